What follows belongs to an exercise in optimizing a design on an open flow for small area, a short achievable clock period and few clock cycles per item; a production flow would make more cautious choices. Where RTL was checked, it was by simulation tests only, not by an equivalence proof against the original. The runs stand in the order in which they began. Some may have run side by side, so a run need not build on the results above it, and the first need not be the original design. Not every run is shown, and edits may drop behaviour that the tests do not exercise. For runs 2 to 9, 12 to 15, 21 to 24, 30, 31 and 36, only the layout was checked, not whether the RTL still works.

File: constraint.sdc
create_clock -name core_clock -period 6.0 [get_ports {clk}]
set_input_delay 1.2000 -clock core_clock [delete_from_list [all_inputs] [get_ports {clk}]]
set_output_delay 1.2000 -clock core_clock [all_outputs]
set_load 0.01 [all_outputs]
File: config.mk
export PLATFORM = sky130hd
export DESIGN_NAME = FP16_MAC_pipeline
export DESIGN_NICKNAME = FP16_MAC_pipeline
export VERILOG_FILES = /design/flow/design.v
export SDC_FILE = /design/flow/constraint.sdc
export NUM_CORES = 4
export LEC_CHECK = 0
export CAP_MARGIN = 20
export CORE_MARGIN = 2
export CORE_UTILIZATION = 40
export SLEW_MARGIN = 20
File: design.v
`timescale 1ns / 1ps
module FP16_MAC_pipeline(
    input [15:0]data_k,
    input [15:0]data_x,
    input [15:0]data_b,
    input rst,
    input input_valid,
    input clk,
    input [1:0]opcode,
    output reg [15:0]data_o,
    output reg output_up,
    output reg [1:0]opcode_o
    );
    reg [1:0]opcode1;
    reg input_check_over;
    reg sign_k;
    reg sign_x;
    reg sign_b;
    reg signed[6:0]exp_k;
    reg signed[6:0]exp_x;
    reg signed[6:0]exp_b;
    reg [10:0]rm_k;
    reg [10:0]rm_x;
    reg [10:0]rm_b;
    always@(posedge clk)    begin
        if(rst) begin                            
            opcode1 <= 2'd0;
            input_check_over <= 1'b0;
            sign_k <= 1'b0;
            sign_x <= 1'b0;
            sign_b <= 1'b0;
            exp_k <= 7'd0;
            exp_x <= 7'd0;
            exp_b <= 7'd0;
            rm_k <= 11'd0;
            rm_x <= 11'd0;
            rm_b <= 11'd0;    
        end
        else if(input_valid)    begin            
            input_check_over <= 1'b1;
            opcode1 <= opcode;
            sign_k <= data_k[15];
            sign_x <= data_x[15];
            sign_b <= data_b[15];
            rm_k[9:0] <= data_k[9:0];
            rm_x[9:0] <= data_x[9:0];
            rm_b[9:0] <= data_b[9:0];
            if(data_k[14:10] == 5'b00000)   begin
                rm_k[10] <= 1'b0;
                if(data_k[9:0] == 10'd0)         
                    exp_k <= 7'd0;
                else                             
                    exp_k <= 7'd1;
            end
            else    begin                        
                rm_k[10] <= 1'b1;
                exp_k <= data_k[14:10];
            end
            if(data_x[14:10] == 5'b00000)   begin
                rm_x[10] <= 1'b0;
                if(data_x[9:0] == 10'd0)         
                    exp_x <= 7'd0;
                else                             
                    exp_x <= 7'd1;
            end
            else    begin                        
                rm_x[10] <= 1'b1;
                exp_x <= data_x[14:10];
            end
            if(data_b[14:10] == 5'b00000)   begin
                rm_b[10] <= 1'b0;
                if(data_b[9:0] == 10'd0)         
                    exp_b <= 7'd0;
                else                             
                    exp_b <= 7'd1;
            end
            else    begin                        
                rm_b[10] <= 1'b1;
                exp_b <= data_b[14:10];
            end
        end
        else    begin                            
            input_check_over <= 1'b0;
            opcode1 <= opcode1;
            sign_k <= sign_k;
            sign_x <= sign_x;
            sign_b <= sign_b;
            exp_k <= exp_k;
            exp_x <= exp_x;
            exp_b <= exp_b;
            rm_k <= rm_k;
            rm_x <= rm_x;
            rm_b <= rm_b;
        end
    end
    reg mcl_over;
    reg [1:0]opcode2;
    reg sign_mcl;
    reg signed[6:0]exp_mcl;
    reg [21:0]rm_mcl;
    reg sign_b2;
    reg signed[6:0]exp_b2;
    reg [10:0]rm_b2;
    always@(posedge clk)    begin
        if(rst) begin                            
            mcl_over <= 1'b0;
            opcode2 <= 2'b0;
            sign_mcl <= 1'b0;
            exp_mcl <= 7'd0;
            rm_mcl <= 22'd0;
            sign_b2 <= 1'b0;
            exp_b2 <= 7'd0;
            rm_b2 <= 11'd0;
        end
        else if(input_check_over)   begin        
            mcl_over <= 1'b1;
            opcode2 <= opcode1;
            sign_mcl <= sign_k ^ sign_x;
            exp_mcl <= exp_k + exp_x - 7'd15;
            rm_mcl <= rm_k * rm_x;
            sign_b2 <= sign_b;
            exp_b2 <= exp_b;
            rm_b2 <= rm_b;
        end
        else    begin                            
            mcl_over <= 1'b0;
            opcode2 <= opcode2;
            sign_mcl <= sign_mcl;
            exp_mcl <= exp_mcl;
            rm_mcl <= rm_mcl;
            sign_b2 <= sign_b2;
            exp_b2 <= exp_b2;
            rm_b2 <= rm_b2;
        end
    end
    reg carry1_over;
    reg [1:0]opcode3;
    reg sign_mcl2;
    reg signed[6:0]exp_mcl2;
    reg [21:0]rm_mcl2;
    reg sign_b3;
    reg signed[6:0]exp_b3;
    reg [10:0]rm_b3;
    always@(posedge clk)    begin
        if(rst) begin                            
            carry1_over <= 1'b0;
            opcode3 <= 2'b0;
            sign_mcl2 <= 1'b0;
            exp_mcl2 <= 7'd0;
            rm_mcl2 <= 22'd0;
            sign_b3 <= 1'b0;
            exp_b3 <= 7'd0;
            rm_b3 <= 11'd0;
        end
        else if(mcl_over)   begin                    
            carry1_over <= 1'b1;
            opcode3 <= opcode2;
            rm_b3 <= rm_b2;
            exp_b3 <= exp_b2;
            sign_mcl2 <= sign_mcl;
            sign_b3 <= sign_b2;
            if(rm_mcl[21])  begin
                rm_mcl2 <= rm_mcl >> 1;
                exp_mcl2 <= exp_mcl + 7'd1;
            end
            else    begin
                rm_mcl2 <= rm_mcl;
                exp_mcl2 <= exp_mcl;
            end
        end
        else    begin                                
            carry1_over <= 1'b0;
            opcode3 <= opcode3;
            sign_mcl2 <= sign_mcl2;
            exp_mcl2 <= exp_mcl2;
            rm_mcl2 <= rm_mcl2;
            sign_b3 <= sign_b3;
            exp_b3 <= exp_b3;
            rm_b3 <= rm_b3;
        end
    end
    reg compare_over;
    reg [1:0]opcode4;
    reg sign_h;
    reg signed[6:0]exp_h;
    reg [32:0]rm_h;
    reg [32:0]rm_l;
    reg addorsub;
    reg [6:0]shift_bits;
    always @(posedge clk)   begin
        if(rst) begin
            compare_over <= 1'b0;
            opcode4 <= 2'b0;
            sign_h <= 1'b0;
            exp_h <= 7'd0;
            rm_h <= 33'd0;
            rm_l <= 33'd0;
            addorsub <= 1'b0;
            shift_bits <= 7'd0;
        end
        else if(carry1_over)    begin
            compare_over <= 1'b1;
            opcode4 <= opcode3;
            addorsub <= sign_mcl2 ^ sign_b3;     
            if((exp_b3 == 7'd0) || (exp_mcl2 > exp_b3)) begin
                sign_h <= sign_mcl2;
                exp_h <= exp_mcl2;
                shift_bits <= exp_mcl2 - exp_b3;
                rm_h <= {1'b0,rm_mcl2[20:0],11'd0};
                rm_l <= {1'b0,rm_b3,21'd0};
            end
            else    begin
                sign_h <= sign_b3;
                exp_h <= exp_b3;
                shift_bits <= exp_b3 - exp_mcl2;
                rm_h <= {1'b0,rm_b3,21'd0};
                rm_l <= {1'b0,rm_mcl2[20:0],11'd0};
            end
        end
        else    begin
            compare_over <= 1'b0;
            opcode4 <= opcode4;
            sign_h <= sign_h;
            exp_h <= exp_h;
            rm_h <= rm_h;
            rm_l <= rm_l;
            addorsub <= addorsub;
            shift_bits <= shift_bits;
        end
    end
    reg shift_over;
    reg [1:0]opcode5;
    reg sign_h2;
    reg signed[6:0]exp_h2;
    reg [32:0]rm_h2;
    reg [32:0]rm_l2;
    reg addorsub2;
    always@(posedge clk)    begin
        if(rst) begin                            
            shift_over <= 1'b0;
            opcode5 <= 2'b0;
            sign_h2 <= 1'b0;
            exp_h2 <= 7'd0;
            rm_h2 <= 33'd0;
            rm_l2 <= 33'd0;
            addorsub2 <= 1'b0;
        end
        else    if(compare_over)    begin        
            shift_over <= 1'b1;
            opcode5 <= opcode4;
            sign_h2 <= sign_h;
            exp_h2 <= exp_h;
            rm_h2 <= rm_h;
            addorsub2 <= addorsub;
            case(shift_bits)
                7'd0 : rm_l2 <= rm_l;
                7'd1 : rm_l2 <= rm_l >> 1;
                7'd2 : rm_l2 <= rm_l >> 2;
                7'd3 : rm_l2 <= rm_l >> 3;
                7'd4 : rm_l2 <= rm_l >> 4;
                7'd5 : rm_l2 <= rm_l >> 5;
                7'd6 : rm_l2 <= rm_l >> 6;
                7'd7 : rm_l2 <= rm_l >> 7;
                7'd8 : rm_l2 <= rm_l >> 8;
                7'd9 : rm_l2 <= rm_l >> 9;
                7'd10 : rm_l2 <= rm_l >> 10;
                7'd11 : rm_l2 <= rm_l >> 11;
                7'd12 : rm_l2 <= rm_l >> 12;
                7'd13 : rm_l2 <= rm_l >> 13;
                7'd14 : rm_l2 <= rm_l >> 14;
                7'd15 : rm_l2 <= rm_l >> 15;
                7'd16 : rm_l2 <= rm_l >> 16;
                7'd17 : rm_l2 <= rm_l >> 17;
                7'd18 : rm_l2 <= rm_l >> 18;
                7'd19 : rm_l2 <= rm_l >> 19;
                7'd20 : rm_l2 <= rm_l >> 20;
                7'd21 : rm_l2 <= rm_l >> 21;
                default : rm_l2 <= 33'd0;
            endcase
        end
        else    begin
            shift_over <= 1'b0;
            opcode5 <= opcode5;
            sign_h2 <= sign_h2;
            exp_h2 <= exp_h2;
            rm_h2 <= rm_h2;
            rm_l2 <= rm_l2;
            addorsub2 <= addorsub2;
        end
    end
    reg add_over;
    reg [1:0]opcode6;
    reg sign_add;
    reg signed[6:0]exp_add;
    reg [33:0]rm_add;                                
    always@(posedge clk)    begin
        if(rst) begin                                
            add_over <= 1'd0;
            opcode6 <= 2'b0;
            sign_add <= 1'b0;
            exp_add <= 7'd0;
            rm_add <= 33'd0;
        end
        else    if(shift_over)  begin                
            add_over <= 1'b1;
            opcode6 <= opcode5;
            sign_add <= sign_h2;
            exp_add <= exp_h2;
            if(addorsub2)
                rm_add <= rm_h2 - rm_l2;
            else
                rm_add <= rm_h2 + rm_l2;
        end
        else    begin
            add_over <= 1'b0;
            opcode6 <= opcode6;
            sign_add <= sign_add;
            exp_add <= exp_add;
            rm_add <= rm_add;
        end
    end
    reg [32:0] rm_add2;
    reg [6:0] exp_add2;
    reg sign_add2;
    reg abs_over;
    reg [1:0]opcode7;
    always @(posedge clk)   begin
        if(rst) begin
            abs_over <= 1'b0;
            opcode7 <= 2'd0;
            exp_add2 <= 0;
            rm_add2 <= 33'd0;
            sign_add2 <= 1'b0;
        end
        else if(add_over)   begin
            abs_over <= 1'b1;
            opcode7 <= opcode6;
            exp_add2 <= exp_add;
            if(rm_add[33])  begin 
                rm_add2 <= 1 + (~rm_add);
                sign_add2 <= ~sign_add;
            end
            else    begin
                rm_add2 <= rm_add;
                sign_add2 <= sign_add;
            end
        end
        else    begin
            abs_over <= 1'b0;
            opcode7 <= opcode7;
            exp_add2 <= exp_add2;
            rm_add2 <= rm_add2;
            sign_add2 <= sign_add2;
        end
    end
    reg nor_pre_over;
    reg [1:0]opcode8;
    reg sign_new;
    reg signed[6:0]exp_new;
    reg [11:0]rm_new;
    reg round_flag;
    always @(posedge clk)   begin
        if(rst) begin                            
            nor_pre_over <= 1'b0;
            opcode8 <= 2'b0;
            sign_new <= 1'b0;
            exp_new <= 7'd0;
            rm_new <= 12'd0;
            round_flag <= 1'b0;
        end
        else if(abs_over)   begin                    
            nor_pre_over <= 1'b1;
            opcode8 <= opcode7;
            sign_new <= sign_add2;
            casex(rm_add2)
                33'b1_xxxx_xxxx_xxxx_xxxx_xxxx_xxxx_xxxx_xxxx : begin
                    exp_new <= exp_add2 + 7'd1;
                    rm_new <= rm_add2[32:22];
                    round_flag <= rm_add2[21];
                end
                33'b0_1xxx_xxxx_xxxx_xxxx_xxxx_xxxx_xxxx_xxxx : begin
                    exp_new <= exp_add2;
                    rm_new <= rm_add2[31:21];
                    round_flag <= rm_add2[20];
                end
                33'b0_01xx_xxxx_xxxx_xxxx_xxxx_xxxx_xxxx_xxxx : begin
                    exp_new <= exp_add2 - 7'd1;
                    rm_new <= rm_add2[30:20];
                    round_flag <= rm_add2[19];
                end
                33'b0_001x_xxxx_xxxx_xxxx_xxxx_xxxx_xxxx_xxxx : begin
                    exp_new <= exp_add2 - 7'd2;
                    rm_new <= rm_add2[29:19];
                    round_flag <= rm_add2[18];
                end
                33'b0_0001_xxxx_xxxx_xxxx_xxxx_xxxx_xxxx_xxxx : begin
                    exp_new <= exp_add2 - 7'd3;
                    rm_new <= rm_add2[28:18];
                    round_flag <= rm_add2[17];
                end
                33'b0_0000_1xxx_xxxx_xxxx_xxxx_xxxx_xxxx_xxxx : begin
                    exp_new <= exp_add2 - 7'd4;
                    rm_new <= rm_add2[27:17];
                    round_flag <= rm_add2[16];
                end
                33'b0_0000_01xx_xxxx_xxxx_xxxx_xxxx_xxxx_xxxx : begin
                    exp_new <= exp_add2 - 7'd5;
                    rm_new <= rm_add2[26:16];
                    round_flag <= rm_add2[15];
                end
                33'b0_0000_001x_xxxx_xxxx_xxxx_xxxx_xxxx_xxxx : begin
                    exp_new <= exp_add2 - 7'd6;
                    rm_new <= rm_add2[25:15];
                    round_flag <= rm_add2[14];
                end
                33'b0_0000_0001_xxxx_xxxx_xxxx_xxxx_xxxx_xxxx : begin
                    exp_new <= exp_add2 - 7'd7;
                    rm_new <= rm_add2[24:14];
                    round_flag <= rm_add2[13];
                end
                33'b0_0000_0000_1xxx_xxxx_xxxx_xxxx_xxxx_xxxx : begin
                    exp_new <= exp_add2 - 7'd8;
                    rm_new <= rm_add2[23:13];
                    round_flag <= rm_add2[12];
                end
                33'b0_0000_0000_01xx_xxxx_xxxx_xxxx_xxxx_xxxx : begin
                    exp_new <= exp_add2 - 7'd9;
                    rm_new <= rm_add2[22:12];
                    round_flag <= rm_add2[11];
                end
                33'b0_0000_0000_001x_xxxx_xxxx_xxxx_xxxx_xxxx : begin
                    exp_new <= exp_add2 - 7'd10;
                    rm_new <= rm_add2[21:11];
                    round_flag <= rm_add2[10];
                end
                33'b0_0000_0000_0001_xxxx_xxxx_xxxx_xxxx_xxxx : begin
                    exp_new <= exp_add2 - 7'd11;
                    rm_new <= rm_add2[20:10];
                    round_flag <= rm_add2[9];
                end
                33'b0_0000_0000_0000_1xxx_xxxx_xxxx_xxxx_xxxx : begin
                    exp_new <= exp_add2 - 7'd12;
                    rm_new <= rm_add2[19:9];
                    round_flag <= rm_add2[8];
                end
                33'b0_0000_0000_0000_01xx_xxxx_xxxx_xxxx_xxxx : begin
                    exp_new <= exp_add2 - 7'd13;
                    rm_new <= rm_add2[18:8];
                    round_flag <= rm_add2[7];
                end
                33'b0_0000_0000_0000_001x_xxxx_xxxx_xxxx_xxxx : begin
                    exp_new <= exp_add2 - 7'd14;
                    rm_new <= rm_add2[17:7];
                    round_flag <= rm_add2[6];
                end
                33'b0_0000_0000_0000_0001_xxxx_xxxx_xxxx_xxxx : begin
                    exp_new <= exp_add2 - 7'd15;
                    rm_new <= rm_add2[16:6];
                    round_flag <= rm_add2[5];
                end
                33'b0_0000_0000_0000_0000_1xxx_xxxx_xxxx_xxxx : begin
                    exp_new <= exp_add2 - 7'd16;
                    rm_new <= rm_add2[15:5];
                    round_flag <= rm_add2[4];
                end
                33'b0_0000_0000_0000_0000_01xx_xxxx_xxxx_xxxx : begin
                    exp_new <= exp_add2 - 7'd17;
                    rm_new <= rm_add2[14:4];
                    round_flag <= rm_add2[3];
                end
                33'b0_0000_0000_0000_0000_001x_xxxx_xxxx_xxxx : begin
                    exp_new <= exp_add2 - 7'd18;
                    rm_new <= rm_add2[13:3];
                    round_flag <= rm_add2[2];
                end
                33'b0_0000_0000_0000_0000_0001_xxxx_xxxx_xxxx : begin
                    exp_new <= exp_add2 - 7'd19;
                    rm_new <= rm_add2[12:2];
                    round_flag <= rm_add2[1];
                end
                33'b0_0000_0000_0000_0000_0000_1xxx_xxxx_xxxx : begin
                    exp_new <= exp_add2 - 7'd20;
                    rm_new <= rm_add2[11:1];
                    round_flag <= rm_add2[0];
                end
                33'b0_0000_0000_0000_0000_0000_01xx_xxxx_xxxx : begin
                    exp_new <= exp_add2 - 7'd21;
                    rm_new <= rm_add2[10:0];
                    round_flag <= 1'b0;
                end
                33'b0_0000_0000_0000_0000_0000_001x_xxxx_xxxx : begin
                    exp_new <= exp_add2 - 7'd22;
                    rm_new <= rm_add2[9:0] << 1;
                    round_flag <= 1'b0;
                end
                33'b0_0000_0000_0000_0000_0000_0001_xxxx_xxxx : begin
                    exp_new <= exp_add2 - 7'd23;
                    rm_new <= rm_add2[9:0] << 2;
                    round_flag <= 1'b0;
                end
                33'b0_0000_0000_0000_0000_0000_0000_1xxx_xxxx : begin
                    exp_new <= exp_add2 - 7'd24;
                    rm_new <= rm_add2[9:0] << 3;
                    round_flag <= 1'b0;
                end
                default : begin
                    exp_new <= 12'd0;
                    rm_new <= 7'd0;
                    round_flag <= 1'b0;
                end
            endcase
        end
        else    begin                            
            nor_pre_over <= 1'b0;
            opcode8 <= opcode8;
            sign_new <= sign_new;
            exp_new <= exp_new;
            rm_new <= rm_new;
            round_flag <= round_flag;
        end
    end
    reg carry2_over;
    reg [1:0]opcode9;
    reg sign_new2;
    reg signed [6:0]exp_new2;
    reg [11:0]rm_new2;
    reg [11:0]rm_new2_cache;
    reg round_cache;
    always@(posedge clk)    begin
        if(rst) begin                        
            carry2_over <= 1'b0;
            opcode9 <= 2'd0;
            sign_new2 <= 1'b0;
            exp_new2 <= 7'd0;
            rm_new2 <= 12'd0;
        end
        else if(nor_pre_over)   begin            
            carry2_over <= 1'b1;
            sign_new2 <= sign_new;
            opcode9 <= opcode8;
            if((exp_new < 1) ) begin                
                case(exp_new)
                    0 : begin
                        round_cache = rm_new[0];
                        rm_new2_cache = rm_new >> 1;
                    end
                    -1 : begin
                        round_cache = rm_new[1];
                        rm_new2_cache = rm_new >> 2;
                    end
                    -2 : begin
                        round_cache = rm_new[2];
                        rm_new2_cache = rm_new >> 3;
                    end
                    -3 : begin
                        round_cache = rm_new[3];
                        rm_new2_cache = rm_new >> 4;
                    end
                    -4 : begin
                        round_cache = rm_new[4];
                        rm_new2_cache = rm_new >> 5;
                    end
                    -5 : begin
                        round_cache = rm_new[5];
                        rm_new2_cache = rm_new >> 6;
                    end
                    -6 : begin
                        round_cache = rm_new[6];
                        rm_new2_cache = rm_new >> 7;
                    end
                    -7 : begin
                        round_cache = rm_new[7];
                        rm_new2_cache = rm_new >> 8;
                    end
                    -8 : begin
                        round_cache = rm_new[8];
                        rm_new2_cache = rm_new >> 9;
                    end
                    -9 : begin
                        round_cache = rm_new[9];
                        rm_new2_cache = rm_new >> 10;
                    end
                    -10 : begin
                        round_cache = rm_new[10];
                        rm_new2_cache = rm_new >> 11;
                    end
                    default : begin
                        round_cache = 1'b0;
                        rm_new2_cache = 12'd0;
                    end
                endcase
                rm_new2 <= round_cache ? rm_new2_cache + 1 : rm_new2_cache;
                if((rm_new2_cache == 12'b001111111111) && round_cache)   
                    exp_new2 <= 7'd1;
                else
                    exp_new2 <= 7'd0;
            end   
            else                      begin               
                rm_new2_cache = round_flag ? rm_new + 1 : rm_new;
                if(rm_new2_cache[11])   begin
                    rm_new2 <= rm_new2_cache >> 1;
                    exp_new2 <= exp_new + 7'd1;
                end
                else    begin
                    rm_new2 <= rm_new2_cache;
                    exp_new2 <= exp_new;
                end
            end
        end 
        else    begin
            carry2_over <= 1'b0;
            opcode9 <= opcode9;
            sign_new2 <= sign_new2;
            exp_new2 <= exp_new2;
            rm_new2 <= rm_new2;
        end
    end
    always@(posedge clk)    begin
        if(rst) begin                        
            data_o <= 16'd0;
            output_up <= 1'b0;
            opcode_o <= 1'b0;
        end
        else if(carry2_over)    begin            
            output_up <= 1'b1;
            opcode_o <= opcode9;
            if(exp_new2 > 30)                 
                data_o <= {sign_new2,15'h7bff};
            else if(rm_new2 == 12'd0)            
                data_o <= 16'h0000;
            else
                data_o <= {sign_new2,exp_new2[4:0],rm_new2[9:0]};
        end
        else    begin                    
            data_o <= data_o;
            output_up <= 1'b0;
            opcode_o <= opcode_o;
        end
    end
endmodule
File: run.sh
#!/bin/bash
# synth_recipe.tcl (not shown) runs the flow's synth.tcl, then flattens the netlist and writes it again
# the make line also repeats each setting of config.mk as NAME=value (left out here)
make -C /OpenROAD-flow-scripts/flow DESIGN_CONFIG=/design/flow/config.mk WORK_HOME=/design/flow/orfs CLKGATE_MAP_FILE= SYNTH_SCRIPT=/design/flow/synth_recipe.tcl finish
==> results of run 1 <==
## state kept, by name (all words and copies together) (netlist names), 16 cells and up
| register | cells |
|---|---|
| rm_mcl2 | 21 |
| rm_l2 | 32 |
| rm_add | 34 |
| data_o | 16 |
| rm_add2 | 33 |
| rm_h | 21 |
| rm_h2 | 21 |
| rm_l | 21 |
| rm_mcl | 22 |
## through the flow
step	util (%)	cell area (µm²)	hold slack, ps	setup WS, ps
floorplan	-	29800	440	915
global placement	41.9	31000	456	477
detailed placement	41.9	31000	461	429
CTS	44.3	32800	469	418
global route	44.4	32900	489	147
finish	44.4	32900	467	555
## critical path, cell delays in order (launching register included)
cell     delay [ps]
dfxtp_1         600
nand2_1         140
fa_1            580
fa_1            440
fa_1            490
inv_1            50
fa_1            520
inv_1            50
fa_1            520
inv_1            40
ha_1            340
nand2_1          70
o21ai_0         400
a21oi_1         190
a21oi_1         260
a31oi_1         150
and4_1          220
a311o_1         260
## worst max path at each step
stage | endpoint | from | slack, ps | depth (start not counted)
global route | rm_mcl[21] | rm_x[3] | 150 | 22
CTS | rm_mcl[21] | rm_x[4] | 420 | 18
detailed placement | rm_mcl[21] | rm_x[4] | 430 | 18
global placement | rm_mcl[21] | rm_k[4] | 480 | 18
finish | rm_mcl[20] | rm_k[5] | 560 | 17
floorplan | rm_mcl[21] | rm_x[4] | 910 | 19
## metal layers
metal  GRT usage (%)  wire [µm]  vias up
met3            2.44       4270      148
met4            7.79       2770        0
met5               0          0        -
met1            29.0      38000    12700
li1                -          -    13000
met2            34.5      38200      805
## synthesized netlist by cell type (19+ instances only)
cell type and count:
inv_1 190, buf_1 31, xnor2_1 74, ha_1 121
xor2_1 61, nor2b_1 31, nor2_1 475, fa_1 87
nand3_1 90, a211oi_1 93, a31oi_1 31, mux2i_1 217
a222oi_1 41, and2_1 82, nand2_1 295, o21ai_0 107
a22oi_1 125, nor3_1 56, a22o_1 39, a311oi_1 32
a221o_1 19, nand4_1 40, nand2b_1 32, and3_1 38
a21oi_1 214, nor4_1 39, dfxtp_1 434, a21o_1 43
clkbuf_1 287, a221oi_1 57
## cell type report
| class | instances | area, µm² |
|---|---|---|
| Clock buffer | 64 | 1430 |
| Timing Repair Buffer | 140 | 1250 |
| Fill cell | 7438 | 41200 |
| Inverter | 192 | 721 |
| Sequential cell | 434 | 8700 |
| Tap cell | 969 | 1210 |
| Clock inverter | 29 | 377 |
| Multi-Input combinational cell | 2754 | 19200 |
## cells in the final DEF, fill, tap and decap left out, drive strengths merged, types with 38 or more instances in the layout
cell,n
a211oi,93
a21o,43
a21oi,216
a221oi,57
a222oi,41
a22o,39
a22oi,125
and2,83
and3,38
buf,71
clkbuf,64
clkdlybuf4s50,69
dfxtp,434
fa,87
ha,121
inv,193
mux2i,217
nand2,295
nand3,90
nand4,40
nor2,475
nor3,58
nor4,39
o21ai,112
xnor2,74
xor2,61
## cell families (layout without fill, tap and decap cells)
group,after synthesis,in the layout
AOI/OAI and AO/OA,938,938
DFF,434,434
muxes,221,221
xor gates and xnor gates,135,135
adders and majority gates,208,208
and+or+nand+nor,1252,1252
buffers and inverters,520,425
## what timing repair did
item                       CTS  global route
hold buffers                 0             0
gates resized for setup      0             1
setup endpoints to repair    0             1
==> results.txt, run 1 <==
Die Y=277 µm; final period utilization=90.7%; Yosys Warn Count=1; multiplexer area fraction after synthesis=7.44%; layout cells sized above 1=6.14%; Routed WL per cell=18.2 µm; Max Clk Rate=184 MHz; routability cong.=0.931; Worst-Skew Late Latency=610 ps; EDFF count, synth=0; Post-Place Cells=4488; Starting Density=40.3%; CTS clk-pin slew, worst paths=60 ps; Reg-to-Reg Start=rm_k[5]; Final Hold Fails=0; post-route ant nets=0; Num CTS Buffers=50; Post-DP HPWL=57.9 mm; Unique masters post-synth=89; vias post-DR=26700; IO buf count=71; R2R depth=17; H-tree levels=2; floorplan row count=100; Yosys top cell by area=dfxtp_1; post-synth top area share=29.1%; Vias/cell=5.82; nets@finish=3833; status=complete, no violations; first-pass GRT wire length=137 mm; Worst Hold Class=reg -> reg; xor/xnor share of the synthesized area=3.97%; sequential share of the synthesized area=29.1%; Antenna Cells=0; syn_area_per_cell=8.04 µm²; Post-Syn Instances=3708; #FFs+latches synth=434; Area Overhead vs Synth=10.2%; largest net degree at the start of global routing=159; asr flop ratio synth=0%; postcts setup bufs=0; Final Setup Violations=0; clk root buf=clkbuf_16; Die W=277 µm; CP startpoint kind=register; Hold Path Cell Cnt=2; Compound-Gate Fraction of Synth Area=22.3%; Max Clock Skew=30.5 ps; fin crit period=5440 ps; total negative slack=0 ps; Synth Cell Area=29800 µm²; Final Instance Count excl. Fillers=4582; synth top area cells=dfxtp_1, mux2i_1, nor2_1; Post-Syn Nets=3969; ys flop type=dfxtp_1; vias in the first global route=24900; Total GRT Usage=21.2%; reg2reg setup slack=560 ps; Final Max Tran Viols=0; CTS Sinks=434; RR Endpoint=rm_mcl[20]; CP Data Required Time=6490 ps; critical path arrival=5940 ps; WHS Endpoint=rm_mcl[0]; Rel. slew slack=22.3%; CTS tree=done; Core Region=74100 µm²; Detailed Route WL=83.3 mm; largest family of logic cells by synthesized area=compound AO/OA/AOI/OAI gates; adder-cell area share of the yosys netlist=10.9%; max cap viols=0; CTS max path bufs=3; antenna violations before repair=1; 1st-iter DRT viols=2570; Max FO, Critical Path=12; Die ar.=76700 µm²; drt drc=0; Crit Path Class=reg -> reg; crit path capture type=register; RSZ-0062 raised after global routing=no; final global-route overflow total=0; num ports=72; min-delay src=rm_mcl[0]; Worst Tran Pin Value=1160 ps; TritonRoute pass-1 iters=7; Simple-Gate Fraction of Synth Area=19.6%
Testbench counts, summed over its fixed seeds: cycles 2,128, items 2,048.
Power of run 1 is not shown: the default activity estimate is doubtful for this run.
==> run 2: changes to the inputs <==
==> design.v (replaced) <==
module FP16_MAC_pipeline(
    input [15:0]data_k,
    input [15:0]data_x,
    input [15:0]data_b,
    input rst,
    input input_valid,
    input clk,
    input [1:0]opcode,
    output reg [15:0]data_o,
    output reg output_up,
    output reg [1:0]opcode_o
    );
    wire [15:0] k_0;
    wire [15:0] x_0;
    wire [15:0] b_0;
    wire [1:0] op_0;
    wire v_0;
    assign k_0 = data_k;
    assign x_0 = data_x;
    assign b_0 = data_b;
    assign op_0 = opcode;
    assign v_0 = input_valid;
    reg [15:0] b_r1;
    reg [15:0] k_r1;
    reg [1:0] op_r1;
    reg v_r1;
    reg [15:0] x_r1;
    always @(posedge clk) begin
        b_r1 <= b_0;
        k_r1 <= k_0;
        op_r1 <= op_0;
        v_r1 <= v_0 & ~rst;
        x_r1 <= x_0;
    end
    wire [10:0] mk_1;
    wire [10:0] mx_1;
    wire [4:0] eb_1;
    wire [10:0] mb_1;
    wire [6:0] e0_1;
    wire sub_1;
    wire sp_1;
    wire sb_1;
    wire nzk_dec1 = |k_r1[14:10];
    wire nzx_dec1 = |x_r1[14:10];
    wire nzb_dec1 = |b_r1[14:10];
    assign mk_1 = {nzk_dec1, k_r1[9:0]};
    assign mx_1 = {nzx_dec1, x_r1[9:0]};
    assign mb_1 = {nzb_dec1, b_r1[9:0]};
    wire [4:0] ek_dec1 = nzk_dec1 ? k_r1[14:10] : {4'd0, |k_r1[9:0]};
    wire [4:0] ex_dec1 = nzx_dec1 ? x_r1[14:10] : {4'd0, |x_r1[9:0]};
    assign eb_1 = nzb_dec1 ? b_r1[14:10] : {4'd0, |b_r1[9:0]};
    assign e0_1 = {2'b00, ek_dec1} + {2'b00, ex_dec1} - 7'd15;
    assign sp_1 = k_r1[15] ^ x_r1[15];
    assign sb_1 = b_r1[15];
    assign sub_1 = k_r1[15] ^ x_r1[15] ^ b_r1[15];
    wire pp0_0_1;
    wire nbn0_1;
    wire pp0_1_1;
    wire pp0_2_1;
    wire pp1_0_1;
    wire nbn1_1;
    wire pp0_3_1;
    wire pp1_1_1;
    wire pp0_4_1;
    wire pp1_2_1;
    wire pp2_0_1;
    wire nbn2_1;
    wire pp0_5_1;
    wire pp1_3_1;
    wire pp2_1_1;
    wire pp0_6_1;
    wire pp1_4_1;
    wire pp2_2_1;
    wire pp3_0_1;
    wire nbn3_1;
    wire pp0_7_1;
    wire pp1_5_1;
    wire pp2_3_1;
    wire pp3_1_1;
    wire pp0_8_1;
    wire pp1_6_1;
    wire pp2_4_1;
    wire pp3_2_1;
    wire pp4_0_1;
    wire nbn4_1;
    wire pp0_9_1;
    wire pp1_7_1;
    wire pp2_5_1;
    wire pp3_3_1;
    wire pp4_1_1;
    wire pp0_10_1;
    wire pp1_8_1;
    wire pp2_6_1;
    wire pp3_4_1;
    wire pp4_2_1;
    wire pp5_0_1;
    wire pp0_11_1;
    wire pp1_9_1;
    wire pp2_7_1;
    wire pp3_5_1;
    wire pp4_3_1;
    wire pp5_1_1;
    wire ps0_1;
    wire pp1_10_1;
    wire pp2_8_1;
    wire pp3_6_1;
    wire pp4_4_1;
    wire pp5_2_1;
    wire pp1_11_1;
    wire pp2_9_1;
    wire pp3_7_1;
    wire pp4_5_1;
    wire pp5_3_1;
    wire ps1_1;
    wire pp2_10_1;
    wire pp3_8_1;
    wire pp4_6_1;
    wire pp5_4_1;
    wire pp2_11_1;
    wire pp3_9_1;
    wire pp4_7_1;
    wire pp5_5_1;
    wire ps2_1;
    wire pp3_10_1;
    wire pp4_8_1;
    wire pp5_6_1;
    wire pp3_11_1;
    wire pp4_9_1;
    wire pp5_7_1;
    wire ps3_1;
    wire pp4_10_1;
    wire pp5_8_1;
    wire pp4_11_1;
    wire pp5_9_1;
    wire ps4_1;
    wire pp5_10_1;
    wire pp5_11_1;
    wire bo0_ppg1 = mx_1[0] ^ 1'b0;
    wire bt0_ppg1 = (mx_1[1] & ~mx_1[0] & ~1'b0) | (~mx_1[1] & mx_1[0] & 1'b0);
    wire bn0_ppg1 = mx_1[1];
    assign pp0_0_1 = ((bo0_ppg1 & mk_1[0]) | (bt0_ppg1 & 1'b0)) ^ bn0_ppg1;
    assign pp0_1_1 = ((bo0_ppg1 & mk_1[1]) | (bt0_ppg1 & mk_1[0])) ^ bn0_ppg1;
    assign pp0_2_1 = ((bo0_ppg1 & mk_1[2]) | (bt0_ppg1 & mk_1[1])) ^ bn0_ppg1;
    assign pp0_3_1 = ((bo0_ppg1 & mk_1[3]) | (bt0_ppg1 & mk_1[2])) ^ bn0_ppg1;
    assign pp0_4_1 = ((bo0_ppg1 & mk_1[4]) | (bt0_ppg1 & mk_1[3])) ^ bn0_ppg1;
    assign pp0_5_1 = ((bo0_ppg1 & mk_1[5]) | (bt0_ppg1 & mk_1[4])) ^ bn0_ppg1;
    assign pp0_6_1 = ((bo0_ppg1 & mk_1[6]) | (bt0_ppg1 & mk_1[5])) ^ bn0_ppg1;
    assign pp0_7_1 = ((bo0_ppg1 & mk_1[7]) | (bt0_ppg1 & mk_1[6])) ^ bn0_ppg1;
    assign pp0_8_1 = ((bo0_ppg1 & mk_1[8]) | (bt0_ppg1 & mk_1[7])) ^ bn0_ppg1;
    assign pp0_9_1 = ((bo0_ppg1 & mk_1[9]) | (bt0_ppg1 & mk_1[8])) ^ bn0_ppg1;
    assign pp0_10_1 = ((bo0_ppg1 & mk_1[10]) | (bt0_ppg1 & mk_1[9])) ^ bn0_ppg1;
    assign pp0_11_1 = ((bo0_ppg1 & 1'b0) | (bt0_ppg1 & mk_1[10])) ^ bn0_ppg1;
    assign ps0_1 = ~bn0_ppg1;
    wire bo1_ppg1 = mx_1[2] ^ mx_1[1];
    wire bt1_ppg1 = (mx_1[3] & ~mx_1[2] & ~mx_1[1]) | (~mx_1[3] & mx_1[2] & mx_1[1]);
    wire bn1_ppg1 = mx_1[3];
    assign pp1_0_1 = ((bo1_ppg1 & mk_1[0]) | (bt1_ppg1 & 1'b0)) ^ bn1_ppg1;
    assign pp1_1_1 = ((bo1_ppg1 & mk_1[1]) | (bt1_ppg1 & mk_1[0])) ^ bn1_ppg1;
    assign pp1_2_1 = ((bo1_ppg1 & mk_1[2]) | (bt1_ppg1 & mk_1[1])) ^ bn1_ppg1;
    assign pp1_3_1 = ((bo1_ppg1 & mk_1[3]) | (bt1_ppg1 & mk_1[2])) ^ bn1_ppg1;
    assign pp1_4_1 = ((bo1_ppg1 & mk_1[4]) | (bt1_ppg1 & mk_1[3])) ^ bn1_ppg1;
    assign pp1_5_1 = ((bo1_ppg1 & mk_1[5]) | (bt1_ppg1 & mk_1[4])) ^ bn1_ppg1;
    assign pp1_6_1 = ((bo1_ppg1 & mk_1[6]) | (bt1_ppg1 & mk_1[5])) ^ bn1_ppg1;
    assign pp1_7_1 = ((bo1_ppg1 & mk_1[7]) | (bt1_ppg1 & mk_1[6])) ^ bn1_ppg1;
    assign pp1_8_1 = ((bo1_ppg1 & mk_1[8]) | (bt1_ppg1 & mk_1[7])) ^ bn1_ppg1;
    assign pp1_9_1 = ((bo1_ppg1 & mk_1[9]) | (bt1_ppg1 & mk_1[8])) ^ bn1_ppg1;
    assign pp1_10_1 = ((bo1_ppg1 & mk_1[10]) | (bt1_ppg1 & mk_1[9])) ^ bn1_ppg1;
    assign pp1_11_1 = ((bo1_ppg1 & 1'b0) | (bt1_ppg1 & mk_1[10])) ^ bn1_ppg1;
    assign ps1_1 = ~bn1_ppg1;
    wire bo2_ppg1 = mx_1[4] ^ mx_1[3];
    wire bt2_ppg1 = (mx_1[5] & ~mx_1[4] & ~mx_1[3]) | (~mx_1[5] & mx_1[4] & mx_1[3]);
    wire bn2_ppg1 = mx_1[5];
    assign pp2_0_1 = ((bo2_ppg1 & mk_1[0]) | (bt2_ppg1 & 1'b0)) ^ bn2_ppg1;
    assign pp2_1_1 = ((bo2_ppg1 & mk_1[1]) | (bt2_ppg1 & mk_1[0])) ^ bn2_ppg1;
    assign pp2_2_1 = ((bo2_ppg1 & mk_1[2]) | (bt2_ppg1 & mk_1[1])) ^ bn2_ppg1;
    assign pp2_3_1 = ((bo2_ppg1 & mk_1[3]) | (bt2_ppg1 & mk_1[2])) ^ bn2_ppg1;
    assign pp2_4_1 = ((bo2_ppg1 & mk_1[4]) | (bt2_ppg1 & mk_1[3])) ^ bn2_ppg1;
    assign pp2_5_1 = ((bo2_ppg1 & mk_1[5]) | (bt2_ppg1 & mk_1[4])) ^ bn2_ppg1;
    assign pp2_6_1 = ((bo2_ppg1 & mk_1[6]) | (bt2_ppg1 & mk_1[5])) ^ bn2_ppg1;
    assign pp2_7_1 = ((bo2_ppg1 & mk_1[7]) | (bt2_ppg1 & mk_1[6])) ^ bn2_ppg1;
    assign pp2_8_1 = ((bo2_ppg1 & mk_1[8]) | (bt2_ppg1 & mk_1[7])) ^ bn2_ppg1;
    assign pp2_9_1 = ((bo2_ppg1 & mk_1[9]) | (bt2_ppg1 & mk_1[8])) ^ bn2_ppg1;
    assign pp2_10_1 = ((bo2_ppg1 & mk_1[10]) | (bt2_ppg1 & mk_1[9])) ^ bn2_ppg1;
    assign pp2_11_1 = ((bo2_ppg1 & 1'b0) | (bt2_ppg1 & mk_1[10])) ^ bn2_ppg1;
    assign ps2_1 = ~bn2_ppg1;
    wire bo3_ppg1 = mx_1[6] ^ mx_1[5];
    wire bt3_ppg1 = (mx_1[7] & ~mx_1[6] & ~mx_1[5]) | (~mx_1[7] & mx_1[6] & mx_1[5]);
    wire bn3_ppg1 = mx_1[7];
    assign pp3_0_1 = ((bo3_ppg1 & mk_1[0]) | (bt3_ppg1 & 1'b0)) ^ bn3_ppg1;
    assign pp3_1_1 = ((bo3_ppg1 & mk_1[1]) | (bt3_ppg1 & mk_1[0])) ^ bn3_ppg1;
    assign pp3_2_1 = ((bo3_ppg1 & mk_1[2]) | (bt3_ppg1 & mk_1[1])) ^ bn3_ppg1;
    assign pp3_3_1 = ((bo3_ppg1 & mk_1[3]) | (bt3_ppg1 & mk_1[2])) ^ bn3_ppg1;
    assign pp3_4_1 = ((bo3_ppg1 & mk_1[4]) | (bt3_ppg1 & mk_1[3])) ^ bn3_ppg1;
    assign pp3_5_1 = ((bo3_ppg1 & mk_1[5]) | (bt3_ppg1 & mk_1[4])) ^ bn3_ppg1;
    assign pp3_6_1 = ((bo3_ppg1 & mk_1[6]) | (bt3_ppg1 & mk_1[5])) ^ bn3_ppg1;
    assign pp3_7_1 = ((bo3_ppg1 & mk_1[7]) | (bt3_ppg1 & mk_1[6])) ^ bn3_ppg1;
    assign pp3_8_1 = ((bo3_ppg1 & mk_1[8]) | (bt3_ppg1 & mk_1[7])) ^ bn3_ppg1;
    assign pp3_9_1 = ((bo3_ppg1 & mk_1[9]) | (bt3_ppg1 & mk_1[8])) ^ bn3_ppg1;
    assign pp3_10_1 = ((bo3_ppg1 & mk_1[10]) | (bt3_ppg1 & mk_1[9])) ^ bn3_ppg1;
    assign pp3_11_1 = ((bo3_ppg1 & 1'b0) | (bt3_ppg1 & mk_1[10])) ^ bn3_ppg1;
    assign ps3_1 = ~bn3_ppg1;
    wire bo4_ppg1 = mx_1[8] ^ mx_1[7];
    wire bt4_ppg1 = (mx_1[9] & ~mx_1[8] & ~mx_1[7]) | (~mx_1[9] & mx_1[8] & mx_1[7]);
    wire bn4_ppg1 = mx_1[9];
    assign pp4_0_1 = ((bo4_ppg1 & mk_1[0]) | (bt4_ppg1 & 1'b0)) ^ bn4_ppg1;
    assign pp4_1_1 = ((bo4_ppg1 & mk_1[1]) | (bt4_ppg1 & mk_1[0])) ^ bn4_ppg1;
    assign pp4_2_1 = ((bo4_ppg1 & mk_1[2]) | (bt4_ppg1 & mk_1[1])) ^ bn4_ppg1;
    assign pp4_3_1 = ((bo4_ppg1 & mk_1[3]) | (bt4_ppg1 & mk_1[2])) ^ bn4_ppg1;
    assign pp4_4_1 = ((bo4_ppg1 & mk_1[4]) | (bt4_ppg1 & mk_1[3])) ^ bn4_ppg1;
    assign pp4_5_1 = ((bo4_ppg1 & mk_1[5]) | (bt4_ppg1 & mk_1[4])) ^ bn4_ppg1;
    assign pp4_6_1 = ((bo4_ppg1 & mk_1[6]) | (bt4_ppg1 & mk_1[5])) ^ bn4_ppg1;
    assign pp4_7_1 = ((bo4_ppg1 & mk_1[7]) | (bt4_ppg1 & mk_1[6])) ^ bn4_ppg1;
    assign pp4_8_1 = ((bo4_ppg1 & mk_1[8]) | (bt4_ppg1 & mk_1[7])) ^ bn4_ppg1;
    assign pp4_9_1 = ((bo4_ppg1 & mk_1[9]) | (bt4_ppg1 & mk_1[8])) ^ bn4_ppg1;
    assign pp4_10_1 = ((bo4_ppg1 & mk_1[10]) | (bt4_ppg1 & mk_1[9])) ^ bn4_ppg1;
    assign pp4_11_1 = ((bo4_ppg1 & 1'b0) | (bt4_ppg1 & mk_1[10])) ^ bn4_ppg1;
    assign ps4_1 = ~bn4_ppg1;
    wire bo5_ppg1 = mx_1[10] ^ mx_1[9];
    wire bt5_ppg1 = (1'b0 & ~mx_1[10] & ~mx_1[9]) | (~1'b0 & mx_1[10] & mx_1[9]);
    wire bn5_ppg1 = 1'b0;
    assign pp5_0_1 = ((bo5_ppg1 & mk_1[0]) | (bt5_ppg1 & 1'b0)) ^ bn5_ppg1;
    assign pp5_1_1 = ((bo5_ppg1 & mk_1[1]) | (bt5_ppg1 & mk_1[0])) ^ bn5_ppg1;
    assign pp5_2_1 = ((bo5_ppg1 & mk_1[2]) | (bt5_ppg1 & mk_1[1])) ^ bn5_ppg1;
    assign pp5_3_1 = ((bo5_ppg1 & mk_1[3]) | (bt5_ppg1 & mk_1[2])) ^ bn5_ppg1;
    assign pp5_4_1 = ((bo5_ppg1 & mk_1[4]) | (bt5_ppg1 & mk_1[3])) ^ bn5_ppg1;
    assign pp5_5_1 = ((bo5_ppg1 & mk_1[5]) | (bt5_ppg1 & mk_1[4])) ^ bn5_ppg1;
    assign pp5_6_1 = ((bo5_ppg1 & mk_1[6]) | (bt5_ppg1 & mk_1[5])) ^ bn5_ppg1;
    assign pp5_7_1 = ((bo5_ppg1 & mk_1[7]) | (bt5_ppg1 & mk_1[6])) ^ bn5_ppg1;
    assign pp5_8_1 = ((bo5_ppg1 & mk_1[8]) | (bt5_ppg1 & mk_1[7])) ^ bn5_ppg1;
    assign pp5_9_1 = ((bo5_ppg1 & mk_1[9]) | (bt5_ppg1 & mk_1[8])) ^ bn5_ppg1;
    assign pp5_10_1 = ((bo5_ppg1 & mk_1[10]) | (bt5_ppg1 & mk_1[9])) ^ bn5_ppg1;
    assign pp5_11_1 = ((bo5_ppg1 & 1'b0) | (bt5_ppg1 & mk_1[10])) ^ bn5_ppg1;
    assign nbn0_1 = bn0_ppg1;
    assign nbn1_1 = bn1_ppg1;
    assign nbn2_1 = bn2_ppg1;
    assign nbn3_1 = bn3_ppg1;
    assign nbn4_1 = bn4_ppg1;
    wire hs1_1;
    wire hc2_1;
    wire hs3_1;
    wire hc4_1;
    assign hs1_1 = ps0_1 ^ pp1_10_1;
    assign hc2_1 = ps0_1 & pp1_10_1;
    assign hs3_1 = pp1_11_1 ^ pp2_9_1;
    assign hc4_1 = pp1_11_1 & pp2_9_1;
    wire hs5_1;
    wire hc6_1;
    wire hs7_1;
    wire hc8_1;
    wire fs9_1;
    wire fc10_1;
    wire hs11_1;
    wire hc12_1;
    wire fs13_1;
    wire fc14_1;
    wire hs15_1;
    wire hc16_1;
    wire fs17_1;
    wire fc18_1;
    wire fs19_1;
    wire fc20_1;
    wire fs21_1;
    wire fc22_1;
    wire fs23_1;
    wire fc24_1;
    wire fs25_1;
    wire fc26_1;
    wire fs27_1;
    wire fc28_1;
    wire fs29_1;
    wire fc30_1;
    wire fs31_1;
    wire fc32_1;
    wire fs33_1;
    wire fc34_1;
    wire fs35_1;
    wire fc36_1;
    wire fs37_1;
    wire fc38_1;
    wire hs39_1;
    wire hc40_1;
    wire fs41_1;
    wire fc42_1;
    wire hs43_1;
    wire hc44_1;
    assign hs5_1 = pp0_6_1 ^ pp1_4_1;
    assign hc6_1 = pp0_6_1 & pp1_4_1;
    assign hs7_1 = pp0_7_1 ^ pp1_5_1;
    assign hc8_1 = pp0_7_1 & pp1_5_1;
    assign fs9_1 = pp0_8_1 ^ pp1_6_1 ^ pp2_4_1;
    assign fc10_1 = (pp0_8_1 & pp1_6_1) | (pp0_8_1 & pp2_4_1) | (pp1_6_1 & pp2_4_1);
    assign hs11_1 = pp3_2_1 ^ pp4_0_1;
    assign hc12_1 = pp3_2_1 & pp4_0_1;
    assign fs13_1 = pp0_9_1 ^ pp1_7_1 ^ pp2_5_1;
    assign fc14_1 = (pp0_9_1 & pp1_7_1) | (pp0_9_1 & pp2_5_1) | (pp1_7_1 & pp2_5_1);
    assign hs15_1 = pp3_3_1 ^ pp4_1_1;
    assign hc16_1 = pp3_3_1 & pp4_1_1;
    assign fs17_1 = pp0_10_1 ^ pp1_8_1 ^ pp2_6_1;
    assign fc18_1 = (pp0_10_1 & pp1_8_1) | (pp0_10_1 & pp2_6_1) | (pp1_8_1 & pp2_6_1);
    assign fs19_1 = pp3_4_1 ^ pp4_2_1 ^ pp5_0_1;
    assign fc20_1 = (pp3_4_1 & pp4_2_1) | (pp3_4_1 & pp5_0_1) | (pp4_2_1 & pp5_0_1);
    assign fs21_1 = pp0_11_1 ^ pp1_9_1 ^ pp2_7_1;
    assign fc22_1 = (pp0_11_1 & pp1_9_1) | (pp0_11_1 & pp2_7_1) | (pp1_9_1 & pp2_7_1);
    assign fs23_1 = pp3_5_1 ^ pp4_3_1 ^ pp5_1_1;
    assign fc24_1 = (pp3_5_1 & pp4_3_1) | (pp3_5_1 & pp5_1_1) | (pp4_3_1 & pp5_1_1);
    assign fs25_1 = pp2_8_1 ^ pp3_6_1 ^ pp4_4_1;
    assign fc26_1 = (pp2_8_1 & pp3_6_1) | (pp2_8_1 & pp4_4_1) | (pp3_6_1 & pp4_4_1);
    assign fs27_1 = pp5_2_1 ^ 1'b1 ^ hs1_1;
    assign fc28_1 = (pp5_2_1 & 1'b1) | (pp5_2_1 & hs1_1) | (1'b1 & hs1_1);
    assign fs29_1 = pp3_7_1 ^ pp4_5_1 ^ pp5_3_1;
    assign fc30_1 = (pp3_7_1 & pp4_5_1) | (pp3_7_1 & pp5_3_1) | (pp4_5_1 & pp5_3_1);
    assign fs31_1 = 1'b1 ^ hs3_1 ^ hc2_1;
    assign fc32_1 = (1'b1 & hs3_1) | (1'b1 & hc2_1) | (hs3_1 & hc2_1);
    assign fs33_1 = ps1_1 ^ pp2_10_1 ^ pp3_8_1;
    assign fc34_1 = (ps1_1 & pp2_10_1) | (ps1_1 & pp3_8_1) | (pp2_10_1 & pp3_8_1);
    assign fs35_1 = pp4_6_1 ^ pp5_4_1 ^ hc4_1;
    assign fc36_1 = (pp4_6_1 & pp5_4_1) | (pp4_6_1 & hc4_1) | (pp5_4_1 & hc4_1);
    assign fs37_1 = pp2_11_1 ^ pp3_9_1 ^ pp4_7_1;
    assign fc38_1 = (pp2_11_1 & pp3_9_1) | (pp2_11_1 & pp4_7_1) | (pp3_9_1 & pp4_7_1);
    assign hs39_1 = pp5_5_1 ^ 1'b1;
    assign hc40_1 = pp5_5_1 & 1'b1;
    assign fs41_1 = ps2_1 ^ pp3_10_1 ^ pp4_8_1;
    assign fc42_1 = (ps2_1 & pp3_10_1) | (ps2_1 & pp4_8_1) | (pp3_10_1 & pp4_8_1);
    assign hs43_1 = pp3_11_1 ^ pp4_9_1;
    assign hc44_1 = pp3_11_1 & pp4_9_1;
    reg [6:0] e0_r2;
    reg [4:0] eb_r2;
    reg fc10_r2;
    reg fc14_r2;
    reg fc18_r2;
    reg fc20_r2;
    reg fc22_r2;
    reg fc24_r2;
    reg fc26_r2;
    reg fc28_r2;
    reg fc30_r2;
    reg fc32_r2;
    reg fc34_r2;
    reg fc36_r2;
    reg fc38_r2;
    reg fc42_r2;
    reg fs13_r2;
    reg fs17_r2;
    reg fs19_r2;
    reg fs21_r2;
    reg fs23_r2;
    reg fs25_r2;
    reg fs27_r2;
    reg fs29_r2;
    reg fs31_r2;
    reg fs33_r2;
    reg fs35_r2;
    reg fs37_r2;
    reg fs41_r2;
    reg fs9_r2;
    reg hc12_r2;
    reg hc16_r2;
    reg hc40_r2;
    reg hc44_r2;
    reg hc6_r2;
    reg hc8_r2;
    reg hs11_r2;
    reg hs15_r2;
    reg hs39_r2;
    reg hs43_r2;
    reg hs5_r2;
    reg hs7_r2;
    reg [10:0] mb_r2;
    reg nbn0_r2;
    reg nbn1_r2;
    reg nbn2_r2;
    reg nbn3_r2;
    reg nbn4_r2;
    reg [1:0] op_r2;
    reg pp0_0_r2;
    reg pp0_1_r2;
    reg pp0_2_r2;
    reg pp0_3_r2;
    reg pp0_4_r2;
    reg pp0_5_r2;
    reg pp1_0_r2;
    reg pp1_1_r2;
    reg pp1_2_r2;
    reg pp1_3_r2;
    reg pp2_0_r2;
    reg pp2_1_r2;
    reg pp2_2_r2;
    reg pp2_3_r2;
    reg pp3_0_r2;
    reg pp3_1_r2;
    reg pp4_10_r2;
    reg pp4_11_r2;
    reg pp5_10_r2;
    reg pp5_11_r2;
    reg pp5_6_r2;
    reg pp5_7_r2;
    reg pp5_8_r2;
    reg pp5_9_r2;
    reg ps3_r2;
    reg ps4_r2;
    reg sb_r2;
    reg sp_r2;
    reg sub_r2;
    reg v_r2;
    always @(posedge clk) begin
        e0_r2 <= e0_1;
        eb_r2 <= eb_1;
        fc10_r2 <= fc10_1;
        fc14_r2 <= fc14_1;
        fc18_r2 <= fc18_1;
        fc20_r2 <= fc20_1;
        fc22_r2 <= fc22_1;
        fc24_r2 <= fc24_1;
        fc26_r2 <= fc26_1;
        fc28_r2 <= fc28_1;
        fc30_r2 <= fc30_1;
        fc32_r2 <= fc32_1;
        fc34_r2 <= fc34_1;
        fc36_r2 <= fc36_1;
        fc38_r2 <= fc38_1;
        fc42_r2 <= fc42_1;
        fs13_r2 <= fs13_1;
        fs17_r2 <= fs17_1;
        fs19_r2 <= fs19_1;
        fs21_r2 <= fs21_1;
        fs23_r2 <= fs23_1;
        fs25_r2 <= fs25_1;
        fs27_r2 <= fs27_1;
        fs29_r2 <= fs29_1;
        fs31_r2 <= fs31_1;
        fs33_r2 <= fs33_1;
        fs35_r2 <= fs35_1;
        fs37_r2 <= fs37_1;
        fs41_r2 <= fs41_1;
        fs9_r2 <= fs9_1;
        hc12_r2 <= hc12_1;
        hc16_r2 <= hc16_1;
        hc40_r2 <= hc40_1;
        hc44_r2 <= hc44_1;
        hc6_r2 <= hc6_1;
        hc8_r2 <= hc8_1;
        hs11_r2 <= hs11_1;
        hs15_r2 <= hs15_1;
        hs39_r2 <= hs39_1;
        hs43_r2 <= hs43_1;
        hs5_r2 <= hs5_1;
        hs7_r2 <= hs7_1;
        mb_r2 <= mb_1;
        nbn0_r2 <= nbn0_1;
        nbn1_r2 <= nbn1_1;
        nbn2_r2 <= nbn2_1;
        nbn3_r2 <= nbn3_1;
        nbn4_r2 <= nbn4_1;
        op_r2 <= op_r1;
        pp0_0_r2 <= pp0_0_1;
        pp0_1_r2 <= pp0_1_1;
        pp0_2_r2 <= pp0_2_1;
        pp0_3_r2 <= pp0_3_1;
        pp0_4_r2 <= pp0_4_1;
        pp0_5_r2 <= pp0_5_1;
        pp1_0_r2 <= pp1_0_1;
        pp1_1_r2 <= pp1_1_1;
        pp1_2_r2 <= pp1_2_1;
        pp1_3_r2 <= pp1_3_1;
        pp2_0_r2 <= pp2_0_1;
        pp2_1_r2 <= pp2_1_1;
        pp2_2_r2 <= pp2_2_1;
        pp2_3_r2 <= pp2_3_1;
        pp3_0_r2 <= pp3_0_1;
        pp3_1_r2 <= pp3_1_1;
        pp4_10_r2 <= pp4_10_1;
        pp4_11_r2 <= pp4_11_1;
        pp5_10_r2 <= pp5_10_1;
        pp5_11_r2 <= pp5_11_1;
        pp5_6_r2 <= pp5_6_1;
        pp5_7_r2 <= pp5_7_1;
        pp5_8_r2 <= pp5_8_1;
        pp5_9_r2 <= pp5_9_1;
        ps3_r2 <= ps3_1;
        ps4_r2 <= ps4_1;
        sb_r2 <= sb_1;
        sp_r2 <= sp_1;
        sub_r2 <= sub_1;
        v_r2 <= v_r1 & ~rst;
    end
    wire hs45_2;
    wire hc46_2;
    wire hs47_2;
    wire hc48_2;
    wire fs49_2;
    wire fc50_2;
    wire fs51_2;
    wire fc52_2;
    wire fs53_2;
    wire fc54_2;
    wire fs55_2;
    wire fc56_2;
    wire fs57_2;
    wire fc58_2;
    wire fs59_2;
    wire fc60_2;
    wire fs61_2;
    wire fc62_2;
    wire fs63_2;
    wire fc64_2;
    wire fs65_2;
    wire fc66_2;
    wire fs67_2;
    wire fc68_2;
    wire fs69_2;
    wire fc70_2;
    wire fs71_2;
    wire fc72_2;
    wire fs73_2;
    wire fc74_2;
    wire hs75_2;
    wire hc76_2;
    assign hs45_2 = pp0_4_r2 ^ pp1_2_r2;
    assign hc46_2 = pp0_4_r2 & pp1_2_r2;
    assign hs47_2 = pp0_5_r2 ^ pp1_3_r2;
    assign hc48_2 = pp0_5_r2 & pp1_3_r2;
    assign fs49_2 = pp2_2_r2 ^ pp3_0_r2 ^ nbn3_r2;
    assign fc50_2 = (pp2_2_r2 & pp3_0_r2) | (pp2_2_r2 & nbn3_r2) | (pp3_0_r2 & nbn3_r2);
    assign fs51_2 = pp2_3_r2 ^ pp3_1_r2 ^ hs7_r2;
    assign fc52_2 = (pp2_3_r2 & pp3_1_r2) | (pp2_3_r2 & hs7_r2) | (pp3_1_r2 & hs7_r2);
    assign fs53_2 = nbn4_r2 ^ fs9_r2 ^ hs11_r2;
    assign fc54_2 = (nbn4_r2 & fs9_r2) | (nbn4_r2 & hs11_r2) | (fs9_r2 & hs11_r2);
    assign fs55_2 = fs13_r2 ^ hs15_r2 ^ fc10_r2;
    assign fc56_2 = (fs13_r2 & hs15_r2) | (fs13_r2 & fc10_r2) | (hs15_r2 & fc10_r2);
    assign fs57_2 = fs17_r2 ^ fs19_r2 ^ fc14_r2;
    assign fc58_2 = (fs17_r2 & fs19_r2) | (fs17_r2 & fc14_r2) | (fs19_r2 & fc14_r2);
    assign fs59_2 = fs21_r2 ^ fs23_r2 ^ fc18_r2;
    assign fc60_2 = (fs21_r2 & fs23_r2) | (fs21_r2 & fc18_r2) | (fs23_r2 & fc18_r2);
    assign fs61_2 = fs25_r2 ^ fs27_r2 ^ fc22_r2;
    assign fc62_2 = (fs25_r2 & fs27_r2) | (fs25_r2 & fc22_r2) | (fs27_r2 & fc22_r2);
    assign fs63_2 = fs29_r2 ^ fs31_r2 ^ fc26_r2;
    assign fc64_2 = (fs29_r2 & fs31_r2) | (fs29_r2 & fc26_r2) | (fs31_r2 & fc26_r2);
    assign fs65_2 = fs33_r2 ^ fs35_r2 ^ fc30_r2;
    assign fc66_2 = (fs33_r2 & fs35_r2) | (fs33_r2 & fc30_r2) | (fs35_r2 & fc30_r2);
    assign fs67_2 = fs37_r2 ^ hs39_r2 ^ fc34_r2;
    assign fc68_2 = (fs37_r2 & hs39_r2) | (fs37_r2 & fc34_r2) | (hs39_r2 & fc34_r2);
    assign fs69_2 = pp5_6_r2 ^ fs41_r2 ^ fc38_r2;
    assign fc70_2 = (pp5_6_r2 & fs41_r2) | (pp5_6_r2 & fc38_r2) | (fs41_r2 & fc38_r2);
    assign fs71_2 = pp5_7_r2 ^ 1'b1 ^ hs43_r2;
    assign fc72_2 = (pp5_7_r2 & 1'b1) | (pp5_7_r2 & hs43_r2) | (1'b1 & hs43_r2);
    assign fs73_2 = ps3_r2 ^ pp4_10_r2 ^ pp5_8_r2;
    assign fc74_2 = (ps3_r2 & pp4_10_r2) | (ps3_r2 & pp5_8_r2) | (pp4_10_r2 & pp5_8_r2);
    assign hs75_2 = pp4_11_r2 ^ pp5_9_r2;
    assign hc76_2 = pp4_11_r2 & pp5_9_r2;
    wire hs77_2;
    wire hc78_2;
    wire hs79_2;
    wire hc80_2;
    wire fs81_2;
    wire fc82_2;
    wire fs83_2;
    wire fc84_2;
    wire fs85_2;
    wire fc86_2;
    wire fs87_2;
    wire fc88_2;
    wire fs89_2;
    wire fc90_2;
    wire fs91_2;
    wire fc92_2;
    wire fs93_2;
    wire fc94_2;
    wire fs95_2;
    wire fc96_2;
    wire fs97_2;
    wire fc98_2;
    wire fs99_2;
    wire fc100_2;
    wire fs101_2;
    wire fc102_2;
    wire fs103_2;
    wire fc104_2;
    wire fs105_2;
    wire fc106_2;
    wire fs107_2;
    wire fc108_2;
    wire fs109_2;
    wire fc110_2;
    wire fs111_2;
    wire fc112_2;
    wire fs113_2;
    wire fc114_2;
    wire hs115_2;
    wire hc116_2;
    assign hs77_2 = pp0_2_r2 ^ pp1_0_r2;
    assign hc78_2 = pp0_2_r2 & pp1_0_r2;
    assign hs79_2 = pp0_3_r2 ^ pp1_1_r2;
    assign hc80_2 = pp0_3_r2 & pp1_1_r2;
    assign fs81_2 = pp2_0_r2 ^ nbn2_r2 ^ hs45_2;
    assign fc82_2 = (pp2_0_r2 & nbn2_r2) | (pp2_0_r2 & hs45_2) | (nbn2_r2 & hs45_2);
    assign fs83_2 = pp2_1_r2 ^ hs47_2 ^ hc46_2;
    assign fc84_2 = (pp2_1_r2 & hs47_2) | (pp2_1_r2 & hc46_2) | (hs47_2 & hc46_2);
    assign fs85_2 = hs5_r2 ^ fs49_2 ^ hc48_2;
    assign fc86_2 = (hs5_r2 & fs49_2) | (hs5_r2 & hc48_2) | (fs49_2 & hc48_2);
    assign fs87_2 = hc6_r2 ^ fs51_2 ^ fc50_2;
    assign fc88_2 = (hc6_r2 & fs51_2) | (hc6_r2 & fc50_2) | (fs51_2 & fc50_2);
    assign fs89_2 = hc8_r2 ^ fs53_2 ^ fc52_2;
    assign fc90_2 = (hc8_r2 & fs53_2) | (hc8_r2 & fc52_2) | (fs53_2 & fc52_2);
    assign fs91_2 = hc12_r2 ^ fs55_2 ^ fc54_2;
    assign fc92_2 = (hc12_r2 & fs55_2) | (hc12_r2 & fc54_2) | (fs55_2 & fc54_2);
    assign fs93_2 = hc16_r2 ^ fs57_2 ^ fc56_2;
    assign fc94_2 = (hc16_r2 & fs57_2) | (hc16_r2 & fc56_2) | (fs57_2 & fc56_2);
    assign fs95_2 = fc20_r2 ^ fs59_2 ^ fc58_2;
    assign fc96_2 = (fc20_r2 & fs59_2) | (fc20_r2 & fc58_2) | (fs59_2 & fc58_2);
    assign fs97_2 = fc24_r2 ^ fs61_2 ^ fc60_2;
    assign fc98_2 = (fc24_r2 & fs61_2) | (fc24_r2 & fc60_2) | (fs61_2 & fc60_2);
    assign fs99_2 = fc28_r2 ^ fs63_2 ^ fc62_2;
    assign fc100_2 = (fc28_r2 & fs63_2) | (fc28_r2 & fc62_2) | (fs63_2 & fc62_2);
    assign fs101_2 = fc32_r2 ^ fs65_2 ^ fc64_2;
    assign fc102_2 = (fc32_r2 & fs65_2) | (fc32_r2 & fc64_2) | (fs65_2 & fc64_2);
    assign fs103_2 = fc36_r2 ^ fs67_2 ^ fc66_2;
    assign fc104_2 = (fc36_r2 & fs67_2) | (fc36_r2 & fc66_2) | (fs67_2 & fc66_2);
    assign fs105_2 = hc40_r2 ^ fs69_2 ^ fc68_2;
    assign fc106_2 = (hc40_r2 & fs69_2) | (hc40_r2 & fc68_2) | (fs69_2 & fc68_2);
    assign fs107_2 = fc42_r2 ^ fs71_2 ^ fc70_2;
    assign fc108_2 = (fc42_r2 & fs71_2) | (fc42_r2 & fc70_2) | (fs71_2 & fc70_2);
    assign fs109_2 = hc44_r2 ^ fs73_2 ^ fc72_2;
    assign fc110_2 = (hc44_r2 & fs73_2) | (hc44_r2 & fc72_2) | (fs73_2 & fc72_2);
    assign fs111_2 = 1'b1 ^ hs75_2 ^ fc74_2;
    assign fc112_2 = (1'b1 & hs75_2) | (1'b1 & fc74_2) | (hs75_2 & fc74_2);
    assign fs113_2 = ps4_r2 ^ pp5_10_r2 ^ hc76_2;
    assign fc114_2 = (ps4_r2 & pp5_10_r2) | (ps4_r2 & hc76_2) | (pp5_10_r2 & hc76_2);
    assign hs115_2 = pp5_11_r2 ^ 1'b1;
    assign hc116_2 = pp5_11_r2 & 1'b1;
    wire [21:0] p_2;
    assign p_2 = {hs115_2, fs113_2, fs111_2, fs109_2, fs107_2, fs105_2, fs103_2, fs101_2, fs99_2, fs97_2, fs95_2, fs93_2, fs91_2, fs89_2, fs87_2, fs85_2, fs83_2, fs81_2, hs79_2, nbn1_r2, pp0_1_r2, pp0_0_r2} + {fc114_2, fc112_2, fc110_2, fc108_2, fc106_2, fc104_2, fc102_2, fc100_2, fc98_2, fc96_2, fc94_2, fc92_2, fc90_2, fc88_2, fc86_2, fc84_2, fc82_2, hc80_2, hc78_2, hs77_2, 1'b0, nbn0_r2};
    reg [6:0] e0_r3;
    reg [4:0] eb_r3;
    reg [10:0] mb_r3;
    reg [1:0] op_r3;
    reg [21:0] p_r3;
    reg sb_r3;
    reg sp_r3;
    reg sub_r3;
    reg v_r3;
    always @(posedge clk) begin
        e0_r3 <= e0_r2;
        eb_r3 <= eb_r2;
        mb_r3 <= mb_r2;
        op_r3 <= op_r2;
        p_r3 <= p_2;
        sb_r3 <= sb_r2;
        sp_r3 <= sp_r2;
        sub_r3 <= sub_r2;
        v_r3 <= v_r2 & ~rst;
    end
    wire [20:0] pn_3;
    wire ph_3;
    wire [4:0] d_3;
    wire big_3;
    wire [6:0] eh_3;
    wire sh_3;
    wire p21_norm3 = p_r3[21];
    assign pn_3 = p21_norm3 ? p_r3[21:1] : p_r3[20:0];
    wire signed [6:0] ep_norm3 = e0_r3 + {6'd0, p21_norm3};
    assign ph_3 = ep_norm3 > $signed({2'b00, eb_r3});
    wire [6:0] dd_norm3 = ph_3 ? ep_norm3 - {2'b00, eb_r3} : {2'b00, eb_r3} - ep_norm3;
    assign d_3 = dd_norm3[4:0];
    assign big_3 = dd_norm3 > 7'd21;
    assign eh_3 = ph_3 ? ep_norm3 : {2'b00, eb_r3};
    assign sh_3 = ph_3 ? sp_r3 : sb_r3;
    reg big_r4;
    reg [4:0] d_r4;
    reg [6:0] eh_r4;
    reg [10:0] mb_r4;
    reg [1:0] op_r4;
    reg ph_r4;
    reg [20:0] pn_r4;
    reg sh_r4;
    reg sub_r4;
    reg v_r4;
    always @(posedge clk) begin
        big_r4 <= big_3;
        d_r4 <= d_3;
        eh_r4 <= eh_3;
        mb_r4 <= mb_r3;
        op_r4 <= op_r3;
        ph_r4 <= ph_3;
        pn_r4 <= pn_3;
        sh_r4 <= sh_3;
        sub_r4 <= sub_r3;
        v_r4 <= v_r3 & ~rst;
    end
    wire [20:0] hi_4;
    wire [31:0] lo_4;
    wire [25:0] msk_4;
    assign hi_4 = ph_r4 ? pn_r4 : {mb_r4, 10'd0};
    wire [31:0] lo0_align4 = ph_r4 ? {mb_r4, 21'd0} : {pn_r4, 11'd0};
    assign lo_4 = big_r4 ? 32'd0 : lo0_align4 >> d_r4;
    wire [32:0] mk33_align4 = 33'h100000000 >> eh_r4[5:0];
    assign msk_4 = (eh_r4 <= 7'd25) ? mk33_align4[32:7] : 26'd0;
    reg [6:0] eh_r5;
    reg [20:0] hi_r5;
    reg [31:0] lo_r5;
    reg [25:0] msk_r5;
    reg [1:0] op_r5;
    reg sh_r5;
    reg sub_r5;
    reg v_r5;
    always @(posedge clk) begin
        eh_r5 <= eh_r4;
        hi_r5 <= hi_4;
        lo_r5 <= lo_4;
        msk_r5 <= msk_4;
        op_r5 <= op_r4;
        sh_r5 <= sh_r4;
        sub_r5 <= sub_r4;
        v_r5 <= v_r4 & ~rst;
    end
    wire [32:0] a_5;
    wire sgn_5;
    wire [32:0] hh_addsub5 = {1'b0, hi_r5, 11'd0};
    wire [32:0] r_addsub5 = sub_r5 ? hh_addsub5 - {1'b0, lo_r5} : hh_addsub5 + {1'b0, lo_r5};
    wire neg_addsub5 = sub_r5 & r_addsub5[32];
    assign a_5 = neg_addsub5 ? -r_addsub5 : r_addsub5;
    assign sgn_5 = sh_r5 ^ neg_addsub5;
    reg [32:0] a_r6;
    reg [6:0] eh_r6;
    reg [25:0] msk_r6;
    reg [1:0] op_r6;
    reg sgn_r6;
    reg v_r6;
    always @(posedge clk) begin
        a_r6 <= a_5;
        eh_r6 <= eh_r5;
        msk_r6 <= msk_r5;
        op_r6 <= op_r5;
        sgn_r6 <= sgn_5;
        v_r6 <= v_r5 & ~rst;
    end
    wire [4:0] s_6;
    wire zero_6;
    wire [25:0] q_lzc6 = a_r6[32:7] | msk_r6;
    reg [4:0] lz_lzc6;
    integer i_lzc6;
    always @(*) begin
        lz_lzc6 = 5'd25;
        for (i_lzc6 = 0; i_lzc6 <= 25; i_lzc6 = i_lzc6 + 1)
            if (q_lzc6[i_lzc6]) lz_lzc6 = 25 - i_lzc6;
    end
    assign s_6 = lz_lzc6;
    assign zero_6 = ~|a_r6[32:7];
    reg [32:0] a_r7;
    reg [6:0] eh_r7;
    reg [1:0] op_r7;
    reg [4:0] s_r7;
    reg sgn_r7;
    reg v_r7;
    reg zero_r7;
    always @(posedge clk) begin
        a_r7 <= a_r6;
        eh_r7 <= eh_r6;
        op_r7 <= op_r6;
        s_r7 <= s_6;
        sgn_r7 <= sgn_r6;
        v_r7 <= v_r6 & ~rst;
        zero_r7 <= zero_6;
    end
    wire [10:0] man_7;
    wire rnd_7;
    wire [6:0] ef_7;
    wire [35:0] z_shift7 = {a_r7, 3'b000} << s_r7;
    assign man_7 = z_shift7[35:25];
    assign rnd_7 = z_shift7[24];
    assign ef_7 = eh_r7 - {2'b00, s_r7};
    reg [6:0] ef_r8;
    reg [10:0] man_r8;
    reg [1:0] op_r8;
    reg rnd_r8;
    reg sgn_r8;
    reg v_r8;
    reg zero_r8;
    always @(posedge clk) begin
        ef_r8 <= ef_7;
        man_r8 <= man_7;
        op_r8 <= op_r7;
        rnd_r8 <= rnd_7;
        sgn_r8 <= sgn_r7;
        v_r8 <= v_r7 & ~rst;
        zero_r8 <= zero_r7;
    end
    wire [15:0] res_8;
    wire [16:0] t_round8 = {ef_r8, 10'd0} + {6'd0, man_r8} + {16'd0, rnd_r8};
    assign res_8 = zero_r8 ? 16'd0 :
                   (t_round8[16:10] > 7'd30) ? {sgn_r8, 15'h7bff} :
                   (t_round8 == 17'd0) ? 16'd0 : {sgn_r8, t_round8[14:0]};
always @(posedge clk) begin
    output_up <= v_r8 & ~rst;
    opcode_o  <= op_r8;
    data_o    <= res_8;
end
endmodule
==> run 2 against run 1 <==
Largest cell class unchanged. Worst setup slack better by 1100 ps. Synthesized cell count down 36%. Sequential cell count up 71. Via count down 37%. Critical path depth down 4. First-iteration DRC count down 55%. Global-route usage down 3.6 points. Still clean. Routed wire length down 36%. Fmax up 24%. Cell area down 21%.
==> results.txt, run 2 <==
max cap viols=0 (unchanged); final setup margin=1620 ps (+1060 ps); Post-Syn Nets=2586 (-35%); CTS-repair resized insts=0 (unchanged); Area Overhead vs Synth=12.6%; Final Setup Violations=0 (unchanged); first-pass GRT wire length=86.2 mm (-37%); Die W=244 µm (-12%); antenna violations before repair=1 (unchanged); Yosys Warn Count=1 (unchanged); most common cell after layout, fill and taps aside=dfxtp_1; syn_area_per_cell=9.71 µm² (+21%); min-delay src=a_r6[0]; DR top layer=met4; Crit Path Class=reg -> reg; synth top area cells=dfxtp_1, ha_1, nor2_1; top post-synthesis cells by count=dfxtp_1, nor2_1, a21oi_1; drt drc=0 (unchanged); CTS clk-pin slew, worst paths=60 ps (about the same); Rel. slew slack=34.9% (+13 points); Synth Cell Area=23100 µm² (-23%); num ports=72 (unchanged); Starting Density=40.2% (about the same); 1st-iter DRT viols=1158 (-55%); reg2reg setup slack=1620 ps (+1060 ps); status=complete, no violations; Worst Hold Class=reg -> reg; Reg-to-Reg Start=nbn3_r2; EDFF count, synth=0 (unchanged); post-layout util=45.3% (+0.95 points); ys flop type=dfxtp_1; IO buf count=71 (unchanged); CP Data Required Time=6500 ps (about the same); Post-Syn Instances=2377 (-36%); floorplan row count=88 (-12%); Post-DP HPWL=39.8 mm (-31%); sequential share of the synthesized area=43.8% (+15 points); count leader, synth=dfxtp_1; RSZ-0062 raised after global routing=no; critical path arrival=4880 ps (-1060 ps); met3 WL=2.22 mm (-48%); DRT met1 WL=23.9 mm (-37%); R2R depth=13 (-4); routability cong.=0.877 (-5.8%); post-synth top area share=43.8% (+15 points); Vias/cell=5.25 (-9.8%); metal2 WL=25.6 mm (-33%); leading cell types in the layout, fill and taps excluded=dfxtp_1, nor2_1, a21oi_1; vias in the first global route=16300 (-34%); H-tree levels=2 (unchanged); CP startpoint kind=register; CTS max path bufs=3 (unchanged); worst slack at placement=1600 ps (+1170 ps); Die ar.=59600 µm² (-22%); Unique masters post-synth=98 (+10%); clk root buf=clkbuf_16; #FFs+latches synth=505 (+16%); hold buffer count at CTS=0 (unchanged); Core Region=57400 µm² (-23%); Worst-Skew Late Latency=620 ps (about the same); Largest regs=a_r6: 33 flops, a_r7: 33 flops, lo_r5: 32 flops; Num CTS Buffers=53 (+6.0%); Max Clk Rate=228 MHz (+24%); total negative slack=0 ps (unchanged); fin crit period=4380 ps (-1060 ps); Detailed Route WL=53.0 mm (-36%); final period utilization=73.0% (-18 points); largest net degree at the start of global routing=52 (-67%); vias post-DR=16700 (-37%); Total GRT Usage=17.7% (-3.6 points); layout cells sized above 1=9.52% (+3.4 points); asr flop ratio synth=0% (unchanged); Max FO, Critical Path=6 (-6); WHS Endpoint=a_r7[0]; Worst Tran Pin Value=976 ps (-185 ps); final global-route overflow total=0 (unchanged); Antenna Cells=0 (unchanged); postcts setup bufs=0 (unchanged); Final Max Tran Viols=0 (unchanged); TritonRoute pass-1 iters=5 (-2); post-route ant nets=0 (unchanged); Yosys top cell by area=dfxtp_1; RR Endpoint=p_r3[21]; Routed WL per cell=16.7 µm (-8.4%); Max Clock Skew=34.4 ps (+3.91 ps); crit path capture type=register; CTS tree=done; Hold Path Cell Cnt=0 (-2); nets@finish=2586 (-33%); Die Y=244 µm (-12%); CTS Sinks=505 (+16%); Final Hold Fails=0 (unchanged)
[run 2: metal layers]
| layer | up-vias | GRT usage, % |
|---|---|---|
| met3 | 80 | 2.66 |
| met4 | 0 | 4.88 |
| met2 | 370 | 30.7 |
| li1 | 8348 | - |
| met5 | - | 0 |
| met1 | 7887 | 22.8 |
[run 2: cell type report]
cell class / instances / area (µm²)
multi-input combinational: 1598 / 11900
clock buffer: 78 / 1540
tap: 765 / 957
sequential: 505 / 10100
clock inverter: 15 / 200
inverter: 130 / 488
fill: 5410 / 31400
timing repair buffer: 89 / 846
[run 2: kinds of logic after synthesis]
kind of cell / share of synthesized area, %
and+or+nand+nor: 13.6
AOI/OAI and AO/OA: 15.5
DFF: 43.8
buffers and inverters: 4.88
adders and majority gates: 9.92
muxes: 7.68
xor gates and xnor gates: 4.59
other: 0.0162
[run 2: worst max path at each step]
| stage | slack, ps | from | endpoint |
|---|---|---|---|
| 2_1_floorplan | 2020 | nbn3_r2 | p_r3[21] |
| 3_3_place_gp | 1700 | nbn3_r2 | p_r3[21] |
| 3_5_place_dp | 1600 | nbn3_r2 | p_r3[21] |
| 4_1_cts | 1590 | nbn3_r2 | p_r3[21] |
| 5_1_grt | 1410 | nbn3_r2 | p_r3[21] |
| 6_report | 1620 | nbn3_r2 | p_r3[21] |
[run 2: critical path, cell delays in order, from the launching register on]
cell and delay, ps:
dfxtp_1 310, fa_1 520, inv_1 50, fa_1 490
inv_1 40, ha_1 350, a2111o_1 390, a31o_2 240
a32o_1 260, o41ai_1 570, o21ai_0 310, or4_1 450
a31oi_1 210, xnor2_1 90
[run 2: through the flow]
| stage | hold WS, ps | instances | area, µm² |
|---|---|---|---|
| finish | 298 | 3180 | 26000 |
| global route | 301 | 3180 | 26000 |
| CTS | 306 | 3180 | 26000 |
| detailed placement | 312 | 3087 | 24300 |
| global placement | 310 | 3087 | 24300 |
| floorplan | 310 | 2377 | 23100 |
Power of run 2 is not shown: the default activity estimate is doubtful for this run.
==> run 3: too many edits to list; what changed since run 2 <==
design.v: 797 -> 1050 lines; modules unchanged: 0
  FP16_MAC_pipeline: edited, 797 -> 1050 lines, shown in part
==> module FP16_MAC_pipeline, changes in run 3, first 67 of 810 lines <==
@@ -20,39 +20,53 @@
     assign b_0 = data_b;
     assign op_0 = opcode;
     assign v_0 = input_valid;
-    reg [15:0] b_r1;
-    reg [15:0] k_r1;
+    wire [10:0] mk_0;
+    wire [10:0] mx_0;
+    wire [10:0] mb_0;
+    wire [4:0] ek_0;
+    wire [4:0] ex_0;
+    wire [4:0] eb_0;
+    wire sub_0;
+    wire sp_0;
+    wire sb_0;
+    wire nzk_dec0 = |k_0[14:10];
+    wire nzx_dec0 = |x_0[14:10];
+    wire nzb_dec0 = |b_0[14:10];
+    assign mk_0 = {nzk_dec0, k_0[9:0]};
+    assign mx_0 = {nzx_dec0, x_0[9:0]};
+    assign mb_0 = {nzb_dec0, b_0[9:0]};
+    assign ek_0 = nzk_dec0 ? k_0[14:10] : {4'd0, |k_0[9:0]};
+    assign ex_0 = nzx_dec0 ? x_0[14:10] : {4'd0, |x_0[9:0]};
+    assign eb_0 = nzb_dec0 ? b_0[14:10] : {4'd0, |b_0[9:0]};
+    assign sp_0 = k_0[15] ^ x_0[15];
+    assign sb_0 = b_0[15];
+    assign sub_0 = k_0[15] ^ x_0[15] ^ b_0[15];
+    reg [4:0] eb_r1;
+    reg [4:0] ek_r1;
+    reg [4:0] ex_r1;
+    reg [10:0] mb_r1;
+    reg [10:0] mk_r1;
+    reg [10:0] mx_r1;
     reg [1:0] op_r1;
+    reg sb_r1;
+    reg sp_r1;
+    reg sub_r1;
     reg v_r1;
-    reg [15:0] x_r1;
     always @(posedge clk) begin
-        b_r1 <= b_0;
-        k_r1 <= k_0;
+        eb_r1 <= eb_0;
+        ek_r1 <= ek_0;
+        ex_r1 <= ex_0;
+        mb_r1 <= mb_0;
+        mk_r1 <= mk_0;
+        mx_r1 <= mx_0;
         op_r1 <= op_0;
+        sb_r1 <= sb_0;
+        sp_r1 <= sp_0;
+        sub_r1 <= sub_0;
         v_r1 <= v_0 & ~rst;
-        x_r1 <= x_0;
     end
-    wire [10:0] mk_1;
-    wire [10:0] mx_1;
-    wire [4:0] eb_1;
-    wire [10:0] mb_1;
     wire [6:0] e0_1;
-    wire sub_1;
-    wire sp_1;
-    wire sb_1;
-    wire nzk_dec1 = |k_r1[14:10];
-    wire nzx_dec1 = |x_r1[14:10];
-    wire nzb_dec1 = |b_r1[14:10];
-    assign mk_1 = {nzk_dec1, k_r1[9:0]};
--- a/config.mk
+++ b/config.mk
@@ -7,5 +7,6 @@
 export LEC_CHECK = 0
 export CAP_MARGIN = 20
 export CORE_MARGIN = 2
-export CORE_UTILIZATION = 40
+export CORE_UTILIZATION = 60
+export SETUP_SLACK_MARGIN = 3.0
 export SLEW_MARGIN = 20
==> run 3 against run 2 <==
Still clean. Sequential cell count fell by 82. Clock-buffer cell count down 15. Clock skew is 16 ps lower. Utilization increased by 25 points. Global-route usage is 9.4 points higher. Cell area fell by 8.7%. Critical path type unchanged. Highest routed layer unchanged.
==> results.txt, run 3 <==
status=complete, no violations; fill cell count=2626 (-51%); CTS max path bufs=3 (unchanged); Crit Path Class=reg -> reg; count leader, synth=dfxtp_1; Area Overhead vs Synth=14.9%; largest family of logic cells by synthesized area=compound AO/OA/AOI/OAI gates; xor/xnor share of the synthesized area=5.38% (+0.79 points); Yosys top cell by area=dfxtp_1; Starting Density=61.3% (+21 points); Core Region=33700 µm² (-41%); first-pass GRT wire length=78.1 mm (-9.4%); Routed WL per cell=17.8 µm (+6.7%); TritonRoute pass-1 iters=6 (+1); Final Max Tran Viols=0 (unchanged); CP Data Required Time=6440 ps (-60 ps); Die ar.=35900 µm² (-40%); Synth Cell Area=20700 µm² (-10%); final period utilization=53.9% (-19 points); Max Clk Rate=309 MHz (+35%); post-route ant nets=0 (unchanged); fin crit period=3240 ps (-1140 ps); Antenna Cells=0 (unchanged); adder-cell area share of the yosys netlist=11.9% (+2.0 points); post-layout util=70.5% (+25 points); leading cell types in the layout, fill and taps excluded=dfxtp_1, nand2_1, a21oi_1; routability cong.=0.923 (+5.3%); Post-Syn Instances=2250 (-5.3%); CTS Sinks=423 (-16%); CTS clk-pin slew, worst paths=60 ps (about the same); antenna violations before repair=0 (-1); syn_area_per_cell=9.18 µm² (-5.4%); Total GRT Usage=27.1% (+9.4 points); Worst Tran Pin Value=1050 ps (+69.4 ps); Die Y=190 µm (-22%); final global-route overflow total=0 (unchanged); floorplan row count=67 (-24%); ys flop type=dfxtp_1; post-synth top area share=41.0% (-2.8 points); CP top delay family=adder cells; Yosys Warn Count=1 (unchanged); Largest regs=a_r5: 34 flops, a_r6: 34 flops, lo_r4: 32 flops; total negative slack=0 ps (unchanged); WHS Endpoint=sp_r3; hold_ws=320 ps (+21.3 ps); Reg-to-Reg Start=nbn3_r2; Max stage delay on crit path=540 ps (-30 ps); Vias/cell=5.76 (+9.7%); reg2reg setup slack=2760 ps (+1140 ps); #FFs+latches synth=423 (-16%); critical path arrival=3680 ps (-1200 ps); Die W=190 µm (-22%); Post-Syn Nets=2447 (-5.4%); WP depth=14 (+1); Slowest-stage cell, CP=fa_1; drt drc=0 (unchanged); Final Hold Fails=0 (unchanged); synth top area cells=dfxtp_1, ha_1, mux2i_1; hold buffer count at CTS=0 (unchanged); H-tree levels=2 (unchanged); Sequential cell area=8490 µm² (-16%); Unique masters post-synth=82 (-16%); Max Clock Skew=18.0 ps (-16.4 ps); multiplexer area fraction after synthesis=7.42% (-0.26 points); max cap viols=0 (unchanged); clk root buf=clkbuf_16; sequential share of the synthesized area=41.0% (-2.8 points); Hold Path Cell Cnt=0 (unchanged); EDFF count, synth=0 (unchanged); Max FO, Critical Path=3 (-3); crit path capture type=register; Detailed Route WL=48.7 mm (-8.1%); Simple-Gate Fraction of Synth Area=14.1% (+0.55 points); Worst Hold Class=reg -> reg; Bufs and invs on worst path=2 (unchanged); largest net degree at the start of global routing=67 (+29%); RR Endpoint=p_r3[21]; CTS tree=done; Final Setup Violations=0 (unchanged); vias in the first global route=15300 (-6.3%); RSZ-0062 raised after global routing=yes; vias post-DR=15800 (-5.5%); num ports=72 (unchanged); 1st-iter DRT viols=928 (-20%); asr flop ratio synth=0% (unchanged); layout cells sized above 1=9.65% (+0.13 points); min-delay src=sp_r2; CP startpoint kind=register; most common cell after layout, fill and taps aside=dfxtp_1; R2R depth=14 (+1); multi-input combinational cell area=11600 µm² (-2.2%); nets@finish=2456 (-5.0%); Rel. slew slack=30.3% (-4.5 points); Crit path top cell by count=fa_1; IO buf count=71 (unchanged); Post-DP HPWL=35.2 mm (-12%); Worst-Skew Late Latency=560 ps (-60 ps); Num CTS Buffers=44 (-17%); top post-synthesis cells by count=dfxtp_1, nand2_1, a21oi_1; Compound-Gate Fraction of Synth Area=15.3% (-0.22 points); cells along the critical path=fa_1 > inv_1 > fa_1 > inv_2 > ha_4 > nand3_2 > a21o_1 > a221oi_4 > a31oi_4 > o21ai_4 > nand4_1 > nand4b_1 > a21oi_1 > xnor2_1
==> run 3: changes by cell type in the layout (fill, tap and decap cells not counted), moves of 15 or more <==
| cell | before | now |
|---|---|---|
| nand2_1 | 121 | 257 |
| ha_1 | 111 | 83 |
| a221oi_1 | 38 | 11 |
| mux2i_1 | 50 | 103 |
| mux2_2 | 49 | 11 |
| dfxtp_1 | 503 | 412 |
| nor2_1 | 248 | 125 |
| inv_1 | 124 | 109 |
| maj3_1 | 0 | 30 |
| mux4_2 | 32 | 8 |
| nand2b_1 | 30 | 11 |
==> run 3: worst max-delay path by stage <==
stage | from | end | slack [ps]
3_3_place_gp | nbn3_r2 | p_r3[21] | 2610
5_1_grt | fc30_r2 | p_r3[21] | 2620
6_report | nbn3_r2 | p_r3[21] | 2760
4_1_cts | nbn3_r2 | p_r3[21] | 2740
2_1_floorplan | nbn3_r2 | p_r3[21] | 2930
3_5_place_dp | nbn3_r2 | p_r3[21] | 2560
==> run 3: metal layers <==
metal / GRT usage (%) / vias up / wire [µm]
li1: - / 7791 / -
met1: 31.3 / 7379 / 19500
met2: 49.5 / 458 / 24900
met3: 3.71 / 132 / 2210
met4: 12.6 / 0 / 2060
met5: 0 / - / 0
==> run 3: final cells by class <==
type,instances,area share [%]
tap,448,2.36
clock inverter,14,0.896
multi-input combinational,1564,48.8
timing repair buffer,115,4.91
sequential,423,35.7
clock buffer,63,5.53
inverter,111,1.75
==> run 3: what timing repair did <==
item                                    CTS  global route
gates cloned                              2             2
endpoints found under the hold margin     0             0
endpoints found under the setup margin   65            85
pin swaps                                18            29
resized for setup                        30            57
setup buffers                             8            12
==> run 3: cells by family after synthesis <==
logic type / after synthesis
flops: 423
compound gates: 502
mux: 133
simple gates: 628
fa+ha+maj: 174
buf+inv: 263
xor+xnor: 127
==> run 3: per-stage QoR <==
stage	cell area (µm²)	worst slack [ps]	std cells
after detailed placement	21600	2560	2637
after floorplan	20700	2930	2250
after global placement	21600	2610	2637
final	23700	2760	2738
after CTS	23300	2740	2724
after global routing	23700	2620	2738
==> run 3: worst register-to-register path, stage by stage, from the launching register on <==
cell      delay (ps)
dfxtp_2          320
fa_1             540
inv_1             50
fa_1             490
inv_2             50
ha_4             280
nand3_2           60
a21o_1           210
a221oi_4         360
a31oi_4          160
o21ai_4          190
nand4_1          110
nand4b_1         100
a21oi_1           90
xnor2_1          130
Power of run 3 is not shown: the default activity estimate is doubtful for this run.
==> run 4: changes to the inputs <==
--- a/config.mk
+++ b/config.mk
@@ -7,6 +7,5 @@
 export LEC_CHECK = 0
 export CAP_MARGIN = 20
 export CORE_MARGIN = 2
-export CORE_UTILIZATION = 60
-export SETUP_SLACK_MARGIN = 3.0
+export CORE_UTILIZATION = 40
 export SLEW_MARGIN = 20
==> run 4 against run 3 <==
Still clean on timing, DRC and antenna. Utilization fell by 25 points. Clock skew up 6.0 ps. Global-route usage decreased by 8.5 points. Sequential share of layout area up 0.49 points. Worst setup slack worse by 540 ps. First-iteration DRC count is 3.6% higher. Worst hold slack improved by 2.4 ps. Routed wire length increased by 2.2%. Via count shrank 1.4%. Synthesized cell count is the same. Critical endpoint is now p_r3[19].
==> results.txt, run 4 <==
leading cell types in the layout, fill and taps excluded=dfxtp_1, nand2_1, a21oi_1; crit path capture type=register; Slowest-stage cell, CP=fa_1; status=complete, no violations; syn_area_per_cell=9.18 µm² (unchanged); drt drc=0 (unchanged); synth top area cells=dfxtp_1, ha_1, mux2i_1; Synth Cell Area=20700 µm² (unchanged); Core Region=51200 µm² (+52%); Final Instance Count excl. Fillers=2954 (+7.9%); Yosys top cell by area=dfxtp_1; antenna violations before repair=0 (unchanged); Final Instance Area=23400 µm² (-1.5%); Vias/cell=5.26 (-8.6%); Crit Path Class=reg -> reg; asr flop ratio synth=0% (unchanged); final period utilization=62.9% (+8.9 points); Post-Place Cells=2870 (+8.8%); Post-DP HPWL=37.4 mm (+6.2%); Num CTS Buffers=47 (+6.8%); floorplan row count=83 (+24%); Max Clk Rate=265 MHz (-14%); CTS clk-pin slew, worst paths=60 ps (about the same); Final Max Tran Viols=0 (unchanged); reg2reg setup slack=2230 ps (-540 ps); CTS max path bufs=3 (unchanged); Detailed Route WL=49.7 mm (+2.2%); post-synth top area share=41.0% (unchanged); Worst-Skew Late Latency=580 ps (+20 ps); sequential share of the synthesized area=41.0% (unchanged); Worst Tran Pin Value=1050 ps (+8.37 ps); Sequential cell area=8470 µm² (-0.16%); Compound-Gate Fraction of Synth Area=15.3% (unchanged); critical path arrival=4280 ps (+600 ps); routability cong.=0.888 (-3.8%); Routed WL per cell=16.8 µm (-5.3%); ys flop type=dfxtp_1; adder-cell area share of the yosys netlist=11.9% (unchanged); Max stage delay on crit path=530 ps (about the same); CP Data Required Time=6510 ps (+70 ps); RSZ-0062 raised after global routing=no; Post-Syn Nets=2447 (unchanged); multiplexer area fraction after synthesis=7.42% (unchanged); post-layout util=45.7% (-25 points); H-tree levels=2 (unchanged); CTS tree=done; count leader, synth=dfxtp_1; R2R depth=12 (-2); Total GRT Usage=18.5% (-8.5 points); multi-input combinational cell area=11200 µm² (-3.4%); TritonRoute pass-1 iters=5 (-1); Post-Syn Instances=2250 (unchanged); #FFs+latches synth=423 (unchanged); CTS Sinks=423 (unchanged); clk root buf=clkbuf_16; largest family of logic cells by synthesized area=compound AO/OA/AOI/OAI gates; Max Clock Skew=24.0 ps (+5.99 ps); vias post-DR=15500 (-1.4%); Worst Hold Class=reg -> reg; vias in the first global route=14900 (-2.7%); Largest regs=a_r5: 34 flops, a_r6: 34 flops, lo_r4: 32 flops; max cap viols=0 (unchanged); largest net degree at the start of global routing=67 (unchanged); first-pass GRT wire length=79.8 mm (+2.3%); final global-route overflow total=0 (unchanged); most common cell after layout, fill and taps aside=dfxtp_1; Die ar.=53500 µm² (+49%); EDFF count, synth=0 (unchanged); Final Setup Violations=0 (unchanged); Die W=231 µm (+22%); critical path endpoint=p_r3[19]; layout cells sized above 1=6.68% (-3.0 points); postcts setup bufs=0 (-8); cells along the critical path=fa_1 > inv_1 > fa_1 > inv_1 > ha_1 > a2111oi_0 > a221oi_1 > a31oi_1 > o21ai_0 > a21o_1 > a21oi_1 > xnor2_1; Yosys Warn Count=1 (unchanged); IO buf count=71 (unchanged); post-route ant nets=0 (unchanged); hold buffer count at CTS=0 (unchanged); num ports=72 (unchanged); total negative slack=0 ps (unchanged); Hold Path Cell Cnt=0 (unchanged); fin crit period=3770 ps (+536 ps); top post-synthesis cells by count=dfxtp_1, nand2_1, a21oi_1; CTS-repair resized insts=0 (-100%); Antenna Cells=0 (unchanged); RR Endpoint=p_r3[19]; Reg-to-Reg Start=nbn3_r2; Simple-Gate Fraction of Synth Area=14.1% (unchanged); xor/xnor share of the synthesized area=5.38% (unchanged); Die Y=231 µm (+22%); Starting Density=40.4% (-21 points); Setup crit start=nbn3_r2; Unique masters post-synth=82 (unchanged); CP startpoint kind=register; nets@finish=2436 (-0.81%); Final Hold Fails=0 (unchanged); fill cell count=4843 (+84%); Max FO, Critical Path=5 (+2); Area Overhead vs Synth=13.2%; 1st-iter DRT viols=961 (+3.6%); Rel. slew slack=29.8% (-0.56 points); Post-DP Area=21800 µm² (+1.1%)
==> run 4: worst min path at each step <==
stage / start / endpoint / slack (ps)
final: mb_r2[2] / mb_r3[2] / 320
after global routing: sub_r1 / sub_r2 / 320
after CTS: sub_r1 / sub_r2 / 320
after detailed placement: mb_r1[4] / mb_r2[4] / 310
after global placement: mb_r1[8] / mb_r2[8] / 310
after floorplan: a_r5[0] / a_r6[0] / 310
==> run 4: worst max-delay path: cells and delay by family (launching register included) <==
kind | cells | cell delay [ps]
AO/OA/AOI/OAI | 6 | 1820
XOR/XNOR | 1 | 140
adder cells (fa/ha/maj) | 3 | 1350
buffers and inverters | 2 | 90
flip-flops | 1 | 310
==> run 4: final cells by class <==
type                    count  share of cell area (%)
clock buffers              64                    5.82
inverters                 111                    1.78
multi-input cells        1564                    47.8
repair buffers             92                    3.71
well taps                 680                    3.64
flip-flops and latches    423                    36.2
clock inverters            20                   0.974
==> run 4: kinds of logic after synthesis <==
logic type	Yosys count
AND/OR/NAND/NOR	628
AO/OA/AOI/OAI	502
flip-flops	423
buffers and inverters	263
adder cells (fa/ha/maj)	174
multiplexers	133
XOR/XNOR	127
==> run 4: per-layer routing <==
layer | vias up | share of wire, % | global-route usage (%) | wire (µm)
met2 | 333 | 49 | 32.3 | 24400
met5 | - | 0 | 0 | 0
met1 | 7351 | 44 | 23.2 | 21700
met4 | 0 | 2.9 | 6.33 | 1430
met3 | 86 | 4.3 | 3.04 | 2160
li1 | 7771 | - | - | -
==> run 4: metrics by stage <==
step | hold slack (ps) | worst slack, ps
after detailed placement | 312 | 2240
after floorplan | 310 | 2640
final | 322 | 2230
after CTS | 321 | 2220
after global routing | 321 | 1940
after global placement | 310 | 2220
Power of run 4 is not shown: the default activity estimate is doubtful for this run.
--- run 5: outline of the changes from run 4 ---
design.v: 1050 -> 1036 lines; modules unchanged: 0
  FP16_MAC_pipeline: edited, 1050 -> 1036 lines, shown in part
==> module FP16_MAC_pipeline, changes in run 5, first 64 of 859 lines <==
@@ -41,44 +41,109 @@
     assign sp_0 = k_0[15] ^ x_0[15];
     assign sb_0 = b_0[15];
     assign sub_0 = k_0[15] ^ x_0[15] ^ b_0[15];
+    wire bo0_0;
+    wire bt0_0;
+    wire bn0_0;
+    wire bo1_0;
+    wire bt1_0;
+    wire bn1_0;
+    wire bo2_0;
+    wire bt2_0;
+    wire bn2_0;
+    wire bo3_0;
+    wire bt3_0;
+    wire bn3_0;
+    wire bo4_0;
+    wire bt4_0;
+    wire bn4_0;
+    wire bo5_0;
+    wire bt5_0;
+    wire bn5_0;
+    assign bo0_0 = mx_0[0] ^ 1'b0;
+    assign bt0_0 = (mx_0[1] & ~mx_0[0] & ~1'b0) | (~mx_0[1] & mx_0[0] & 1'b0);
+    assign bn0_0 = mx_0[1];
+    assign bo1_0 = mx_0[2] ^ mx_0[1];
+    assign bt1_0 = (mx_0[3] & ~mx_0[2] & ~mx_0[1]) | (~mx_0[3] & mx_0[2] & mx_0[1]);
+    assign bn1_0 = mx_0[3];
+    assign bo2_0 = mx_0[4] ^ mx_0[3];
+    assign bt2_0 = (mx_0[5] & ~mx_0[4] & ~mx_0[3]) | (~mx_0[5] & mx_0[4] & mx_0[3]);
+    assign bn2_0 = mx_0[5];
+    assign bo3_0 = mx_0[6] ^ mx_0[5];
+    assign bt3_0 = (mx_0[7] & ~mx_0[6] & ~mx_0[5]) | (~mx_0[7] & mx_0[6] & mx_0[5]);
+    assign bn3_0 = mx_0[7];
+    assign bo4_0 = mx_0[8] ^ mx_0[7];
+    assign bt4_0 = (mx_0[9] & ~mx_0[8] & ~mx_0[7]) | (~mx_0[9] & mx_0[8] & mx_0[7]);
+    assign bn4_0 = mx_0[9];
+    assign bo5_0 = mx_0[10] ^ mx_0[9];
+    assign bt5_0 = (1'b0 & ~mx_0[10] & ~mx_0[9]) | (~1'b0 & mx_0[10] & mx_0[9]);
+    assign bn5_0 = 1'b0;
+    reg bn0_r1;
+    reg bn1_r1;
+    reg bn2_r1;
+    reg bn3_r1;
+    reg bn4_r1;
+    reg bn5_r1;
+    reg bo0_r1;
+    reg bo1_r1;
+    reg bo2_r1;
+    reg bo3_r1;
+    reg bo4_r1;
+    reg bo5_r1;
+    reg bt0_r1;
+    reg bt1_r1;
+    reg bt2_r1;
+    reg bt3_r1;
+    reg bt4_r1;
+    reg bt5_r1;
     reg [4:0] eb_r1;
     reg [4:0] ek_r1;
     reg [4:0] ex_r1;
     reg [10:0] mb_r1;
     reg [10:0] mk_r1;
-    reg [10:0] mx_r1;
--- a/config.mk
+++ b/config.mk
@@ -7,5 +7,6 @@
 export LEC_CHECK = 0
 export CAP_MARGIN = 20
 export CORE_MARGIN = 2
-export CORE_UTILIZATION = 40
+export CORE_UTILIZATION = 65
+export SETUP_SLACK_MARGIN = 4.0
 export SLEW_MARGIN = 20
==> run 5 against run 4 <==
Cell area rose by 11%. Die area shrank 42%. Synthesized area shrank 6.0%. Critical path type unchanged. First-iteration DRC count rose by 110%. Worst setup slack better by 870 ps. Register-to-register slack better by 870 ps. Cell count down 11%.
==> results.txt, run 5 <==
status=complete, no violations; top post-synthesis cells by count=dfxtp_1, nand2_1, nor2_1; cells along the critical path=ha_4 > a21oi_2 > o21bai_4 > a221oi_4 > o211ai_4 > buf_6 > a211oi_4 > buf_6 > buf_6 > o21ai_4 > o211ai_1 > xnor2_1; Setup crit start=hi_r4[10]; post-route ant nets=0 (unchanged); TritonRoute pass-1 iters=8 (+3); num ports=72 (unchanged); met3 Use GR=4.68% (+1.6 points); reg2reg setup slack=3100 ps (+870 ps); Die ar.=31300 µm² (-42%); asr flop ratio synth=0% (unchanged); vias in the first global route=16400 (+9.7%); Routed WL per cell=25.9 µm (+54%); EDFF count, synth=0 (unchanged); H-tree levels=2 (unchanged); Starting Density=65.7% (+25 points); 1st-iter DRT viols=2019 (+110%); CTS clk-pin slew, worst paths=70 ps (about the same); Post-Syn Nets=2197 (-10%); vias post-DR=17700 (+14%); CP startpoint kind=register; Detailed Route WL=68.3 mm (+37%); CTS tree=done; Max stage delay on crit path=380 ps (-150 ps); max cap viols=0 (unchanged); Max Clock Skew=13.7 ps (-10.3 ps); GRT busiest layer=met2; Reg-to-Reg Start=hi_r4[10]; floorplan row count=63 (-24%); fin crit period=2900 ps (-874 ps); count leader, synth=dfxtp_1; final period utilization=48.3% (-15 points); Worst Tran Pin Value=1100 ps (+49.7 ps); crit path capture type=register; RR Endpoint=a_r5[29]; Crit Path Class=reg -> reg; Worst-Skew Late Latency=540 ps (-40 ps); Crit path top cell by count=buf_6; total negative slack=0 ps (unchanged); IO buf count=71 (unchanged); syn_area_per_cell=9.70 µm² (+5.6%); Unique masters post-synth=82 (unchanged); R2R depth=12 (unchanged); Slowest-stage cell, CP=dfxtp_1; nets@finish=2409 (-1.1%); Max Clk Rate=345 MHz (+30%); leading cell types in the layout, fill and taps excluded=dfxtp_1, nand2_1, buf_4; CTS Sinks=401 (-5.2%); antenna violations before repair=1 (+1); Rel. slew slack=25.8% (-4.0 points); Post-Syn Instances=2002 (-11%); post-synth top area share=41.4% (+0.36 points); first-pass GRT wire length=86.1 mm (+7.9%); Total GRT Usage=34.8% (+16 points); routability cong.=0.971 (+9.4%); most common cell after layout, fill and taps aside=dfxtp_1; Area Overhead vs Synth=34.2%; CTS max path bufs=3 (unchanged); Largest regs=a_r5: 34 flops, a_r6: 34 flops, lo_r4: 32 flops; Yosys Warn Count=1 (unchanged); Yosys top cell by area=dfxtp_1; Final Max Tran Viols=0 (unchanged); Final Hold Fails=0 (unchanged); Post-DP HPWL=34.3 mm (-8.2%); Num CTS Buffers=40 (-15%); GR Util met2=64.5% (+32 points); CP Data Required Time=6430 ps (-80 ps); met1 Track Usage GR=38.9% (+16 points); Worst Hold Class=reg -> reg; sequential share of the synthesized area=41.4% (+0.36 points); hold_ws=326 ps (+3.85 ps); Synth Cell Area=19400 µm² (-6.0%); #FFs+latches synth=401 (-5.2%); drt drc=0 (unchanged); Die Y=177 µm (-24%); final global-route overflow total=0 (unchanged); ys flop type=dfxtp_1; critical path arrival=3330 ps (-950 ps); clk root buf=clkbuf_16; critical path endpoint=a_r5[29]; Vias/cell=6.70 (+27%); synth top area cells=dfxtp_1, ha_1, xnor2_1; Final Setup Violations=0 (unchanged); RSZ-0062 raised after global routing=yes; Core Region=29600 µm² (-42%); layout cells sized above 1=34.8% (+28 points); Max FO, Critical Path=6 (+1); Die W=177 µm (-24%); largest net degree at the start of global routing=45 (-33%)
-- run 5: changes by cell type after synthesis, moves of 13 or more --
cell,before,now
xnor2_1,77,108
a21oi_1,170,93
mux2i_1,107,84
clkbuf_1,122,89
nand2_1,260,172
o21ai_0,107,70
a22oi_1,3,60
o22ai_1,46,5
xor2_1,50,70
nor2b_1,48,30
mux4_2,8,21
maj3_1,30,0
dfxtp_1,423,401
-- run 5: worst max-delay path: cells and delay by family (launching register included) --
family / cells / cell delay [ps]
compound gates: 7 / 1500
xor+xnor: 1 / 200
fa+ha+maj: 1 / 250
buf+inv: 3 / 440
flops: 1 / 380
-- run 5: per-stage QoR --
stage	instances	area, µm²	setup WS (ps)	utilization [%]
after detailed placement	2356	20700	2490	69.9
after global placement	2356	20700	2580	69.9
final	2636	26100	3100	88.2
after CTS	2564	24400	3170	82.6
after global routing	2634	26100	3050	88.1
after floorplan	2002	20200	3180	-
-- run 5: area by class of cell --
type,count,area (µm²)
multi-input combinational,1390,12900
sequential,401,8210
fill,1238,3500
timing repair buffer,272,2540
clock buffer,56,1190
tap,390,488
inverter,107,445
clock inverter,16,236
timing repair inverter,2,15.0
antenna,2,5.00
-- run 5: metal layers --
layer  up-vias  part of all wire [%]  wire length (µm)
li1       7443                     -                 -
met1      8438                    34             23100
met2      1239                    49             33300
met3       542                   7.8              5320
met4         0                   9.6              6530
met5         -                     0                 0
-- run 5: how the worst min path moves through the flow --
stage,depth (start not counted),to,start
after floorplan,0,eb_r2[0],eb_r1[0]
after global placement,0,zs_r5,zs_r4
after detailed placement,0,mb_r2[1],mb_r1[1]
after CTS,0,a_r6[6],a_r5[6]
after global routing,0,eh_r5[3],eh_r4[3]
final,0,a_r6[5],a_r5[5]
-- run 5: timing repair --
action,in CTS,in global routing
pin swaps,124,138
setup buffers,127,68
hold buffers,0,0
setup endpoints to repair,171,164
gates cloned,9,2
resized for setup,439,237
-- run 5: kinds of logic (layout without fill, tap and decap cells) --
group / Yosys count / count (layout) / synth area share, %
simple gates: 528 / 530 / 13.1
compound gates: 416 / 421 / 14.6
flops: 401 / 401 / 41.4
buf+inv: 218 / 453 / 4.41
xor+xnor: 178 / 178 / 8.03
fa+ha+maj: 142 / 142 / 10.9
mux: 119 / 119 / 7.58
other cells: 0 / 2 / 0
Power of run 5 is not shown: the default activity estimate is doubtful for this run.
==> run 6: changes to the inputs <==
--- a/config.mk
+++ b/config.mk
@@ -7,6 +7,6 @@
 export LEC_CHECK = 0
 export CAP_MARGIN = 20
 export CORE_MARGIN = 2
-export CORE_UTILIZATION = 65
-export SETUP_SLACK_MARGIN = 4.0
+export CORE_UTILIZATION = 60
+export SETUP_SLACK_MARGIN = 3.5
 export SLEW_MARGIN = 20
==> run 6 against run 5 <==
Still clean. Via count is 13% lower. Sequential cell count stayed put. Cell count is 2.7% lower. Critical endpoint is now a_r5[32]. Worst setup slack better by 130 ps. Worst hold slack worse by 15 ps. Clock skew is 7.1 ps higher. Clock-buffer cell count is 3 lower. Sequential share of layout area is 2.4 points higher. Routed wire length is 24% lower. Synthesized area stayed put.
==> results.txt, run 6 <==
H-tree levels=2 (unchanged); 1st-iter DRT viols=1204 (-40%); CTS tree=done; CTS max path bufs=3 (unchanged); Largest regs=a_r5: 34 flops, a_r6: 34 flops, lo_r4: 32 flops; antenna violations before repair=0 (-1); fin crit period=2770 ps (-131 ps); cells along the critical path=ha_4 > a21o_1 > o21bai_4 > a221oi_4 > o211ai_4 > buf_6 > buf_6 > o41a_4 > xor2_1 > a21oi_1 > mux2_2; ys flop type=dfxtp_1; Final Instance Count excl. Fillers=2565 (-2.7%); Unique masters post-synth=82 (unchanged); post-synth top area share=41.4% (unchanged); hold buffer count at CTS=0 (unchanged); post-route ant nets=0 (unchanged); Final Hold Fails=0 (unchanged); Bufs and invs on worst path=2 (-1); critical path arrival=3180 ps (-150 ps); syn_area_per_cell=9.70 µm² (unchanged); drt drc=0 (unchanged); Vias/cell=6.00 (-10%); Slowest-stage cell, CP=o41a_4; vias post-DR=15400 (-13%); count leader, synth=dfxtp_1; routability cong.=0.899 (-7.5%); vias in the first global route=15200 (-7.2%); post-layout util=76.1% (-12 points); Synth Cell Area=19400 µm² (unchanged); Rel. slew slack=36.2% (+10 points); CTS Sinks=401 (unchanged); Detailed Route WL=51.8 mm (-24%); asr flop ratio synth=0% (unchanged); Max Clock Skew=20.9 ps (+7.13 ps); Post-Place Cells=2371 (+0.64%); IO buf count=71 (unchanged); top post-synthesis cells by count=dfxtp_1, nand2_1, nor2_1; Final Setup Violations=0 (unchanged); Post-DP HPWL=34.6 mm (+0.79%); leading cell types in the layout, fill and taps excluded=dfxtp_1, nand2_1, nor2_1; CP Data Required Time=6410 ps (-20 ps); sequential share of the synthesized area=41.4% (unchanged); max cap viols=0 (unchanged); Die Y=184 µm (+4.0%); Final Instance Area=24100 µm² (-7.4%); CTS clk-pin slew, worst paths=60 ps (about the same); first-pass GRT wire length=80.3 mm (-6.7%); #FFs+latches synth=401 (unchanged); Total GRT Usage=29.8% (-5.0 points); RSZ-0062 raised after global routing=yes; largest net degree at the start of global routing=45 (unchanged); final period utilization=46.1% (-2.2 points); Num CTS Buffers=40 (unchanged); Post-Syn Nets=2197 (unchanged); clk root buf=clkbuf_16; Worst Hold Class=reg -> reg; synth top area cells=dfxtp_1, ha_1, xnor2_1; Antenna Cells=0 (-2); Worst Tran Pin Value=956 ps (-147 ps); crit path capture type=register; Crit Path Class=reg -> reg; Post-DP Area=20300 µm² (-1.8%); Max Clk Rate=361 MHz (+4.7%); EDFF count, synth=0 (unchanged); nets@finish=2327 (-3.4%); Yosys top cell by area=dfxtp_1; layout cells sized above 1=22.8% (-12 points); final global-route overflow total=0 (unchanged); TritonRoute pass-1 iters=5 (-3); Worst-Skew Late Latency=540 ps (about the same); Starting Density=61.2% (-4.5 points); CP startpoint kind=register; Max FO, Critical Path=5 (-1); Post-Syn Instances=2002 (unchanged); Area Overhead vs Synth=24.3%; Routed WL per cell=20.2 µm (-22%); Core Region=31700 µm² (+7.3%); Die ar.=33800 µm² (+8.1%); most common cell after layout, fill and taps aside=dfxtp_1; CP top delay family=compound AO/OA/AOI/OAI gates; Die W=184 µm (+4.0%); Yosys Warn Count=1 (unchanged); status=complete, no violations; Final Max Tran Viols=0 (unchanged); Max stage delay on crit path=390 ps (about the same); num ports=72 (unchanged); Crit path top cell by count=buf_6; total negative slack=0 ps (unchanged); floorplan row count=65 (+3.2%)
## run 6: path summary, 6_finish.rpt
| kind | slack, ps | cells past startpoint | startpoint | end |
|---|---|---|---|---|
| min | 310 | 0 | a_r5[6] | a_r6[6] |
| max | 3230 | 11 | lo_r4[23] | a_r5[32] |
| min reg2reg | 310 | 0 | a_r5[6] | a_r6[6] |
| max reg2reg | 3230 | 11 | lo_r4[23] | a_r5[32] |
## run 6: kinds of logic (layout without fill, tap and decap cells)
kind of cell / after synthesis / after routing / share of synthesized area [%]
AO/OA/AOI/OAI: 416 / 421 / 14.6
XOR/XNOR: 178 / 178 / 8.03
adder cells (fa/ha/maj): 142 / 142 / 10.9
buffers and inverters: 218 / 374 / 4.41
flip-flops: 401 / 401 / 41.4
multiplexers: 119 / 119 / 7.58
AND/OR/NAND/NOR: 528 / 528 / 13.1
## run 6: repair_timing
| item | 4_1_cts | 5_1_grt |
|---|---|---|
| resized for setup | 209 | 134 |
| buffers inserted | 58 | 57 |
| pin swaps | 62 | 66 |
| gates cloned | 5 | 1 |
| setup endpoints to repair | 127 | 102 |
## run 6: stage by stage
stage / hold slack, ps / worst slack, ps
detailed placement: 312 / 2540
finish: 311 / 3230
global route: 308 / 3140
global placement: 310 / 2590
floorplan: 310 / 3180
CTS: 303 / 3190
## run 6: final cells by class
class	count	area [µm²]
Timing Repair Buffer	193	1710
Inverter	107	427
Multi-Input combinational cell	1388	11700
Clock inverter	20	404
Timing Repair inverter	1	5.00
Fill cell	2112	7600
Sequential cell	401	8180
Tap cell	402	503
Clock buffer	53	1150
## run 6: per-layer routing
layer	global-route usage, %	up-vias	share of wire [%]
li1	-	7270	-
met1	35.1	7413	39
met2	55.3	554	52
met3	3.66	151	5.2
met4	10.7	0	3.8
met5	0	-	0
## run 6: worst reg2reg max path, stage by stage, from the launching register on
cell and delay, ps:
dfxtp_2 330, ha_4 240, a21o_1 170, o21bai_4 180, a221oi_4 350, o211ai_4 160, buf_6 160, buf_6 100
o41a_4 390, xor2_1 180, a21oi_1 90, mux2_2 290
Power of run 6 is not shown: the default activity estimate is doubtful for this run.
==> run 7: changes to the inputs <==
--- a/design.v
+++ b/design.v
@@ -1003,9 +1003,34 @@
     wire [10:0] man_6;
     wire rnd_6;
     wire [6:0] ef_6;
-    wire [36:0] z_shift6 = {a_r6, 3'b000} << s_r6;
-    assign man_6 = z_shift6[36:26];
-    assign rnd_6 = z_shift6[25];
+    wire [36:0] z0_shift6 = {a_r6, 3'b000};
+    wire [36:10] z16_shift6;
+    genvar g16_shift6;
+    generate for (g16_shift6 = 10; g16_shift6 <= 36; g16_shift6 = g16_shift6 + 1) begin : l16_shift6
+        assign z16_shift6[g16_shift6] = s_r6[4] ? ((g16_shift6 >= 16) ? z0_shift6[g16_shift6 - 16] : 1'b0) : z0_shift6[g16_shift6];
+    end endgenerate
+    wire [36:18] z8_shift6;
+    genvar g8_shift6;
+    generate for (g8_shift6 = 18; g8_shift6 <= 36; g8_shift6 = g8_shift6 + 1) begin : l8_shift6
+        assign z8_shift6[g8_shift6] = s_r6[3] ? ((g8_shift6 >= 8) ? z16_shift6[g8_shift6 - 8] : 1'b0) : z16_shift6[g8_shift6];
+    end endgenerate
+    wire [36:22] z4_shift6;
+    genvar g4_shift6;
+    generate for (g4_shift6 = 22; g4_shift6 <= 36; g4_shift6 = g4_shift6 + 1) begin : l4_shift6
+        assign z4_shift6[g4_shift6] = s_r6[2] ? ((g4_shift6 >= 4) ? z8_shift6[g4_shift6 - 4] : 1'b0) : z8_shift6[g4_shift6];
+    end endgenerate
+    wire [36:24] z2_shift6;
+    genvar g2_shift6;
+    generate for (g2_shift6 = 24; g2_shift6 <= 36; g2_shift6 = g2_shift6 + 1) begin : l2_shift6
+        assign z2_shift6[g2_shift6] = s_r6[1] ? ((g2_shift6 >= 2) ? z4_shift6[g2_shift6 - 2] : 1'b0) : z4_shift6[g2_shift6];
+    end endgenerate
+    wire [36:25] z1_shift6;
+    genvar g1_shift6;
+    generate for (g1_shift6 = 25; g1_shift6 <= 36; g1_shift6 = g1_shift6 + 1) begin : l1_shift6
+        assign z1_shift6[g1_shift6] = s_r6[0] ? ((g1_shift6 >= 1) ? z2_shift6[g1_shift6 - 1] : 1'b0) : z2_shift6[g1_shift6];
+    end endgenerate
+    assign man_6 = z1_shift6[36:26];
+    assign rnd_6 = z1_shift6[25];
     assign ef_6 = eh_r6 + 7'd1 - {2'b00, s_r6};
     reg [6:0] ef_r7;
     reg [10:0] man_r7;
==> run 7 against run 6 <==
Synthesized area down 4.3%. Worst setup slack worse by 110 ps. Non-clock buffer count down 40. Clock skew down 1.4 ps. Die area down 4.2%. Routed wire length down 13%. Cell area down 6.0%. Fmax down 3.8%. Critical path depth up 2. First-iteration DRC count down 24%. Critical endpoint is now a_r5[22].
==> results.txt, run 7 <==
RSZ-0062 raised after global routing=yes; post-route ant nets=0 (unchanged); critical path arrival=3310 ps (+130 ps); Slowest-stage cell, CP=a31oi_4; Max Clock Skew=19.4 ps (-1.43 ps); antenna violations before repair=0 (unchanged); post-synth top area share=43.2% (+1.8 points); TritonRoute pass-1 iters=5 (unchanged); Num CTS Buffers=42 (+5.0%); Compound-Gate Fraction of Synth Area=13.8% (-0.76 points); clk root buf=clkbuf_16; Final Hold Fails=0 (unchanged); Yosys Warn Count=1 (unchanged); layout cells sized above 1=19.6% (-3.2 points); count leader, synth=dfxtp_1; CTS max path bufs=3 (unchanged); Max stage delay on crit path=370 ps (-20 ps); Final Instance Area=22700 µm² (-6.0%); ys flop type=dfxtp_1; Post-DP Area=19600 µm² (-3.4%); adder-cell area share of the yosys netlist=11.4% (+0.48 points); Total GRT Usage=25.9% (-3.8 points); Detailed Route WL=44.9 mm (-13%); Bufs and invs on worst path=3 (+1); Simple-Gate Fraction of Synth Area=11.6% (-1.6 points); Post-Syn Nets=2074 (-5.6%); worst slack at placement=3060 ps (+521 ps); Die ar.=32400 µm² (-4.2%); Post-DP HPWL=30.8 mm (-11%); #FFs+latches synth=401 (unchanged); Crit path top cell by count=buf_12; Post-Syn Instances=1879 (-6.1%); Core Region=30500 µm² (-3.8%); status=complete, no violations; Die W=180 µm (-2.1%); first-pass GRT wire length=69.0 mm (-14%); final period utilization=48.0% (+1.8 points); xor/xnor share of the synthesized area=8.67% (+0.64 points); CP startpoint kind=register; multiplexer area fraction after synthesis=6.96% (-0.62 points); CTS Sinks=401 (unchanged); Max FO, Critical Path=7 (+2); synth top area cells=dfxtp_1, ha_1, mux2i_1; Max Clk Rate=347 MHz (-3.8%); Routed WL per cell=18.7 µm (-7.6%); Yosys top cell by area=dfxtp_1; max cap viols=0 (unchanged); largest family of logic cells by synthesized area=compound AO/OA/AOI/OAI gates; Area Overhead vs Synth=22.0%; Final Max Tran Viols=0 (unchanged); Antenna Cells=0 (unchanged); drt drc=0 (unchanged); Largest regs=a_r5: 34 flops, a_r6: 34 flops, lo_r4: 32 flops; Crit Path Class=reg -> reg; nets@finish=2176 (-6.5%); total negative slack=0 ps (unchanged); Worst-Skew Late Latency=530 ps (about the same); fin crit period=2880 ps (+110 ps); Vias/cell=5.74 (-4.3%); vias in the first global route=13700 (-9.9%); Starting Density=60.9% (-0.29 points); final global-route overflow total=0 (unchanged); asr flop ratio synth=0% (unchanged); Unique masters post-synth=83 (+1.2%); H-tree levels=2 (unchanged); CP top delay family=compound AO/OA/AOI/OAI gates; 1st-iter DRT viols=910 (-24%); cells along the critical path=ha_4 > a211o_1 > a21oi_4 > nand3_2 > a21oi_4 > buf_12 > o31ai_4 > buf_12 > a31oi_4 > buf_12 > nor2_4 > a21oi_2 > xor2_1; EDFF count, synth=0 (unchanged); vias post-DR=13800 (-10%); num ports=72 (unchanged); leading cell types in the layout, fill and taps excluded=dfxtp_1, nand2_1, inv_1; IO buf count=71 (unchanged); CTS tree=done; largest net degree at the start of global routing=34 (-24%); Synth Cell Area=18600 µm² (-4.3%); Die Y=180 µm (-2.1%); CP Data Required Time=6440 ps (+30 ps); floorplan row count=64 (-1.5%); Worst Hold Class=reg -> reg; CTS clk-pin slew, worst paths=60 ps (about the same); most common cell after layout, fill and taps aside=dfxtp_1; fill cell count=2093 (-0.90%); routability cong.=0.953 (+6.1%); sequential share of the synthesized area=43.2% (+1.8 points); top post-synthesis cells by count=dfxtp_1, nand2_1, xnor2_1; syn_area_per_cell=9.89 µm² (+2.0%); crit path capture type=register; post-layout util=74.3% (-1.7 points); Worst Tran Pin Value=915 ps (-41.6 ps); final setup margin=3120 ps (-110 ps); Rel. slew slack=39.0% (+2.8 points); Final Setup Violations=0 (unchanged)
-- run 7: changes by cell type after synthesis, moves of 6 or more --
cell,before,now
a211oi_1,29,22
a21oi_2,0,6
a31oi_1,19,12
and2_1,25,17
clkbuf_1,89,82
mux2i_1,84,100
mux4_2,21,8
nand2_1,172,165
nand4_1,17,7
nor2_1,122,80
nor3_1,39,23
o22ai_1,5,11
o31ai_1,9,3
-- run 7: cell families (layout without fill, tap and decap cells) --
logic type | Yosys count | count (layout)
AND/OR/NAND/NOR | 439 | 439
flip-flops | 401 | 401
AO/OA/AOI/OAI | 385 | 387
buffers and inverters | 210 | 337
XOR/XNOR | 184 | 184
adder cells (fa/ha/maj) | 142 | 142
multiplexers | 118 | 118
-- run 7: area by class of cell --
class / count / area [µm²] / share of cell area (%)
Timing Repair inverter: 1 / 5.00 / 0.0221
Timing Repair Buffer: 153 / 1560 / 6.86
Clock inverter: 17 / 184 / 0.811
Inverter: 112 / 432 / 1.90
Sequential cell: 401 / 8150 / 36.0
Tap cell: 396 / 495 / 2.19
Multi-Input combinational cell: 1270 / 10700 / 47.0
Clock buffer: 54 / 1200 / 5.28
-- run 7: per-stage QoR --
stage / hold slack [ps] / std cells
global placement: 309 / 2256
finish: 319 / 2404
detailed placement: 312 / 2256
CTS: 321 / 2366
floorplan: 310 / 1879
global route: 327 / 2404
-- run 7: layer usage --
layer  track usage (%)  vias to the layer above  wire, µm
met4              10.7                        0      2080
met1              30.5                     6517     17700
li1                  -                     6684         -
met2              47.8                      450     23100
met5                 0                        -         0
met3              2.98                      150      1960
-- run 7: final timing paths --
kind                  start  endpoint  slack, ps  depth (start not counted)
setup / recovery  lo_r4[17]  a_r5[22]       3120                         13
hold / removal     op_r1[0]  op_r2[0]        320                          0
setup reg to reg  lo_r4[17]  a_r5[22]       3120                         13
hold reg to reg    op_r1[0]  op_r2[0]        320                          0
-- run 7: repair_timing --
action / 4_1_cts / 5_1_grt
endpoints found under the setup margin: 129 / 98
buffers inserted: 35 / 35
pin swaps: 54 / 73
cloned: 4 / 3
gates resized for setup: 161 / 117
hold buffers: 0 / 0
-- run 7: worst register-to-register path, cell delays in order (launching register included) --
cell	delay (ps)
dfxtp_2	330
ha_4	250
a211o_1	290
a21oi_4	230
nand3_2	140
a21oi_4	270
buf_12	140
o31ai_4	60
buf_12	150
a31oi_4	370
buf_12	210
nor2_4	40
a21oi_2	130
xor2_1	190
Power of run 7 is not shown: the default activity estimate is doubtful for this run.
==> run 8: changes to the inputs <==
--- a/design.v
+++ b/design.v
@@ -680,8 +680,8 @@
         sub_r3 <= sub_r2;
         v_r3 <= v_r2 & ~rst;
     end
-    wire [21:0] hi_3;
-    wire [31:0] lo_3;
+    wire [32:0] pv_3;
+    wire [21:0] gv_3;
     wire [6:0] eh_3;
     wire zs_3;
     wire sh_3;
@@ -689,26 +689,29 @@
     wire ph_align3 = dpos_r3 | (dz_r3 & p21_align3);
     wire [21:0] pp_align3 = {p_r3[21:1], p_r3[0] & ~p21_align3};
     wire big_align3 = ph_align3 ? (bA_r3 | (eA_r3 & p21_align3)) : (bB_r3 | (eB_r3 & ~p21_align3));
-    assign hi_3 = ph_align3 ? pp_align3 : {1'b0, mb_r3, 10'd0};
+    wire [21:0] hi_align3 = ph_align3 ? pp_align3 : {1'b0, mb_r3, 10'd0};
     wire [32:0] lo0_align3 = ph_align3 ? {1'b0, mb_r3, 21'd0} : {pp_align3, 11'd0};
     wire [32:0] lo1_align3 = lo0_align3 >> ad_r3;
     assign zs_3 = ph_align3 & p21_align3;
-    assign lo_3 = (big_align3 ? 32'd0 : {lo1_align3[31:1], lo1_align3[0] & ~zs_3}) ^ {32{sub_r3}};
+    wire [32:0] lx_align3 = {1'b0, (big_align3 ? 32'd0 : {lo1_align3[31:1], lo1_align3[0] & ~zs_3})} ^ {33{sub_r3}};
+    wire [32:0] hx_align3 = {hi_align3, 11'd0};
+    assign pv_3 = hx_align3 ^ lx_align3;
+    assign gv_3 = hi_align3 & lx_align3[32:11];
     assign eh_3 = ph_align3 ? e0_r3 : {2'b00, eb_r3};
     assign sh_3 = ph_align3 ? sp_r3 : sb_r3;
     reg [6:0] eh_r4;
-    reg [21:0] hi_r4;
-    reg [31:0] lo_r4;
+    reg [21:0] gv_r4;
     reg [1:0] op_r4;
+    reg [32:0] pv_r4;
     reg sh_r4;
     reg sub_r4;
     reg v_r4;
     reg zs_r4;
     always @(posedge clk) begin
         eh_r4 <= eh_3;
-        hi_r4 <= hi_3;
-        lo_r4 <= lo_3;
+        gv_r4 <= gv_3;
         op_r4 <= op_r3;
+        pv_r4 <= pv_3;
         sh_r4 <= sh_3;
         sub_r4 <= sub_r3;
         v_r4 <= v_r3 & ~rst;
@@ -716,76 +719,76 @@
     end
     wire [33:0] a_4;
     wire sgn_4;
-    wire [33:0] hh_addsub4 = {1'b0, hi_r4, 11'd0};
-    wire [33:0] bb_addsub4 = {sub_r4, sub_r4, lo_r4};
-    wire xaddsub4_p0 = hh_addsub4[0] ^ bb_addsub4[0];
-    wire xaddsub4_g0 = hh_addsub4[0] & bb_addsub4[0];
-    wire xaddsub4_p1 = hh_addsub4[1] ^ bb_addsub4[1];
-    wire xaddsub4_g1 = hh_addsub4[1] & bb_addsub4[1];
-    wire xaddsub4_p2 = hh_addsub4[2] ^ bb_addsub4[2];
-    wire xaddsub4_g2 = hh_addsub4[2] & bb_addsub4[2];
-    wire xaddsub4_p3 = hh_addsub4[3] ^ bb_addsub4[3];
-    wire xaddsub4_g3 = hh_addsub4[3] & bb_addsub4[3];
-    wire xaddsub4_p4 = hh_addsub4[4] ^ bb_addsub4[4];
-    wire xaddsub4_g4 = hh_addsub4[4] & bb_addsub4[4];
-    wire xaddsub4_p5 = hh_addsub4[5] ^ bb_addsub4[5];
-    wire xaddsub4_g5 = hh_addsub4[5] & bb_addsub4[5];
-    wire xaddsub4_p6 = hh_addsub4[6] ^ bb_addsub4[6];
-    wire xaddsub4_g6 = hh_addsub4[6] & bb_addsub4[6];
-    wire xaddsub4_p7 = hh_addsub4[7] ^ bb_addsub4[7];
-    wire xaddsub4_g7 = hh_addsub4[7] & bb_addsub4[7];
-    wire xaddsub4_p8 = hh_addsub4[8] ^ bb_addsub4[8];
-    wire xaddsub4_g8 = hh_addsub4[8] & bb_addsub4[8];
-    wire xaddsub4_p9 = hh_addsub4[9] ^ bb_addsub4[9];
-    wire xaddsub4_g9 = hh_addsub4[9] & bb_addsub4[9];
-    wire xaddsub4_p10 = hh_addsub4[10] ^ bb_addsub4[10];
-    wire xaddsub4_g10 = hh_addsub4[10] & bb_addsub4[10];
-    wire xaddsub4_p11 = hh_addsub4[11] ^ bb_addsub4[11];
-    wire xaddsub4_g11 = hh_addsub4[11] & bb_addsub4[11];
-    wire xaddsub4_p12 = hh_addsub4[12] ^ bb_addsub4[12];
-    wire xaddsub4_g12 = hh_addsub4[12] & bb_addsub4[12];
-    wire xaddsub4_p13 = hh_addsub4[13] ^ bb_addsub4[13];
-    wire xaddsub4_g13 = hh_addsub4[13] & bb_addsub4[13];
-    wire xaddsub4_p14 = hh_addsub4[14] ^ bb_addsub4[14];
-    wire xaddsub4_g14 = hh_addsub4[14] & bb_addsub4[14];
-    wire xaddsub4_p15 = hh_addsub4[15] ^ bb_addsub4[15];
-    wire xaddsub4_g15 = hh_addsub4[15] & bb_addsub4[15];
-    wire xaddsub4_p16 = hh_addsub4[16] ^ bb_addsub4[16];
-    wire xaddsub4_g16 = hh_addsub4[16] & bb_addsub4[16];
-    wire xaddsub4_p17 = hh_addsub4[17] ^ bb_addsub4[17];
-    wire xaddsub4_g17 = hh_addsub4[17] & bb_addsub4[17];
-    wire xaddsub4_p18 = hh_addsub4[18] ^ bb_addsub4[18];
-    wire xaddsub4_g18 = hh_addsub4[18] & bb_addsub4[18];
-    wire xaddsub4_p19 = hh_addsub4[19] ^ bb_addsub4[19];
-    wire xaddsub4_g19 = hh_addsub4[19] & bb_addsub4[19];
-    wire xaddsub4_p20 = hh_addsub4[20] ^ bb_addsub4[20];
-    wire xaddsub4_g20 = hh_addsub4[20] & bb_addsub4[20];
-    wire xaddsub4_p21 = hh_addsub4[21] ^ bb_addsub4[21];
-    wire xaddsub4_g21 = hh_addsub4[21] & bb_addsub4[21];
-    wire xaddsub4_p22 = hh_addsub4[22] ^ bb_addsub4[22];
-    wire xaddsub4_g22 = hh_addsub4[22] & bb_addsub4[22];
-    wire xaddsub4_p23 = hh_addsub4[23] ^ bb_addsub4[23];
-    wire xaddsub4_g23 = hh_addsub4[23] & bb_addsub4[23];
-    wire xaddsub4_p24 = hh_addsub4[24] ^ bb_addsub4[24];
-    wire xaddsub4_g24 = hh_addsub4[24] & bb_addsub4[24];
-    wire xaddsub4_p25 = hh_addsub4[25] ^ bb_addsub4[25];
-    wire xaddsub4_g25 = hh_addsub4[25] & bb_addsub4[25];
-    wire xaddsub4_p26 = hh_addsub4[26] ^ bb_addsub4[26];
-    wire xaddsub4_g26 = hh_addsub4[26] & bb_addsub4[26];
-    wire xaddsub4_p27 = hh_addsub4[27] ^ bb_addsub4[27];
-    wire xaddsub4_g27 = hh_addsub4[27] & bb_addsub4[27];
-    wire xaddsub4_p28 = hh_addsub4[28] ^ bb_addsub4[28];
-    wire xaddsub4_g28 = hh_addsub4[28] & bb_addsub4[28];
-    wire xaddsub4_p29 = hh_addsub4[29] ^ bb_addsub4[29];
-    wire xaddsub4_g29 = hh_addsub4[29] & bb_addsub4[29];
-    wire xaddsub4_p30 = hh_addsub4[30] ^ bb_addsub4[30];
-    wire xaddsub4_g30 = hh_addsub4[30] & bb_addsub4[30];
-    wire xaddsub4_p31 = hh_addsub4[31] ^ bb_addsub4[31];
-    wire xaddsub4_g31 = hh_addsub4[31] & bb_addsub4[31];
-    wire xaddsub4_p32 = hh_addsub4[32] ^ bb_addsub4[32];
-    wire xaddsub4_g32 = hh_addsub4[32] & bb_addsub4[32];
-    wire xaddsub4_p33 = hh_addsub4[33] ^ bb_addsub4[33];
-    wire xaddsub4_g33 = hh_addsub4[33] & bb_addsub4[33];
+    wire [33:0] pp34_addsub4 = {sub_r4, pv_r4};
+    wire [33:0] gg34_addsub4 = {1'b0, gv_r4, 11'd0};
+    wire xaddsub4_p0 = pp34_addsub4[0];
+    wire xaddsub4_g0 = gg34_addsub4[0];
+    wire xaddsub4_p1 = pp34_addsub4[1];
+    wire xaddsub4_g1 = gg34_addsub4[1];
+    wire xaddsub4_p2 = pp34_addsub4[2];
+    wire xaddsub4_g2 = gg34_addsub4[2];
+    wire xaddsub4_p3 = pp34_addsub4[3];
+    wire xaddsub4_g3 = gg34_addsub4[3];
+    wire xaddsub4_p4 = pp34_addsub4[4];
+    wire xaddsub4_g4 = gg34_addsub4[4];
+    wire xaddsub4_p5 = pp34_addsub4[5];
+    wire xaddsub4_g5 = gg34_addsub4[5];
+    wire xaddsub4_p6 = pp34_addsub4[6];
+    wire xaddsub4_g6 = gg34_addsub4[6];
+    wire xaddsub4_p7 = pp34_addsub4[7];
+    wire xaddsub4_g7 = gg34_addsub4[7];
+    wire xaddsub4_p8 = pp34_addsub4[8];
+    wire xaddsub4_g8 = gg34_addsub4[8];
+    wire xaddsub4_p9 = pp34_addsub4[9];
+    wire xaddsub4_g9 = gg34_addsub4[9];
+    wire xaddsub4_p10 = pp34_addsub4[10];
+    wire xaddsub4_g10 = gg34_addsub4[10];
+    wire xaddsub4_p11 = pp34_addsub4[11];
+    wire xaddsub4_g11 = gg34_addsub4[11];
+    wire xaddsub4_p12 = pp34_addsub4[12];
+    wire xaddsub4_g12 = gg34_addsub4[12];
+    wire xaddsub4_p13 = pp34_addsub4[13];
+    wire xaddsub4_g13 = gg34_addsub4[13];
+    wire xaddsub4_p14 = pp34_addsub4[14];
+    wire xaddsub4_g14 = gg34_addsub4[14];
+    wire xaddsub4_p15 = pp34_addsub4[15];
+    wire xaddsub4_g15 = gg34_addsub4[15];
+    wire xaddsub4_p16 = pp34_addsub4[16];
+    wire xaddsub4_g16 = gg34_addsub4[16];
+    wire xaddsub4_p17 = pp34_addsub4[17];
+    wire xaddsub4_g17 = gg34_addsub4[17];
+    wire xaddsub4_p18 = pp34_addsub4[18];
+    wire xaddsub4_g18 = gg34_addsub4[18];
+    wire xaddsub4_p19 = pp34_addsub4[19];
+    wire xaddsub4_g19 = gg34_addsub4[19];
+    wire xaddsub4_p20 = pp34_addsub4[20];
+    wire xaddsub4_g20 = gg34_addsub4[20];
+    wire xaddsub4_p21 = pp34_addsub4[21];
+    wire xaddsub4_g21 = gg34_addsub4[21];
+    wire xaddsub4_p22 = pp34_addsub4[22];
+    wire xaddsub4_g22 = gg34_addsub4[22];
+    wire xaddsub4_p23 = pp34_addsub4[23];
+    wire xaddsub4_g23 = gg34_addsub4[23];
+    wire xaddsub4_p24 = pp34_addsub4[24];
+    wire xaddsub4_g24 = gg34_addsub4[24];
+    wire xaddsub4_p25 = pp34_addsub4[25];
+    wire xaddsub4_g25 = gg34_addsub4[25];
+    wire xaddsub4_p26 = pp34_addsub4[26];
+    wire xaddsub4_g26 = gg34_addsub4[26];
+    wire xaddsub4_p27 = pp34_addsub4[27];
+    wire xaddsub4_g27 = gg34_addsub4[27];
+    wire xaddsub4_p28 = pp34_addsub4[28];
+    wire xaddsub4_g28 = gg34_addsub4[28];
+    wire xaddsub4_p29 = pp34_addsub4[29];
+    wire xaddsub4_g29 = gg34_addsub4[29];
+    wire xaddsub4_p30 = pp34_addsub4[30];
+    wire xaddsub4_g30 = gg34_addsub4[30];
+    wire xaddsub4_p31 = pp34_addsub4[31];
+    wire xaddsub4_g31 = gg34_addsub4[31];
+    wire xaddsub4_p32 = pp34_addsub4[32];
+    wire xaddsub4_g32 = gg34_addsub4[32];
+    wire xaddsub4_p33 = pp34_addsub4[33];
+    wire xaddsub4_g33 = gg34_addsub4[33];
     wire xaddsub4_g1_0 = xaddsub4_g1 | (xaddsub4_p1 & xaddsub4_g0);
     wire xaddsub4_q1_0 = xaddsub4_p1 & xaddsub4_p0;
     wire xaddsub4_g3_0 = xaddsub4_g3 | (xaddsub4_p3 & xaddsub4_g2);
==> run 8 against run 7 <==
Cell area is 5.3% higher. First-iteration DRC count is 21% higher. Synthesized area is 3.1% higher. Fmax is 2.8% higher. Worst hold slack better by 2.9 ps. Sequential share of layout area is 1.5 points lower.
==> results.txt, run 8 <==
crit path capture type=register; Final Instance Area=23900 µm² (+5.3%); TritonRoute pass-1 iters=5 (unchanged); Max FO, Critical Path=6 (-1); IO buf count=71 (unchanged); Yosys Warn Count=1 (unchanged); top post-synthesis cells by count=dfxtp_1, nand2_1, xnor2_1; 1st-iter DRT viols=1102 (+21%); CTS Sinks=402 (+0.25%); Post-DP Area=19900 µm² (+1.7%); largest net degree at the start of global routing=42 (+24%); Routed WL per cell=19.6 µm (+5.1%); CTS clk-pin slew, worst paths=60 ps (about the same); Detailed Route WL=49.5 mm (+10%); Worst Tran Pin Value=996 ps (+81.3 ps); syn_area_per_cell=9.85 µm² (-0.47%); cells along the critical path=buf_4 > a21oi_1 > o21ai_1 > a221oi_4 > a31o_4 > a21o_4 > buf_12 > nand2_4 > buf_4 > a2111oi_1; antenna violations before repair=0 (unchanged); leading cell types in the layout, fill and taps excluded=dfxtp_1, nand2_1, xnor2_1; Largest regs=a_r5: 34 flops, a_r6: 34 flops, pv_r4: 33 flops; RR Endpoint=a_r5[27]; Post-Syn Nets=2140 (+3.2%); final global-route overflow total=0 (unchanged); routability cong.=0.930 (-2.4%); WHS Endpoint=sub_r3; critical path arrival=3190 ps (-120 ps); RSZ-0062 raised after global routing=yes; Antenna Cells=0 (unchanged); vias post-DR=15000 (+8.4%); Crit path top cell by count=buf_4; R2R depth=10 (-3); fill cell count=2071 (-1.1%); Die ar.=33400 µm² (+3.0%); Total GRT Usage=28.0% (+2.1 points); drt drc=0 (unchanged); EDFF count, synth=0 (unchanged); first-pass GRT wire length=74.7 mm (+8.1%); Area Overhead vs Synth=24.6%; ys flop type=dfxtp_1; Post-DP HPWL=33.3 mm (+8.0%); CTS tree=done; Yosys top cell by area=dfxtp_1; num ports=72 (unchanged); total negative slack=0 ps (unchanged); Final Setup Violations=0 (unchanged); Starting Density=60.9% (about the same); Crit Path Class=reg -> reg; sequential share of the synthesized area=42.0% (-1.2 points); Post-Place Cells=2309 (+2.3%); synth top area cells=dfxtp_1, ha_1, xnor2_1; min-delay src=sub_r2; vias in the first global route=14400 (+5.2%); Core Region=31500 µm² (+3.2%); Hold Path Cell Cnt=0 (unchanged); Final Max Tran Viols=0 (unchanged); asr flop ratio synth=0% (unchanged); CP Data Required Time=6390 ps (-50 ps); Die Y=183 µm (+1.5%); hold_ws=321 ps (+2.85 ps); status=complete, no violations; Synth Cell Area=19200 µm² (+3.1%); Num CTS Buffers=42 (unchanged); Final Instance Count excl. Fillers=2520 (+4.8%); most common cell after layout, fill and taps aside=dfxtp_1; Max Clock Skew=18.3 ps (-1.13 ps); Final Hold Fails=0 (unchanged); Reg-to-Reg Start=pv_r4[22]; max cap viols=0 (unchanged); Vias/cell=5.94 (+3.4%); Unique masters post-synth=94 (+13%); Rel. slew slack=33.5% (-5.5 points); Worst Hold Class=reg -> reg; #FFs+latches synth=402 (+0.25%); fin crit period=2800 ps (-79.1 ps); Die W=183 µm (+1.5%); CP startpoint kind=register; nets@finish=2280 (+4.8%); Slowest-stage cell, CP=a2111oi_1; Max Clk Rate=357 MHz (+2.8%); final period utilization=46.6% (-1.3 points); Max stage delay on crit path=580 ps (+210 ps); Post-Syn Instances=1946 (+3.6%); count leader, synth=dfxtp_1; reg2reg setup slack=3200 ps (+80 ps); H-tree levels=2 (unchanged); layout cells sized above 1=24.8% (+5.2 points); post-route ant nets=0 (unchanged); floorplan row count=65 (+1.6%); Worst-Skew Late Latency=560 ps (+30 ps); post-synth top area share=42.0% (-1.2 points); clk root buf=clkbuf_16; CTS max path bufs=3 (unchanged)
-- run 8: cell count changes after synthesis, moves of 7 or more --
cell / before / now
nor3_1: 23 / 40
and3_1: 21 / 11
o21ai_2: 9 / 1
mux4_2: 8 / 18
o21a_1: 2 / 12
nor2_1: 80 / 105
o211ai_1: 6 / 13
nand2_1: 165 / 148
buf_2: 5 / 15
mux2i_1: 100 / 66
a21oi_1: 98 / 108
o21ai_0: 69 / 62
-- run 8: how the worst max path moves through the flow --
stage | from | to | slack (ps) | cells past startpoint
after floorplan | pv_r4[19] | a_r5[32] | 3440 | 11
after global placement | ad_r3[0] | pv_r4[16] | 2550 | 8
after detailed placement | ad_r3[0] | pv_r4[16] | 2470 | 8
after CTS | p_r3[21] | pv_r4[16] | 3370 | 9
after global routing | pv_r4[22] | a_r5[27] | 3130 | 10
final | pv_r4[22] | a_r5[27] | 3200 | 10
-- run 8: what timing repair did --
action                                 4_1_cts  5_1_grt
pin swaps                                   68      100
endpoints found under the hold margin        0        0
hold buffers                                 0        0
gates resized for setup                    213      175
setup buffers                               69       59
setup endpoints to repair                  152      128
cloned                                       7        0
-- run 8: stage by stage --
step | worst slack, ps | utilization [%]
after floorplan | 3440 | -
after global placement | 2550 | 63.3
after detailed placement | 2470 | 63.3
after CTS | 3370 | 72.3
after global routing | 3130 | 75.9
final | 3200 | 75.9
-- run 8: cell type report --
cell class	instances	area [µm²]	share of cell area, %
Multi-Input combinational cell	1314	11300	47.2
Inverter	117	462	1.93
Timing Repair Buffer	208	1960	8.20
Sequential cell	402	8220	34.4
Clock inverter	24	320	1.34
Timing Repair inverter	1	5.00	0.0210
Tap cell	402	503	2.11
Clock buffer	52	1150	4.81
-- run 8: per-layer routing --
metal,share of wire (%),up-vias,wire [µm],track usage (%)
met5,0,-,0,0
met4,5.4,0,2690,13.4
met3,4.8,158,2370,3.81
met2,50,579,24600,50.1
met1,40,7137,19800,33.2
li1,-,7091,-,-
-- run 8: critical path, delay by kind of cell, from the launching register on --
kind	cells	cell delay (ps)
AOI/OAI and AO/OA	6	1750
buffers and inverters	3	430
and+or+nand+nor	1	80
DFF	1	350
-- run 8: logic make-up (layout without fill, tap and decap cells) --
| family | after synthesis | in the layout | synth area share (%) |
|---|---|---|---|
| adder cells (fa/ha/maj) | 141 | 141 | 10.9 |
| flip-flops | 402 | 402 | 42.0 |
| buffers and inverters | 234 | 402 | 5.12 |
| multiplexers | 99 | 99 | 6.52 |
| AND/OR/NAND/NOR | 469 | 470 | 12.3 |
| XOR/XNOR | 183 | 183 | 8.37 |
| AO/OA/AOI/OAI | 418 | 421 | 14.8 |
Power of run 8 is not shown: the default activity estimate is doubtful for this run.
==> run 9: changes to the inputs <==
--- a/design.v
+++ b/design.v
@@ -177,7 +177,6 @@
     wire pp3_5_1;
     wire pp4_3_1;
     wire pp5_1_1;
-    wire ps0_1;
     wire pp1_10_1;
     wire pp2_8_1;
     wire pp3_6_1;
@@ -193,6 +192,7 @@
     wire pp3_8_1;
     wire pp4_6_1;
     wire pp5_4_1;
+    wire ps0_1;
     wire pp2_11_1;
     wire pp3_9_1;
     wire pp4_7_1;
@@ -295,12 +295,8 @@
     wire hc2_1;
     wire hs3_1;
     wire hc4_1;
-    assign hs1_1 = ps0_1 ^ pp1_10_1;
-    assign hc2_1 = ps0_1 & pp1_10_1;
-    assign hs3_1 = pp1_11_1 ^ pp2_9_1;
-    assign hc4_1 = pp1_11_1 & pp2_9_1;
-    wire hs5_1;
-    wire hc6_1;
+    wire fs5_1;
+    wire fc6_1;
     wire hs7_1;
     wire hc8_1;
     wire fs9_1;
@@ -309,8 +305,8 @@
     wire hc12_1;
     wire fs13_1;
     wire fc14_1;
-    wire hs15_1;
-    wire hc16_1;
+    wire fs15_1;
+    wire fc16_1;
     wire fs17_1;
     wire fc18_1;
     wire fs19_1;
@@ -329,60 +325,60 @@
     wire fc32_1;
     wire fs33_1;
     wire fc34_1;
-    wire fs35_1;
-    wire fc36_1;
+    wire hs35_1;
+    wire hc36_1;
     wire fs37_1;
     wire fc38_1;
     wire hs39_1;
     wire hc40_1;
-    wire fs41_1;
-    wire fc42_1;
+    assign hs1_1 = pp0_6_1 ^ pp1_4_1;
+    assign hc2_1 = pp0_6_1 & pp1_4_1;
+    assign hs3_1 = pp0_7_1 ^ pp1_5_1;
+    assign hc4_1 = pp0_7_1 & pp1_5_1;
+    assign fs5_1 = pp0_8_1 ^ pp1_6_1 ^ pp2_4_1;
+    assign fc6_1 = (pp0_8_1 & pp1_6_1) | (pp0_8_1 & pp2_4_1) | (pp1_6_1 & pp2_4_1);
+    assign hs7_1 = pp3_2_1 ^ pp4_0_1;
+    assign hc8_1 = pp3_2_1 & pp4_0_1;
+    assign fs9_1 = pp0_9_1 ^ pp1_7_1 ^ pp2_5_1;
+    assign fc10_1 = (pp0_9_1 & pp1_7_1) | (pp0_9_1 & pp2_5_1) | (pp1_7_1 & pp2_5_1);
+    assign hs11_1 = pp3_3_1 ^ pp4_1_1;
+    assign hc12_1 = pp3_3_1 & pp4_1_1;
+    assign fs13_1 = pp0_10_1 ^ pp1_8_1 ^ pp2_6_1;
+    assign fc14_1 = (pp0_10_1 & pp1_8_1) | (pp0_10_1 & pp2_6_1) | (pp1_8_1 & pp2_6_1);
+    assign fs15_1 = pp3_4_1 ^ pp4_2_1 ^ pp5_0_1;
+    assign fc16_1 = (pp3_4_1 & pp4_2_1) | (pp3_4_1 & pp5_0_1) | (pp4_2_1 & pp5_0_1);
+    assign fs17_1 = pp0_11_1 ^ pp1_9_1 ^ pp2_7_1;
+    assign fc18_1 = (pp0_11_1 & pp1_9_1) | (pp0_11_1 & pp2_7_1) | (pp1_9_1 & pp2_7_1);
+    assign fs19_1 = pp3_5_1 ^ pp4_3_1 ^ pp5_1_1;
+    assign fc20_1 = (pp3_5_1 & pp4_3_1) | (pp3_5_1 & pp5_1_1) | (pp4_3_1 & pp5_1_1);
+    assign fs21_1 = pp1_10_1 ^ pp2_8_1 ^ pp3_6_1;
+    assign fc22_1 = (pp1_10_1 & pp2_8_1) | (pp1_10_1 & pp3_6_1) | (pp2_8_1 & pp3_6_1);
+    assign fs23_1 = pp4_4_1 ^ pp5_2_1 ^ bn0_r1;
+    assign fc24_1 = (pp4_4_1 & pp5_2_1) | (pp4_4_1 & bn0_r1) | (pp5_2_1 & bn0_r1);
+    assign fs25_1 = pp1_11_1 ^ pp2_9_1 ^ pp3_7_1;
+    assign fc26_1 = (pp1_11_1 & pp2_9_1) | (pp1_11_1 & pp3_7_1) | (pp2_9_1 & pp3_7_1);
+    assign fs27_1 = pp4_5_1 ^ pp5_3_1 ^ bn0_r1;
+    assign fc28_1 = (pp4_5_1 & pp5_3_1) | (pp4_5_1 & bn0_r1) | (pp5_3_1 & bn0_r1);
+    assign fs29_1 = ps1_1 ^ pp2_10_1 ^ pp3_8_1;
+    assign fc30_1 = (ps1_1 & pp2_10_1) | (ps1_1 & pp3_8_1) | (pp2_10_1 & pp3_8_1);
+    assign fs31_1 = pp4_6_1 ^ pp5_4_1 ^ ps0_1;
+    assign fc32_1 = (pp4_6_1 & pp5_4_1) | (pp4_6_1 & ps0_1) | (pp5_4_1 & ps0_1);
+    assign fs33_1 = pp2_11_1 ^ pp3_9_1 ^ pp4_7_1;
+    assign fc34_1 = (pp2_11_1 & pp3_9_1) | (pp2_11_1 & pp4_7_1) | (pp3_9_1 & pp4_7_1);
+    assign hs35_1 = pp5_5_1 ^ 1'b1;
+    assign hc36_1 = pp5_5_1 & 1'b1;
+    assign fs37_1 = ps2_1 ^ pp3_10_1 ^ pp4_8_1;
+    assign fc38_1 = (ps2_1 & pp3_10_1) | (ps2_1 & pp4_8_1) | (pp3_10_1 & pp4_8_1);
+    assign hs39_1 = pp3_11_1 ^ pp4_9_1;
+    assign hc40_1 = pp3_11_1 & pp4_9_1;
+    wire hs41_1;
+    wire hc42_1;
     wire hs43_1;
     wire hc44_1;
-    assign hs5_1 = pp0_6_1 ^ pp1_4_1;
-    assign hc6_1 = pp0_6_1 & pp1_4_1;
-    assign hs7_1 = pp0_7_1 ^ pp1_5_1;
-    assign hc8_1 = pp0_7_1 & pp1_5_1;
-    assign fs9_1 = pp0_8_1 ^ pp1_6_1 ^ pp2_4_1;
-    assign fc10_1 = (pp0_8_1 & pp1_6_1) | (pp0_8_1 & pp2_4_1) | (pp1_6_1 & pp2_4_1);
-    assign hs11_1 = pp3_2_1 ^ pp4_0_1;
-    assign hc12_1 = pp3_2_1 & pp4_0_1;
-    assign fs13_1 = pp0_9_1 ^ pp1_7_1 ^ pp2_5_1;
-    assign fc14_1 = (pp0_9_1 & pp1_7_1) | (pp0_9_1 & pp2_5_1) | (pp1_7_1 & pp2_5_1);
-    assign hs15_1 = pp3_3_1 ^ pp4_1_1;
-    assign hc16_1 = pp3_3_1 & pp4_1_1;
-    assign fs17_1 = pp0_10_1 ^ pp1_8_1 ^ pp2_6_1;
-    assign fc18_1 = (pp0_10_1 & pp1_8_1) | (pp0_10_1 & pp2_6_1) | (pp1_8_1 & pp2_6_1);
-    assign fs19_1 = pp3_4_1 ^ pp4_2_1 ^ pp5_0_1;
-    assign fc20_1 = (pp3_4_1 & pp4_2_1) | (pp3_4_1 & pp5_0_1) | (pp4_2_1 & pp5_0_1);
-    assign fs21_1 = pp0_11_1 ^ pp1_9_1 ^ pp2_7_1;
-    assign fc22_1 = (pp0_11_1 & pp1_9_1) | (pp0_11_1 & pp2_7_1) | (pp1_9_1 & pp2_7_1);
-    assign fs23_1 = pp3_5_1 ^ pp4_3_1 ^ pp5_1_1;
-    assign fc24_1 = (pp3_5_1 & pp4_3_1) | (pp3_5_1 & pp5_1_1) | (pp4_3_1 & pp5_1_1);
-    assign fs25_1 = pp2_8_1 ^ pp3_6_1 ^ pp4_4_1;
-    assign fc26_1 = (pp2_8_1 & pp3_6_1) | (pp2_8_1 & pp4_4_1) | (pp3_6_1 & pp4_4_1);
-    assign fs27_1 = pp5_2_1 ^ 1'b1 ^ hs1_1;
-    assign fc28_1 = (pp5_2_1 & 1'b1) | (pp5_2_1 & hs1_1) | (1'b1 & hs1_1);
-    assign fs29_1 = pp3_7_1 ^ pp4_5_1 ^ pp5_3_1;
-    assign fc30_1 = (pp3_7_1 & pp4_5_1) | (pp3_7_1 & pp5_3_1) | (pp4_5_1 & pp5_3_1);
-    assign fs31_1 = 1'b1 ^ hs3_1 ^ hc2_1;
-    assign fc32_1 = (1'b1 & hs3_1) | (1'b1 & hc2_1) | (hs3_1 & hc2_1);
-    assign fs33_1 = ps1_1 ^ pp2_10_1 ^ pp3_8_1;
-    assign fc34_1 = (ps1_1 & pp2_10_1) | (ps1_1 & pp3_8_1) | (pp2_10_1 & pp3_8_1);
-    assign fs35_1 = pp4_6_1 ^ pp5_4_1 ^ hc4_1;
-    assign fc36_1 = (pp4_6_1 & pp5_4_1) | (pp4_6_1 & hc4_1) | (pp5_4_1 & hc4_1);
-    assign fs37_1 = pp2_11_1 ^ pp3_9_1 ^ pp4_7_1;
-    assign fc38_1 = (pp2_11_1 & pp3_9_1) | (pp2_11_1 & pp4_7_1) | (pp3_9_1 & pp4_7_1);
-    assign hs39_1 = pp5_5_1 ^ 1'b1;
-    assign hc40_1 = pp5_5_1 & 1'b1;
-    assign fs41_1 = ps2_1 ^ pp3_10_1 ^ pp4_8_1;
-    assign fc42_1 = (ps2_1 & pp3_10_1) | (ps2_1 & pp4_8_1) | (pp3_10_1 & pp4_8_1);
-    assign hs43_1 = pp3_11_1 ^ pp4_9_1;
-    assign hc44_1 = pp3_11_1 & pp4_9_1;
-    wire hs45_1;
-    wire hc46_1;
-    wire hs47_1;
-    wire hc48_1;
+    wire fs45_1;
+    wire fc46_1;
+    wire fs47_1;
+    wire fc48_1;
     wire fs49_1;
     wire fc50_1;
     wire fs51_1;
@@ -405,48 +401,48 @@
     wire fc68_1;
     wire fs69_1;
     wire fc70_1;
-    wire fs71_1;
-    wire fc72_1;
-    wire fs73_1;
-    wire fc74_1;
+    wire hs71_1;
+    wire hc72_1;
+    assign hs41_1 = pp0_4_1 ^ pp1_2_1;
+    assign hc42_1 = pp0_4_1 & pp1_2_1;
+    assign hs43_1 = pp0_5_1 ^ pp1_3_1;
+    assign hc44_1 = pp0_5_1 & pp1_3_1;
+    assign fs45_1 = pp2_2_1 ^ pp3_0_1 ^ bn3_r1;
+    assign fc46_1 = (pp2_2_1 & pp3_0_1) | (pp2_2_1 & bn3_r1) | (pp3_0_1 & bn3_r1);
+    assign fs47_1 = pp2_3_1 ^ pp3_1_1 ^ hs3_1;
+    assign fc48_1 = (pp2_3_1 & pp3_1_1) | (pp2_3_1 & hs3_1) | (pp3_1_1 & hs3_1);
+    assign fs49_1 = bn4_r1 ^ fs5_1 ^ hs7_1;
+    assign fc50_1 = (bn4_r1 & fs5_1) | (bn4_r1 & hs7_1) | (fs5_1 & hs7_1);
+    assign fs51_1 = fs9_1 ^ hs11_1 ^ fc6_1;
+    assign fc52_1 = (fs9_1 & hs11_1) | (fs9_1 & fc6_1) | (hs11_1 & fc6_1);
+    assign fs53_1 = fs13_1 ^ fs15_1 ^ fc10_1;
+    assign fc54_1 = (fs13_1 & fs15_1) | (fs13_1 & fc10_1) | (fs15_1 & fc10_1);
+    assign fs55_1 = fs17_1 ^ fs19_1 ^ fc14_1;
+    assign fc56_1 = (fs17_1 & fs19_1) | (fs17_1 & fc14_1) | (fs19_1 & fc14_1);
+    assign fs57_1 = fs21_1 ^ fs23_1 ^ fc18_1;
+    assign fc58_1 = (fs21_1 & fs23_1) | (fs21_1 & fc18_1) | (fs23_1 & fc18_1);
+    assign fs59_1 = fs25_1 ^ fs27_1 ^ fc22_1;
+    assign fc60_1 = (fs25_1 & fs27_1) | (fs25_1 & fc22_1) | (fs27_1 & fc22_1);
+    assign fs61_1 = fs29_1 ^ fs31_1 ^ fc26_1;
+    assign fc62_1 = (fs29_1 & fs31_1) | (fs29_1 & fc26_1) | (fs31_1 & fc26_1);
+    assign fs63_1 = fs33_1 ^ hs35_1 ^ fc30_1;
+    assign fc64_1 = (fs33_1 & hs35_1) | (fs33_1 & fc30_1) | (hs35_1 & fc30_1);
+    assign fs65_1 = pp5_6_1 ^ fs37_1 ^ fc34_1;
+    assign fc66_1 = (pp5_6_1 & fs37_1) | (pp5_6_1 & fc34_1) | (fs37_1 & fc34_1);
+    assign fs67_1 = pp5_7_1 ^ 1'b1 ^ hs39_1;
+    assign fc68_1 = (pp5_7_1 & 1'b1) | (pp5_7_1 & hs39_1) | (1'b1 & hs39_1);
+    assign fs69_1 = ps3_1 ^ pp4_10_1 ^ pp5_8_1;
+    assign fc70_1 = (ps3_1 & pp4_10_1) | (ps3_1 & pp5_8_1) | (pp4_10_1 & pp5_8_1);
+    assign hs71_1 = pp4_11_1 ^ pp5_9_1;
+    assign hc72_1 = pp4_11_1 & pp5_9_1;
+    wire hs73_1;
+    wire hc74_1;
     wire hs75_1;
     wire hc76_1;
-    assign hs45_1 = pp0_4_1 ^ pp1_2_1;
-    assign hc46_1 = pp0_4_1 & pp1_2_1;
-    assign hs47_1 = pp0_5_1 ^ pp1_3_1;
-    assign hc48_1 = pp0_5_1 & pp1_3_1;
-    assign fs49_1 = pp2_2_1 ^ pp3_0_1 ^ bn3_r1;
-    assign fc50_1 = (pp2_2_1 & pp3_0_1) | (pp2_2_1 & bn3_r1) | (pp3_0_1 & bn3_r1);
-    assign fs51_1 = pp2_3_1 ^ pp3_1_1 ^ hs7_1;
-    assign fc52_1 = (pp2_3_1 & pp3_1_1) | (pp2_3_1 & hs7_1) | (pp3_1_1 & hs7_1);
-    assign fs53_1 = bn4_r1 ^ fs9_1 ^ hs11_1;
-    assign fc54_1 = (bn4_r1 & fs9_1) | (bn4_r1 & hs11_1) | (fs9_1 & hs11_1);
-    assign fs55_1 = fs13_1 ^ hs15_1 ^ fc10_1;
-    assign fc56_1 = (fs13_1 & hs15_1) | (fs13_1 & fc10_1) | (hs15_1 & fc10_1);
-    assign fs57_1 = fs17_1 ^ fs19_1 ^ fc14_1;
-    assign fc58_1 = (fs17_1 & fs19_1) | (fs17_1 & fc14_1) | (fs19_1 & fc14_1);
-    assign fs59_1 = fs21_1 ^ fs23_1 ^ fc18_1;
-    assign fc60_1 = (fs21_1 & fs23_1) | (fs21_1 & fc18_1) | (fs23_1 & fc18_1);
-    assign fs61_1 = fs25_1 ^ fs27_1 ^ fc22_1;
-    assign fc62_1 = (fs25_1 & fs27_1) | (fs25_1 & fc22_1) | (fs27_1 & fc22_1);
-    assign fs63_1 = fs29_1 ^ fs31_1 ^ fc26_1;
-    assign fc64_1 = (fs29_1 & fs31_1) | (fs29_1 & fc26_1) | (fs31_1 & fc26_1);
-    assign fs65_1 = fs33_1 ^ fs35_1 ^ fc30_1;
-    assign fc66_1 = (fs33_1 & fs35_1) | (fs33_1 & fc30_1) | (fs35_1 & fc30_1);
-    assign fs67_1 = fs37_1 ^ hs39_1 ^ fc34_1;
-    assign fc68_1 = (fs37_1 & hs39_1) | (fs37_1 & fc34_1) | (hs39_1 & fc34_1);
-    assign fs69_1 = pp5_6_1 ^ fs41_1 ^ fc38_1;
-    assign fc70_1 = (pp5_6_1 & fs41_1) | (pp5_6_1 & fc38_1) | (fs41_1 & fc38_1);
-    assign fs71_1 = pp5_7_1 ^ 1'b1 ^ hs43_1;
-    assign fc72_1 = (pp5_7_1 & 1'b1) | (pp5_7_1 & hs43_1) | (1'b1 & hs43_1);
-    assign fs73_1 = ps3_1 ^ pp4_10_1 ^ pp5_8_1;
-    assign fc74_1 = (ps3_1 & pp4_10_1) | (ps3_1 & pp5_8_1) | (pp4_10_1 & pp5_8_1);
-    assign hs75_1 = pp4_11_1 ^ pp5_9_1;
-    assign hc76_1 = pp4_11_1 & pp5_9_1;
-    wire hs77_1;
-    wire hc78_1;
-    wire hs79_1;
-    wire hc80_1;
+    wire fs77_1;
+    wire fc78_1;
+    wire fs79_1;
+    wire fc80_1;
     wire fs81_1;
     wire fc82_1;
     wire fs83_1;
@@ -477,52 +473,48 @@
     wire fc108_1;
     wire fs109_1;
     wire fc110_1;
-    wire fs111_1;
-    wire fc112_1;
-    wire fs113_1;
-    wire fc114_1;
-    wire hs115_1;
-    wire hc116_1;
-    assign hs77_1 = pp0_2_1 ^ pp1_0_1;
-    assign hc78_1 = pp0_2_1 & pp1_0_1;
-    assign hs79_1 = pp0_3_1 ^ pp1_1_1;
-    assign hc80_1 = pp0_3_1 & pp1_1_1;
-    assign fs81_1 = pp2_0_1 ^ bn2_r1 ^ hs45_1;
-    assign fc82_1 = (pp2_0_1 & bn2_r1) | (pp2_0_1 & hs45_1) | (bn2_r1 & hs45_1);
-    assign fs83_1 = pp2_1_1 ^ hs47_1 ^ hc46_1;
-    assign fc84_1 = (pp2_1_1 & hs47_1) | (pp2_1_1 & hc46_1) | (hs47_1 & hc46_1);
-    assign fs85_1 = hs5_1 ^ fs49_1 ^ hc48_1;
-    assign fc86_1 = (hs5_1 & fs49_1) | (hs5_1 & hc48_1) | (fs49_1 & hc48_1);
-    assign fs87_1 = hc6_1 ^ fs51_1 ^ fc50_1;
-    assign fc88_1 = (hc6_1 & fs51_1) | (hc6_1 & fc50_1) | (fs51_1 & fc50_1);
-    assign fs89_1 = hc8_1 ^ fs53_1 ^ fc52_1;
-    assign fc90_1 = (hc8_1 & fs53_1) | (hc8_1 & fc52_1) | (fs53_1 & fc52_1);
-    assign fs91_1 = hc12_1 ^ fs55_1 ^ fc54_1;
-    assign fc92_1 = (hc12_1 & fs55_1) | (hc12_1 & fc54_1) | (fs55_1 & fc54_1);
-    assign fs93_1 = hc16_1 ^ fs57_1 ^ fc56_1;
-    assign fc94_1 = (hc16_1 & fs57_1) | (hc16_1 & fc56_1) | (fs57_1 & fc56_1);
-    assign fs95_1 = fc20_1 ^ fs59_1 ^ fc58_1;
-    assign fc96_1 = (fc20_1 & fs59_1) | (fc20_1 & fc58_1) | (fs59_1 & fc58_1);
-    assign fs97_1 = fc24_1 ^ fs61_1 ^ fc60_1;
-    assign fc98_1 = (fc24_1 & fs61_1) | (fc24_1 & fc60_1) | (fs61_1 & fc60_1);
-    assign fs99_1 = fc28_1 ^ fs63_1 ^ fc62_1;
-    assign fc100_1 = (fc28_1 & fs63_1) | (fc28_1 & fc62_1) | (fs63_1 & fc62_1);
-    assign fs101_1 = fc32_1 ^ fs65_1 ^ fc64_1;
-    assign fc102_1 = (fc32_1 & fs65_1) | (fc32_1 & fc64_1) | (fs65_1 & fc64_1);
-    assign fs103_1 = fc36_1 ^ fs67_1 ^ fc66_1;
-    assign fc104_1 = (fc36_1 & fs67_1) | (fc36_1 & fc66_1) | (fs67_1 & fc66_1);
+    wire hs111_1;
+    wire hc112_1;
+    assign hs73_1 = pp0_2_1 ^ pp1_0_1;
+    assign hc74_1 = pp0_2_1 & pp1_0_1;
+    assign hs75_1 = pp0_3_1 ^ pp1_1_1;
+    assign hc76_1 = pp0_3_1 & pp1_1_1;
+    assign fs77_1 = pp2_0_1 ^ bn2_r1 ^ hs41_1;
+    assign fc78_1 = (pp2_0_1 & bn2_r1) | (pp2_0_1 & hs41_1) | (bn2_r1 & hs41_1);
+    assign fs79_1 = pp2_1_1 ^ hs43_1 ^ hc42_1;
+    assign fc80_1 = (pp2_1_1 & hs43_1) | (pp2_1_1 & hc42_1) | (hs43_1 & hc42_1);
+    assign fs81_1 = hs1_1 ^ fs45_1 ^ hc44_1;
+    assign fc82_1 = (hs1_1 & fs45_1) | (hs1_1 & hc44_1) | (fs45_1 & hc44_1);
+    assign fs83_1 = hc2_1 ^ fs47_1 ^ fc46_1;
+    assign fc84_1 = (hc2_1 & fs47_1) | (hc2_1 & fc46_1) | (fs47_1 & fc46_1);
+    assign fs85_1 = hc4_1 ^ fs49_1 ^ fc48_1;
+    assign fc86_1 = (hc4_1 & fs49_1) | (hc4_1 & fc48_1) | (fs49_1 & fc48_1);
+    assign fs87_1 = hc8_1 ^ fs51_1 ^ fc50_1;
+    assign fc88_1 = (hc8_1 & fs51_1) | (hc8_1 & fc50_1) | (fs51_1 & fc50_1);
+    assign fs89_1 = hc12_1 ^ fs53_1 ^ fc52_1;
+    assign fc90_1 = (hc12_1 & fs53_1) | (hc12_1 & fc52_1) | (fs53_1 & fc52_1);
+    assign fs91_1 = fc16_1 ^ fs55_1 ^ fc54_1;
+    assign fc92_1 = (fc16_1 & fs55_1) | (fc16_1 & fc54_1) | (fs55_1 & fc54_1);
+    assign fs93_1 = fc20_1 ^ fs57_1 ^ fc56_1;
+    assign fc94_1 = (fc20_1 & fs57_1) | (fc20_1 & fc56_1) | (fs57_1 & fc56_1);
+    assign fs95_1 = fc24_1 ^ fs59_1 ^ fc58_1;
+    assign fc96_1 = (fc24_1 & fs59_1) | (fc24_1 & fc58_1) | (fs59_1 & fc58_1);
+    assign fs97_1 = fc28_1 ^ fs61_1 ^ fc60_1;
+    assign fc98_1 = (fc28_1 & fs61_1) | (fc28_1 & fc60_1) | (fs61_1 & fc60_1);
+    assign fs99_1 = fc32_1 ^ fs63_1 ^ fc62_1;
+    assign fc100_1 = (fc32_1 & fs63_1) | (fc32_1 & fc62_1) | (fs63_1 & fc62_1);
+    assign fs101_1 = hc36_1 ^ fs65_1 ^ fc64_1;
+    assign fc102_1 = (hc36_1 & fs65_1) | (hc36_1 & fc64_1) | (fs65_1 & fc64_1);
+    assign fs103_1 = fc38_1 ^ fs67_1 ^ fc66_1;
+    assign fc104_1 = (fc38_1 & fs67_1) | (fc38_1 & fc66_1) | (fs67_1 & fc66_1);
     assign fs105_1 = hc40_1 ^ fs69_1 ^ fc68_1;
     assign fc106_1 = (hc40_1 & fs69_1) | (hc40_1 & fc68_1) | (fs69_1 & fc68_1);
-    assign fs107_1 = fc42_1 ^ fs71_1 ^ fc70_1;
-    assign fc108_1 = (fc42_1 & fs71_1) | (fc42_1 & fc70_1) | (fs71_1 & fc70_1);
-    assign fs109_1 = hc44_1 ^ fs73_1 ^ fc72_1;
-    assign fc110_1 = (hc44_1 & fs73_1) | (hc44_1 & fc72_1) | (fs73_1 & fc72_1);
-    assign fs111_1 = 1'b1 ^ hs75_1 ^ fc74_1;
-    assign fc112_1 = (1'b1 & hs75_1) | (1'b1 & fc74_1) | (hs75_1 & fc74_1);
-    assign fs113_1 = ps4_1 ^ pp5_10_1 ^ hc76_1;
-    assign fc114_1 = (ps4_1 & pp5_10_1) | (ps4_1 & hc76_1) | (pp5_10_1 & hc76_1);
-    assign hs115_1 = pp5_11_1 ^ 1'b1;
-    assign hc116_1 = pp5_11_1 & 1'b1;
+    assign fs107_1 = 1'b1 ^ hs71_1 ^ fc70_1;
+    assign fc108_1 = (1'b1 & hs71_1) | (1'b1 & fc70_1) | (hs71_1 & fc70_1);
+    assign fs109_1 = ps4_1 ^ pp5_10_1 ^ hc72_1;
+    assign fc110_1 = (ps4_1 & pp5_10_1) | (ps4_1 & hc72_1) | (pp5_10_1 & hc72_1);
+    assign hs111_1 = pp5_11_1 ^ 1'b1;
+    assign hc112_1 = pp5_11_1 & 1'b1;
     reg bn0_r2;
     reg bn1_r2;
     reg [6:0] e0_r2;
@@ -533,8 +525,8 @@
     reg fc106_r2;
     reg fc108_r2;
     reg fc110_r2;
-    reg fc112_r2;
-    reg fc114_r2;
+    reg fc78_r2;
+    reg fc80_r2;
     reg fc82_r2;
     reg fc84_r2;
     reg fc86_r2;
@@ -549,8 +541,8 @@
     reg fs105_r2;
     reg fs107_r2;
     reg fs109_r2;
-    reg fs111_r2;
-    reg fs113_r2;
+    reg fs77_r2;
+    reg fs79_r2;
     reg fs81_r2;
     reg fs83_r2;
     reg fs85_r2;
@@ -561,11 +553,11 @@
     reg fs95_r2;
     reg fs97_r2;
     reg fs99_r2;
-    reg hc78_r2;
-    reg hc80_r2;
-    reg hs115_r2;
-    reg hs77_r2;
-    reg hs79_r2;
+    reg hc74_r2;
+    reg hc76_r2;
+    reg hs111_r2;
+    reg hs73_r2;
+    reg hs75_r2;
     reg [10:0] mb_r2;
     reg [1:0] op_r2;
     reg pp0_0_r2;
@@ -585,8 +577,8 @@
         fc106_r2 <= fc106_1;
         fc108_r2 <= fc108_1;
         fc110_r2 <= fc110_1;
-        fc112_r2 <= fc112_1;
-        fc114_r2 <= fc114_1;
+        fc78_r2 <= fc78_1;
+        fc80_r2 <= fc80_1;
         fc82_r2 <= fc82_1;
         fc84_r2 <= fc84_1;
         fc86_r2 <= fc86_1;
@@ -601,8 +593,8 @@
         fs105_r2 <= fs105_1;
         fs107_r2 <= fs107_1;
         fs109_r2 <= fs109_1;
-        fs111_r2 <= fs111_1;
-        fs113_r2 <= fs113_1;
+        fs77_r2 <= fs77_1;
+        fs79_r2 <= fs79_1;
         fs81_r2 <= fs81_1;
         fs83_r2 <= fs83_1;
         fs85_r2 <= fs85_1;
@@ -613,11 +605,11 @@
         fs95_r2 <= fs95_1;
         fs97_r2 <= fs97_1;
         fs99_r2 <= fs99_1;
-        hc78_r2 <= hc78_1;
-        hc80_r2 <= hc80_1;
-        hs115_r2 <= hs115_1;
-        hs77_r2 <= hs77_1;
-        hs79_r2 <= hs79_1;
+        hc74_r2 <= hc74_1;
+        hc76_r2 <= hc76_1;
+        hs111_r2 <= hs111_1;
+        hs73_r2 <= hs73_1;
+        hs75_r2 <= hs75_1;
         mb_r2 <= mb_r1;
         op_r2 <= op_r1;
         pp0_0_r2 <= pp0_0_1;
@@ -628,7 +620,7 @@
         v_r2 <= v_r1 & ~rst;
     end
     wire [21:0] p_2;
-    assign p_2 = {hs115_r2, fs113_r2, fs111_r2, fs109_r2, fs107_r2, fs105_r2, fs103_r2, fs101_r2, fs99_r2, fs97_r2, fs95_r2, fs93_r2, fs91_r2, fs89_r2, fs87_r2, fs85_r2, fs83_r2, fs81_r2, hs79_r2, bn1_r2, pp0_1_r2, pp0_0_r2} + {fc114_r2, fc112_r2, fc110_r2, fc108_r2, fc106_r2, fc104_r2, fc102_r2, fc100_r2, fc98_r2, fc96_r2, fc94_r2, fc92_r2, fc90_r2, fc88_r2, fc86_r2, fc84_r2, fc82_r2, hc80_r2, hc78_r2, hs77_r2, 1'b0, bn0_r2};
+    assign p_2 = {hs111_r2, fs109_r2, fs107_r2, fs105_r2, fs103_r2, fs101_r2, fs99_r2, fs97_r2, fs95_r2, fs93_r2, fs91_r2, fs89_r2, fs87_r2, fs85_r2, fs83_r2, fs81_r2, fs79_r2, fs77_r2, hs75_r2, bn1_r2, pp0_1_r2, pp0_0_r2} + {fc110_r2, fc108_r2, fc106_r2, fc104_r2, fc102_r2, fc100_r2, fc98_r2, fc96_r2, fc94_r2, fc92_r2, fc90_r2, fc88_r2, fc86_r2, fc84_r2, fc82_r2, fc80_r2, fc78_r2, hc76_r2, hc74_r2, hs73_r2, 1'b0, bn0_r2};
     wire [6:0] dd_2;
     wire [4:0] ad_2;
     wire dpos_2;
==> run 9 against run 8 <==
Cell area down 3.7%. Worst hold slack improved by 1.5 ps. Cell count is 2.5% lower. Die area down 1.1%. Global-route usage up 0.18 points. Via count fell by 2.5%. Synthesized cell count shrank 1.4%.
==> results.txt, run 9 <==
Yosys Warn Count=1 (unchanged); leading cell types in the layout, fill and taps excluded=dfxtp_1, nand2_1, xnor2_1; final global-route overflow total=0 (unchanged); CTS Sinks=402 (unchanged); Rel. slew slack=37.6% (+4.1 points); layout cells sized above 1=20.0% (-4.8 points); drt drc=0 (unchanged); largest net degree at the start of global routing=36 (-14%); ys flop type=dfxtp_1; Max Clock Skew=18.8 ps (+0.508 ps); most common cell after layout, fill and taps aside=dfxtp_1; count leader, synth=dfxtp_1; CTS max path bufs=3 (unchanged); CTS clk-pin slew, worst paths=60 ps (about the same); total negative slack=0 ps (unchanged); asr flop ratio synth=0% (unchanged); post-route ant nets=0 (unchanged); Worst Hold Class=reg -> reg; Yosys top cell by area=dfxtp_1; CP Data Required Time=6480 ps (+90 ps); Max Clk Rate=390 MHz (+9.0%); syn_area_per_cell=9.88 µm² (+0.35%); Num CTS Buffers=41 (-2.4%); Die Y=182 µm (-0.54%); WHS Endpoint=a_r6[4]; critical path arrival=3050 ps (-140 ps); num ports=72 (unchanged); sequential share of the synthesized area=42.5% (+0.47 points); R2R depth=7 (-3); Hold Path Cell Cnt=0 (unchanged); status=complete, no violations; H-tree levels=2 (unchanged); Routed WL per cell=19.5 µm (-0.46%); RSZ-0062 raised after global routing=yes; Synth Cell Area=18900 µm² (-1.1%); antenna violations before repair=0 (unchanged); floorplan row count=65 (unchanged); Total GRT Usage=28.2% (+0.18 points); synth top area cells=dfxtp_1, ha_1, xnor2_1; nets@finish=2215 (-2.9%); #FFs+latches synth=402 (unchanged); hold buffer count at CTS=0 (unchanged); Worst Tran Pin Value=935 ps (-60.7 ps); Final Setup Violations=0 (unchanged); IO buf count=71 (unchanged); Largest regs=a_r5: 34 flops, a_r6: 34 flops, pv_r4: 33 flops; Reg-to-Reg Start=mk_r1[5]; fin crit period=2570 ps (-231 ps); CP startpoint kind=register; min-delay src=a_r5[4]; crit path capture type=register; vias in the first global route=14400 (-0.028%); first-pass GRT wire length=74.6 mm (-0.12%); Post-Syn Instances=1918 (-1.4%); Worst-Skew Late Latency=540 ps (-20 ps); Core Region=31300 µm² (-0.52%); 1st-iter DRT viols=981 (-11%); Post-DP Area=19800 µm² (-0.51%); Unique masters post-synth=87 (-7.4%); Final Instance Area=23000 µm² (-3.7%); Area Overhead vs Synth=21.4%; routability cong.=0.905 (-2.8%); Post-Syn Nets=2110 (-1.4%); TritonRoute pass-1 iters=5 (unchanged); Die W=182 µm (-0.54%); Max FO, Critical Path=7 (+1); Detailed Route WL=48.0 mm (-2.9%); CTS tree=done; Final Hold Fails=0 (unchanged); EDFF count, synth=0 (unchanged); Post-DP HPWL=33.9 mm (+1.8%); Vias/cell=5.94 (about the same); vias post-DR=14600 (-2.5%); final period utilization=42.8% (-3.9 points); Crit Path Class=reg -> reg; post-synth top area share=42.5% (+0.47 points); top post-synthesis cells by count=dfxtp_1, nand2_1, a21oi_1; Final Max Tran Viols=0 (unchanged); reg2reg setup slack=3430 ps (+230 ps); RR Endpoint=fs87_r2; Antenna Cells=0 (unchanged); Starting Density=60.5% (-0.36 points); Die ar.=33000 µm² (-1.1%); clk root buf=clkbuf_16; max cap viols=0 (unchanged)
-- run 9: cell types whose count changed in the layout (fill, tap and decap cells not counted), moves of 10 or more --
cell	before	now
nor2_2	12	1
buf_4	101	69
nand3_1	28	38
and3_1	8	22
-- run 9: cell families after synthesis --
group	share of synthesized area [%]
AOI/OAI and AO/OA	15.1
and+or+nand+nor	12.5
buffers and inverters	4.44
muxes	6.49
adders and majority gates	10.9
xor gates and xnor gates	8.14
DFF	42.5
-- run 9: per-stage QoR --
| step | utilization (%) | setup WS (ps) | hold slack, ps | cells |
|---|---|---|---|---|
| 6_report | 73.4 | 3430 | 323 | 2457 |
| 5_1_grt | 73.4 | 3330 | 330 | 2457 |
| 4_1_cts | 70.8 | 3430 | 324 | 2412 |
| 3_5_place_dp | 63.3 | 2760 | 312 | 2290 |
| 3_3_place_gp | 63.3 | 2780 | 310 | 2290 |
| 2_1_floorplan | - | 3500 | 310 | 1918 |
-- run 9: critical path, stage by stage, from the launching register on --
cell	delay (ps)
dfxtp_4	430
buf_2	220
a22oi_1	100
xnor2_1	180
fa_1	480
fa_2	550
inv_1	50
fa_2	510
-- run 9: worst max path at each step --
stage / startpoint / depth (start not counted) / slack, ps / end
2_1_floorplan: bn1_r1 / 6 / 3500 / fs87_r2
3_3_place_gp: p_r3[21] / 9 / 2780 / pv_r4[11]
3_5_place_dp: ad_r3[1] / 8 / 2760 / pv_r4[17]
4_1_cts: dz_r3 / 10 / 3430 / pv_r4[17]
5_1_grt: dz_r3 / 9 / 3330 / pv_r4[12]
6_report: mk_r1[5] / 7 / 3430 / fs87_r2
-- run 9: per-layer routing --
| layer | vias up | track usage (%) | routed length (µm) |
|---|---|---|---|
| met3 | 167 | 3.45 | 2380 |
| met5 | - | 0 | 0 |
| met4 | 0 | 11.3 | 2170 |
| li1 | 6957 | - | - |
| met2 | 524 | 53.4 | 25000 |
| met1 | 6941 | 32.1 | 18400 |
-- run 9: layout make-up --
type / count / area [µm²]
multi-input combinational: 1307 / 10900
fill: 2214 / 8320
sequential: 402 / 8200
timing repair buffer: 163 / 1520
clock buffer: 58 / 1190
tap: 402 / 503
inverter: 108 / 423
clock inverter: 17 / 230
-- run 9: repair_timing --
item	CTS	global route
gates cloned	5	2
setup buffers	42	43
pin swaps	48	65
resized for setup	176	123
setup endpoints to repair	153	104
Power of run 9 is not shown: the default activity estimate is doubtful for this run.
==> run 10: changes to the inputs <==
--- a/design.v
+++ b/design.v
@@ -621,7 +621,6 @@
     end
     wire [21:0] p_2;
     assign p_2 = {hs111_r2, fs109_r2, fs107_r2, fs105_r2, fs103_r2, fs101_r2, fs99_r2, fs97_r2, fs95_r2, fs93_r2, fs91_r2, fs89_r2, fs87_r2, fs85_r2, fs83_r2, fs81_r2, fs79_r2, fs77_r2, hs75_r2, bn1_r2, pp0_1_r2, pp0_0_r2} + {fc110_r2, fc108_r2, fc106_r2, fc104_r2, fc102_r2, fc100_r2, fc98_r2, fc96_r2, fc94_r2, fc92_r2, fc90_r2, fc88_r2, fc86_r2, fc84_r2, fc82_r2, fc80_r2, fc78_r2, hc76_r2, hc74_r2, hs73_r2, 1'b0, bn0_r2};
-    wire [6:0] dd_2;
     wire [4:0] ad_2;
     wire dpos_2;
     wire dz_2;
@@ -629,15 +628,15 @@
     wire eA_2;
     wire bB_2;
     wire eB_2;
-    assign dd_2 = e0_r2 - {2'b00, eb_r2};
-    wire [6:0] nd_ctl2 = {2'b00, eb_r2} - e0_r2;
-    assign dpos_2 = ~dd_2[6] & |dd_2[5:0];
-    assign dz_2 = ~|dd_2;
-    assign ad_2 = dd_2[6] ? nd_ctl2[4:0] : dd_2[4:0];
-    assign bA_2 = ~dd_2[6] & (dd_2[5:0] >= 6'd22);
-    assign eA_2 = dd_2 == 7'd21;
-    assign bB_2 = ~nd_ctl2[6] & (nd_ctl2[5:0] >= 6'd23);
-    assign eB_2 = nd_ctl2 == 7'd22;
+    wire signed [6:0] dd_ctl2 = e0_r2 - {2'b00, eb_r2};
+    wire [6:0] nd_ctl2 = -dd_ctl2;
+    assign dpos_2 = dd_ctl2 > 7'sd0;
+    assign dz_2 = dd_ctl2 == 7'sd0;
+    assign ad_2 = dd_ctl2[6] ? nd_ctl2[4:0] : dd_ctl2[4:0];
+    assign bA_2 = dd_ctl2 >= 7'sd22;
+    assign eA_2 = dd_ctl2 == 7'sd21;
+    assign bB_2 = dd_ctl2 <= -7'sd23;
+    assign eB_2 = dd_ctl2 == -7'sd22;
     reg [4:0] ad_r3;
     reg bA_r3;
     reg bB_r3;
==> run 10 against run 9 <==
Die area shrank 1.3%. Fmax shrank 9.5%. Sequential share of layout area shrank 0.34 points. Non-clock buffer count grew 22. Global-route usage grew 0.060 points. Cell area grew 0.64%. Utilization grew 2.0 points.
==> results.txt, run 10 <==
hold buffer count at CTS=0 (unchanged); max cap viols=0 (unchanged); Slowest-stage cell, CP=mux4_2; 1st-iter DRT viols=883 (-10%); Largest regs=a_r5: 34 flops, a_r6: 34 flops, pv_r4: 33 flops; H-tree levels=2 (unchanged); vias in the first global route=14500 (+0.92%); total negative slack=0 ps (unchanged); CTS Sinks=402 (unchanged); synth top area cells=dfxtp_1, ha_1, xnor2_1; critical path arrival=3270 ps (+220 ps); Final Instance Count excl. Fillers=2452 (-0.20%); #FFs+latches synth=402 (unchanged); Post-Syn Nets=2091 (-0.90%); Worst-Skew Late Latency=540 ps (about the same); Reg-to-Reg Start=dz_r3; layout cells sized above 1=22.4% (+2.4 points); Yosys Warn Count=1 (unchanged); post-synth top area share=43.0% (+0.55 points); count leader, synth=dfxtp_1; Crit Path Class=reg -> reg; Worst Tran Pin Value=973 ps (+37.6 ps); Vias/cell=5.90 (-0.68%); vias post-DR=14500 (-0.88%); Rel. slew slack=35.1% (-2.5 points); reg2reg setup slack=3160 ps (-270 ps); Final Setup Violations=0 (unchanged); Final Hold Fails=0 (unchanged); num ports=72 (unchanged); Max FO, Critical Path=3 (-4); top post-synthesis cells by count=dfxtp_1, nand2_1, nor2_1; Post-Syn Instances=1902 (-0.83%); Hold Path Cell Cnt=0 (unchanged); cells along the critical path=a21oi_4 > buf_12 > mux4_2 > and3_4 > a311o_1 > mux2i_1 > nor2_1 > a41oi_2 > nor2_2 > xor2_1 > ha_2; Unique masters post-synth=90 (+3.4%); CP Data Required Time=6430 ps (-50 ps); final period utilization=47.3% (+4.5 points); Post-DP Area=19600 µm² (-1.4%); Max Clock Skew=16.2 ps (-2.60 ps); Num CTS Buffers=42 (+2.4%); status=complete, no violations; Bufs and invs on worst path=1 (-1); multi-input combinational cell area=10900 µm² (-0.48%); Final Instance Area=23100 µm² (+0.64%); post-route ant nets=0 (unchanged); Post-Place Cells=2273 (-0.74%); first-pass GRT wire length=74.8 mm (+0.29%); Max stage delay on crit path=510 ps (-40 ps); largest net degree at the start of global routing=35 (-2.8%); floorplan row count=64 (-1.5%); Starting Density=61.0% (+0.48 points); Post-DP HPWL=32.9 mm (-3.0%); Sequential cell area=8180 µm² (-0.32%); clk root buf=clkbuf_16; Total GRT Usage=28.3% (+0.060 points); most common cell after layout, fill and taps aside=dfxtp_1; Area Overhead vs Synth=23.7%; Detailed Route WL=47.7 mm (-0.61%); final global-route overflow total=0 (unchanged); Antenna Cells=0 (unchanged); EDFF count, synth=0 (unchanged); CTS tree=done; TritonRoute pass-1 iters=5 (unchanged); nets@finish=2216 (+0.045%); R2R depth=11 (+4); RR Endpoint=pv_r4[16]; drt drc=0 (unchanged); Die Y=181 µm (-0.63%); Final Max Tran Viols=0 (unchanged); Yosys top cell by area=dfxtp_1; WHS Endpoint=mb_r3[8]; syn_area_per_cell=9.83 µm² (-0.45%); Die ar.=32600 µm² (-1.3%); fill cell count=2052 (-7.3%); antenna violations before repair=0 (unchanged); CP startpoint kind=register; Synth Cell Area=18700 µm² (-1.3%); Max Clk Rate=352 MHz (-9.5%); fin crit period=2840 ps (+270 ps); leading cell types in the layout, fill and taps excluded=dfxtp_1, nand2_1, nor2_1; asr flop ratio synth=0% (unchanged); crit path capture type=register; Core Region=30700 µm² (-2.1%); Worst Hold Class=reg -> reg; ys flop type=dfxtp_1; routability cong.=0.985 (+8.9%); CP top delay family=compound AO/OA/AOI/OAI gates; RSZ-0062 raised after global routing=yes; sequential share of the synthesized area=43.0% (+0.55 points); Routed WL per cell=19.5 µm (-0.41%); CTS clk-pin slew, worst paths=70 ps (about the same); CTS max path bufs=3 (unchanged); Die W=181 µm (-0.63%); min-delay src=mb_r2[8]; IO buf count=71 (unchanged)
==> run 10: cell count changes in the layout (fill, tap and decap cells not counted), sizes merged, moves of 7 or more <==
| cell | before | now |
|---|---|---|
| mux4 | 24 | 17 |
| nor3 | 32 | 48 |
| xor2 | 68 | 76 |
| and3 | 27 | 14 |
| nor2 | 86 | 116 |
| inv | 109 | 96 |
| buf | 90 | 111 |
| clkbuf | 60 | 51 |
| nand3 | 39 | 28 |
==> run 10: layout make-up <==
cell class              instances  area share (%)
clock buffers                  50            4.98
clock inverters                23            1.24
inverters                      95            1.60
multi-input cells            1301            47.0
flip-flops and latches        402            35.3
well taps                     396            2.14
repair buffers                185            7.71
==> run 10: layer usage <==
metal  track usage (%)  share of wire (%)  up-vias
met1              31.1                 38     6850
met2              52.8                 51      526
met5                 0                  0        -
li1                  -                  -     6891
met3              3.66                4.5      194
met4              14.8                6.4        0
==> run 10: worst max path at each step <==
stage | startpoint | endpoint | slack (ps) | cells past startpoint
after floorplan | p_r3[21] | pv_r4[16] | 3330 | 12
after global placement | p_r3[21] | pv_r4[16] | 2560 | 11
after detailed placement | p_r3[21] | pv_r4[16] | 2520 | 11
after CTS | p_r3[21] | pv_r4[16] | 3210 | 11
after global routing | dz_r3 | pv_r4[16] | 3120 | 11
final | dz_r3 | pv_r4[16] | 3160 | 11
==> run 10: worst register-to-register path, stage by stage, from the launching register on <==
cell,delay (ps)
dfxtp_2,340
a21oi_4,230
buf_12,150
mux4_2,510
and3_4,200
a311o_1,300
mux2i_1,200
nor2_1,80
a41oi_2,190
nor2_2,60
xor2_1,170
ha_2,300
==> run 10: stage by stage <==
stage / util (%) / hold WS [ps] / worst slack, ps
after floorplan: - / 310 / 3330
after global placement: 63.8 / 310 / 2560
after detailed placement: 63.8 / 312 / 2520
after CTS: 72.6 / 321 / 3210
after global routing: 75.5 / 329 / 3120
final: 75.5 / 318 / 3160
==> run 10: cells by family (layout without fill, tap and decap cells) <==
group | Yosys count | after routing | synth area share [%]
XOR/XNOR | 179 | 179 | 8.38
multiplexers | 91 | 91 | 6.14
AND/OR/NAND/NOR | 486 | 486 | 12.4
adder cells (fa/ha/maj) | 136 | 136 | 10.8
flip-flops | 402 | 402 | 43.0
buffers and inverters | 201 | 353 | 4.35
AO/OA/AOI/OAI | 407 | 409 | 14.8
==> run 10: repair_timing <==
item / CTS / global route
buffers inserted: 61 / 39
pin swaps: 44 / 66
endpoints found under the setup margin: 144 / 117
cloned: 6 / 0
gates resized for setup: 207 / 140
Testbench counts for the RTL of run 10, summed over its fixed seeds: cycles 2,112, items 2,048.
Power of run 10 is not shown: the default activity estimate is doubtful for this run.
==> run 11: changes to the inputs <==
--- a/config.mk
+++ b/config.mk
@@ -5,6 +5,7 @@
 export SDC_FILE = /design/flow/constraint.sdc
 export NUM_CORES = 4
 export LEC_CHECK = 0
+export ABC_AREA = 1
 export CAP_MARGIN = 20
 export CORE_MARGIN = 2
 export CORE_UTILIZATION = 60
==> run 11 against run 10 <==
Cell area rose by 3.6%. Utilization rose by 3.6 points. Synthesized area is 1.8% lower. Highest routed layer is now met5. Clock-buffer cell count rose by 2.
==> results.txt, run 11 <==
Core Region=30300 µm² (-1.0%); final period utilization=47.5% (+0.17 points); xor/xnor share of the synthesized area=8.39% (about the same); syn_area_per_cell=8.41 µm² (-14%); ys flop type=dfxtp_1; CP startpoint kind=register; CP Data Required Time=6420 ps (about the same); vias in the first global route=15200 (+4.5%); synth top area cells=dfxtp_1, nand2_1, xor2_1; Yosys Warn Count=1 (unchanged); Post-DP HPWL=33.5 mm (+1.9%); 1st-iter DRT viols=1415 (+60%); Num CTS Buffers=42 (unchanged); CTS tree=done; count leader, synth=dfxtp_1; #FFs+latches synth=402 (unchanged); asr flop ratio synth=0% (unchanged); leading cell types in the layout, fill and taps excluded=nand2_1, dfxtp_1, inv_1; floorplan row count=64 (unchanged); total negative slack=0 ps (unchanged); Reg-to-Reg Start=pv_r4[8]; largest net degree at the start of global routing=29 (-17%); post-synth top area share=43.8% (+0.77 points); Total GRT Usage=30.8% (+2.6 points); fin crit period=2850 ps (+10.5 ps); H-tree levels=2 (unchanged); Yosys top cell by area=dfxtp_1; Detailed Route WL=54.8 mm (+15%); RSZ-0062 raised after global routing=yes; drt drc=0 (unchanged); Setup crit start=pv_r4[8]; Max Clk Rate=351 MHz (-0.37%); vias post-DR=15900 (+10%); CTS clk-pin slew, worst paths=60 ps (about the same); crit path capture type=register; Hold Path Cell Cnt=0 (unchanged); Largest regs=a_r5: 34 flops, a_r6: 34 flops, pv_r4: 33 flops; Rel. slew slack=27.4% (-7.8 points); num ports=72 (unchanged); min-delay src=eb_r1[0]; adder-cell area share of the yosys netlist=11.0% (+0.19 points); Vias/cell=5.64 (-4.5%); IO buf count=71 (unchanged); Area Overhead vs Synth=30.5%; nets@finish=2584 (+17%); Max FO, Critical Path=5 (+2); CTS Sinks=402 (unchanged); Die W=179 µm (-0.86%); TritonRoute pass-1 iters=7 (+2); hold buffer count at CTS=0 (unchanged); post-route ant nets=0 (unchanged); Post-DP Area=19300 µm² (-1.2%); worst slack at placement=2600 ps (+75.9 ps); final global-route overflow total=0 (unchanged); R2R depth=13 (+2); top post-synthesis cells by count=dfxtp_1, nand2_1, inv_1; Die ar.=32000 µm² (-1.7%); Routed WL per cell=19.4 µm (-0.28%); Post-Syn Instances=2185 (+15%); Post-Syn Nets=2374 (+14%); largest family of logic cells by synthesized area=simple AND/OR/NAND/NOR gates; Simple-Gate Fraction of Synth Area=15.6% (+3.2 points); most common cell after layout, fill and taps aside=nand2_1; sequential share of the synthesized area=43.8% (+0.77 points); Worst Tran Pin Value=1090 ps (+115 ps); Final Setup Violations=0 (unchanged); Final Instance Area=24000 µm² (+3.6%); CTS max path bufs=3 (unchanged); Worst Hold Class=reg -> reg; max cap viols=0 (unchanged); Compound-Gate Fraction of Synth Area=12.6% (-2.3 points); status=complete, no violations; first-pass GRT wire length=76.8 mm (+2.7%); clk root buf=clkbuf_16; Final Hold Fails=0 (unchanged); Unique masters post-synth=57 (-37%); post-layout util=79.0% (+3.6 points); Starting Density=60.5% (-0.44 points); Final Max Tran Viols=0 (unchanged); layout cells sized above 1=24.5% (+2.1 points); antenna violations before repair=2 (+2); critical path arrival=3270 ps (about the same); Max Clock Skew=20.7 ps (+4.47 ps); EDFF count, synth=0 (unchanged); routability cong.=0.903 (-8.4%); final setup margin=3150 ps (-10.5 ps); Synth Cell Area=18400 µm² (-1.8%); multiplexer area fraction after synthesis=0.987% (-5.2 points); Die Y=179 µm (-0.86%); Worst-Skew Late Latency=560 ps (+20 ps); Crit Path Class=reg -> reg
## run 11: cell count changes after synthesis, sizes merged, moves of 33 or more
cell    previous run  this run
xor2              76       159
o22ai             11        62
a211oi            36         3
inv               93       269
mux2i             64        17
xnor2            103        17
nand3             28        75
a22oi             64         2
o21ai             65       188
nand2            160       406
## run 11: final timing paths
check        slack (ps)       end
max reg2reg        3150  a_r5[21]
max                3150  a_r5[21]
min                 320  eb_r2[0]
min reg2reg         320  eb_r2[0]
## run 11: kinds of logic (layout without fill, tap and decap cells)
group	Yosys count	count (layout)
xor+xnor	176	176
flops	402	402
mux	18	18
buf+inv	367	601
fa+ha+maj	136	136
simple gates	682	690
compound gates	404	404
other cells	0	2
## run 11: metrics by stage
stage          std cells  hold WS (ps)
2_1_floorplan       2185           310
3_3_place_gp        2578           310
3_5_place_dp        2578           312
4_1_cts             2760           322
5_1_grt             2823           319
6_report            2825           319
## run 11: metal layers
metal	wire length (µm)	track usage (%)
met5	15	0
met4	2950	14.4
met3	3390	5.11
met2	27500	55.5
met1	21000	35.6
## run 11: timing repair
item / in CTS / in global routing
setup buffers: 99 / 58
pin swaps: 118 / 93
gates cloned: 7 / 5
endpoints found under the hold margin: 0 / 0
resized for setup: 249 / 277
endpoints found under the setup margin: 173 / 126
## run 11: critical path, stage by stage, from the launching register on
cell      delay, ps
dfxtp_1         470
nand2_1          90
inv_1           130
nand3_1         260
nor4_4          300
nand2_1         200
o21ai_2         210
nand2_1         130
nand2_1         110
nand2_2          80
nand2_2         100
a21oi_2          70
xor2_1          420
o21bai_4        130
## run 11: layout make-up
cell class	count	area, µm²
repair buffers	235	2180
repair inverters	2	15.0
multi-input cells	1424	10500
flip-flops and latches	402	8140
fillers	1858	6360
inverters	288	1230
clock buffers	52	1130
well taps	396	495
clock inverters	24	297
diodes	2	5.00
Power of run 11 is not shown: the default activity estimate is doubtful for this run.
==> run 12: changes to the inputs <==
--- a/design.v
+++ b/design.v
@@ -622,16 +622,14 @@
     wire [21:0] p_2;
     assign p_2 = {hs111_r2, fs109_r2, fs107_r2, fs105_r2, fs103_r2, fs101_r2, fs99_r2, fs97_r2, fs95_r2, fs93_r2, fs91_r2, fs89_r2, fs87_r2, fs85_r2, fs83_r2, fs81_r2, fs79_r2, fs77_r2, hs75_r2, bn1_r2, pp0_1_r2, pp0_0_r2} + {fc110_r2, fc108_r2, fc106_r2, fc104_r2, fc102_r2, fc100_r2, fc98_r2, fc96_r2, fc94_r2, fc92_r2, fc90_r2, fc88_r2, fc86_r2, fc84_r2, fc82_r2, fc80_r2, fc78_r2, hc76_r2, hc74_r2, hs73_r2, 1'b0, bn0_r2};
     wire [4:0] ad_2;
-    wire dpos_2;
-    wire dz_2;
+    wire ph_2;
     wire bA_2;
     wire eA_2;
     wire bB_2;
     wire eB_2;
     wire signed [6:0] dd_ctl2 = e0_r2 - {2'b00, eb_r2};
     wire [6:0] nd_ctl2 = -dd_ctl2;
-    assign dpos_2 = dd_ctl2 > 7'sd0;
-    assign dz_2 = dd_ctl2 == 7'sd0;
+    assign ph_2 = ~dd_ctl2[6];
     assign ad_2 = dd_ctl2[6] ? nd_ctl2[4:0] : dd_ctl2[4:0];
     assign bA_2 = dd_ctl2 >= 7'sd22;
     assign eA_2 = dd_ctl2 == 7'sd21;
@@ -640,8 +638,6 @@
     reg [4:0] ad_r3;
     reg bA_r3;
     reg bB_r3;
-    reg dpos_r3;
-    reg dz_r3;
     reg [6:0] e0_r3;
     reg eA_r3;
     reg eB_r3;
@@ -649,6 +645,7 @@
     reg [10:0] mb_r3;
     reg [1:0] op_r3;
     reg [21:0] p_r3;
+    reg ph_r3;
     reg sb_r3;
     reg sp_r3;
     reg sub_r3;
@@ -657,8 +654,6 @@
         ad_r3 <= ad_2;
         bA_r3 <= bA_2;
         bB_r3 <= bB_2;
-        dpos_r3 <= dpos_2;
-        dz_r3 <= dz_2;
         e0_r3 <= e0_r2;
         eA_r3 <= eA_2;
         eB_r3 <= eB_2;
@@ -666,6 +661,7 @@
         mb_r3 <= mb_r2;
         op_r3 <= op_r2;
         p_r3 <= p_2;
+        ph_r3 <= ph_2;
         sb_r3 <= sb_r2;
         sp_r3 <= sp_r2;
         sub_r3 <= sub_r2;
@@ -677,7 +673,7 @@
     wire zs_3;
     wire sh_3;
     wire p21_align3 = p_r3[21];
-    wire ph_align3 = dpos_r3 | (dz_r3 & p21_align3);
+    wire ph_align3 = ph_r3;
     wire [21:0] pp_align3 = {p_r3[21:1], p_r3[0] & ~p21_align3};
     wire big_align3 = ph_align3 ? (bA_r3 | (eA_r3 & p21_align3)) : (bB_r3 | (eB_r3 & ~p21_align3));
     wire [21:0] hi_align3 = ph_align3 ? pp_align3 : {1'b0, mb_r3, 10'd0};
--- a/config.mk
+++ b/config.mk
@@ -5,7 +5,6 @@
 export SDC_FILE = /design/flow/constraint.sdc
 export NUM_CORES = 4
 export LEC_CHECK = 0
-export ABC_AREA = 1
 export CAP_MARGIN = 20
 export CORE_MARGIN = 2
 export CORE_UTILIZATION = 60
==> run 12 against run 11 <==
Sequential cell count fell by 1. Critical path depth decreased by 2. Critical endpoint is now a_r5[24]. Fmax up 6.9%. Non-clock buffer count shrank 55. Clock skew fell by 6.6 ps. Still clean on timing, DRC and antenna. Worst setup slack improved by 180 ps. Utilization fell by 4.0 points. Register-to-register slack better by 180 ps. Cell count down 15%. Synthesized area increased by 0.87%.
==> results.txt, run 12 <==
fill cell count=2103 (+13%); Crit Path Class=reg -> reg; Yosys top cell by area=dfxtp_1; asr flop ratio synth=0% (unchanged); sequential share of the synthesized area=43.3% (-0.49 points); hold buffer count at CTS=0 (unchanged); Hold Path Cell Cnt=0 (unchanged); Final Instance Area=22900 µm² (-4.5%); RSZ-0062 raised after global routing=yes; drt drc=0 (unchanged); final global-route overflow total=0 (unchanged); Num CTS Buffers=41 (-2.4%); Unique masters post-synth=89 (+56%); num ports=72 (unchanged); Post-Syn Instances=1863 (-15%); Routed WL per cell=19.7 µm (+1.3%); DR top layer=met4; final period utilization=44.4% (-3.1 points); clk root buf=clkbuf_16; routability cong.=0.898 (-0.58%); syn_area_per_cell=9.95 µm² (+18%); CTS max path bufs=3 (unchanged); critical path arrival=3080 ps (-190 ps); Worst Hold Class=reg -> reg; Max Clk Rate=375 MHz (+6.9%); Max FO, Critical Path=10 (+5); DRT met1 WL=19.2 mm (-8.8%); metal2 WL=23.8 mm (-13%); top post-synthesis cells by count=dfxtp_1, nand2_1, xnor2_1; Die Y=180 µm (+0.42%); floorplan row count=64 (unchanged); CTS Sinks=401 (-0.25%); IO buf count=71 (unchanged); CP startpoint kind=register; post-layout util=75.0% (-4.0 points); R2R depth=11 (-2); leading cell types in the layout, fill and taps excluded=dfxtp_1, nand2_1, xnor2_1; EDFF count, synth=0 (unchanged); Detailed Route WL=47.4 mm (-13%); Largest regs=a_r5: 34 flops, a_r6: 34 flops, pv_r4: 33 flops; post-synth top area share=43.3% (-0.49 points); Die W=180 µm (+0.42%); count leader, synth=dfxtp_1; Post-DP HPWL=31.9 mm (-4.7%); met3 WL=2.27 mm (-33%); Yosys Warn Count=1 (unchanged); Starting Density=60.8% (+0.21 points); Final Hold Fails=0 (unchanged); total negative slack=0 ps (unchanged); most common cell after layout, fill and taps aside=dfxtp_1; post-route ant nets=0 (unchanged); Post-Syn Nets=2052 (-14%); CTS clk-pin slew, worst paths=60 ps (about the same); max cap viols=0 (unchanged); Synth Cell Area=18500 µm² (+0.87%); fin crit period=2660 ps (-184 ps); CP Data Required Time=6420 ps (about the same); TritonRoute pass-1 iters=7 (unchanged); largest net degree at the start of global routing=43 (+48%); synth top area cells=dfxtp_1, ha_1, xnor2_1; Total GRT Usage=27.6% (-3.3 points); nets@finish=2174 (-16%); Core Region=30500 µm² (+0.53%); antenna violations before repair=0 (-2); #FFs+latches synth=401 (-0.25%); crit path capture type=register; layout cells sized above 1=23.7% (-0.81 points); Final Max Tran Viols=0 (unchanged); Vias/cell=5.91 (+4.8%); first-pass GRT wire length=72.4 mm (-5.7%); Final Setup Violations=0 (unchanged); H-tree levels=2 (unchanged); Rel. slew slack=38.4% (+11 points); vias post-DR=14200 (-11%); Worst-Skew Late Latency=530 ps (-30 ps); Die ar.=32300 µm² (+0.85%); ys flop type=dfxtp_1; status=complete, no violations; CTS tree=done; Area Overhead vs Synth=23.5%; Worst Tran Pin Value=924 ps (-164 ps); vias in the first global route=13900 (-8.2%); Antenna Cells=0 (-2); 1st-iter DRT viols=846 (-40%); Post-DP Area=19400 µm² (+0.47%); Max Clock Skew=14.1 ps (-6.62 ps)
[run 12: metal layers]
layer  track usage [%]  vias up
li1                  -     6780
met1              34.0     6863
met2              48.7      464
met3              3.26      139
met4              11.9        0
met5                 0        -
[run 12: logic make-up (layout without fill, tap and decap cells)]
group / count (synthesis) / count (layout) / synth area share, %
simple gates: 432 / 432 / 11.4
compound gates: 416 / 419 / 15.0
flops: 401 / 401 / 43.3
buf+inv: 202 / 352 / 4.36
xor+xnor: 177 / 177 / 8.36
fa+ha+maj: 136 / 136 / 10.9
mux: 99 / 99 / 6.68
[run 12: metrics by stage]
stage,setup WS (ps),instances,hold WS [ps]
after global routing,3200,2412,328
after detailed placement,2280,2231,312
after floorplan,3500,1863,310
after global placement,2340,2231,311
after CTS,3310,2352,316
final,3340,2412,319
[run 12: worst paths after layout]
path	from	endpoint	slack [ps]
setup reg to reg	pv_r4[22]	a_r5[24]	3340
setup / recovery	pv_r4[22]	a_r5[24]	3340
hold / removal	eh_r4[2]	eh_r5[2]	320
hold reg to reg	eh_r4[2]	eh_r5[2]	320
[run 12: what timing repair did]
action,in CTS,in global routing
setup buffers,42,59
pin swaps,53,96
resized for setup,171,189
endpoints found under the setup margin,148,102
gates cloned,5,1
[run 12: worst max-delay path, stage by stage (launching register included)]
cell and delay, ps:
dfxtp_4 350, a21oi_2 110, o21bai_1 70, a221o_2 400, o31ai_4 360, a2111oi_4 110, buf_4 170, o31ai_4 220
buf_6 170, nand2_8 100, a221o_1 370, xnor2_1 130
[run 12: area by class of cell]
cell class	count	area (µm²)	share of cell area (%)
clock inverters	22	231	1.01
inverters	97	383	1.67
repair buffers	180	1680	7.35
clock buffers	52	1190	5.20
repair inverters	1	7.51	0.0328
well taps	396	495	2.16
multi-input cells	1263	10700	46.9
flip-flops and latches	401	8170	35.7
Power of run 12 is not shown: the default activity estimate is doubtful for this run.
==> run 13: changes to the inputs <==
--- a/config.mk
+++ b/config.mk
@@ -8,5 +8,7 @@
 export CAP_MARGIN = 20
 export CORE_MARGIN = 2
 export CORE_UTILIZATION = 60
+export CTS_CLUSTER_DIAMETER = 80
+export CTS_CLUSTER_SIZE = 30
 export SETUP_SLACK_MARGIN = 3.5
 export SLEW_MARGIN = 20
==> run 13 against run 12 <==
Die area unchanged. Sequential share of layout area increased by 0.99 points. Worst hold slack got worse by 12 ps. Still clean on timing, DRC and antenna. Largest cell class unchanged. Highest routed layer unchanged.
==> results.txt, run 13 <==
Routed WL per cell=19.5 µm (-0.77%); Vias/cell=5.92 (+0.29%); Unique masters post-synth=89 (unchanged); antenna violations before repair=0 (unchanged); CTS max path bufs=3 (unchanged); Post-DP HPWL=31.9 mm (unchanged); Synth Cell Area=18500 µm² (unchanged); Final Max Tran Viols=0 (unchanged); routability cong.=0.898 (unchanged); Max FO, Critical Path=5 (-5); largest net degree at the start of global routing=43 (unchanged); ys flop type=dfxtp_1; Post-Syn Nets=2052 (unchanged); reg2reg setup slack=3230 ps (-100 ps); Num CTS Buffers=20 (-51%); CTS tree=done; Max stage delay on crit path=370 ps (-30 ps); crit path capture type=register; total negative slack=0 ps (unchanged); asr flop ratio synth=0% (unchanged); top post-synthesis cells by count=dfxtp_1, nand2_1, xnor2_1; Yosys Warn Count=1 (unchanged); Yosys top cell by area=dfxtp_1; clk root buf=clkbuf_16; Setup crit start=pv_r4[12]; critical path endpoint=a_r5[20]; Slowest-stage cell, CP=dfxtp_4; Rel. slew slack=28.9% (-9.5 points); drt drc=0 (unchanged); final setup margin=3230 ps (-103 ps); final period utilization=46.1% (+1.7 points); Core Region=30500 µm² (unchanged); sequential share of the synthesized area=43.3% (unchanged); leading cell types in the layout, fill and taps excluded=dfxtp_1, nand2_1, xnor2_1; Worst-Skew Late Latency=550 ps (+20 ps); cells along the critical path=a211oi_4 > o21bai_2 > and3_4 > o31ai_4 > a2111oi_4 > buf_4 > o31ai_4 > buf_6 > buf_12 > buf_12 > nand2_8 > a311o_1 > nor2_1; Starting Density=60.8% (unchanged); CTS Sinks=401 (unchanged); floorplan row count=64 (unchanged); Detailed Route WL=46.2 mm (-2.6%); status=complete, no violations; Final Setup Violations=0 (unchanged); CP Data Required Time=6490 ps (+70 ps); CTS clk-pin slew, worst paths=110 ps (+50 ps); Reg-to-Reg Start=pv_r4[12]; fin crit period=2770 ps (+103 ps); most common cell after layout, fill and taps aside=dfxtp_1; R2R depth=13 (+2); vias in the first global route=13600 (-2.2%); TritonRoute pass-1 iters=5 (-2); Worst Hold Class=reg -> reg; num ports=72 (unchanged); RSZ-0062 raised after global routing=yes; first-pass GRT wire length=71.8 mm (-0.88%); vias post-DR=14000 (-1.5%); CP startpoint kind=register; Die Y=180 µm (unchanged); post-route ant nets=0 (unchanged); syn_area_per_cell=9.95 µm² (unchanged); Worst Tran Pin Value=1060 ps (+139 ps); Post-Syn Instances=1863 (unchanged); RR Endpoint=a_r5[20]; #FFs+latches synth=401 (unchanged); H-tree levels=1 (-1); critical path arrival=3260 ps (+180 ps); EDFF count, synth=0 (unchanged); 1st-iter DRT viols=887 (+4.8%); Area Overhead vs Synth=20.6%; final global-route overflow total=0 (unchanged); Largest regs=a_r5: 34 flops, a_r6: 34 flops, pv_r4: 33 flops; Antenna Cells=0 (unchanged); nets@finish=2152 (-1.0%); worst slack at placement=2280 ps (unchanged); Final Hold Fails=0 (unchanged); count leader, synth=dfxtp_1; IO buf count=71 (unchanged); Die W=180 µm (unchanged); Die ar.=32300 µm² (unchanged); post-synth top area share=43.3% (unchanged); Crit Path Class=reg -> reg; max cap viols=0 (unchanged); Max Clk Rate=361 MHz (-3.7%); Total GRT Usage=27.2% (-0.38 points); layout cells sized above 1=23.4% (-0.28 points); Max Clock Skew=27.1 ps (+13.0 ps); synth top area cells=dfxtp_1, ha_1, xnor2_1
## run 13: changes by cell type in the layout (fill, tap and decap cells not counted), sizes merged
cell	previous run	this run
o31a	6	5
clkinvlp	5	4
nand2	142	143
bufinv	4	2
buf	106	104
clkbuf	54	25
clkinv	14	4
## run 13: critical path, delay by kind of cell (launching register included)
kind,cells,cell delay (ps)
flip-flops,1,370
buffers and inverters,4,540
AND/OR/NAND/NOR,3,390
AO/OA/AOI/OAI,6,1390
## run 13: cells by family (layout without fill, tap and decap cells)
logic type	after synthesis	count (layout)	share of synthesized area, %
buffers and inverters	202	308	4.36
AOI/OAI and AO/OA	416	418	15.0
DFF	401	401	43.3
xor gates and xnor gates	177	177	8.36
adders and majority gates	136	136	10.9
and+or+nand+nor	432	433	11.4
muxes	99	99	6.68
## run 13: worst min-delay path by stage
stage | cells past startpoint | from | to | slack (ps)
floorplan | 0 | a_r5[0] | a_r6[0] | 310
global placement | 0 | eh_r4[1] | eh_r5[1] | 310
detailed placement | 0 | mb_r1[6] | mb_r2[6] | 310
CTS | 0 | sb_r2 | sb_r3 | 310
global route | 0 | sb_r2 | sb_r3 | 310
finish | 0 | sb_r2 | sb_r3 | 310
## run 13: repair_timing
action,in CTS,in global routing
hold buffers,0,0
setup endpoints to repair,146,105
resized for setup,190,216
buffers inserted,56,44
pin swaps,51,100
endpoints found under the hold margin,0,0
cloned,5,1
## run 13: layout make-up
class	count	area, µm²
multi-input combinational	1263	10900
fill	2165	8160
sequential	401	8200
timing repair buffer	179	1700
timing repair inverter	1	7.51
clock inverter	9	175
tap	396	495
inverter	97	383
clock buffer	22	529
## run 13: metrics by stage
step	utilization [%]	instances	hold WS [ps]	instance area (µm²)
floorplan	-	1863	310	18600
global placement	63.6	2231	311	19400
detailed placement	63.6	2231	312	19400
CTS	69.5	2323	309	21200
global route	73.3	2368	314	22400
finish	73.3	2368	307	22400
## run 13: metal layers
metal	up-vias	wire [µm]	global-route usage, %
met4	0	2230	12.7
li1	6718	-	-
met5	-	0	0
met1	6752	18800	33.8
met2	436	23000	47.1
met3	120	2210	3.38
Power of run 13 is not shown: the default activity estimate is doubtful for this run.
==> run 14: changes to the inputs <==
--- a/design.v
+++ b/design.v
@@ -26,7 +26,6 @@
     wire [4:0] ek_0;
     wire [4:0] ex_0;
     wire [4:0] eb_0;
-    wire sub_0;
     wire sp_0;
     wire sb_0;
     wire nzk_dec0 = |k_0[14:10];
@@ -40,7 +39,6 @@
     assign eb_0 = nzb_dec0 ? b_0[14:10] : {4'd0, |b_0[9:0]};
     assign sp_0 = k_0[15] ^ x_0[15];
     assign sb_0 = b_0[15];
-    assign sub_0 = k_0[15] ^ x_0[15] ^ b_0[15];
     wire bo0_0;
     wire bt0_0;
     wire bn0_0;
@@ -103,7 +101,6 @@
     reg [1:0] op_r1;
     reg sb_r1;
     reg sp_r1;
-    reg sub_r1;
     reg v_r1;
     always @(posedge clk) begin
         bn0_r1 <= bn0_0;
@@ -132,7 +129,6 @@
         op_r1 <= op_0;
         sb_r1 <= sb_0;
         sp_r1 <= sp_0;
-        sub_r1 <= sub_0;
         v_r1 <= v_0 & ~rst;
     end
     wire pp0_0_1;
@@ -564,7 +560,6 @@
     reg pp0_1_r2;
     reg sb_r2;
     reg sp_r2;
-    reg sub_r2;
     reg v_r2;
     always @(posedge clk) begin
         bn0_r2 <= bn0_r1;
@@ -616,7 +611,6 @@
         pp0_1_r2 <= pp0_1_1;
         sb_r2 <= sb_r1;
         sp_r2 <= sp_r1;
-        sub_r2 <= sub_r1;
         v_r2 <= v_r1 & ~rst;
     end
     wire [21:0] p_2;
@@ -648,7 +642,6 @@
     reg ph_r3;
     reg sb_r3;
     reg sp_r3;
-    reg sub_r3;
     reg v_r3;
     always @(posedge clk) begin
         ad_r3 <= ad_2;
@@ -664,7 +657,6 @@
         ph_r3 <= ph_2;
         sb_r3 <= sb_r2;
         sp_r3 <= sp_r2;
-        sub_r3 <= sub_r2;
         v_r3 <= v_r2 & ~rst;
     end
     wire [32:0] pv_3;
@@ -672,6 +664,8 @@
     wire [6:0] eh_3;
     wire zs_3;
     wire sh_3;
+    wire sub_3;
+    assign sub_3 = sp_r3 ^ sb_r3;
     wire p21_align3 = p_r3[21];
     wire ph_align3 = ph_r3;
     wire [21:0] pp_align3 = {p_r3[21:1], p_r3[0] & ~p21_align3};
@@ -680,7 +674,7 @@
     wire [32:0] lo0_align3 = ph_align3 ? {1'b0, mb_r3, 21'd0} : {pp_align3, 11'd0};
     wire [32:0] lo1_align3 = lo0_align3 >> ad_r3;
     assign zs_3 = ph_align3 & p21_align3;
-    wire [32:0] lx_align3 = {1'b0, (big_align3 ? 32'd0 : {lo1_align3[31:1], lo1_align3[0] & ~zs_3})} ^ {33{sub_r3}};
+    wire [32:0] lx_align3 = {1'b0, (big_align3 ? 32'd0 : {lo1_align3[31:1], lo1_align3[0] & ~zs_3})} ^ {33{sub_3}};
     wire [32:0] hx_align3 = {hi_align3, 11'd0};
     assign pv_3 = hx_align3 ^ lx_align3;
     assign gv_3 = hi_align3 & lx_align3[32:11];
@@ -700,7 +694,7 @@
         op_r4 <= op_r3;
         pv_r4 <= pv_3;
         sh_r4 <= sh_3;
-        sub_r4 <= sub_r3;
+        sub_r4 <= sub_3;
         v_r4 <= v_r3 & ~rst;
         zs_r4 <= zs_3;
     end
--- a/config.mk
+++ b/config.mk
@@ -8,7 +8,6 @@
 export CAP_MARGIN = 20
 export CORE_MARGIN = 2
 export CORE_UTILIZATION = 60
-export CTS_CLUSTER_DIAMETER = 80
-export CTS_CLUSTER_SIZE = 30
+export PLACE_DENSITY = 0.75
 export SETUP_SLACK_MARGIN = 3.5
 export SLEW_MARGIN = 20
==> run 14 against run 13 <==
Still clean. Sequential share of layout area fell by 0.94 points. Via count rose by 2.0%. Register-to-register slack improved by 130 ps. Clock-buffer cell count rose by 34. Utilization rose by 1.8 points. Critical path type unchanged.
==> results.txt, run 14 <==
routability cong.=0.899 (+0.18%); Routed WL per cell=20.1 µm (+3.2%); max cap viols=0 (unchanged); Die W=179 µm (-0.53%); critical path arrival=3080 ps (-180 ps); CTS Sinks=398 (-0.75%); Worst-Skew Late Latency=540 ps (about the same); Worst Tran Pin Value=801 ps (-261 ps); H-tree levels=2 (+1); synth top area cells=dfxtp_1, ha_1, xnor2_1; Final Setup Violations=0 (unchanged); TritonRoute pass-1 iters=5 (unchanged); total negative slack=0 ps (unchanged); Setup crit start=pv_r4[19]; IO buf count=71 (unchanged); Synth Cell Area=18300 µm² (-1.1%); CTS clk-pin slew, worst paths=60 ps (-50 ps); post-synth top area share=43.4% (+0.14 points); Post-DP HPWL=31.3 mm (-2.0%); vias in the first global route=13500 (-0.86%); CTS tree=done; Core Region=30300 µm² (-0.53%); Max stage delay on crit path=430 ps (+60 ps); CTS max path bufs=3 (unchanged); reg2reg setup slack=3360 ps (+130 ps); Die ar.=32000 µm² (-1.0%); Reg-to-Reg Start=pv_r4[19]; Die Y=179 µm (-0.53%); Post-Syn Nets=2052 (unchanged); Largest regs=a_r5: 34 flops, a_r6: 34 flops, pv_r4: 33 flops; largest net degree at the start of global routing=47 (+9.3%); Post-Syn Instances=1863 (unchanged); crit path capture type=register; Final Hold Fails=0 (unchanged); R2R depth=11 (-2); Num CTS Buffers=42 (+110%); post-route ant nets=0 (unchanged); nets@finish=2157 (+0.23%); clk root buf=clkbuf_16; Crit Path Class=reg -> reg; RR Endpoint=a_r5[21]; num ports=72 (unchanged); Final Max Tran Viols=0 (unchanged); 1st-iter DRT viols=1050 (+18%); most common cell after layout, fill and taps aside=dfxtp_1; asr flop ratio synth=0% (unchanged); leading cell types in the layout, fill and taps excluded=dfxtp_1, xnor2_1, nand2_1; vias post-DR=14300 (+2.0%); cells along the critical path=nand4_1 > or3_4 > nor4_4 > nor3_2 > a31o_4 > buf_6 > a21oi_4 > buf_6 > nand2_2 > a31oi_2 > xnor2_1; Area Overhead vs Synth=24.2%; first-pass GRT wire length=70.2 mm (-2.2%); syn_area_per_cell=9.84 µm² (-1.1%); Crit path top cell by count=buf_6; hold buffer count at CTS=0 (unchanged); drt drc=0 (unchanged); Max Clk Rate=379 MHz (+4.8%); final global-route overflow total=0 (unchanged); status=complete, no violations; critical path endpoint=a_r5[21]; Bufs and invs on worst path=2 (-2); Unique masters post-synth=83 (-6.7%); sequential share of the synthesized area=43.4% (+0.14 points); Vias/cell=5.98 (+0.92%); antenna violations before repair=1 (+1); Yosys top cell by area=dfxtp_1; min-delay src=sp_r2; Total GRT Usage=27.9% (+0.75 points); Rel. slew slack=46.1% (+17 points); top post-synthesis cells by count=dfxtp_1, xnor2_1, nor2_1; #FFs+latches synth=398 (-0.75%); fill cell count=2013 (-7.0%); Yosys Warn Count=1 (unchanged); final period utilization=44.0% (-2.1 points); CP Data Required Time=6440 ps (-50 ps); EDFF count, synth=0 (unchanged); fin crit period=2640 ps (-126 ps); RSZ-0062 raised after global routing=yes; Worst Hold Class=reg -> reg; Detailed Route WL=48.2 mm (+4.3%); Max FO, Critical Path=5 (unchanged); CP startpoint kind=register; floorplan row count=64 (unchanged); CP top delay family=simple AND/OR/NAND/NOR gates; Max Clock Skew=18.5 ps (-8.61 ps); WP depth=11 (-2); ys flop type=dfxtp_1; Slowest-stage cell, CP=or3_4; count leader, synth=dfxtp_1; Starting Density=60.4% (-0.33 points); layout cells sized above 1=23.1% (-0.29 points)
==> run 14: cell type report <==
type                       count  area (µm²)  area share, %
clock inverter                17         263           1.15
timing repair buffer         155        1420           6.24
tap                          396         495           2.18
multi-input combinational   1258       10800           47.6
sequential                   398        8140           35.7
antenna                        1        2.50         0.0110
clock buffer                  56        1170           5.15
inverter                     112         434           1.91
timing repair inverter         1        5.00         0.0220
==> run 14: worst min path at each step <==
| stage | end | slack (ps) | cells past startpoint |
|---|---|---|---|
| after floorplan | a_r6[0] | 310 | 0 |
| after global placement | eh_r5[5] | 310 | 0 |
| after detailed placement | eb_r2[4] | 310 | 0 |
| after CTS | zs_r5 | 330 | 0 |
| after global routing | op_r3[0] | 330 | 0 |
| final | sp_r3 | 320 | 0 |
==> run 14: worst reg2reg max path, cell delays in order (launching register included) <==
cell	delay (ps)
dfxtp_4	370
nand4_1	140
or3_4	430
nor4_4	370
nor3_2	110
a31o_4	260
buf_6	120
a21oi_4	200
buf_6	140
nand2_2	40
a31oi_2	180
xnor2_1	180
==> run 14: stage by stage <==
step	instance area (µm²)	cells	hold slack, ps	util, %	setup WS (ps)
after floorplan	18400	1863	310	-	3500
after global placement	19300	2237	310	63.5	2870
after detailed placement	19300	2237	312	63.5	2820
after CTS	21600	2350	326	71.1	3300
after global routing	22800	2394	326	75.1	3200
final	22800	2394	322	75.1	3360
==> run 14: repair_timing <==
item	CTS	global route
endpoints found under the setup margin	150	103
pin swaps	47	85
setup buffers	36	41
gates cloned	4	2
gates resized for setup	158	228
==> run 14: layer usage <==
metal | global-route usage (%) | up-vias | part of all wire, %
met2 | 48.2 | 592 | 49
li1 | - | 6719 | -
met4 | 13.2 | 0 | 5.6
met1 | 34.7 | 6810 | 39
met3 | 3.58 | 189 | 5.7
met5 | 0 | - | 0
==> run 14: kinds of logic after synthesis <==
family                   synth area share (%)
multiplexers                             6.64
AND/OR/NAND/NOR                          11.8
adder cells (fa/ha/maj)                  11.0
XOR/XNOR                                 8.41
buffers and inverters                    4.43
AO/OA/AOI/OAI                            14.3
flip-flops                               43.4
Power of run 14 is not shown: the default activity estimate is doubtful for this run.
==> run 15: changes to the inputs <==
--- a/design.v
+++ b/design.v
@@ -700,76 +700,55 @@
     end
     wire [33:0] a_4;
     wire sgn_4;
-    wire [33:0] pp34_addsub4 = {sub_r4, pv_r4};
-    wire [33:0] gg34_addsub4 = {1'b0, gv_r4, 11'd0};
-    wire xaddsub4_p0 = pp34_addsub4[0];
-    wire xaddsub4_g0 = gg34_addsub4[0];
-    wire xaddsub4_p1 = pp34_addsub4[1];
-    wire xaddsub4_g1 = gg34_addsub4[1];
-    wire xaddsub4_p2 = pp34_addsub4[2];
-    wire xaddsub4_g2 = gg34_addsub4[2];
-    wire xaddsub4_p3 = pp34_addsub4[3];
-    wire xaddsub4_g3 = gg34_addsub4[3];
-    wire xaddsub4_p4 = pp34_addsub4[4];
-    wire xaddsub4_g4 = gg34_addsub4[4];
-    wire xaddsub4_p5 = pp34_addsub4[5];
-    wire xaddsub4_g5 = gg34_addsub4[5];
-    wire xaddsub4_p6 = pp34_addsub4[6];
-    wire xaddsub4_g6 = gg34_addsub4[6];
-    wire xaddsub4_p7 = pp34_addsub4[7];
-    wire xaddsub4_g7 = gg34_addsub4[7];
-    wire xaddsub4_p8 = pp34_addsub4[8];
-    wire xaddsub4_g8 = gg34_addsub4[8];
-    wire xaddsub4_p9 = pp34_addsub4[9];
-    wire xaddsub4_g9 = gg34_addsub4[9];
-    wire xaddsub4_p10 = pp34_addsub4[10];
-    wire xaddsub4_g10 = gg34_addsub4[10];
-    wire xaddsub4_p11 = pp34_addsub4[11];
-    wire xaddsub4_g11 = gg34_addsub4[11];
-    wire xaddsub4_p12 = pp34_addsub4[12];
-    wire xaddsub4_g12 = gg34_addsub4[12];
-    wire xaddsub4_p13 = pp34_addsub4[13];
-    wire xaddsub4_g13 = gg34_addsub4[13];
-    wire xaddsub4_p14 = pp34_addsub4[14];
-    wire xaddsub4_g14 = gg34_addsub4[14];
-    wire xaddsub4_p15 = pp34_addsub4[15];
-    wire xaddsub4_g15 = gg34_addsub4[15];
-    wire xaddsub4_p16 = pp34_addsub4[16];
-    wire xaddsub4_g16 = gg34_addsub4[16];
-    wire xaddsub4_p17 = pp34_addsub4[17];
-    wire xaddsub4_g17 = gg34_addsub4[17];
-    wire xaddsub4_p18 = pp34_addsub4[18];
-    wire xaddsub4_g18 = gg34_addsub4[18];
-    wire xaddsub4_p19 = pp34_addsub4[19];
-    wire xaddsub4_g19 = gg34_addsub4[19];
-    wire xaddsub4_p20 = pp34_addsub4[20];
-    wire xaddsub4_g20 = gg34_addsub4[20];
-    wire xaddsub4_p21 = pp34_addsub4[21];
-    wire xaddsub4_g21 = gg34_addsub4[21];
-    wire xaddsub4_p22 = pp34_addsub4[22];
-    wire xaddsub4_g22 = gg34_addsub4[22];
-    wire xaddsub4_p23 = pp34_addsub4[23];
-    wire xaddsub4_g23 = gg34_addsub4[23];
-    wire xaddsub4_p24 = pp34_addsub4[24];
-    wire xaddsub4_g24 = gg34_addsub4[24];
-    wire xaddsub4_p25 = pp34_addsub4[25];
-    wire xaddsub4_g25 = gg34_addsub4[25];
-    wire xaddsub4_p26 = pp34_addsub4[26];
-    wire xaddsub4_g26 = gg34_addsub4[26];
-    wire xaddsub4_p27 = pp34_addsub4[27];
-    wire xaddsub4_g27 = gg34_addsub4[27];
-    wire xaddsub4_p28 = pp34_addsub4[28];
-    wire xaddsub4_g28 = gg34_addsub4[28];
-    wire xaddsub4_p29 = pp34_addsub4[29];
-    wire xaddsub4_g29 = gg34_addsub4[29];
-    wire xaddsub4_p30 = pp34_addsub4[30];
-    wire xaddsub4_g30 = gg34_addsub4[30];
-    wire xaddsub4_p31 = pp34_addsub4[31];
-    wire xaddsub4_g31 = gg34_addsub4[31];
-    wire xaddsub4_p32 = pp34_addsub4[32];
-    wire xaddsub4_g32 = gg34_addsub4[32];
-    wire xaddsub4_p33 = pp34_addsub4[33];
-    wire xaddsub4_g33 = gg34_addsub4[33];
+    wire [22:0] pu_addsub4 = {sub_r4, pv_r4[32:11]};
+    wire [22:0] gu_addsub4 = {1'b0, gv_r4};
+    wire c11_addsub4 = &pv_r4[10:0];
+    wire xaddsub4_p0 = pu_addsub4[0];
+    wire xaddsub4_g0 = gu_addsub4[0];
+    wire xaddsub4_p1 = pu_addsub4[1];
+    wire xaddsub4_g1 = gu_addsub4[1];
+    wire xaddsub4_p2 = pu_addsub4[2];
+    wire xaddsub4_g2 = gu_addsub4[2];
+    wire xaddsub4_p3 = pu_addsub4[3];
+    wire xaddsub4_g3 = gu_addsub4[3];
+    wire xaddsub4_p4 = pu_addsub4[4];
+    wire xaddsub4_g4 = gu_addsub4[4];
+    wire xaddsub4_p5 = pu_addsub4[5];
+    wire xaddsub4_g5 = gu_addsub4[5];
+    wire xaddsub4_p6 = pu_addsub4[6];
+    wire xaddsub4_g6 = gu_addsub4[6];
+    wire xaddsub4_p7 = pu_addsub4[7];
+    wire xaddsub4_g7 = gu_addsub4[7];
+    wire xaddsub4_p8 = pu_addsub4[8];
+    wire xaddsub4_g8 = gu_addsub4[8];
+    wire xaddsub4_p9 = pu_addsub4[9];
+    wire xaddsub4_g9 = gu_addsub4[9];
+    wire xaddsub4_p10 = pu_addsub4[10];
+    wire xaddsub4_g10 = gu_addsub4[10];
+    wire xaddsub4_p11 = pu_addsub4[11];
+    wire xaddsub4_g11 = gu_addsub4[11];
+    wire xaddsub4_p12 = pu_addsub4[12];
+    wire xaddsub4_g12 = gu_addsub4[12];
+    wire xaddsub4_p13 = pu_addsub4[13];
+    wire xaddsub4_g13 = gu_addsub4[13];
+    wire xaddsub4_p14 = pu_addsub4[14];
+    wire xaddsub4_g14 = gu_addsub4[14];
+    wire xaddsub4_p15 = pu_addsub4[15];
+    wire xaddsub4_g15 = gu_addsub4[15];
+    wire xaddsub4_p16 = pu_addsub4[16];
+    wire xaddsub4_g16 = gu_addsub4[16];
+    wire xaddsub4_p17 = pu_addsub4[17];
+    wire xaddsub4_g17 = gu_addsub4[17];
+    wire xaddsub4_p18 = pu_addsub4[18];
+    wire xaddsub4_g18 = gu_addsub4[18];
+    wire xaddsub4_p19 = pu_addsub4[19];
+    wire xaddsub4_g19 = gu_addsub4[19];
+    wire xaddsub4_p20 = pu_addsub4[20];
+    wire xaddsub4_g20 = gu_addsub4[20];
+    wire xaddsub4_p21 = pu_addsub4[21];
+    wire xaddsub4_g21 = gu_addsub4[21];
+    wire xaddsub4_p22 = pu_addsub4[22];
+    wire xaddsub4_g22 = gu_addsub4[22];
     wire xaddsub4_g1_0 = xaddsub4_g1 | (xaddsub4_p1 & xaddsub4_g0);
     wire xaddsub4_q1_0 = xaddsub4_p1 & xaddsub4_p0;
     wire xaddsub4_g3_0 = xaddsub4_g3 | (xaddsub4_p3 & xaddsub4_g2);
@@ -792,18 +771,6 @@
     wire xaddsub4_q19_0 = xaddsub4_p19 & xaddsub4_p18;
     wire xaddsub4_g21_0 = xaddsub4_g21 | (xaddsub4_p21 & xaddsub4_g20);
     wire xaddsub4_q21_0 = xaddsub4_p21 & xaddsub4_p20;
-    wire xaddsub4_g23_0 = xaddsub4_g23 | (xaddsub4_p23 & xaddsub4_g22);
-    wire xaddsub4_q23_0 = xaddsub4_p23 & xaddsub4_p22;
-    wire xaddsub4_g25_0 = xaddsub4_g25 | (xaddsub4_p25 & xaddsub4_g24);
-    wire xaddsub4_q25_0 = xaddsub4_p25 & xaddsub4_p24;
-    wire xaddsub4_g27_0 = xaddsub4_g27 | (xaddsub4_p27 & xaddsub4_g26);
-    wire xaddsub4_q27_0 = xaddsub4_p27 & xaddsub4_p26;
-    wire xaddsub4_g29_0 = xaddsub4_g29 | (xaddsub4_p29 & xaddsub4_g28);
-    wire xaddsub4_q29_0 = xaddsub4_p29 & xaddsub4_p28;
-    wire xaddsub4_g31_0 = xaddsub4_g31 | (xaddsub4_p31 & xaddsub4_g30);
-    wire xaddsub4_q31_0 = xaddsub4_p31 & xaddsub4_p30;
-    wire xaddsub4_g33_0 = xaddsub4_g33 | (xaddsub4_p33 & xaddsub4_g32);
-    wire xaddsub4_q33_0 = xaddsub4_p33 & xaddsub4_p32;
     wire xaddsub4_g2_1 = xaddsub4_g2 | (xaddsub4_p2 & xaddsub4_g1_0);
     wire xaddsub4_q2_1 = xaddsub4_p2 & xaddsub4_q1_0;
     wire xaddsub4_g3_1 = xaddsub4_g3_0 | (xaddsub4_q3_0 & xaddsub4_g1_0);
@@ -826,16 +793,6 @@
     wire xaddsub4_q19_1 = xaddsub4_q19_0 & xaddsub4_q17_0;
     wire xaddsub4_g22_1 = xaddsub4_g22 | (xaddsub4_p22 & xaddsub4_g21_0);
     wire xaddsub4_q22_1 = xaddsub4_p22 & xaddsub4_q21_0;
-    wire xaddsub4_g23_1 = xaddsub4_g23_0 | (xaddsub4_q23_0 & xaddsub4_g21_0);
-    wire xaddsub4_q23_1 = xaddsub4_q23_0 & xaddsub4_q21_0;
-    wire xaddsub4_g26_1 = xaddsub4_g26 | (xaddsub4_p26 & xaddsub4_g25_0);
-    wire xaddsub4_q26_1 = xaddsub4_p26 & xaddsub4_q25_0;
-    wire xaddsub4_g27_1 = xaddsub4_g27_0 | (xaddsub4_q27_0 & xaddsub4_g25_0);
-    wire xaddsub4_q27_1 = xaddsub4_q27_0 & xaddsub4_q25_0;
-    wire xaddsub4_g30_1 = xaddsub4_g30 | (xaddsub4_p30 & xaddsub4_g29_0);
-    wire xaddsub4_q30_1 = xaddsub4_p30 & xaddsub4_q29_0;
-    wire xaddsub4_g31_1 = xaddsub4_g31_0 | (xaddsub4_q31_0 & xaddsub4_g29_0);
-    wire xaddsub4_q31_1 = xaddsub4_q31_0 & xaddsub4_q29_0;
     wire xaddsub4_g4_2 = xaddsub4_g4 | (xaddsub4_p4 & xaddsub4_g3_1);
     wire xaddsub4_q4_2 = xaddsub4_p4 & xaddsub4_q3_1;
     wire xaddsub4_g5_2 = xaddsub4_g5_0 | (xaddsub4_q5_0 & xaddsub4_g3_1);
@@ -858,16 +815,6 @@
     wire xaddsub4_q21_2 = xaddsub4_q21_0 & xaddsub4_q19_1;
     wire xaddsub4_g22_2 = xaddsub4_g22_1 | (xaddsub4_q22_1 & xaddsub4_g19_1);
     wire xaddsub4_q22_2 = xaddsub4_q22_1 & xaddsub4_q19_1;
-    wire xaddsub4_g23_2 = xaddsub4_g23_1 | (xaddsub4_q23_1 & xaddsub4_g19_1);
-    wire xaddsub4_q23_2 = xaddsub4_q23_1 & xaddsub4_q19_1;
-    wire xaddsub4_g28_2 = xaddsub4_g28 | (xaddsub4_p28 & xaddsub4_g27_1);
-    wire xaddsub4_q28_2 = xaddsub4_p28 & xaddsub4_q27_1;
-    wire xaddsub4_g29_2 = xaddsub4_g29_0 | (xaddsub4_q29_0 & xaddsub4_g27_1);
-    wire xaddsub4_q29_2 = xaddsub4_q29_0 & xaddsub4_q27_1;
-    wire xaddsub4_g30_2 = xaddsub4_g30_1 | (xaddsub4_q30_1 & xaddsub4_g27_1);
-    wire xaddsub4_q30_2 = xaddsub4_q30_1 & xaddsub4_q27_1;
-    wire xaddsub4_g31_2 = xaddsub4_g31_1 | (xaddsub4_q31_1 & xaddsub4_g27_1);
-    wire xaddsub4_q31_2 = xaddsub4_q31_1 & xaddsub4_q27_1;
     wire xaddsub4_g8_3 = xaddsub4_g8 | (xaddsub4_p8 & xaddsub4_g7_2);
     wire xaddsub4_q8_3 = xaddsub4_p8 & xaddsub4_q7_2;
     wire xaddsub4_g9_3 = xaddsub4_g9_0 | (xaddsub4_q9_0 & xaddsub4_g7_2);
@@ -884,22 +831,6 @@
     wire xaddsub4_q14_3 = xaddsub4_q14_2 & xaddsub4_q7_2;
     wire xaddsub4_g15_3 = xaddsub4_g15_2 | (xaddsub4_q15_2 & xaddsub4_g7_2);
     wire xaddsub4_q15_3 = xaddsub4_q15_2 & xaddsub4_q7_2;
-    wire xaddsub4_g24_3 = xaddsub4_g24 | (xaddsub4_p24 & xaddsub4_g23_2);
-    wire xaddsub4_q24_3 = xaddsub4_p24 & xaddsub4_q23_2;
-    wire xaddsub4_g25_3 = xaddsub4_g25_0 | (xaddsub4_q25_0 & xaddsub4_g23_2);
-    wire xaddsub4_q25_3 = xaddsub4_q25_0 & xaddsub4_q23_2;
-    wire xaddsub4_g26_3 = xaddsub4_g26_1 | (xaddsub4_q26_1 & xaddsub4_g23_2);
-    wire xaddsub4_q26_3 = xaddsub4_q26_1 & xaddsub4_q23_2;
-    wire xaddsub4_g27_3 = xaddsub4_g27_1 | (xaddsub4_q27_1 & xaddsub4_g23_2);
-    wire xaddsub4_q27_3 = xaddsub4_q27_1 & xaddsub4_q23_2;
-    wire xaddsub4_g28_3 = xaddsub4_g28_2 | (xaddsub4_q28_2 & xaddsub4_g23_2);
-    wire xaddsub4_q28_3 = xaddsub4_q28_2 & xaddsub4_q23_2;
-    wire xaddsub4_g29_3 = xaddsub4_g29_2 | (xaddsub4_q29_2 & xaddsub4_g23_2);
-    wire xaddsub4_q29_3 = xaddsub4_q29_2 & xaddsub4_q23_2;
-    wire xaddsub4_g30_3 = xaddsub4_g30_2 | (xaddsub4_q30_2 & xaddsub4_g23_2);
-    wire xaddsub4_q30_3 = xaddsub4_q30_2 & xaddsub4_q23_2;
-    wire xaddsub4_g31_3 = xaddsub4_g31_2 | (xaddsub4_q31_2 & xaddsub4_g23_2);
-    wire xaddsub4_q31_3 = xaddsub4_q31_2 & xaddsub4_q23_2;
     wire xaddsub4_g16_4 = xaddsub4_g16 | (xaddsub4_p16 & xaddsub4_g15_3);
     wire xaddsub4_q16_4 = xaddsub4_p16 & xaddsub4_q15_3;
     wire xaddsub4_g17_4 = xaddsub4_g17_0 | (xaddsub4_q17_0 & xaddsub4_g15_3);
@@ -914,31 +845,9 @@
     wire xaddsub4_q21_4 = xaddsub4_q21_2 & xaddsub4_q15_3;
     wire xaddsub4_g22_4 = xaddsub4_g22_2 | (xaddsub4_q22_2 & xaddsub4_g15_3);
     wire xaddsub4_q22_4 = xaddsub4_q22_2 & xaddsub4_q15_3;
-    wire xaddsub4_g23_4 = xaddsub4_g23_2 | (xaddsub4_q23_2 & xaddsub4_g15_3);
-    wire xaddsub4_q23_4 = xaddsub4_q23_2 & xaddsub4_q15_3;
-    wire xaddsub4_g24_4 = xaddsub4_g24_3 | (xaddsub4_q24_3 & xaddsub4_g15_3);
-    wire xaddsub4_q24_4 = xaddsub4_q24_3 & xaddsub4_q15_3;
-    wire xaddsub4_g25_4 = xaddsub4_g25_3 | (xaddsub4_q25_3 & xaddsub4_g15_3);
-    wire xaddsub4_q25_4 = xaddsub4_q25_3 & xaddsub4_q15_3;
-    wire xaddsub4_g26_4 = xaddsub4_g26_3 | (xaddsub4_q26_3 & xaddsub4_g15_3);
-    wire xaddsub4_q26_4 = xaddsub4_q26_3 & xaddsub4_q15_3;
-    wire xaddsub4_g27_4 = xaddsub4_g27_3 | (xaddsub4_q27_3 & xaddsub4_g15_3);
-    wire xaddsub4_q27_4 = xaddsub4_q27_3 & xaddsub4_q15_3;
-    wire xaddsub4_g28_4 = xaddsub4_g28_3 | (xaddsub4_q28_3 & xaddsub4_g15_3);
-    wire xaddsub4_q28_4 = xaddsub4_q28_3 & xaddsub4_q15_3;
-    wire xaddsub4_g29_4 = xaddsub4_g29_3 | (xaddsub4_q29_3 & xaddsub4_g15_3);
-    wire xaddsub4_q29_4 = xaddsub4_q29_3 & xaddsub4_q15_3;
-    wire xaddsub4_g30_4 = xaddsub4_g30_3 | (xaddsub4_q30_3 & xaddsub4_g15_3);
-    wire xaddsub4_q30_4 = xaddsub4_q30_3 & xaddsub4_q15_3;
-    wire xaddsub4_g31_4 = xaddsub4_g31_3 | (xaddsub4_q31_3 & xaddsub4_g15_3);
-    wire xaddsub4_q31_4 = xaddsub4_q31_3 & xaddsub4_q15_3;
-    wire xaddsub4_g32_5 = xaddsub4_g32 | (xaddsub4_p32 & xaddsub4_g31_4);
-    wire xaddsub4_q32_5 = xaddsub4_p32 & xaddsub4_q31_4;
-    wire xaddsub4_g33_5 = xaddsub4_g33_0 | (xaddsub4_q33_0 & xaddsub4_g31_4);
-    wire xaddsub4_q33_5 = xaddsub4_q33_0 & xaddsub4_q31_4;
-    wire [33:0] s0_addsub4 = {xaddsub4_p33 ^ xaddsub4_g32_5, xaddsub4_p32 ^ xaddsub4_g31_4, xaddsub4_p31 ^ xaddsub4_g30_4, xaddsub4_p30 ^ xaddsub4_g29_4, xaddsub4_p29 ^ xaddsub4_g28_4, xaddsub4_p28 ^ xaddsub4_g27_4, xaddsub4_p27 ^ xaddsub4_g26_4, xaddsub4_p26 ^ xaddsub4_g25_4, xaddsub4_p25 ^ xaddsub4_g24_4, xaddsub4_p24 ^ xaddsub4_g23_4, xaddsub4_p23 ^ xaddsub4_g22_4, xaddsub4_p22 ^ xaddsub4_g21_4, xaddsub4_p21 ^ xaddsub4_g20_4, xaddsub4_p20 ^ xaddsub4_g19_4, xaddsub4_p19 ^ xaddsub4_g18_4, xaddsub4_p18 ^ xaddsub4_g17_4, xaddsub4_p17 ^ xaddsub4_g16_4, xaddsub4_p16 ^ xaddsub4_g15_3, xaddsub4_p15 ^ xaddsub4_g14_3, xaddsub4_p14 ^ xaddsub4_g13_3, xaddsub4_p13 ^ xaddsub4_g12_3, xaddsub4_p12 ^ xaddsub4_g11_3, xaddsub4_p11 ^ xaddsub4_g10_3, xaddsub4_p10 ^ xaddsub4_g9_3, xaddsub4_p9 ^ xaddsub4_g8_3, xaddsub4_p8 ^ xaddsub4_g7_2, xaddsub4_p7 ^ xaddsub4_g6_2, xaddsub4_p6 ^ xaddsub4_g5_2, xaddsub4_p5 ^ xaddsub4_g4_2, xaddsub4_p4 ^ xaddsub4_g3_1, xaddsub4_p3 ^ xaddsub4_g2_1, xaddsub4_p2 ^ xaddsub4_g1_0, xaddsub4_p1 ^ xaddsub4_g0, xaddsub4_p0};
-    wire [33:0] s1_addsub4 = {xaddsub4_p33 ^ (xaddsub4_g32_5 | xaddsub4_q32_5), xaddsub4_p32 ^ (xaddsub4_g31_4 | xaddsub4_q31_4), xaddsub4_p31 ^ (xaddsub4_g30_4 | xaddsub4_q30_4), xaddsub4_p30 ^ (xaddsub4_g29_4 | xaddsub4_q29_4), xaddsub4_p29 ^ (xaddsub4_g28_4 | xaddsub4_q28_4), xaddsub4_p28 ^ (xaddsub4_g27_4 | xaddsub4_q27_4), xaddsub4_p27 ^ (xaddsub4_g26_4 | xaddsub4_q26_4), xaddsub4_p26 ^ (xaddsub4_g25_4 | xaddsub4_q25_4), xaddsub4_p25 ^ (xaddsub4_g24_4 | xaddsub4_q24_4), xaddsub4_p24 ^ (xaddsub4_g23_4 | xaddsub4_q23_4), xaddsub4_p23 ^ (xaddsub4_g22_4 | xaddsub4_q22_4), xaddsub4_p22 ^ (xaddsub4_g21_4 | xaddsub4_q21_4), xaddsub4_p21 ^ (xaddsub4_g20_4 | xaddsub4_q20_4), xaddsub4_p20 ^ (xaddsub4_g19_4 | xaddsub4_q19_4), xaddsub4_p19 ^ (xaddsub4_g18_4 | xaddsub4_q18_4), xaddsub4_p18 ^ (xaddsub4_g17_4 | xaddsub4_q17_4), xaddsub4_p17 ^ (xaddsub4_g16_4 | xaddsub4_q16_4), xaddsub4_p16 ^ (xaddsub4_g15_3 | xaddsub4_q15_3), xaddsub4_p15 ^ (xaddsub4_g14_3 | xaddsub4_q14_3), xaddsub4_p14 ^ (xaddsub4_g13_3 | xaddsub4_q13_3), xaddsub4_p13 ^ (xaddsub4_g12_3 | xaddsub4_q12_3), xaddsub4_p12 ^ (xaddsub4_g11_3 | xaddsub4_q11_3), xaddsub4_p11 ^ (xaddsub4_g10_3 | xaddsub4_q10_3), xaddsub4_p10 ^ (xaddsub4_g9_3 | xaddsub4_q9_3), xaddsub4_p9 ^ (xaddsub4_g8_3 | xaddsub4_q8_3), xaddsub4_p8 ^ (xaddsub4_g7_2 | xaddsub4_q7_2), xaddsub4_p7 ^ (xaddsub4_g6_2 | xaddsub4_q6_2), xaddsub4_p6 ^ (xaddsub4_g5_2 | xaddsub4_q5_2), xaddsub4_p5 ^ (xaddsub4_g4_2 | xaddsub4_q4_2), xaddsub4_p4 ^ (xaddsub4_g3_1 | xaddsub4_q3_1), xaddsub4_p3 ^ (xaddsub4_g2_1 | xaddsub4_q2_1), xaddsub4_p2 ^ (xaddsub4_g1_0 | xaddsub4_q1_0), xaddsub4_p1 ^ (xaddsub4_g0 | xaddsub4_p0), ~xaddsub4_p0};
-    wire neg_addsub4 = sub_r4 & ~(xaddsub4_g33_5 | xaddsub4_q33_5);
+    wire [33:0] s0_addsub4 = {xaddsub4_p22 ^ xaddsub4_g21_4, xaddsub4_p21 ^ xaddsub4_g20_4, xaddsub4_p20 ^ xaddsub4_g19_4, xaddsub4_p19 ^ xaddsub4_g18_4, xaddsub4_p18 ^ xaddsub4_g17_4, xaddsub4_p17 ^ xaddsub4_g16_4, xaddsub4_p16 ^ xaddsub4_g15_3, xaddsub4_p15 ^ xaddsub4_g14_3, xaddsub4_p14 ^ xaddsub4_g13_3, xaddsub4_p13 ^ xaddsub4_g12_3, xaddsub4_p12 ^ xaddsub4_g11_3, xaddsub4_p11 ^ xaddsub4_g10_3, xaddsub4_p10 ^ xaddsub4_g9_3, xaddsub4_p9 ^ xaddsub4_g8_3, xaddsub4_p8 ^ xaddsub4_g7_2, xaddsub4_p7 ^ xaddsub4_g6_2, xaddsub4_p6 ^ xaddsub4_g5_2, xaddsub4_p5 ^ xaddsub4_g4_2, xaddsub4_p4 ^ xaddsub4_g3_1, xaddsub4_p3 ^ xaddsub4_g2_1, xaddsub4_p2 ^ xaddsub4_g1_0, xaddsub4_p1 ^ xaddsub4_g0, xaddsub4_p0, pv_r4[10], pv_r4[9], pv_r4[8], pv_r4[7], pv_r4[6], pv_r4[5], pv_r4[4], pv_r4[3], pv_r4[2], pv_r4[1], pv_r4[0]};
+    wire [33:0] s1_addsub4 = {xaddsub4_p22 ^ (xaddsub4_g21_4 | (xaddsub4_q21_4 & c11_addsub4)), xaddsub4_p21 ^ (xaddsub4_g20_4 | (xaddsub4_q20_4 & c11_addsub4)), xaddsub4_p20 ^ (xaddsub4_g19_4 | (xaddsub4_q19_4 & c11_addsub4)), xaddsub4_p19 ^ (xaddsub4_g18_4 | (xaddsub4_q18_4 & c11_addsub4)), xaddsub4_p18 ^ (xaddsub4_g17_4 | (xaddsub4_q17_4 & c11_addsub4)), xaddsub4_p17 ^ (xaddsub4_g16_4 | (xaddsub4_q16_4 & c11_addsub4)), xaddsub4_p16 ^ (xaddsub4_g15_3 | (xaddsub4_q15_3 & c11_addsub4)), xaddsub4_p15 ^ (xaddsub4_g14_3 | (xaddsub4_q14_3 & c11_addsub4)), xaddsub4_p14 ^ (xaddsub4_g13_3 | (xaddsub4_q13_3 & c11_addsub4)), xaddsub4_p13 ^ (xaddsub4_g12_3 | (xaddsub4_q12_3 & c11_addsub4)), xaddsub4_p12 ^ (xaddsub4_g11_3 | (xaddsub4_q11_3 & c11_addsub4)), xaddsub4_p11 ^ (xaddsub4_g10_3 | (xaddsub4_q10_3 & c11_addsub4)), xaddsub4_p10 ^ (xaddsub4_g9_3 | (xaddsub4_q9_3 & c11_addsub4)), xaddsub4_p9 ^ (xaddsub4_g8_3 | (xaddsub4_q8_3 & c11_addsub4)), xaddsub4_p8 ^ (xaddsub4_g7_2 | (xaddsub4_q7_2 & c11_addsub4)), xaddsub4_p7 ^ (xaddsub4_g6_2 | (xaddsub4_q6_2 & c11_addsub4)), xaddsub4_p6 ^ (xaddsub4_g5_2 | (xaddsub4_q5_2 & c11_addsub4)), xaddsub4_p5 ^ (xaddsub4_g4_2 | (xaddsub4_q4_2 & c11_addsub4)), xaddsub4_p4 ^ (xaddsub4_g3_1 | (xaddsub4_q3_1 & c11_addsub4)), xaddsub4_p3 ^ (xaddsub4_g2_1 | (xaddsub4_q2_1 & c11_addsub4)), xaddsub4_p2 ^ (xaddsub4_g1_0 | (xaddsub4_q1_0 & c11_addsub4)), xaddsub4_p1 ^ (xaddsub4_g0 | (xaddsub4_p0 & c11_addsub4)), xaddsub4_p0 ^ c11_addsub4, pv_r4[10] ^ (pv_r4[0] & pv_r4[1] & pv_r4[2] & pv_r4[3] & pv_r4[4] & pv_r4[5] & pv_r4[6] & pv_r4[7] & pv_r4[8] & pv_r4[9]), pv_r4[9] ^ (pv_r4[0] & pv_r4[1] & pv_r4[2] & pv_r4[3] & pv_r4[4] & pv_r4[5] & pv_r4[6] & pv_r4[7] & pv_r4[8]), pv_r4[8] ^ (pv_r4[0] & pv_r4[1] & pv_r4[2] & pv_r4[3] & pv_r4[4] & pv_r4[5] & pv_r4[6] & pv_r4[7]), pv_r4[7] ^ (pv_r4[0] & pv_r4[1] & pv_r4[2] & pv_r4[3] & pv_r4[4] & pv_r4[5] & pv_r4[6]), pv_r4[6] ^ (pv_r4[0] & pv_r4[1] & pv_r4[2] & pv_r4[3] & pv_r4[4] & pv_r4[5]), pv_r4[5] ^ (pv_r4[0] & pv_r4[1] & pv_r4[2] & pv_r4[3] & pv_r4[4]), pv_r4[4] ^ (pv_r4[0] & pv_r4[1] & pv_r4[2] & pv_r4[3]), pv_r4[3] ^ (pv_r4[0] & pv_r4[1] & pv_r4[2]), pv_r4[2] ^ (pv_r4[0] & pv_r4[1]), pv_r4[1] ^ (pv_r4[0]), pv_r4[0] ^ (1'b1)};
+    wire neg_addsub4 = sub_r4 & ~(xaddsub4_g22_4 | (xaddsub4_q22_4 & c11_addsub4));
     assign a_4 = ~sub_r4 ? s0_addsub4 : neg_addsub4 ? ~s0_addsub4 : s1_addsub4;
     assign sgn_4 = sh_r4 ^ neg_addsub4;
     reg [33:0] a_r5;
==> run 15 against run 14 <==
First-iteration DRC count shrank 31%. Fmax rose by 2.9%. Synthesized area up 0.63%. Sequential cell count is the same. Global-route usage is 1.3 points lower. Clock-buffer cell count shrank 5. Critical endpoint is now fs93_r2.
==> results.txt, run 15 <==
most common cell after layout, fill and taps aside=dfxtp_1; critical path arrival=2980 ps (-100 ps); Final Instance Count excl. Fillers=2365 (-1.2%); Final Max Tran Viols=0 (unchanged); nets@finish=2133 (-1.1%); first-pass GRT wire length=67.6 mm (-3.7%); Worst-Skew Late Latency=540 ps (about the same); total negative slack=0 ps (unchanged); final global-route overflow total=0 (unchanged); Final Setup Violations=0 (unchanged); count leader, synth=dfxtp_1; Post-Place Cells=2204 (-1.5%); Final Instance Area=22400 µm² (-1.8%); largest net degree at the start of global routing=46 (-2.1%); Max Clk Rate=390 MHz (+2.9%); Area Overhead vs Synth=21.2%; Max FO, Critical Path=12 (+7); layout cells sized above 1=20.1% (-3.0 points); min-delay src=op_r4[0]; crit path capture type=register; max cap viols=0 (unchanged); status=complete, no violations; RSZ-0062 raised after global routing=yes; asr flop ratio synth=0% (unchanged); sequential share of the synthesized area=43.2% (-0.27 points); Routed WL per cell=18.9 µm (-6.1%); Post-Syn Nets=2025 (-1.3%); Die ar.=32200 µm² (+0.62%); Post-DP Area=19300 µm² (+0.37%); EDFF count, synth=0 (unchanged); H-tree levels=2 (unchanged); Post-DP HPWL=30.9 mm (-1.3%); Die Y=179 µm (+0.31%); 1st-iter DRT viols=721 (-31%); ys flop type=dfxtp_1; hold_ws=323 ps (+1.65 ps); CTS Sinks=398 (unchanged); routability cong.=0.923 (+2.6%); antenna violations before repair=0 (-1); Worst Hold Class=reg -> reg; Detailed Route WL=44.7 mm (-7.2%); vias post-DR=13800 (-3.9%); Yosys Warn Count=1 (unchanged); fin crit period=2570 ps (-75.4 ps); Setup crit start=mk_r1[6]; syn_area_per_cell=10.1 µm² (+2.6%); Synth Cell Area=18500 µm² (+0.63%); Core Region=30400 µm² (+0.26%); CTS max path bufs=3 (unchanged); leading cell types in the layout, fill and taps excluded=dfxtp_1, nand2_1, xnor2_1; final period utilization=42.8% (-1.3 points); Worst Tran Pin Value=869 ps (+68.4 ps); CTS clk-pin slew, worst paths=60 ps (about the same); floorplan row count=64 (unchanged); CTS tree=done; Total GRT Usage=26.6% (-1.3 points); drt drc=0 (unchanged); Max Clock Skew=9.19 ps (-9.30 ps); Num CTS Buffers=40 (-4.8%); Reg-to-Reg Start=mk_r1[6]; Vias/cell=5.81 (-2.7%); synth top area cells=dfxtp_1, ha_1, xnor2_1; Die W=179 µm (+0.31%); Crit Path Class=reg -> reg; Final Hold Fails=0 (unchanged); TritonRoute pass-1 iters=7 (+2); Starting Density=60.6% (+0.22 points); CP startpoint kind=register; CP Data Required Time=6410 ps (-30 ps); IO buf count=71 (unchanged); post-route ant nets=0 (unchanged); #FFs+latches synth=398 (unchanged); Rel. slew slack=42.0% (-4.1 points); vias in the first global route=13100 (-2.9%); num ports=72 (unchanged); hold buffer count at CTS=0 (unchanged); Unique masters post-synth=85 (+2.4%); post-synth top area share=43.2% (-0.27 points); clk root buf=clkbuf_16; top post-synthesis cells by count=dfxtp_1, nand2_1, a21oi_1; Post-Syn Instances=1828 (-1.9%); Yosys top cell by area=dfxtp_1; Largest regs=a_r5: 34 flops, a_r6: 34 flops, pv_r4: 33 flops
run 15: worst paths after layout:
check	end	slack, ps	cells after the start
setup / recovery	fs93_r2	3430	6
hold / removal	op_r5[0]	320	0
setup reg to reg	fs93_r2	3430	6
hold reg to reg	op_r5[0]	320	0
run 15: area by class of cell:
type | instances | area, µm²
multi-input cells | 1244 | 10400
well taps | 396 | 495
fillers | 2106 | 8060
clock buffers | 51 | 1110
repair buffers | 163 | 1560
flip-flops and latches | 398 | 8090
clock inverters | 23 | 319
inverters | 89 | 348
diodes | 1 | 2.50
run 15: layer usage:
metal / GRT usage, % / wire [µm] / vias to the layer above
li1: - / - / 6608
met1: 30.6 / 17400 / 6539
met2: 50.1 / 23600 / 485
met3: 3.65 / 2150 / 119
met4: 9.54 / 1670 / 0
met5: 0 / 0 / -
run 15: repair_timing:
| action | in CTS | in global routing |
|---|---|---|
| pin swaps | 17 | 62 |
| gates cloned | 5 | 1 |
| gates resized for setup | 104 | 136 |
| setup buffers | 30 | 50 |
| endpoints found under the setup margin | 151 | 105 |
run 15: worst max-delay path, stage by stage (launching register included):
cell and delay (ps):
dfxtp_4 410, a22oi_1 270, xor2_1 250, fa_1 480, fa_1 540, inv_1 50, fa_1 450
run 15: metrics by stage:
| step | util [%] | setup slack, ps |
|---|---|---|
| after detailed placement | 63.6 | 2760 |
| after global routing | 73.5 | 3360 |
| after floorplan | - | 3500 |
| after CTS | 70.3 | 3410 |
| final | 73.5 | 3430 |
| after global placement | 63.6 | 2810 |
run 15: kinds of logic (layout without fill, tap and decap cells):
logic type,Yosys count,count (layout),share of synthesized area [%]
AOI/OAI and AO/OA,398,399,14.3
muxes,115,115,7.64
DFF,398,398,43.2
other,0,1,0
xor gates and xnor gates,172,172,8.16
adders and majority gates,144,144,11.5
buffers and inverters,188,326,4.10
and+or+nand+nor,413,414,11.1
Power of run 15 is not shown: the default activity estimate is doubtful for this run.
==> run 16: changes to the inputs <==
--- a/design.v
+++ b/design.v
@@ -617,25 +617,20 @@
     assign p_2 = {hs111_r2, fs109_r2, fs107_r2, fs105_r2, fs103_r2, fs101_r2, fs99_r2, fs97_r2, fs95_r2, fs93_r2, fs91_r2, fs89_r2, fs87_r2, fs85_r2, fs83_r2, fs81_r2, fs79_r2, fs77_r2, hs75_r2, bn1_r2, pp0_1_r2, pp0_0_r2} + {fc110_r2, fc108_r2, fc106_r2, fc104_r2, fc102_r2, fc100_r2, fc98_r2, fc96_r2, fc94_r2, fc92_r2, fc90_r2, fc88_r2, fc86_r2, fc84_r2, fc82_r2, fc80_r2, fc78_r2, hc76_r2, hc74_r2, hs73_r2, 1'b0, bn0_r2};
     wire [4:0] ad_2;
     wire ph_2;
-    wire bA_2;
-    wire eA_2;
-    wire bB_2;
-    wire eB_2;
+    wire bX_2;
+    wire eX_2;
+    wire [6:0] eh_2;
     wire signed [6:0] dd_ctl2 = e0_r2 - {2'b00, eb_r2};
     wire [6:0] nd_ctl2 = -dd_ctl2;
     assign ph_2 = ~dd_ctl2[6];
     assign ad_2 = dd_ctl2[6] ? nd_ctl2[4:0] : dd_ctl2[4:0];
-    assign bA_2 = dd_ctl2 >= 7'sd22;
-    assign eA_2 = dd_ctl2 == 7'sd21;
-    assign bB_2 = dd_ctl2 <= -7'sd23;
-    assign eB_2 = dd_ctl2 == -7'sd22;
+    assign bX_2 = ph_2 ? (dd_ctl2 >= 7'sd22) : (dd_ctl2 <= -7'sd23);
+    assign eX_2 = ph_2 ? (dd_ctl2 == 7'sd21) : (dd_ctl2 == -7'sd22);
+    assign eh_2 = ph_2 ? e0_r2 : {2'b00, eb_r2};
     reg [4:0] ad_r3;
-    reg bA_r3;
-    reg bB_r3;
-    reg [6:0] e0_r3;
-    reg eA_r3;
-    reg eB_r3;
-    reg [4:0] eb_r3;
+    reg bX_r3;
+    reg eX_r3;
+    reg [6:0] eh_r3;
     reg [10:0] mb_r3;
     reg [1:0] op_r3;
     reg [21:0] p_r3;
@@ -645,12 +640,9 @@
     reg v_r3;
     always @(posedge clk) begin
         ad_r3 <= ad_2;
-        bA_r3 <= bA_2;
-        bB_r3 <= bB_2;
-        e0_r3 <= e0_r2;
-        eA_r3 <= eA_2;
-        eB_r3 <= eB_2;
-        eb_r3 <= eb_r2;
+        bX_r3 <= bX_2;
+        eX_r3 <= eX_2;
+        eh_r3 <= eh_2;
         mb_r3 <= mb_r2;
         op_r3 <= op_r2;
         p_r3 <= p_2;
@@ -661,7 +653,6 @@
     end
     wire [32:0] pv_3;
     wire [21:0] gv_3;
-    wire [6:0] eh_3;
     wire zs_3;
     wire sh_3;
     wire sub_3;
@@ -669,7 +660,7 @@
     wire p21_align3 = p_r3[21];
     wire ph_align3 = ph_r3;
     wire [21:0] pp_align3 = {p_r3[21:1], p_r3[0] & ~p21_align3};
-    wire big_align3 = ph_align3 ? (bA_r3 | (eA_r3 & p21_align3)) : (bB_r3 | (eB_r3 & ~p21_align3));
+    wire big_align3 = bX_r3 | (eX_r3 & (ph_align3 ~^ p21_align3));
     wire [21:0] hi_align3 = ph_align3 ? pp_align3 : {1'b0, mb_r3, 10'd0};
     wire [32:0] lo0_align3 = ph_align3 ? {1'b0, mb_r3, 21'd0} : {pp_align3, 11'd0};
     wire [32:0] lo1_align3 = lo0_align3 >> ad_r3;
@@ -678,7 +669,6 @@
     wire [32:0] hx_align3 = {hi_align3, 11'd0};
     assign pv_3 = hx_align3 ^ lx_align3;
     assign gv_3 = hi_align3 & lx_align3[32:11];
-    assign eh_3 = ph_align3 ? e0_r3 : {2'b00, eb_r3};
     assign sh_3 = ph_align3 ? sp_r3 : sb_r3;
     reg [6:0] eh_r4;
     reg [21:0] gv_r4;
@@ -689,7 +679,7 @@
     reg v_r4;
     reg zs_r4;
     always @(posedge clk) begin
-        eh_r4 <= eh_3;
+        eh_r4 <= eh_r3;
         gv_r4 <= gv_3;
         op_r4 <= op_r3;
         pv_r4 <= pv_3;
--- a/config.mk
+++ b/config.mk
@@ -8,6 +8,8 @@
 export CAP_MARGIN = 20
 export CORE_MARGIN = 2
 export CORE_UTILIZATION = 60
+export CTS_CLUSTER_DIAMETER = 80
+export CTS_CLUSTER_SIZE = 30
 export PLACE_DENSITY = 0.75
 export SETUP_SLACK_MARGIN = 3.5
 export SLEW_MARGIN = 20
==> run 16 against run 15 <==
Synthesized area shrank 0.71%. Still clean. Cell area decreased by 5.0%. Critical endpoint is now eX_r3. Die area is 0.69% lower. Clock skew grew 15 ps.
==> results.txt, run 16 <==
reg2reg setup slack=3430 ps (about the same); layout cells sized above 1=17.1% (-2.9 points); post-layout util=71.2% (-2.4 points); final period utilization=42.9% (+0.13 points); Hold Path Cell Cnt=0 (unchanged); synth top area cells=dfxtp_1, ha_1, xnor2_1; H-tree levels=1 (-1); final setup margin=3430 ps (-7.97 ps); top post-synthesis cells by count=dfxtp_1, nand2_1, nor2_1; status=complete, no violations; Vias/cell=5.85 (+0.57%); most common cell after layout, fill and taps aside=dfxtp_1; max cap viols=0 (unchanged); nets@finish=2120 (-0.61%); Yosys top cell by area=dfxtp_1; Core Region=29900 µm² (-1.8%); CP Data Required Time=6440 ps (+30 ps); ys flop type=dfxtp_1; largest net degree at the start of global routing=50 (+8.7%); CTS clk-pin slew, worst paths=110 ps (+50 ps); min-delay src=eh_r4[4]; Antenna Cells=0 (-1); worst slack at placement=2680 ps (-86.4 ps); clk root buf=clkbuf_16; Final Hold Fails=0 (unchanged); Die ar.=32000 µm² (-0.69%); Unique masters post-synth=76 (-11%); CTS tree=done; Worst Hold Class=reg -> reg; TritonRoute pass-1 iters=7 (unchanged); vias in the first global route=12700 (-3.0%); total negative slack=0 ps (unchanged); Starting Density=61.3% (+0.69 points); Max Clk Rate=389 MHz (-0.31%); Detailed Route WL=41.7 mm (-6.7%); leading cell types in the layout, fill and taps excluded=dfxtp_1, nand2_1, nor2_1; Max Clock Skew=24.0 ps (+14.8 ps); drt drc=0 (unchanged); Post-DP HPWL=29.4 mm (-4.8%); IO buf count=71 (unchanged); sequential share of the synthesized area=42.7% (-0.46 points); Die Y=179 µm (-0.35%); final global-route overflow total=0 (unchanged); antenna violations before repair=0 (unchanged); Worst Tran Pin Value=701 ps (-168 ps); CP startpoint kind=register; EDFF count, synth=0 (unchanged); fin crit period=2570 ps (+7.97 ps); Final Max Tran Viols=0 (unchanged); asr flop ratio synth=0% (unchanged); Synth Cell Area=18300 µm² (-0.71%); RSZ-0062 raised after global routing=yes; 1st-iter DRT viols=959 (+33%); R2R depth=13 (+7); Num CTS Buffers=18 (-55%); post-route ant nets=0 (unchanged); WHS Endpoint=eh_r5[4]; Largest regs=a_r5: 34 flops, a_r6: 34 flops, pv_r4: 33 flops; CTS max path bufs=3 (unchanged); routability cong.=0.996 (+8.0%); hold buffer count at CTS=0 (unchanged); RR Endpoint=eX_r3; Worst-Skew Late Latency=540 ps (about the same); syn_area_per_cell=9.88 µm² (-2.1%); Max FO, Critical Path=2 (-10); Crit Path Class=reg -> reg; Yosys Warn Count=1 (unchanged); CTS Sinks=391 (-1.8%); #FFs+latches synth=391 (-1.8%); Total GRT Usage=24.9% (-1.6 points); Routed WL per cell=18.0 µm (-4.7%); Final Setup Violations=0 (unchanged); num ports=72 (unchanged); Reg-to-Reg Start=e0_r2[0]; post-synth top area share=42.7% (-0.46 points); first-pass GRT wire length=63.9 mm (-5.5%); Area Overhead vs Synth=16.0%; count leader, synth=dfxtp_1; Rel. slew slack=52.9% (+11 points); critical path arrival=3020 ps (+40 ps); crit path capture type=register; Post-Syn Instances=1854 (+1.4%); Die W=179 µm (-0.35%); floorplan row count=63 (-1.6%); Post-Syn Nets=2055 (+1.5%); vias post-DR=13500 (-1.5%)
-- run 16: worst max-delay path by stage --
stage,startpoint,end,slack [ps],depth (start not counted)
after floorplan,e0_r2[0],eX_r3,3230,14
after global placement,ph_r3,pv_r4[25],2750,9
after global routing,e0_r2[0],eX_r3,3360,13
after detailed placement,ph_r3,pv_r4[25],2680,9
after CTS,e0_r2[0],eX_r3,3470,13
final,e0_r2[0],eX_r3,3430,13
-- run 16: stage by stage --
stage          hold slack, ps  cell area, µm²  instances
6_report                  314           21300       2316
5_1_grt                   331           21300       2316
4_1_cts                   322           20300       2267
3_5_place_dp              312           19200       2220
3_3_place_gp              310           19200       2220
2_1_floorplan             310           18400       1854
-- run 16: repair_timing --
action | in CTS | in global routing
pin swaps | 16 | 50
endpoints found under the setup margin | 144 | 109
setup buffers | 15 | 45
gates resized for setup | 120 | 146
gates cloned | 5 | 4
-- run 16: critical path, cell delays in order, from the launching register on --
cell and delay [ps]:
dfxtp_2 330, inv_2 60, ha_4 130, inv_2 30
fa_2 340, a21o_1 170, a21oi_2 160, o21ai_2 110
xnor2_2 220, buf_6 140, inv_4 30, ha_4 220
or3_1 350, o41ai_2 190
-- run 16: cell families after synthesis --
| kind of cell | synth area share, % |
|---|---|
| DFF | 42.7 |
| xor gates and xnor gates | 8.37 |
| muxes | 7.29 |
| and+or+nand+nor | 11.5 |
| adders and majority gates | 11.9 |
| AOI/OAI and AO/OA | 13.9 |
| buffers and inverters | 4.37 |
-- run 16: area by class of cell --
cell class              count  area [µm²]
multi-input cells        1266       10500
fillers                  2188        8620
flip-flops and latches    391        7960
repair buffers            141        1350
well taps                 390         488
clock buffers              19         475
inverters                 101         398
clock inverters             8         126
-- run 16: routing by layer --
metal | share of wire (%) | wire length (µm) | global-route usage, %
met2 | 51 | 21300 | 46.2
met4 | 4.1 | 1730 | 8.77
met5 | 0 | 0 | 0
met3 | 4.4 | 1830 | 2.48
met1 | 40 | 16900 | 30.0
Testbench counts for the RTL of run 16, summed over its fixed seeds: cycles 2,112, items 2,048.
Power of run 16 is not shown: the default activity estimate is doubtful for this run.
==> run 17: changes to the inputs <==
==> flow/run.sh (new file) <==
#!/bin/bash
# The standard layout (standard.sh), with one change: the buffers that
# buffer_ports puts on every input and output port are buf_2 cells.
set -o pipefail
export BUFFER_PORTS_ARGS="-buffer_cell sky130_fd_sc_hd__buf_2"
bash standard.sh > standard.log 2>&1
==> standard.sh (new file) <==
#!/bin/bash
# synth_recipe.tcl (not shown) runs the flow's synth.tcl, then flattens the netlist and writes it again
# the make line also repeats each setting of config.mk as NAME=value (left out here)
make -C /OpenROAD-flow-scripts/flow DESIGN_CONFIG=/design/flow/config.mk WORK_HOME=/design/flow/orfs CLKGATE_MAP_FILE= SYNTH_SCRIPT=/design/flow/synth_recipe.tcl "${@:-finish}"
removed: run.sh
==> run 17 against run 16 <==
Die area stayed put. Clock-buffer cell count is 1 higher. Clock skew is 4.9 ps lower. Utilization is 0.60 points lower. Highest routed layer unchanged.
==> results.txt, run 17 <==
Largest regs=a_r5: 34 flops, a_r6: 34 flops, pv_r4: 33 flops; Total GRT Usage=25.5% (+0.60 points); Worst Hold Class=reg -> reg; total negative slack=0 ps (unchanged); Max Clock Skew=19.1 ps (-4.92 ps); post-route ant nets=0 (unchanged); Slowest-stage cell, CP=fa_2; Compound-Gate Fraction of Synth Area=13.9% (unchanged); asr flop ratio synth=0% (unchanged); CP top delay family=adder cells; antenna violations before repair=0 (unchanged); Starting Density=61.3% (unchanged); crit path capture type=register; routability cong.=0.963 (-3.4%); Detailed Route WL=43.8 mm (+4.8%); Routed WL per cell=18.8 µm (+4.3%); Vias/cell=5.90 (+0.92%); multiplexer area fraction after synthesis=7.29% (unchanged); H-tree levels=1 (unchanged); Core Region=29900 µm² (unchanged); Final Setup Violations=0 (unchanged); reg2reg setup slack=3390 ps (-40 ps); largest family of logic cells by synthesized area=compound AO/OA/AOI/OAI gates; Bufs and invs on worst path=2 (-2); sequential share of the synthesized area=42.7% (unchanged); EDFF count, synth=0 (unchanged); count leader, synth=dfxtp_1; cells along the critical path=buf_12 > a22oi_2 > xor2_1 > fa_1 > fa_2 > inv_1 > fa_2; floorplan row count=63 (unchanged); CTS Sinks=391 (unchanged); Reg-to-Reg Start=mk_r1[6]; Final Max Tran Viols=0 (unchanged); Final Hold Fails=0 (unchanged); Crit Path Class=reg -> reg; most common cell after layout, fill and taps aside=dfxtp_1; RSZ-0062 raised after global routing=yes; Die Y=179 µm (unchanged); layout cells sized above 1=22.0% (+4.9 points); ys flop type=dfxtp_1; clk root buf=clkbuf_16; Die ar.=32000 µm² (unchanged); top post-synthesis cells by count=dfxtp_1, nand2_1, nor2_1; num ports=72 (unchanged); Max FO, Critical Path=6 (+4); final global-route overflow total=0 (unchanged); min-delay src=mb_r2[8]; syn_area_per_cell=9.88 µm² (unchanged); CTS clk-pin slew, worst paths=100 ps (about the same); largest net degree at the start of global routing=50 (unchanged); CP Data Required Time=6470 ps (+30 ps); drt drc=0 (unchanged); IO buf count=71 (unchanged); Synth Cell Area=18300 µm² (unchanged); hold_ws=330 ps (+16.0 ps); status=complete, no violations; Worst Tran Pin Value=693 ps (-7.90 ps); Hold Path Cell Cnt=0 (unchanged); critical path arrival=3080 ps (+60 ps); WHS Endpoint=mb_r3[8]; Num CTS Buffers=18 (unchanged); Max stage delay on crit path=570 ps (+220 ps); vias post-DR=13700 (+1.4%); Area Overhead vs Synth=15.1%; fin crit period=2610 ps (+39.2 ps); final period utilization=43.5% (+0.65 points); synth top area cells=dfxtp_1, ha_1, xnor2_1; Crit path top cell by count=fa_2; TritonRoute pass-1 iters=5 (-2); Antenna Cells=0 (unchanged); post-synth top area share=42.7% (unchanged); Rel. slew slack=53.3% (+0.46 points); nets@finish=2133 (+0.61%); Worst-Skew Late Latency=530 ps (about the same); RR Endpoint=fs97_r2; #FFs+latches synth=391 (unchanged); max cap viols=0 (unchanged); xor/xnor share of the synthesized area=8.37% (unchanged); Unique masters post-synth=76 (unchanged); CTS tree=done; CP startpoint kind=register; Post-Syn Instances=1854 (unchanged); Yosys top cell by area=dfxtp_1; Simple-Gate Fraction of Synth Area=11.5% (unchanged); adder-cell area share of the yosys netlist=11.9% (unchanged); Die W=179 µm (unchanged); Post-Syn Nets=2055 (unchanged); Post-DP HPWL=29.8 mm (+1.4%); Max Clk Rate=383 MHz (-1.5%); leading cell types in the layout, fill and taps excluded=dfxtp_1, nand2_1, nor2_1; 1st-iter DRT viols=829 (-14%); first-pass GRT wire length=65.4 mm (+2.4%); R2R depth=7 (-6); vias in the first global route=12900 (+1.6%); Yosys Warn Count=1 (unchanged); CTS max path bufs=3 (unchanged)
## run 17: worst max-delay path by stage
stage | startpoint | end | cells past startpoint
global placement | ph_r3 | pv_r4[28] | 8
detailed placement | pv_r4[12] | a_r5[29] | 8
floorplan | e0_r2[0] | eX_r3 | 14
finish | mk_r1[6] | fs97_r2 | 7
global route | pv_r4[19] | a_r5[31] | 9
CTS | eb_r2[1] | eX_r3 | 11
## run 17: cell families after synthesis
kind of cell             Yosys count
AO/OA/AOI/OAI                    392
adder cells (fa/ha/maj)          148
XOR/XNOR                         175
multiplexers                     113
flip-flops                       391
AND/OR/NAND/NOR                  432
buffers and inverters            203
## run 17: metal layers
metal / global-route usage, % / part of all wire (%) / up-vias
met3: 2.52 / 4.8 / 121
li1: - / - / 6588
met2: 47.7 / 51 / 477
met4: 7.93 / 4.2 / 0
met5: 0 / 0 / -
met1: 30.8 / 40 / 6546
## run 17: what timing repair did
| item | 4_1_cts | 5_1_grt |
|---|---|---|
| endpoints found under the setup margin | 125 | 120 |
| pin swaps | 22 | 72 |
| hold buffers | 0 | 0 |
| gates cloned | 4 | 6 |
| setup buffers | 22 | 50 |
| gates resized for setup | 87 | 193 |
## run 17: final cells by class
cell class              count  area [µm²]
well taps                 390         488
multi-input cells        1266       10600
clock buffers              20         479
inverters                 101         394
fillers                  2183        8790
flip-flops and latches    391        7960
clock inverters             5        66.3
repair buffers            154        1130
## run 17: per-stage QoR
| stage | cell area, µm² | utilization [%] | std cells | setup WS [ps] |
|---|---|---|---|---|
| 2_1_floorplan | 18400 | - | 1854 | 3230 |
| 3_3_place_gp | 18800 | 63.1 | 2220 | 2830 |
| 3_5_place_dp | 18800 | 63.1 | 2220 | 2840 |
| 4_1_cts | 19900 | 66.7 | 2271 | 3390 |
| 5_1_grt | 21100 | 70.6 | 2327 | 3270 |
| 6_report | 21100 | 70.6 | 2327 | 3390 |
Power of run 17 is not shown: the default activity estimate is doubtful for this run.
==> run 18: changes to the inputs <==
==> run.sh (new file) <==
#!/bin/bash
# synth_recipe.tcl (not shown) runs the flow's synth.tcl, then flattens the netlist and writes it again
# the make line also repeats each setting of config.mk as NAME=value (left out here)
make -C /OpenROAD-flow-scripts/flow DESIGN_CONFIG=/design/flow/config.mk WORK_HOME=/design/flow/orfs CLKGATE_MAP_FILE= SYNTH_SCRIPT=/design/flow/synth_recipe.tcl finish
--- a/config.mk
+++ b/config.mk
@@ -13,3 +13,4 @@
 export PLACE_DENSITY = 0.75
 export SETUP_SLACK_MARGIN = 3.5
 export SLEW_MARGIN = 20
+export TNS_END_PERCENT = 20
removed: flow/run.sh
removed: standard.sh
==> run 18 against run 17 <==
Still clean. Clock-buffer cell count unchanged. Routed wire length down 3.6%. Critical path depth up 6. Via count down 1.8%. Sequential share of layout area up 0.14 points. Critical endpoint is now eX_r3.
==> results.txt, run 18 <==
status=complete, no violations; CP startpoint kind=register; antenna violations before repair=0 (unchanged); Simple-Gate Fraction of Synth Area=11.5% (unchanged); num ports=72 (unchanged); Die W=179 µm (unchanged); multiplexer area fraction after synthesis=7.29% (unchanged); reg2reg setup slack=3290 ps (-100 ps); CTS tree=done; IO buf count=71 (unchanged); Synth Cell Area=18300 µm² (unchanged); critical path arrival=3140 ps (+60 ps); Num CTS Buffers=19 (+1); Worst Hold Class=reg -> reg; TritonRoute pass-1 iters=6 (+1); Total GRT Usage=25.6% (+0.030 points); drt drc=0 (unchanged); synth top area cells=dfxtp_1, ha_1, xnor2_1; leading cell types in the layout, fill and taps excluded=dfxtp_1, nand2_1, nor2_1; ys flop type=dfxtp_1; Max FO, Critical Path=2 (-4); Area Overhead vs Synth=13.6%; asr flop ratio synth=0% (unchanged); Final Max Tran Viols=0 (unchanged); H-tree levels=1 (unchanged); vias post-DR=13500 (-1.8%); post-route ant nets=0 (unchanged); Final Hold Fails=0 (unchanged); Antenna Cells=0 (unchanged); hold buffer count at CTS=0 (unchanged); Starting Density=61.3% (unchanged); Worst-Skew Late Latency=530 ps (about the same); Final Setup Violations=0 (unchanged); nets@finish=2103 (-1.4%); CP Data Required Time=6430 ps (-40 ps); Post-Syn Instances=1854 (unchanged); CTS Sinks=391 (unchanged); Core Region=29900 µm² (unchanged); first-pass GRT wire length=65.5 mm (+0.23%); Max Clk Rate=369 MHz (-3.6%); EDFF count, synth=0 (unchanged); 1st-iter DRT viols=922 (+11%); fin crit period=2710 ps (+96.2 ps); Routed WL per cell=18.4 µm (-2.4%); sequential share of the synthesized area=42.7% (unchanged); Yosys Warn Count=1 (unchanged); CTS clk-pin slew, worst paths=110 ps (about the same); final period utilization=45.1% (+1.6 points); max cap viols=0 (unchanged); Yosys top cell by area=dfxtp_1; Rel. slew slack=47.3% (-6.0 points); #FFs+latches synth=391 (unchanged); Crit Path Class=reg -> reg; Die Y=179 µm (unchanged); syn_area_per_cell=9.88 µm² (unchanged); vias in the first global route=13100 (+1.4%); Compound-Gate Fraction of Synth Area=13.9% (unchanged); final global-route overflow total=0 (unchanged); top post-synthesis cells by count=dfxtp_1, nand2_1, nor2_1; adder-cell area share of the yosys netlist=11.9% (unchanged); count leader, synth=dfxtp_1; largest net degree at the start of global routing=50 (unchanged); xor/xnor share of the synthesized area=8.37% (unchanged); Vias/cell=5.87 (-0.57%); Post-Syn Nets=2055 (unchanged); Unique masters post-synth=76 (unchanged); Max Clock Skew=19.8 ps (+0.629 ps); layout cells sized above 1=13.6% (-8.4 points); total negative slack=0 ps (unchanged); Largest regs=a_r5: 34 flops, a_r6: 34 flops, pv_r4: 33 flops; CTS max path bufs=3 (unchanged); post-synth top area share=42.7% (unchanged); Die ar.=32000 µm² (unchanged); most common cell after layout, fill and taps aside=dfxtp_1; RSZ-0062 raised after global routing=yes; floorplan row count=63 (unchanged); crit path capture type=register; clk root buf=clkbuf_16; largest family of logic cells by synthesized area=compound AO/OA/AOI/OAI gates; Post-DP HPWL=30.0 mm (+0.59%); routability cong.=0.976 (+1.4%); Detailed Route WL=42.2 mm (-3.6%); Worst Tran Pin Value=789 ps (+95.9 ps)
-- run 18: cell types whose count changed in the layout (fill, tap and decap cells not counted), sizes merged --
| cell | delta |
|---|---|
| clkbuf | -2 |
| clkdlybuf4s50 | +71 |
| or2 | -1 |
| buf | -100 |
| clkinv | +1 |
| clkinvlp | +2 |
| bufinv | +1 |
| inv | -1 |
| bufbuf | +1 |
-- run 18: layer usage --
layer / part of all wire (%) / routed length (µm) / global-route usage [%]
met5: 0 / 0 / 0
met3: 4.7 / 1970 / 2.57
met1: 40 / 16900 / 29.8
met2: 52 / 21900 / 48.5
met4: 3.4 / 1450 / 8.74
-- run 18: through the flow --
stage	area (µm²)	setup slack (ps)	hold WS [ps]	cells	utilization, %
floorplan	18400	3230	310	1854	-
global placement	19200	2740	310	2220	64.3
detailed placement	19200	2670	312	2220	64.3
CTS	20300	3340	323	2276	68.1
global route	20800	3190	340	2299	69.7
finish	20800	3290	328	2299	69.7
-- run 18: timing repair --
action | 4_1_cts | 5_1_grt
cloned | 6 | 3
gates resized for setup | 76 | 67
setup buffers | 22 | 20
pin swaps | 21 | 31
endpoints found under the setup margin | 149 | 133
-- run 18: logic make-up after synthesis --
logic type / after synthesis
AND/OR/NAND/NOR: 432
AO/OA/AOI/OAI: 392
flip-flops: 391
buffers and inverters: 203
XOR/XNOR: 175
adder cells (fa/ha/maj): 148
multiplexers: 113
-- run 18: final timing paths --
check / start / endpoint / depth (start not counted)
worst max-delay path: e0_r2[0] / eX_r3 / 13
worst max register to register: e0_r2[0] / eX_r3 / 13
worst min-delay path: op_r5[1] / op_r6[1] / 0
worst min register to register: op_r5[1] / op_r6[1] / 0
-- run 18: critical path, cell delays in order (launching register included) --
cell and delay (ps):
dfxtp_2 340, inv_2 50, ha_4 140, inv_2 40, fa_2 370, a21o_1 180, a21oi_2 170, o21ai_2 100
xnor2_2 220, buf_6 140, inv_2 40, ha_4 220, or3_1 350, o41ai_2 240
-- run 18: cell type report --
class | count | area [µm²]
inverters | 101 | 393
flip-flops and latches | 391 | 7890
multi-input cells | 1265 | 10200
fillers | 2228 | 9070
clock inverters | 8 | 131
well taps | 390 | 488
clock buffers | 20 | 489
repair buffers | 124 | 1220
Power of run 18 is not shown: the default activity estimate is doubtful for this run.
==> run 19: changes to the inputs <==
--- a/config.mk
+++ b/config.mk
@@ -11,6 +11,5 @@
 export CTS_CLUSTER_DIAMETER = 80
 export CTS_CLUSTER_SIZE = 30
 export PLACE_DENSITY = 0.75
-export SETUP_SLACK_MARGIN = 3.5
+export SETUP_SLACK_MARGIN = 3.3
 export SLEW_MARGIN = 20
-export TNS_END_PERCENT = 20
==> run 19 against run 18 <==
Critical path type unchanged. Global-route usage is 0.74 points lower. Via count is 3.5% lower. Highest routed layer unchanged. Worst setup slack improved by 79 ps. Non-clock buffer count is 32 lower. Sequential cell count unchanged. Cell count decreased by 1.7%. Sequential share of layout area is 1.2 points higher. Critical path depth decreased by 2.
==> results.txt, run 19 <==
CTS tree=done; Final Setup Violations=0 (unchanged); RSZ-0062 raised after global routing=yes; num ports=72 (unchanged); largest net degree at the start of global routing=50 (unchanged); CTS max path bufs=3 (unchanged); Die ar.=32000 µm² (unchanged); Die W=179 µm (unchanged); Final Hold Fails=0 (unchanged); Routed WL per cell=17.5 µm (-4.7%); Worst-Skew Late Latency=530 ps (about the same); Detailed Route WL=39.5 mm (-6.3%); R2R depth=11 (-2); status=complete, no violations; Max Clock Skew=11.7 ps (-8.08 ps); first-pass GRT wire length=63.7 mm (-2.8%); Crit Path Class=reg -> reg; Post-DP Area=19200 µm² (about the same); Area Overhead vs Synth=9.95%; Num CTS Buffers=17 (-2); Starting Density=61.3% (unchanged); routability cong.=0.963 (-1.4%); TritonRoute pass-1 iters=7 (+1); Worst Hold Class=reg -> reg; Core Region=29900 µm² (unchanged); H-tree levels=1 (unchanged); Final Instance Area=20100 µm² (-3.2%); syn_area_per_cell=9.88 µm² (unchanged); Max Clk Rate=380 MHz (+3.0%); antenna violations before repair=0 (unchanged); crit path capture type=register; Total GRT Usage=24.8% (-0.74 points); nets@finish=2066 (-1.8%); Max FO, Critical Path=4 (+2); leading cell types in the layout, fill and taps excluded=dfxtp_1, nand2_1, nor2_1; post-route ant nets=0 (unchanged); Post-Syn Instances=1854 (unchanged); Antenna Cells=0 (unchanged); asr flop ratio synth=0% (unchanged); post-synth top area share=42.7% (unchanged); total negative slack=0 ps (unchanged); critical path endpoint=p_r3[16]; drt drc=0 (unchanged); Setup crit start=bn0_r2; Final Max Tran Viols=0 (unchanged); reg2reg setup slack=3370 ps (+80 ps); Worst Tran Pin Value=681 ps (-108 ps); count leader, synth=dfxtp_1; fill cell count=2325 (+4.4%); floorplan row count=63 (unchanged); final period utilization=43.8% (-1.3 points); CTS clk-pin slew, worst paths=100 ps (about the same); max cap viols=0 (unchanged); Vias/cell=5.76 (-1.8%); vias in the first global route=12600 (-3.8%); final global-route overflow total=0 (unchanged); most common cell after layout, fill and taps aside=dfxtp_1; EDFF count, synth=0 (unchanged); fin crit period=2630 ps (-79.2 ps); Reg-to-Reg Start=bn0_r2; top post-synthesis cells by count=dfxtp_1, nand2_1, nor2_1; Yosys top cell by area=dfxtp_1; layout cells sized above 1=9.79% (-3.8 points); Post-Syn Nets=2055 (unchanged); clk root buf=clkbuf_16; Rel. slew slack=54.0% (+6.7 points); CTS Sinks=391 (unchanged); 1st-iter DRT viols=785 (-15%); #FFs+latches synth=391 (unchanged); Unique masters post-synth=76 (unchanged); Post-DP HPWL=29.7 mm (-0.92%); RR Endpoint=p_r3[16]; sequential share of the synthesized area=42.7% (unchanged); critical path arrival=3090 ps (-50 ps); Yosys Warn Count=1 (unchanged); IO buf count=71 (unchanged); CP Data Required Time=6460 ps (+30 ps); Largest regs=a_r5: 34 flops, a_r6: 34 flops, pv_r4: 33 flops; CP startpoint kind=register; vias post-DR=13000 (-3.5%); Die Y=179 µm (unchanged); synth top area cells=dfxtp_1, ha_1, xnor2_1; ys flop type=dfxtp_1; hold buffer count at CTS=0 (unchanged); Synth Cell Area=18300 µm² (unchanged)
## run 19: logic make-up (layout without fill, tap and decap cells)
family	count (synthesis)	count (layout)	share of synthesized area (%)
buffers and inverters	203	217	4.37
and+or+nand+nor	432	434	11.5
DFF	391	391	42.7
xor gates and xnor gates	175	175	8.37
AOI/OAI and AO/OA	392	392	13.9
muxes	113	113	7.29
adders and majority gates	148	148	11.9
## run 19: worst min-delay path by stage
stage | startpoint | endpoint | slack, ps | cells after the start
5_1_grt | eb_r1[0] | eb_r2[0] | 340 | 0
6_report | sp_r1 | sp_r2 | 330 | 0
4_1_cts | sp_r1 | sp_r2 | 330 | 0
3_5_place_dp | eb_r1[4] | eb_r2[4] | 310 | 0
3_3_place_gp | sp_r1 | sp_r2 | 310 | 0
2_1_floorplan | a_r5[0] | a_r6[0] | 310 | 0
## run 19: routing by layer
metal,track usage [%],routed length [µm],share of wire [%],up-vias
met3,2.48,1510,3.8,71
met4,7.32,994,2.5,0
li1,-,-,-,6443
met2,46.3,20500,52,349
met1,30.1,16500,42,6155
met5,0,0,0,-
## run 19: through the flow
step,worst slack (ps),util [%],cells,hold slack [ps]
finish,3370,67.4,2260,330
global placement,2870,64.2,2220,310
floorplan,3230,-,1854,310
global route,3260,67.4,2260,341
CTS,3290,66.8,2256,334
detailed placement,2880,64.2,2220,312
## run 19: final cells by class
type | instances | area (µm²) | area share [%]
multi-input combinational | 1262 | 9960 | 49.4
sequential | 391 | 7880 | 39.1
timing repair buffer | 92 | 928 | 4.61
tap | 390 | 488 | 2.42
clock buffer | 19 | 443 | 2.20
inverter | 101 | 387 | 1.92
clock inverter | 5 | 66.3 | 0.329
## run 19: repair_timing
action                                  CTS  global route
endpoints found under the setup margin  110            96
cloned                                    3             1
resized for setup                        44            47
setup buffers                             9             3
pin swaps                                19            12
## run 19: critical path: stages (launching register included)
cell	delay, ps
dfxtp_1	320
ha_2	190
ha_2	190
a21oi_2	170
o21ai_2	100
o41a_1	460
o41ai_4	360
buf_4	230
o31ai_2	100
o21a_1	200
nor2_1	130
xnor2_1	120
Power of run 19 is not shown: the default activity estimate is doubtful for this run.
==> run 20: changes to the inputs <==
--- a/config.mk
+++ b/config.mk
@@ -11,5 +11,5 @@
 export CTS_CLUSTER_DIAMETER = 80
 export CTS_CLUSTER_SIZE = 30
 export PLACE_DENSITY = 0.75
-export SETUP_SLACK_MARGIN = 3.3
+export SETUP_SLACK_MARGIN = 3.1
 export SLEW_MARGIN = 20
==> run 20 against run 19 <==
Still clean. Via count is 0.38% lower. Fmax is 7.4% lower. Sequential cell count stayed put. Cell area is 0.57% lower. First-iteration DRC count is 4.1% lower. Clock-buffer cell count is 1 higher. Synthesized cell count stayed put. Synthesized area stayed put. Largest cell class unchanged.
==> results.txt, run 20 <==
CP Data Required Time=6450 ps (about the same); Die W=179 µm (unchanged); syn_area_per_cell=9.88 µm² (unchanged); Post-Syn Instances=1854 (unchanged); Post-Place Cells=2221 (+0.045%); Detailed Route WL=38.8 mm (-1.8%); Final Max Tran Viols=0 (unchanged); Antenna Cells=0 (unchanged); 1st-iter DRT viols=753 (-4.1%); ys flop type=dfxtp_1; critical path arrival=3290 ps (+200 ps); Yosys top cell by area=dfxtp_1; floorplan row count=63 (unchanged); CP startpoint kind=register; Routed WL per cell=17.2 µm (-1.9%); Max Clk Rate=352 MHz (-7.4%); Worst Hold Class=reg -> reg; nets@finish=2065 (-0.048%); first-pass GRT wire length=62.9 mm (-1.2%); H-tree levels=1 (unchanged); Starting Density=61.3% (unchanged); Post-Syn Nets=2055 (unchanged); crit path capture type=register; Final Instance Count excl. Fillers=2263 (+0.13%); CTS Sinks=391 (unchanged); status=complete, no violations; EDFF count, synth=0 (unchanged); IO buf count=71 (unchanged); fin crit period=2840 ps (+209 ps); top post-synthesis cells by count=dfxtp_1, nand2_1, nor2_1; Rel. slew slack=33.5% (-21 points); hold buffer count at CTS=0 (unchanged); asr flop ratio synth=0% (unchanged); Unique masters post-synth=76 (unchanged); CTS clk-pin slew, worst paths=100 ps (about the same); post-synth top area share=42.7% (unchanged); most common cell after layout, fill and taps aside=dfxtp_1; Crit Path Class=reg -> reg; layout cells sized above 1=7.58% (-2.2 points); post-route ant nets=0 (unchanged); Core Region=29900 µm² (unchanged); Die Y=179 µm (unchanged); drt drc=0 (unchanged); sequential share of the synthesized area=42.7% (unchanged); Vias/cell=5.73 (-0.52%); Synth Cell Area=18300 µm² (unchanged); Final Hold Fails=0 (unchanged); Final Setup Violations=0 (unchanged); Post-DP HPWL=29.7 mm (about the same); max cap viols=0 (unchanged); TritonRoute pass-1 iters=7 (unchanged); largest net degree at the start of global routing=50 (unchanged); Max FO, Critical Path=2 (-2); Die ar.=32000 µm² (unchanged); vias in the first global route=12700 (+0.77%); Total GRT Usage=24.3% (-0.49 points); RSZ-0062 raised after global routing=yes; Yosys Warn Count=1 (unchanged); CTS max path bufs=3 (unchanged); final period utilization=47.3% (+3.5 points); num ports=72 (unchanged); Worst-Skew Late Latency=540 ps (about the same); vias post-DR=13000 (-0.38%); total negative slack=0 ps (unchanged); antenna violations before repair=0 (unchanged); synth top area cells=dfxtp_1, ha_1, xnor2_1; CTS tree=done; Num CTS Buffers=19 (+2); count leader, synth=dfxtp_1; leading cell types in the layout, fill and taps excluded=dfxtp_1, nand2_1, nor2_1; clk root buf=clkbuf_16; #FFs+latches synth=391 (unchanged); Largest regs=a_r5: 34 flops, a_r6: 34 flops, pv_r4: 33 flops; Area Overhead vs Synth=9.33%; final global-route overflow total=0 (unchanged); Max Clock Skew=27.1 ps (+15.4 ps); Worst Tran Pin Value=996 ps (+315 ps); routability cong.=0.940 (-2.4%)
[run 20: cell counts after synthesis]
Identical to the previous run, type by type.
[run 20: worst paths after layout]
path,start,endpoint,slack [ps],depth (start not counted)
worst min register to register,eh_r3[0],eh_r4[0],330,0
worst max-delay path,eb_r2[0],eX_r3,3160,12
worst min-delay path,eh_r3[0],eh_r4[0],330,0
worst max register to register,eb_r2[0],eX_r3,3160,12
[run 20: what timing repair did]
item                                    4_1_cts  5_1_grt
hold endpoints to repair                      0        0
gates resized for setup                      13       27
pin swaps                                     1       12
buffers inserted                              1        9
cloned                                        1        1
endpoints found under the setup margin       60       55
[run 20: worst max-delay path, cell delays in order, from the launching register on]
cell	delay, ps
dfxtp_1	390
ha_4	150
inv_2	40
fa_2	390
a21o_1	210
a21oi_2	160
o21ai_2	110
xnor2_2	180
buf_6	130
inv_2	40
ha_4	230
or3_4	360
o41ai_2	350
[run 20: per-layer routing]
metal  global-route usage [%]  vias up  routed length [µm]
met5                        0        -                   0
met4                     7.35        0                1250
met3                     2.76       89                1660
met2                     45.3      362               19800
met1                     29.4     6095               16100
li1                         -     6422                   -
[run 20: layout make-up]
class / instances / area, µm²
tap: 390 / 488
multi-input combinational: 1261 / 9860
clock inverter: 10 / 116
inverter: 101 / 383
timing repair buffer: 90 / 873
fill: 2310 / 9840
clock buffer: 20 / 479
sequential: 391 / 7840
[run 20: kinds of logic (layout without fill, tap and decap cells)]
group,count (synthesis),after routing,share of synthesized area (%)
AND/OR/NAND/NOR,432,433,11.5
AO/OA/AOI/OAI,392,392,13.9
flip-flops,391,391,42.7
XOR/XNOR,175,175,8.37
multiplexers,113,113,7.29
buffers and inverters,203,221,4.37
adder cells (fa/ha/maj),148,148,11.9
[run 20: through the flow]
stage / hold WS, ps / setup WS (ps) / area [µm²] / utilization (%)
6_report: 335 / 3160 / 20000 / 67.1
5_1_grt: 342 / 3080 / 20000 / 67.1
4_1_cts: 336 / 3090 / 19800 / 66.4
3_5_place_dp: 312 / 2850 / 19200 / 64.2
3_3_place_gp: 310 / 2910 / 19200 / 64.2
2_1_floorplan: 310 / 3020 / 18300 / -
Power of run 20 is not shown: the default activity estimate is doubtful for this run.
==> run 21: changes to the inputs <==
--- a/design.v
+++ b/design.v
@@ -511,8 +511,8 @@
     assign fc110_1 = (ps4_1 & pp5_10_1) | (ps4_1 & hc72_1) | (pp5_10_1 & hc72_1);
     assign hs111_1 = pp5_11_1 ^ 1'b1;
     assign hc112_1 = pp5_11_1 & 1'b1;
-    reg bn0_r2;
-    reg bn1_r2;
+    wire [8:0] plo_1;
+    assign plo_1 = {fs83_1, fs81_1, fs79_1, fs77_1, hs75_1, bn1_r1, pp0_1_1, pp0_0_1} + {fc82_1, fc80_1, fc78_1, hc76_1, hc74_1, hs73_1, 1'b0, bn0_r1};
     reg [6:0] e0_r2;
     reg [4:0] eb_r2;
     reg fc100_r2;
@@ -521,9 +521,6 @@
     reg fc106_r2;
     reg fc108_r2;
     reg fc110_r2;
-    reg fc78_r2;
-    reg fc80_r2;
-    reg fc82_r2;
     reg fc84_r2;
     reg fc86_r2;
     reg fc88_r2;
@@ -537,10 +534,6 @@
     reg fs105_r2;
     reg fs107_r2;
     reg fs109_r2;
-    reg fs77_r2;
-    reg fs79_r2;
-    reg fs81_r2;
-    reg fs83_r2;
     reg fs85_r2;
     reg fs87_r2;
     reg fs89_r2;
@@ -549,21 +542,14 @@
     reg fs95_r2;
     reg fs97_r2;
     reg fs99_r2;
-    reg hc74_r2;
-    reg hc76_r2;
     reg hs111_r2;
-    reg hs73_r2;
-    reg hs75_r2;
     reg [10:0] mb_r2;
     reg [1:0] op_r2;
-    reg pp0_0_r2;
-    reg pp0_1_r2;
+    reg [8:0] plo_r2;
     reg sb_r2;
     reg sp_r2;
     reg v_r2;
     always @(posedge clk) begin
-        bn0_r2 <= bn0_r1;
-        bn1_r2 <= bn1_r1;
         e0_r2 <= e0_1;
         eb_r2 <= eb_r1;
         fc100_r2 <= fc100_1;
@@ -572,9 +558,6 @@
         fc106_r2 <= fc106_1;
         fc108_r2 <= fc108_1;
         fc110_r2 <= fc110_1;
-        fc78_r2 <= fc78_1;
-        fc80_r2 <= fc80_1;
-        fc82_r2 <= fc82_1;
         fc84_r2 <= fc84_1;
         fc86_r2 <= fc86_1;
         fc88_r2 <= fc88_1;
@@ -588,10 +571,6 @@
         fs105_r2 <= fs105_1;
         fs107_r2 <= fs107_1;
         fs109_r2 <= fs109_1;
-        fs77_r2 <= fs77_1;
-        fs79_r2 <= fs79_1;
-        fs81_r2 <= fs81_1;
-        fs83_r2 <= fs83_1;
         fs85_r2 <= fs85_1;
         fs87_r2 <= fs87_1;
         fs89_r2 <= fs89_1;
@@ -600,21 +579,16 @@
         fs95_r2 <= fs95_1;
         fs97_r2 <= fs97_1;
         fs99_r2 <= fs99_1;
-        hc74_r2 <= hc74_1;
-        hc76_r2 <= hc76_1;
         hs111_r2 <= hs111_1;
-        hs73_r2 <= hs73_1;
-        hs75_r2 <= hs75_1;
         mb_r2 <= mb_r1;
         op_r2 <= op_r1;
-        pp0_0_r2 <= pp0_0_1;
-        pp0_1_r2 <= pp0_1_1;
+        plo_r2 <= plo_1;
         sb_r2 <= sb_r1;
         sp_r2 <= sp_r1;
         v_r2 <= v_r1 & ~rst;
     end
     wire [21:0] p_2;
-    assign p_2 = {hs111_r2, fs109_r2, fs107_r2, fs105_r2, fs103_r2, fs101_r2, fs99_r2, fs97_r2, fs95_r2, fs93_r2, fs91_r2, fs89_r2, fs87_r2, fs85_r2, fs83_r2, fs81_r2, fs79_r2, fs77_r2, hs75_r2, bn1_r2, pp0_1_r2, pp0_0_r2} + {fc110_r2, fc108_r2, fc106_r2, fc104_r2, fc102_r2, fc100_r2, fc98_r2, fc96_r2, fc94_r2, fc92_r2, fc90_r2, fc88_r2, fc86_r2, fc84_r2, fc82_r2, fc80_r2, fc78_r2, hc76_r2, hc74_r2, hs73_r2, 1'b0, bn0_r2};
+    assign p_2 = {{hs111_r2, fs109_r2, fs107_r2, fs105_r2, fs103_r2, fs101_r2, fs99_r2, fs97_r2, fs95_r2, fs93_r2, fs91_r2, fs89_r2, fs87_r2, fs85_r2} + {fc110_r2, fc108_r2, fc106_r2, fc104_r2, fc102_r2, fc100_r2, fc98_r2, fc96_r2, fc94_r2, fc92_r2, fc90_r2, fc88_r2, fc86_r2, fc84_r2} + plo_r2[8], plo_r2[7:0]};
     wire [4:0] ad_2;
     wire ph_2;
     wire bX_2;
@@ -624,8 +598,8 @@
     wire [6:0] nd_ctl2 = -dd_ctl2;
     assign ph_2 = ~dd_ctl2[6];
     assign ad_2 = dd_ctl2[6] ? nd_ctl2[4:0] : dd_ctl2[4:0];
-    assign bX_2 = ph_2 ? (dd_ctl2 >= 7'sd22) : (dd_ctl2 <= -7'sd23);
-    assign eX_2 = ph_2 ? (dd_ctl2 == 7'sd21) : (dd_ctl2 == -7'sd22);
+    assign bX_2 = (dd_ctl2 >= 7'sd22) | (dd_ctl2 <= -7'sd23);
+    assign eX_2 = (dd_ctl2 == 7'sd21) | (dd_ctl2 == -7'sd22);
     assign eh_2 = ph_2 ? e0_r2 : {2'b00, eb_r2};
     reg [4:0] ad_r3;
     reg bX_r3;
--- a/config.mk
+++ b/config.mk
@@ -11,5 +11,5 @@
 export CTS_CLUSTER_DIAMETER = 80
 export CTS_CLUSTER_SIZE = 30
 export PLACE_DENSITY = 0.75
-export SETUP_SLACK_MARGIN = 3.1
+export SETUP_SLACK_MARGIN = 3.3
 export SLEW_MARGIN = 20
==> run 21 against run 20 <==
Worst hold slack lost 1.2 ps. Via count is 2.1% higher. Global-route usage increased by 1.3 points. Sequential share of layout area decreased by 0.91 points. Synthesized area down 1.0%. Cell area rose by 1.7%. Sequential cell count is 6 lower. Clock-buffer cell count decreased by 1. Worst setup slack better by 220 ps. Routed wire length is 5.8% higher. Fmax up 8.3%.
==> results.txt, run 21 <==
status=complete, no violations; synth top area cells=dfxtp_1, ha_1, xnor2_1; TritonRoute pass-1 iters=5 (-2); Final Max Tran Viols=0 (unchanged); total negative slack=0 ps (unchanged); Die ar.=31600 µm² (-1.0%); CTS max path bufs=3 (unchanged); largest net degree at the start of global routing=58 (+16%); final period utilization=43.7% (-3.6 points); Total GRT Usage=25.7% (+1.3 points); nets@finish=2057 (-0.39%); Vias/cell=5.87 (+2.4%); final global-route overflow total=0 (unchanged); CTS Sinks=385 (-1.5%); Max stage delay on crit path=390 ps (about the same); CTS tree=done; Final Setup Violations=0 (unchanged); Rel. slew slack=48.3% (+15 points); Max Clock Skew=20.2 ps (-6.87 ps); hold buffer count at CTS=0 (unchanged); Yosys Warn Count=1 (unchanged); CP Data Required Time=6430 ps (-20 ps); top post-synthesis cells by count=dfxtp_1, nand2_1, xnor2_1; num ports=72 (unchanged); routability cong.=0.940 (about the same); Final Instance Area=20400 µm² (+1.7%); Post-Syn Nets=2012 (-2.1%); CP top delay family=simple AND/OR/NAND/NOR gates; Die W=178 µm (-0.51%); Post-DP Area=19000 µm² (-0.75%); syn_area_per_cell=10.0 µm² (+1.3%); reg2reg setup slack=3380 ps (+220 ps); layout cells sized above 1=12.1% (+4.5 points); vias post-DR=13200 (+2.1%); antenna violations before repair=0 (unchanged); fin crit period=2620 ps (-218 ps); Reg-to-Reg Start=pv_r4[0]; clk root buf=clkbuf_16; crit path capture type=register; vias in the first global route=12600 (-0.90%); critical path arrival=3050 ps (-240 ps); Antenna Cells=0 (unchanged); EDFF count, synth=0 (unchanged); Post-DP HPWL=30.5 mm (+2.8%); Die Y=178 µm (-0.51%); Worst Tran Pin Value=774 ps (-221 ps); Num CTS Buffers=19 (unchanged); most common cell after layout, fill and taps aside=dfxtp_1; Area Overhead vs Synth=12.4%; Crit Path Class=reg -> reg; #FFs+latches synth=385 (-1.5%); Max Clk Rate=382 MHz (+8.3%); asr flop ratio synth=0% (unchanged); drt drc=0 (unchanged); IO buf count=71 (unchanged); sequential share of the synthesized area=42.5% (-0.22 points); count leader, synth=dfxtp_1; H-tree levels=1 (unchanged); Setup crit start=pv_r4[0]; R2R depth=10 (-2); fill cell count=2276 (-1.5%); Post-Syn Instances=1812 (-2.3%); WP depth=10 (-2); RSZ-0062 raised after global routing=yes; Yosys top cell by area=dfxtp_1; RR Endpoint=a_r5[22]; Core Region=29700 µm² (-0.53%); Unique masters post-synth=74 (-2.6%); max cap viols=0 (unchanged); Slowest-stage cell, CP=dfxtp_2; post-route ant nets=0 (unchanged); ys flop type=dfxtp_1; Detailed Route WL=41.1 mm (+5.8%); critical path endpoint=a_r5[22]; leading cell types in the layout, fill and taps excluded=dfxtp_1, nand2_1, xnor2_1; CTS clk-pin slew, worst paths=110 ps (about the same); Largest regs=a_r5: 34 flops, a_r6: 34 flops, pv_r4: 33 flops; Routed WL per cell=18.2 µm (+6.1%); floorplan row count=63 (unchanged); Worst Hold Class=reg -> reg; first-pass GRT wire length=65.2 mm (+3.6%); post-synth top area share=42.5% (-0.22 points); Final Hold Fails=0 (unchanged); cells along the critical path=ha_4 > nand4_1 > nor4_4 > nand3_2 > nor3b_4 > a211oi_4 > buf_4 > o22ai_1 > a31oi_1 > xnor2_1; CP startpoint kind=register; Max FO, Critical Path=10 (+8); Bufs and invs on worst path=1 (-2); Starting Density=61.0% (-0.31 points); Synth Cell Area=18100 µm² (-1.0%); Worst-Skew Late Latency=540 ps (about the same); 1st-iter DRT viols=929 (+23%)
[run 21: cell count changes after synthesis, sizes merged, moves of 5 or more]
cell    change
a211oi      +7
xor2       -24
and3       -11
nor2       -23
o211ai      +8
inv         +9
nor4        -5
xnor2      +19
o22ai       +6
and4        +6
dfxtp       -6
a21oi      -35
o21a        +8
[run 21: worst min path at each step]
stage,cells past startpoint,to,startpoint,slack (ps)
final,0,eh_r5[0],eh_r4[0],330
after global routing,0,eh_r5[2],eh_r4[2],340
after CTS,0,zs_r5,zs_r4,340
after detailed placement,0,eh_r4[5],eh_r3[5],310
after global placement,0,op_r3[0],op_r2[0],310
after floorplan,0,a_r6[0],a_r5[0],310
[run 21: timing repair]
action                     CTS  global route
setup buffers               11            27
gates cloned                 0             3
gates resized for setup     43            64
pin swaps                    4            19
setup endpoints to repair  104            84
[run 21: area by class of cell]
cell class,instances,area (µm²),share of cell area (%)
clock buffers,19,475,2.33
clock inverters,11,176,0.866
inverters,108,418,2.05
multi-input cells,1222,9870,48.4
flip-flops and latches,385,7790,38.2
well taps,390,488,2.39
repair buffers,121,1170,5.72
[run 21: stage by stage]
stage | cells | setup WS, ps | util, % | hold WS [ps]
after floorplan | 1812 | 3300 | - | 310
after global placement | 2185 | 2680 | 64.1 | 310
after detailed placement | 2185 | 2710 | 64.1 | 312
after CTS | 2226 | 3290 | 67.0 | 335
after global routing | 2256 | 3260 | 68.6 | 342
final | 2256 | 3380 | 68.6 | 334
[run 21: kinds of logic after synthesis]
| kind of cell | count (synthesis) | synth area share [%] |
|---|---|---|
| mux | 110 | 7.45 |
| compound gates | 391 | 14.4 |
| buf+inv | 206 | 4.36 |
| xor+xnor | 170 | 8.21 |
| flops | 385 | 42.5 |
| simple gates | 403 | 11.1 |
| fa+ha+maj | 147 | 12.0 |
[run 21: worst reg2reg max path, cell delays in order (launching register included)]
cell      delay (ps)
dfxtp_2          390
ha_4             140
nand4_1          140
nor4_4           350
nand3_2          130
nor3b_4          190
a211oi_4         370
buf_4            260
o22ai_1           90
a31oi_1          240
xnor2_1          210
[run 21: layer usage]
layer  GRT usage [%]  part of all wire (%)
met1            33.3                    43
met2            43.4                    48
met3            3.30                   5.0
met4            10.1                   3.8
met5               0                     0
Power of run 21 is not shown: the default activity estimate is doubtful for this run.
==> run 22: changes to the inputs <==
--- a/config.mk
+++ b/config.mk
@@ -11,5 +11,5 @@
 export CTS_CLUSTER_DIAMETER = 80
 export CTS_CLUSTER_SIZE = 30
 export PLACE_DENSITY = 0.75
-export SETUP_SLACK_MARGIN = 3.3
+export SETUP_SLACK_MARGIN = 3.4
 export SLEW_MARGIN = 20
==> run 22 against run 21 <==
Cell area grew 1.2%. Worst hold slack worse by 2.7 ps. Worst setup slack lost 65 ps. First-iteration DRC count decreased by 0.11%. Synthesized area is the same. Fmax is 2.4% lower. Cell count unchanged. Global-route usage down 0.22 points. Highest routed layer unchanged. Utilization rose by 0.80 points. Sequential cell count is the same. Critical path depth unchanged. Largest cell class unchanged. Clock-buffer cell count up 2.
==> results.txt, run 22 <==
status=complete, no violations; final global-route overflow total=0 (unchanged); Largest regs=a_r5: 34 flops, a_r6: 34 flops, pv_r4: 33 flops; CTS max path bufs=3 (unchanged); syn_area_per_cell=10.0 µm² (unchanged); total negative slack=0 ps (unchanged); Max Clk Rate=373 MHz (-2.4%); Starting Density=61.0% (unchanged); Post-Syn Nets=2012 (unchanged); Final Instance Count excl. Fillers=2256 (unchanged); clk root buf=clkbuf_16; asr flop ratio synth=0% (unchanged); Synth Cell Area=18100 µm² (unchanged); critical path arrival=3100 ps (+50 ps); EDFF count, synth=0 (unchanged); final period utilization=44.7% (+1.1 points); Setup crit start=pv_r4[1]; R2R depth=10 (unchanged); fin crit period=2680 ps (+64.6 ps); crit path capture type=register; Sequential cell area=7810 µm² (+0.26%); Final Max Tran Viols=0 (unchanged); #FFs+latches synth=385 (unchanged); H-tree levels=1 (unchanged); RSZ-0062 raised after global routing=yes; Post-DP HPWL=30.2 mm (-1.1%); fill cell count=2223 (-2.3%); Final Hold Fails=0 (unchanged); Post-DP Area=19000 µm² (about the same); IO buf count=71 (unchanged); most common cell after layout, fill and taps aside=dfxtp_1; Rel. slew slack=33.4% (-15 points); ys flop type=dfxtp_1; Reg-to-Reg Start=pv_r4[1]; CP Data Required Time=6420 ps (about the same); CTS Sinks=385 (unchanged); multi-input combinational cell area=10100 µm² (+2.3%); first-pass GRT wire length=64.5 mm (-1.1%); Unique masters post-synth=74 (unchanged); sequential share of the synthesized area=42.5% (unchanged); post-route ant nets=0 (unchanged); max cap viols=0 (unchanged); Core Region=29700 µm² (unchanged); Vias/cell=5.86 (about the same); leading cell types in the layout, fill and taps excluded=dfxtp_1, nand2_1, xnor2_1; TritonRoute pass-1 iters=5 (unchanged); RR Endpoint=a_r5[16]; drt drc=0 (unchanged); critical path endpoint=a_r5[16]; Crit Path Class=reg -> reg; routability cong.=0.914 (-2.7%); Worst Hold Class=reg -> reg; num ports=72 (unchanged); Max Clock Skew=12.3 ps (-7.86 ps); vias post-DR=13200 (-0.083%); Area Overhead vs Synth=13.7%; Worst Tran Pin Value=998 ps (+224 ps); floorplan row count=63 (unchanged); Num CTS Buffers=18 (-1); Worst-Skew Late Latency=530 ps (about the same); Yosys Warn Count=1 (unchanged); count leader, synth=dfxtp_1; Die Y=178 µm (unchanged); reg2reg setup slack=3320 ps (-60 ps); Final Setup Violations=0 (unchanged); CP startpoint kind=register; antenna violations before repair=0 (unchanged); top post-synthesis cells by count=dfxtp_1, nand2_1, xnor2_1; CTS tree=done; Die ar.=31600 µm² (unchanged); CTS clk-pin slew, worst paths=110 ps (about the same); Final Instance Area=20600 µm² (+1.2%); post-synth top area share=42.5% (unchanged); Post-Syn Instances=1812 (unchanged); layout cells sized above 1=14.2% (+2.1 points); Routed WL per cell=18.3 µm (+0.66%); largest net degree at the start of global routing=33 (-43%); Yosys top cell by area=dfxtp_1; post-layout util=69.4% (+0.80 points); nets@finish=2058 (+0.049%); Detailed Route WL=41.3 mm (+0.66%); Die W=178 µm (unchanged); vias in the first global route=12500 (-0.60%); synth top area cells=dfxtp_1, ha_1, xnor2_1; Max FO, Critical Path=6 (-4); Post-Place Cells=2182 (-0.14%); Total GRT Usage=25.4% (-0.22 points); Antenna Cells=0 (unchanged); hold buffer count at CTS=0 (unchanged); 1st-iter DRT viols=928 (-0.11%)
-- run 22: cell counts after synthesis --
No cell type changed its count.
-- run 22: routing by layer --
layer / global-route usage [%] / vias up / part of all wire, %
li1: - / 6420 / -
met1: 33.5 / 6206 / 43
met2: 43.1 / 502 / 47
met3: 3.08 / 97 / 6.3
met4: 9.19 / 0 / 3.8
met5: 0 / - / 0
-- run 22: how the worst min path moves through the flow --
stage               depth (start not counted)           to     start
finish                                      0        sp_r2     sp_r1
global placement                            0  opcode_o[0]  op_r7[0]
detailed placement                          0     eh_r4[1]  eh_r3[1]
global route                                0     eh_r5[0]  eh_r4[0]
CTS                                         0        sp_r2     sp_r1
floorplan                                   0      a_r6[0]   a_r5[0]
-- run 22: logic make-up (layout without fill, tap and decap cells) --
kind of cell / after synthesis / in the layout / synth area share [%]
AOI/OAI and AO/OA: 391 / 391 / 14.4
adders and majority gates: 147 / 147 / 12.0
xor gates and xnor gates: 170 / 170 / 8.21
buffers and inverters: 206 / 259 / 4.36
muxes: 110 / 110 / 7.45
DFF: 385 / 385 / 42.5
and+or+nand+nor: 403 / 404 / 11.1
-- run 22: cell type report --
cell class / count / share of cell area (%)
Timing Repair Buffer: 123 / 6.00
Inverter: 108 / 2.01
Multi-Input combinational cell: 1222 / 49.0
Clock buffer: 21 / 2.39
Clock inverter: 7 / 0.382
Tap cell: 390 / 2.37
Sequential cell: 385 / 37.9
-- run 22: through the flow --
step | setup slack, ps | hold WS, ps
floorplan | 3400 | 310
global placement | 2720 | 310
detailed placement | 2660 | 312
CTS | 3400 | 333
global route | 3260 | 339
finish | 3320 | 331
-- run 22: critical path, stage by stage (launching register included) --
cell      delay [ps]
dfxtp_2          380
ha_4             140
nand4_1          170
nor4_4           380
nand3_2          120
nor3b_4          190
a211oi_4         460
buf_6            190
o21ai_0           80
a31oi_1          230
xnor2_1          220
-- run 22: repair_timing --
item | CTS | global route
resized for setup | 65 | 130
endpoints found under the setup margin | 122 | 86
gates cloned | 0 | 4
pin swaps | 5 | 44
setup buffers | 18 | 24
Power of run 22 is not shown: the default activity estimate is doubtful for this run.
==> run 23: changes to the inputs <==
--- a/config.mk
+++ b/config.mk
@@ -7,9 +7,9 @@
 export LEC_CHECK = 0
 export CAP_MARGIN = 20
 export CORE_MARGIN = 2
-export CORE_UTILIZATION = 60
+export CORE_UTILIZATION = 70
 export CTS_CLUSTER_DIAMETER = 80
 export CTS_CLUSTER_SIZE = 30
 export PLACE_DENSITY = 0.75
-export SETUP_SLACK_MARGIN = 3.4
+export SETUP_SLACK_MARGIN = 3.3
 export SLEW_MARGIN = 20
==> run 23 against run 22 <==
Still clean. Global-route usage up 4.9 points. Critical path depth down 3. Worst hold slack improved by 3.9 ps. Worst setup slack worse by 2.0 ps. Utilization rose by 10 points. Synthesized area stayed put. Non-clock buffer count shrank 4. Cell area decreased by 2.5%. Highest routed layer unchanged.
==> results.txt, run 23 <==
count leader, synth=dfxtp_1; Max stage delay on crit path=460 ps (about the same); total negative slack=0 ps (unchanged); Slowest-stage cell, CP=fa_1; first-pass GRT wire length=65.2 mm (+1.1%); CTS Sinks=385 (unchanged); Yosys Warn Count=1 (unchanged); #FFs+latches synth=385 (unchanged); multiplexer area fraction after synthesis=7.45% (unchanged); Crit Path Class=reg -> reg; Die ar.=27200 µm² (-14%); Worst Hold Class=reg -> reg; Final Instance Count excl. Fillers=2186 (-3.1%); critical path arrival=3080 ps (-20 ps); Yosys top cell by area=dfxtp_1; CP startpoint kind=register; layout cells sized above 1=11.7% (-2.5 points); Antenna Cells=0 (unchanged); sequential share of the synthesized area=42.5% (unchanged); post-synth top area share=42.5% (unchanged); post-route ant nets=0 (unchanged); clk root buf=clkbuf_16; largest net degree at the start of global routing=58 (+76%); routability cong.=0.957 (+4.6%); Compound-Gate Fraction of Synth Area=14.4% (unchanged); Synth Cell Area=18100 µm² (unchanged); syn_area_per_cell=10.0 µm² (unchanged); Post-Syn Instances=1812 (unchanged); synth top area cells=dfxtp_1, ha_1, xnor2_1; Post-DP HPWL=30.7 mm (+1.7%); floorplan row count=58 (-7.9%); fin crit period=2690 ps (+2.04 ps); top post-synthesis cells by count=dfxtp_1, nand2_1, xnor2_1; Unique masters post-synth=74 (unchanged); 1st-iter DRT viols=1176 (+27%); Die W=165 µm (-7.3%); adder-cell area share of the yosys netlist=12.0% (unchanged); Crit path top cell by count=fa_1; Post-DP Area=18900 µm² (-0.41%); Die Y=165 µm (-7.3%); ys flop type=dfxtp_1; CP Data Required Time=6400 ps (-20 ps); cells along the critical path=buf_2 > a22oi_1 > xor2_1 > fa_1 > inv_1 > fa_1 > fa_1; CTS clk-pin slew, worst paths=100 ps (about the same); H-tree levels=1 (unchanged); largest family of logic cells by synthesized area=compound AO/OA/AOI/OAI gates; Vias/cell=6.14 (+4.7%); leading cell types in the layout, fill and taps excluded=dfxtp_1, nand2_1, xnor2_1; CTS tree=done; nets@finish=2052 (-0.29%); Starting Density=71.6% (+11 points); Setup crit start=mk_r1[5]; critical path endpoint=fs85_r2; Max FO, Critical Path=7 (+1); antenna violations before repair=2 (+2); Detailed Route WL=41.8 mm (+1.1%); Area Overhead vs Synth=10.8%; Worst Tran Pin Value=773 ps (-225 ps); TritonRoute pass-1 iters=6 (+1); status=complete, no violations; CTS max path bufs=3 (unchanged); final period utilization=44.8% (about the same); Post-Syn Nets=2012 (unchanged); xor/xnor share of the synthesized area=8.21% (unchanged); vias post-DR=13400 (+1.4%); Final Setup Violations=0 (unchanged); crit path capture type=register; post-layout util=79.4% (+10 points); asr flop ratio synth=0% (unchanged); EDFF count, synth=0 (unchanged); IO buf count=71 (unchanged); final global-route overflow total=0 (unchanged); vias in the first global route=12700 (+1.5%); hold buffer count at CTS=0 (unchanged); Post-Place Cells=2122 (-2.7%); Num CTS Buffers=17 (-1); Total GRT Usage=30.3% (+4.9 points); Max Clock Skew=10.9 ps (-1.42 ps); Reg-to-Reg Start=mk_r1[5]; Largest regs=a_r5: 34 flops, a_r6: 34 flops, pv_r4: 33 flops; R2R depth=7 (-3); num ports=72 (unchanged); most common cell after layout, fill and taps aside=dfxtp_1; Final Instance Area=20100 µm² (-2.5%); Rel. slew slack=48.4% (+15 points); RR Endpoint=fs85_r2; drt drc=0 (unchanged); RSZ-0062 raised after global routing=yes; Routed WL per cell=19.1 µm (+4.3%); Max Clk Rate=372 MHz (about the same); max cap viols=0 (unchanged); Core Region=25300 µm² (-15%); Final Hold Fails=0 (unchanged); Simple-Gate Fraction of Synth Area=11.1% (unchanged); Final Max Tran Viols=0 (unchanged); reg2reg setup slack=3310 ps (about the same); Worst-Skew Late Latency=510 ps (-20 ps)
## run 23: repair_timing
item / in CTS / in global routing
resized for setup: 44 / 66
pin swaps: 6 / 24
cloned: 0 / 1
setup buffers: 18 / 22
endpoints found under the setup margin: 115 / 65
## run 23: how the worst min path moves through the flow
stage                          from  endpoint  slack [ps]  cells past startpoint
final                     plo_r2[5]   p_r3[5]         330                      0
after global routing          sb_r1     sb_r2         340                      0
after CTS                  mb_r2[2]  mb_r3[2]         330                      0
after detailed placement   mb_r1[2]  mb_r2[2]         310                      0
after global placement     mb_r2[9]  mb_r3[9]         310                      0
after floorplan             a_r5[0]   a_r6[0]         310                      0
## run 23: kinds of logic (layout without fill, tap and decap cells)
| group | after synthesis | in the layout |
|---|---|---|
| adder cells (fa/ha/maj) | 147 | 147 |
| multiplexers | 110 | 110 |
| buffers and inverters | 206 | 250 |
| XOR/XNOR | 170 | 170 |
| AND/OR/NAND/NOR | 403 | 403 |
| flip-flops | 385 | 385 |
| AO/OA/AOI/OAI | 391 | 391 |
## run 23: layer usage
metal	share of wire [%]	vias up	wire length, µm	global-route usage [%]
met4	4.1	0	1730	11.7
li1	-	6389	-	-
met2	49	533	20300	53.3
met1	41	6377	17000	38.3
met3	6.3	117	2650	3.59
met5	0	-	0	0
## run 23: stage by stage
step | hold WS [ps] | worst slack [ps]
floorplan | 310 | 3300
global placement | 310 | 2540
detailed placement | 312 | 2550
CTS | 333 | 3300
global route | 339 | 3190
finish | 335 | 3310
## run 23: area by class of cell
cell class | count | area, µm²
Fill cell | 1627 | 5230
Clock inverter | 5 | 71.3
Inverter | 108 | 418
Sequential cell | 385 | 7790
Multi-Input combinational cell | 1221 | 9870
Timing Repair Buffer | 119 | 1110
Clock buffer | 18 | 429
Tap cell | 330 | 413
## run 23: worst max-delay path, delay by kind of cell, from the launching register on
family	cells	cell delay (ps)
compound gates	1	250
xor+xnor	1	300
fa+ha+maj	3	1350
buf+inv	2	280
flops	1	390
Power of run 23 is not shown: the default activity estimate is doubtful for this run.
==> run 24: changes to the inputs <==
--- a/config.mk
+++ b/config.mk
@@ -7,9 +7,9 @@
 export LEC_CHECK = 0
 export CAP_MARGIN = 20
 export CORE_MARGIN = 2
-export CORE_UTILIZATION = 70
+export CORE_UTILIZATION = 65
 export CTS_CLUSTER_DIAMETER = 80
 export CTS_CLUSTER_SIZE = 30
-export PLACE_DENSITY = 0.75
+export PLACE_DENSITY = 0.7
 export SETUP_SLACK_MARGIN = 3.3
 export SLEW_MARGIN = 20
==> run 24 against run 23 <==
Still clean on timing, DRC and antenna. First-iteration DRC count decreased by 15%. Sequential share of layout area decreased by 0.19 points. Die area increased by 7.5%. Sequential cell count unchanged. Worst setup slack better by 1.8 ps. Synthesized cell count is the same. Utilization decreased by 6.4 points. Fmax about the same. Clock skew increased by 13 ps. Cell area up 0.33%. Non-clock buffer count shrank 15. Critical path type unchanged. Critical endpoint is now fs91_r2. Highest routed layer unchanged.
==> results.txt, run 24 <==
status=complete, no violations; Worst Hold Class=reg -> reg; clk root buf=clkbuf_16; final period utilization=44.7% (about the same); EDFF count, synth=0 (unchanged); Core Region=27600 µm² (+9.1%); post-synth top area share=42.5% (unchanged); Post-Syn Nets=2012 (unchanged); Final Instance Area=20200 µm² (+0.33%); Crit Path Class=reg -> reg; H-tree levels=1 (unchanged); Reg-to-Reg Start=bt1_r1; Worst-Skew Late Latency=520 ps (about the same); Die Y=171 µm (+3.7%); RSZ-0062 raised after global routing=yes; metal2 WL=20.2 mm (-0.71%); total negative slack=0 ps (unchanged); Final Max Tran Viols=0 (unchanged); asr flop ratio synth=0% (unchanged); CTS max path bufs=3 (unchanged); Vias/cell=5.91 (-3.7%); leading cell types in the layout, fill and taps excluded=dfxtp_1, nand2_1, xnor2_1; Yosys Warn Count=1 (unchanged); reg2reg setup slack=3320 ps (about the same); CTS Sinks=385 (unchanged); fill cell count=2030 (+25%); #FFs+latches synth=385 (unchanged); post-layout util=73.0% (-6.4 points); num ports=72 (unchanged); Num CTS Buffers=18 (+1); Max FO, Critical Path=6 (-1); Unique masters post-synth=74 (unchanged); met3 WL=2.24 mm (-16%); Routed WL per cell=18.6 µm (-2.9%); top post-synthesis cells by count=dfxtp_1, nand2_1, xnor2_1; IO buf count=71 (unchanged); nets@finish=2039 (-0.63%); hold buffer count at CTS=0 (unchanged); DR top layer=met4; Antenna Cells=0 (unchanged); Final Hold Fails=0 (unchanged); WHS Endpoint=eh_r5[3]; RR Endpoint=fs91_r2; Hold Path Cell Cnt=0 (unchanged); Final Instance Count excl. Fillers=2222 (+1.6%); drt drc=0 (unchanged); DRT met1 WL=17.3 mm (+1.6%); 1st-iter DRT viols=1004 (-15%); max cap viols=0 (unchanged); most common cell after layout, fill and taps aside=dfxtp_1; Post-Syn Instances=1812 (unchanged); Rel. slew slack=48.5% (+0.16 points); critical path arrival=3090 ps (about the same); sequential share of the synthesized area=42.5% (unchanged); CP Data Required Time=6410 ps (about the same); crit path capture type=register; ys flop type=dfxtp_1; Die ar.=29200 µm² (+7.5%); Post-DP HPWL=31.2 mm (+1.7%); CP startpoint kind=register; post-route ant nets=0 (unchanged); Max Clock Skew=24.1 ps (+13.2 ps); floorplan row count=61 (+5.2%); Final Setup Violations=0 (unchanged); min-delay src=eh_r4[3]; Detailed Route WL=41.2 mm (-1.3%); fin crit period=2680 ps (-1.84 ps); count leader, synth=dfxtp_1; Synth Cell Area=18100 µm² (unchanged); Starting Density=65.6% (-6.0 points); synth top area cells=dfxtp_1, ha_1, xnor2_1; routability cong.=0.939 (-1.8%); multi-input combinational cell area=9890 µm² (+0.20%); Post-DP Area=19000 µm² (+0.32%); Worst Tran Pin Value=771 ps (-2.40 ps); Max Clk Rate=372 MHz (about the same); Sequential cell area=7770 µm² (-0.16%); Post-Place Cells=2171 (+2.3%); antenna violations before repair=0 (-2); first-pass GRT wire length=65.3 mm (+0.15%); Total GRT Usage=28.0% (-2.4 points); Yosys top cell by area=dfxtp_1; vias in the first global route=12700 (+0.30%); vias post-DR=13100 (-2.1%); Largest regs=a_r5: 34 flops, a_r6: 34 flops, pv_r4: 33 flops; final global-route overflow total=0 (unchanged); layout cells sized above 1=11.4% (-0.30 points); CTS tree=done; largest net degree at the start of global routing=58 (unchanged); Die W=171 µm (+3.7%); CTS clk-pin slew, worst paths=100 ps (about the same); Area Overhead vs Synth=11.2%; TritonRoute pass-1 iters=5 (-1); R2R depth=7 (unchanged); syn_area_per_cell=10.0 µm² (unchanged)
[run 24: worst max-delay path: stages (launching register included)]
cell     delay, ps
dfxtp_4        390
buf_12         140
a22oi_1        220
xor2_1         270
fa_1           500
fa_1           550
inv_1           50
fa_1           450
[run 24: kinds of logic after synthesis]
| logic type | after synthesis | synth area share (%) |
|---|---|---|
| XOR/XNOR | 170 | 8.21 |
| adder cells (fa/ha/maj) | 147 | 12.0 |
| flip-flops | 385 | 42.5 |
| AND/OR/NAND/NOR | 403 | 11.1 |
| AO/OA/AOI/OAI | 391 | 14.4 |
| multiplexers | 110 | 7.45 |
| buffers and inverters | 206 | 4.36 |
[run 24: worst max-delay path by stage]
stage / start / cells after the start / slack, ps / endpoint
detailed placement: ph_r3 / 9 / 2770 / pv_r4[27]
global placement: ph_r3 / 9 / 2790 / pv_r4[25]
CTS: bo1_r1 / 10 / 3300 / plo_r2[8]
global route: ph_r3 / 10 / 3240 / pv_r4[13]
floorplan: bn1_r1 / 10 / 3300 / plo_r2[8]
finish: bt1_r1 / 7 / 3320 / fs91_r2
[run 24: metrics by stage]
stage | hold WS (ps) | setup slack [ps]
finish | 330 | 3320
global route | 339 | 3240
CTS | 333 | 3300
detailed placement | 312 | 2770
global placement | 310 | 2790
floorplan | 310 | 3300
[run 24: timing repair]
action	in CTS	in global routing
setup buffers	6	16
endpoints found under the hold margin	0	0
endpoints found under the setup margin	102	76
cloned	1	3
gates resized for setup	49	61
pin swaps	3	19
[run 24: final cells by class]
cell class	instances	area share, %
multi-input combinational	1222	49.1
sequential	385	38.6
timing repair buffer	104	5.02
clock buffer	20	2.43
tap	378	2.35
inverter	108	2.06
clock inverter	5	0.527
[run 24: per-layer routing]
layer | GRT usage, % | up-vias
met2 | 49.7 | 437
li1 | - | 6363
met1 | 35.4 | 6246
met4 | 9.03 | 0
met3 | 3.38 | 92
met5 | 0 | -
Power of run 24 is not shown: the default activity estimate is doubtful for this run.
==> run 25: changes to the inputs <==
--- a/design.v
+++ b/design.v
@@ -593,18 +593,18 @@
     wire ph_2;
     wire bX_2;
     wire eX_2;
-    wire [6:0] eh_2;
+    wire [5:0] eh_2;
     wire signed [6:0] dd_ctl2 = e0_r2 - {2'b00, eb_r2};
     wire [6:0] nd_ctl2 = -dd_ctl2;
     assign ph_2 = ~dd_ctl2[6];
     assign ad_2 = dd_ctl2[6] ? nd_ctl2[4:0] : dd_ctl2[4:0];
     assign bX_2 = (dd_ctl2 >= 7'sd22) | (dd_ctl2 <= -7'sd23);
     assign eX_2 = (dd_ctl2 == 7'sd21) | (dd_ctl2 == -7'sd22);
-    assign eh_2 = ph_2 ? e0_r2 : {2'b00, eb_r2};
+    assign eh_2 = ph_2 ? e0_r2[5:0] : {1'b0, eb_r2};
     reg [4:0] ad_r3;
     reg bX_r3;
     reg eX_r3;
-    reg [6:0] eh_r3;
+    reg [5:0] eh_r3;
     reg [10:0] mb_r3;
     reg [1:0] op_r3;
     reg [21:0] p_r3;
@@ -644,7 +644,7 @@
     assign pv_3 = hx_align3 ^ lx_align3;
     assign gv_3 = hi_align3 & lx_align3[32:11];
     assign sh_3 = ph_align3 ? sp_r3 : sb_r3;
-    reg [6:0] eh_r4;
+    reg [5:0] eh_r4;
     reg [21:0] gv_r4;
     reg [1:0] op_r4;
     reg [32:0] pv_r4;
@@ -815,7 +815,7 @@
     assign a_4 = ~sub_r4 ? s0_addsub4 : neg_addsub4 ? ~s0_addsub4 : s1_addsub4;
     assign sgn_4 = sh_r4 ^ neg_addsub4;
     reg [33:0] a_r5;
-    reg [6:0] eh_r5;
+    reg [5:0] eh_r5;
     reg [1:0] op_r5;
     reg sgn_r5;
     reg v_r5;
@@ -842,7 +842,7 @@
     assign s_5 = lz_lzc5;
     assign zero_5 = ~|a_r5[33:8] & ~(a_r5[7] & ~zs_r5);
     reg [33:0] a_r6;
-    reg [6:0] eh_r6;
+    reg [5:0] eh_r6;
     reg [1:0] op_r6;
     reg [4:0] s_r6;
     reg sgn_r6;
@@ -859,7 +859,7 @@
     end
     wire [10:0] man_6;
     wire rnd_6;
-    wire [6:0] ef_6;
+    wire [5:0] ef_6;
     wire [36:0] z0_shift6 = {a_r6, 3'b000};
     wire [36:10] z16_shift6;
     genvar g16_shift6;
@@ -888,8 +888,8 @@
     end endgenerate
     assign man_6 = z1_shift6[36:26];
     assign rnd_6 = z1_shift6[25];
-    assign ef_6 = eh_r6 + 7'd1 - {2'b00, s_r6};
-    reg [6:0] ef_r7;
+    assign ef_6 = eh_r6 + 6'd1 - {1'b0, s_r6};
+    reg [5:0] ef_r7;
     reg [10:0] man_r7;
     reg [1:0] op_r7;
     reg rnd_r7;
@@ -906,7 +906,7 @@
         zero_r7 <= zero_r6;
     end
     wire [15:0] res_7;
-    wire [16:0] t_round7 = {ef_r7, 10'd0} + {6'd0, man_r7} + {16'd0, rnd_r7};
+    wire [16:0] t_round7 = {1'b0, ef_r7, 10'd0} + {6'd0, man_r7} + {16'd0, rnd_r7};
     assign res_7 = zero_r7 ? 16'd0 :
                    (t_round7[16:10] > 7'd30) ? {sgn_r7, 15'h7bff} :
                    (t_round7 == 17'd0) ? 16'd0 : {sgn_r7, t_round7[14:0]};
--- a/config.mk
+++ b/config.mk
@@ -7,9 +7,9 @@
 export LEC_CHECK = 0
 export CAP_MARGIN = 20
 export CORE_MARGIN = 2
-export CORE_UTILIZATION = 65
+export CORE_UTILIZATION = 60
 export CTS_CLUSTER_DIAMETER = 80
 export CTS_CLUSTER_SIZE = 30
-export PLACE_DENSITY = 0.7
+export PLACE_DENSITY = 0.75
 export SETUP_SLACK_MARGIN = 3.3
 export SLEW_MARGIN = 20
==> run 25 against run 24 <==
Non-clock buffer count decreased by 7. Clock-buffer cell count down 3. Register-to-register slack improved by 60 ps.
==> results.txt, run 25 <==
Hold Path Cell Cnt=0 (unchanged); leading cell types in the layout, fill and taps excluded=dfxtp_1, nand2_1, nor2_1; Die ar.=31100 µm² (+6.5%); Post-DP HPWL=29.5 mm (-5.5%); RSZ-0062 raised after global routing=yes; Detailed Route WL=38.4 mm (-6.9%); CP top delay family=compound AO/OA/AOI/OAI gates; 1st-iter DRT viols=770 (-23%); cells along the critical path=xor2_1 > nor2b_1 > a21boi_0 > o21ai_0 > a21boi_0 > o21ai_0 > a221oi_1 > a311oi_1; EDFF count, synth=0 (unchanged); min-delay src=eb_r1[3]; drt drc=0 (unchanged); Rel. slew slack=50.8% (+2.2 points); largest net degree at the start of global routing=47 (-19%); Worst Hold Class=reg -> reg; Final Instance Count excl. Fillers=2210 (-0.54%); CTS tree=done; H-tree levels=1 (unchanged); Routed WL per cell=17.4 µm (-6.4%); Die W=176 µm (+3.2%); ys flop type=dfxtp_1; top post-synthesis cells by count=dfxtp_1, nand2_1, nor2_1; WHS Endpoint=eb_r2[3]; #FFs+latches synth=380 (-1.3%); count leader, synth=dfxtp_1; Yosys top cell by area=dfxtp_1; CTS Sinks=380 (-1.3%); hold buffer count at CTS=0 (unchanged); synth top area cells=dfxtp_1, ha_1, xnor2_1; R2R depth=8 (+1); Yosys Warn Count=1 (unchanged); IO buf count=71 (unchanged); Antenna Cells=0 (unchanged); Num CTS Buffers=17 (-1); final global-route overflow total=0 (unchanged); fin crit period=2630 ps (-55.5 ps); Die Y=176 µm (+3.2%); Total GRT Usage=24.5% (-3.5 points); crit path capture type=register; sequential share of the synthesized area=42.6% (+0.11 points); RR Endpoint=s_r6[1]; vias post-DR=12600 (-4.0%); post-route ant nets=0 (unchanged); first-pass GRT wire length=61.7 mm (-5.6%); post-synth top area share=42.6% (+0.11 points); Worst Tran Pin Value=738 ps (-33.1 ps); syn_area_per_cell=9.91 µm² (-1.0%); Slowest-stage cell, CP=dfxtp_1; Post-Place Cells=2172 (+0.046%); Worst-Skew Late Latency=520 ps (about the same); Post-Syn Nets=2001 (-0.55%); CP startpoint kind=register; floorplan row count=63 (+3.3%); Starting Density=60.6% (-5.1 points); Unique masters post-synth=73 (-1.4%); antenna violations before repair=0 (unchanged); vias in the first global route=12300 (-3.7%); post-layout util=66.6% (-6.3 points); asr flop ratio synth=0% (unchanged); Crit Path Class=reg -> reg; Largest regs=a_r5: 34 flops, a_r6: 34 flops, pv_r4: 33 flops; Post-Syn Instances=1802 (-0.55%); TritonRoute pass-1 iters=5 (unchanged); CTS max path bufs=3 (unchanged); max cap viols=0 (unchanged); Reg-to-Reg Start=eh_r5[0]; status=complete, no violations; num ports=72 (unchanged); Core Region=29500 µm² (+6.7%); Max FO, Critical Path=19 (+13); most common cell after layout, fill and taps aside=dfxtp_1; Max Clock Skew=15.6 ps (-8.47 ps); Final Max Tran Viols=0 (unchanged); Max Clk Rate=380 MHz (+2.1%); reg2reg setup slack=3370 ps (+60 ps); Synth Cell Area=17900 µm² (-1.6%); total negative slack=0 ps (unchanged); layout cells sized above 1=9.29% (-2.1 points); Final Hold Fails=0 (unchanged); final period utilization=43.8% (-0.93 points); Bufs and invs on worst path=0 (-2); Final Instance Area=19600 µm² (-2.6%); critical path arrival=3040 ps (-50 ps); CTS clk-pin slew, worst paths=110 ps (about the same); Vias/cell=5.71 (-3.5%); Max stage delay on crit path=800 ps (+250 ps); CP Data Required Time=6410 ps (about the same); nets@finish=2015 (-1.2%); Final Setup Violations=0 (unchanged); Area Overhead vs Synth=10.0%; routability cong.=0.914 (-2.7%); clk root buf=clkbuf_16; Post-DP Area=18700 µm² (-1.4%)
run 25: changes by cell type after synthesis, sizes merged, moves of 9 or more:
| cell | change |
|---|---|
| a21oi | +32 |
| inv | -17 |
| o21a | -12 |
| xor2 | +18 |
| xnor2 | -20 |
| nor2 | +20 |
| o22ai | -9 |
| o211ai | -11 |
run 25: how the worst max path moves through the flow:
stage,from,to,slack [ps],depth (start not counted)
after floorplan,bn1_r1,plo_r2[8],3300,10
after global placement,ph_r3,pv_r4[28],2920,8
after detailed placement,ph_r3,pv_r4[28],2880,8
after CTS,ph_r3,pv_r4[31],3230,8
after global routing,eh_r5[0],s_r6[1],3180,8
final,eh_r5[0],s_r6[1],3370,8
run 25: area by class of cell:
type,instances,area (µm²)
sequential,380,7670
multi-input combinational,1227,9660
timing repair buffer,97,943
clock inverter,6,98.8
clock buffer,17,425
tap,390,488
fill,2321,9840
inverter,93,354
run 25: timing repair:
item	CTS	global route
setup endpoints to repair	93	85
setup buffers	3	11
pin swaps	4	5
cloned	0	1
resized for setup	37	47
run 25: worst register-to-register path: stages (launching register included):
cell and delay (ps):
dfxtp_1 800, xor2_1 450, nor2b_1 270, a21boi_0 140
o21ai_0 110, a21boi_0 100, o21ai_0 230, a221oi_1 110
a311oi_1 330
run 25: cells by family (layout without fill, tap and decap cells):
family,after synthesis,after routing,share of synthesized area [%]
multiplexers,111,111,7.34
XOR/XNOR,168,168,8.24
AO/OA/AOI/OAI,382,382,14.1
flip-flops,380,380,42.6
AND/OR/NAND/NOR,420,420,11.3
adder cells (fa/ha/maj),146,146,12.1
buffers and inverters,195,213,4.25
run 25: per-stage QoR:
step           worst slack (ps)  hold WS [ps]
2_1_floorplan              3300           310
3_3_place_gp               2920           310
3_5_place_dp               2880           312
4_1_cts                    3230           326
5_1_grt                    3180           340
6_report                   3370           326
run 25: routing by layer:
layer  track usage, %  share of wire (%)  vias to the layer above
met5                0                  0                        -
li1                 -                  -                     6271
met3             2.15                3.2                       77
met1             28.6                 41                     5959
met2             47.1                 53                      307
met4             7.13                2.9                        0
Testbench counts for the RTL of run 25, summed over its fixed seeds: cycles 2,112, items 2,048.
Power of run 25 is not shown: the default activity estimate is doubtful for this run.
==> run 26: changes to the inputs <==
--- a/config.mk
+++ b/config.mk
@@ -7,9 +7,10 @@
 export LEC_CHECK = 0
 export CAP_MARGIN = 20
 export CORE_MARGIN = 2
-export CORE_UTILIZATION = 60
+export CORE_UTILIZATION = 65
 export CTS_CLUSTER_DIAMETER = 80
 export CTS_CLUSTER_SIZE = 30
-export PLACE_DENSITY = 0.75
+export GPL_ROUTABILITY_DRIVEN = 0
+export PLACE_DENSITY = 0.8
 export SETUP_SLACK_MARGIN = 3.3
 export SLEW_MARGIN = 20
==> run 26 against run 25 <==
Register-to-register slack worse by 30 ps. Routed wire length shrank 0.91%. First-iteration DRC count increased by 12%. Clock skew increased by 5.3 ps. Non-clock buffer count increased by 6. Worst setup slack worse by 29 ps. Cell count shrank 1.9%. Die area fell by 7.5%. Still clean. Utilization up 6.5 points. Via count up 2.5%. Clock-buffer cell count rose by 1. Synthesized area unchanged.
==> results.txt, run 26 <==
CP startpoint kind=register; Core Region=27000 µm² (-8.6%); Area Overhead vs Synth=10.4%; Final Max Tran Viols=0 (unchanged); final period utilization=44.3% (+0.49 points); antenna violations before repair=0 (unchanged); Post-Syn Nets=2001 (unchanged); Post-Syn Instances=1802 (unchanged); CP Data Required Time=6450 ps (+40 ps); met3 Use GR=3.10% (+0.95 points); Yosys top cell by area=dfxtp_1; synth top area cells=dfxtp_1, ha_1, xnor2_1; Crit Path Class=reg -> reg; status=complete, no violations; drt drc=0 (unchanged); Total GRT Usage=25.9% (+1.5 points); total negative slack=0 ps (unchanged); GR Util met2=48.6% (+1.4 points); Antenna Cells=0 (unchanged); Die Y=170 µm (-3.8%); Yosys Warn Count=1 (unchanged); Worst Tran Pin Value=723 ps (-14.7 ps); Die ar.=28800 µm² (-7.5%); Worst Hold Class=reg -> reg; count leader, synth=dfxtp_1; leading cell types in the layout, fill and taps excluded=dfxtp_1, nand2_1, nor2_1; fin crit period=2660 ps (+29.2 ps); 1st-iter DRT viols=866 (+12%); Worst-Skew Late Latency=530 ps (about the same); post-synth top area share=42.6% (unchanged); most common cell after layout, fill and taps aside=dfxtp_1; H-tree levels=1 (unchanged); clk root buf=clkbuf_16; nets@finish=2021 (+0.30%); Num CTS Buffers=17 (unchanged); Starting Density=66.2% (+5.7 points); top post-synthesis cells by count=dfxtp_1, nand2_1, nor2_1; min-delay src=eh_r4[1]; met1 Track Usage GR=30.3% (+1.7 points); Max FO, Critical Path=12 (-7); CTS max path bufs=3 (unchanged); floorplan row count=60 (-4.8%); syn_area_per_cell=9.91 µm² (unchanged); Vias/cell=5.97 (+4.5%); Synth Cell Area=17900 µm² (unchanged); IO buf count=71 (unchanged); GRT busiest layer=met2; sequential share of the synthesized area=42.6% (unchanged); Max Clock Skew=20.9 ps (+5.31 ps); TritonRoute pass-1 iters=5 (unchanged); first-pass GRT wire length=61.2 mm (-0.82%); final global-route overflow total=0 (unchanged); RSZ-0062 raised after global routing=yes; CTS clk-pin slew, worst paths=110 ps (about the same); Final Hold Fails=0 (unchanged); Routed WL per cell=17.6 µm (+1.1%); Reg-to-Reg Start=pv_r4[20]; crit path capture type=register; Post-DP HPWL=28.4 mm (-3.8%); layout cells sized above 1=10.1% (+0.85 points); ys flop type=dfxtp_1; critical path arrival=3110 ps (+70 ps); Largest regs=a_r5: 34 flops, a_r6: 34 flops, pv_r4: 33 flops; num ports=72 (unchanged); Rel. slew slack=51.7% (+0.98 points); Detailed Route WL=38.0 mm (-0.91%); vias in the first global route=12800 (+3.9%); Setup crit start=pv_r4[20]; vias post-DR=12900 (+2.5%); post-route ant nets=0 (unchanged); Final Setup Violations=0 (unchanged); Unique masters post-synth=73 (unchanged); max cap viols=0 (unchanged); largest net degree at the start of global routing=47 (unchanged); CTS Sinks=380 (unchanged); Die W=170 µm (-3.8%); EDFF count, synth=0 (unchanged); #FFs+latches synth=380 (unchanged); Max Clk Rate=376 MHz (-1.1%); hold buffer count at CTS=0 (unchanged); CTS tree=done; fill cell count=1912 (-18%); asr flop ratio synth=0% (unchanged)
==> run 26: cell counts after synthesis <==
Identical to the previous run, type by type.
==> run 26: final cells by class <==
type / instances / area (µm²) / share of cell area (%)
Multi-Input combinational cell: 1227 / 9680 / 49.2
Sequential cell: 380 / 7680 / 39.0
Timing Repair Buffer: 103 / 1060 / 5.40
Clock buffer: 18 / 439 / 2.23
Tap cell: 341 / 427 / 2.17
Inverter: 93 / 355 / 1.80
Clock inverter: 5 / 53.8 / 0.273
==> run 26: final timing paths <==
check / cells past startpoint / end / slack, ps
setup / recovery: 9 / a_r5[30] / 3340
hold / removal: 0 / eh_r5[1] / 330
setup reg to reg: 9 / a_r5[30] / 3340
hold reg to reg: 0 / eh_r5[1] / 330
==> run 26: cell families after synthesis <==
logic type / synth area share (%)
AND/OR/NAND/NOR: 11.3
AO/OA/AOI/OAI: 14.1
flip-flops: 42.6
buffers and inverters: 4.25
XOR/XNOR: 8.24
adder cells (fa/ha/maj): 12.1
multiplexers: 7.34
==> run 26: repair_timing <==
action / CTS / global route
hold endpoints to repair: 0 / 0
gates resized for setup: 32 / 56
setup buffers: 5 / 17
gates cloned: 0 / 3
pin swaps: 6 / 14
endpoints found under the setup margin: 97 / 81
==> run 26: per-stage QoR <==
stage          hold WS (ps)  cell area (µm²)  std cells  setup WS (ps)  util, %
2_1_floorplan           310            17900       1802           3300        -
3_3_place_gp            310            18700       2119           2960     69.2
3_5_place_dp            312            18700       2119           2930     69.2
4_1_cts                 335            19300       2147           3230     71.5
5_1_grt                 336            19700       2167           3240     73.1
6_report                334            19700       2167           3340     73.1
==> run 26: critical path, cell delays in order, from the launching register on <==
cell	delay [ps]
dfxtp_1	380
a21oi_1	180
o22ai_1	120
or4_1	420
o221a_4	260
o41a_1	470
buf_12	180
nor2_4	190
mux2i_1	250
xnor2_1	150
==> run 26: metal layers <==
layer	vias up	routed length [µm]	share of wire, %
li1	6278	-	-
met1	6094	15200	40
met2	460	19400	51
met3	96	2000	5.3
met4	0	1410	3.7
met5	-	0	0
Power of run 26 is not shown: the default activity estimate is doubtful for this run.
==> run 27: changes to the inputs <==
--- a/config.mk
+++ b/config.mk
@@ -7,10 +7,10 @@
 export LEC_CHECK = 0
 export CAP_MARGIN = 20
 export CORE_MARGIN = 2
-export CORE_UTILIZATION = 65
+export CORE_UTILIZATION = 60
 export CTS_CLUSTER_DIAMETER = 80
 export CTS_CLUSTER_SIZE = 30
 export GPL_ROUTABILITY_DRIVEN = 0
-export PLACE_DENSITY = 0.8
-export SETUP_SLACK_MARGIN = 3.3
+export PLACE_DENSITY = 0.75
+export SETUP_SLACK_MARGIN = 3.2
 export SLEW_MARGIN = 20
==> run 27 against run 26 <==
Register-to-register slack got worse by 30 ps. Routed wire length decreased by 4.4%. Cell count increased by 1.6%. Clock-buffer cell count increased by 1. Die area increased by 8.1%. Non-clock buffer count decreased by 18. Sequential cell count unchanged. Global-route usage decreased by 2.7 points. Critical path type unchanged. Fmax decreased by 1.2%. Synthesized area unchanged.
==> results.txt, run 27 <==
Crit Path Class=reg -> reg; Yosys Warn Count=1 (unchanged); worst slack at placement=2930 ps (+0.260 ps); Area Overhead vs Synth=9.64%; most common cell after layout, fill and taps aside=dfxtp_1; Max FO, Critical Path=12 (unchanged); ys flop type=dfxtp_1; fin crit period=2690 ps (+32.2 ps); EDFF count, synth=0 (unchanged); Post-Syn Nets=2001 (unchanged); Unique masters post-synth=73 (unchanged); Largest regs=a_r5: 34 flops, a_r6: 34 flops, pv_r4: 33 flops; synth top area cells=dfxtp_1, ha_1, xnor2_1; hold buffer count at CTS=0 (unchanged); Slowest-stage cell, CP=dfxtp_1; Starting Density=60.6% (-5.7 points); post-synth top area share=42.6% (unchanged); final period utilization=44.8% (+0.54 points); antenna violations before repair=0 (unchanged); total negative slack=0 ps (unchanged); CTS tree=done; Worst-Skew Late Latency=530 ps (about the same); Die ar.=31100 µm² (+8.1%); CTS max path bufs=3 (unchanged); first-pass GRT wire length=59.4 mm (-2.8%); Final Hold Fails=0 (unchanged); count leader, synth=dfxtp_1; vias in the first global route=12300 (-3.5%); Yosys top cell by area=dfxtp_1; layout cells sized above 1=8.22% (-1.9 points); final global-route overflow total=0 (unchanged); Antenna Cells=0 (unchanged); Synth Cell Area=17900 µm² (unchanged); sequential share of the synthesized area=42.6% (unchanged); 1st-iter DRT viols=708 (-18%); Die W=176 µm (+4.0%); largest net degree at the start of global routing=47 (unchanged); critical path arrival=3120 ps (about the same); final setup margin=3310 ps (-32.2 ps); clk root buf=clkbuf_16; CP startpoint kind=register; hold_ws=319 ps (-15.0 ps); Max Clock Skew=14.6 ps (-6.32 ps); num ports=72 (unchanged); Max Clk Rate=372 MHz (-1.2%); Worst Hold Class=reg -> reg; asr flop ratio synth=0% (unchanged); Vias/cell=5.73 (-4.0%); #FFs+latches synth=380 (unchanged); Post-DP HPWL=27.9 mm (-1.6%); H-tree levels=1 (unchanged); Routed WL per cell=16.5 µm (-5.9%); Rel. slew slack=28.1% (-24 points); Final Max Tran Viols=0 (unchanged); Final Instance Count excl. Fillers=2202 (+1.6%); cells along the critical path=a22oi_1 > xnor2_1 > fa_1 > inv_1 > fa_1 > fa_1 > inv_1; nets@finish=2004 (-0.84%); syn_area_per_cell=9.91 µm² (unchanged); Num CTS Buffers=18 (+1); Detailed Route WL=36.4 mm (-4.4%); Die Y=176 µm (+4.0%); Final Setup Violations=0 (unchanged); post-route ant nets=0 (unchanged); vias post-DR=12600 (-2.4%); top post-synthesis cells by count=dfxtp_1, nand2_1, nor2_1; crit path capture type=register; IO buf count=71 (unchanged); max cap viols=0 (unchanged); Max stage delay on crit path=640 ps (+170 ps); Total GRT Usage=23.2% (-2.7 points); Core Region=29500 µm² (+9.4%); Worst Tran Pin Value=1080 ps (+354 ps); floorplan row count=63 (+5.0%); status=complete, no violations; Post-Place Cells=2168 (+2.3%); Crit path top cell by count=fa_1; TritonRoute pass-1 iters=5 (unchanged); leading cell types in the layout, fill and taps excluded=dfxtp_1, nand2_1, nor2_1; CTS Sinks=380 (unchanged); CTS clk-pin slew, worst paths=100 ps (about the same); CP Data Required Time=6430 ps (-20 ps); Post-Syn Instances=1802 (unchanged); drt drc=0 (unchanged); RSZ-0062 raised after global routing=no
run 27: cell count changes in the layout (fill, tap and decap cells not counted), sizes merged:
| cell | change |
|---|---|
| clkinvlp | -1 |
| bufinv | +3 |
| inv | +2 |
| clkbuf | -2 |
| clkinv | -1 |
| buf | -15 |
run 27: final cells by class:
cell class	instances	area, µm²
Fill cell	2363	9910
Multi-Input combinational cell	1227	9580
Sequential cell	380	7660
Timing Repair Buffer	85	858
Tap cell	390	488
Clock buffer	19	475
Inverter	93	357
Clock inverter	8	158
run 27: per-stage QoR:
stage,area [µm²],utilization (%)
6_report,19600,66.4
5_1_grt,19600,66.4
4_1_cts,19400,65.8
3_5_place_dp,18700,63.5
3_3_place_gp,18700,63.5
2_1_floorplan,17900,-
run 27: cell families (layout without fill, tap and decap cells):
group                    Yosys count  after routing  share of synthesized area, %
AND/OR/NAND/NOR                  420            420                          11.3
AO/OA/AOI/OAI                    382            382                          14.1
flip-flops                       380            380                          42.6
buffers and inverters            195            205                          4.25
XOR/XNOR                         168            168                          8.24
adder cells (fa/ha/maj)          146            146                          12.1
multiplexers                     111            111                          7.34
run 27: critical path: cells and delay by family (launching register included):
family	cells	cell delay [ps]
adders and majority gates	3	1510
xor gates and xnor gates	1	170
DFF	1	640
AOI/OAI and AO/OA	1	180
buffers and inverters	2	100
run 27: layer usage:
layer,vias to the layer above,share of wire (%),global-route usage (%)
li1,6234,-,-
met1,5941,42,28.0
met2,342,50,42.2
met3,98,3.9,2.09
met4,0,4.3,9.95
met5,-,0,0
run 27: worst paths after layout:
kind | depth (start not counted) | startpoint | slack, ps | to
worst min register to register | 0 | eh_r4[1] | 320 | eh_r5[1]
worst min-delay path | 0 | eh_r4[1] | 320 | eh_r5[1]
worst max register to register | 7 | mk_r1[10] | 3310 | fs101_r2
worst max-delay path | 7 | mk_r1[10] | 3310 | fs101_r2
run 27: repair_timing:
action                                  4_1_cts  5_1_grt
buffers inserted                              3        3
gates cloned                                  0        1
endpoints found under the setup margin       79       66
resized for setup                            18       43
pin swaps                                     1        7
Power of run 27 is not shown: the default activity estimate is doubtful for this run.
==> run 28: changes to the inputs <==
--- a/config.mk
+++ b/config.mk
@@ -12,5 +12,5 @@
 export CTS_CLUSTER_SIZE = 30
 export GPL_ROUTABILITY_DRIVEN = 0
 export PLACE_DENSITY = 0.75
-export SETUP_SLACK_MARGIN = 3.2
+export SETUP_SLACK_MARGIN = 3.3
 export SLEW_MARGIN = 20
==> run 28 against run 27 <==
Still clean. Worst setup slack improved by 47 ps. Die area unchanged. Clock-buffer cell count shrank 1. Fmax grew 1.8%. Non-clock buffer count grew 11. Cell area up 0.63%. Utilization is 0.42 points higher. Via count fell by 0.40%. Critical path depth is 3 higher. First-iteration DRC count up 6.5%. Largest cell class unchanged.
==> results.txt, run 28 <==
Die W=176 µm (unchanged); max cap viols=0 (unchanged); first-pass GRT wire length=58.7 mm (-1.2%); Max Clk Rate=378 MHz (+1.8%); vias in the first global route=12000 (-2.2%); Max stage delay on crit path=510 ps (-130 ps); num ports=72 (unchanged); CP startpoint kind=register; Die Y=176 µm (unchanged); Final Hold Fails=0 (unchanged); vias post-DR=12600 (-0.40%); final global-route overflow total=0 (unchanged); Die ar.=31100 µm² (unchanged); #FFs+latches synth=380 (unchanged); CTS tree=done; syn_area_per_cell=9.91 µm² (unchanged); floorplan row count=63 (unchanged); sequential share of the synthesized area=42.6% (unchanged); fin crit period=2640 ps (-47.4 ps); ys flop type=dfxtp_1; most common cell after layout, fill and taps aside=dfxtp_1; post-synth top area share=42.6% (unchanged); Max FO, Critical Path=11 (-1); Synth Cell Area=17900 µm² (unchanged); Worst Hold Class=reg -> reg; leading cell types in the layout, fill and taps excluded=dfxtp_1, nand2_1, nor2_1; post-layout util=66.8% (+0.42 points); layout cells sized above 1=9.78% (+1.6 points); Post-DP HPWL=27.6 mm (-1.3%); antenna violations before repair=0 (unchanged); Vias/cell=5.69 (-0.76%); top post-synthesis cells by count=dfxtp_1, nand2_1, nor2_1; Routed WL per cell=16.3 µm (-1.2%); total negative slack=0 ps (unchanged); Core Region=29500 µm² (unchanged); Post-Syn Nets=2001 (unchanged); Detailed Route WL=36.1 mm (-0.79%); IO buf count=71 (unchanged); hold buffer count at CTS=0 (unchanged); Worst-Skew Late Latency=510 ps (-20 ps); Antenna Cells=0 (unchanged); EDFF count, synth=0 (unchanged); critical path arrival=3050 ps (-70 ps); Yosys Warn Count=1 (unchanged); status=complete, no violations; largest net degree at the start of global routing=47 (unchanged); Area Overhead vs Synth=10.3%; Starting Density=60.6% (unchanged); Final Setup Violations=0 (unchanged); Post-Syn Instances=1802 (unchanged); Rel. slew slack=54.6% (+27 points); Final Instance Count excl. Fillers=2210 (+0.36%); count leader, synth=dfxtp_1; post-route ant nets=0 (unchanged); drt drc=0 (unchanged); synth top area cells=dfxtp_1, ha_1, xnor2_1; RSZ-0062 raised after global routing=yes; clk root buf=clkbuf_16; Post-Place Cells=2169 (+0.046%); CTS max path bufs=3 (unchanged); Crit Path Class=reg -> reg; 1st-iter DRT viols=754 (+6.5%); Worst Tran Pin Value=680 ps (-398 ps); Total GRT Usage=22.9% (-0.31 points); TritonRoute pass-1 iters=6 (+1); CTS Sinks=380 (unchanged); cells along the critical path=a22oi_2 > xnor2_1 > ha_1 > inv_1 > fa_1 > fa_1 > inv_1 > ha_1 > o21ai_0 > nand2b_1; asr flop ratio synth=0% (unchanged); nets@finish=2014 (+0.50%); H-tree levels=1 (unchanged); final period utilization=44.1% (-0.79 points); crit path capture type=register; CTS clk-pin slew, worst paths=100 ps (about the same); Yosys top cell by area=dfxtp_1; Largest regs=a_r5: 34 flops, a_r6: 34 flops, pv_r4: 33 flops; Unique masters post-synth=73 (unchanged); Num CTS Buffers=17 (-1); Max Clock Skew=13.2 ps (-1.38 ps); Slowest-stage cell, CP=fa_1; CP Data Required Time=6400 ps (-30 ps); Final Max Tran Viols=0 (unchanged)
[run 28: cell counts after synthesis]
No cell type changed its count.
[run 28: path summary, 6_finish.rpt]
kind	from	endpoint	slack [ps]	depth (start not counted)
max	bt0_r1	plo_r2[8]	3360	10
min	eh_r4[5]	eh_r5[5]	330	0
max reg2reg	bt0_r1	plo_r2[8]	3360	10
min reg2reg	eh_r4[5]	eh_r5[5]	330	0
[run 28: per-layer routing]
layer / GRT usage, % / share of wire, % / vias to the layer above
met3: 2.05 / 3.5 / 75
met4: 9.06 / 3.7 / 0
li1: - / - / 6279
met5: 0 / 0 / -
met2: 40.9 / 50 / 345
met1: 28.6 / 42 / 5865
[run 28: area by class of cell]
class	instances	area, µm²
clock inverters	6	103
inverters	93	355
flip-flops and latches	380	7680
well taps	390	488
repair buffers	96	988
multi-input cells	1227	9640
clock buffers	18	439
fillers	2359	9790
[run 28: worst max-delay path: cells and delay by family (launching register included)]
| kind | cells | cell delay (ps) |
|---|---|---|
| flip-flops | 1 | 400 |
| AO/OA/AOI/OAI | 2 | 320 |
| XOR/XNOR | 1 | 90 |
| AND/OR/NAND/NOR | 1 | 70 |
| buffers and inverters | 2 | 90 |
| adder cells (fa/ha/maj) | 4 | 1570 |
[run 28: kinds of logic after synthesis]
family	Yosys count	share of synthesized area, %
mux	111	7.34
simple gates	420	11.3
xor+xnor	168	8.24
flops	380	42.6
buf+inv	195	4.25
fa+ha+maj	146	12.1
compound gates	382	14.1
[run 28: repair_timing]
item | 4_1_cts | 5_1_grt
cloned | 0 | 3
pin swaps | 2 | 10
endpoints found under the setup margin | 92 | 83
resized for setup | 26 | 61
setup buffers | 3 | 11
[run 28: metrics by stage]
step                setup slack [ps]  area, µm²  hold slack (ps)
floorplan                       3300      17900              310
global placement                2980      18700              310
detailed placement              2940      18700              312
CTS                             3300      19400              333
global route                    3250      19700              340
finish                          3360      19700              325
Power of run 28 is not shown: the default activity estimate is doubtful for this run.
==> run 29: changes to the inputs <==
--- a/config.mk
+++ b/config.mk
@@ -5,7 +5,7 @@
 export SDC_FILE = /design/flow/constraint.sdc
 export NUM_CORES = 4
 export LEC_CHECK = 0
-export CAP_MARGIN = 20
+export CAP_MARGIN = 10
 export CORE_MARGIN = 2
 export CORE_UTILIZATION = 60
 export CTS_CLUSTER_DIAMETER = 80
@@ -13,4 +13,4 @@
 export GPL_ROUTABILITY_DRIVEN = 0
 export PLACE_DENSITY = 0.75
 export SETUP_SLACK_MARGIN = 3.3
-export SLEW_MARGIN = 20
+export SLEW_MARGIN = 10
==> run 29 against run 28 <==
Critical endpoint unchanged. Critical path depth is the same. Via count unchanged. Critical path type unchanged. Routed wire length unchanged. Global-route usage is the same. Clock-buffer cell count unchanged.
==> results.txt, run 29 <==
status=complete, no violations; Final Hold Fails=0 (unchanged); synth top area cells=dfxtp_1, ha_1, xnor2_1; GR Util met2=40.9% (unchanged); 1st-iter DRT viols=754 (unchanged); CTS tree=done; GRT busiest layer=met2; post-route ant nets=0 (unchanged); Yosys top cell by area=dfxtp_1; Post-DP HPWL=27.6 mm (unchanged); Max FO, Critical Path=11 (unchanged); CTS Sinks=380 (unchanged); largest family of logic cells by synthesized area=compound AO/OA/AOI/OAI gates; Final Max Tran Viols=0 (unchanged); RSZ-0062 raised after global routing=yes; Sequential cell area=7680 µm² (unchanged); Area Overhead vs Synth=10.3% (unchanged); syn_area_per_cell=9.91 µm² (unchanged); TritonRoute pass-1 iters=6 (unchanged); Worst Hold Class=reg -> reg; Rel. slew slack=54.6% (unchanged); top post-synthesis cells by count=dfxtp_1, nand2_1, nor2_1; layout cells sized above 1=9.78% (unchanged); Max Clk Rate=378 MHz (unchanged); multiplexer area fraction after synthesis=7.34% (unchanged); antenna violations before repair=0 (unchanged); Largest regs=a_r5: 34 flops, a_r6: 34 flops, pv_r4: 33 flops; final period utilization=44.1% (unchanged); Compound-Gate Fraction of Synth Area=14.1% (unchanged); CP Data Required Time=6400 ps (about the same); met1 Track Usage GR=28.6% (unchanged); leading cell types in the layout, fill and taps excluded=dfxtp_1, nand2_1, nor2_1; vias in the first global route=12000 (unchanged); nets@finish=2014 (unchanged); xor/xnor share of the synthesized area=8.24% (unchanged); floorplan row count=63 (unchanged); drt drc=0 (unchanged); Die Y=176 µm (unchanged); total negative slack=0 ps (unchanged); multi-input combinational cell area=9640 µm² (unchanged); adder-cell area share of the yosys netlist=12.1% (unchanged); Post-Syn Instances=1802 (unchanged); sequential share of the synthesized area=42.6% (unchanged); max cap viols=0 (unchanged); met3 Use GR=2.05% (unchanged); CP startpoint kind=register; Unique masters post-synth=73 (unchanged); Final Setup Violations=0 (unchanged); #FFs+latches synth=380 (unchanged); CTS max path bufs=3 (unchanged); CTS clk-pin slew, worst paths=100 ps (about the same); Starting Density=60.6% (unchanged); Vias/cell=5.69 (unchanged); hold buffer count at CTS=0 (unchanged); Antenna Cells=0 (unchanged); Core Region=29500 µm² (unchanged); Synth Cell Area=17900 µm² (unchanged); num ports=72 (unchanged); Die ar.=31100 µm² (unchanged); Routed WL per cell=16.3 µm (unchanged); asr flop ratio synth=0% (unchanged); final global-route overflow total=0 (unchanged); most common cell after layout, fill and taps aside=dfxtp_1; ys flop type=dfxtp_1; Num CTS Buffers=17 (unchanged); critical path arrival=3050 ps (about the same); Yosys Warn Count=1 (unchanged); fin crit period=2640 ps (unchanged); vias post-DR=12600 (unchanged); fill cell count=2359 (unchanged); first-pass GRT wire length=58.7 mm (unchanged); Worst-Skew Late Latency=510 ps (about the same); Max Clock Skew=13.2 ps (unchanged); post-synth top area share=42.6% (unchanged); Total GRT Usage=22.9% (unchanged); Crit Path Class=reg -> reg; Die W=176 µm (unchanged); EDFF count, synth=0 (unchanged); IO buf count=71 (unchanged); Post-Syn Nets=2001 (unchanged); largest net degree at the start of global routing=47 (unchanged); hold_ws=325 ps (unchanged); crit path capture type=register; Worst Tran Pin Value=680 ps (unchanged); Simple-Gate Fraction of Synth Area=11.3% (unchanged); H-tree levels=1 (unchanged); Detailed Route WL=36.1 mm (unchanged); count leader, synth=dfxtp_1; clk root buf=clkbuf_16
==> run 29: cell counts after synthesis <==
Identical to the previous run, type by type.
==> run 29: repair_timing <==
item,4_1_cts,5_1_grt
setup endpoints to repair,92,83
cloned,0,3
resized for setup,26,61
buffers inserted,3,11
pin swaps,2,10
==> run 29: metal layers <==
| layer | routed length (µm) | part of all wire [%] |
|---|---|---|
| met1 | 15300 | 42 |
| met2 | 18100 | 50 |
| met3 | 1280 | 3.5 |
| met4 | 1330 | 3.7 |
| met5 | 0 | 0 |
==> run 29: kinds of logic (layout without fill, tap and decap cells) <==
kind of cell,count (synthesis),in the layout
AOI/OAI and AO/OA,382,382
xor gates and xnor gates,168,168
adders and majority gates,146,146
buffers and inverters,195,213
DFF,380,380
muxes,111,111
and+or+nand+nor,420,420
==> run 29: final cells by class <==
type                       instances  share of cell area (%)
clock inverter                     6                   0.521
clock buffer                      18                    2.23
tap                              390                    2.48
inverter                          93                    1.80
multi-input combinational       1227                    48.9
sequential                       380                    39.0
timing repair buffer              96                    5.02
==> run 29: critical path: stages, from the launching register on <==
cell	delay (ps)
dfxtp_4	400
a22oi_2	240
xnor2_1	90
ha_1	270
inv_1	50
fa_1	490
fa_1	510
inv_1	40
ha_1	300
o21ai_0	80
nand2b_1	70
==> run 29: final timing paths <==
check / from / endpoint / slack [ps] / cells after the start
worst max-delay path: bt0_r1 / plo_r2[8] / 3360 / 10
worst min-delay path: eh_r4[5] / eh_r5[5] / 330 / 0
worst max register to register: bt0_r1 / plo_r2[8] / 3360 / 10
worst min register to register: eh_r4[5] / eh_r5[5] / 330 / 0
==> run 29: per-stage QoR <==
step	area, µm²	util [%]	worst slack (ps)	cells
after global routing	19700	66.8	3250	2210
final	19700	66.8	3360	2210
after CTS	19400	65.7	3300	2196
after detailed placement	18700	63.5	2940	2169
after global placement	18700	63.5	2980	2169
after floorplan	17900	-	3300	1802
Power of run 29 is not shown: the default activity estimate is doubtful for this run.
==> run 30: changes to the inputs <==
--- a/design.v
+++ b/design.v
@@ -630,16 +630,43 @@
     wire zs_3;
     wire sh_3;
     wire sub_3;
-    assign sub_3 = sp_r3 ^ sb_r3;
+    wire sub_align3 = sp_r3 ^ sb_r3;
+    assign sub_3 = sub_align3;
     wire p21_align3 = p_r3[21];
     wire ph_align3 = ph_r3;
     wire [21:0] pp_align3 = {p_r3[21:1], p_r3[0] & ~p21_align3};
     wire big_align3 = bX_r3 | (eX_r3 & (ph_align3 ~^ p21_align3));
     wire [21:0] hi_align3 = ph_align3 ? pp_align3 : {1'b0, mb_r3, 10'd0};
-    wire [32:0] lo0_align3 = ph_align3 ? {1'b0, mb_r3, 21'd0} : {pp_align3, 11'd0};
-    wire [32:0] lo1_align3 = lo0_align3 >> ad_r3;
+    wire [32:0] fa_align3 = {1'b0, mb_r3, 21'd0} ^ {33{sub_align3}};
+    wire [32:0] fb_align3 = {pp_align3, 11'd0} ^ {33{sub_align3}};
+    wire [32:0] l0x_align3 = ph_align3 ? fa_align3 : fb_align3;
+    wire [32:0] l1x_align3;
+    genvar q1_align3;
+    generate for (q1_align3 = 0; q1_align3 <= 32; q1_align3 = q1_align3 + 1) begin : r1_align3
+        assign l1x_align3[q1_align3] = ad_r3[0] ? ((q1_align3 + 1 <= 32) ? l0x_align3[q1_align3 + 1] : sub_align3) : l0x_align3[q1_align3];
+    end endgenerate
+    wire [32:0] l2x_align3;
+    genvar q2_align3;
+    generate for (q2_align3 = 0; q2_align3 <= 32; q2_align3 = q2_align3 + 1) begin : r2_align3
+        assign l2x_align3[q2_align3] = ad_r3[1] ? ((q2_align3 + 2 <= 32) ? l1x_align3[q2_align3 + 2] : sub_align3) : l1x_align3[q2_align3];
+    end endgenerate
+    wire [32:0] l4x_align3;
+    genvar q4_align3;
+    generate for (q4_align3 = 0; q4_align3 <= 32; q4_align3 = q4_align3 + 1) begin : r4_align3
+        assign l4x_align3[q4_align3] = ad_r3[2] ? ((q4_align3 + 4 <= 32) ? l2x_align3[q4_align3 + 4] : sub_align3) : l2x_align3[q4_align3];
+    end endgenerate
+    wire [32:0] l8x_align3;
+    genvar q8_align3;
+    generate for (q8_align3 = 0; q8_align3 <= 32; q8_align3 = q8_align3 + 1) begin : r8_align3
+        assign l8x_align3[q8_align3] = ad_r3[3] ? ((q8_align3 + 8 <= 32) ? l4x_align3[q8_align3 + 8] : sub_align3) : l4x_align3[q8_align3];
+    end endgenerate
+    wire [32:0] l16x_align3;
+    genvar q16_align3;
+    generate for (q16_align3 = 0; q16_align3 <= 32; q16_align3 = q16_align3 + 1) begin : r16_align3
+        assign l16x_align3[q16_align3] = ad_r3[4] ? ((q16_align3 + 16 <= 32) ? l8x_align3[q16_align3 + 16] : sub_align3) : l8x_align3[q16_align3];
+    end endgenerate
     assign zs_3 = ph_align3 & p21_align3;
-    wire [32:0] lx_align3 = {1'b0, (big_align3 ? 32'd0 : {lo1_align3[31:1], lo1_align3[0] & ~zs_3})} ^ {33{sub_3}};
+    wire [32:0] lx_align3 = {sub_align3, big_align3 ? {31{sub_align3}} : l16x_align3[31:1], (big_align3 | zs_3) ? sub_align3 : l16x_align3[0]};
     wire [32:0] hx_align3 = {hi_align3, 11'd0};
     assign pv_3 = hx_align3 ^ lx_align3;
     assign gv_3 = hi_align3 & lx_align3[32:11];
--- a/config.mk
+++ b/config.mk
@@ -5,12 +5,12 @@
 export SDC_FILE = /design/flow/constraint.sdc
 export NUM_CORES = 4
 export LEC_CHECK = 0
-export CAP_MARGIN = 10
+export CAP_MARGIN = 20
 export CORE_MARGIN = 2
 export CORE_UTILIZATION = 60
 export CTS_CLUSTER_DIAMETER = 80
 export CTS_CLUSTER_SIZE = 30
 export GPL_ROUTABILITY_DRIVEN = 0
 export PLACE_DENSITY = 0.75
-export SETUP_SLACK_MARGIN = 3.3
-export SLEW_MARGIN = 10
+export SETUP_SLACK_MARGIN = 3.4
+export SLEW_MARGIN = 20
==> run 30 against run 29 <==
Global-route usage rose by 1.9 points. Clock skew rose by 1.1 ps. Fmax rose by 1.5%. Worst hold slack improved by 2.4 ps. Critical endpoint is now pv_r4[15]. Still clean. First-iteration DRC count rose by 46%. Via count rose by 10%. Synthesized area rose by 2.8%. Cell area rose by 6.0%. Utilization rose by 2.0 points. Cell count rose by 4.8%. Critical path depth fell by 1. Routed wire length rose by 14%.
==> results.txt, run 30 <==
status=complete, no violations; Max Clock Skew=14.3 ps (+1.08 ps); Final Setup Violations=0 (unchanged); first-pass GRT wire length=64.3 mm (+9.5%); clk root buf=clkbuf_16; Crit Path Class=reg -> reg; #FFs+latches synth=380 (unchanged); Total GRT Usage=24.8% (+1.9 points); Worst Tran Pin Value=830 ps (+151 ps); post-layout util=68.8% (+2.0 points); Slowest-stage cell, CP=mux4_2; most common cell after layout, fill and taps aside=dfxtp_1; Area Overhead vs Synth=13.8%; Worst Hold Class=reg -> reg; syn_area_per_cell=9.75 µm² (-1.5%); synth top area cells=dfxtp_1, ha_1, xnor2_1; Hold Path Cell Cnt=0 (unchanged); floorplan row count=64 (+1.6%); cells along the critical path=buf_4 > mux2i_1 > xnor2_1 > mux4_2 > mux2_4 > nand2_2 > o21ai_2 > a221oi_2 > ha_1; post-route ant nets=0 (unchanged); Die ar.=32000 µm² (+2.7%); CP Data Required Time=6410 ps (about the same); RR Endpoint=pv_r4[15]; leading cell types in the layout, fill and taps excluded=dfxtp_1, a21oi_1, nor2_1; Yosys top cell by area=dfxtp_1; critical path arrival=3020 ps (-30 ps); Post-Syn Nets=2079 (+3.9%); EDFF count, synth=0 (unchanged); vias in the first global route=13000 (+8.1%); Worst-Skew Late Latency=520 ps (about the same); hold buffer count at CTS=0 (unchanged); TritonRoute pass-1 iters=9 (+3); Final Max Tran Viols=0 (unchanged); ys flop type=dfxtp_1; Core Region=30300 µm² (+2.9%); WHS Endpoint=opcode_o[0]; Starting Density=60.5% (-0.10 points); Post-Syn Instances=1881 (+4.4%); Sequential cell area=7710 µm² (+0.36%); IO buf count=71 (unchanged); Rel. slew slack=44.2% (-10 points); CTS tree=done; R2R depth=9 (-1); CTS max path bufs=3 (unchanged); CTS Sinks=380 (unchanged); top post-synthesis cells by count=dfxtp_1, a21oi_1, xnor2_1; drt drc=0 (unchanged); Antenna Cells=0 (unchanged); vias post-DR=13800 (+10%); Detailed Route WL=41.2 mm (+14%); fin crit period=2600 ps (-39.4 ps); max cap viols=0 (unchanged); final period utilization=43.4% (-0.66 points); Max Clk Rate=384 MHz (+1.5%); Compound-Gate Fraction of Synth Area=15.1% (+1.0 points); Final Instance Count excl. Fillers=2316 (+4.8%); crit path capture type=register; H-tree levels=1 (unchanged); sequential share of the synthesized area=41.5% (-1.2 points); Largest regs=a_r5: 34 flops, a_r6: 34 flops, pv_r4: 33 flops; final global-route overflow total=0 (unchanged); asr flop ratio synth=0% (unchanged); Max FO, Critical Path=7 (-4); min-delay src=op_r7[0]; reg2reg setup slack=3400 ps (+40 ps); Post-Place Cells=2246 (+3.6%); multiplexer area fraction after synthesis=7.87% (+0.53 points); Final Hold Fails=0 (unchanged); num ports=72 (unchanged); fill cell count=2267 (-3.9%); nets@finish=2114 (+5.0%); Routed WL per cell=17.8 µm (+9.0%); CP startpoint kind=register; total negative slack=0 ps (unchanged); layout cells sized above 1=14.0% (+4.2 points); Vias/cell=5.97 (+5.1%); Die Y=179 µm (+1.3%); count leader, synth=dfxtp_1; Reg-to-Reg Start=ph_r3; Unique masters post-synth=80 (+9.6%); Post-DP HPWL=29.8 mm (+8.1%); antenna violations before repair=0 (unchanged); RSZ-0062 raised after global routing=yes; Num CTS Buffers=17 (unchanged); largest family of logic cells by synthesized area=compound AO/OA/AOI/OAI gates; post-synth top area share=41.5% (-1.2 points); Max stage delay on crit path=550 ps (+40 ps); 1st-iter DRT viols=1102 (+46%); Simple-Gate Fraction of Synth Area=11.4% (+0.028 points); multi-input combinational cell area=10500 µm² (+8.8%); Synth Cell Area=18300 µm² (+2.8%); xor/xnor share of the synthesized area=7.82% (-0.42 points); largest net degree at the start of global routing=55 (+17%); Die W=179 µm (+1.3%); CTS clk-pin slew, worst paths=110 ps (about the same); adder-cell area share of the yosys netlist=11.7% (-0.40 points); Yosys Warn Count=1 (unchanged)
## run 30: changes by cell type in the layout (fill, tap and decap cells not counted), sizes merged, moves of 11 or more
cell,before,now
a21oi,105,128
buf,22,54
nand2,125,109
clkdlybuf4s50,71,52
a31oi,12,33
nor3,31,43
xnor2,107,118
dlymetal6s2s,0,18
mux2i,69,80
xor2,61,45
## run 30: how the worst max path moves through the flow
stage | from | end | cells past startpoint
2_1_floorplan | bo1_r1 | plo_r2[8] | 11
3_3_place_gp | ph_r3 | pv_r4[27] | 8
3_5_place_dp | ph_r3 | pv_r4[27] | 8
4_1_cts | mk_r1[6] | plo_r2[8] | 10
5_1_grt | eh_r5[0] | s_r6[1] | 8
6_report | ph_r3 | pv_r4[15] | 9
## run 30: final cells by class
class / instances / share of cell area [%]
Multi-Input combinational cell: 1289 / 50.2
Clock buffer: 19 / 2.12
Clock inverter: 4 / 0.341
Sequential cell: 380 / 36.9
Inverter: 101 / 1.94
Tap cell: 396 / 2.37
Timing Repair Buffer: 127 / 6.11
## run 30: layer usage
metal	global-route usage, %	share of wire, %	vias to the layer above
met5	0	0	-
met4	10.6	4.5	0
met3	2.63	5.3	142
met2	44.5	50	510
met1	30.1	41	6528
li1	-	-	6653
## run 30: timing repair
item	4_1_cts	5_1_grt
pin swaps	4	38
resized for setup	53	161
buffers inserted	13	30
cloned	2	2
endpoints found under the setup margin	117	116
## run 30: kinds of logic (layout without fill, tap and decap cells)
logic type | Yosys count | count (layout)
flip-flops | 380 | 380
AND/OR/NAND/NOR | 426 | 426
AO/OA/AOI/OAI | 432 | 433
multiplexers | 122 | 122
XOR/XNOR | 163 | 163
adder cells (fa/ha/maj) | 145 | 145
buffers and inverters | 213 | 251
## run 30: per-stage QoR
stage / hold slack, ps / instance area (µm²) / setup slack (ps)
3_3_place_gp: 310 / 19200 / 2530
4_1_cts: 335 / 20000 / 3290
2_1_floorplan: 310 / 18400 / 3390
3_5_place_dp: 312 / 19200 / 2390
5_1_grt: 337 / 20900 / 3240
6_report: 327 / 20900 / 3400
## run 30: critical path, delay by kind of cell (launching register included)
family | cells | cell delay [ps]
fa+ha+maj | 1 | 270
buf+inv | 1 | 130
compound gates | 2 | 350
xor+xnor | 1 | 170
simple gates | 1 | 70
flops | 1 | 440
mux | 3 | 1070
Power of run 30 is not shown: the default activity estimate is doubtful for this run.
==> run 31: changes to the inputs <==
--- a/config.mk
+++ b/config.mk
@@ -12,5 +12,5 @@
 export CTS_CLUSTER_SIZE = 30
 export GPL_ROUTABILITY_DRIVEN = 0
 export PLACE_DENSITY = 0.75
-export SETUP_SLACK_MARGIN = 3.4
+export SETUP_SLACK_MARGIN = 3.3
 export SLEW_MARGIN = 20
==> run 31 against run 30 <==
Still clean on timing, DRC and antenna. Register-to-register slack lost 30 ps. Fmax shrank 1.1%. Synthesized area is the same. Clock-buffer cell count is the same. Cell area shrank 3.5%. Worst setup slack lost 30 ps. Routed wire length shrank 3.6%. First-iteration DRC count shrank 3.6%. Critical path depth grew 1. Clock skew grew 11 ps. Non-clock buffer count shrank 25. Critical endpoint is now plo_r2[8]. Highest routed layer is now met5.
==> results.txt, run 31 <==
1st-iter DRT viols=1062 (-3.6%); Area Overhead vs Synth=9.89%; Rel. slew slack=39.2% (-5.1 points); ys flop type=dfxtp_1; TritonRoute pass-1 iters=5 (-4); max cap viols=0 (unchanged); H-tree levels=1 (unchanged); Largest regs=a_r5: 34 flops, a_r6: 34 flops, pv_r4: 33 flops; reg2reg setup slack=3370 ps (-30 ps); post-synth top area share=41.5% (unchanged); syn_area_per_cell=9.75 µm² (unchanged); Crit path top cell by count=ha_1; adder-cell area share of the yosys netlist=11.7% (unchanged); most common cell after layout, fill and taps aside=dfxtp_1; nets@finish=2090 (-1.1%); final global-route overflow total=0 (unchanged); leading cell types in the layout, fill and taps excluded=dfxtp_1, a21oi_1, xnor2_1; Max FO, Critical Path=8 (+1); Yosys top cell by area=dfxtp_1; hold buffer count at CTS=0 (unchanged); EDFF count, synth=0 (unchanged); #FFs+latches synth=380 (unchanged); Synth Cell Area=18300 µm² (unchanged); Max Clk Rate=380 MHz (-1.1%); IO buf count=71 (unchanged); Vias/cell=5.95 (-0.37%); Routed WL per cell=17.3 µm (-2.6%); top post-synthesis cells by count=dfxtp_1, a21oi_1, xnor2_1; Die W=179 µm (unchanged); Final Max Tran Viols=0 (unchanged); CTS clk-pin slew, worst paths=110 ps (about the same); Starting Density=60.5% (unchanged); synth top area cells=dfxtp_1, ha_1, xnor2_1; CP startpoint kind=register; Antenna Cells=0 (unchanged); Slowest-stage cell, CP=fa_1; Yosys Warn Count=1 (unchanged); count leader, synth=dfxtp_1; fin crit period=2630 ps (+30.2 ps); layout cells sized above 1=9.70% (-4.3 points); Die Y=179 µm (unchanged); Final Hold Fails=0 (unchanged); drt drc=0 (unchanged); largest net degree at the start of global routing=55 (unchanged); Sequential cell area=7670 µm² (-0.47%); crit path capture type=register; multi-input combinational cell area=10100 µm² (-3.6%); cells along the critical path=buf_4 > a22oi_1 > xnor2_1 > ha_1 > fa_1 > ha_1 > a21oi_1 > nor2b_1 > o21ai_0 > nand2b_1; largest family of logic cells by synthesized area=compound AO/OA/AOI/OAI gates; CTS tree=done; Worst-Skew Late Latency=530 ps (about the same); vias in the first global route=12900 (-1.2%); Unique masters post-synth=80 (unchanged); Core Region=30300 µm² (unchanged); Max Clock Skew=25.6 ps (+11.3 ps); fill cell count=2348 (+3.6%); Post-DP HPWL=29.5 mm (-0.90%); Max stage delay on crit path=460 ps (-90 ps); num ports=72 (unchanged); asr flop ratio synth=0% (unchanged); Detailed Route WL=39.7 mm (-3.6%); Worst Hold Class=reg -> reg; post-route ant nets=0 (unchanged); clk root buf=clkbuf_16; Worst Tran Pin Value=911 ps (+81.1 ps); CTS Sinks=380 (unchanged); Die ar.=32000 µm² (unchanged); total negative slack=0 ps (unchanged); Post-Syn Nets=2079 (unchanged); status=complete, no violations; Num CTS Buffers=17 (unchanged); first-pass GRT wire length=63.3 mm (-1.6%); RSZ-0062 raised after global routing=no; Compound-Gate Fraction of Synth Area=15.1% (unchanged); Final Setup Violations=0 (unchanged); Simple-Gate Fraction of Synth Area=11.4% (unchanged); Crit Path Class=reg -> reg; xor/xnor share of the synthesized area=7.82% (unchanged); CTS max path bufs=3 (unchanged); antenna violations before repair=1 (+1); vias post-DR=13600 (-1.4%); Total GRT Usage=24.4% (-0.37 points); final period utilization=43.9% (+0.50 points); CP Data Required Time=6420 ps (about the same); critical path arrival=3050 ps (+30 ps); floorplan row count=64 (unchanged); multiplexer area fraction after synthesis=7.87% (unchanged); Post-Syn Instances=1881 (unchanged); sequential share of the synthesized area=41.5% (unchanged)
[run 31: cell counts after synthesis]
No cell type changed its count.
[run 31: metal layers]
layer / up-vias / wire, µm / global-route usage, %
met5: - / 17 / 0
met1: 6403 / 16200 / 29.9
li1: 6606 / - / -
met4: 2 / 1340 / 8.77
met3: 110 / 2120 / 2.59
met2: 518 / 20000 / 44.4
[run 31: cells by family (layout without fill, tap and decap cells)]
group,Yosys count,count (layout)
AOI/OAI and AO/OA,432,433
adders and majority gates,145,145
buffers and inverters,213,226
xor gates and xnor gates,163,164
muxes,122,122
and+or+nand+nor,426,426
DFF,380,380
[run 31: area by class of cell]
| type | instances | area share, % |
|---|---|---|
| clock buffer | 19 | 2.20 |
| clock inverter | 4 | 0.230 |
| inverter | 101 | 1.96 |
| multi-input combinational | 1290 | 50.1 |
| sequential | 380 | 38.1 |
| tap | 396 | 2.46 |
| timing repair buffer | 102 | 4.96 |
[run 31: critical path: cells and delay by family (launching register included)]
kind | cells | cell delay [ps]
AO/OA/AOI/OAI | 3 | 600
XOR/XNOR | 1 | 150
adder cells (fa/ha/maj) | 3 | 1060
buffers and inverters | 1 | 150
flip-flops | 1 | 400
AND/OR/NAND/NOR | 2 | 150
[run 31: path summary, 6_finish.rpt]
| path | end | startpoint | cells after the start |
|---|---|---|---|
| max | plo_r2[8] | mk_r1[4] | 10 |
| min reg2reg | eh_r5[5] | eh_r4[5] | 0 |
| min | eh_r5[5] | eh_r4[5] | 0 |
| max reg2reg | plo_r2[8] | mk_r1[4] | 10 |
[run 31: metrics by stage]
step	utilization (%)	std cells	area, µm²	setup slack (ps)	hold slack (ps)
after floorplan	-	1881	18400	3300	310
after global placement	63.1	2245	19200	2520	310
after detailed placement	63.1	2245	19200	2440	312
after CTS	65.3	2272	19800	3260	333
after global routing	66.4	2292	20200	3270	332
final	66.4	2292	20200	3370	325
[run 31: repair_timing]
item	CTS	global route
pin swaps	1	6
setup buffers	3	17
resized for setup	40	51
gates cloned	1	3
endpoints found under the setup margin	108	87
Power of run 31 is not shown: the default activity estimate is doubtful for this run.
==> run 32: changes to the inputs <==
==> design.v: back to that of run 25 <==
--- a/config.mk
+++ b/config.mk
@@ -8,8 +8,8 @@
 export CAP_MARGIN = 20
 export CORE_MARGIN = 2
 export CORE_UTILIZATION = 60
-export CTS_CLUSTER_DIAMETER = 80
-export CTS_CLUSTER_SIZE = 30
+export CTS_CLUSTER_DIAMETER = 70
+export CTS_CLUSTER_SIZE = 25
 export GPL_ROUTABILITY_DRIVEN = 0
 export PLACE_DENSITY = 0.75
 export SETUP_SLACK_MARGIN = 3.3
==> run 32 against run 31 <==
Synthesized area decreased by 2.7%. Worst setup slack got worse by 9.5 ps. Critical path depth unchanged. Cell count decreased by 3.1%. Still clean on timing, DRC and antenna. Clock skew decreased by 9.9 ps. Worst hold slack improved by 4.3 ps. First-iteration DRC count decreased by 28%. Fmax decreased by 0.36%. Via count decreased by 7.4%. Sequential share of layout area increased by 0.73 points. Routed wire length decreased by 9.5%.
==> results.txt, run 32 <==
Max Clk Rate=378 MHz (-0.36%); Worst-Skew Late Latency=530 ps (about the same); antenna violations before repair=0 (-1); max cap viols=0 (unchanged); Yosys top cell by area=dfxtp_1; Largest regs=a_r5: 34 flops, a_r6: 34 flops, pv_r4: 33 flops; Reg-to-Reg Start=bt0_r1; Worst Tran Pin Value=709 ps (-202 ps); most common cell after layout, fill and taps aside=dfxtp_1; IO buf count=71 (unchanged); R2R depth=10 (unchanged); Final Setup Violations=0 (unchanged); Final Max Tran Viols=0 (unchanged); #FFs+latches synth=380 (unchanged); Die W=176 µm (-1.3%); CP startpoint kind=register; Setup crit start=bt0_r1; worst slack at placement=2940 ps (+498 ps); CP Data Required Time=6430 ps (about the same); first-pass GRT wire length=59.0 mm (-6.7%); CP top delay family=adder cells; num ports=72 (unchanged); sequential share of the synthesized area=42.6% (+1.2 points); post-layout util=67.1% (+0.67 points); WHS Endpoint=eh_r5[5]; Core Region=29500 µm² (-2.9%); critical path arrival=3070 ps (+20 ps); Num CTS Buffers=22 (+5); asr flop ratio synth=0% (unchanged); EDFF count, synth=0 (unchanged); layout cells sized above 1=9.78% (+0.071 points); reg2reg setup slack=3360 ps (about the same); Unique masters post-synth=73 (-8.8%); largest net degree at the start of global routing=47 (-15%); leading cell types in the layout, fill and taps excluded=dfxtp_1, nand2_1, nor2_1; Post-Syn Instances=1802 (-4.2%); crit path capture type=register; Post-Syn Nets=2001 (-3.8%); vias post-DR=12600 (-7.4%); CTS clk-pin slew, worst paths=90 ps (-20 ps); Area Overhead vs Synth=10.8%; ys flop type=dfxtp_1; CTS tree=done; H-tree levels=1 (unchanged); syn_area_per_cell=9.91 µm² (+1.6%); Total GRT Usage=23.0% (-1.4 points); Rel. slew slack=52.7% (+14 points); CTS max path bufs=3 (unchanged); CTS Sinks=380 (unchanged); count leader, synth=dfxtp_1; Slowest-stage cell, CP=fa_1; Max FO, Critical Path=11 (+3); 1st-iter DRT viols=767 (-28%); RR Endpoint=plo_r2[8]; final setup margin=3360 ps (-9.49 ps); total negative slack=0 ps (unchanged); Detailed Route WL=36.0 mm (-9.5%); vias in the first global route=12100 (-5.6%); final global-route overflow total=0 (unchanged); Yosys Warn Count=1 (unchanged); Starting Density=60.6% (+0.10 points); status=complete, no violations; min-delay src=eh_r4[5]; Synth Cell Area=17900 µm² (-2.7%); cells along the critical path=a22oi_2 > xnor2_1 > ha_1 > inv_1 > fa_1 > fa_1 > inv_1 > ha_1 > o21ai_0 > nand2b_1; Final Hold Fails=0 (unchanged); RSZ-0062 raised after global routing=yes; Hold Path Cell Cnt=0 (unchanged); Antenna Cells=0 (unchanged); synth top area cells=dfxtp_1, ha_1, xnor2_1; final period utilization=44.1% (+0.16 points); post-synth top area share=42.6% (+1.2 points); floorplan row count=63 (-1.6%); fin crit period=2640 ps (+9.49 ps); nets@finish=2015 (-3.6%); Bufs and invs on worst path=2 (+1); hold buffer count at CTS=0 (unchanged); top post-synthesis cells by count=dfxtp_1, nand2_1, nor2_1; Post-DP HPWL=27.6 mm (-6.7%); drt drc=0 (unchanged); Crit Path Class=reg -> reg; Die ar.=31100 µm² (-2.6%); Worst Hold Class=reg -> reg; Max Clock Skew=15.8 ps (-9.87 ps); Max stage delay on crit path=510 ps (+50 ps); Routed WL per cell=16.2 µm (-6.6%); TritonRoute pass-1 iters=5 (unchanged); Die Y=176 µm (-1.3%); Vias/cell=5.68 (-4.5%); post-route ant nets=0 (unchanged); clk root buf=clkbuf_16
==> run 32: logic make-up (layout without fill, tap and decap cells) <==
| logic type | after synthesis | in the layout | synth area share, % |
|---|---|---|---|
| simple gates | 420 | 420 | 11.3 |
| buf+inv | 195 | 224 | 4.25 |
| compound gates | 382 | 382 | 14.1 |
| fa+ha+maj | 146 | 146 | 12.1 |
| mux | 111 | 111 | 7.34 |
| flops | 380 | 380 | 42.6 |
| xor+xnor | 168 | 168 | 8.24 |
==> run 32: per-layer routing <==
metal / up-vias / wire, µm / global-route usage, %
met5: - / 0 / 0
met4: 0 / 1290 / 8.57
met3: 84 / 1410 / 2.15
met2: 361 / 18200 / 41.8
met1: 5911 / 15000 / 28.3
li1: 6269 / - / -
==> run 32: worst max path at each step <==
stage,endpoint,slack (ps),cells after the start
after global routing,plo_r2[8],3240,12
final,plo_r2[8],3360,10
after floorplan,plo_r2[8],3300,10
after global placement,pv_r4[28],2980,8
after CTS,pv_r4[30],3290,8
after detailed placement,pv_r4[26],2940,7
==> run 32: cell type report <==
cell class	instances	area, µm²
Tap cell	390	488
Multi-Input combinational cell	1227	9610
Inverter	93	352
Sequential cell	380	7670
Fill cell	2339	9700
Timing Repair Buffer	92	923
Clock buffer	28	614
Clock inverter	11	118
==> run 32: through the flow <==
stage          std cells  area (µm²)  hold slack [ps]
6_report            2221       19800              329
5_1_grt             2221       19800              335
4_1_cts             2211       19600              332
3_5_place_dp        2169       18700              312
3_3_place_gp        2169       18700              310
2_1_floorplan       1802       17900              310
==> run 32: what timing repair did <==
| action | 4_1_cts | 5_1_grt |
|---|---|---|
| setup buffers | 3 | 9 |
| gates resized for setup | 26 | 49 |
| cloned | 0 | 1 |
| endpoints found under the setup margin | 93 | 74 |
| pin swaps | 2 | 10 |
Testbench counts for the RTL of run 32, summed over its fixed seeds: cycles 2,112, items 2,048.
Power of run 32 is not shown: the default activity estimate is doubtful for this run.
==> run 33: changes to the inputs <==
--- a/config.mk
+++ b/config.mk
@@ -8,8 +8,8 @@
 export CAP_MARGIN = 20
 export CORE_MARGIN = 2
 export CORE_UTILIZATION = 60
-export CTS_CLUSTER_DIAMETER = 70
-export CTS_CLUSTER_SIZE = 25
+export CTS_CLUSTER_DIAMETER = 80
+export CTS_CLUSTER_SIZE = 35
 export GPL_ROUTABILITY_DRIVEN = 0
 export PLACE_DENSITY = 0.75
 export SETUP_SLACK_MARGIN = 3.3
==> run 33 against run 32 <==
Still clean. Register-to-register slack about the same. Critical path depth unchanged. Utilization decreased by 0.69 points. Cell area decreased by 1.0%. Synthesized area unchanged. Via count decreased by 0.78%. Sequential cell count unchanged. Cell count decreased by 0.63%. Fmax about the same. Critical endpoint unchanged.
==> results.txt, run 33 <==
status=complete, no violations; Yosys Warn Count=1 (unchanged); hold buffer count at CTS=0 (unchanged); H-tree levels=1 (unchanged); EDFF count, synth=0 (unchanged); synth top area cells=dfxtp_1, ha_1, xnor2_1; reg2reg setup slack=3360 ps (about the same); CTS max path bufs=3 (unchanged); asr flop ratio synth=0% (unchanged); Total GRT Usage=22.9% (-0.14 points); Post-DP Area=18700 µm² (unchanged); IO buf count=71 (unchanged); Starting Density=60.6% (unchanged); crit path capture type=register; largest net degree at the start of global routing=47 (unchanged); fin crit period=2640 ps (+0.580 ps); drt drc=0 (unchanged); #FFs+latches synth=380 (unchanged); Core Region=29500 µm² (unchanged); nets@finish=2012 (-0.15%); R2R depth=10 (unchanged); total negative slack=0 ps (unchanged); Worst-Skew Late Latency=520 ps (about the same); critical path arrival=3040 ps (-30 ps); CTS tree=done; fill cell count=2368 (+1.2%); Die W=176 µm (unchanged); Area Overhead vs Synth=9.66%; top post-synthesis cells by count=dfxtp_1, nand2_1, nor2_1; Antenna Cells=0 (unchanged); Max Clock Skew=26.3 ps (+10.5 ps); layout cells sized above 1=9.69% (-0.090 points); final period utilization=44.1% (about the same); Die Y=176 µm (unchanged); Crit Path Class=reg -> reg; met1 Track Usage GR=28.4% (+0.067 points); count leader, synth=dfxtp_1; post-synth top area share=42.6% (unchanged); Routed WL per cell=16.3 µm (+0.87%); Yosys top cell by area=dfxtp_1; floorplan row count=63 (unchanged); post-layout util=66.4% (-0.69 points); vias post-DR=12500 (-0.78%); most common cell after layout, fill and taps aside=dfxtp_1; Final Max Tran Viols=0 (unchanged); met3 Use GR=1.96% (-0.19 points); Vias/cell=5.68 (-0.15%); cells along the critical path=a22oi_2 > xnor2_1 > ha_1 > inv_1 > fa_1 > fa_1 > inv_1 > ha_1 > o21ai_0 > nand2b_1; Max Clk Rate=378 MHz (about the same); final global-route overflow total=0 (unchanged); TritonRoute pass-1 iters=5 (unchanged); max cap viols=0 (unchanged); CP Data Required Time=6400 ps (-30 ps); sequential share of the synthesized area=42.6% (unchanged); Final Setup Violations=0 (unchanged); ys flop type=dfxtp_1; Largest regs=a_r5: 34 flops, a_r6: 34 flops, pv_r4: 33 flops; first-pass GRT wire length=58.7 mm (-0.63%); antenna violations before repair=0 (unchanged); post-route ant nets=0 (unchanged); RSZ-0062 raised after global routing=yes; Die ar.=31100 µm² (unchanged); leading cell types in the layout, fill and taps excluded=dfxtp_1, nand2_1, nor2_1; Unique masters post-synth=73 (unchanged); GRT busiest layer=met2; Detailed Route WL=36.1 mm (+0.23%); vias in the first global route=12000 (-0.90%); Post-DP HPWL=27.6 mm (unchanged); Max FO, Critical Path=11 (unchanged); Synth Cell Area=17900 µm² (unchanged); GR Util met2=41.4% (-0.44 points); Rel. slew slack=53.8% (+1.2 points); CTS clk-pin slew, worst paths=120 ps (+30 ps); CTS Sinks=380 (unchanged); Final Instance Area=19600 µm² (-1.0%); clk root buf=clkbuf_16; Slowest-stage cell, CP=fa_1; Num CTS Buffers=15 (-32%); Hold Path Cell Cnt=0 (unchanged); num ports=72 (unchanged); 1st-iter DRT viols=750 (-2.2%); Worst Tran Pin Value=692 ps (-17.5 ps); Post-Syn Nets=2001 (unchanged); Post-Syn Instances=1802 (unchanged); Max stage delay on crit path=510 ps (about the same); CP startpoint kind=register; syn_area_per_cell=9.91 µm² (unchanged); hold_ws=321 ps (-7.79 ps); Final Hold Fails=0 (unchanged); Worst Hold Class=reg -> reg
==> run 33: cell counts after synthesis <==
Identical to the previous run, type by type.
==> run 33: per-stage QoR <==
step | worst slack [ps] | instances
finish | 3360 | 2207
floorplan | 3300 | 1802
CTS | 3300 | 2193
detailed placement | 2940 | 2169
global placement | 2980 | 2169
global route | 3240 | 2207
==> run 33: worst paths after layout <==
path / start / to
worst max-delay path: bt0_r1 / plo_r2[8]
worst min-delay path: eh_r4[0] / eh_r5[0]
worst max register to register: bt0_r1 / plo_r2[8]
worst min register to register: eh_r4[0] / eh_r5[0]
==> run 33: cell families after synthesis <==
kind of cell    count (synthesis)  synth area share, %
fa+ha+maj                     146                 12.1
xor+xnor                      168                 8.24
simple gates                  420                 11.3
compound gates                382                 14.1
mux                           111                 7.34
buf+inv                       195                 4.25
flops                         380                 42.6
==> run 33: cell type report <==
| type | count | area, µm² | area share, % |
|---|---|---|---|
| Tap cell | 390 | 488 | 2.49 |
| Clock buffer | 15 | 375 | 1.92 |
| Inverter | 93 | 355 | 1.82 |
| Timing Repair Buffer | 96 | 988 | 5.05 |
| Sequential cell | 380 | 7680 | 39.2 |
| Clock inverter | 6 | 53.8 | 0.275 |
| Multi-Input combinational cell | 1227 | 9630 | 49.2 |
==> run 33: what timing repair did <==
item,CTS,global route
buffers inserted,3,11
gates resized for setup,27,59
gates cloned,0,3
setup endpoints to repair,92,78
pin swaps,2,10
==> run 33: metal layers <==
layer | wire, µm | up-vias
met5 | 0 | -
met2 | 18200 | 324
met3 | 1250 | 75
met1 | 15300 | 5869
met4 | 1340 | 0
li1 | - | 6258
==> run 33: worst max-delay path: cells and delay by family (launching register included) <==
kind            cells  cell delay [ps]
flops               1              400
xor+xnor            1               90
fa+ha+maj           4             1570
compound gates      2              310
buf+inv             2               90
simple gates        1               70
Power of run 33 is not shown: the default activity estimate is doubtful for this run.
==> run 34: changes to the inputs <==
--- a/config.mk
+++ b/config.mk
@@ -7,10 +7,10 @@
 export LEC_CHECK = 0
 export CAP_MARGIN = 20
 export CORE_MARGIN = 2
-export CORE_UTILIZATION = 60
+export CORE_UTILIZATION = 62
 export CTS_CLUSTER_DIAMETER = 80
-export CTS_CLUSTER_SIZE = 35
+export CTS_CLUSTER_SIZE = 30
 export GPL_ROUTABILITY_DRIVEN = 0
-export PLACE_DENSITY = 0.75
+export PLACE_DENSITY = 0.78
 export SETUP_SLACK_MARGIN = 3.3
 export SLEW_MARGIN = 20
==> run 34 against run 33 <==
Register-to-register slack about the same. Clock-buffer cell count is 2 higher. Cell count grew 0.41%. Sequential share of layout area shrank 0.59 points. Worst hold slack better by 10 ps. Via count is 2.7% higher. Synthesized area unchanged. Highest routed layer unchanged.
==> results.txt, run 34 <==
clk root buf=clkbuf_16; Core Region=28500 µm² (-3.2%); final period utilization=44.3% (+0.19 points); Final Instance Count excl. Fillers=2216 (+0.41%); crit path capture type=register; final global-route overflow total=0 (unchanged); Unique masters post-synth=73 (unchanged); Slowest-stage cell, CP=dfxtp_4; Post-Place Cells=2162 (-0.32%); Final Max Tran Viols=0 (unchanged); cells along the critical path=ha_2 > o211ai_1 > a21oi_1 > o21a_1 > o221a_4 > buf_4 > o41ai_4 > buf_6 > o21ai_0 > mux2i_1 > xnor2_1; RR Endpoint=a_r5[23]; most common cell after layout, fill and taps aside=dfxtp_1; post-synth top area share=42.6% (unchanged); Post-Syn Nets=2001 (unchanged); Area Overhead vs Synth=11.4%; Num CTS Buffers=17 (+2); num ports=72 (unchanged); first-pass GRT wire length=60.8 mm (+3.7%); Rel. slew slack=53.9% (about the same); vias in the first global route=12600 (+5.0%); antenna violations before repair=0 (unchanged); R2R depth=11 (+1); #FFs+latches synth=380 (unchanged); Antenna Cells=0 (unchanged); vias post-DR=12900 (+2.7%); IO buf count=71 (unchanged); syn_area_per_cell=9.91 µm² (unchanged); count leader, synth=dfxtp_1; nets@finish=2027 (+0.75%); Largest regs=a_r5: 34 flops, a_r6: 34 flops, pv_r4: 33 flops; largest net degree at the start of global routing=47 (unchanged); asr flop ratio synth=0% (unchanged); H-tree levels=1 (unchanged); Post-Syn Instances=1802 (unchanged); CP Data Required Time=6430 ps (+30 ps); Max Clock Skew=11.8 ps (-14.4 ps); CTS tree=done; Vias/cell=5.81 (+2.3%); Routed WL per cell=16.9 µm (+3.5%); Setup crit start=pv_r4[12]; Detailed Route WL=37.5 mm (+4.0%); Die W=174 µm (-1.6%); Worst-Skew Late Latency=510 ps (about the same); TritonRoute pass-1 iters=6 (+1); Worst Hold Class=reg -> reg; Worst Tran Pin Value=691 ps (-0.322 ps); status=complete, no violations; Max stage delay on crit path=370 ps (-140 ps); CP startpoint kind=register; Die ar.=30200 µm² (-3.2%); CTS max path bufs=3 (unchanged); Synth Cell Area=17900 µm² (unchanged); min-delay src=zero_r6; Max FO, Critical Path=8 (-3); Yosys Warn Count=1 (unchanged); Final Hold Fails=0 (unchanged); total negative slack=0 ps (unchanged); Reg-to-Reg Start=pv_r4[12]; Post-DP HPWL=28.0 mm (+1.6%); post-route ant nets=0 (unchanged); top post-synthesis cells by count=dfxtp_1, nand2_1, nor2_1; 1st-iter DRT viols=789 (+5.2%); Final Setup Violations=0 (unchanged); Crit Path Class=reg -> reg; sequential share of the synthesized area=42.6% (unchanged); drt drc=0 (unchanged); Total GRT Usage=24.3% (+1.4 points); synth top area cells=dfxtp_1, ha_1, xnor2_1; Max Clk Rate=377 MHz (-0.43%); Die Y=174 µm (-1.6%); reg2reg setup slack=3340 ps (about the same); Starting Density=62.5% (+2.0 points); CTS clk-pin slew, worst paths=110 ps (about the same); layout cells sized above 1=11.3% (+1.6 points); ys flop type=dfxtp_1; critical path endpoint=a_r5[23]; RSZ-0062 raised after global routing=yes; leading cell types in the layout, fill and taps excluded=dfxtp_1, nand2_1, xnor2_1; Yosys top cell by area=dfxtp_1; CTS Sinks=380 (unchanged); EDFF count, synth=0 (unchanged); fin crit period=2660 ps (+11.5 ps); max cap viols=0 (unchanged); critical path arrival=3080 ps (+40 ps); hold buffer count at CTS=0 (unchanged); floorplan row count=62 (-1.6%)
-- run 34: cell counts after synthesis --
No cell type changed its count.
-- run 34: kinds of logic after synthesis --
| kind of cell | count (synthesis) | synth area share [%] |
|---|---|---|
| simple gates | 420 | 11.3 |
| mux | 111 | 7.34 |
| flops | 380 | 42.6 |
| xor+xnor | 168 | 8.24 |
| compound gates | 382 | 14.1 |
| fa+ha+maj | 146 | 12.1 |
| buf+inv | 195 | 4.25 |
-- run 34: layout make-up --
| class | instances | area (µm²) |
|---|---|---|
| Inverter | 93 | 355 |
| Timing Repair Buffer | 109 | 1140 |
| Fill cell | 2213 | 8660 |
| Sequential cell | 380 | 7690 |
| Multi-Input combinational cell | 1227 | 9720 |
| Clock inverter | 6 | 78.8 |
| Tap cell | 384 | 480 |
| Clock buffer | 17 | 425 |
-- run 34: critical path: cells and delay by family, from the launching register on --
kind	cells	cell delay (ps)
xor+xnor	1	180
mux	1	250
buf+inv	2	340
flops	1	370
compound gates	6	1250
fa+ha+maj	1	170
-- run 34: worst min path at each step --
| stage | endpoint | cells past startpoint |
|---|---|---|
| floorplan | a_r6[0] | 0 |
| CTS | zero_r7 | 0 |
| global route | eb_r2[1] | 0 |
| global placement | mb_r2[2] | 0 |
| detailed placement | a_r6[5] | 0 |
| finish | zero_r7 | 0 |
-- run 34: repair_timing --
| action | in CTS | in global routing |
|---|---|---|
| setup endpoints to repair | 95 | 92 |
| endpoints found under the hold margin | 0 | 0 |
| gates resized for setup | 34 | 77 |
| gates cloned | 1 | 3 |
| pin swaps | 5 | 11 |
| buffers inserted | 6 | 21 |
-- run 34: metal layers --
| layer | vias to the layer above | routed length, µm | track usage [%] |
|---|---|---|---|
| met5 | - | 0 | 0 |
| met4 | 0 | 1380 | 9.24 |
| met3 | 91 | 1570 | 2.48 |
| met2 | 396 | 19300 | 45.1 |
| met1 | 6095 | 15300 | 29.1 |
| li1 | 6282 | - | - |
-- run 34: stage by stage --
stage | util, % | cell area (µm²) | setup WS (ps) | hold WS [ps]
after detailed placement | 65.5 | 18700 | 2880 | 312
after floorplan | - | 17900 | 3300 | 310
after global routing | 69.7 | 19900 | 3230 | 336
final | 69.7 | 19900 | 3340 | 331
after global placement | 65.5 | 18700 | 2930 | 310
after CTS | 67.9 | 19400 | 3220 | 333
Power of run 34 is not shown: the default activity estimate is doubtful for this run.
==> run 35: changes to the inputs <==
--- a/config.mk
+++ b/config.mk
@@ -7,10 +7,10 @@
 export LEC_CHECK = 0
 export CAP_MARGIN = 20
 export CORE_MARGIN = 2
-export CORE_UTILIZATION = 62
-export CTS_CLUSTER_DIAMETER = 80
+export CORE_UTILIZATION = 60
+export CTS_CLUSTER_DIAMETER = 60
 export CTS_CLUSTER_SIZE = 30
 export GPL_ROUTABILITY_DRIVEN = 0
-export PLACE_DENSITY = 0.78
+export PLACE_DENSITY = 0.75
 export SETUP_SLACK_MARGIN = 3.3
 export SLEW_MARGIN = 20
==> run 35 against run 34 <==
Critical path type unchanged. Cell count rose by 0.86%. Still clean on timing, DRC and antenna. Cell area grew 1.1%. Largest cell class unchanged. Synthesized cell count unchanged. Critical endpoint is now plo_r2[8]. Non-clock buffer count is 15 lower.
==> results.txt, run 35 <==
status=complete, no violations; Worst-Skew Late Latency=570 ps (+60 ps); Final Max Tran Viols=0 (unchanged); Area Overhead vs Synth=12.7%; fin crit period=2640 ps (-14.3 ps); Yosys top cell by area=dfxtp_1; Worst Hold Class=reg -> reg; vias post-DR=12800 (-0.79%); critical path arrival=3090 ps (about the same); fill cell count=2295 (+3.7%); Final Hold Fails=0 (unchanged); CTS max path bufs=3 (unchanged); Largest regs=a_r5: 34 flops, a_r6: 34 flops, pv_r4: 33 flops; first-pass GRT wire length=59.6 mm (-2.1%); Post-Syn Nets=2001 (unchanged); Post-DP HPWL=27.6 mm (-1.5%); nets@finish=2023 (-0.20%); Crit Path Class=reg -> reg; 1st-iter DRT viols=700 (-11%); EDFF count, synth=0 (unchanged); synth top area cells=dfxtp_1, ha_1, xnor2_1; post-layout util=68.2% (-1.4 points); post-synth top area share=42.6% (unchanged); vias in the first global route=12200 (-3.0%); Yosys Warn Count=1 (unchanged); final period utilization=44.0% (-0.24 points); num ports=72 (unchanged); #FFs+latches synth=380 (unchanged); count leader, synth=dfxtp_1; Synth Cell Area=17900 µm² (unchanged); Die ar.=31100 µm² (+3.3%); CP Data Required Time=6450 ps (+20 ps); met3 WL=1.43 mm (-8.9%); top post-synthesis cells by count=dfxtp_1, nand2_1, nor2_1; layout cells sized above 1=10.8% (-0.46 points); CTS tree=done; H-tree levels=1 (unchanged); Post-Syn Instances=1802 (unchanged); TritonRoute pass-1 iters=5 (-1); Post-DP Area=18700 µm² (about the same); Max Clock Skew=20.6 ps (+8.78 ps); final global-route overflow total=0 (unchanged); R2R depth=10 (-1); Final Setup Violations=0 (unchanged); IO buf count=71 (unchanged); Unique masters post-synth=73 (unchanged); antenna violations before repair=0 (unchanged); asr flop ratio synth=0% (unchanged); RSZ-0062 raised after global routing=yes; Die W=176 µm (+1.6%); Hold Path Cell Cnt=0 (unchanged); sequential share of the synthesized area=42.6% (unchanged); total negative slack=0 ps (unchanged); Total GRT Usage=23.3% (-1.0 points); CTS Sinks=380 (unchanged); ys flop type=dfxtp_1; CTS clk-pin slew, worst paths=80 ps (-30 ps); Num CTS Buffers=28 (+11); Worst Tran Pin Value=731 ps (+40.1 ps); leading cell types in the layout, fill and taps excluded=dfxtp_1, nand2_1, xnor2_1, nor2_1, ha_1; Routed WL per cell=16.4 µm (-2.8%); drt drc=0 (unchanged); Final Instance Area=20100 µm² (+1.1%); Vias/cell=5.71 (-1.6%); metal2 WL=18.6 mm (-3.5%); Max Clk Rate=379 MHz (+0.54%); floorplan row count=63 (+1.6%); most common cell after layout, fill and taps aside=dfxtp_1; max cap viols=0 (unchanged); syn_area_per_cell=9.91 µm² (unchanged); Rel. slew slack=51.2% (-2.7 points); Detailed Route WL=36.7 mm (-2.0%); largest net degree at the start of global routing=47 (unchanged); Starting Density=60.6% (-2.0 points); crit path capture type=register; Die Y=176 µm (+1.6%); Max FO, Critical Path=11 (+3); Core Region=29500 µm² (+3.3%); Antenna Cells=0 (unchanged); clk root buf=clkbuf_16; post-route ant nets=0 (unchanged); DR top layer=met4; CP startpoint kind=register; DRT met1 WL=15.3 mm (+0.33%)
run 35: cell types whose count changed in the layout (fill, tap and decap cells not counted), moves of 4 or more:
| cell | previous run | this run |
|---|---|---|
| a21oi_2 | 17 | 6 |
| a21oi_1 | 87 | 97 |
| clkbuf_16 | 20 | 30 |
| buf_4 | 26 | 18 |
| inv_8 | 1 | 6 |
| buf_6 | 4 | 0 |
| clkbuf_8 | 0 | 4 |
| dfxtp_4 | 15 | 11 |
| nor2_1 | 103 | 107 |
run 35: layout make-up:
class | count | area [µm²] | share of cell area, %
Multi-Input combinational cell | 1227 | 9660 | 48.0
Timing Repair Buffer | 94 | 956 | 4.75
Sequential cell | 380 | 7680 | 38.2
Tap cell | 390 | 488 | 2.43
Clock inverter | 18 | 228 | 1.13
Inverter | 93 | 352 | 1.75
Clock buffer | 33 | 759 | 3.78
run 35: metrics by stage:
step           cells  worst slack, ps  hold WS (ps)
6_report        2235             3360           318
5_1_grt         2235             3220           328
4_1_cts         2223             3300           327
3_5_place_dp    2169             2940           312
3_3_place_gp    2169             2980           310
2_1_floorplan   1802             3300           310
run 35: routing by layer:
metal | track usage (%) | vias up
met5 | 0 | -
met4 | 8.85 | 0
met3 | 2.43 | 74
met2 | 42.2 | 370
met1 | 28.5 | 6014
li1 | - | 6305
run 35: worst paths after layout:
path | from | endpoint | slack (ps)
max | bt0_r1 | plo_r2[8] | 3360
min | eh_r4[5] | eh_r5[5] | 320
max reg2reg | bt0_r1 | plo_r2[8] | 3360
min reg2reg | eh_r4[5] | eh_r5[5] | 320
run 35: worst max-delay path, cell delays in order (launching register included):
cell and delay, ps:
dfxtp_4 390, a22oi_2 230, xnor2_1 90, ha_1 270, inv_1 50, fa_1 490, fa_1 510, inv_1 40
ha_1 300, o21ai_0 80, nand2b_1 70
run 35: logic make-up (layout without fill, tap and decap cells):
| family | after synthesis | count (layout) | synth area share, % |
|---|---|---|---|
| simple gates | 420 | 420 | 11.3 |
| fa+ha+maj | 146 | 146 | 12.1 |
| mux | 111 | 111 | 7.34 |
| buf+inv | 195 | 238 | 4.25 |
| compound gates | 382 | 382 | 14.1 |
| flops | 380 | 380 | 42.6 |
| xor+xnor | 168 | 168 | 8.24 |
run 35: timing repair:
action | in CTS | in global routing
endpoints found under the hold margin | 0 | 0
gates resized for setup | 28 | 56
buffers inserted | 3 | 10
gates cloned | 0 | 2
pin swaps | 2 | 11
setup endpoints to repair | 95 | 70
hold buffers | 0 | 0
Power of run 35 is not shown: the default activity estimate is doubtful for this run.
==> run 36: changes to the inputs <==
--- a/design.v
+++ b/design.v
@@ -511,8 +511,8 @@
     assign fc110_1 = (ps4_1 & pp5_10_1) | (ps4_1 & hc72_1) | (pp5_10_1 & hc72_1);
     assign hs111_1 = pp5_11_1 ^ 1'b1;
     assign hc112_1 = pp5_11_1 & 1'b1;
-    wire [8:0] plo_1;
-    assign plo_1 = {fs83_1, fs81_1, fs79_1, fs77_1, hs75_1, bn1_r1, pp0_1_1, pp0_0_1} + {fc82_1, fc80_1, fc78_1, hc76_1, hc74_1, hs73_1, 1'b0, bn0_r1};
+    wire [6:0] plo_1;
+    assign plo_1 = {fs79_1, fs77_1, hs75_1, bn1_r1, pp0_1_1, pp0_0_1} + {fc78_1, hc76_1, hc74_1, hs73_1, 1'b0, bn0_r1};
     reg [6:0] e0_r2;
     reg [4:0] eb_r2;
     reg fc100_r2;
@@ -521,6 +521,8 @@
     reg fc106_r2;
     reg fc108_r2;
     reg fc110_r2;
+    reg fc80_r2;
+    reg fc82_r2;
     reg fc84_r2;
     reg fc86_r2;
     reg fc88_r2;
@@ -534,6 +536,8 @@
     reg fs105_r2;
     reg fs107_r2;
     reg fs109_r2;
+    reg fs81_r2;
+    reg fs83_r2;
     reg fs85_r2;
     reg fs87_r2;
     reg fs89_r2;
@@ -545,7 +549,7 @@
     reg hs111_r2;
     reg [10:0] mb_r2;
     reg [1:0] op_r2;
-    reg [8:0] plo_r2;
+    reg [6:0] plo_r2;
     reg sb_r2;
     reg sp_r2;
     reg v_r2;
@@ -558,6 +562,8 @@
         fc106_r2 <= fc106_1;
         fc108_r2 <= fc108_1;
         fc110_r2 <= fc110_1;
+        fc80_r2 <= fc80_1;
+        fc82_r2 <= fc82_1;
         fc84_r2 <= fc84_1;
         fc86_r2 <= fc86_1;
         fc88_r2 <= fc88_1;
@@ -571,6 +577,8 @@
         fs105_r2 <= fs105_1;
         fs107_r2 <= fs107_1;
         fs109_r2 <= fs109_1;
+        fs81_r2 <= fs81_1;
+        fs83_r2 <= fs83_1;
         fs85_r2 <= fs85_1;
         fs87_r2 <= fs87_1;
         fs89_r2 <= fs89_1;
@@ -588,7 +596,7 @@
         v_r2 <= v_r1 & ~rst;
     end
     wire [21:0] p_2;
-    assign p_2 = {{hs111_r2, fs109_r2, fs107_r2, fs105_r2, fs103_r2, fs101_r2, fs99_r2, fs97_r2, fs95_r2, fs93_r2, fs91_r2, fs89_r2, fs87_r2, fs85_r2} + {fc110_r2, fc108_r2, fc106_r2, fc104_r2, fc102_r2, fc100_r2, fc98_r2, fc96_r2, fc94_r2, fc92_r2, fc90_r2, fc88_r2, fc86_r2, fc84_r2} + plo_r2[8], plo_r2[7:0]};
+    assign p_2 = {{hs111_r2, fs109_r2, fs107_r2, fs105_r2, fs103_r2, fs101_r2, fs99_r2, fs97_r2, fs95_r2, fs93_r2, fs91_r2, fs89_r2, fs87_r2, fs85_r2, fs83_r2, fs81_r2} + {fc110_r2, fc108_r2, fc106_r2, fc104_r2, fc102_r2, fc100_r2, fc98_r2, fc96_r2, fc94_r2, fc92_r2, fc90_r2, fc88_r2, fc86_r2, fc84_r2, fc82_r2, fc80_r2} + plo_r2[6], plo_r2[5:0]};
     wire [4:0] ad_2;
     wire ph_2;
     wire bX_2;
--- a/config.mk
+++ b/config.mk
@@ -8,7 +8,7 @@
 export CAP_MARGIN = 20
 export CORE_MARGIN = 2
 export CORE_UTILIZATION = 60
-export CTS_CLUSTER_DIAMETER = 60
+export CTS_CLUSTER_DIAMETER = 80
 export CTS_CLUSTER_SIZE = 30
 export GPL_ROUTABILITY_DRIVEN = 0
 export PLACE_DENSITY = 0.75
==> run 36 against run 35 <==
Still clean on timing, DRC and antenna. Sequential cell count up 2. Non-clock buffer count down 5. Critical endpoint is now a_r5[1]. Fmax down 0.16%. Cell area down 2.5%. Critical path type unchanged. Global-route usage up 1.6 points. Die area up 0.47%. Critical path depth down 2.
==> results.txt, run 36 <==
vias post-DR=12900 (+1.3%); Unique masters post-synth=72 (-1.4%); TritonRoute pass-1 iters=5 (unchanged); status=complete, no violations; largest net degree at the start of global routing=48 (+2.1%); vias in the first global route=12600 (+3.2%); num ports=72 (unchanged); Slowest-stage cell, CP=a22o_2; min-delay src=eh_r4[1]; most common cell after layout, fill and taps aside=dfxtp_1; reg2reg setup slack=3350 ps (about the same); Max FO, Critical Path=16 (+5); top post-synthesis cells by count=dfxtp_1, nand2_1, xnor2_1; Antenna Cells=0 (unchanged); Total GRT Usage=24.9% (+1.6 points); CTS tree=done; leading cell types in the layout, fill and taps excluded=dfxtp_1, nand2_1, xnor2_1; Routed WL per cell=17.5 µm (+6.5%); floorplan row count=63 (unchanged); Core Region=29600 µm² (+0.27%); RR Endpoint=a_r5[1]; final global-route overflow total=0 (unchanged); nets@finish=2023 (unchanged); Worst Hold Class=reg -> reg; synth top area cells=dfxtp_1, ha_1, xnor2_1; CP Data Required Time=6410 ps (-40 ps); sequential share of the synthesized area=42.6% (about the same); first-pass GRT wire length=63.2 mm (+6.1%); drt drc=0 (unchanged); hold buffer count at CTS=0 (unchanged); fill cell count=2352 (+2.5%); Die W=177 µm (+0.23%); Hold Path Cell Cnt=0 (unchanged); Rel. slew slack=45.7% (-5.5 points); clk root buf=clkbuf_16; CTS clk-pin slew, worst paths=110 ps (+30 ps); Reg-to-Reg Start=gv_r4[9]; Yosys top cell by area=dfxtp_1; Yosys Warn Count=1 (unchanged); Post-Syn Nets=2012 (+0.55%); Num CTS Buffers=17 (-39%); Detailed Route WL=38.9 mm (+5.7%); max cap viols=0 (unchanged); fin crit period=2650 ps (+4.12 ps); Final Max Tran Viols=0 (unchanged); #FFs+latches synth=382 (+0.53%); Largest regs=a_r5: 34 flops, a_r6: 34 flops, pv_r4: 33 flops; Worst Tran Pin Value=814 ps (+82.8 ps); asr flop ratio synth=0% (unchanged); CP startpoint kind=register; Area Overhead vs Synth=9.37%; Crit Path Class=reg -> reg; Max Clock Skew=16.1 ps (-4.47 ps); Die Y=177 µm (+0.23%); Worst-Skew Late Latency=530 ps (-40 ps); H-tree levels=1 (unchanged); CTS Sinks=382 (+0.53%); Final Setup Violations=0 (unchanged); count leader, synth=dfxtp_1; WHS Endpoint=eh_r5[1]; Bufs and invs on worst path=1 (-1); antenna violations before repair=0 (unchanged); WP depth=8 (-2); final period utilization=44.1% (+0.069 points); R2R depth=8 (-2); Max stage delay on crit path=410 ps (-100 ps); ys flop type=dfxtp_1; post-synth top area share=42.6% (about the same); Die ar.=31300 µm² (+0.47%); post-route ant nets=0 (unchanged); Post-Syn Instances=1813 (+0.61%); syn_area_per_cell=9.89 µm² (-0.13%); CTS max path bufs=3 (unchanged); crit path capture type=register; RSZ-0062 raised after global routing=yes; Synth Cell Area=17900 µm² (+0.48%); Vias/cell=5.83 (+2.0%); total negative slack=0 ps (unchanged); EDFF count, synth=0 (unchanged); CP top delay family=compound AO/OA/AOI/OAI gates; Post-DP HPWL=29.4 mm (+6.7%); critical path arrival=3060 ps (-30 ps); IO buf count=71 (unchanged); cells along the critical path=or3_1 > a211o_1 > o22ai_4 > o2111ai_4 > buf_4 > a22o_2 > a211oi_1 > nor2_1; 1st-iter DRT viols=1025 (+46%); Max Clk Rate=378 MHz (-0.16%); Final Hold Fails=0 (unchanged); Starting Density=60.7% (+0.13 points); layout cells sized above 1=9.08% (-1.8 points)
[run 36: final cells by class]
class,instances,area (µm²),area share (%)
multi-input combinational,1235,9700,49.4
clock inverter,5,53.8,0.274
tap,390,488,2.49
clock buffer,19,443,2.26
inverter,99,378,1.93
sequential,382,7700,39.2
timing repair buffer,89,858,4.38
[run 36: stage by stage]
step | cell area [µm²] | utilization [%] | hold slack [ps] | cells | setup WS (ps)
after CTS | 19400 | 65.6 | 328 | 2209 | 3300
after floorplan | 18000 | - | 310 | 1813 | 3290
after global routing | 19600 | 66.4 | 342 | 2219 | 3250
after detailed placement | 18800 | 63.6 | 312 | 2180 | 2740
final | 19600 | 66.4 | 323 | 2219 | 3350
after global placement | 18800 | 63.6 | 309 | 2180 | 2780
[run 36: worst max path at each step]
stage | slack (ps) | endpoint | startpoint
after global placement | 2780 | pv_r4[17] | ph_r3
after global routing | 3250 | a_r5[1] | gv_r4[9]
after floorplan | 3290 | pv_r4[12] | ph_r3
after detailed placement | 2740 | pv_r4[27] | ph_r3
after CTS | 3300 | fs91_r2 | bo3_r1
final | 3350 | a_r5[1] | gv_r4[9]
[run 36: timing repair]
action	in CTS	in global routing
cloned	0	1
endpoints found under the setup margin	118	77
setup buffers	5	9
gates resized for setup	30	43
pin swaps	2	7
[run 36: metal layers]
layer / up-vias / track usage (%) / wire length [µm] / part of all wire [%]
met2: 406 / 44.7 / 19500 / 50
li1: 6314 / - / - / -
met5: - / 0 / 0 / 0
met1: 6102 / 30.1 / 16100 / 41
met4: 0 / 9.99 / 1430 / 3.7
met3: 108 / 3.14 / 1860 / 4.8
[run 36: cell families (layout without fill, tap and decap cells)]
group	count (synthesis)	after routing	synth area share, %
xor+xnor	166	166	8.11
flops	382	382	42.6
simple gates	429	429	11.4
buf+inv	197	212	4.29
fa+ha+maj	146	146	12.1
mux	104	104	7.23
compound gates	389	390	14.3
Power of run 36 is not shown: the default activity estimate is doubtful for this run.

## static timing again, ports no longer ideal
The results above use ideal ports. As a check the final layouts listed here were re-extracted and re-timed, cells and wires unchanged. Step 1: set_driving_cell puts a clkbuf_16 on clk and a buf_2 on each other input, an assumption about the parent block. Step 2 adds t to the input delays and takes it off the output delays; t is the mean of the earliest and latest rising clock arrival at the registers after step 1. Input paths then give back, and output paths get back, about the clock's delay inside the block. Three values: no drivers, after step 1, after step 2; two values: the first two.
run	shift t [ns]	setup slack, ns	clock arrival spread, ns
run 1	0.651	0.555 / 0.555 / 0.555	0.031 / 0.031
run 2	0.659	1.618 / 1.618 / 1.618	0.035 / 0.035
run 3	0.613	2.763 / 2.763 / 2.763	0.019 / 0.019
run 4	0.628	2.228 / 2.228 / 2.228	0.026 / 0.026
run 5	0.599	3.101 / 3.101 / 3.101	0.017 / 0.017
run 6	0.581	3.232 / 3.232 / 3.038	0.023 / 0.023
run 7	0.575	3.122 / 3.122 / 3.122	0.021 / 0.021
run 8	0.599	3.201 / 3.201 / 3.132	0.021 / 0.020
run 9	0.589	3.433 / 3.433 / 2.939	0.021 / 0.021
run 10	0.590	3.163 / 3.163 / 3.045	0.017 / 0.018
run 11	0.595	3.152 / 3.152 / 3.152	0.022 / 0.021
run 12	0.581	3.336 / 3.336 / 3.035	0.019 / 0.020
run 13	0.590	3.233 / 3.233 / 3.047	0.030 / 0.030
run 14	0.583	3.359 / 3.359 / 3.055	0.019 / 0.019
run 15	0.585	3.435 / 3.435 / 3.086	0.009 / 0.010
run 16	0.573	3.427 / 3.427 / 3.059	0.027 / 0.027
run 17	0.575	3.388 / 3.388 / 3.294	0.019 / 0.019
run 18	0.568	3.291 / 3.291 / 2.967	0.021 / 0.020
run 19	0.579	3.371 / 3.354 / 3.091	0.018 / 0.018
run 20	0.582	3.162 / 3.162 / 3.077	0.030 / 0.030
run 21	0.583	3.380 / 3.346 / 2.950	0.024 / 0.024
run 22	0.575	3.315 / 3.315 / 2.934	0.015 / 0.015
run 23	0.557	3.313 / 3.313 / 3.135	0.011 / 0.012
run 24	0.555	3.315 / 3.315 / 3.090	0.028 / 0.028
run 25	0.558	3.371 / 3.366 / 3.094	0.017 / 0.017
run 26	0.572	3.342 / 3.338 / 3.176	0.023 / 0.023
run 27	0.570	3.309 / 3.309 / 3.084	0.018 / 0.018
run 28	0.558	3.357 / 3.357 / 3.115	0.016 / 0.016
run 29	0.558	3.357 / 3.357 / 3.115	0.016 / 0.016
run 30	0.558	3.396 / 3.396 / 3.025	0.015 / 0.016
run 31	0.565	3.366 / 3.364 / 2.954	0.027 / 0.028
run 32	0.573	3.357 / 3.352 / 3.040	0.017 / 0.016
run 33	0.555	3.356 / 3.355 / 3.061	0.028 / 0.028
run 34	0.557	3.345 / 3.345 / 3.101	0.013 / 0.013
run 35	0.607	3.359 / 3.339 / 3.047	0.022 / 0.023
run 36	0.573	3.355 / 3.355 / 3.000	0.018 / 0.017
After both steps setup and hold are still met in every run listed. The setup slack of run 9, which loses most, moves by 0.000 ns with the drivers and by -0.494 ns with both steps.
